This is an optimization exercise on Yosys and OpenROAD, whose aim is a short achievable clock period and low power, not a production implementation.
RTL that was checked went through simulation tests only; none was proved equivalent to the original.
Runs are listed by start time; runs that overlapped did not see each other's results, and the first one shown may already differ from the original design.
Not every run is shown, and edits may drop behaviour that the tests do not exercise.
The RTL of runs 5, 8 to 11, 13, 17, 19 and 25 to 27 was laid out without a check of its function.
The clock port is modelled as an ideal driver; clocking choices that lean on that would not hold on a real chip.

--- design/flow/config.mk ---
export PLATFORM = sky130hd
export DESIGN_NAME = macs_axi4s
export DESIGN_NICKNAME = macs_axi4s
export VERILOG_FILES = /design/flow/design.v
export SDC_FILE = /design/flow/constraint.sdc
export NUM_CORES = 4
export LEC_CHECK = 0
export CAP_MARGIN = 20
export CORE_MARGIN = 2
export CORE_UTILIZATION = 40
export SLEW_MARGIN = 20
--- design/flow/constraint.sdc ---
create_clock -name core_clock -period 5.0 [get_ports {clk}]
set_input_delay 1.0000 -clock core_clock [delete_from_list [all_inputs] [get_ports {clk}]]
set_output_delay 1.0000 -clock core_clock [all_outputs]
set_load 0.01 [all_outputs]
--- design/flow/design.v ---
`timescale 1ns / 1ps
module mac_axi4s(
    input valid,
    input reset,
    input clk,
    input wire s_axis_tvalid,        
    output reg s_axis_tready,        
    input wire [15:0] s_axis_tdata,  
    output reg m_axis_tvalid,        
    input wire m_axis_tready,        
    output reg [15:0] m_axis_tdata   
);
    wire [7:0] data, weight;   
    reg [15:0] out1, w1;      
    assign data = s_axis_tdata[7:0];
    assign weight = s_axis_tdata[15:8];
    always @(posedge clk) begin
        if (!reset) begin
            m_axis_tdata <= 16'b0;
            w1 <= 16'b0;
            s_axis_tready <= 1'b0;
        end 
        else begin
            if (s_axis_tvalid && m_axis_tready && valid) begin
                    out1 = data * weight;       
                    m_axis_tdata = out1 + w1;   
                    w1 <= m_axis_tdata;         
            end
            s_axis_tready <= m_axis_tready;     
        end
    end
    always@(posedge clk) begin
        if (!reset)
            m_axis_tvalid <= 1'b0;
        else
            m_axis_tvalid <= s_axis_tvalid;
    end
endmodule
`timescale 1ns / 1ps
module macs_axi4s#(
    parameter NUM_MACS = 8
) (
    input reset,
    input clk,
    input wire s_axis_tvalid,           
    output wire s_axis_tready,          
    input wire [127:0] s_axis_tdata,    
    output wire [127:0] m_axis_tdata,   
    output wire m_axis_tvalid,          
    input wire m_axis_tready,           
    input wire [15:0] s_axis_tkeep,    
    output wire [15:0] m_axis_tkeep,
    input wire s_axis_tlast,
    output reg m_axis_tlast
);
    wire [7:0] mac_tready;                
    wire [7:0] mac_tvalid;                
    assign s_axis_tready = &mac_tready;   
    assign m_axis_tvalid = &mac_tvalid;   
    genvar i;
    generate
        for (i = 0; i < NUM_MACS; i = i + 1) begin
            mac_axi4s mac_i (
                .valid(1'b1),   
                .reset(reset),
                .clk(clk),
                .s_axis_tvalid(s_axis_tvalid),
                .s_axis_tready(mac_tready[i]),
                .s_axis_tdata(s_axis_tdata[(16*i+15):(16*i)]),  
                .m_axis_tvalid(mac_tvalid[i]),
                .m_axis_tready(m_axis_tready),
                .m_axis_tdata(m_axis_tdata[(16*i+15):(16*i)])    
            );
        end
    endgenerate
    always@(posedge clk) begin
        m_axis_tlast <= s_axis_tlast;
    end
    assign m_axis_tkeep = 16'hffff;
endmodule
--- design/flow/run.sh ---
#!/bin/bash
# synth_recipe.tcl (not shown) runs the flow's synth.tcl, then flattens the netlist and writes it again
# the make line also repeats each setting of config.mk as NAME=value (left out here)
make -C /OpenROAD-flow-scripts/flow DESIGN_CONFIG=/design/flow/config.mk WORK_HOME=/design/flow/orfs CLKGATE_MAP_FILE= SYNTH_SCRIPT=/design/flow/synth_recipe.tcl finish
==> metrics.cfg, run 1 <==
[hold_path]
worstHoldPathType = flop to flop
min_path_cells = 2

[place]
hpwlAfterDp_mm = 50.83
finalWeightedCongestion = 0.8396
place.port_buffers = 263

[drt]
via_count = 20290
iteration_count_of_the_initial_detailed_routing_pass = 5
drt-total-wl_mm = 61.77
drt.antenna.violating_nets = 0
drc_errors = 0
drt_iter0_markers = 777
route.detailed.vias_per_inst = 4.683
wl_per_cell_um = 14.26

[cts]
tritoncts_clock_tree = yes
clock_latency_on_the_worst_skew_pair_ns = 0.48
maximum_clock_insertion_buffer_count = 2
cts_inserted_buffers = 17
cts_root_buffer = sky130_fd_sc_hd__clkbuf_16
clkSlewWorstSetupHoldPaths_ns = 0.07
htree_levels = 4
cts_sink_cnt = 131
holdBufCountCts = 0

[critical_path]
crit_required_ns = 5.37
cpPeakStageDelay_ns = 0.55
crit_path_depth = 16
reg2reg_depth = 15
top_fanout_value_on_the_critical_path = 5
timing.setup.critical_path_class = input pin to flop
timing.critical_path.slowest_stage_cell = sky130_fd_sc_hd__fa_1
start_kind = input pin
r2r_setup_slack_ns = 0.60
crit_path_frequent_cell = sky130_fd_sc_hd__fa_1
cp_num_buf_inv = 4
cp_data_arrival_time_ns = 5.26
cp_cell_sequence = dlygate4sd2_1 -> buf_4 -> and2_1 -> fa_1 -> fa_1 -> fa_1 -> inv_1 -> fa_1 -> inv_1 -> ha_1 -> a21o_1 -> a21oi_1 -> o21ai_0 -> a31o_2 -> or3b_1 -> mux2i_1
cp_capture_type = flop
cpLargestDelayFamily = adder cells

[synthesis]
synth.yosys.warnings = 2
syn-cell-area_um2 = 24490
prevailing_post_synth_register_cell = sky130_fd_sc_hd__dfxtp_1
synth_enable_flop_cells = 0
async_set_reset_flop_share_out_of_synthesis_pct = 0
synth.yosys.seq_area_share_pct = 10.71
yosys_register_bits = 131
cell_count_after_synthesis = 2963
synth.distinct_cells = 66
synthesis.area_per_instance_um2 = 8.264

[floorplan]
rows = 90
die_width_um = 251.4
io-pin-count = 296
core_region_um2 = 60470
initial_core_util_pct = 40.49
design.die.area_um2 = 63210
die_height_um = 251.4

[sta]
maxSlewViolCount = 0
finalCriticalPeriod_ns = 4.888
timing.clock.skew_ns = 0.01729
setup_viol_count_final = 0
worst-slew-pin-transition_ns = 1.014
clock.fmax_mhz = 204.6
min_period_over_period_pct = 97.76
slew_headroom_pct = 32.12
hold_violations = 0
final_hold_slack_ns = 0.4740

[global_route]
antenna_found_initial = 2
track_usage_pct = 20.71
grt_pass1_vias = 20970
globalRouteOverflowTotal = 0
first_pass_grt_wire_length_mm = 105.2
grt_start_max_net_pins = 65

[cells_and_area]
syn2layout_area_growth_pct = 28.87
nets = 4364
drive_gt1_share_pct = 13.08
layout.cells.most_common_list = sky130_fd_sc_hd__inv_1, sky130_fd_sc_hd__nand2_1, sky130_fd_sc_hd__fa_1
most_frequent_standard_cell_in_the_layout_excluding_fill_and_tap_cells = sky130_fd_sc_hd__inv_1

[run]
cap_violations = 0

[outcome]
status = complete, no violations

==> cell type report <==
class	count	area, um^2
repair buffers	612	5420
diodes	2	5.005
multi-input cells	1990	18980
clock buffers	17	425.4
flip-flops and latches	131	2623
clock inverters	15	180.2
inverters	783	2942
well taps	782	978.4
fillers	5779	28920
==> stage by stage <==
stage | instance area [um^2] | setup TNS (ns) | setup slack, ns | utilization [%] | instances
after CTS | 31060 | 0 | 0.001064 | 51.37 | 4324
after detailed placement | 30460 | -26.96 | -0.7250 | 50.37 | 4292
after global placement | 30460 | -25.26 | -0.6849 | 50.37 | 4292
after global routing | 31560 | -0.02645 | -0.01464 | 52.18 | 4332
final | 31560 | 0 | 0.1119 | 52.18 | 4332
after floorplan | 24560 | 0 | 0.01411 | - | 2978
==> cell families (layout without fill, tap and decap cells) <==
| group | Yosys count | after routing | synth area share, % |
|---|---|---|---|
| compound gates | 349 | 349 | 9.004 |
| xor+xnor | 55 | 55 | 1.967 |
| fa+ha+maj | 680 | 680 | 47.01 |
| buf+inv | 857 | 1427 | 13.39 |
| flops | 131 | 131 | 10.71 |
| mux | 15 | 15 | 0.6234 |
| other cells | 1 | 18 | 0.01531 |
| simple gates | 875 | 875 | 17.28 |
==> worst paths after layout <==
kind                                                 start                                             end
min reg2reg           genblk1[3].mac_i.w1[15]$_SDFFE_PN0P_            genblk1[3].mac_i.w1[15]$_SDFFE_PN0P_
min                   genblk1[3].mac_i.w1[15]$_SDFFE_PN0P_            genblk1[3].mac_i.w1[15]$_SDFFE_PN0P_
max                                       s_axis_tdata[69]  genblk1[4].mac_i.m_axis_tdata[15]$_SDFFE_PN0P_
max reg2reg  genblk1[4].mac_i.m_axis_tdata[6]$_SDFFE_PN0P_  genblk1[4].mac_i.m_axis_tdata[15]$_SDFFE_PN0P_
==> layer usage <==
layer  track usage [%]  wire length [um]  up-vias
met1             28.38             29120     9837
met4             5.527              1073        0
met2             34.20             29270      319
met3             3.136              2298       54
li1                  -                 -    10080
met5                 0                 0        -
==> synth_stat cells (3+ instances only) <==
master | instances | area share, %
sky130_fd_sc_hd__a2111oi_0 | 4 | 0.14
sky130_fd_sc_hd__a211oi_1 | 33 | 1.0
sky130_fd_sc_hd__a21o_1 | 24 | 0.74
sky130_fd_sc_hd__a21oi_1 | 124 | 2.5
sky130_fd_sc_hd__a221o_1 | 4 | 0.16
sky130_fd_sc_hd__a31o_2 | 3 | 0.11
sky130_fd_sc_hd__a31oi_1 | 8 | 0.20
sky130_fd_sc_hd__and2_1 | 268 | 6.8
sky130_fd_sc_hd__and3_1 | 9 | 0.23
sky130_fd_sc_hd__buf_1 | 8 | 0.12
sky130_fd_sc_hd__buf_4 | 16 | 0.49
sky130_fd_sc_hd__clkbuf_1 | 48 | 0.74
sky130_fd_sc_hd__dfxtp_1 | 131 | 11
sky130_fd_sc_hd__fa_1 | 400 | 33
sky130_fd_sc_hd__ha_1 | 280 | 14
sky130_fd_sc_hd__inv_1 | 783 | 12
sky130_fd_sc_hd__mux2i_1 | 13 | 0.53
sky130_fd_sc_hd__nand2_1 | 409 | 6.3
sky130_fd_sc_hd__nand2b_1 | 19 | 0.49
sky130_fd_sc_hd__nand3_1 | 27 | 0.55
sky130_fd_sc_hd__nand3b_1 | 6 | 0.18
sky130_fd_sc_hd__nand4_1 | 3 | 0.077
sky130_fd_sc_hd__nand4b_1 | 5 | 0.18
sky130_fd_sc_hd__nor2_1 | 77 | 1.2
sky130_fd_sc_hd__nor2b_1 | 13 | 0.33
sky130_fd_sc_hd__nor3_1 | 20 | 0.41
sky130_fd_sc_hd__o211ai_1 | 4 | 0.12
sky130_fd_sc_hd__o21a_1 | 16 | 0.49
sky130_fd_sc_hd__o21ai_0 | 72 | 1.5
sky130_fd_sc_hd__o21bai_1 | 13 | 0.40
sky130_fd_sc_hd__o22ai_1 | 3 | 0.077
sky130_fd_sc_hd__o31a_1 | 6 | 0.21
sky130_fd_sc_hd__o31ai_1 | 6 | 0.18
sky130_fd_sc_hd__or3_1 | 9 | 0.23
sky130_fd_sc_hd__or4_1 | 3 | 0.092
sky130_fd_sc_hd__xnor2_1 | 42 | 1.5
sky130_fd_sc_hd__xor2_1 | 13 | 0.47
==> state kept, by name, indices dropped and copies added (netlist names) <==
name,flops
genblk1.mac_i.m_axis_tdata,112
genblk1.mac_i.m_axis_tvalid,1
genblk1.mac_i.s_axis_tready,1
genblk1.mac_i.w1,16
m_axis_tlast,1
==> what timing repair did <==
item                                   4_1_cts  5_1_grt
setup endpoints to repair                   19       46
gates resized for setup                     60      148
buffers inserted                             0        6
gates cloned                                 0        0
pin swaps                                   10       42
endpoints found under the hold margin        0        0
==> worst register-to-register path: stages (launching register included) <==
cell and delay [ns]:
sky130_fd_sc_hd__dfxtp_1 0.40, sky130_fd_sc_hd__inv_1 0.09, sky130_fd_sc_hd__fa_1 0.53, sky130_fd_sc_hd__inv_1 0.05, sky130_fd_sc_hd__fa_1 0.50, sky130_fd_sc_hd__inv_1 0.06
sky130_fd_sc_hd__fa_1 0.48, sky130_fd_sc_hd__fa_1 0.49, sky130_fd_sc_hd__inv_1 0.05, sky130_fd_sc_hd__ha_1 0.31, sky130_fd_sc_hd__o21a_1 0.19, sky130_fd_sc_hd__o31a_1 0.11
sky130_fd_sc_hd__o31a_1 0.36, sky130_fd_sc_hd__nand4_1 0.11, sky130_fd_sc_hd__or3b_1 0.42, sky130_fd_sc_hd__mux2i_1 0.14
Power of run 1 is not shown: the default activity estimate is doubtful for this run.
==> inputs of run 2 (changes only) <==
==> design/flow/design.v (replaced) <==
`timescale 1ns / 1ps
module mac_axi4s (
    input clk, input reset, input en,
    input [7:0] data, input [7:0] weight,
    output reg [15:0] acc
);
    wire [7:0] d = data & {8{en}};
    wire [7:0] w = weight & {8{en}};
    always @(posedge clk)
        if (!reset) acc <= 16'd0;
        else if (en) acc <= acc + d * w;
endmodule
`timescale 1ns / 1ps
module macs_axi4s #(
    parameter NUM_MACS = 8
) (
    input reset,
    input clk,
    input wire s_axis_tvalid,
    output reg s_axis_tready,
    input wire [127:0] s_axis_tdata,
    output wire [127:0] m_axis_tdata,
    output reg m_axis_tvalid,
    input wire m_axis_tready,
    input wire [15:0] s_axis_tkeep,
    output wire [15:0] m_axis_tkeep,
    input wire s_axis_tlast,
    output reg m_axis_tlast
);
    assign m_axis_tkeep = 16'hffff;
    always @(posedge clk) begin
        m_axis_tlast <= s_axis_tlast;
        if (!reset) begin
            s_axis_tready <= 1'b0;
            m_axis_tvalid <= 1'b0;
        end else begin
            s_axis_tready <= m_axis_tready;
            m_axis_tvalid <= s_axis_tvalid;
        end
    end
    wire en = s_axis_tvalid & m_axis_tready & reset;
    genvar i;
    generate
        for (i = 0; i < NUM_MACS; i = i + 1) begin : lane
            mac_axi4s mac_i (.clk(clk), .reset(reset), .en(en),
                .data(s_axis_tdata[16*i +: 8]), .weight(s_axis_tdata[16*i+8 +: 8]),
                .acc(m_axis_tdata[16*i +: 16]));
        end
    endgenerate
endmodule
==> metrics.cfg, run 2 <==
[outcome]
status = complete, but fails checks
violated_checks = setup timing

[cts]
cts_sink_cnt = 131  ; unchanged
htree_levels = 4  ; unchanged
clkSlewWorstSetupHoldPaths_ns = 0.07  ; about the same
maximum_clock_insertion_buffer_count = 2  ; unchanged
cts_inserted_buffers = 17  ; unchanged
cts_root_buffer = sky130_fd_sc_hd__clkbuf_16
holdBufCountCts = 0  ; unchanged
clock_latency_on_the_worst_skew_pair_ns = 0.49  ; about the same
tritoncts_clock_tree = yes

[critical_path]
top_fanout_value_on_the_critical_path = 7  ; +2
cp_capture_type = flop
cp_data_arrival_time_ns = 5.52  ; +0.26 ns
start_kind = input pin
crit_required_ns = 5.38  ; about the same
timing.setup.critical_path_class = input pin to flop

[floorplan]
die_height_um = 253.0  ; +0.64%
core_region_um2 = 61480  ; +1.7%
rows = 91  ; +1.1%
io-pin-count = 296  ; unchanged
initial_core_util_pct = 40.34  ; -0.15 points
die_width_um = 253.0  ; +0.64%
design.die.area_um2 = 64020  ; +1.3%

[place]
pre_cts_ws_ns = -1.163  ; -0.4375 ns
dpl-instance-area_um2 = 31360  ; +3.0%
hpwlAfterDp_mm = 57.31  ; +13%
finalWeightedCongestion = 0.8807  ; +4.9%
place.port_buffers = 263  ; unchanged
place_inst = 4277  ; -0.35%

[global_route]
antenna_found_initial = 1  ; -1
track_usage_pct = 23.12  ; +2.4 points
first_pass_grt_wire_length_mm = 118.0  ; +12%
globalRouteOverflowTotal = 0  ; unchanged
grt_pass1_vias = 23240  ; +11%
grt_start_max_net_pins = 81  ; +25%

[cells_and_area]
drive_gt1_share_pct = 20.34  ; +7.3 points
syn2layout_area_growth_pct = 35.94
most_frequent_standard_cell_in_the_layout_excluding_fill_and_tap_cells = sky130_fd_sc_hd__inv_1
finalInstanceArea_um2 = 33720  ; +6.9%
top_register = lane.mac_i.acc
fin_cells = 4360  ; +0.65%
antenna_diode_instance_count = 0  ; -2
layout.cells.most_common_list = sky130_fd_sc_hd__inv_1, sky130_fd_sc_hd__fa_1, sky130_fd_sc_hd__buf_4
nets = 4386  ; +0.50%
largest_register_ff_count = 128  ; +14%

[drt]
drt-total-wl_mm = 71.99  ; +17%
drt.antenna.violating_nets = 0  ; unchanged
wl_per_cell_um = 16.51  ; +16%
drc_errors = 0  ; unchanged
drt_iter0_markers = 1084  ; +40%
iteration_count_of_the_initial_detailed_routing_pass = 5  ; unchanged
via_count = 21920  ; +8.0%
route.detailed.vias_per_inst = 5.027  ; +7.3%

[sta]
rsz0062_at_grt = yes
timing.clock.skew_ns = 0.01687  ; -0.0004189 ns
clock.fmax_mhz = 194.6  ; -4.9%
finalCriticalPeriod_ns = 5.140  ; +0.2515 ns
worst-slew-pin-transition_ns = 0.8250  ; -0.1895 ns
min_period_over_period_pct = 102.8  ; +5.0 points
maxSlewViolCount = 0  ; unchanged
slew_headroom_pct = 45.00  ; +13 points
setup_viol_count_final = 16  ; +16
hold_violations = 0  ; unchanged
worst_slack_ns = -0.1396  ; -0.2515 ns

[synthesis]
post-synth-top-count-cell = sky130_fd_sc_hd__inv_1
synth.distinct_cells = 63  ; -4.5%
synth_top_area_cell = sky130_fd_sc_hd__fa_1
prevailing_post_synth_register_cell = sky130_fd_sc_hd__dfxtp_1
area_share_of_the_largest_cell_type_after_synthesis_pct = 32.28  ; -0.42 points
synth.yosys.warnings = 2  ; unchanged
yosys_register_bits = 131  ; unchanged
post_synth_main_area_contributors = sky130_fd_sc_hd__fa_1, sky130_fd_sc_hd__ha_1, sky130_fd_sc_hd__inv_1, sky130_fd_sc_hd__dfxtp_1, sky130_fd_sc_hd__and3_1
synth.yosys.seq_area_share_pct = 10.57  ; -0.14 points
synthesis.area_per_instance_um2 = 8.324  ; +0.73%
async_set_reset_flop_share_out_of_synthesis_pct = 0  ; unchanged
synth_enable_flop_cells = 0  ; unchanged
syn-cell-area_um2 = 24810  ; +1.3%
cell_count_after_synthesis = 2980  ; +0.57%
synth_commonest_cells = sky130_fd_sc_hd__inv_1, sky130_fd_sc_hd__fa_1, sky130_fd_sc_hd__ha_1, sky130_fd_sc_hd__nand2_1, sky130_fd_sc_hd__and3_1

[run]
cap_violations = 0  ; unchanged

[hold_path]
worstHoldPathType = flop to flop

[run 2: cells by family after synthesis]
group,Yosys count,synth area share (%)
buffers and inverters,907,14.11
other,1,0.01512
multiplexers,2,0.08071
AND/OR/NAND/NOR,852,17.43
flip-flops,131,10.57
adder cells (fa/ha/maj),680,46.41
XOR/XNOR,83,2.931
AO/OA/AOI/OAI,324,8.459
[run 2: layout make-up]
| cell class | count | area [um^2] |
|---|---|---|
| Timing Repair Buffer | 667 | 6186 |
| Fill cell | 5542 | 27760 |
| Clock inverter | 9 | 152.6 |
| Clock buffer | 23 | 467.9 |
| Tap cell | 790 | 988.4 |
| Multi-Input combinational cell | 1957 | 20360 |
| Sequential cell | 131 | 2623 |
| Inverter | 783 | 2939 |
[run 2: final timing paths]
| kind | startpoint | to | slack, ns | cells after the start |
|---|---|---|---|---|
| max reg2reg | lane[4].mac_i.acc[7]$_SDFFE_PN0N_ | lane[4].mac_i.acc[15]$_SDFFE_PN0N_ | 0.80 | 15 |
| min | lane[5].mac_i.acc[2]$_SDFFE_PN0N_ | lane[5].mac_i.acc[2]$_SDFFE_PN0N_ | 0.48 | 2 |
| min reg2reg | lane[5].mac_i.acc[2]$_SDFFE_PN0N_ | lane[5].mac_i.acc[2]$_SDFFE_PN0N_ | 0.48 | 2 |
| max | s_axis_tvalid | lane[3].mac_i.acc[15]$_SDFFE_PN0N_ | -0.14 | 20 |
[run 2: worst max-delay path, cell delays in order]
cell,delay (ns)
sky130_fd_sc_hd__buf_6,0.07
sky130_fd_sc_hd__and3_4,0.27
sky130_fd_sc_hd__buf_12,0.18
sky130_fd_sc_hd__buf_12,0.15
sky130_fd_sc_hd__buf_16,0.13
sky130_fd_sc_hd__buf_12,0.13
sky130_fd_sc_hd__nand3_2,0.09
sky130_fd_sc_hd__fa_1,0.57
sky130_fd_sc_hd__inv_1,0.06
sky130_fd_sc_hd__fa_2,0.38
sky130_fd_sc_hd__fa_1,0.51
sky130_fd_sc_hd__inv_1,0.05
sky130_fd_sc_hd__fa_1,0.50
sky130_fd_sc_hd__inv_1,0.07
sky130_fd_sc_hd__ha_4,0.22
sky130_fd_sc_hd__a211o_1,0.36
sky130_fd_sc_hd__o2111ai_2,0.24
sky130_fd_sc_hd__nand4_1,0.13
sky130_fd_sc_hd__a31o_1,0.23
sky130_fd_sc_hd__a21o_1,0.14
[run 2: stage by stage]
step | TNS [ns] | hold slack (ns) | util [%]
floorplan | -8.495 | 0.4816 | -
detailed placement | -70.44 | 0.4650 | 51.01
global route | -5.020 | 0.4970 | 54.84
global placement | -62.03 | 0.4612 | 51.01
finish | -0.6846 | 0.4762 | 54.84
CTS | -0.4198 | 0.4782 | 53.05
[run 2: layer usage]
layer	vias up	share of wire [%]	wire length (um)	global-route usage (%)
met3	119	5.2	3751	4.245
met2	522	48	34870	39.33
met1	10820	43	30870	29.33
li1	10450	-	-	-
met4	2	3.5	2484	8.301
met5	-	0.018	13	0
[run 2: timing repair]
item,4_1_cts,5_1_grt
endpoints found under the setup margin,71,54
cloned,5,7
pin swaps,58,147
endpoints found under the hold margin,0,0
gates resized for setup,103,198
buffers inserted,17,25
Power of run 2 is not shown: the default activity estimate is doubtful for this run.
==> inputs of run 3 (changes only) <==
--- a/design/flow/config.mk
+++ b/design/flow/config.mk
@@ -9,3 +9,7 @@
 export CORE_MARGIN = 2
 export CORE_UTILIZATION = 40
+export CTS_BUF_LIST = sky130_fd_sc_hd__clkbuf_4 sky130_fd_sc_hd__clkbuf_8
+export CTS_CLUSTER_DIAMETER = 100
+export CTS_CLUSTER_SIZE = 30
+export SETUP_SLACK_MARGIN = 0.3
 export SLEW_MARGIN = 20
==> metrics.cfg, run 3 <==
[outcome]
violated_checks = setup timing
status = complete, but fails checks

[synthesis]
post_synth_main_area_contributors = sky130_fd_sc_hd__fa_1, sky130_fd_sc_hd__ha_1, sky130_fd_sc_hd__inv_1, sky130_fd_sc_hd__dfxtp_1, sky130_fd_sc_hd__and3_1
synth_enable_flop_cells = 0  ; unchanged
syn-cell-area_um2 = 24810  ; unchanged
synth.distinct_cells = 63  ; unchanged
yosys_register_bits = 131  ; unchanged
synth.yosys.seq_area_share_pct = 10.57  ; unchanged
synth.yosys.warnings = 2  ; unchanged
synthesis.area_per_instance_um2 = 8.324  ; unchanged
area_share_of_the_largest_cell_type_after_synthesis_pct = 32.28  ; unchanged
post-synth-top-count-cell = sky130_fd_sc_hd__inv_1
prevailing_post_synth_register_cell = sky130_fd_sc_hd__dfxtp_1
async_set_reset_flop_share_out_of_synthesis_pct = 0  ; unchanged
synth_commonest_cells = sky130_fd_sc_hd__inv_1, sky130_fd_sc_hd__fa_1, sky130_fd_sc_hd__ha_1, sky130_fd_sc_hd__nand2_1, sky130_fd_sc_hd__and3_1
synth_top_area_cell = sky130_fd_sc_hd__fa_1
cell_count_after_synthesis = 2980  ; unchanged

[cts]
cts_inserted_buffers = 17  ; unchanged
clkSlewWorstSetupHoldPaths_ns = 0.08  ; about the same
maximum_clock_insertion_buffer_count = 2  ; unchanged
tritoncts_clock_tree = yes
htree_levels = 4  ; unchanged
cts_sink_cnt = 131  ; unchanged
cts_root_buffer = sky130_fd_sc_hd__clkbuf_8
clock_latency_on_the_worst_skew_pair_ns = 0.56  ; +0.07 ns

[sta]
slew_headroom_pct = 33.19  ; -12 points
finalCriticalPeriod_ns = 5.038  ; -0.1012 ns
worst_slack_ns = -0.03834  ; +0.1012 ns
rsz0062_at_grt = yes
timing.clock.skew_ns = 0.01439  ; -0.002485 ns
worst-slew-pin-transition_ns = 1.002  ; +0.1772 ns
maxSlewViolCount = 0  ; unchanged
setup_viol_count_final = 4  ; -12
min_period_over_period_pct = 100.8  ; -2.0 points
clock.fmax_mhz = 198.5  ; +2.0%
hold_violations = 0  ; unchanged
final_hold_slack_ns = 0.4670  ; -0.009220 ns

[floorplan]
io-pin-count = 296  ; unchanged
die_height_um = 253.0  ; unchanged
core_region_um2 = 61480  ; unchanged
initial_core_util_pct = 40.34  ; unchanged
design.die.area_um2 = 64020  ; unchanged
die_width_um = 253.0  ; unchanged
rows = 91  ; unchanged

[cells_and_area]
fill_cells = 5599  ; +1.0%
syn2layout_area_growth_pct = 35.02
sequential_cell_area_um2 = 2623  ; unchanged
drive_gt1_share_pct = 20.37  ; +0.030 points
nets = 4371  ; -0.34%
layout.cells.most_common_list = sky130_fd_sc_hd__inv_1, sky130_fd_sc_hd__fa_1, sky130_fd_sc_hd__buf_4
most_frequent_standard_cell_in_the_layout_excluding_fill_and_tap_cells = sky130_fd_sc_hd__inv_1
top_register = lane.mac_i.acc
multiInputGateArea_um2 = 20410  ; +0.25%
fin_cells = 4352  ; -0.18%
largest_register_ff_count = 128  ; unchanged

[place]
place_inst = 4263  ; -0.33%
place.port_buffers = 263  ; unchanged
finalWeightedCongestion = 0.8977  ; +1.9%
hpwlAfterDp_mm = 56.57  ; -1.3%

[drt]
wl_per_cell_um = 16.20  ; -1.9%
drt_iter0_markers = 1058  ; -2.4%
route.detailed.vias_per_inst = 5.015  ; -0.23%
drt-total-wl_mm = 70.50  ; -2.1%
drt.antenna.violating_nets = 0  ; unchanged
via_count = 21830  ; -0.41%
iteration_count_of_the_initial_detailed_routing_pass = 5  ; unchanged
drc_errors = 0  ; unchanged

[critical_path]
top_fanout_value_on_the_critical_path = 7  ; unchanged
r2r_setup_slack_ns = 0.77  ; -0.03 ns
r2r-start = lane[0].mac_i.acc[7]$_SDFFE_PN0N_
crit_required_ns = 5.45  ; +0.07 ns
cp_capture_type = flop
regToRegEndpoint = lane[0].mac_i.acc[14]$_SDFFE_PN0N_
crit_end = lane[0].mac_i.acc[15]$_SDFFE_PN0N_
timing.setup.critical_path_class = input pin to flop
reg2reg_depth = 15  ; unchanged
cp_data_arrival_time_ns = 5.49  ; -0.03 ns
start_kind = input pin
timing.critical_path.from = m_axis_tready

[global_route]
globalRouteOverflowTotal = 0  ; unchanged
antenna_found_initial = 5  ; +4
grt_start_max_net_pins = 80  ; -1.2%
track_usage_pct = 22.74  ; -0.38 points
grt_pass1_vias = 23310  ; +0.32%
first_pass_grt_wire_length_mm = 116.3  ; -1.5%

[run]
cap_violations = 0  ; unchanged

[hold_path]
worstHoldPathType = flop to flop

==> run 3: cell counts after synthesis <==
No cell type changed its count.
==> run 3: worst max-delay path, stage by stage <==
cell                       delay [ns]
sky130_fd_sc_hd__buf_6           0.09
sky130_fd_sc_hd__and3_4          0.22
sky130_fd_sc_hd__buf_12          0.16
sky130_fd_sc_hd__buf_8           0.13
sky130_fd_sc_hd__buf_6           0.12
sky130_fd_sc_hd__buf_16          0.12
sky130_fd_sc_hd__and3_4          0.18
sky130_fd_sc_hd__fa_1            0.51
sky130_fd_sc_hd__fa_1            0.53
sky130_fd_sc_hd__fa_1            0.57
sky130_fd_sc_hd__inv_2           0.04
sky130_fd_sc_hd__fa_1            0.48
sky130_fd_sc_hd__inv_2           0.05
sky130_fd_sc_hd__ha_4            0.23
sky130_fd_sc_hd__o21a_1          0.12
sky130_fd_sc_hd__o21a_2          0.24
sky130_fd_sc_hd__o211ai_1        0.12
sky130_fd_sc_hd__nand4_1         0.16
sky130_fd_sc_hd__a31o_2          0.27
sky130_fd_sc_hd__a21o_1          0.14
==> run 3: logic make-up after synthesis <==
kind of cell	Yosys count	synth area share [%]
other cells	1	0.01512
xor+xnor	83	2.931
simple gates	852	17.43
fa+ha+maj	680	46.41
mux	2	0.08071
buf+inv	907	14.11
flops	131	10.57
compound gates	324	8.459
==> run 3: final cells by class <==
cell class | instances | share of cell area (%)
flip-flops and latches | 131 | 7.831
diodes | 7 | 0.05230
inverters | 783 | 8.776
clock inverters | 11 | 0.4707
multi-input cells | 1957 | 60.95
clock buffers | 21 | 0.8256
well taps | 790 | 2.951
repair buffers | 652 | 18.14
==> run 3: metrics by stage <==
stage          instance area, um^2  utilization [%]  TNS (ns)  worst slack (ns)
6_report                     33490            54.47  -0.08052          -0.03834
4_1_cts                      32570            52.97         0           0.03548
3_3_place_gp                 31310            50.92    -62.22            -1.061
2_1_floorplan                25820                -    -8.515           -0.3667
5_1_grt                      33490            54.47    -1.629           -0.1607
3_5_place_dp                 31310            50.92    -69.78            -1.130
==> run 3: what timing repair did <==
| item | 4_1_cts | 5_1_grt |
|---|---|---|
| pin swaps | 58 | 83 |
| resized for setup | 144 | 170 |
| setup endpoints to repair | 83 | 68 |
| hold buffers | 0 | 0 |
| gates cloned | 5 | 3 |
| buffers inserted | 24 | 18 |
==> run 3: layer usage <==
metal  GRT usage (%)  vias to the layer above  wire, um
li1                -                    10430         -
met1           28.49                    10860     29890
met2           40.09                      438     36020
met3           3.413                      102      2822
met4           7.303                        0      1764
met5               0                        -         0
==> run 3: worst min-delay path by stage <==
stage	end	slack [ns]	depth (start not counted)	start
2_1_floorplan	lane[3].mac_i.acc[13]$_SDFFE_PN0N_	0.48	2	lane[3].mac_i.acc[13]$_SDFFE_PN0N_
6_report	lane[3].mac_i.acc[13]$_SDFFE_PN0N_	0.47	2	lane[3].mac_i.acc[13]$_SDFFE_PN0N_
3_3_place_gp	lane[3].mac_i.acc[13]$_SDFFE_PN0N_	0.46	2	lane[3].mac_i.acc[13]$_SDFFE_PN0N_
5_1_grt	lane[3].mac_i.acc[13]$_SDFFE_PN0N_	0.50	2	lane[3].mac_i.acc[13]$_SDFFE_PN0N_
3_5_place_dp	lane[3].mac_i.acc[13]$_SDFFE_PN0N_	0.46	2	lane[3].mac_i.acc[13]$_SDFFE_PN0N_
4_1_cts	lane[3].mac_i.acc[13]$_SDFFE_PN0N_	0.47	2	lane[3].mac_i.acc[13]$_SDFFE_PN0N_
Power of run 3 is not shown: the default activity estimate is doubtful for this run.
==> inputs of run 4 (changes only) <==
--- a/design/flow/config.mk
+++ b/design/flow/config.mk
@@ -8,8 +8,9 @@
 export CAP_MARGIN = 20
 export CORE_MARGIN = 2
-export CORE_UTILIZATION = 40
+export CORE_UTILIZATION = 65
 export CTS_BUF_LIST = sky130_fd_sc_hd__clkbuf_4 sky130_fd_sc_hd__clkbuf_8
 export CTS_CLUSTER_DIAMETER = 100
 export CTS_CLUSTER_SIZE = 30
+export PLACE_DENSITY = 0.75
 export SETUP_SLACK_MARGIN = 0.3
 export SLEW_MARGIN = 20
==> metrics.cfg, run 4 <==
[outcome]
status = complete, but fails checks
violated_checks = setup timing

[drt]
drc_errors = 0  ; unchanged
iteration_count_of_the_initial_detailed_routing_pass = 7  ; +2
drt_iter0_markers = 2927  ; +180%
drt.antenna.violating_nets = 0  ; unchanged
drt-total-wl_mm = 100.8  ; +43%
wl_per_cell_um = 24.37  ; +50%
via_count = 26310  ; +21%
route.detailed.vias_per_inst = 6.361  ; +27%

[critical_path]
timing.setup.critical_path_class = input pin to flop
reg2reg_depth = 15  ; unchanged
cp_num_buf_inv = 9  ; +2
crit_path_depth = 22  ; +10%
cpLargestDelayFamily = adder cells
cp_data_arrival_time_ns = 5.80  ; +0.31 ns
cpPeakStageDelay_ns = 0.55  ; -0.02 ns
timing.critical_path.from = reset
crit_required_ns = 5.46  ; about the same
r2r_setup_slack_ns = 0.45  ; -0.32 ns
regToRegEndpoint = lane[6].mac_i.acc[12]$_SDFFE_PN0N_
r2r-start = lane[6].mac_i.acc[6]$_SDFFE_PN0N_
crit_path_frequent_cell = sky130_fd_sc_hd__fa_1
cp_capture_type = flop
timing.critical_path.slowest_stage_cell = sky130_fd_sc_hd__fa_1
crit_end = lane[0].mac_i.acc[13]$_SDFFE_PN0N_
top_fanout_value_on_the_critical_path = 8  ; +1
cp_cell_sequence = buf_8 -> and3_4 -> buf_12 -> buf_16 -> buf_16 -> nand3_4 -> fa_1 -> fa_1 -> inv_2 -> fa_1 -> inv_2 -> fa_1 -> inv_2 -> ha_4 -> buf_4 -> buf_6 -> o21ai_4 -> a21oi_4 -> or2_4 -> a221oi_4 -> xor2_1 -> o21ai_0
start_kind = input pin

[cells_and_area]
fill_cells = 1349  ; -76%
sequential_cell_area_um2 = 2623  ; unchanged
syn2layout_area_growth_pct = 40.96
multiInputGateArea_um2 = 21330  ; +4.5%
drive_gt1_share_pct = 26.94  ; +6.6 points
top_register = lane.mac_i.acc
layout.cells.most_common_list = sky130_fd_sc_hd__inv_1, sky130_fd_sc_hd__fa_1, sky130_fd_sc_hd__buf_4
finish.utilization_pct = 92.83  ; +38 points
fin_cells = 4136  ; -5.0%
nets = 4439  ; +1.6%
largest_register_ff_count = 128  ; unchanged
most_frequent_standard_cell_in_the_layout_excluding_fill_and_tap_cells = sky130_fd_sc_hd__inv_1

[sta]
setup_viol_count_final = 55  ; +51
hold_violations = 0  ; unchanged
maxSlewViolCount = 0  ; unchanged
worst_slack_ns = -0.3385  ; -0.3001 ns
worst-slew-pin-transition_ns = 1.067  ; +0.06476 ns
slew_headroom_pct = 28.87  ; -4.3 points
finalCriticalPeriod_ns = 5.338  ; +0.3001 ns
timing.clock.skew_ns = 0.02729  ; +0.01290 ns
clock.fmax_mhz = 187.3  ; -5.6%
rsz0062_at_grt = yes
min_period_over_period_pct = 106.8  ; +6.0 points

[cts]
cts_inserted_buffers = 17  ; unchanged
htree_levels = 4  ; unchanged
clock_latency_on_the_worst_skew_pair_ns = 0.60  ; +0.04 ns
tritoncts_clock_tree = yes
cts_root_buffer = sky130_fd_sc_hd__clkbuf_8
cts_sink_cnt = 131  ; unchanged
holdBufCountCts = 0  ; unchanged
maximum_clock_insertion_buffer_count = 2  ; unchanged
clkSlewWorstSetupHoldPaths_ns = 0.12  ; +0.04 ns

[synthesis]
cell_count_after_synthesis = 2980  ; unchanged
syn-cell-area_um2 = 24810  ; unchanged
synth_top_area_cell = sky130_fd_sc_hd__fa_1
synth.yosys.warnings = 2  ; unchanged
async_set_reset_flop_share_out_of_synthesis_pct = 0  ; unchanged
yosys_register_bits = 131  ; unchanged
synthesis.area_per_instance_um2 = 8.324  ; unchanged
synth.yosys.seq_area_share_pct = 10.57  ; unchanged
post_synth_main_area_contributors = sky130_fd_sc_hd__fa_1, sky130_fd_sc_hd__ha_1, sky130_fd_sc_hd__inv_1, sky130_fd_sc_hd__dfxtp_1, sky130_fd_sc_hd__and3_1
post-synth-top-count-cell = sky130_fd_sc_hd__inv_1
area_share_of_the_largest_cell_type_after_synthesis_pct = 32.28  ; unchanged
synth_commonest_cells = sky130_fd_sc_hd__inv_1, sky130_fd_sc_hd__fa_1, sky130_fd_sc_hd__ha_1, sky130_fd_sc_hd__nand2_1, sky130_fd_sc_hd__and3_1
synth_enable_flop_cells = 0  ; unchanged
synth.distinct_cells = 63  ; unchanged
prevailing_post_synth_register_cell = sky130_fd_sc_hd__dfxtp_1

[floorplan]
die_height_um = 199.4  ; -21%
design.die.area_um2 = 39740  ; -38%
die_width_um = 199.4  ; -21%
initial_core_util_pct = 65.86  ; +26 points
core_region_um2 = 37670  ; -39%
io-pin-count = 296  ; unchanged
rows = 71  ; -22%

[place]
hpwlAfterDp_mm = 54.93  ; -2.9%
finalWeightedCongestion = 0.9142  ; +1.8%
place_inst = 3973  ; -6.8%
pre_cts_ws_ns = -1.139  ; -0.008400 ns
place.port_buffers = 263  ; unchanged

[global_route]
antenna_found_initial = 2  ; -3
grt_pass1_vias = 26520  ; +14%
track_usage_pct = 42.26  ; +20 points
globalRouteOverflowTotal = 0  ; unchanged
grt_start_max_net_pins = 84  ; +5.0%
first_pass_grt_wire_length_mm = 130.8  ; +12%

[hold_path]
worstHoldPathType = flop to flop

[run]
cap_violations = 0  ; unchanged

[run 4: cell types whose count changed in the layout (fill, tap and decap cells not counted), moves of 14 or more]
cell                      before  now
sky130_fd_sc_hd__and3_1      257  231
sky130_fd_sc_hd__ha_4         47   65
sky130_fd_sc_hd__nand2_2      16   32
sky130_fd_sc_hd__fa_1        375  359
sky130_fd_sc_hd__nand2_1     256  234
sky130_fd_sc_hd__o21ai_0      85   71
sky130_fd_sc_hd__ha_1        231  209
sky130_fd_sc_hd__inv_1       757  708
sky130_fd_sc_hd__and3_4       13   38
sky130_fd_sc_hd__inv_2        26   74
sky130_fd_sc_hd__fa_2         25   41
sky130_fd_sc_hd__buf_4       333  351
sky130_fd_sc_hd__buf_6        30   63
[run 4: final cells by class]
| class | instances | share of cell area, % |
|---|---|---|
| clock buffer | 19 | 0.7300 |
| multi-input combinational | 1957 | 61.01 |
| antenna | 2 | 0.01431 |
| timing repair buffer | 720 | 20.00 |
| tap | 511 | 1.829 |
| sequential | 131 | 7.500 |
| clock inverter | 13 | 0.5010 |
| inverter | 783 | 8.413 |
[run 4: worst register-to-register path, delay by kind of cell (launching register included)]
| kind | cells | cell delay (ns) |
|---|---|---|
| adders and majority gates | 5 | 2.47 |
| xor gates and xnor gates | 1 | 0.13 |
| and+or+nand+nor | 1 | 0.26 |
| AOI/OAI and AO/OA | 4 | 0.79 |
| buffers and inverters | 4 | 0.35 |
| DFF | 1 | 0.45 |
[run 4: worst min path at each step]
stage | start | cells past startpoint | slack (ns) | to
6_report | lane[6].mac_i.acc[13]$_SDFFE_PN0N_ | 2 | 0.49 | lane[6].mac_i.acc[13]$_SDFFE_PN0N_
5_1_grt | lane[2].mac_i.acc[0]$_SDFFE_PN0N_ | 2 | 0.52 | lane[2].mac_i.acc[0]$_SDFFE_PN0N_
4_1_cts | lane[6].mac_i.acc[1]$_SDFFE_PN0N_ | 2 | 0.48 | lane[6].mac_i.acc[1]$_SDFFE_PN0N_
3_5_place_dp | lane[6].mac_i.acc[1]$_SDFFE_PN0N_ | 2 | 0.47 | lane[6].mac_i.acc[1]$_SDFFE_PN0N_
3_3_place_gp | lane[3].mac_i.acc[13]$_SDFFE_PN0N_ | 2 | 0.46 | lane[3].mac_i.acc[13]$_SDFFE_PN0N_
2_1_floorplan | lane[3].mac_i.acc[13]$_SDFFE_PN0N_ | 2 | 0.48 | lane[3].mac_i.acc[13]$_SDFFE_PN0N_
[run 4: routing by layer]
metal | wire [um] | vias up | GRT usage, %
met4 | 10720 | 0 | 29.90
met5 | 0 | - | 0
met3 | 12010 | 984 | 8.321
li1 | - | 10560 | -
met2 | 46660 | 2309 | 73.14
met1 | 31420 | 12460 | 46.72
[run 4: cell families after synthesis]
kind of cell    synth area share (%)
buf+inv                        14.11
simple gates                   17.43
fa+ha+maj                      46.41
compound gates                 8.459
flops                          10.57
xor+xnor                       2.931
mux                          0.08071
other cells                  0.01512
[run 4: metrics by stage]
stage          setup TNS (ns)  instance area (um^2)  hold WS [ns]
2_1_floorplan          -8.515                 25820        0.4816
3_3_place_gp           -59.77                 30890        0.4635
3_5_place_dp           -70.27                 30890        0.4716
4_1_cts                -1.157                 33550        0.4837
5_1_grt                -15.03                 34960        0.5173
6_report               -9.673                 34970        0.4898
[run 4: repair_timing]
item,CTS,global route
endpoints found under the setup margin,88,80
cloned,15,6
hold endpoints to repair,0,0
setup buffers,57,51
pin swaps,215,196
resized for setup,364,226
Power of run 4 is not shown: the default activity estimate is doubtful for this run.
==> inputs of run 5 (changes only) <==
--- a/design/flow/design.v
+++ b/design/flow/design.v
@@ -1,13 +1,167 @@
 `timescale 1ns / 1ps
+module mac_iso (
+    input en,
+    input [7:0] a, input [7:0] b,
+    output [7:0] ya, output [7:0] yb
+);
+    assign ya = a & {8{en}};
+    assign yb = b & {8{en}};
+endmodule
 module mac_axi4s (
     input clk, input reset, input en,
     input [7:0] data, input [7:0] weight,
-    output reg [15:0] acc
+    output [15:0] acc
 );
-    wire [7:0] d = data & {8{en}};
-    wire [7:0] w = weight & {8{en}};
+    wire [7:0] d, w;
+    mac_iso iso (.en(en), .a(data), .b(weight), .ya(d), .yb(w));
+    reg [15:0] s;
+    reg [2:0] c;
+    wire [7:0] pp0 = d & {8{w[0]}};
+    wire [7:0] pp1 = d & {8{w[1]}};
+    wire [7:0] pp2 = d & {8{w[2]}};
+    wire [7:0] pp3 = d & {8{w[3]}};
+    wire [7:0] pp4 = d & {8{w[4]}};
+    wire [7:0] pp5 = d & {8{w[5]}};
+    wire [7:0] pp6 = d & {8{w[6]}};
+    wire [7:0] pp7 = d & {8{w[7]}};
+    wire t1 = pp0[4] ^ pp1[3];
+    wire u2 = pp0[4] & pp1[3];
+    wire t3 = pp0[5] ^ pp1[4] ^ pp2[3];
+    wire u4 = (pp0[5] & pp1[4]) | (pp0[5] & pp2[3]) | (pp1[4] & pp2[3]);
+    wire t5 = pp0[6] ^ pp1[5] ^ pp2[4];
+    wire u6 = (pp0[6] & pp1[5]) | (pp0[6] & pp2[4]) | (pp1[5] & pp2[4]);
+    wire t7 = pp3[3] ^ pp4[2];
+    wire u8 = pp3[3] & pp4[2];
+    wire t9 = pp0[7] ^ pp1[6] ^ pp2[5];
+    wire u10 = (pp0[7] & pp1[6]) | (pp0[7] & pp2[5]) | (pp1[6] & pp2[5]);
+    wire t11 = pp3[4] ^ pp4[3] ^ pp5[2];
+    wire u12 = (pp3[4] & pp4[3]) | (pp3[4] & pp5[2]) | (pp4[3] & pp5[2]);
+    wire t13 = pp6[1] ^ pp7[0];
+    wire u14 = pp6[1] & pp7[0];
+    wire t15 = pp1[7] ^ pp2[6] ^ pp3[5];
+    wire u16 = (pp1[7] & pp2[6]) | (pp1[7] & pp3[5]) | (pp2[6] & pp3[5]);
+    wire t17 = pp4[4] ^ pp5[3] ^ pp6[2];
+    wire u18 = (pp4[4] & pp5[3]) | (pp4[4] & pp6[2]) | (pp5[3] & pp6[2]);
+    wire t19 = pp7[1] ^ s[8] ^ c[1];
+    wire u20 = (pp7[1] & s[8]) | (pp7[1] & c[1]) | (s[8] & c[1]);
+    wire t21 = pp2[7] ^ pp3[6] ^ pp4[5];
+    wire u22 = (pp2[7] & pp3[6]) | (pp2[7] & pp4[5]) | (pp3[6] & pp4[5]);
+    wire t23 = pp5[4] ^ pp6[3] ^ pp7[2];
+    wire u24 = (pp5[4] & pp6[3]) | (pp5[4] & pp7[2]) | (pp6[3] & pp7[2]);
+    wire t25 = pp3[7] ^ pp4[6] ^ pp5[5];
+    wire u26 = (pp3[7] & pp4[6]) | (pp3[7] & pp5[5]) | (pp4[6] & pp5[5]);
+    wire t27 = pp0[3] ^ pp1[2];
+    wire u28 = pp0[3] & pp1[2];
+    wire t29 = t1 ^ pp2[2] ^ pp3[1];
+    wire u30 = (t1 & pp2[2]) | (t1 & pp3[1]) | (pp2[2] & pp3[1]);
+    wire t31 = pp4[0] ^ s[4];
+    wire u32 = pp4[0] & s[4];
+    wire t33 = u2 ^ t3 ^ pp3[2];
+    wire u34 = (u2 & t3) | (u2 & pp3[2]) | (t3 & pp3[2]);
+    wire t35 = pp4[1] ^ pp5[0] ^ s[5];
+    wire u36 = (pp4[1] & pp5[0]) | (pp4[1] & s[5]) | (pp5[0] & s[5]);
+    wire t37 = u4 ^ t5 ^ t7;
+    wire u38 = (u4 & t5) | (u4 & t7) | (t5 & t7);
+    wire t39 = pp5[1] ^ pp6[0] ^ s[6];
+    wire u40 = (pp5[1] & pp6[0]) | (pp5[1] & s[6]) | (pp6[0] & s[6]);
+    wire t41 = u6 ^ u8 ^ t9;
+    wire u42 = (u6 & u8) | (u6 & t9) | (u8 & t9);
+    wire t43 = t11 ^ t13 ^ s[7];
+    wire u44 = (t11 & t13) | (t11 & s[7]) | (t13 & s[7]);
+    wire t45 = u10 ^ u12 ^ u14;
+    wire u46 = (u10 & u12) | (u10 & u14) | (u12 & u14);
+    wire t47 = t15 ^ t17 ^ t19;
+    wire u48 = (t15 & t17) | (t15 & t19) | (t17 & t19);
+    wire t49 = u16 ^ u18 ^ u20;
+    wire u50 = (u16 & u18) | (u16 & u20) | (u18 & u20);
+    wire t51 = t21 ^ t23 ^ s[9];
+    wire u52 = (t21 & t23) | (t21 & s[9]) | (t23 & s[9]);
+    wire t53 = u22 ^ u24 ^ t25;
+    wire u54 = (u22 & u24) | (u22 & t25) | (u24 & t25);
+    wire t55 = pp6[4] ^ pp7[3] ^ s[10];
+    wire u56 = (pp6[4] & pp7[3]) | (pp6[4] & s[10]) | (pp7[3] & s[10]);
+    wire t57 = u26 ^ pp4[7] ^ pp5[6];
+    wire u58 = (u26 & pp4[7]) | (u26 & pp5[6]) | (pp4[7] & pp5[6]);
+    wire t59 = pp6[5] ^ pp7[4] ^ s[11];
+    wire u60 = (pp6[5] & pp7[4]) | (pp6[5] & s[11]) | (pp7[4] & s[11]);
+    wire t61 = pp5[7] ^ pp6[6] ^ pp7[5];
+    wire u62 = (pp5[7] & pp6[6]) | (pp5[7] & pp7[5]) | (pp6[6] & pp7[5]);
+    wire t63 = s[12] ^ c[2];
+    wire u64 = s[12] & c[2];
+    wire t65 = pp6[7] ^ pp7[6];
+    wire u66 = pp6[7] & pp7[6];
+    wire t67 = pp0[2] ^ pp1[1];
+    wire u68 = pp0[2] & pp1[1];
+    wire t69 = t27 ^ pp2[1] ^ pp3[0];
+    wire u70 = (t27 & pp2[1]) | (t27 & pp3[0]) | (pp2[1] & pp3[0]);
+    wire t71 = u28 ^ t29 ^ t31;
+    wire u72 = (u28 & t29) | (u28 & t31) | (t29 & t31);
+    wire t73 = u30 ^ u32 ^ t33;
+    wire u74 = (u30 & u32) | (u30 & t33) | (u32 & t33);
+    wire t75 = u34 ^ u36 ^ t37;
+    wire u76 = (u34 & u36) | (u34 & t37) | (u36 & t37);
+    wire t77 = u38 ^ u40 ^ t41;
+    wire u78 = (u38 & u40) | (u38 & t41) | (u40 & t41);
+    wire t79 = u42 ^ u44 ^ t45;
+    wire u80 = (u42 & u44) | (u42 & t45) | (u44 & t45);
+    wire t81 = u46 ^ u48 ^ t49;
+    wire u82 = (u46 & u48) | (u46 & t49) | (u48 & t49);
+    wire t83 = u50 ^ u52 ^ t53;
+    wire u84 = (u50 & u52) | (u50 & t53) | (u52 & t53);
+    wire t85 = u54 ^ u56 ^ t57;
+    wire u86 = (u54 & u56) | (u54 & t57) | (u56 & t57);
+    wire t87 = u58 ^ u60 ^ t61;
+    wire u88 = (u58 & u60) | (u58 & t61) | (u60 & t61);
+    wire t89 = u62 ^ u64 ^ t65;
+    wire u90 = (u62 & u64) | (u62 & t65) | (u64 & t65);
+    wire t91 = u66 ^ pp7[7];
+    wire u92 = u66 & pp7[7];
+    wire t93 = pp0[1] ^ pp1[0];
+    wire u94 = pp0[1] & pp1[0];
+    wire t95 = t67 ^ pp2[0] ^ s[2];
+    wire u96 = (t67 & pp2[0]) | (t67 & s[2]) | (pp2[0] & s[2]);
+    wire t97 = u68 ^ t69 ^ s[3];
+    wire u98 = (u68 & t69) | (u68 & s[3]) | (t69 & s[3]);
+    wire t99 = u70 ^ t71 ^ c[0];
+    wire u100 = (u70 & t71) | (u70 & c[0]) | (t71 & c[0]);
+    wire t101 = u72 ^ t73 ^ t35;
+    wire u102 = (u72 & t73) | (u72 & t35) | (t73 & t35);
+    wire t103 = u74 ^ t75 ^ t39;
+    wire u104 = (u74 & t75) | (u74 & t39) | (t75 & t39);
+    wire t105 = u76 ^ t77 ^ t43;
+    wire u106 = (u76 & t77) | (u76 & t43) | (t77 & t43);
+    wire t107 = u78 ^ t79 ^ t47;
+    wire u108 = (u78 & t79) | (u78 & t47) | (t79 & t47);
+    wire t109 = u80 ^ t81 ^ t51;
+    wire u110 = (u80 & t81) | (u80 & t51) | (t81 & t51);
+    wire t111 = u82 ^ t83 ^ t55;
+    wire u112 = (u82 & t83) | (u82 & t55) | (t83 & t55);
+    wire t113 = u84 ^ t85 ^ t59;
+    wire u114 = (u84 & t85) | (u84 & t59) | (t85 & t59);
+    wire t115 = u86 ^ t87 ^ t63;
+    wire u116 = (u86 & t87) | (u86 & t63) | (t87 & t63);
+    wire t117 = u88 ^ t89 ^ s[13];
+    wire u118 = (u88 & t89) | (u88 & s[13]) | (t89 & s[13]);
+    wire t119 = u90 ^ t91 ^ s[14];
+    wire u120 = (u90 & t91) | (u90 & s[14]) | (t91 & s[14]);
+    wire t121 = u92 ^ s[15];
+    wire u122 = u92 & s[15];
+    wire [15:0] x = {u120, u118, u116, u114, u112, u110, u108, u106, u104, u102, u100, u98, u96, u94, t93, pp0[0]};
+    wire [15:0] y = {t121, t119, t117, t115, t113, t111, t109, t107, t105, t103, t101, t99, t97, t95, s[1], s[0]};
+    wire [4:0] blk0 = {1'b0, x[3:0]} + {1'b0, y[3:0]};
+    wire [4:0] blk1 = {1'b0, x[7:4]} + {1'b0, y[7:4]};
+    wire [4:0] blk2 = {1'b0, x[11:8]} + {1'b0, y[11:8]};
+    wire [4:0] blk3 = {1'b0, x[15:12]} + {1'b0, y[15:12]};
+    wire [15:0] s_next = {blk3[3:0], blk2[3:0], blk1[3:0], blk0[3:0]};
+    wire [2:0] c_next = {blk2[4], blk1[4], blk0[4]};
+    assign acc = s + ({15'd0, c[0]} << 4) + ({15'd0, c[1]} << 8) + ({15'd0, c[2]} << 12);
     always @(posedge clk)
-        if (!reset) acc <= 16'd0;
-        else if (en) acc <= acc + d * w;
+        if (!reset) begin
+            s <= 16'd0;
+            c <= 0;
+        end else if (en) begin
+            s <= s_next;
+            c <= c_next;
+        end
 endmodule
 `timescale 1ns / 1ps
--- a/design/flow/config.mk
+++ b/design/flow/config.mk
@@ -8,9 +8,7 @@
 export CAP_MARGIN = 20
 export CORE_MARGIN = 2
-export CORE_UTILIZATION = 65
+export CORE_UTILIZATION = 40
 export CTS_BUF_LIST = sky130_fd_sc_hd__clkbuf_4 sky130_fd_sc_hd__clkbuf_8
-export CTS_CLUSTER_DIAMETER = 100
-export CTS_CLUSTER_SIZE = 30
-export PLACE_DENSITY = 0.75
 export SETUP_SLACK_MARGIN = 0.3
 export SLEW_MARGIN = 20
+export SYNTH_HIERARCHICAL = 1
==> metrics.cfg, run 5 <==
[cts]
cts_inserted_buffers = 17  ; unchanged
clkSlewWorstSetupHoldPaths_ns = 0.09  ; -0.03 ns
holdBufCountCts = 0  ; unchanged
htree_levels = 4  ; unchanged
clock_latency_on_the_worst_skew_pair_ns = 0.59  ; about the same
cts_sink_cnt = 155  ; +18%
tritoncts_clock_tree = yes
cts_root_buffer = sky130_fd_sc_hd__clkbuf_8
maximum_clock_insertion_buffer_count = 2  ; unchanged

[place]
dpl-instance-area_um2 = 30740  ; -0.49%
hpwlAfterDp_mm = 52.05  ; -5.3%
finalWeightedCongestion = 0.9039  ; -1.1%
place.port_buffers = 263  ; unchanged

[floorplan]
initial_core_util_pct = 40.47  ; -25 points
rows = 93  ; +31%
die_width_um = 259.4  ; +30%
die_height_um = 259.4  ; +30%
design.die.area_um2 = 67280  ; +69%
core_region_um2 = 64460  ; +71%
io-pin-count = 296  ; unchanged

[sta]
maxSlewViolCount = 0  ; unchanged
rsz0062_at_grt = no
final_hold_slack_ns = 0.5120  ; +0.02223 ns
slew_headroom_pct = 48.24  ; +19 points
fin_setup_tns_ns = 0  ; +9.673 ns
hold_violations = 0  ; unchanged
clock.fmax_mhz = 215.6  ; +15%
worst-slew-pin-transition_ns = 0.7764  ; -0.2905 ns
setup_viol_count_final = 0  ; -100%
timing.clock.skew_ns = 0.01956  ; -0.007725 ns
min_period_over_period_pct = 92.76  ; -14 points
finalCriticalPeriod_ns = 4.638  ; -0.7005 ns

[critical_path]
start_kind = input pin
timing.critical_path.slowest_stage_cell = sky130_fd_sc_hd__fa_1
cpPeakStageDelay_ns = 0.55  ; about the same
cp_cell_sequence = buf_6 -> and3_4 -> buf_12 -> buf_16 -> buf_8 -> and2_4 -> and2_4 -> fa_1 -> inv_2 -> fa_1 -> fa_1 -> inv_1 -> fa_1 -> inv_2 -> fa_2 -> nor2b_4 -> nor3_2 -> a21oi_1 -> nor2b_1
crit_required_ns = 5.52  ; +0.06 ns
top_fanout_value_on_the_critical_path = 7  ; -1
cp_data_arrival_time_ns = 5.15  ; -0.65 ns
timing.setup.critical_path_class = input pin to flop
cp_num_buf_inv = 7  ; -2
crit_path_frequent_cell = sky130_fd_sc_hd__fa_1
cp_capture_type = flop
cpLargestDelayFamily = adder cells

[synthesis]
post_synth_main_area_contributors = sky130_fd_sc_hd__fa_1, sky130_fd_sc_hd__dfxtp_1, sky130_fd_sc_hd__ha_1, sky130_fd_sc_hd__and2_1, sky130_fd_sc_hd__inv_1
synth.yosys.warnings = 8  ; +6
synth_commonest_cells = sky130_fd_sc_hd__inv_1, sky130_fd_sc_hd__fa_1, sky130_fd_sc_hd__and2_1, sky130_fd_sc_hd__nand2_1, sky130_fd_sc_hd__ha_1
cell_count_after_synthesis = 2815  ; -5.5%
synth.distinct_cells = 36  ; -43%
area_share_of_the_largest_cell_type_after_synthesis_pct = 33.15  ; +0.87 points
prevailing_post_synth_register_cell = sky130_fd_sc_hd__dfxtp_1
async_set_reset_flop_share_out_of_synthesis_pct = 0  ; unchanged
syn-cell-area_um2 = 26090  ; +5.2%
synthesis.area_per_instance_um2 = 9.268  ; +11%
post-synth-top-count-cell = sky130_fd_sc_hd__inv_1
synth_top_area_cell = sky130_fd_sc_hd__fa_1
synth.yosys.seq_area_share_pct = 11.89  ; +1.3 points
yosys_register_bits = 155  ; +18%
synth_enable_flop_cells = 0  ; unchanged

[cells_and_area]
most_frequent_standard_cell_in_the_layout_excluding_fill_and_tap_cells = sky130_fd_sc_hd__inv_1
layout_top_registers = lane.mac_i.s: 128 flops, lane.mac_i.c: 24 flops
largest_register_ff_count = 128  ; unchanged
syn2layout_area_growth_pct = 20.41
finalInstanceArea_um2 = 31410  ; -10%
drive_gt1_share_pct = 13.87  ; -13 points
top_register = lane.mac_i.s
nets = 3985  ; -10%
layout.cells.most_common_list = sky130_fd_sc_hd__inv_1, sky130_fd_sc_hd__fa_1, sky130_fd_sc_hd__and2_1

[run]
cap_violations = 0  ; unchanged

[drt]
drt-total-wl_mm = 61.72  ; -39%
via_count = 19860  ; -25%
wl_per_cell_um = 15.24  ; -37%
iteration_count_of_the_initial_detailed_routing_pass = 5  ; -2
drt.antenna.violating_nets = 0  ; unchanged
drc_errors = 0  ; unchanged
route.detailed.vias_per_inst = 4.904  ; -23%
drt_iter0_markers = 672  ; -77%

[global_route]
grt_pass1_vias = 21930  ; -17%
globalRouteOverflowTotal = 0  ; unchanged
grt_start_max_net_pins = 77  ; -8.3%
antenna_found_initial = 6  ; +4
track_usage_pct = 19.34  ; -23 points
first_pass_grt_wire_length_mm = 105.3  ; -19%

[outcome]
status = complete, no violations

[hold_path]
worstHoldPathType = flop to flop

run 5: changes by cell type in the layout (fill, tap and decap cells not counted), moves of 79 or more:
cell / change
sky130_fd_sc_hd__and3_1: -231
sky130_fd_sc_hd__buf_4: -191
sky130_fd_sc_hd__and2_1: +340
sky130_fd_sc_hd__inv_1: -248
sky130_fd_sc_hd__nand3_1: -79
sky130_fd_sc_hd__nor2b_1: +95
run 5: through the flow:
| stage | util (%) | cells | setup WS [ns] |
|---|---|---|---|
| after CTS | 48.43 | 4039 | 0.2769 |
| after global placement | 47.68 | 4003 | -0.4459 |
| after detailed placement | 47.68 | 4003 | -0.5055 |
| after global routing | 48.73 | 4049 | 0.3035 |
| after floorplan | - | 2830 | 0.2802 |
| final | 48.73 | 4050 | 0.3620 |
run 5: per-module statistics from Yosys, one instance, submodules excluded:
module      cell area [um^2]  copies in the design  cells  flops+latches
mac_iso                126.4                     8     17              0
macs_axi4s             205.2                     1     23              3
mac_axi4s               3109                     8    332             19
run 5: final timing paths:
path / to / slack, ns / depth (start not counted) / from
setup / recovery: lane[6].mac_i.s[6]$_SDFFE_PN0P_ / 0.36 / 19 / reset
setup reg to reg: lane[7].mac_i.s[10]$_SDFFE_PN0P_ / 1.55 / 12 / lane[7].mac_i.c[1]$_SDFFE_PN0P_
hold / removal: lane[6].mac_i.s[2]$_SDFFE_PN0P_ / 0.51 / 1 / lane[6].mac_i.s[2]$_SDFFE_PN0P_
hold reg to reg: lane[6].mac_i.s[2]$_SDFFE_PN0P_ / 0.51 / 1 / lane[6].mac_i.s[2]$_SDFFE_PN0P_
run 5: kinds of logic after synthesis:
kind of cell,after synthesis,share of synthesized area (%)
compound gates,264,7.251
xor+xnor,96,3.223
fa+ha+maj,656,43.89
buf+inv,576,9.246
flops,155,11.89
mux,56,2.148
other cells,1,0.01437
simple gates,1011,22.33
run 5: what timing repair did:
item	CTS	global route
endpoints found under the hold margin	0	0
gates resized for setup	15	29
setup endpoints to repair	64	80
pin swaps	3	17
buffers inserted	3	8
gates cloned	1	1
run 5: worst register-to-register path: stages, from the launching register on:
cell	delay (ns)
sky130_fd_sc_hd__dfxtp_1	0.43
sky130_fd_sc_hd__inv_1	0.09
sky130_fd_sc_hd__fa_1	0.45
sky130_fd_sc_hd__fa_1	0.46
sky130_fd_sc_hd__fa_1	0.49
sky130_fd_sc_hd__inv_1	0.05
sky130_fd_sc_hd__fa_1	0.53
sky130_fd_sc_hd__inv_1	0.07
sky130_fd_sc_hd__fa_2	0.35
sky130_fd_sc_hd__nor2b_1	0.16
sky130_fd_sc_hd__nor3_1	0.07
sky130_fd_sc_hd__a21oi_1	0.13
sky130_fd_sc_hd__nor2b_1	0.06
run 5: routing by layer:
layer  up-vias  share of wire (%)  GRT usage (%)
met1      9952                 42          22.80
met2       267                 52          35.53
li1       9539                  -              -
met5         -              0.063              0
met4         6                2.7          6.130
met3        98                3.2          3.310
run 5: cell type report:
| cell class | count | area, um^2 |
|---|---|---|
| antenna | 2 | 5.005 |
| clock buffer | 20 | 269.0 |
| clock inverter | 12 | 128.9 |
| fill | 6168 | 33050 |
| inverter | 472 | 1772 |
| multi-input combinational | 2099 | 21000 |
| sequential | 155 | 3103 |
| tap | 855 | 1070 |
| timing repair buffer | 435 | 4069 |
Power of run 5 is not shown: the default activity estimate is doubtful for this run.
==> inputs of run 6 (changes only) <==
==> design/flow/design.v (replaced) <==
`timescale 1ns / 1ps
module mac_iso (
    input s_axis_tvalid, input m_axis_tready, input reset,
    input [7:0] a, input [7:0] b,
    output en,
    output [7:0] ya, output [7:0] yb
);
    assign en = s_axis_tvalid & m_axis_tready & reset;
    assign ya = a & {8{en}};
    assign yb = b & {8{en}};
endmodule
module mac_axi4s (
    input clk, input reset,
    input s_axis_tvalid, input m_axis_tready,
    input [7:0] data, input [7:0] weight,
    output reg [15:0] acc
);
    wire en;
    wire [7:0] d, w;
    mac_iso iso (.s_axis_tvalid(s_axis_tvalid), .m_axis_tready(m_axis_tready), .reset(reset),
                 .a(data), .b(weight), .en(en), .ya(d), .yb(w));
    always @(posedge clk)
        if (!reset) acc <= 16'd0;
        else if (en) acc <= acc + d * w;
endmodule
`timescale 1ns / 1ps
module macs_axi4s #(
    parameter NUM_MACS = 8
) (
    input reset,
    input clk,
    input wire s_axis_tvalid,
    output reg s_axis_tready,
    input wire [127:0] s_axis_tdata,    
    output wire [127:0] m_axis_tdata,   
    output reg m_axis_tvalid,
    input wire m_axis_tready,
    input wire [15:0] s_axis_tkeep,
    output wire [15:0] m_axis_tkeep,
    input wire s_axis_tlast,
    output reg m_axis_tlast
);
    assign m_axis_tkeep = 16'hffff;
    always @(posedge clk) begin
        m_axis_tlast <= s_axis_tlast;
        if (!reset) begin
            s_axis_tready <= 1'b0;
            m_axis_tvalid <= 1'b0;
        end else begin
            s_axis_tready <= m_axis_tready;
            m_axis_tvalid <= s_axis_tvalid;
        end
    end
    genvar i;
    generate
        for (i = 0; i < NUM_MACS; i = i + 1) begin : lane
            mac_axi4s mac_i (
                .clk(clk), .reset(reset),
                .s_axis_tvalid(s_axis_tvalid), .m_axis_tready(m_axis_tready),
                .data(s_axis_tdata[16*i +: 8]), .weight(s_axis_tdata[16*i+8 +: 8]),
                .acc(m_axis_tdata[16*i +: 16]));
        end
    endgenerate
endmodule
--- a/design/flow/config.mk
+++ b/design/flow/config.mk
@@ -10,5 +10,5 @@
 export CORE_UTILIZATION = 40
 export CTS_BUF_LIST = sky130_fd_sc_hd__clkbuf_4 sky130_fd_sc_hd__clkbuf_8
-export SETUP_SLACK_MARGIN = 0.3
+export SETUP_SLACK_MARGIN = 0.5
 export SLEW_MARGIN = 20
 export SYNTH_HIERARCHICAL = 1
==> metrics.cfg, run 6 <==
[outcome]
status = complete, no violations

[global_route]
grt_pass1_vias = 24750  ; +13%
grt_start_max_net_pins = 46  ; -40%
globalRouteOverflowTotal = 0  ; unchanged
antenna_found_initial = 14  ; +8
first_pass_grt_wire_length_mm = 128.7  ; +22%
track_usage_pct = 23.08  ; +3.7 points

[critical_path]
crit_path_frequent_cell = sky130_fd_sc_hd__fa_1
regToRegEndpoint = lane[3].mac_i.acc[12]$_SDFFE_PN0P_
timing.critical_path.slowest_stage_cell = sky130_fd_sc_hd__fa_1
reg2reg_depth = 16  ; +4
cp_cell_sequence = buf_16 -> buf_12 -> buf_8 -> and4_4 -> nand2_2 -> fa_1 -> inv_2 -> fa_1 -> inv_2 -> fa_1 -> fa_1 -> inv_2 -> ha_4 -> a21o_1 -> a21oi_2 -> o31ai_4 -> a221oi_2 -> nand4_1 -> o211ai_1
start_kind = input pin
crit_required_ns = 5.47  ; -0.05 ns
top_fanout_value_on_the_critical_path = 7  ; unchanged
cp_capture_type = flop
timing.setup.critical_path_class = input pin to flop
cp_data_arrival_time_ns = 5.33  ; +0.18 ns
r2r-start = lane[3].mac_i.acc[6]$_SDFFE_PN0P_
cpPeakStageDelay_ns = 0.53  ; -0.02 ns
r2r_setup_slack_ns = 0.85  ; -0.70 ns

[sta]
rsz0062_at_grt = yes
fin_setup_tns_ns = 0  ; unchanged
clock.fmax_mhz = 205.8  ; -4.5%
maxSlewViolCount = 0  ; unchanged
finalCriticalPeriod_ns = 4.859  ; +0.2208 ns
worst_slack_ns = 0.1412  ; -0.2208 ns
hold_violations = 0  ; unchanged
worst-slew-pin-transition_ns = 1.026  ; +0.2495 ns
slew_headroom_pct = 31.60  ; -17 points
min_period_over_period_pct = 97.18  ; +4.4 points
setup_viol_count_final = 0  ; unchanged
timing.clock.skew_ns = 0.02072  ; +0.001161 ns

[synthesis]
syn-cell-area_um2 = 26670  ; +2.2%
synth_compound_gate_area_share_pct = 7.618  ; +0.37 points
post_synth_main_area_contributors = sky130_fd_sc_hd__fa_1, sky130_fd_sc_hd__ha_1, sky130_fd_sc_hd__inv_1, sky130_fd_sc_hd__dfxtp_1, sky130_fd_sc_hd__and2_1
synth.area.mux_share_pct = 3.002  ; +0.85 points
synth-adder-area-share_pct = 43.16  ; -0.73 points
prevailing_post_synth_register_cell = sky130_fd_sc_hd__dfxtp_1
synthesis.area_per_instance_um2 = 8.711  ; -6.0%
area_share_of_the_largest_cell_type_after_synthesis_pct = 30.02  ; -3.1 points
synth_top_area_cell = sky130_fd_sc_hd__fa_1
synth_xor_xnor_area_share_pct = 2.364  ; -0.86 points
yosys_register_bits = 131  ; -15%
synth-simple-area-share_pct = 21.33  ; -1.0 points
cell_count_after_synthesis = 3062  ; +8.8%
synth.distinct_cells = 40  ; +11%
synth.yosys.warnings = 8  ; unchanged
synth.yosys.seq_area_share_pct = 9.833  ; -2.1 points
async_set_reset_flop_share_out_of_synthesis_pct = 0  ; unchanged
post-synth-top-count-cell = sky130_fd_sc_hd__inv_1
synth_enable_flop_cells = 0  ; unchanged
main_combinational_cell_family_by_area_after_synthesis = adder cells
synth_commonest_cells = sky130_fd_sc_hd__inv_1, sky130_fd_sc_hd__fa_1, sky130_fd_sc_hd__nand2_1, sky130_fd_sc_hd__and2_1, sky130_fd_sc_hd__ha_1

[place]
finalWeightedCongestion = 0.8749  ; -3.2%
pre_cts_ws_ns = -0.5710  ; -0.06546 ns
hpwlAfterDp_mm = 58.07  ; +12%
place.port_buffers = 263  ; unchanged
place_inst = 4431  ; +11%

[hold_path]
min_to = lane[0].mac_i.acc[15]$_SDFFE_PN0P_
worstHoldPathType = flop to flop
min_from = lane[0].mac_i.acc[15]$_SDFFE_PN0P_
min_path_cells = 2  ; +1

[drt]
drt.antenna.violating_nets = 0  ; unchanged
iteration_count_of_the_initial_detailed_routing_pass = 5  ; unchanged
drt-total-wl_mm = 77.98  ; +26%
wl_per_cell_um = 16.82  ; +10%
drc_errors = 0  ; unchanged
drt_iter0_markers = 836  ; +24%
via_count = 22840  ; +15%
route.detailed.vias_per_inst = 4.926  ; +0.44%

[cells_and_area]
layout.cells.most_common_list = sky130_fd_sc_hd__inv_1, sky130_fd_sc_hd__fa_1, sky130_fd_sc_hd__buf_4
top_register = lane.mac_i.acc
fin_cells = 4636  ; +14%
finish.utilization_pct = 57.05  ; +8.3 points
most_frequent_standard_cell_in_the_layout_excluding_fill_and_tap_cells = sky130_fd_sc_hd__inv_1
fill_cells = 5791  ; -6.1%
syn2layout_area_growth_pct = 40.88
drive_gt1_share_pct = 29.05  ; +15 points
largest_register_ff_count = 128  ; unchanged
nets = 4586  ; +15%

[cts]
cts_sink_cnt = 131  ; -15%
tritoncts_clock_tree = yes
clkSlewWorstSetupHoldPaths_ns = 0.09  ; about the same
maximum_clock_insertion_buffer_count = 2  ; unchanged
clock_latency_on_the_worst_skew_pair_ns = 0.56  ; -0.03 ns
htree_levels = 4  ; unchanged
cts_inserted_buffers = 17  ; unchanged
cts_root_buffer = sky130_fd_sc_hd__clkbuf_8

[floorplan]
initial_core_util_pct = 40.50  ; about the same
core_region_um2 = 65860  ; +2.2%
design.die.area_um2 = 68760  ; +2.2%
io-pin-count = 296  ; unchanged
rows = 94  ; +1.1%
die_width_um = 262.2  ; +1.1%
die_height_um = 262.2  ; +1.1%

[run]
cap_violations = 0  ; unchanged

run 6: cell types whose count changed in the layout (fill, tap and decap cells not counted), sizes merged, moves of 43 or more:
cell | before | now
ha | 224 | 280
clkdlybuf4s50 | 260 | 207
buf | 172 | 476
and2 | 474 | 298
and4 | 0 | 128
nand2 | 232 | 304
inv | 477 | 795
dlygate4sd2 | 0 | 43
run 6: worst max path at each step:
| stage | from | endpoint | slack [ns] | depth (start not counted) |
|---|---|---|---|---|
| 2_1_floorplan | reset | lane[1].mac_i.acc[13]$_SDFFE_PN0P_ | 0.28 | 16 |
| 3_3_place_gp | s_axis_tdata[66] | lane[4].mac_i.acc[10]$_SDFFE_PN0P_ | -0.58 | 16 |
| 3_5_place_dp | s_axis_tdata[47] | lane[2].mac_i.acc[13]$_SDFFE_PN0P_ | -0.57 | 17 |
| 4_1_cts | reset | lane[3].mac_i.acc[12]$_SDFFE_PN0P_ | 0.21 | 20 |
| 5_1_grt | s_axis_tdata[41] | lane[2].mac_i.acc[12]$_SDFFE_PN0P_ | 0.04 | 18 |
| 6_report | s_axis_tvalid | lane[6].mac_i.acc[12]$_SDFFE_PN0P_ | 0.14 | 19 |
run 6: per-stage QoR:
stage	instance area (um^2)	hold WS, ns
after CTS	36320	0.4739
after floorplan	28180	0.4839
after global placement	33740	0.4526
after global routing	37580	0.4893
final	37580	0.4715
after detailed placement	33740	0.4608
run 6: timing repair:
item,CTS,global route
pin swaps,257,233
endpoints found under the hold margin,0,0
setup endpoints to repair,75,82
resized for setup,323,216
setup buffers,91,57
gates cloned,21,2
hold buffers,0,0
run 6: cells by family after synthesis:
group / Yosys count
AOI/OAI and AO/OA: 256
xor gates and xnor gates: 72
adders and majority gates: 680
buffers and inverters: 872
DFF: 131
muxes: 80
other: 1
and+or+nand+nor: 970
run 6: area by class of cell:
| class | instances | area (um^2) | area share (%) |
|---|---|---|---|
| Tap cell | 864 | 1081 | 2.877 |
| Clock inverter | 10 | 146.4 | 0.3896 |
| Inverter | 792 | 2973 | 7.912 |
| Clock buffer | 22 | 290.3 | 0.7725 |
| Timing Repair Buffer | 741 | 7430 | 19.77 |
| Sequential cell | 131 | 2623 | 6.979 |
| Antenna cell | 2 | 5.005 | 0.01332 |
| Multi-Input combinational cell | 2074 | 23030 | 61.28 |
run 6: layer usage:
metal,routed length (um),vias up,part of all wire (%),global-route usage (%)
li1,-,10920,-,-
met1,34710,11390,45,30.33
met2,38250,416,49,39.75
met3,3024,104,3.9,3.097
met4,1956,8,2.5,6.281
met5,37,-,0.047,0
run 6: Yosys stat by module (local to each module, per instance):
module	flip-flops and latches	cell area, um^2	cells inside	copies in the design
mac_iso	0	161.4	20	8
mac_axi4s	16	3148	360	8
macs_axi4s	3	196.4	22	1
run 6: worst max-delay path: cells and delay by family:
family,cells,cell delay [ns]
and+or+nand+nor,3,0.45
buffers and inverters,6,0.55
adders and majority gates,5,2.28
AOI/OAI and AO/OA,5,1.01
Power of run 6 is not shown: the default activity estimate is doubtful for this run.
==> inputs of run 7 (changes only) <==
==> design/flow/flow/run.sh (new file) <==
#!/bin/bash
# Own layout flow: the standard flow, run in two parts.
#  1. the standard synthesis, unchanged;
#  2. the rest of the standard flow, with clock tree synthesis told not to add dummy
#     load cells (they only balance the tree and burn clock power).
# Each part's full output goes to its own log file in the work folder.
set -euo pipefail
bash standard.sh synth > flow_synth.log 2>&1
CTS="-sink_clustering_enable -repair_clock_nets -dont_use_dummy_load"
CTS="$CTS -buf_list {sky130_fd_sc_hd__clkbuf_4 sky130_fd_sc_hd__clkbuf_8}"
bash standard.sh "CTS_ARGS=$CTS" finish > flow_layout.log 2>&1
==> design/flow/standard.sh (new file) <==
#!/bin/bash
# synth_recipe.tcl (not shown) runs the flow's synth.tcl, then flattens the netlist and writes it again
# the make line also repeats each setting of config.mk as NAME=value (left out here)
make -C /OpenROAD-flow-scripts/flow DESIGN_CONFIG=/design/flow/config.mk WORK_HOME=/design/flow/orfs CLKGATE_MAP_FILE= SYNTH_SCRIPT=/design/flow/synth_recipe.tcl "${@:-finish}"
removed: design/flow/run.sh
==> metrics.cfg, run 7 <==
[critical_path]
r2r-start = lane[3].mac_i.acc[6]$_SDFFE_PN0P_
timing.setup.critical_path_class = input pin to flop
timing.critical_path.slowest_stage_cell = sky130_fd_sc_hd__fa_1
cpLargestDelayFamily = adder cells
crit_path_frequent_cell = sky130_fd_sc_hd__fa_1
top_fanout_value_on_the_critical_path = 8  ; +1
cpPeakStageDelay_ns = 0.53  ; about the same
cp_capture_type = flop
cp_data_arrival_time_ns = 5.33  ; about the same
start_kind = input pin
cp_num_buf_inv = 6  ; unchanged
timing.critical_path.from = reset
crit_required_ns = 5.45  ; -0.02 ns
cp_cell_sequence = buf_16 -> buf_16 -> buf_6 -> and4_4 -> nand2_2 -> fa_1 -> inv_1 -> fa_1 -> inv_1 -> fa_1 -> fa_1 -> inv_2 -> ha_4 -> a21o_1 -> a21oi_2 -> o31ai_4 -> a221oi_2 -> nand4_1 -> o211ai_1

[sta]
worst-slew-pin-transition_ns = 1.036  ; +0.01042 ns
slew_headroom_pct = 30.91  ; -0.69 points
setup_viol_count_final = 0  ; unchanged
timing.clock.skew_ns = 0.03430  ; +0.01358 ns
min_period_over_period_pct = 97.60  ; +0.43 points
finalCriticalPeriod_ns = 4.880  ; +0.02126 ns
maxSlewViolCount = 0  ; unchanged
rsz0062_at_grt = yes
worst_slack_ns = 0.1200  ; -0.02126 ns
hold_violations = 0  ; unchanged
clock.fmax_mhz = 204.9  ; -0.44%

[floorplan]
core_region_um2 = 65860  ; unchanged
rows = 94  ; unchanged
die_width_um = 262.2  ; unchanged
initial_core_util_pct = 40.50  ; unchanged
io-pin-count = 296  ; unchanged
die_height_um = 262.2  ; unchanged
design.die.area_um2 = 68760  ; unchanged

[hold_path]
min_from = lane[2].mac_i.acc[15]$_SDFFE_PN0P_
worstHoldPathType = flop to flop

[global_route]
use_met3_pct = 3.539  ; +0.44 points
groute.layer.met1.usage_pct = 29.49  ; -0.84 points
grt_pass1_vias = 24530  ; -0.87%
globalRouteOverflowTotal = 0  ; unchanged
antenna_found_initial = 10  ; -4
track_usage_pct = 22.71  ; -0.37 points
busiest_layer = met2
grt_start_max_net_pins = 46  ; unchanged
first_pass_grt_wire_length_mm = 126.5  ; -1.7%
grt_use_met2_pct = 38.22  ; -1.5 points

[synthesis]
prevailing_post_synth_register_cell = sky130_fd_sc_hd__dfxtp_1
synth_enable_flop_cells = 0  ; unchanged
post_synth_main_area_contributors = sky130_fd_sc_hd__fa_1, sky130_fd_sc_hd__ha_1, sky130_fd_sc_hd__inv_1, sky130_fd_sc_hd__dfxtp_1, sky130_fd_sc_hd__and2_1
yosys_register_bits = 131  ; unchanged
area_share_of_the_largest_cell_type_after_synthesis_pct = 30.02  ; unchanged
synth_commonest_cells = sky130_fd_sc_hd__inv_1, sky130_fd_sc_hd__fa_1, sky130_fd_sc_hd__nand2_1, sky130_fd_sc_hd__and2_1, sky130_fd_sc_hd__ha_1
async_set_reset_flop_share_out_of_synthesis_pct = 0  ; unchanged
cell_count_after_synthesis = 3062  ; unchanged
post-synth-top-count-cell = sky130_fd_sc_hd__inv_1
synth.yosys.warnings = 8  ; unchanged
syn-cell-area_um2 = 26670  ; unchanged
synth_top_area_cell = sky130_fd_sc_hd__fa_1
synth.distinct_cells = 40  ; unchanged
synthesis.area_per_instance_um2 = 8.711  ; unchanged
synth.yosys.seq_area_share_pct = 9.833  ; unchanged

[drt]
via_count = 22730  ; -0.47%
route.detailed.vias_per_inst = 4.926  ; about the same
iteration_count_of_the_initial_detailed_routing_pass = 5  ; unchanged
drt_iter0_markers = 874  ; +4.5%
wl_per_cell_um = 17.04  ; +1.3%
drc_errors = 0  ; unchanged
drt-total-wl_mm = 78.62  ; +0.82%
drt.antenna.violating_nets = 0  ; unchanged

[cells_and_area]
finalInstanceArea_um2 = 37170  ; -1.1%
syn2layout_area_growth_pct = 39.36
layout.cells.most_common_list = sky130_fd_sc_hd__inv_1, sky130_fd_sc_hd__fa_1, sky130_fd_sc_hd__buf_4
top_register = lane.mac_i.acc
drive_gt1_share_pct = 26.94  ; -2.1 points
most_frequent_standard_cell_in_the_layout_excluding_fill_and_tap_cells = sky130_fd_sc_hd__inv_1
largest_register_ff_count = 128  ; unchanged
fin_cells = 4614  ; -0.47%
nets = 4576  ; -0.22%

[place]
pre_cts_ws_ns = -0.5710  ; unchanged
place.port_buffers = 263  ; unchanged
finalWeightedCongestion = 0.8749  ; unchanged
place_inst = 4431  ; unchanged
hpwlAfterDp_mm = 58.07  ; unchanged
dpl-instance-area_um2 = 33740  ; unchanged

[cts]
tritoncts_clock_tree = yes
htree_levels = 4  ; unchanged
clock_latency_on_the_worst_skew_pair_ns = 0.55  ; about the same
cts_sink_cnt = 131  ; unchanged
clkSlewWorstSetupHoldPaths_ns = 0.07  ; -0.02 ns
maximum_clock_insertion_buffer_count = 2  ; unchanged
cts_root_buffer = sky130_fd_sc_hd__clkbuf_8
cts_inserted_buffers = 17  ; unchanged

[run]
cap_violations = 0  ; unchanged

[outcome]
status = complete, no violations

## run 7: cell counts after synthesis
No cell type changed its count.
## run 7: worst register-to-register path: cells and delay by family, from the launching register on
kind	cells	cell delay (ns)
AOI/OAI and AO/OA	5	0.83
DFF	1	0.43
adders and majority gates	5	2.28
buffers and inverters	6	0.56
## run 7: metrics by stage
| step | setup TNS (ns) | util (%) | hold slack, ns |
|---|---|---|---|
| 2_1_floorplan | 0 | - | 0.4839 |
| 3_3_place_gp | -28.37 | 51.23 | 0.4526 |
| 3_5_place_dp | -31.56 | 51.23 | 0.4608 |
| 4_1_cts | 0 | 53.77 | 0.4714 |
| 5_1_grt | 0 | 56.43 | 0.4883 |
| 6_report | 0 | 56.43 | 0.4689 |
## run 7: Yosys stat by module (local to each module, per instance)
module / times used / flip-flops and latches
mac_iso: 8 / 0
macs_axi4s: 1 / 3
mac_axi4s: 8 / 16
## run 7: routing by layer
layer | up-vias | wire [um] | share of wire [%]
met5 | - | 42 | 0.053
met4 | 8 | 2506 | 3.2
met3 | 115 | 3089 | 3.9
met2 | 421 | 38100 | 48
met1 | 11280 | 34880 | 44
li1 | 10910 | - | -
## run 7: path summary, 6_finish.rpt
path / endpoint / slack (ns) / cells after the start
worst max-delay path: lane[6].mac_i.acc[12]$_SDFFE_PN0P_ / 0.12 / 19
worst min-delay path: lane[2].mac_i.acc[15]$_SDFFE_PN0P_ / 0.47 / 2
worst max register to register: lane[3].mac_i.acc[12]$_SDFFE_PN0P_ / 0.82 / 16
worst min register to register: lane[2].mac_i.acc[15]$_SDFFE_PN0P_ / 0.47 / 2
## run 7: repair_timing
item                                    in CTS  in global routing
gates resized for setup                    180                254
pin swaps                                  148                272
hold buffers                                 0                  0
gates cloned                                19                 10
buffers inserted                            48                 84
endpoints found under the setup margin      80                 84
## run 7: cells by family after synthesis
kind of cell / Yosys count / synth area share, %
other cells: 1 / 0.01406
mux: 80 / 3.002
flops: 131 / 9.833
fa+ha+maj: 680 / 43.16
compound gates: 256 / 7.618
xor+xnor: 72 / 2.364
buf+inv: 872 / 12.68
simple gates: 970 / 21.33
## run 7: area by class of cell
cell class	instances	area, um^2
diodes	5	12.51
clock buffers	17	234.0
fillers	5814	28690
inverters	792	2973
multi-input cells	2074	22820
flip-flops and latches	131	2623
well taps	864	1081
repair buffers	731	7428
Power of run 7 is not shown: the default activity estimate is doubtful for this run.
==> inputs of run 8 (changes only) <==
--- a/design/flow/design.v
+++ b/design/flow/design.v
@@ -14,5 +14,5 @@
     input s_axis_tvalid, input m_axis_tready,
     input [7:0] data, input [7:0] weight,
-    output reg [15:0] acc
+    output [15:0] acc
 );
     wire en;
@@ -20,7 +20,153 @@
     mac_iso iso (.s_axis_tvalid(s_axis_tvalid), .m_axis_tready(m_axis_tready), .reset(reset),
                  .a(data), .b(weight), .en(en), .ya(d), .yb(w));
+    reg [15:0] s;
+    reg [2:0] c;
+    wire [7:0] pp0 = d & {8{w[0]}};
+    wire [7:0] pp1 = d & {8{w[1]}};
+    wire [7:0] pp2 = d & {8{w[2]}};
+    wire [7:0] pp3 = d & {8{w[3]}};
+    wire [7:0] pp4 = d & {8{w[4]}};
+    wire [7:0] pp5 = d & {8{w[5]}};
+    wire [7:0] pp6 = d & {8{w[6]}};
+    wire [7:0] pp7 = d & {8{w[7]}};
+    wire t1 = pp0[4] ^ pp1[3];
+    wire u2 = pp0[4] & pp1[3];
+    wire t3 = pp0[5] ^ pp1[4] ^ pp2[3];
+    wire u4 = (pp0[5] & pp1[4]) | (pp0[5] & pp2[3]) | (pp1[4] & pp2[3]);
+    wire t5 = pp0[6] ^ pp1[5] ^ pp2[4];
+    wire u6 = (pp0[6] & pp1[5]) | (pp0[6] & pp2[4]) | (pp1[5] & pp2[4]);
+    wire t7 = pp3[3] ^ pp4[2];
+    wire u8 = pp3[3] & pp4[2];
+    wire t9 = pp0[7] ^ pp1[6] ^ pp2[5];
+    wire u10 = (pp0[7] & pp1[6]) | (pp0[7] & pp2[5]) | (pp1[6] & pp2[5]);
+    wire t11 = pp3[4] ^ pp4[3] ^ pp5[2];
+    wire u12 = (pp3[4] & pp4[3]) | (pp3[4] & pp5[2]) | (pp4[3] & pp5[2]);
+    wire t13 = pp6[1] ^ pp7[0];
+    wire u14 = pp6[1] & pp7[0];
+    wire t15 = pp1[7] ^ pp2[6] ^ pp3[5];
+    wire u16 = (pp1[7] & pp2[6]) | (pp1[7] & pp3[5]) | (pp2[6] & pp3[5]);
+    wire t17 = pp4[4] ^ pp5[3] ^ pp6[2];
+    wire u18 = (pp4[4] & pp5[3]) | (pp4[4] & pp6[2]) | (pp5[3] & pp6[2]);
+    wire t19 = pp7[1] ^ s[8] ^ c[1];
+    wire u20 = (pp7[1] & s[8]) | (pp7[1] & c[1]) | (s[8] & c[1]);
+    wire t21 = pp2[7] ^ pp3[6] ^ pp4[5];
+    wire u22 = (pp2[7] & pp3[6]) | (pp2[7] & pp4[5]) | (pp3[6] & pp4[5]);
+    wire t23 = pp5[4] ^ pp6[3] ^ pp7[2];
+    wire u24 = (pp5[4] & pp6[3]) | (pp5[4] & pp7[2]) | (pp6[3] & pp7[2]);
+    wire t25 = pp3[7] ^ pp4[6] ^ pp5[5];
+    wire u26 = (pp3[7] & pp4[6]) | (pp3[7] & pp5[5]) | (pp4[6] & pp5[5]);
+    wire t27 = pp0[3] ^ pp1[2];
+    wire u28 = pp0[3] & pp1[2];
+    wire t29 = t1 ^ pp2[2] ^ pp3[1];
+    wire u30 = (t1 & pp2[2]) | (t1 & pp3[1]) | (pp2[2] & pp3[1]);
+    wire t31 = pp4[0] ^ s[4];
+    wire u32 = pp4[0] & s[4];
+    wire t33 = u2 ^ t3 ^ pp3[2];
+    wire u34 = (u2 & t3) | (u2 & pp3[2]) | (t3 & pp3[2]);
+    wire t35 = pp4[1] ^ pp5[0] ^ s[5];
+    wire u36 = (pp4[1] & pp5[0]) | (pp4[1] & s[5]) | (pp5[0] & s[5]);
+    wire t37 = u4 ^ t5 ^ t7;
+    wire u38 = (u4 & t5) | (u4 & t7) | (t5 & t7);
+    wire t39 = pp5[1] ^ pp6[0] ^ s[6];
+    wire u40 = (pp5[1] & pp6[0]) | (pp5[1] & s[6]) | (pp6[0] & s[6]);
+    wire t41 = u6 ^ u8 ^ t9;
+    wire u42 = (u6 & u8) | (u6 & t9) | (u8 & t9);
+    wire t43 = t11 ^ t13 ^ s[7];
+    wire u44 = (t11 & t13) | (t11 & s[7]) | (t13 & s[7]);
+    wire t45 = u10 ^ u12 ^ u14;
+    wire u46 = (u10 & u12) | (u10 & u14) | (u12 & u14);
+    wire t47 = t15 ^ t17 ^ t19;
+    wire u48 = (t15 & t17) | (t15 & t19) | (t17 & t19);
+    wire t49 = u16 ^ u18 ^ u20;
+    wire u50 = (u16 & u18) | (u16 & u20) | (u18 & u20);
+    wire t51 = t21 ^ t23 ^ s[9];
+    wire u52 = (t21 & t23) | (t21 & s[9]) | (t23 & s[9]);
+    wire t53 = u22 ^ u24 ^ t25;
+    wire u54 = (u22 & u24) | (u22 & t25) | (u24 & t25);
+    wire t55 = pp6[4] ^ pp7[3] ^ s[10];
+    wire u56 = (pp6[4] & pp7[3]) | (pp6[4] & s[10]) | (pp7[3] & s[10]);
+    wire t57 = u26 ^ pp4[7] ^ pp5[6];
+    wire u58 = (u26 & pp4[7]) | (u26 & pp5[6]) | (pp4[7] & pp5[6]);
+    wire t59 = pp6[5] ^ pp7[4] ^ s[11];
+    wire u60 = (pp6[5] & pp7[4]) | (pp6[5] & s[11]) | (pp7[4] & s[11]);
+    wire t61 = pp5[7] ^ pp6[6] ^ pp7[5];
+    wire u62 = (pp5[7] & pp6[6]) | (pp5[7] & pp7[5]) | (pp6[6] & pp7[5]);
+    wire t63 = s[12] ^ c[2];
+    wire u64 = s[12] & c[2];
+    wire t65 = pp6[7] ^ pp7[6];
+    wire u66 = pp6[7] & pp7[6];
+    wire t67 = pp0[2] ^ pp1[1];
+    wire u68 = pp0[2] & pp1[1];
+    wire t69 = t27 ^ pp2[1] ^ pp3[0];
+    wire u70 = (t27 & pp2[1]) | (t27 & pp3[0]) | (pp2[1] & pp3[0]);
+    wire t71 = u28 ^ t29 ^ t31;
+    wire u72 = (u28 & t29) | (u28 & t31) | (t29 & t31);
+    wire t73 = u30 ^ u32 ^ t33;
+    wire u74 = (u30 & u32) | (u30 & t33) | (u32 & t33);
+    wire t75 = u34 ^ u36 ^ t37;
+    wire u76 = (u34 & u36) | (u34 & t37) | (u36 & t37);
+    wire t77 = u38 ^ u40 ^ t41;
+    wire u78 = (u38 & u40) | (u38 & t41) | (u40 & t41);
+    wire t79 = u42 ^ u44 ^ t45;
+    wire u80 = (u42 & u44) | (u42 & t45) | (u44 & t45);
+    wire t81 = u46 ^ u48 ^ t49;
+    wire u82 = (u46 & u48) | (u46 & t49) | (u48 & t49);
+    wire t83 = u50 ^ u52 ^ t53;
+    wire u84 = (u50 & u52) | (u50 & t53) | (u52 & t53);
+    wire t85 = u54 ^ u56 ^ t57;
+    wire u86 = (u54 & u56) | (u54 & t57) | (u56 & t57);
+    wire t87 = u58 ^ u60 ^ t61;
+    wire u88 = (u58 & u60) | (u58 & t61) | (u60 & t61);
+    wire t89 = u62 ^ u64 ^ t65;
+    wire u90 = (u62 & u64) | (u62 & t65) | (u64 & t65);
+    wire t91 = u66 ^ pp7[7];
+    wire u92 = u66 & pp7[7];
+    wire t93 = pp0[1] ^ pp1[0];
+    wire u94 = pp0[1] & pp1[0];
+    wire t95 = t67 ^ pp2[0] ^ s[2];
+    wire u96 = (t67 & pp2[0]) | (t67 & s[2]) | (pp2[0] & s[2]);
+    wire t97 = u68 ^ t69 ^ s[3];
+    wire u98 = (u68 & t69) | (u68 & s[3]) | (t69 & s[3]);
+    wire t99 = u70 ^ t71 ^ c[0];
+    wire u100 = (u70 & t71) | (u70 & c[0]) | (t71 & c[0]);
+    wire t101 = u72 ^ t73 ^ t35;
+    wire u102 = (u72 & t73) | (u72 & t35) | (t73 & t35);
+    wire t103 = u74 ^ t75 ^ t39;
+    wire u104 = (u74 & t75) | (u74 & t39) | (t75 & t39);
+    wire t105 = u76 ^ t77 ^ t43;
+    wire u106 = (u76 & t77) | (u76 & t43) | (t77 & t43);
+    wire t107 = u78 ^ t79 ^ t47;
+    wire u108 = (u78 & t79) | (u78 & t47) | (t79 & t47);
+    wire t109 = u80 ^ t81 ^ t51;
+    wire u110 = (u80 & t81) | (u80 & t51) | (t81 & t51);
+    wire t111 = u82 ^ t83 ^ t55;
+    wire u112 = (u82 & t83) | (u82 & t55) | (t83 & t55);
+    wire t113 = u84 ^ t85 ^ t59;
+    wire u114 = (u84 & t85) | (u84 & t59) | (t85 & t59);
+    wire t115 = u86 ^ t87 ^ t63;
+    wire u116 = (u86 & t87) | (u86 & t63) | (t87 & t63);
+    wire t117 = u88 ^ t89 ^ s[13];
+    wire u118 = (u88 & t89) | (u88 & s[13]) | (t89 & s[13]);
+    wire t119 = u90 ^ t91 ^ s[14];
+    wire u120 = (u90 & t91) | (u90 & s[14]) | (t91 & s[14]);
+    wire t121 = u92 ^ s[15];
+    wire u122 = u92 & s[15];
+    wire [15:0] x = {u120, u118, u116, u114, u112, u110, u108, u106, u104, u102, u100, u98, u96, u94, t93, pp0[0]};
+    wire [15:0] y = {t121, t119, t117, t115, t113, t111, t109, t107, t105, t103, t101, t99, t97, t95, s[1], s[0]};
+    wire [4:0] blk0 = {1'b0, x[3:0]} + {1'b0, y[3:0]};
+    wire [4:0] blk1 = {1'b0, x[7:4]} + {1'b0, y[7:4]};
+    wire [4:0] blk2 = {1'b0, x[11:8]} + {1'b0, y[11:8]};
+    wire [4:0] blk3 = {1'b0, x[15:12]} + {1'b0, y[15:12]};
+    wire [15:0] s_next = {blk3[3:0], blk2[3:0], blk1[3:0], blk0[3:0]};
+    wire [2:0] c_next = {blk2[4], blk1[4], blk0[4]};
+    assign acc = s + ({15'd0, c[0]} << 4) + ({15'd0, c[1]} << 8) + ({15'd0, c[2]} << 12);
     always @(posedge clk)
-        if (!reset) acc <= 16'd0;
-        else if (en) acc <= acc + d * w;
+        if (!reset) begin
+            s <= 16'd0;
+            c <= 0;
+        end else if (en) begin
+            s <= s_next;
+            c <= c_next;
+        end
 endmodule
 `timescale 1ns / 1ps
--- a/design/flow/config.mk
+++ b/design/flow/config.mk
@@ -10,5 +10,5 @@
 export CORE_UTILIZATION = 40
 export CTS_BUF_LIST = sky130_fd_sc_hd__clkbuf_4 sky130_fd_sc_hd__clkbuf_8
-export SETUP_SLACK_MARGIN = 0.5
+export SETUP_SLACK_MARGIN = 1.0
 export SLEW_MARGIN = 20
 export SYNTH_HIERARCHICAL = 1
==> metrics.cfg, run 8 <==
[floorplan]
rows = 94  ; unchanged
initial_core_util_pct = 40.24  ; -0.26 points
io-pin-count = 296  ; unchanged
die_width_um = 260.7  ; -0.58%
design.die.area_um2 = 67970  ; -1.1%
die_height_um = 260.7  ; -0.58%
core_region_um2 = 65510  ; -0.54%

[sta]
finalCriticalPeriod_ns = 4.360  ; -0.5196 ns
maxSlewViolCount = 0  ; unchanged
hold_violations = 0  ; unchanged
timing.clock.skew_ns = 0.02917  ; -0.005137 ns
clock.fmax_mhz = 229.3  ; +12%
slew_headroom_pct = 59.41  ; +28 points
min_period_over_period_pct = 87.21  ; -10 points
rsz0062_at_grt = yes
setup_viol_count_final = 0  ; unchanged
final_hold_slack_ns = 0.5153  ; +0.04641 ns
worst-slew-pin-transition_ns = 0.6089  ; -0.4275 ns

[synthesis]
synthesis.area_per_instance_um2 = 9.289  ; +6.6%
cell_count_after_synthesis = 2838  ; -7.3%
synth.yosys.warnings = 8  ; unchanged
post-synth-top-count-cell = sky130_fd_sc_hd__inv_1
synth.distinct_cells = 35  ; -13%
synth.yosys.seq_area_share_pct = 11.77  ; +1.9 points
synth_commonest_cells = sky130_fd_sc_hd__inv_1, sky130_fd_sc_hd__fa_1, sky130_fd_sc_hd__and2_1, sky130_fd_sc_hd__nand2_1, sky130_fd_sc_hd__ha_1
synth_enable_flop_cells = 0  ; unchanged
async_set_reset_flop_share_out_of_synthesis_pct = 0  ; unchanged
yosys_register_bits = 155  ; +18%
post_synth_main_area_contributors = sky130_fd_sc_hd__fa_1, sky130_fd_sc_hd__dfxtp_1, sky130_fd_sc_hd__ha_1, sky130_fd_sc_hd__and2_1, sky130_fd_sc_hd__inv_1
syn-cell-area_um2 = 26360  ; -1.2%
synth_top_area_cell = sky130_fd_sc_hd__fa_1
area_share_of_the_largest_cell_type_after_synthesis_pct = 32.81  ; +2.8 points
prevailing_post_synth_register_cell = sky130_fd_sc_hd__dfxtp_1

[global_route]
antenna_found_initial = 16  ; +6
grt_start_max_net_pins = 58  ; +26%
first_pass_grt_wire_length_mm = 116.7  ; -7.8%
track_usage_pct = 21.80  ; -0.91 points
grt_pass1_vias = 22440  ; -8.5%
globalRouteOverflowTotal = 0  ; unchanged

[hold_path]
worstHoldPathType = flop to flop
min_from = lane[6].mac_i.s[15]$_SDFFE_PN0P_

[cts]
clock_latency_on_the_worst_skew_pair_ns = 0.57  ; +0.02 ns
tritoncts_clock_tree = yes
maximum_clock_insertion_buffer_count = 2  ; unchanged
cts_sink_cnt = 155  ; +18%
cts_root_buffer = sky130_fd_sc_hd__clkbuf_8
clkSlewWorstSetupHoldPaths_ns = 0.08  ; about the same
cts_inserted_buffers = 17  ; unchanged
htree_levels = 4  ; unchanged
holdBufCountCts = 0  ; unchanged

[drt]
route.detailed.vias_per_inst = 5.142  ; +4.4%
iteration_count_of_the_initial_detailed_routing_pass = 7  ; +2
via_count = 21370  ; -6.0%
drc_errors = 0  ; unchanged
wl_per_cell_um = 17.80  ; +4.5%
drt_iter0_markers = 895  ; +2.4%
drt-total-wl_mm = 74.00  ; -5.9%
drt.antenna.violating_nets = 0  ; unchanged

[cells_and_area]
nets = 4092  ; -11%
multiInputGateArea_um2 = 22530  ; -1.3%
most_frequent_standard_cell_in_the_layout_excluding_fill_and_tap_cells = sky130_fd_sc_hd__inv_1
layout.cells.most_common_list = sky130_fd_sc_hd__inv_1, sky130_fd_sc_hd__and2_1, sky130_fd_sc_hd__fa_1
sequential_cell_area_um2 = 3103  ; +18%
top_register = lane.mac_i.s
largest_register_ff_count = 128  ; unchanged
drive_gt1_share_pct = 25.36  ; -1.6 points
syn2layout_area_growth_pct = 30.78
layout_top_registers = lane.mac_i.s: 128 flops, lane.mac_i.c: 24 flops
fill_cells = 5878  ; +1.1%

[run]
cap_violations = 0  ; unchanged

[place]
place.port_buffers = 263  ; unchanged
finalWeightedCongestion = 0.8767  ; +0.21%
hpwlAfterDp_mm = 54.16  ; -6.7%

[critical_path]
cp_capture_type = flop
timing.setup.critical_path_class = input pin to flop
r2r-start = lane[0].mac_i.c[1]$_SDFFE_PN0P_
start_kind = input pin
crit_required_ns = 5.50  ; +0.05 ns
cp_data_arrival_time_ns = 4.86  ; -0.47 ns
timing.critical_path.from = s_axis_tvalid
top_fanout_value_on_the_critical_path = 8  ; unchanged

[outcome]
status = complete, no violations

-- run 8: cell types whose count changed after synthesis, moves of 32 or more --
cell,previous run,this run
sky130_fd_sc_hd__ha_1,280,224
sky130_fd_sc_hd__xnor2_1,24,56
sky130_fd_sc_hd__fa_1,400,432
sky130_fd_sc_hd__o21ai_0,16,48
sky130_fd_sc_hd__and2_1,298,346
sky130_fd_sc_hd__inv_1,792,472
sky130_fd_sc_hd__buf_4,16,48
sky130_fd_sc_hd__nand2_1,304,232
-- run 8: final cells by class --
class                           count  share of cell area (%)
Tap cell                          864                   3.136
Antenna cell                        7                 0.05081
Timing Repair Buffer              535                   16.64
Multi-Input combinational cell   2106                   65.35
Clock buffer                       17                  0.6786
Sequential cell                   155                   9.000
Inverter                          472                   5.139
-- run 8: logic make-up after synthesis --
family / synth area share, %
xor+xnor: 3.190
flops: 11.77
fa+ha+maj: 43.44
other cells: 0.01423
buf+inv: 9.265
mux: 2.126
compound gates: 7.176
simple gates: 23.02
-- run 8: critical path, cell delays in order --
cell	delay [ns]
sky130_fd_sc_hd__buf_16	0.14
sky130_fd_sc_hd__buf_16	0.17
sky130_fd_sc_hd__clkbuf_16	0.18
sky130_fd_sc_hd__and4_4	0.20
sky130_fd_sc_hd__and2_1	0.16
sky130_fd_sc_hd__ha_1	0.27
sky130_fd_sc_hd__inv_1	0.05
sky130_fd_sc_hd__fa_1	0.53
sky130_fd_sc_hd__inv_1	0.06
sky130_fd_sc_hd__fa_1	0.51
sky130_fd_sc_hd__fa_1	0.51
sky130_fd_sc_hd__ha_2	0.18
sky130_fd_sc_hd__inv_1	0.05
sky130_fd_sc_hd__fa_2	0.36
sky130_fd_sc_hd__nor2b_1	0.15
sky130_fd_sc_hd__nor3_1	0.15
sky130_fd_sc_hd__a21oi_1	0.07
sky130_fd_sc_hd__nor2b_1	0.11
-- run 8: metal layers --
metal	up-vias	GRT usage [%]	share of wire [%]
met3	93	4.186	5.3
li1	10030	-	-
met4	20	6.730	1.9
met5	-	0	0.16
met1	10800	28.04	43
met2	427	36.97	49
-- run 8: repair_timing --
action | CTS | global route
setup endpoints to repair | 86 | 90
resized for setup | 246 | 199
cloned | 15 | 10
pin swaps | 156 | 175
buffers inserted | 102 | 59
-- run 8: worst paths after layout --
| path | to | slack, ns | depth (start not counted) |
|---|---|---|---|
| setup reg to reg | lane[0].mac_i.s[10]$_SDFFE_PN0P_ | 1.55 | 12 |
| hold / removal | lane[6].mac_i.s[15]$_SDFFE_PN0P_ | 0.52 | 2 |
| setup / recovery | lane[2].mac_i.s[6]$_SDFFE_PN0P_ | 0.64 | 18 |
| hold reg to reg | lane[6].mac_i.s[15]$_SDFFE_PN0P_ | 0.52 | 2 |
-- run 8: per-stage QoR --
step / setup slack [ns] / util, % / TNS (ns) / cells / instance area (um^2)
after floorplan: 0.6142 / - / 0 / 2853 / 27470
after global placement: -0.01359 / 47.41 / -0.01359 / 3946 / 31060
after detailed placement: -0.08001 / 47.41 / -0.4055 / 3946 / 31060
after CTS: 0.7277 / 50.56 / 0 / 4080 / 33120
after global routing: 0.5354 / 52.61 / 0 / 4152 / 34470
final: 0.6395 / 52.63 / 0 / 4156 / 34480
-- run 8: Yosys stat by module, one instance, submodules excluded --
module,area (um^2),cells,times used
mac_axi4s,3109,332,8
macs_axi4s,196.4,22,1
mac_iso,161.4,20,8
Power of run 8 is not shown: the default activity estimate is doubtful for this run.
==> inputs of run 9 (changes only) <==
==> design/flow/design.v (replaced) <==
`timescale 1ns / 1ps
module mac_iso (
    input s_axis_tvalid, input m_axis_tready, input reset,
    input [7:0] a, input [7:0] b,
    output en,
    output [7:0] ya, output [7:0] yb
);
    assign en = s_axis_tvalid & m_axis_tready & reset;
    assign ya = a & {8{en}};
    assign yb = b & {8{en}};
endmodule
module mac_axi4s (
    input clk, input reset,
    input s_axis_tvalid, input m_axis_tready,
    input [7:0] data, input [7:0] weight,
    output [15:0] acc
);
    wire en;
    wire [7:0] d, w;
    mac_iso iso (.s_axis_tvalid(s_axis_tvalid), .m_axis_tready(m_axis_tready), .reset(reset),
                 .a(data), .b(weight), .en(en), .ya(d), .yb(w));
    reg [15:0] s;
    reg [0:0] c;
    wire [7:0] pp0 = d & {8{w[0]}};
    wire [7:0] pp1 = d & {8{w[1]}};
    wire [7:0] pp2 = d & {8{w[2]}};
    wire [7:0] pp3 = d & {8{w[3]}};
    wire [7:0] pp4 = d & {8{w[4]}};
    wire [7:0] pp5 = d & {8{w[5]}};
    wire [7:0] pp6 = d & {8{w[6]}};
    wire [7:0] pp7 = d & {8{w[7]}};
    wire t1 = pp0[5] ^ pp1[4];
    wire u2 = pp0[5] & pp1[4];
    wire t3 = pp0[6] ^ pp1[5] ^ pp2[4];
    wire u4 = (pp0[6] & pp1[5]) | (pp0[6] & pp2[4]) | (pp1[5] & pp2[4]);
    wire t5 = pp3[3] ^ pp4[2];
    wire u6 = pp3[3] & pp4[2];
    wire t7 = pp0[7] ^ pp1[6] ^ pp2[5];
    wire u8 = (pp0[7] & pp1[6]) | (pp0[7] & pp2[5]) | (pp1[6] & pp2[5]);
    wire t9 = pp3[4] ^ pp4[3] ^ pp5[2];
    wire u10 = (pp3[4] & pp4[3]) | (pp3[4] & pp5[2]) | (pp4[3] & pp5[2]);
    wire t11 = pp6[1] ^ pp7[0];
    wire u12 = pp6[1] & pp7[0];
    wire t13 = pp1[7] ^ pp2[6] ^ pp3[5];
    wire u14 = (pp1[7] & pp2[6]) | (pp1[7] & pp3[5]) | (pp2[6] & pp3[5]);
    wire t15 = pp4[4] ^ pp5[3] ^ pp6[2];
    wire u16 = (pp4[4] & pp5[3]) | (pp4[4] & pp6[2]) | (pp5[3] & pp6[2]);
    wire t17 = pp7[1] ^ s[8] ^ c[0];
    wire u18 = (pp7[1] & s[8]) | (pp7[1] & c[0]) | (s[8] & c[0]);
    wire t19 = pp2[7] ^ pp3[6] ^ pp4[5];
    wire u20 = (pp2[7] & pp3[6]) | (pp2[7] & pp4[5]) | (pp3[6] & pp4[5]);
    wire t21 = pp5[4] ^ pp6[3] ^ pp7[2];
    wire u22 = (pp5[4] & pp6[3]) | (pp5[4] & pp7[2]) | (pp6[3] & pp7[2]);
    wire t23 = pp3[7] ^ pp4[6] ^ pp5[5];
    wire u24 = (pp3[7] & pp4[6]) | (pp3[7] & pp5[5]) | (pp4[6] & pp5[5]);
    wire t25 = pp0[3] ^ pp1[2];
    wire u26 = pp0[3] & pp1[2];
    wire t27 = pp0[4] ^ pp1[3] ^ pp2[2];
    wire u28 = (pp0[4] & pp1[3]) | (pp0[4] & pp2[2]) | (pp1[3] & pp2[2]);
    wire t29 = pp3[1] ^ pp4[0];
    wire u30 = pp3[1] & pp4[0];
    wire t31 = t1 ^ pp2[3] ^ pp3[2];
    wire u32 = (t1 & pp2[3]) | (t1 & pp3[2]) | (pp2[3] & pp3[2]);
    wire t33 = pp4[1] ^ pp5[0] ^ s[5];
    wire u34 = (pp4[1] & pp5[0]) | (pp4[1] & s[5]) | (pp5[0] & s[5]);
    wire t35 = u2 ^ t3 ^ t5;
    wire u36 = (u2 & t3) | (u2 & t5) | (t3 & t5);
    wire t37 = pp5[1] ^ pp6[0] ^ s[6];
    wire u38 = (pp5[1] & pp6[0]) | (pp5[1] & s[6]) | (pp6[0] & s[6]);
    wire t39 = u4 ^ u6 ^ t7;
    wire u40 = (u4 & u6) | (u4 & t7) | (u6 & t7);
    wire t41 = t9 ^ t11 ^ s[7];
    wire u42 = (t9 & t11) | (t9 & s[7]) | (t11 & s[7]);
    wire t43 = u8 ^ u10 ^ u12;
    wire u44 = (u8 & u10) | (u8 & u12) | (u10 & u12);
    wire t45 = t13 ^ t15 ^ t17;
    wire u46 = (t13 & t15) | (t13 & t17) | (t15 & t17);
    wire t47 = u14 ^ u16 ^ u18;
    wire u48 = (u14 & u16) | (u14 & u18) | (u16 & u18);
    wire t49 = t19 ^ t21 ^ s[9];
    wire u50 = (t19 & t21) | (t19 & s[9]) | (t21 & s[9]);
    wire t51 = u20 ^ u22 ^ t23;
    wire u52 = (u20 & u22) | (u20 & t23) | (u22 & t23);
    wire t53 = pp6[4] ^ pp7[3] ^ s[10];
    wire u54 = (pp6[4] & pp7[3]) | (pp6[4] & s[10]) | (pp7[3] & s[10]);
    wire t55 = u24 ^ pp4[7] ^ pp5[6];
    wire u56 = (u24 & pp4[7]) | (u24 & pp5[6]) | (pp4[7] & pp5[6]);
    wire t57 = pp6[5] ^ pp7[4] ^ s[11];
    wire u58 = (pp6[5] & pp7[4]) | (pp6[5] & s[11]) | (pp7[4] & s[11]);
    wire t59 = pp5[7] ^ pp6[6] ^ pp7[5];
    wire u60 = (pp5[7] & pp6[6]) | (pp5[7] & pp7[5]) | (pp6[6] & pp7[5]);
    wire t61 = pp0[2] ^ pp1[1];
    wire u62 = pp0[2] & pp1[1];
    wire t63 = t25 ^ pp2[1] ^ pp3[0];
    wire u64 = (t25 & pp2[1]) | (t25 & pp3[0]) | (pp2[1] & pp3[0]);
    wire t65 = u26 ^ t27 ^ t29;
    wire u66 = (u26 & t27) | (u26 & t29) | (t27 & t29);
    wire t67 = u28 ^ u30 ^ t31;
    wire u68 = (u28 & u30) | (u28 & t31) | (u30 & t31);
    wire t69 = u32 ^ u34 ^ t35;
    wire u70 = (u32 & u34) | (u32 & t35) | (u34 & t35);
    wire t71 = u36 ^ u38 ^ t39;
    wire u72 = (u36 & u38) | (u36 & t39) | (u38 & t39);
    wire t73 = u40 ^ u42 ^ t43;
    wire u74 = (u40 & u42) | (u40 & t43) | (u42 & t43);
    wire t75 = u44 ^ u46 ^ t47;
    wire u76 = (u44 & u46) | (u44 & t47) | (u46 & t47);
    wire t77 = u48 ^ u50 ^ t51;
    wire u78 = (u48 & u50) | (u48 & t51) | (u50 & t51);
    wire t79 = u52 ^ u54 ^ t55;
    wire u80 = (u52 & u54) | (u52 & t55) | (u54 & t55);
    wire t81 = u56 ^ u58 ^ t59;
    wire u82 = (u56 & u58) | (u56 & t59) | (u58 & t59);
    wire t83 = u60 ^ pp6[7] ^ pp7[6];
    wire u84 = (u60 & pp6[7]) | (u60 & pp7[6]) | (pp6[7] & pp7[6]);
    wire t85 = pp0[1] ^ pp1[0];
    wire u86 = pp0[1] & pp1[0];
    wire t87 = t61 ^ pp2[0] ^ s[2];
    wire u88 = (t61 & pp2[0]) | (t61 & s[2]) | (pp2[0] & s[2]);
    wire t89 = u62 ^ t63 ^ s[3];
    wire u90 = (u62 & t63) | (u62 & s[3]) | (t63 & s[3]);
    wire t91 = u64 ^ t65 ^ s[4];
    wire u92 = (u64 & t65) | (u64 & s[4]) | (t65 & s[4]);
    wire t93 = u66 ^ t67 ^ t33;
    wire u94 = (u66 & t67) | (u66 & t33) | (t67 & t33);
    wire t95 = u68 ^ t69 ^ t37;
    wire u96 = (u68 & t69) | (u68 & t37) | (t69 & t37);
    wire t97 = u70 ^ t71 ^ t41;
    wire u98 = (u70 & t71) | (u70 & t41) | (t71 & t41);
    wire t99 = u72 ^ t73 ^ t45;
    wire u100 = (u72 & t73) | (u72 & t45) | (t73 & t45);
    wire t101 = u74 ^ t75 ^ t49;
    wire u102 = (u74 & t75) | (u74 & t49) | (t75 & t49);
    wire t103 = u76 ^ t77 ^ t53;
    wire u104 = (u76 & t77) | (u76 & t53) | (t77 & t53);
    wire t105 = u78 ^ t79 ^ t57;
    wire u106 = (u78 & t79) | (u78 & t57) | (t79 & t57);
    wire t107 = u80 ^ t81 ^ s[12];
    wire u108 = (u80 & t81) | (u80 & s[12]) | (t81 & s[12]);
    wire t109 = u82 ^ t83 ^ s[13];
    wire u110 = (u82 & t83) | (u82 & s[13]) | (t83 & s[13]);
    wire t111 = u84 ^ pp7[7] ^ s[14];
    wire u112 = (u84 & pp7[7]) | (u84 & s[14]) | (pp7[7] & s[14]);
    wire [15:0] x = {u112, u110, u108, u106, u104, u102, u100, u98, u96, u94, u92, u90, u88, u86, t85, pp0[0]};
    wire [15:0] y = {s[15], t111, t109, t107, t105, t103, t101, t99, t97, t95, t93, t91, t89, t87, s[1], s[0]};
    wire [8:0] blk0 = {1'b0, x[7:0]} + {1'b0, y[7:0]};
    wire [8:0] blk1 = {1'b0, x[15:8]} + {1'b0, y[15:8]};
    wire [15:0] s_next = {blk1[7:0], blk0[7:0]};
    wire [0:0] c_next = {blk0[8]};
    assign acc = s + ({15'd0, c[0]} << 8);
    always @(posedge clk)
        if (!reset) begin
            s <= 16'd0;
            c <= 0;
        end else if (en) begin
            s <= s_next;
            c <= c_next;
        end
endmodule
`timescale 1ns / 1ps
module macs_axi4s #(
    parameter NUM_MACS = 8
) (
    input reset,
    input clk,
    input wire s_axis_tvalid,
    output reg s_axis_tready,
    input wire [127:0] s_axis_tdata,    
    output wire [127:0] m_axis_tdata,   
    output reg m_axis_tvalid,
    input wire m_axis_tready,
    input wire [15:0] s_axis_tkeep,
    output wire [15:0] m_axis_tkeep,
    input wire s_axis_tlast,
    output reg m_axis_tlast
);
    assign m_axis_tkeep = 16'hffff;
    always @(posedge clk) begin
        m_axis_tlast <= s_axis_tlast;
        if (!reset) begin
            s_axis_tready <= 1'b0;
            m_axis_tvalid <= 1'b0;
        end else begin
            s_axis_tready <= m_axis_tready;
            m_axis_tvalid <= s_axis_tvalid;
        end
    end
    genvar i;
    generate
        for (i = 0; i < NUM_MACS; i = i + 1) begin : lane
            mac_axi4s mac_i (
                .clk(clk), .reset(reset),
                .s_axis_tvalid(s_axis_tvalid), .m_axis_tready(m_axis_tready),
                .data(s_axis_tdata[16*i +: 8]), .weight(s_axis_tdata[16*i+8 +: 8]),
                .acc(m_axis_tdata[16*i +: 16]));
        end
    endgenerate
endmodule
==> metrics.cfg, run 9 <==
[synthesis]
synth_commonest_cells = sky130_fd_sc_hd__inv_1, sky130_fd_sc_hd__and2_1, sky130_fd_sc_hd__fa_1, sky130_fd_sc_hd__nand2_1, sky130_fd_sc_hd__ha_1
synth_enable_flop_cells = 0  ; unchanged
synth_top_area_cell = sky130_fd_sc_hd__fa_1
syn-cell-area_um2 = 26010  ; -1.3%
synth.yosys.seq_area_share_pct = 10.70  ; -1.1 points
area_share_of_the_largest_cell_type_after_synthesis_pct = 30.79  ; -2.0 points
prevailing_post_synth_register_cell = sky130_fd_sc_hd__dfxtp_1
synthesis.area_per_instance_um2 = 9.013  ; -3.0%
cell_count_after_synthesis = 2886  ; +1.7%
yosys_register_bits = 139  ; -10%
async_set_reset_flop_share_out_of_synthesis_pct = 0  ; unchanged
synth.yosys.warnings = 8  ; unchanged
post-synth-top-count-cell = sky130_fd_sc_hd__inv_1
post_synth_main_area_contributors = sky130_fd_sc_hd__fa_1, sky130_fd_sc_hd__dfxtp_1, sky130_fd_sc_hd__and2_1, sky130_fd_sc_hd__ha_1, sky130_fd_sc_hd__inv_1
synth.distinct_cells = 37  ; +5.7%

[place]
place_inst = 4163  ; +5.5%
finalWeightedCongestion = 0.8932  ; +1.9%
hpwlAfterDp_mm = 57.02  ; +5.3%
pre_cts_ws_ns = -0.4484  ; -0.3684 ns
place.port_buffers = 263  ; unchanged

[sta]
setup_viol_count_final = 0  ; unchanged
rsz0062_at_grt = yes
min_period_over_period_pct = 94.23  ; +7.0 points
maxSlewViolCount = 0  ; unchanged
timing.clock.skew_ns = 0.01588  ; -0.01329 ns
final_hold_slack_ns = 0.5221  ; +0.006818 ns
fin_setup_tns_ns = 0  ; unchanged
clock.fmax_mhz = 212.2  ; -7.5%
hold_violations = 0  ; unchanged
worst-slew-pin-transition_ns = 0.9782  ; +0.3693 ns
slew_headroom_pct = 34.79  ; -25 points
worst_slack_ns = 0.2885  ; -0.3510 ns
finalCriticalPeriod_ns = 4.711  ; +0.3510 ns

[floorplan]
io-pin-count = 296  ; unchanged
die_height_um = 259.0  ; -0.66%
rows = 93  ; -1.1%
die_width_um = 259.0  ; -0.66%
design.die.area_um2 = 67080  ; -1.3%
initial_core_util_pct = 40.42  ; +0.18 points
core_region_um2 = 64350  ; -1.8%

[critical_path]
r2r-start = lane[4].mac_i.c$_SDFFE_PN0P_
crit_required_ns = 5.47  ; -0.03 ns
cpPeakStageDelay_ns = 0.57  ; +0.04 ns
cp_capture_type = flop
cp_cell_sequence = buf_16 -> buf_12 -> buf_16 -> buf_6 -> and4_4 -> and2_4 -> fa_2 -> inv_2 -> fa_2 -> fa_1 -> inv_2 -> fa_1 -> buf_4 -> ha_4 -> a211oi_4 -> nor3_2 -> mux2_4 -> and3_4 -> o21a_1
top_fanout_value_on_the_critical_path = 7  ; -1
timing.critical_path.from = m_axis_tready
timing.setup.critical_path_class = input pin to flop
start_kind = input pin
regToRegEndpoint = lane[4].mac_i.s[15]$_SDFFE_PN0P_
cp_data_arrival_time_ns = 5.18  ; +0.32 ns
timing.critical_path.slowest_stage_cell = sky130_fd_sc_hd__fa_2
reg2reg_depth = 13  ; +1
r2r_setup_slack_ns = 1.08  ; -0.47 ns

[cells_and_area]
layout_top_registers = lane.mac_i.s: 128 flops, lane.mac_i.c: 8 flops
largest_register_ff_count = 128  ; unchanged
fill_cells = 5653  ; -3.8%
fin_cells = 4315  ; +3.8%
most_frequent_standard_cell_in_the_layout_excluding_fill_and_tap_cells = sky130_fd_sc_hd__inv_1
top_register = lane.mac_i.s
drive_gt1_share_pct = 31.83  ; +6.5 points
syn2layout_area_growth_pct = 38.70
nets = 4204  ; +2.7%
layout.cells.most_common_list = sky130_fd_sc_hd__inv_1, sky130_fd_sc_hd__and2_1, sky130_fd_sc_hd__fa_1

[hold_path]
min_from = lane[1].mac_i.s[2]$_SDFFE_PN0P_
min_to = lane[1].mac_i.s[2]$_SDFFE_PN0P_
worstHoldPathType = flop to flop
min_path_cells = 1  ; -1

[drt]
drt.antenna.violating_nets = 0  ; unchanged
wl_per_cell_um = 17.94  ; +0.76%
iteration_count_of_the_initial_detailed_routing_pass = 4  ; -3
drt_iter0_markers = 913  ; +2.0%
drt-total-wl_mm = 77.41  ; +4.6%
route.detailed.vias_per_inst = 5.057  ; -1.7%
via_count = 21820  ; +2.1%
drc_errors = 0  ; unchanged

[global_route]
grt_start_max_net_pins = 33  ; -43%
track_usage_pct = 23.44  ; +1.6 points
first_pass_grt_wire_length_mm = 123.4  ; +5.8%
antenna_found_initial = 14  ; -2
globalRouteOverflowTotal = 0  ; unchanged
grt_pass1_vias = 23480  ; +4.6%

[cts]
clkSlewWorstSetupHoldPaths_ns = 0.09  ; about the same
tritoncts_clock_tree = yes
cts_inserted_buffers = 17  ; unchanged
clock_latency_on_the_worst_skew_pair_ns = 0.56  ; about the same
maximum_clock_insertion_buffer_count = 2  ; unchanged
holdBufCountCts = 0  ; unchanged
cts_root_buffer = sky130_fd_sc_hd__clkbuf_8
htree_levels = 4  ; unchanged
cts_sink_cnt = 139  ; -10%

[run]
cap_violations = 0  ; unchanged

[outcome]
status = complete, no violations

-- run 9: changes by cell type in the layout (fill, tap and decap cells not counted), sizes merged, moves of 24 or more --
cell and delta:
fa -32, buf +162, nand4b +24, a31oi -24, xor2 -32, nor2 +24
nor2b -24, a21oi +24, ha -24, xnor2 +40, and2 +64
-- run 9: final cells by class --
cell class / instances / area (um^2) / share of cell area (%)
tap: 855 / 1070 / 2.965
antenna: 7 / 17.52 / 0.04855
multi-input combinational: 2154 / 23280 / 64.52
timing repair buffer: 687 / 6983 / 19.36
sequential: 139 / 2783 / 7.713
inverter: 456 / 1712 / 4.744
clock buffer: 17 / 234.0 / 0.6485
-- run 9: cells by family (layout without fill, tap and decap cells) --
group | count (synthesis) | in the layout | synth area share, %
AO/OA/AOI/OAI | 288 | 288 | 7.542
XOR/XNOR | 104 | 104 | 3.502
adder cells (fa/ha/maj) | 600 | 600 | 40.41
buffers and inverters | 608 | 1160 | 10.12
flip-flops | 139 | 139 | 10.70
multiplexers | 80 | 80 | 3.232
other | 1 | 23 | 0.01442
AND/OR/NAND/NOR | 1066 | 1066 | 24.48
-- run 9: timing repair --
action | 4_1_cts | 5_1_grt
gates cloned | 21 | 1
buffers inserted | 76 | 30
gates resized for setup | 462 | 224
pin swaps | 232 | 236
setup endpoints to repair | 86 | 94
hold endpoints to repair | 0 | 0
-- run 9: routing by layer --
| metal | global-route usage [%] | wire, um |
|---|---|---|
| met2 | 40.65 | 38840 |
| met1 | 29.11 | 33400 |
| met4 | 6.680 | 1592 |
| met5 | 0 | 125 |
| met3 | 5.331 | 3460 |
-- run 9: worst max-delay path by stage --
stage                     cells after the start                                to  slack, ns
after floorplan                              15  lane[1].mac_i.s[15]$_SDFFE_PN0P_       0.24
after global placement                       17  lane[7].mac_i.s[14]$_SDFFE_PN0P_      -0.40
after detailed placement                     16  lane[0].mac_i.s[14]$_SDFFE_PN0P_      -0.45
after CTS                                    17  lane[6].mac_i.s[15]$_SDFFE_PN0P_       0.35
after global routing                         19  lane[0].mac_i.s[14]$_SDFFE_PN0P_       0.23
final                                        19  lane[4].mac_i.s[15]$_SDFFE_PN0P_       0.29
-- run 9: critical path, delay by kind of cell --
kind                       cells  cell delay (ns)
and+or+nand+nor                4             0.53
adders and majority gates      5             2.16
AOI/OAI and AO/OA              2             0.39
buffers and inverters          7             0.76
muxes                          1             0.31
-- run 9: per-module statistics from Yosys (local to each module, per instance) --
module      copies in the design  flip-flops and latches  area [um^2]
mac_iso                        8                       0        161.4
macs_axi4s                     1                       3        196.4
mac_axi4s                      8                      17         3065
-- run 9: per-stage QoR --
step,cell area (um^2),util (%)
detailed placement,32210,50.06
finish,36080,56.07
global placement,32210,50.06
floorplan,27250,-
global route,36070,56.05
CTS,34950,54.31
Power of run 9 is not shown: the default activity estimate is doubtful for this run.
==> inputs of run 10 (changes only) <==
==> design/flow/design.v (replaced) <==
`timescale 1ns / 1ps
module mac_en (
    input s_axis_tvalid, input m_axis_tready, input reset,
    output en
);
    assign en = s_axis_tvalid & m_axis_tready & reset;
endmodule
module mac_iso (
    input en,
    input [7:0] a, input [7:0] b,
    output [7:0] ya, output [7:0] yb
);
    assign ya = a & {8{en}};
    assign yb = b & {8{en}};
endmodule
module mac_axi4s (
    input clk, input reset,
    input s_axis_tvalid, input m_axis_tready,
    input [7:0] data, input [7:0] weight,
    output [15:0] acc
);
    wire en;
    wire [7:0] d, w;
    mac_en acc_en (.s_axis_tvalid(s_axis_tvalid), .m_axis_tready(m_axis_tready), .reset(reset), .en(en));
    mac_iso iso (.en(en), .a(data), .b(weight), .ya(d), .yb(w));
    reg [15:0] s;
    reg [2:0] c;
    wire [7:0] pp0 = d & {8{w[0]}};
    wire [7:0] pp1 = d & {8{w[1]}};
    wire [7:0] pp2 = d & {8{w[2]}};
    wire [7:0] pp3 = d & {8{w[3]}};
    wire [7:0] pp4 = d & {8{w[4]}};
    wire [7:0] pp5 = d & {8{w[5]}};
    wire [7:0] pp6 = d & {8{w[6]}};
    wire [7:0] pp7 = d & {8{w[7]}};
    wire t1 = pp0[4] ^ pp1[3];
    wire u2 = pp0[4] & pp1[3];
    wire t3 = pp0[5] ^ pp1[4] ^ pp2[3];
    wire u4 = (pp0[5] & pp1[4]) | (pp0[5] & pp2[3]) | (pp1[4] & pp2[3]);
    wire t5 = pp0[6] ^ pp1[5] ^ pp2[4];
    wire u6 = (pp0[6] & pp1[5]) | (pp0[6] & pp2[4]) | (pp1[5] & pp2[4]);
    wire t7 = pp3[3] ^ pp4[2];
    wire u8 = pp3[3] & pp4[2];
    wire t9 = pp0[7] ^ pp1[6] ^ pp2[5];
    wire u10 = (pp0[7] & pp1[6]) | (pp0[7] & pp2[5]) | (pp1[6] & pp2[5]);
    wire t11 = pp3[4] ^ pp4[3] ^ pp5[2];
    wire u12 = (pp3[4] & pp4[3]) | (pp3[4] & pp5[2]) | (pp4[3] & pp5[2]);
    wire t13 = pp6[1] ^ pp7[0];
    wire u14 = pp6[1] & pp7[0];
    wire t15 = pp1[7] ^ pp2[6] ^ pp3[5];
    wire u16 = (pp1[7] & pp2[6]) | (pp1[7] & pp3[5]) | (pp2[6] & pp3[5]);
    wire t17 = pp4[4] ^ pp5[3] ^ pp6[2];
    wire u18 = (pp4[4] & pp5[3]) | (pp4[4] & pp6[2]) | (pp5[3] & pp6[2]);
    wire t19 = pp7[1] ^ s[8] ^ c[1];
    wire u20 = (pp7[1] & s[8]) | (pp7[1] & c[1]) | (s[8] & c[1]);
    wire t21 = pp2[7] ^ pp3[6] ^ pp4[5];
    wire u22 = (pp2[7] & pp3[6]) | (pp2[7] & pp4[5]) | (pp3[6] & pp4[5]);
    wire t23 = pp5[4] ^ pp6[3] ^ pp7[2];
    wire u24 = (pp5[4] & pp6[3]) | (pp5[4] & pp7[2]) | (pp6[3] & pp7[2]);
    wire t25 = pp3[7] ^ pp4[6] ^ pp5[5];
    wire u26 = (pp3[7] & pp4[6]) | (pp3[7] & pp5[5]) | (pp4[6] & pp5[5]);
    wire t27 = pp0[3] ^ pp1[2];
    wire u28 = pp0[3] & pp1[2];
    wire t29 = t1 ^ pp2[2] ^ pp3[1];
    wire u30 = (t1 & pp2[2]) | (t1 & pp3[1]) | (pp2[2] & pp3[1]);
    wire t31 = pp4[0] ^ s[4];
    wire u32 = pp4[0] & s[4];
    wire t33 = u2 ^ t3 ^ pp3[2];
    wire u34 = (u2 & t3) | (u2 & pp3[2]) | (t3 & pp3[2]);
    wire t35 = pp4[1] ^ pp5[0] ^ s[5];
    wire u36 = (pp4[1] & pp5[0]) | (pp4[1] & s[5]) | (pp5[0] & s[5]);
    wire t37 = u4 ^ t5 ^ t7;
    wire u38 = (u4 & t5) | (u4 & t7) | (t5 & t7);
    wire t39 = pp5[1] ^ pp6[0] ^ s[6];
    wire u40 = (pp5[1] & pp6[0]) | (pp5[1] & s[6]) | (pp6[0] & s[6]);
    wire t41 = u6 ^ u8 ^ t9;
    wire u42 = (u6 & u8) | (u6 & t9) | (u8 & t9);
    wire t43 = t11 ^ t13 ^ s[7];
    wire u44 = (t11 & t13) | (t11 & s[7]) | (t13 & s[7]);
    wire t45 = u10 ^ u12 ^ u14;
    wire u46 = (u10 & u12) | (u10 & u14) | (u12 & u14);
    wire t47 = t15 ^ t17 ^ t19;
    wire u48 = (t15 & t17) | (t15 & t19) | (t17 & t19);
    wire t49 = u16 ^ u18 ^ u20;
    wire u50 = (u16 & u18) | (u16 & u20) | (u18 & u20);
    wire t51 = t21 ^ t23 ^ s[9];
    wire u52 = (t21 & t23) | (t21 & s[9]) | (t23 & s[9]);
    wire t53 = u22 ^ u24 ^ t25;
    wire u54 = (u22 & u24) | (u22 & t25) | (u24 & t25);
    wire t55 = pp6[4] ^ pp7[3] ^ s[10];
    wire u56 = (pp6[4] & pp7[3]) | (pp6[4] & s[10]) | (pp7[3] & s[10]);
    wire t57 = u26 ^ pp4[7] ^ pp5[6];
    wire u58 = (u26 & pp4[7]) | (u26 & pp5[6]) | (pp4[7] & pp5[6]);
    wire t59 = pp6[5] ^ pp7[4] ^ s[11];
    wire u60 = (pp6[5] & pp7[4]) | (pp6[5] & s[11]) | (pp7[4] & s[11]);
    wire t61 = pp5[7] ^ pp6[6] ^ pp7[5];
    wire u62 = (pp5[7] & pp6[6]) | (pp5[7] & pp7[5]) | (pp6[6] & pp7[5]);
    wire t63 = s[12] ^ c[2];
    wire u64 = s[12] & c[2];
    wire t65 = pp6[7] ^ pp7[6];
    wire u66 = pp6[7] & pp7[6];
    wire t67 = pp0[2] ^ pp1[1];
    wire u68 = pp0[2] & pp1[1];
    wire t69 = t27 ^ pp2[1] ^ pp3[0];
    wire u70 = (t27 & pp2[1]) | (t27 & pp3[0]) | (pp2[1] & pp3[0]);
    wire t71 = u28 ^ t29 ^ t31;
    wire u72 = (u28 & t29) | (u28 & t31) | (t29 & t31);
    wire t73 = u30 ^ u32 ^ t33;
    wire u74 = (u30 & u32) | (u30 & t33) | (u32 & t33);
    wire t75 = u34 ^ u36 ^ t37;
    wire u76 = (u34 & u36) | (u34 & t37) | (u36 & t37);
    wire t77 = u38 ^ u40 ^ t41;
    wire u78 = (u38 & u40) | (u38 & t41) | (u40 & t41);
    wire t79 = u42 ^ u44 ^ t45;
    wire u80 = (u42 & u44) | (u42 & t45) | (u44 & t45);
    wire t81 = u46 ^ u48 ^ t49;
    wire u82 = (u46 & u48) | (u46 & t49) | (u48 & t49);
    wire t83 = u50 ^ u52 ^ t53;
    wire u84 = (u50 & u52) | (u50 & t53) | (u52 & t53);
    wire t85 = u54 ^ u56 ^ t57;
    wire u86 = (u54 & u56) | (u54 & t57) | (u56 & t57);
    wire t87 = u58 ^ u60 ^ t61;
    wire u88 = (u58 & u60) | (u58 & t61) | (u60 & t61);
    wire t89 = u62 ^ u64 ^ t65;
    wire u90 = (u62 & u64) | (u62 & t65) | (u64 & t65);
    wire t91 = u66 ^ pp7[7];
    wire u92 = u66 & pp7[7];
    wire t93 = pp0[1] ^ pp1[0];
    wire u94 = pp0[1] & pp1[0];
    wire t95 = t67 ^ pp2[0] ^ s[2];
    wire u96 = (t67 & pp2[0]) | (t67 & s[2]) | (pp2[0] & s[2]);
    wire t97 = u68 ^ t69 ^ s[3];
    wire u98 = (u68 & t69) | (u68 & s[3]) | (t69 & s[3]);
    wire t99 = u70 ^ t71 ^ c[0];
    wire u100 = (u70 & t71) | (u70 & c[0]) | (t71 & c[0]);
    wire t101 = u72 ^ t73 ^ t35;
    wire u102 = (u72 & t73) | (u72 & t35) | (t73 & t35);
    wire t103 = u74 ^ t75 ^ t39;
    wire u104 = (u74 & t75) | (u74 & t39) | (t75 & t39);
    wire t105 = u76 ^ t77 ^ t43;
    wire u106 = (u76 & t77) | (u76 & t43) | (t77 & t43);
    wire t107 = u78 ^ t79 ^ t47;
    wire u108 = (u78 & t79) | (u78 & t47) | (t79 & t47);
    wire t109 = u80 ^ t81 ^ t51;
    wire u110 = (u80 & t81) | (u80 & t51) | (t81 & t51);
    wire t111 = u82 ^ t83 ^ t55;
    wire u112 = (u82 & t83) | (u82 & t55) | (t83 & t55);
    wire t113 = u84 ^ t85 ^ t59;
    wire u114 = (u84 & t85) | (u84 & t59) | (t85 & t59);
    wire t115 = u86 ^ t87 ^ t63;
    wire u116 = (u86 & t87) | (u86 & t63) | (t87 & t63);
    wire t117 = u88 ^ t89 ^ s[13];
    wire u118 = (u88 & t89) | (u88 & s[13]) | (t89 & s[13]);
    wire t119 = u90 ^ t91 ^ s[14];
    wire u120 = (u90 & t91) | (u90 & s[14]) | (t91 & s[14]);
    wire t121 = u92 ^ s[15];
    wire u122 = u92 & s[15];
    wire [15:0] x = {u120, u118, u116, u114, u112, u110, u108, u106, u104, u102, u100, u98, u96, u94, t93, pp0[0]};
    wire [15:0] y = {t121, t119, t117, t115, t113, t111, t109, t107, t105, t103, t101, t99, t97, t95, s[1], s[0]};
    wire [4:0] blk0 = {1'b0, x[3:0]} + {1'b0, y[3:0]};
    wire [4:0] blk1 = {1'b0, x[7:4]} + {1'b0, y[7:4]};
    wire [4:0] blk2 = {1'b0, x[11:8]} + {1'b0, y[11:8]};
    wire [4:0] blk3 = {1'b0, x[15:12]} + {1'b0, y[15:12]};
    wire [15:0] s_next = {blk3[3:0], blk2[3:0], blk1[3:0], blk0[3:0]};
    wire [2:0] c_next = {blk2[4], blk1[4], blk0[4]};
    assign acc = s + ({15'd0, c[0]} << 4) + ({15'd0, c[1]} << 8) + ({15'd0, c[2]} << 12);
    always @(posedge clk)
        if (!reset) begin
            s <= 16'd0;
            c <= 0;
        end else if (en) begin
            s <= s_next;
            c <= c_next;
        end
endmodule
`timescale 1ns / 1ps
module macs_axi4s #(
    parameter NUM_MACS = 8
) (
    input reset,
    input clk,
    input wire s_axis_tvalid,
    output reg s_axis_tready,
    input wire [127:0] s_axis_tdata,    
    output wire [127:0] m_axis_tdata,   
    output reg m_axis_tvalid,
    input wire m_axis_tready,
    input wire [15:0] s_axis_tkeep,
    output wire [15:0] m_axis_tkeep,
    input wire s_axis_tlast,
    output reg m_axis_tlast
);
    assign m_axis_tkeep = 16'hffff;
    always @(posedge clk) begin
        m_axis_tlast <= s_axis_tlast;
        if (!reset) begin
            s_axis_tready <= 1'b0;
            m_axis_tvalid <= 1'b0;
        end else begin
            s_axis_tready <= m_axis_tready;
            m_axis_tvalid <= s_axis_tvalid;
        end
    end
    genvar i;
    generate
        for (i = 0; i < NUM_MACS; i = i + 1) begin : lane
            mac_axi4s mac_i (
                .clk(clk), .reset(reset),
                .s_axis_tvalid(s_axis_tvalid), .m_axis_tready(m_axis_tready),
                .data(s_axis_tdata[16*i +: 8]), .weight(s_axis_tdata[16*i+8 +: 8]),
                .acc(m_axis_tdata[16*i +: 16]));
        end
    endgenerate
endmodule
==> metrics.cfg, run 10 <==
[sta]
fin_setup_tns_ns = 0  ; unchanged
hold_violations = 0  ; unchanged
slew_headroom_pct = 44.76  ; +10 points
clock.fmax_mhz = 226.5  ; +6.7%
maxSlewViolCount = 0  ; unchanged
rsz0062_at_grt = yes
finalCriticalPeriod_ns = 4.415  ; -0.2961 ns
worst-slew-pin-transition_ns = 0.8286  ; -0.1497 ns
setup_viol_count_final = 0  ; unchanged
timing.clock.skew_ns = 0.03657  ; +0.02070 ns
min_period_over_period_pct = 88.31  ; -5.9 points

[drt]
iteration_count_of_the_initial_detailed_routing_pass = 5  ; +1
wl_per_cell_um = 16.74  ; -6.7%
drt_iter0_markers = 787  ; -14%
drt.antenna.violating_nets = 0  ; unchanged
drt-total-wl_mm = 70.14  ; -9.4%
route.detailed.vias_per_inst = 4.943  ; -2.3%
via_count = 20710  ; -5.1%
drc_errors = 0  ; unchanged

[cells_and_area]
most_frequent_standard_cell_in_the_layout_excluding_fill_and_tap_cells = sky130_fd_sc_hd__inv_1
finalInstanceArea_um2 = 34370  ; -4.7%
sequential_cell_area_um2 = 3103  ; +12%
largest_register_ff_count = 128  ; unchanged
layout.cells.most_common_list = sky130_fd_sc_hd__inv_1, sky130_fd_sc_hd__and2_1, sky130_fd_sc_hd__fa_1
layout_top_registers = lane.mac_i.s: 128 flops, lane.mac_i.c: 24 flops
top_register = lane.mac_i.s
fill_cells = 5838  ; +3.3%
syn2layout_area_growth_pct = 31.54
nets = 4139  ; -1.5%
drive_gt1_share_pct = 28.87  ; -3.0 points
multiInputGateArea_um2 = 22680  ; -2.6%

[cts]
tritoncts_clock_tree = yes
holdBufCountCts = 0  ; unchanged
cts_inserted_buffers = 17  ; unchanged
clkSlewWorstSetupHoldPaths_ns = 0.10  ; about the same
htree_levels = 4  ; unchanged
maximum_clock_insertion_buffer_count = 2  ; unchanged
cts_root_buffer = sky130_fd_sc_hd__clkbuf_8
clock_latency_on_the_worst_skew_pair_ns = 0.58  ; +0.02 ns
cts_sink_cnt = 155  ; +12%

[synthesis]
cell_count_after_synthesis = 2822  ; -2.2%
synth.distinct_cells = 36  ; -2.7%
post-synth-top-count-cell = sky130_fd_sc_hd__inv_1
synth.yosys.warnings = 8  ; unchanged
synth_enable_flop_cells = 0  ; unchanged
synth_commonest_cells = sky130_fd_sc_hd__inv_1, sky130_fd_sc_hd__fa_1, sky130_fd_sc_hd__and2_1, sky130_fd_sc_hd__nand2_1, sky130_fd_sc_hd__ha_1
post_synth_main_area_contributors = sky130_fd_sc_hd__fa_1, sky130_fd_sc_hd__dfxtp_1, sky130_fd_sc_hd__ha_1, sky130_fd_sc_hd__and2_1, sky130_fd_sc_hd__inv_1
syn-cell-area_um2 = 26130  ; +0.46%
synth.yosys.seq_area_share_pct = 11.87  ; +1.2 points
yosys_register_bits = 155  ; +12%
async_set_reset_flop_share_out_of_synthesis_pct = 0  ; unchanged
synthesis.area_per_instance_um2 = 9.260  ; +2.7%
synth_top_area_cell = sky130_fd_sc_hd__fa_1
area_share_of_the_largest_cell_type_after_synthesis_pct = 33.10  ; +2.3 points
prevailing_post_synth_register_cell = sky130_fd_sc_hd__dfxtp_1

[place]
finalWeightedCongestion = 0.8465  ; -5.2%
hpwlAfterDp_mm = 53.74  ; -5.8%
place.port_buffers = 263  ; unchanged
dpl-instance-area_um2 = 31350  ; -2.7%

[floorplan]
design.die.area_um2 = 67390  ; +0.46%
die_height_um = 259.6  ; +0.23%
initial_core_util_pct = 40.54  ; +0.11 points
die_width_um = 259.6  ; +0.23%
core_region_um2 = 64460  ; +0.18%
rows = 93  ; unchanged
io-pin-count = 296  ; unchanged

[global_route]
track_usage_pct = 21.59  ; -1.8 points
grt_start_max_net_pins = 88  ; +170%
first_pass_grt_wire_length_mm = 115.5  ; -6.4%
grt_pass1_vias = 22700  ; -3.3%
globalRouteOverflowTotal = 0  ; unchanged
antenna_found_initial = 3  ; -11

[critical_path]
start_kind = input pin
crit_required_ns = 5.51  ; +0.04 ns
top_fanout_value_on_the_critical_path = 7  ; unchanged
timing.setup.critical_path_class = input pin to flop
cp_data_arrival_time_ns = 4.92  ; -0.26 ns
cp_capture_type = flop

[outcome]
status = complete, no violations

[run]
cap_violations = 0  ; unchanged

[hold_path]
worstHoldPathType = flop to flop

## run 10: cell count changes in the layout (fill, tap and decap cells not counted), moves of 32 or more
cell	delta
sky130_fd_sc_hd__buf_6	-52
sky130_fd_sc_hd__dlygate4sd2_1	-37
sky130_fd_sc_hd__xor2_1	+32
sky130_fd_sc_hd__ha_1	+51
sky130_fd_sc_hd__and4_4	-111
sky130_fd_sc_hd__buf_4	-44
sky130_fd_sc_hd__clkdlybuf4s50_1	+52
sky130_fd_sc_hd__fa_2	+49
sky130_fd_sc_hd__and2_4	+53
## run 10: cell families (layout without fill, tap and decap cells)
group                      count (synthesis)  count (layout)  synth area share, %
AOI/OAI and AO/OA                        264             264                7.240
xor gates and xnor gates                  96              96                3.218
adders and majority gates                656             656                43.82
buffers and inverters                    576            1058                9.232
DFF                                      155             155                11.87
muxes                                     56              56                2.145
other                                      1              19              0.01435
and+or+nand+nor                         1018            1031                22.46
## run 10: stage by stage
stage / utilization, % / setup slack (ns) / instances / hold slack (ns)
6_report: 53.32 / 0.5846 / 4190 / 0.5170
5_1_grt: 53.32 / 0.4778 / 4190 / 0.5418
4_1_cts: 52.04 / 0.6403 / 4150 / 0.5155
3_5_place_dp: 48.63 / -0.4715 / 4029 / 0.5048
3_3_place_gp: 48.63 / -0.4511 / 4029 / 0.4858
2_1_floorplan: - / 0.5093 / 2837 / 0.4747
## run 10: area by class of cell
cell class	instances	share of cell area, %
Antenna cell	3	0.02184
Clock buffer	17	0.6807
Inverter	472	5.154
Multi-Input combinational cell	2119	65.97
Sequential cell	155	9.027
Tap cell	855	3.112
Timing Repair Buffer	569	16.03
## run 10: critical path, stage by stage
cell,delay [ns]
sky130_fd_sc_hd__buf_16,0.13
sky130_fd_sc_hd__buf_12,0.15
sky130_fd_sc_hd__buf_12,0.12
sky130_fd_sc_hd__and3_4,0.18
sky130_fd_sc_hd__and2_4,0.16
sky130_fd_sc_hd__and2_4,0.16
sky130_fd_sc_hd__fa_1,0.53
sky130_fd_sc_hd__inv_1,0.05
sky130_fd_sc_hd__fa_1,0.45
sky130_fd_sc_hd__fa_1,0.49
sky130_fd_sc_hd__inv_1,0.05
sky130_fd_sc_hd__fa_1,0.54
sky130_fd_sc_hd__inv_2,0.05
sky130_fd_sc_hd__fa_2,0.39
sky130_fd_sc_hd__nor2b_4,0.14
sky130_fd_sc_hd__nor3_2,0.17
sky130_fd_sc_hd__a21oi_2,0.04
sky130_fd_sc_hd__nor2b_1,0.11
## run 10: final timing paths
| kind | endpoint | cells past startpoint | slack (ns) | start |
|---|---|---|---|---|
| worst max-delay path | lane[5].mac_i.s[6]$_SDFFE_PN0P_ | 18 | 0.58 | s_axis_tvalid |
| worst min-delay path | lane[5].mac_i.s[15]$_SDFFE_PN0P_ | 2 | 0.52 | lane[5].mac_i.s[15]$_SDFFE_PN0P_ |
| worst max register to register | lane[6].mac_i.s[10]$_SDFFE_PN0P_ | 12 | 1.54 | lane[6].mac_i.c[1]$_SDFFE_PN0P_ |
| worst min register to register | lane[5].mac_i.s[15]$_SDFFE_PN0P_ | 2 | 0.52 | lane[5].mac_i.s[15]$_SDFFE_PN0P_ |
## run 10: per-module statistics from Yosys (local to each module, per instance)
module | times used | area (um^2) | flops+latches | cells
mac_axi4s | 8 | 3109 | 19 | 332
mac_en | 8 | 6.256 | 0 | 1
mac_iso | 8 | 126.4 | 0 | 17
macs_axi4s | 1 | 196.4 | 3 | 22
## run 10: timing repair
item,in CTS,in global routing
gates resized for setup,325,147
pin swaps,307,152
hold endpoints to repair,0,0
setup endpoints to repair,114,92
buffers inserted,84,37
cloned,20,0
## run 10: routing by layer
layer | up-vias | global-route usage (%) | routed length, um
li1 | 9867 | - | -
met5 | - | 0 | 0
met1 | 10400 | 26.89 | 30010
met4 | 0 | 7.599 | 1750
met3 | 93 | 3.752 | 2830
met2 | 352 | 37.59 | 35550
Power of run 10 is not shown: the default activity estimate is doubtful for this run.
==> inputs of run 11 (changes only) <==
==> design/flow/design.v (replaced) <==
`timescale 1ns / 1ps
module mac_en (
    input s_axis_tvalid, input m_axis_tready, input reset,
    output en
);
    assign en = s_axis_tvalid & m_axis_tready & reset;
endmodule
module mac_iso (
    input en,
    input [7:0] a, input [7:0] b,
    output [7:0] ya, output [7:0] yb
);
    assign ya = a & {8{en}};
    assign yb = b & {8{en}};
endmodule
module mac_axi4s (
    input clk, input reset,
    input s_axis_tvalid, input m_axis_tready,
    input [7:0] data, input [7:0] weight,
    output [15:0] acc
);
    wire en;
    wire [7:0] d, w;
    mac_en acc_en (.s_axis_tvalid(s_axis_tvalid), .m_axis_tready(m_axis_tready), .reset(reset), .en(en));
    mac_iso iso (.en(en), .a(data), .b(weight), .ya(d), .yb(w));
    reg [15:0] s;
    wire [7:0] pp0 = d & {8{w[0]}};
    wire [7:0] pp1 = d & {8{w[1]}};
    wire [7:0] pp2 = d & {8{w[2]}};
    wire [7:0] pp3 = d & {8{w[3]}};
    wire [7:0] pp4 = d & {8{w[4]}};
    wire [7:0] pp5 = d & {8{w[5]}};
    wire [7:0] pp6 = d & {8{w[6]}};
    wire [7:0] pp7 = d & {8{w[7]}};
    wire t1 = pp0[5] ^ pp1[4];
    wire u2 = pp0[5] & pp1[4];
    wire t3 = pp0[6] ^ pp1[5] ^ pp2[4];
    wire u4 = (pp0[6] & pp1[5]) | (pp0[6] & pp2[4]) | (pp1[5] & pp2[4]);
    wire t5 = pp3[3] ^ pp4[2];
    wire u6 = pp3[3] & pp4[2];
    wire t7 = pp0[7] ^ pp1[6] ^ pp2[5];
    wire u8 = (pp0[7] & pp1[6]) | (pp0[7] & pp2[5]) | (pp1[6] & pp2[5]);
    wire t9 = pp3[4] ^ pp4[3] ^ pp5[2];
    wire u10 = (pp3[4] & pp4[3]) | (pp3[4] & pp5[2]) | (pp4[3] & pp5[2]);
    wire t11 = pp6[1] ^ pp7[0];
    wire u12 = pp6[1] & pp7[0];
    wire t13 = pp1[7] ^ pp2[6] ^ pp3[5];
    wire u14 = (pp1[7] & pp2[6]) | (pp1[7] & pp3[5]) | (pp2[6] & pp3[5]);
    wire t15 = pp4[4] ^ pp5[3] ^ pp6[2];
    wire u16 = (pp4[4] & pp5[3]) | (pp4[4] & pp6[2]) | (pp5[3] & pp6[2]);
    wire t17 = pp7[1] ^ s[8];
    wire u18 = pp7[1] & s[8];
    wire t19 = pp2[7] ^ pp3[6] ^ pp4[5];
    wire u20 = (pp2[7] & pp3[6]) | (pp2[7] & pp4[5]) | (pp3[6] & pp4[5]);
    wire t21 = pp5[4] ^ pp6[3] ^ pp7[2];
    wire u22 = (pp5[4] & pp6[3]) | (pp5[4] & pp7[2]) | (pp6[3] & pp7[2]);
    wire t23 = pp3[7] ^ pp4[6] ^ pp5[5];
    wire u24 = (pp3[7] & pp4[6]) | (pp3[7] & pp5[5]) | (pp4[6] & pp5[5]);
    wire t25 = pp0[3] ^ pp1[2];
    wire u26 = pp0[3] & pp1[2];
    wire t27 = pp0[4] ^ pp1[3] ^ pp2[2];
    wire u28 = (pp0[4] & pp1[3]) | (pp0[4] & pp2[2]) | (pp1[3] & pp2[2]);
    wire t29 = pp3[1] ^ pp4[0];
    wire u30 = pp3[1] & pp4[0];
    wire t31 = t1 ^ pp2[3] ^ pp3[2];
    wire u32 = (t1 & pp2[3]) | (t1 & pp3[2]) | (pp2[3] & pp3[2]);
    wire t33 = pp4[1] ^ pp5[0] ^ s[5];
    wire u34 = (pp4[1] & pp5[0]) | (pp4[1] & s[5]) | (pp5[0] & s[5]);
    wire t35 = u2 ^ t3 ^ t5;
    wire u36 = (u2 & t3) | (u2 & t5) | (t3 & t5);
    wire t37 = pp5[1] ^ pp6[0] ^ s[6];
    wire u38 = (pp5[1] & pp6[0]) | (pp5[1] & s[6]) | (pp6[0] & s[6]);
    wire t39 = u4 ^ u6 ^ t7;
    wire u40 = (u4 & u6) | (u4 & t7) | (u6 & t7);
    wire t41 = t9 ^ t11 ^ s[7];
    wire u42 = (t9 & t11) | (t9 & s[7]) | (t11 & s[7]);
    wire t43 = u8 ^ u10 ^ u12;
    wire u44 = (u8 & u10) | (u8 & u12) | (u10 & u12);
    wire t45 = t13 ^ t15 ^ t17;
    wire u46 = (t13 & t15) | (t13 & t17) | (t15 & t17);
    wire t47 = u14 ^ u16 ^ u18;
    wire u48 = (u14 & u16) | (u14 & u18) | (u16 & u18);
    wire t49 = t19 ^ t21 ^ s[9];
    wire u50 = (t19 & t21) | (t19 & s[9]) | (t21 & s[9]);
    wire t51 = u20 ^ u22 ^ t23;
    wire u52 = (u20 & u22) | (u20 & t23) | (u22 & t23);
    wire t53 = pp6[4] ^ pp7[3] ^ s[10];
    wire u54 = (pp6[4] & pp7[3]) | (pp6[4] & s[10]) | (pp7[3] & s[10]);
    wire t55 = u24 ^ pp4[7] ^ pp5[6];
    wire u56 = (u24 & pp4[7]) | (u24 & pp5[6]) | (pp4[7] & pp5[6]);
    wire t57 = pp6[5] ^ pp7[4] ^ s[11];
    wire u58 = (pp6[5] & pp7[4]) | (pp6[5] & s[11]) | (pp7[4] & s[11]);
    wire t59 = pp5[7] ^ pp6[6] ^ pp7[5];
    wire u60 = (pp5[7] & pp6[6]) | (pp5[7] & pp7[5]) | (pp6[6] & pp7[5]);
    wire t61 = pp0[2] ^ pp1[1];
    wire u62 = pp0[2] & pp1[1];
    wire t63 = t25 ^ pp2[1] ^ pp3[0];
    wire u64 = (t25 & pp2[1]) | (t25 & pp3[0]) | (pp2[1] & pp3[0]);
    wire t65 = u26 ^ t27 ^ t29;
    wire u66 = (u26 & t27) | (u26 & t29) | (t27 & t29);
    wire t67 = u28 ^ u30 ^ t31;
    wire u68 = (u28 & u30) | (u28 & t31) | (u30 & t31);
    wire t69 = u32 ^ u34 ^ t35;
    wire u70 = (u32 & u34) | (u32 & t35) | (u34 & t35);
    wire t71 = u36 ^ u38 ^ t39;
    wire u72 = (u36 & u38) | (u36 & t39) | (u38 & t39);
    wire t73 = u40 ^ u42 ^ t43;
    wire u74 = (u40 & u42) | (u40 & t43) | (u42 & t43);
    wire t75 = u44 ^ u46 ^ t47;
    wire u76 = (u44 & u46) | (u44 & t47) | (u46 & t47);
    wire t77 = u48 ^ u50 ^ t51;
    wire u78 = (u48 & u50) | (u48 & t51) | (u50 & t51);
    wire t79 = u52 ^ u54 ^ t55;
    wire u80 = (u52 & u54) | (u52 & t55) | (u54 & t55);
    wire t81 = u56 ^ u58 ^ t59;
    wire u82 = (u56 & u58) | (u56 & t59) | (u58 & t59);
    wire t83 = u60 ^ pp6[7] ^ pp7[6];
    wire u84 = (u60 & pp6[7]) | (u60 & pp7[6]) | (pp6[7] & pp7[6]);
    wire t85 = pp0[1] ^ pp1[0];
    wire u86 = pp0[1] & pp1[0];
    wire t87 = t61 ^ pp2[0] ^ s[2];
    wire u88 = (t61 & pp2[0]) | (t61 & s[2]) | (pp2[0] & s[2]);
    wire t89 = u62 ^ t63 ^ s[3];
    wire u90 = (u62 & t63) | (u62 & s[3]) | (t63 & s[3]);
    wire t91 = u64 ^ t65 ^ s[4];
    wire u92 = (u64 & t65) | (u64 & s[4]) | (t65 & s[4]);
    wire t93 = u66 ^ t67 ^ t33;
    wire u94 = (u66 & t67) | (u66 & t33) | (t67 & t33);
    wire t95 = u68 ^ t69 ^ t37;
    wire u96 = (u68 & t69) | (u68 & t37) | (t69 & t37);
    wire t97 = u70 ^ t71 ^ t41;
    wire u98 = (u70 & t71) | (u70 & t41) | (t71 & t41);
    wire t99 = u72 ^ t73 ^ t45;
    wire u100 = (u72 & t73) | (u72 & t45) | (t73 & t45);
    wire t101 = u74 ^ t75 ^ t49;
    wire u102 = (u74 & t75) | (u74 & t49) | (t75 & t49);
    wire t103 = u76 ^ t77 ^ t53;
    wire u104 = (u76 & t77) | (u76 & t53) | (t77 & t53);
    wire t105 = u78 ^ t79 ^ t57;
    wire u106 = (u78 & t79) | (u78 & t57) | (t79 & t57);
    wire t107 = u80 ^ t81 ^ s[12];
    wire u108 = (u80 & t81) | (u80 & s[12]) | (t81 & s[12]);
    wire t109 = u82 ^ t83 ^ s[13];
    wire u110 = (u82 & t83) | (u82 & s[13]) | (t83 & s[13]);
    wire t111 = u84 ^ pp7[7] ^ s[14];
    wire u112 = (u84 & pp7[7]) | (u84 & s[14]) | (pp7[7] & s[14]);
    wire [15:0] x = {u112, u110, u108, u106, u104, u102, u100, u98, u96, u94, u92, u90, u88, u86, t85, pp0[0]};
    wire [15:0] y = {s[15], t111, t109, t107, t105, t103, t101, t99, t97, t95, t93, t91, t89, t87, s[1], s[0]};
    wire [16:0] blk0 = {1'b0, x[15:0]} + {1'b0, y[15:0]};
    wire [15:0] s_next = {blk0[15:0]};
    assign acc = s;
    always @(posedge clk)
        if (!reset) begin
            s <= 16'd0;
        end else if (en) begin
            s <= s_next;
        end
endmodule
`timescale 1ns / 1ps
module macs_axi4s #(
    parameter NUM_MACS = 8
) (
    input reset,
    input clk,
    input wire s_axis_tvalid,
    output reg s_axis_tready,
    input wire [127:0] s_axis_tdata,    
    output wire [127:0] m_axis_tdata,   
    output reg m_axis_tvalid,
    input wire m_axis_tready,
    input wire [15:0] s_axis_tkeep,
    output wire [15:0] m_axis_tkeep,
    input wire s_axis_tlast,
    output reg m_axis_tlast
);
    assign m_axis_tkeep = 16'hffff;
    always @(posedge clk) begin
        m_axis_tlast <= s_axis_tlast;
        if (!reset) begin
            s_axis_tready <= 1'b0;
            m_axis_tvalid <= 1'b0;
        end else begin
            s_axis_tready <= m_axis_tready;
            m_axis_tvalid <= s_axis_tvalid;
        end
    end
    genvar i;
    generate
        for (i = 0; i < NUM_MACS; i = i + 1) begin : lane
            mac_axi4s mac_i (
                .clk(clk), .reset(reset),
                .s_axis_tvalid(s_axis_tvalid), .m_axis_tready(m_axis_tready),
                .data(s_axis_tdata[16*i +: 8]), .weight(s_axis_tdata[16*i+8 +: 8]),
                .acc(m_axis_tdata[16*i +: 16]));
        end
    endgenerate
endmodule
==> metrics.cfg, run 11 <==
[sta]
finalCriticalPeriod_ns = 5.041  ; +0.6260 ns
min_period_over_period_pct = 100.8  ; +13 points
slew_headroom_pct = 31.60  ; -13 points
hold_violations = 0  ; unchanged
maxSlewViolCount = 0  ; unchanged
worst-slew-pin-transition_ns = 1.026  ; +0.1974 ns
timing.clock.skew_ns = 0.02948  ; -0.007095 ns
worst_slack_ns = -0.04147  ; -0.6260 ns
setup_viol_count_final = 8  ; +8
clock.fmax_mhz = 198.4  ; -12%
rsz0062_at_grt = yes

[synthesis]
syn-cell-area_um2 = 25770  ; -1.4%
yosys_register_bits = 131  ; -15%
main_combinational_cell_family_by_area_after_synthesis = adder cells
synth_xor_xnor_area_share_pct = 2.175  ; -1.0 points
area_share_of_the_largest_cell_type_after_synthesis_pct = 29.83  ; -3.3 points
prevailing_post_synth_register_cell = sky130_fd_sc_hd__dfxtp_1
post_synth_main_area_contributors = sky130_fd_sc_hd__fa_1, sky130_fd_sc_hd__and2_1, sky130_fd_sc_hd__dfxtp_1, sky130_fd_sc_hd__ha_1, sky130_fd_sc_hd__inv_1
synth.yosys.warnings = 8  ; unchanged
synth.area.mux_share_pct = 3.146  ; +1.0 points
synth_top_area_cell = sky130_fd_sc_hd__fa_1
synth_commonest_cells = sky130_fd_sc_hd__inv_1, sky130_fd_sc_hd__and2_1, sky130_fd_sc_hd__fa_1, sky130_fd_sc_hd__ha_1, sky130_fd_sc_hd__nand2_1
synth_compound_gate_area_share_pct = 10.06  ; +2.8 points
cell_count_after_synthesis = 2958  ; +4.8%
synth.yosys.seq_area_share_pct = 10.18  ; -1.7 points
synthesis.area_per_instance_um2 = 8.712  ; -5.9%
synth-simple-area-share_pct = 24.75  ; +2.3 points
post-synth-top-count-cell = sky130_fd_sc_hd__inv_1
async_set_reset_flop_share_out_of_synthesis_pct = 0  ; unchanged
synth-adder-area-share_pct = 39.15  ; -4.7 points
synth.distinct_cells = 50  ; +39%
synth_enable_flop_cells = 0  ; unchanged

[cells_and_area]
finalInstanceArea_um2 = 36430  ; +6.0%
most_frequent_standard_cell_in_the_layout_excluding_fill_and_tap_cells = sky130_fd_sc_hd__inv_1
largest_register_ff_count = 128  ; unchanged
top_register = lane.mac_i.s
fill_cells = 5581  ; -4.4%
layout.cells.most_common_list = sky130_fd_sc_hd__inv_1, sky130_fd_sc_hd__buf_4, sky130_fd_sc_hd__and2_1
syn2layout_area_growth_pct = 41.36
nets = 4437  ; +7.2%
drive_gt1_share_pct = 29.89  ; +1.0 points

[global_route]
grt_pass1_vias = 24340  ; +7.2%
antenna_found_initial = 13  ; +10
globalRouteOverflowTotal = 0  ; unchanged
first_pass_grt_wire_length_mm = 121.9  ; +5.6%
grt_start_max_net_pins = 97  ; +10%
track_usage_pct = 22.67  ; +1.1 points

[critical_path]
timing.setup.critical_path_class = input pin to flop
start_kind = input pin
cp_cell_sequence = buf_12 -> buf_12 -> and3_4 -> buf_6 -> and2_4 -> and2_4 -> fa_1 -> inv_1 -> fa_1 -> inv_2 -> fa_1 -> inv_2 -> fa_1 -> inv_2 -> ha_4 -> a21oi_4 -> or3_4 -> a31oi_4 -> a211oi_2 -> buf_4 -> nand4_1 -> o211ai_1
cp_data_arrival_time_ns = 5.47  ; +0.55 ns
timing.critical_path.slowest_stage_cell = sky130_fd_sc_hd__fa_1
crit_required_ns = 5.42  ; -0.09 ns
top_fanout_value_on_the_critical_path = 8  ; +1
crit_path_frequent_cell = sky130_fd_sc_hd__fa_1
cpPeakStageDelay_ns = 0.53  ; about the same
cp_capture_type = flop

[cts]
clkSlewWorstSetupHoldPaths_ns = 0.08  ; -0.02 ns
holdBufCountCts = 0  ; unchanged
cts_root_buffer = sky130_fd_sc_hd__clkbuf_8
tritoncts_clock_tree = yes
htree_levels = 4  ; unchanged
clock_latency_on_the_worst_skew_pair_ns = 0.56  ; -0.02 ns
cts_inserted_buffers = 17  ; unchanged
cts_sink_cnt = 131  ; -15%
maximum_clock_insertion_buffer_count = 2  ; unchanged

[place]
finalWeightedCongestion = 0.9128  ; +7.8%
dpl-instance-area_um2 = 33290  ; +6.2%
hpwlAfterDp_mm = 57.43  ; +6.9%
place.port_buffers = 263  ; unchanged

[hold_path]
worstHoldPathType = flop to flop

[drt]
wl_per_cell_um = 16.24  ; -3.0%
drt_iter0_markers = 857  ; +8.9%
drc_errors = 0  ; unchanged
route.detailed.vias_per_inst = 4.921  ; -0.44%
iteration_count_of_the_initial_detailed_routing_pass = 4  ; -1
drt-total-wl_mm = 74.22  ; +5.8%
drt.antenna.violating_nets = 0  ; unchanged
via_count = 22500  ; +8.6%

[run]
cap_violations = 0  ; unchanged

[floorplan]
design.die.area_um2 = 66470  ; -1.4%
io-pin-count = 296  ; unchanged
die_height_um = 257.8  ; -0.68%
die_width_um = 257.8  ; -0.68%
rows = 93  ; unchanged
initial_core_util_pct = 40.19  ; -0.34 points
core_region_um2 = 64120  ; -0.54%

[outcome]
status = complete, but fails checks
violated_checks = setup timing

[run 11: worst max-delay path: cells and delay by family]
family | cells | cell delay (ns)
adders and majority gates | 5 | 2.29
and+or+nand+nor | 5 | 0.97
buffers and inverters | 8 | 0.71
AOI/OAI and AO/OA | 4 | 0.47
[run 11: cell type report]
cell class	count	area, um^2	share of cell area [%]
Timing Repair Buffer	792	7029	19.30
Antenna cell	6	15.01	0.04121
Tap cell	855	1070	2.937
Sequential cell	131	2623	7.199
Inverter	592	2222	6.100
Clock buffer	17	234.0	0.6423
Multi-Input combinational cell	2178	23240	63.79
[run 11: what timing repair did]
action	CTS	global route
endpoints found under the setup margin	104	98
cloned	10	1
buffers inserted	45	41
pin swaps	168	172
gates resized for setup	251	255
[run 11: cells by family after synthesis]
| kind of cell | Yosys count |
|---|---|
| AND/OR/NAND/NOR | 1074 |
| flip-flops | 131 |
| other | 1 |
| buffers and inverters | 672 |
| AO/OA/AOI/OAI | 360 |
| multiplexers | 80 |
| adder cells (fa/ha/maj) | 576 |
| XOR/XNOR | 64 |
[run 11: metrics by stage]
step	hold slack [ns]	cells	TNS (ns)	util (%)	worst slack (ns)
final	0.4681	4571	-0.1957	56.82	-0.04147
after global routing	0.4967	4570	-1.786	56.82	-0.1485
after CTS	0.4722	4523	0	54.53	0.05428
after detailed placement	0.4592	4451	-70.98	51.92	-1.129
after global placement	0.4576	4451	-66.40	51.92	-1.037
after floorplan	0.4863	2973	0	-	0.001857
[run 11: worst paths after layout]
path / startpoint / to / slack, ns / cells past startpoint
max: m_axis_tready / lane[7].mac_i.s[13]$_SDFFE_PN0P_ / -0.04 / 22
min: lane[7].mac_i.s[15]$_SDFFE_PN0P_ / lane[7].mac_i.s[15]$_SDFFE_PN0P_ / 0.47 / 2
min reg2reg: lane[7].mac_i.s[15]$_SDFFE_PN0P_ / lane[7].mac_i.s[15]$_SDFFE_PN0P_ / 0.47 / 2
max reg2reg: lane[2].mac_i.s[8]$_SDFFE_PN0P_ / lane[2].mac_i.s[15]$_SDFFE_PN0P_ / 1.23 / 13
[run 11: per-layer routing]
layer / vias to the layer above / wire (um) / GRT usage [%] / part of all wire, %
met1: 11170 / 32210 / 28.57 / 43
met4: 16 / 1609 / 6.535 / 2.2
met3: 108 / 2779 / 3.857 / 3.7
li1: 10850 / - / - / -
met2: 350 / 37520 / 39.79 / 51
met5: - / 96 / 0 / 0.13
[run 11: per-module statistics from Yosys (local to each module, per instance)]
module      area (um^2)  copies in the design  cells inside  flops+latches
mac_axi4s          3064                     8           349             16
macs_axi4s        196.4                     1            22              3
mac_iso           126.4                     8            17              0
mac_en            6.256                     8             1              0
Power of run 11 is not shown: the default activity estimate is doubtful for this run.
==> inputs of run 12 (changes only) <==
==> design/flow/design.v (replaced) <==
`timescale 1ns / 1ps
module mac_iso (
    input s_axis_tvalid, input m_axis_tready, input reset,
    input [7:0] a, input [7:0] b,
    output en,
    output [7:0] ya, output [7:0] yb
);
    assign en = s_axis_tvalid & m_axis_tready & reset;
    assign ya = a & {8{en}};
    assign yb = b & {8{en}};
endmodule
module mac_axi4s (
    input clk, input reset,
    input s_axis_tvalid, input m_axis_tready,
    input [7:0] data, input [7:0] weight,
    output reg [15:0] acc
);
    wire en;
    wire [7:0] d, w;
    mac_iso iso (.s_axis_tvalid(s_axis_tvalid), .m_axis_tready(m_axis_tready), .reset(reset),
                 .a(data), .b(weight), .en(en), .ya(d), .yb(w));
    always @(posedge clk)
        if (!reset) acc <= 16'd0;
        else if (en) acc <= acc + d * w;
endmodule
`timescale 1ns / 1ps
module macs_axi4s #(
    parameter NUM_MACS = 8
) (
    input reset,
    input clk,
    input wire s_axis_tvalid,
    output reg s_axis_tready,
    input wire [127:0] s_axis_tdata,    
    output wire [127:0] m_axis_tdata,   
    output reg m_axis_tvalid,
    input wire m_axis_tready,
    input wire [15:0] s_axis_tkeep,
    output wire [15:0] m_axis_tkeep,
    input wire s_axis_tlast,
    output reg m_axis_tlast
);
    assign m_axis_tkeep = 16'hffff;
    always @(posedge clk) begin
        m_axis_tlast <= s_axis_tlast;
        if (!reset) begin
            s_axis_tready <= 1'b0;
            m_axis_tvalid <= 1'b0;
        end else begin
            s_axis_tready <= m_axis_tready;
            m_axis_tvalid <= s_axis_tvalid;
        end
    end
    genvar i;
    generate
        for (i = 0; i < NUM_MACS; i = i + 1) begin : lane
            mac_axi4s mac_i (
                .clk(clk), .reset(reset),
                .s_axis_tvalid(s_axis_tvalid), .m_axis_tready(m_axis_tready),
                .data(s_axis_tdata[16*i +: 8]), .weight(s_axis_tdata[16*i+8 +: 8]),
                .acc(m_axis_tdata[16*i +: 16]));
        end
    endgenerate
endmodule
==> design/flow/flow/run.sh (replaced) <==
#!/bin/bash
# Own layout flow: the standard flow, run in two parts.
#  1. the standard synthesis, unchanged;
#  2. the rest of the standard flow, with clock tree synthesis told not to add dummy
#     load cells (they only balance the tree and burn clock power), plus any extra ORFS
#     make variables listed one per line in flow/extra_vars.txt.
# Each part's full output goes to its own log file in the work folder.
set -euo pipefail
bash standard.sh synth > flow_synth.log 2>&1
CTS="-sink_clustering_enable -repair_clock_nets -dont_use_dummy_load"
CTS="$CTS -buf_list {sky130_fd_sc_hd__clkbuf_4 sky130_fd_sc_hd__clkbuf_8}"
EXTRA=()
if [[ -f flow/extra_vars.txt ]]; then
  mapfile -t EXTRA < <(grep -v '^#' flow/extra_vars.txt | grep . || true)
fi
bash standard.sh "CTS_ARGS=$CTS" "${EXTRA[@]}" finish > flow_layout.log 2>&1
--- a/design/flow/config.mk
+++ b/design/flow/config.mk
@@ -10,5 +10,5 @@
 export CORE_UTILIZATION = 40
 export CTS_BUF_LIST = sky130_fd_sc_hd__clkbuf_4 sky130_fd_sc_hd__clkbuf_8
-export SETUP_SLACK_MARGIN = 1.0
+export SETUP_SLACK_MARGIN = 0.5
 export SLEW_MARGIN = 20
 export SYNTH_HIERARCHICAL = 1
==> metrics.cfg, run 12 <==
[drt]
wl_per_cell_um = 17.04  ; +4.9%
via_count = 22730  ; +1.0%
iteration_count_of_the_initial_detailed_routing_pass = 5  ; +1
drt-total-wl_mm = 78.62  ; +5.9%
route.detailed.vias_per_inst = 4.926  ; about the same
drc_errors = 0  ; unchanged
drt.antenna.violating_nets = 0  ; unchanged
drt_iter0_markers = 874  ; +2.0%

[synthesis]
cell_count_after_synthesis = 3062  ; +3.5%
async_set_reset_flop_share_out_of_synthesis_pct = 0  ; unchanged
prevailing_post_synth_register_cell = sky130_fd_sc_hd__dfxtp_1
post-synth-top-count-cell = sky130_fd_sc_hd__inv_1
synth_top_area_cell = sky130_fd_sc_hd__fa_1
synthesis.area_per_instance_um2 = 8.711  ; about the same
syn-cell-area_um2 = 26670  ; +3.5%
post_synth_main_area_contributors = sky130_fd_sc_hd__fa_1, sky130_fd_sc_hd__ha_1, sky130_fd_sc_hd__inv_1, sky130_fd_sc_hd__dfxtp_1, sky130_fd_sc_hd__and2_1
synth.distinct_cells = 40  ; -20%
area_share_of_the_largest_cell_type_after_synthesis_pct = 30.02  ; +0.19 points
synth.yosys.seq_area_share_pct = 9.833  ; -0.34 points
synth_enable_flop_cells = 0  ; unchanged
synth_commonest_cells = sky130_fd_sc_hd__inv_1, sky130_fd_sc_hd__fa_1, sky130_fd_sc_hd__nand2_1, sky130_fd_sc_hd__and2_1, sky130_fd_sc_hd__ha_1
synth.yosys.warnings = 8  ; unchanged
yosys_register_bits = 131  ; unchanged

[floorplan]
initial_core_util_pct = 40.50  ; +0.30 points
design.die.area_um2 = 68760  ; +3.4%
rows = 94  ; +1.1%
die_width_um = 262.2  ; +1.7%
die_height_um = 262.2  ; +1.7%
core_region_um2 = 65860  ; +2.7%
io-pin-count = 296  ; unchanged

[cells_and_area]
nets = 4576  ; +3.1%
largest_register_ff_count = 128  ; unchanged
layout.cells.most_common_list = sky130_fd_sc_hd__inv_1, sky130_fd_sc_hd__fa_1, sky130_fd_sc_hd__buf_4
finalInstanceArea_um2 = 37170  ; +2.0%
drive_gt1_share_pct = 26.94  ; -2.9 points
top_register = lane.mac_i.acc
most_frequent_standard_cell_in_the_layout_excluding_fill_and_tap_cells = sky130_fd_sc_hd__inv_1
syn2layout_area_growth_pct = 39.36

[sta]
fin_setup_tns_ns = 0  ; +0.1957 ns
final_hold_slack_ns = 0.4689  ; +0.0007850 ns
rsz0062_at_grt = yes
worst_slack_ns = 0.1200  ; +0.1614 ns
hold_violations = 0  ; unchanged
setup_viol_count_final = 0  ; -8
timing.clock.skew_ns = 0.03430  ; +0.004824 ns
slew_headroom_pct = 30.91  ; -0.70 points
maxSlewViolCount = 0  ; unchanged
min_period_over_period_pct = 97.60  ; -3.2 points
finalCriticalPeriod_ns = 4.880  ; -0.1614 ns
clock.fmax_mhz = 204.9  ; +3.3%
worst-slew-pin-transition_ns = 1.036  ; +0.01044 ns

[critical_path]
r2r_setup_slack_ns = 0.82  ; -0.41 ns
timing.setup.critical_path_class = input pin to flop
crit_required_ns = 5.45  ; +0.03 ns
reg2reg_depth = 16  ; +3
top_fanout_value_on_the_critical_path = 8  ; unchanged
cp_capture_type = flop
start_kind = input pin
cp_data_arrival_time_ns = 5.33  ; -0.14 ns

[global_route]
globalRouteOverflowTotal = 0  ; unchanged
antenna_found_initial = 10  ; -3
first_pass_grt_wire_length_mm = 126.5  ; +3.7%
track_usage_pct = 22.71  ; +0.046 points
grt_start_max_net_pins = 46  ; -53%
grt_pass1_vias = 24530  ; +0.80%

[place]
place.port_buffers = 263  ; unchanged
hpwlAfterDp_mm = 58.07  ; +1.1%
finalWeightedCongestion = 0.8749  ; -4.2%
pre_cts_ws_ns = -0.5710  ; +0.5575 ns
dpl-instance-area_um2 = 33740  ; +1.4%

[cts]
holdBufCountCts = 0  ; unchanged
cts_inserted_buffers = 17  ; unchanged
tritoncts_clock_tree = yes
cts_root_buffer = sky130_fd_sc_hd__clkbuf_8
clkSlewWorstSetupHoldPaths_ns = 0.07  ; about the same
maximum_clock_insertion_buffer_count = 2  ; unchanged
cts_sink_cnt = 131  ; unchanged
clock_latency_on_the_worst_skew_pair_ns = 0.55  ; about the same
htree_levels = 4  ; unchanged

[outcome]
status = complete, no violations

[run]
cap_violations = 0  ; unchanged

[hold_path]
worstHoldPathType = flop to flop
min_path_cells = 2  ; unchanged

run 12: changes by cell type after synthesis, sizes merged, moves of 64 or more:
| cell | previous run | this run |
|---|---|---|
| and2 | 570 | 298 |
| inv | 592 | 792 |
| and4 | 0 | 128 |
| nand2 | 184 | 304 |
| ha | 192 | 280 |
| o21ai | 96 | 32 |
run 12: cells by family after synthesis:
| family | share of synthesized area, % |
|---|---|
| AO/OA/AOI/OAI | 7.618 |
| XOR/XNOR | 2.364 |
| adder cells (fa/ha/maj) | 43.16 |
| buffers and inverters | 12.68 |
| flip-flops | 9.833 |
| multiplexers | 3.002 |
| other | 0.01406 |
| AND/OR/NAND/NOR | 21.33 |
run 12: final timing paths:
kind | start | endpoint
min | lane[2].mac_i.acc[15]$_SDFFE_PN0P_ | lane[2].mac_i.acc[15]$_SDFFE_PN0P_
min reg2reg | lane[2].mac_i.acc[15]$_SDFFE_PN0P_ | lane[2].mac_i.acc[15]$_SDFFE_PN0P_
max reg2reg | lane[3].mac_i.acc[6]$_SDFFE_PN0P_ | lane[3].mac_i.acc[12]$_SDFFE_PN0P_
max | reset | lane[6].mac_i.acc[12]$_SDFFE_PN0P_
run 12: critical path: stages:
cell and delay [ns]:
sky130_fd_sc_hd__buf_16 0.16, sky130_fd_sc_hd__buf_16 0.17, sky130_fd_sc_hd__buf_6 0.12, sky130_fd_sc_hd__and4_4 0.30, sky130_fd_sc_hd__nand2_2 0.07, sky130_fd_sc_hd__fa_1 0.48, sky130_fd_sc_hd__inv_1 0.05, sky130_fd_sc_hd__fa_1 0.47
sky130_fd_sc_hd__inv_1 0.05, sky130_fd_sc_hd__fa_1 0.46, sky130_fd_sc_hd__fa_1 0.53, sky130_fd_sc_hd__inv_2 0.05, sky130_fd_sc_hd__ha_4 0.23, sky130_fd_sc_hd__a21o_1 0.18, sky130_fd_sc_hd__a21oi_2 0.20, sky130_fd_sc_hd__o31ai_4 0.14
sky130_fd_sc_hd__a221oi_2 0.34, sky130_fd_sc_hd__nand4_1 0.14, sky130_fd_sc_hd__o211ai_1 0.16
run 12: per-stage QoR:
| step | cells | utilization, % |
|---|---|---|
| after floorplan | 3077 | - |
| after global placement | 4431 | 51.23 |
| after global routing | 4613 | 56.43 |
| after CTS | 4515 | 53.77 |
| after detailed placement | 4431 | 51.23 |
| final | 4614 | 56.43 |
run 12: layer usage:
metal	vias to the layer above	track usage [%]	part of all wire, %	wire [um]
li1	10910	-	-	-
met1	11280	29.49	44	34880
met2	421	38.22	48	38100
met3	115	3.539	3.9	3089
met4	8	8.216	3.2	2506
met5	-	0	0.053	42
run 12: timing repair:
item | CTS | global route
gates resized for setup | 180 | 254
pin swaps | 148 | 272
hold endpoints to repair | 0 | 0
endpoints found under the setup margin | 80 | 84
buffers inserted | 48 | 84
gates cloned | 19 | 10
run 12: Yosys stat by module, one instance, submodules excluded:
module	flops+latches	copies in the design	cells
macs_axi4s	3	1	22
mac_iso	0	8	20
mac_axi4s	16	8	360
run 12: layout make-up:
class | instances | area [um^2]
multi-input combinational | 2074 | 22820
timing repair buffer | 731 | 7428
antenna | 5 | 12.51
tap | 864 | 1081
inverter | 792 | 2973
clock buffer | 17 | 234.0
sequential | 131 | 2623
fill | 5814 | 28690
Power of run 12 is not shown: the default activity estimate is doubtful for this run.
==> inputs of run 13 (changes only) <==
--- a/design/flow/design.v
+++ b/design/flow/design.v
@@ -1,10 +1,14 @@
 `timescale 1ns / 1ps
+module mac_en (
+    input s_axis_tvalid, input m_axis_tready, input reset,
+    output en
+);
+    assign en = s_axis_tvalid & m_axis_tready & reset;
+endmodule
 module mac_iso (
-    input s_axis_tvalid, input m_axis_tready, input reset,
+    input en,
     input [7:0] a, input [7:0] b,
-    output en,
     output [7:0] ya, output [7:0] yb
 );
-    assign en = s_axis_tvalid & m_axis_tready & reset;
     assign ya = a & {8{en}};
     assign yb = b & {8{en}};
@@ -14,13 +18,147 @@
     input s_axis_tvalid, input m_axis_tready,
     input [7:0] data, input [7:0] weight,
-    output reg [15:0] acc
+    output [15:0] acc
 );
     wire en;
     wire [7:0] d, w;
-    mac_iso iso (.s_axis_tvalid(s_axis_tvalid), .m_axis_tready(m_axis_tready), .reset(reset),
-                 .a(data), .b(weight), .en(en), .ya(d), .yb(w));
+    mac_en acc_en (.s_axis_tvalid(s_axis_tvalid), .m_axis_tready(m_axis_tready), .reset(reset), .en(en));
+    mac_iso iso (.en(en), .a(data), .b(weight), .ya(d), .yb(w));
+    reg [15:0] s;
+    reg [0:0] c;
+    wire [7:0] pp0 = d & {8{w[0]}};
+    wire [7:0] pp1 = d & {8{w[1]}};
+    wire [7:0] pp2 = d & {8{w[2]}};
+    wire [7:0] pp3 = d & {8{w[3]}};
+    wire [7:0] pp4 = d & {8{w[4]}};
+    wire [7:0] pp5 = d & {8{w[5]}};
+    wire [7:0] pp6 = d & {8{w[6]}};
+    wire [7:0] pp7 = d & {8{w[7]}};
+    wire t1 = pp0[5] ^ pp1[4];
+    wire u2 = pp0[5] & pp1[4];
+    wire t3 = pp0[6] ^ pp1[5] ^ pp2[4];
+    wire u4 = (pp0[6] & pp1[5]) | (pp0[6] & pp2[4]) | (pp1[5] & pp2[4]);
+    wire t5 = pp3[3] ^ pp4[2];
+    wire u6 = pp3[3] & pp4[2];
+    wire t7 = pp0[7] ^ pp1[6] ^ pp2[5];
+    wire u8 = (pp0[7] & pp1[6]) | (pp0[7] & pp2[5]) | (pp1[6] & pp2[5]);
+    wire t9 = pp3[4] ^ pp4[3] ^ pp5[2];
+    wire u10 = (pp3[4] & pp4[3]) | (pp3[4] & pp5[2]) | (pp4[3] & pp5[2]);
+    wire t11 = pp6[1] ^ pp7[0];
+    wire u12 = pp6[1] & pp7[0];
+    wire t13 = pp1[7] ^ pp2[6] ^ pp3[5];
+    wire u14 = (pp1[7] & pp2[6]) | (pp1[7] & pp3[5]) | (pp2[6] & pp3[5]);
+    wire t15 = pp4[4] ^ pp5[3] ^ pp6[2];
+    wire u16 = (pp4[4] & pp5[3]) | (pp4[4] & pp6[2]) | (pp5[3] & pp6[2]);
+    wire t17 = pp7[1] ^ s[8] ^ c[0];
+    wire u18 = (pp7[1] & s[8]) | (pp7[1] & c[0]) | (s[8] & c[0]);
+    wire t19 = pp2[7] ^ pp3[6] ^ pp4[5];
+    wire u20 = (pp2[7] & pp3[6]) | (pp2[7] & pp4[5]) | (pp3[6] & pp4[5]);
+    wire t21 = pp5[4] ^ pp6[3] ^ pp7[2];
+    wire u22 = (pp5[4] & pp6[3]) | (pp5[4] & pp7[2]) | (pp6[3] & pp7[2]);
+    wire t23 = pp3[7] ^ pp4[6] ^ pp5[5];
+    wire u24 = (pp3[7] & pp4[6]) | (pp3[7] & pp5[5]) | (pp4[6] & pp5[5]);
+    wire t25 = pp0[3] ^ pp1[2];
+    wire u26 = pp0[3] & pp1[2];
+    wire t27 = pp0[4] ^ pp1[3] ^ pp2[2];
+    wire u28 = (pp0[4] & pp1[3]) | (pp0[4] & pp2[2]) | (pp1[3] & pp2[2]);
+    wire t29 = pp3[1] ^ pp4[0];
+    wire u30 = pp3[1] & pp4[0];
+    wire t31 = t1 ^ pp2[3] ^ pp3[2];
+    wire u32 = (t1 & pp2[3]) | (t1 & pp3[2]) | (pp2[3] & pp3[2]);
+    wire t33 = pp4[1] ^ pp5[0] ^ s[5];
+    wire u34 = (pp4[1] & pp5[0]) | (pp4[1] & s[5]) | (pp5[0] & s[5]);
+    wire t35 = u2 ^ t3 ^ t5;
+    wire u36 = (u2 & t3) | (u2 & t5) | (t3 & t5);
+    wire t37 = pp5[1] ^ pp6[0] ^ s[6];
+    wire u38 = (pp5[1] & pp6[0]) | (pp5[1] & s[6]) | (pp6[0] & s[6]);
+    wire t39 = u4 ^ u6 ^ t7;
+    wire u40 = (u4 & u6) | (u4 & t7) | (u6 & t7);
+    wire t41 = t9 ^ t11 ^ s[7];
+    wire u42 = (t9 & t11) | (t9 & s[7]) | (t11 & s[7]);
+    wire t43 = u8 ^ u10 ^ u12;
+    wire u44 = (u8 & u10) | (u8 & u12) | (u10 & u12);
+    wire t45 = t13 ^ t15 ^ t17;
+    wire u46 = (t13 & t15) | (t13 & t17) | (t15 & t17);
+    wire t47 = u14 ^ u16 ^ u18;
+    wire u48 = (u14 & u16) | (u14 & u18) | (u16 & u18);
+    wire t49 = t19 ^ t21 ^ s[9];
+    wire u50 = (t19 & t21) | (t19 & s[9]) | (t21 & s[9]);
+    wire t51 = u20 ^ u22 ^ t23;
+    wire u52 = (u20 & u22) | (u20 & t23) | (u22 & t23);
+    wire t53 = pp6[4] ^ pp7[3] ^ s[10];
+    wire u54 = (pp6[4] & pp7[3]) | (pp6[4] & s[10]) | (pp7[3] & s[10]);
+    wire t55 = u24 ^ pp4[7] ^ pp5[6];
+    wire u56 = (u24 & pp4[7]) | (u24 & pp5[6]) | (pp4[7] & pp5[6]);
+    wire t57 = pp6[5] ^ pp7[4] ^ s[11];
+    wire u58 = (pp6[5] & pp7[4]) | (pp6[5] & s[11]) | (pp7[4] & s[11]);
+    wire t59 = pp5[7] ^ pp6[6] ^ pp7[5];
+    wire u60 = (pp5[7] & pp6[6]) | (pp5[7] & pp7[5]) | (pp6[6] & pp7[5]);
+    wire t61 = pp0[2] ^ pp1[1];
+    wire u62 = pp0[2] & pp1[1];
+    wire t63 = t25 ^ pp2[1] ^ pp3[0];
+    wire u64 = (t25 & pp2[1]) | (t25 & pp3[0]) | (pp2[1] & pp3[0]);
+    wire t65 = u26 ^ t27 ^ t29;
+    wire u66 = (u26 & t27) | (u26 & t29) | (t27 & t29);
+    wire t67 = u28 ^ u30 ^ t31;
+    wire u68 = (u28 & u30) | (u28 & t31) | (u30 & t31);
+    wire t69 = u32 ^ u34 ^ t35;
+    wire u70 = (u32 & u34) | (u32 & t35) | (u34 & t35);
+    wire t71 = u36 ^ u38 ^ t39;
+    wire u72 = (u36 & u38) | (u36 & t39) | (u38 & t39);
+    wire t73 = u40 ^ u42 ^ t43;
+    wire u74 = (u40 & u42) | (u40 & t43) | (u42 & t43);
+    wire t75 = u44 ^ u46 ^ t47;
+    wire u76 = (u44 & u46) | (u44 & t47) | (u46 & t47);
+    wire t77 = u48 ^ u50 ^ t51;
+    wire u78 = (u48 & u50) | (u48 & t51) | (u50 & t51);
+    wire t79 = u52 ^ u54 ^ t55;
+    wire u80 = (u52 & u54) | (u52 & t55) | (u54 & t55);
+    wire t81 = u56 ^ u58 ^ t59;
+    wire u82 = (u56 & u58) | (u56 & t59) | (u58 & t59);
+    wire t83 = u60 ^ pp6[7] ^ pp7[6];
+    wire u84 = (u60 & pp6[7]) | (u60 & pp7[6]) | (pp6[7] & pp7[6]);
+    wire t85 = pp0[1] ^ pp1[0];
+    wire u86 = pp0[1] & pp1[0];
+    wire t87 = t61 ^ pp2[0] ^ s[2];
+    wire u88 = (t61 & pp2[0]) | (t61 & s[2]) | (pp2[0] & s[2]);
+    wire t89 = u62 ^ t63 ^ s[3];
+    wire u90 = (u62 & t63) | (u62 & s[3]) | (t63 & s[3]);
+    wire t91 = u64 ^ t65 ^ s[4];
+    wire u92 = (u64 & t65) | (u64 & s[4]) | (t65 & s[4]);
+    wire t93 = u66 ^ t67 ^ t33;
+    wire u94 = (u66 & t67) | (u66 & t33) | (t67 & t33);
+    wire t95 = u68 ^ t69 ^ t37;
+    wire u96 = (u68 & t69) | (u68 & t37) | (t69 & t37);
+    wire t97 = u70 ^ t71 ^ t41;
+    wire u98 = (u70 & t71) | (u70 & t41) | (t71 & t41);
+    wire t99 = u72 ^ t73 ^ t45;
+    wire u100 = (u72 & t73) | (u72 & t45) | (t73 & t45);
+    wire t101 = u74 ^ t75 ^ t49;
+    wire u102 = (u74 & t75) | (u74 & t49) | (t75 & t49);
+    wire t103 = u76 ^ t77 ^ t53;
+    wire u104 = (u76 & t77) | (u76 & t53) | (t77 & t53);
+    wire t105 = u78 ^ t79 ^ t57;
+    wire u106 = (u78 & t79) | (u78 & t57) | (t79 & t57);
+    wire t107 = u80 ^ t81 ^ s[12];
+    wire u108 = (u80 & t81) | (u80 & s[12]) | (t81 & s[12]);
+    wire t109 = u82 ^ t83 ^ s[13];
+    wire u110 = (u82 & t83) | (u82 & s[13]) | (t83 & s[13]);
+    wire t111 = u84 ^ pp7[7] ^ s[14];
+    wire u112 = (u84 & pp7[7]) | (u84 & s[14]) | (pp7[7] & s[14]);
+    wire [15:0] x = {u112, u110, u108, u106, u104, u102, u100, u98, u96, u94, u92, u90, u88, u86, t85, pp0[0]};
+    wire [15:0] y = {s[15], t111, t109, t107, t105, t103, t101, t99, t97, t95, t93, t91, t89, t87, s[1], s[0]};
+    wire [8:0] blk0 = {1'b0, x[7:0]} + {1'b0, y[7:0]};
+    wire [8:0] blk1 = {1'b0, x[15:8]} + {1'b0, y[15:8]};
+    wire [15:0] s_next = {blk1[7:0], blk0[7:0]};
+    wire [0:0] c_next = {blk0[8]};
+    assign acc = s + ({15'd0, c[0]} << 8);
     always @(posedge clk)
-        if (!reset) acc <= 16'd0;
-        else if (en) acc <= acc + d * w;
+        if (!reset) begin
+            s <= 16'd0;
+            c <= 0;
+        end else if (en) begin
+            s <= s_next;
+            c <= c_next;
+        end
 endmodule
 `timescale 1ns / 1ps
==> design/flow/flow/extra_vars.txt (new file) <==
RECOVER_POWER=100
--- a/design/flow/config.mk
+++ b/design/flow/config.mk
@@ -6,9 +6,9 @@
 export NUM_CORES = 4
 export LEC_CHECK = 0
-export CAP_MARGIN = 20
+export CAP_MARGIN = 0
 export CORE_MARGIN = 2
 export CORE_UTILIZATION = 40
 export CTS_BUF_LIST = sky130_fd_sc_hd__clkbuf_4 sky130_fd_sc_hd__clkbuf_8
-export SETUP_SLACK_MARGIN = 0.5
-export SLEW_MARGIN = 20
+export SETUP_SLACK_MARGIN = 1.0
+export SLEW_MARGIN = 0
 export SYNTH_HIERARCHICAL = 1
==> metrics.cfg, run 13 <==
[cells_and_area]
top_register = lane.mac_i.s
layout.cells.most_common_list = sky130_fd_sc_hd__inv_1, sky130_fd_sc_hd__buf_4, sky130_fd_sc_hd__and2_1
nets = 4182  ; -8.6%
fill_cells = 5895  ; +1.4%
largest_register_ff_count = 128  ; unchanged
most_frequent_standard_cell_in_the_layout_excluding_fill_and_tap_cells = sky130_fd_sc_hd__inv_1
layout_top_registers = lane.mac_i.s: 128 flops, lane.mac_i.c: 8 flops
finalInstanceArea_um2 = 34440  ; -7.3%
syn2layout_area_growth_pct = 33.59
drive_gt1_share_pct = 29.99  ; +3.0 points

[synthesis]
synth_top_area_cell = sky130_fd_sc_hd__fa_1
synth.distinct_cells = 38  ; -5.0%
prevailing_post_synth_register_cell = sky130_fd_sc_hd__dfxtp_1
yosys_register_bits = 139  ; +6.1%
syn-cell-area_um2 = 25780  ; -3.3%
synth.yosys.seq_area_share_pct = 10.79  ; +0.96 points
async_set_reset_flop_share_out_of_synthesis_pct = 0  ; unchanged
post_synth_main_area_contributors = sky130_fd_sc_hd__fa_1, sky130_fd_sc_hd__dfxtp_1, sky130_fd_sc_hd__and2_1, sky130_fd_sc_hd__ha_1, sky130_fd_sc_hd__inv_1
synth_commonest_cells = sky130_fd_sc_hd__inv_1, sky130_fd_sc_hd__and2_1, sky130_fd_sc_hd__fa_1, sky130_fd_sc_hd__nand2_1, sky130_fd_sc_hd__ha_1
post-synth-top-count-cell = sky130_fd_sc_hd__inv_1
synth.yosys.warnings = 8  ; unchanged
synthesis.area_per_instance_um2 = 8.983  ; +3.1%
area_share_of_the_largest_cell_type_after_synthesis_pct = 31.06  ; +1.0 points
cell_count_after_synthesis = 2870  ; -6.3%
synth_enable_flop_cells = 0  ; unchanged

[global_route]
globalRouteOverflowTotal = 0  ; unchanged
grt_pass1_vias = 22750  ; -7.3%
antenna_found_initial = 10  ; unchanged
first_pass_grt_wire_length_mm = 113.7  ; -10%
track_usage_pct = 21.34  ; -1.4 points
grt_start_max_net_pins = 95  ; +110%

[drt]
drt-total-wl_mm = 69.29  ; -12%
via_count = 21030  ; -7.5%
wl_per_cell_um = 16.13  ; -5.3%
met2_length_mm = 34.53  ; -9.4%
met1_length_mm = 30.78  ; -12%
highest-signal-layer = met5
drt.antenna.violating_nets = 0  ; unchanged
dr_wl_met3_mm = 2.411  ; -22%
drc_errors = 0  ; unchanged
route.detailed.vias_per_inst = 4.896  ; -0.62%
iteration_count_of_the_initial_detailed_routing_pass = 5  ; unchanged
drt_iter0_markers = 703  ; -20%

[cts]
clock_latency_on_the_worst_skew_pair_ns = 0.55  ; about the same
cts_inserted_buffers = 17  ; unchanged
cts_sink_cnt = 139  ; +6.1%
holdBufCountCts = 0  ; unchanged
cts_root_buffer = sky130_fd_sc_hd__clkbuf_8
clkSlewWorstSetupHoldPaths_ns = 0.09  ; +0.02 ns
htree_levels = 4  ; unchanged
tritoncts_clock_tree = yes
maximum_clock_insertion_buffer_count = 2  ; unchanged

[sta]
slew_headroom_pct = 38.92  ; +8.0 points
setup_viol_count_final = 0  ; unchanged
rsz0062_at_grt = yes
min_period_over_period_pct = 96.85  ; -0.75 points
maxSlewViolCount = 0  ; unchanged
hold_violations = 0  ; unchanged
timing.clock.skew_ns = 0.03151  ; -0.002792 ns
clock.fmax_mhz = 206.5  ; +0.78%
worst-slew-pin-transition_ns = 0.9162  ; -0.1202 ns
finalCriticalPeriod_ns = 4.842  ; -0.03755 ns

[place]
hpwlAfterDp_mm = 53.52  ; -7.8%
finalWeightedCongestion = 0.8622  ; -1.5%
dpl-instance-area_um2 = 32460  ; -3.8%
place.port_buffers = 263  ; unchanged

[critical_path]
timing.setup.critical_path_class = input pin to flop
cp_data_arrival_time_ns = 5.28  ; -0.05 ns
crit_required_ns = 5.44  ; about the same
top_fanout_value_on_the_critical_path = 4  ; -4
start_kind = input pin
cp_capture_type = flop
r2r_setup_slack_ns = 1.08  ; +0.26 ns

[floorplan]
rows = 93  ; -1.1%
design.die.area_um2 = 66500  ; -3.3%
die_height_um = 257.9  ; -1.7%
initial_core_util_pct = 40.21  ; -0.29 points
core_region_um2 = 64120  ; -2.7%
io-pin-count = 296  ; unchanged
die_width_um = 257.9  ; -1.7%

[hold_path]
worstHoldPathType = flop to flop

[run]
cap_violations = 0  ; unchanged

[outcome]
status = complete, no violations

## run 13: cell count changes in the layout (fill, tap and decap cells not counted), sizes merged, moves of 80 or more
| cell | before | now |
|---|---|---|
| clkdlybuf4s50 | 221 | 128 |
| dlygate4sd3 | 0 | 132 |
| ha | 280 | 200 |
| nand2 | 304 | 216 |
| inv | 792 | 456 |
| and4 | 128 | 0 |
| and2 | 298 | 538 |
| buf | 458 | 375 |
## run 13: final timing paths
kind	start	depth (start not counted)	endpoint
setup / recovery	s_axis_tvalid	18	lane[6].mac_i.s[14]$_SDFFE_PN0P_
hold / removal	lane[1].mac_i.s[2]$_SDFFE_PN0P_	1	lane[1].mac_i.s[2]$_SDFFE_PN0P_
setup reg to reg	lane[0].mac_i.c$_SDFFE_PN0P_	13	lane[0].mac_i.s[14]$_SDFFE_PN0P_
hold reg to reg	lane[1].mac_i.s[2]$_SDFFE_PN0P_	1	lane[1].mac_i.s[2]$_SDFFE_PN0P_
## run 13: per-module statistics from Yosys, one instance, submodules excluded
module      flip-flops and latches  area [um^2]  copies in the design
mac_iso                          0        126.4                     8
macs_axi4s                       3        196.4                     1
mac_axi4s                       17         3065                     8
mac_en                           0        6.256                     8
## run 13: cell type report
| type | count | area, um^2 | share of cell area, % |
|---|---|---|---|
| diodes | 9 | 22.52 | 0.06539 |
| flip-flops and latches | 139 | 2783 | 8.080 |
| inverters | 456 | 1712 | 4.970 |
| repair buffers | 651 | 5827 | 16.92 |
| clock buffers | 17 | 234.0 | 0.6794 |
| well taps | 855 | 1070 | 3.106 |
| multi-input cells | 2168 | 22790 | 66.18 |
## run 13: what timing repair did
action                                  in CTS  in global routing
pin swaps                                  128                196
gates cloned                                20                  1
setup buffers                               35                 27
resized for setup                          180                211
endpoints found under the setup margin     107                 89
## run 13: per-layer routing
layer	track usage, %	vias to the layer above
met3	3.877	77
met5	0	-
met1	26.90	10520
li1	-	10140
met4	6.439	2
met2	37.13	289
## run 13: critical path, cell delays in order
cell and delay (ns):
sky130_fd_sc_hd__buf_12 0.13, sky130_fd_sc_hd__buf_16 0.16, sky130_fd_sc_hd__and3_1 0.23, sky130_fd_sc_hd__and2_4 0.20
sky130_fd_sc_hd__and2_4 0.16, sky130_fd_sc_hd__fa_2 0.54, sky130_fd_sc_hd__inv_2 0.04, sky130_fd_sc_hd__fa_2 0.34
sky130_fd_sc_hd__fa_2 0.57, sky130_fd_sc_hd__inv_1 0.05, sky130_fd_sc_hd__fa_2 0.33, sky130_fd_sc_hd__ha_1 0.25
sky130_fd_sc_hd__fa_2 0.40, sky130_fd_sc_hd__a21o_1 0.19, sky130_fd_sc_hd__a21oi_2 0.17, sky130_fd_sc_hd__o21ai_1 0.10
sky130_fd_sc_hd__mux2i_1 0.12, sky130_fd_sc_hd__a311o_1 0.31
## run 13: logic make-up (layout without fill, tap and decap cells)
kind of cell / Yosys count / count (layout) / share of synthesized area [%]
xor+xnor: 104 / 104 / 3.533
mux: 80 / 80 / 3.261
simple gates: 1066 / 1080 / 23.93
flops: 139 / 139 / 10.79
buf+inv: 592 / 1124 / 10.09
other cells: 1 / 25 / 0.01455
compound gates: 288 / 288 / 7.610
fa+ha+maj: 600 / 600 / 40.77
## run 13: stage by stage
stage / worst slack, ns / setup TNS [ns] / util [%] / std cells / hold WS [ns]
detailed placement: -0.8720 / -36.11 / 50.62 / 4186 / 0.4996
global route: 0.1046 / 0 / 53.70 / 4291 / 0.5494
CTS: 0.3271 / 0 / 52.71 / 4258 / 0.5217
global placement: -0.7530 / -32.04 / 50.62 / 4186 / 0.4916
floorplan: 0.04559 / 0 / - / 2885 / 0.4759
finish: 0.1575 / 0 / 53.72 / 4295 / 0.5107
Power of run 13 is not shown: the default activity estimate is doubtful for this run.
==> inputs of run 14 (changes only) <==
--- a/design/flow/design.v
+++ b/design/flow/design.v
@@ -154,10 +154,10 @@
     assign acc = s + ({15'd0, c[0]} << 8);
     always @(posedge clk)
-        if (!reset) begin
-            s <= 16'd0;
-            c <= 0;
-        end else if (en) begin
+        if (en) begin
             s <= s_next;
             c <= c_next;
+        end else begin
+            s <= s & {16{reset}};
+            c <= c & {1{reset}};
         end
 endmodule
--- a/design/flow/config.mk
+++ b/design/flow/config.mk
@@ -10,4 +10,5 @@
 export CORE_UTILIZATION = 40
 export CTS_BUF_LIST = sky130_fd_sc_hd__clkbuf_4 sky130_fd_sc_hd__clkbuf_8
+export PLACE_DENSITY = 0.8
 export SETUP_SLACK_MARGIN = 1.0
 export SLEW_MARGIN = 0
==> metrics.cfg, run 14 <==
[drt]
drt-total-wl_mm = 68.23  ; -1.5%
drt.antenna.violating_nets = 0  ; unchanged
route.detailed.vias_per_inst = 4.955  ; +1.2%
iteration_count_of_the_initial_detailed_routing_pass = 5  ; unchanged
wl_per_cell_um = 16.36  ; +1.4%
via_count = 20660  ; -1.7%
drc_errors = 0  ; unchanged
drt_iter0_markers = 962  ; +37%

[synthesis]
synth_commonest_cells = sky130_fd_sc_hd__inv_1, sky130_fd_sc_hd__and2_1, sky130_fd_sc_hd__fa_1, sky130_fd_sc_hd__nand2_1, sky130_fd_sc_hd__ha_1
main_combinational_cell_family_by_area_after_synthesis = adder cells
prevailing_post_synth_register_cell = sky130_fd_sc_hd__dfxtp_1
synth-simple-area-share_pct = 22.27  ; -1.7 points
async_set_reset_flop_share_out_of_synthesis_pct = 0  ; unchanged
syn-cell-area_um2 = 24960  ; -3.2%
synthesis.area_per_instance_um2 = 8.870  ; -1.3%
synth-adder-area-share_pct = 42.11  ; +1.3 points
synth_compound_gate_area_share_pct = 9.785  ; +2.2 points
synth_top_area_cell = sky130_fd_sc_hd__fa_1
synth.area.mux_share_pct = 0.3208  ; -2.9 points
synth_xor_xnor_area_share_pct = 3.649  ; +0.12 points
cell_count_after_synthesis = 2814  ; -2.0%
synth.yosys.seq_area_share_pct = 11.15  ; +0.35 points
synth.distinct_cells = 40  ; +5.3%
post_synth_main_area_contributors = sky130_fd_sc_hd__fa_1, sky130_fd_sc_hd__dfxtp_1, sky130_fd_sc_hd__and2_1, sky130_fd_sc_hd__ha_1, sky130_fd_sc_hd__inv_1
synth_enable_flop_cells = 0  ; unchanged
post-synth-top-count-cell = sky130_fd_sc_hd__inv_1
synth.yosys.warnings = 8  ; unchanged
yosys_register_bits = 139  ; unchanged
area_share_of_the_largest_cell_type_after_synthesis_pct = 32.08  ; +1.0 points

[floorplan]
initial_core_util_pct = 40.45  ; +0.24 points
io-pin-count = 296  ; unchanged
design.die.area_um2 = 64410  ; -3.1%
die_width_um = 253.8  ; -1.6%
die_height_um = 253.8  ; -1.6%
core_region_um2 = 61710  ; -3.7%
rows = 91  ; -2.2%

[sta]
clock.fmax_mhz = 206.1  ; -0.22%
worst-slew-pin-transition_ns = 1.130  ; +0.2136 ns
min_period_over_period_pct = 97.06  ; +0.21 points
fin_setup_tns_ns = 0  ; unchanged
slew_headroom_pct = 24.68  ; -14 points
timing.clock.skew_ns = 0.02531  ; -0.006204 ns
setup_viol_count_final = 0  ; unchanged
rsz0062_at_grt = yes
worst_slack_ns = 0.1470  ; -0.01049 ns
maxSlewViolCount = 0  ; unchanged
finalCriticalPeriod_ns = 4.853  ; +0.01049 ns
final_hold_slack_ns = 0.4740  ; -0.03672 ns
hold_violations = 0  ; unchanged

[cells_and_area]
largest_register_ff_count = 128  ; unchanged
layout.cells.most_common_list = sky130_fd_sc_hd__inv_1, sky130_fd_sc_hd__and2_1, sky130_fd_sc_hd__fa_1
drive_gt1_share_pct = 27.02  ; -3.0 points
most_frequent_standard_cell_in_the_layout_excluding_fill_and_tap_cells = sky130_fd_sc_hd__inv_1
fill_cells = 5362  ; -9.0%
finish.utilization_pct = 53.68  ; about the same
layout_top_registers = lane.mac_i.s: 128 flops, lane.mac_i.c: 8 flops
syn2layout_area_growth_pct = 32.73
top_register = lane.mac_i.s
nets = 4082  ; -2.4%

[critical_path]
timing.setup.critical_path_class = input pin to flop
start_kind = input pin
cp_data_arrival_time_ns = 5.28  ; about the same
r2r_setup_slack_ns = 1.15  ; +0.07 ns
cp_capture_type = flop
crit_required_ns = 5.42  ; -0.02 ns
top_fanout_value_on_the_critical_path = 8  ; +4

[cts]
clock_latency_on_the_worst_skew_pair_ns = 0.55  ; about the same
cts_sink_cnt = 139  ; unchanged
tritoncts_clock_tree = yes
cts_root_buffer = sky130_fd_sc_hd__clkbuf_8
clkSlewWorstSetupHoldPaths_ns = 0.07  ; -0.02 ns
cts_inserted_buffers = 17  ; unchanged
holdBufCountCts = 0  ; unchanged
maximum_clock_insertion_buffer_count = 2  ; unchanged
htree_levels = 4  ; unchanged

[global_route]
groute.layer.met1.usage_pct = 26.55  ; -0.35 points
globalRouteOverflowTotal = 0  ; unchanged
track_usage_pct = 21.41  ; +0.073 points
first_pass_grt_wire_length_mm = 109.3  ; -3.9%
grt_start_max_net_pins = 27  ; -72%
busiest_layer = met2
grt_pass1_vias = 21810  ; -4.1%
use_met3_pct = 4.363  ; +0.49 points
antenna_found_initial = 2  ; -8
grt_use_met2_pct = 37.06  ; -0.069 points

[run]
cap_violations = 0  ; unchanged

[place]
finalWeightedCongestion = 0.8730  ; +1.3%
place.port_buffers = 263  ; unchanged
pre_cts_ws_ns = -0.7370  ; +0.1350 ns
hpwlAfterDp_mm = 52.06  ; -2.7%

[outcome]
status = complete, no violations

[hold_path]
worstHoldPathType = flop to flop

==> run 14: final timing paths <==
kind,start,endpoint,cells past startpoint
hold / removal,lane[1].mac_i.s[2]$_DFF_P_,lane[1].mac_i.s[2]$_DFF_P_,2
setup reg to reg,lane[0].mac_i.c$_DFF_P_,lane[0].mac_i.s[13]$_DFF_P_,12
setup / recovery,m_axis_tready,lane[5].mac_i.s[13]$_DFF_P_,18
hold reg to reg,lane[1].mac_i.s[2]$_DFF_P_,lane[1].mac_i.s[2]$_DFF_P_,2
==> run 14: logic make-up (layout without fill, tap and decap cells) <==
group,after synthesis,in the layout
compound gates,344,344
xor+xnor,104,104
fa+ha+maj,600,600
buf+inv,616,1104
flops,139,139
mux,8,8
other cells,1,18
simple gates,1002,1016
==> run 14: Yosys stat by module, one instance, submodules excluded <==
module / times used / cells inside
mac_iso: 8 / 17
mac_axi4s: 8 / 331
mac_en: 8 / 1
macs_axi4s: 1 / 22
==> run 14: stage by stage <==
stage / std cells / cell area [um^2]
4_1_cts: 4148 / 32200
5_1_grt: 4170 / 33130
3_3_place_gp: 4069 / 30770
2_1_floorplan: 2829 / 25930
6_report: 4170 / 33130
3_5_place_dp: 4069 / 30770
==> run 14: cell type report <==
type | count | area [um^2] | share of cell area (%)
Multi-Input combinational cell | 2088 | 21820 | 65.85
Timing Repair Buffer | 591 | 5381 | 16.24
Sequential cell | 139 | 2783 | 8.399
Inverter | 496 | 1862 | 5.620
Tap cell | 837 | 1047 | 3.161
Clock buffer | 17 | 234.0 | 0.7062
Antenna cell | 2 | 5.005 | 0.01511
==> run 14: repair_timing <==
action                                  CTS  global route
pin swaps                               200           205
cloned                                   15             4
setup buffers                            47            16
gates resized for setup                 224           224
endpoints found under the setup margin  107            91
==> run 14: per-layer routing <==
metal | routed length, um | part of all wire [%]
met1 | 28090 | 41
met2 | 34450 | 50
met3 | 3549 | 5.2
met4 | 2149 | 3.1
met5 | 0 | 0
==> run 14: worst max-delay path, cell delays in order <==
cell and delay, ns:
sky130_fd_sc_hd__buf_12 0.12, sky130_fd_sc_hd__buf_12 0.14, sky130_fd_sc_hd__buf_12 0.13, sky130_fd_sc_hd__and3_1 0.24, sky130_fd_sc_hd__and2_4 0.18, sky130_fd_sc_hd__and2_4 0.16
sky130_fd_sc_hd__fa_1 0.53, sky130_fd_sc_hd__inv_1 0.06, sky130_fd_sc_hd__fa_2 0.38, sky130_fd_sc_hd__fa_1 0.51, sky130_fd_sc_hd__fa_2 0.58, sky130_fd_sc_hd__inv_2 0.05
sky130_fd_sc_hd__ha_4 0.21, sky130_fd_sc_hd__a211oi_2 0.20, sky130_fd_sc_hd__nor2_2 0.08, sky130_fd_sc_hd__o21a_1 0.17, sky130_fd_sc_hd__or3_1 0.31, sky130_fd_sc_hd__a31o_1 0.22
Power of run 14 is not shown: the default activity estimate is doubtful for this run.
==> inputs of run 15 (changes only) <==
--- a/design/flow/config.mk
+++ b/design/flow/config.mk
@@ -8,7 +8,7 @@
 export CAP_MARGIN = 0
 export CORE_MARGIN = 2
-export CORE_UTILIZATION = 40
+export CORE_UTILIZATION = 55
 export CTS_BUF_LIST = sky130_fd_sc_hd__clkbuf_4 sky130_fd_sc_hd__clkbuf_8
-export PLACE_DENSITY = 0.8
+export PLACE_DENSITY = 0.75
 export SETUP_SLACK_MARGIN = 1.0
 export SLEW_MARGIN = 0
==> metrics.cfg, run 15 <==
[cells_and_area]
largest_register_ff_count = 128  ; unchanged
top_register = lane.mac_i.s
layout_top_registers = lane.mac_i.s: 128 flops, lane.mac_i.c: 8 flops
finish.utilization_pct = 72.73  ; +19 points
syn2layout_area_growth_pct = 31.39
sequential_cell_area_um2 = 2783  ; unchanged
drive_gt1_share_pct = 27.29  ; +0.28 points
fin_cells = 3924  ; -5.9%
most_frequent_standard_cell_in_the_layout_excluding_fill_and_tap_cells = sky130_fd_sc_hd__inv_1
layout.cells.most_common_list = sky130_fd_sc_hd__inv_1, sky130_fd_sc_hd__and2_1, sky130_fd_sc_hd__fa_1
multiInputGateArea_um2 = 21770  ; -0.21%
finalInstanceArea_um2 = 32790  ; -1.0%
fill_cells = 3277  ; -39%
nets = 4074  ; -0.20%

[place]
place.port_buffers = 263  ; unchanged
finalWeightedCongestion = 0.8875  ; +1.7%
hpwlAfterDp_mm = 51.94  ; -0.23%
place_inst = 3826  ; -6.0%
dpl-instance-area_um2 = 30430  ; -1.1%

[sta]
maxSlewViolCount = 46  ; +46
slew_headroom_pct = -56.68  ; -81 points
fin_setup_tns_ns = 0  ; unchanged
timing.clock.skew_ns = 0.02631  ; +0.001007 ns
clock.fmax_mhz = 206.3  ; +0.12%
hold_violations = 0  ; unchanged
setup_viol_count_final = 0  ; unchanged
min_period_over_period_pct = 96.94  ; -0.12 points
finalCriticalPeriod_ns = 4.847  ; -0.005873 ns
worst-slew-pin-transition_ns = 2.350  ; +1.220 ns
rsz0062_at_grt = yes

[drt]
route.detailed.vias_per_inst = 5.330  ; +7.6%
via_count = 20910  ; +1.2%
wl_per_cell_um = 17.50  ; +6.9%
drt.antenna.violating_nets = 0  ; unchanged
drc_errors = 0  ; unchanged
iteration_count_of_the_initial_detailed_routing_pass = 5  ; unchanged
drt-total-wl_mm = 68.66  ; +0.63%
drt_iter0_markers = 1038  ; +7.9%

[synthesis]
prevailing_post_synth_register_cell = sky130_fd_sc_hd__dfxtp_1
synth.yosys.seq_area_share_pct = 11.15  ; unchanged
synth_top_area_cell = sky130_fd_sc_hd__fa_1
synth.distinct_cells = 40  ; unchanged
cell_count_after_synthesis = 2814  ; unchanged
synth.yosys.warnings = 8  ; unchanged
yosys_register_bits = 139  ; unchanged
synth_enable_flop_cells = 0  ; unchanged
syn-cell-area_um2 = 24960  ; unchanged
async_set_reset_flop_share_out_of_synthesis_pct = 0  ; unchanged
synth_commonest_cells = sky130_fd_sc_hd__inv_1, sky130_fd_sc_hd__and2_1, sky130_fd_sc_hd__fa_1, sky130_fd_sc_hd__nand2_1, sky130_fd_sc_hd__ha_1
post_synth_main_area_contributors = sky130_fd_sc_hd__fa_1, sky130_fd_sc_hd__dfxtp_1, sky130_fd_sc_hd__and2_1, sky130_fd_sc_hd__ha_1, sky130_fd_sc_hd__inv_1
post-synth-top-count-cell = sky130_fd_sc_hd__inv_1
area_share_of_the_largest_cell_type_after_synthesis_pct = 32.08  ; unchanged
synthesis.area_per_instance_um2 = 8.870  ; unchanged

[critical_path]
reg2reg_depth = 12  ; unchanged
timing.setup.critical_path_class = input pin to flop
timing.critical_path.slowest_stage_cell = sky130_fd_sc_hd__fa_1
r2r_setup_slack_ns = 1.14  ; about the same
cpLargestDelayFamily = adder cells
cp_data_arrival_time_ns = 5.29  ; about the same
cp_capture_type = flop
cp_cell_sequence = buf_12 -> buf_12 -> buf_16 -> and3_1 -> and2_0 -> and2_4 -> fa_1 -> inv_2 -> fa_2 -> fa_1 -> fa_1 -> inv_2 -> ha_4 -> a211oi_2 -> nor2_2 -> o21a_1 -> or3_1 -> a31o_1
r2r-start = lane[1].mac_i.c$_DFF_P_
regToRegEndpoint = lane[1].mac_i.s[13]$_DFF_P_
cp_num_buf_inv = 5  ; unchanged
start_kind = input pin
crit_required_ns = 5.45  ; +0.03 ns
top_fanout_value_on_the_critical_path = 8  ; unchanged
crit_path_frequent_cell = sky130_fd_sc_hd__fa_1
cpPeakStageDelay_ns = 0.55  ; -0.03 ns

[outcome]
violated_checks = capacitance limit, slew limit
status = complete, but fails checks

[hold_path]
min_from = lane[6].mac_i.s[3]$_DFF_P_
worstHoldPathType = flop to flop
min_path_cells = 2  ; unchanged
min_to = lane[6].mac_i.s[3]$_DFF_P_

[cts]
maximum_clock_insertion_buffer_count = 2  ; unchanged
tritoncts_clock_tree = yes
cts_sink_cnt = 139  ; unchanged
cts_inserted_buffers = 17  ; unchanged
htree_levels = 4  ; unchanged
cts_root_buffer = sky130_fd_sc_hd__clkbuf_8
clkSlewWorstSetupHoldPaths_ns = 0.08  ; about the same
clock_latency_on_the_worst_skew_pair_ns = 0.56  ; about the same

[floorplan]
core_region_um2 = 45090  ; -27%
rows = 78  ; -14%
design.die.area_um2 = 47100  ; -27%
die_width_um = 217.0  ; -14%
initial_core_util_pct = 55.36  ; +15 points
die_height_um = 217.0  ; -14%
io-pin-count = 296  ; unchanged

[global_route]
globalRouteOverflowTotal = 0  ; unchanged
antenna_found_initial = 2  ; unchanged
track_usage_pct = 29.78  ; +8.4 points
grt_start_max_net_pins = 46  ; +70%
grt_pass1_vias = 22960  ; +5.3%
first_pass_grt_wire_length_mm = 111.9  ; +2.4%

[run]
cap_violations = 1  ; +1

[run 15: cell types whose count changed in the layout (fill, tap and decap cells not counted), moves of 6 or more]
cell / delta
sky130_fd_sc_hd__inv_1: -13
sky130_fd_sc_hd__buf_4: -12
sky130_fd_sc_hd__inv_2: +13
sky130_fd_sc_hd__and2_2: +6
sky130_fd_sc_hd__and2_1: -9
[run 15: cell type report]
class                           count  area share, %
Tap cell                          600          2.289
Clock buffer                       17         0.7135
Multi-Input combinational cell   2086          66.39
Timing Repair Buffer              585          16.44
Sequential cell                   139          8.485
Inverter                          496          5.677
Antenna cell                        1       0.007631
[run 15: how the worst max path moves through the flow]
stage                        startpoint                           to  cells past startpoint  slack, ns
after floorplan                   reset  lane[0].mac_i.s[13]$_DFF_P_                     16       0.13
after global placement    s_axis_tvalid  lane[7].mac_i.s[13]$_DFF_P_                     16      -0.63
after detailed placement  s_axis_tvalid  lane[7].mac_i.s[14]$_DFF_P_                     20      -0.73
after CTS                 m_axis_tready  lane[0].mac_i.s[14]$_DFF_P_                     20       0.27
after global routing      m_axis_tready  lane[0].mac_i.s[14]$_DFF_P_                     21       0.03
final                     s_axis_tvalid  lane[6].mac_i.s[13]$_DFF_P_                     18       0.15
[run 15: timing repair]
| action | in CTS | in global routing |
|---|---|---|
| cloned | 14 | 1 |
| pin swaps | 174 | 222 |
| hold buffers | 0 | 0 |
| gates resized for setup | 234 | 248 |
| endpoints found under the hold margin | 0 | 0 |
| endpoints found under the setup margin | 107 | 96 |
| setup buffers | 47 | 18 |
[run 15: layer usage]
metal	vias up	GRT usage, %	wire length, um
met3	176	4.095	3122
met1	10420	36.46	27890
met5	-	0	0
li1	9758	-	-
met4	0	13.15	2972
met2	558	52.37	34680
[run 15: cell families (layout without fill, tap and decap cells)]
family / after synthesis / after routing / synth area share (%)
and+or+nand+nor: 1002 / 1014 / 22.27
DFF: 139 / 139 / 11.15
xor gates and xnor gates: 104 / 104 / 3.649
AOI/OAI and AO/OA: 344 / 344 / 9.785
other: 1 / 17 / 0.01502
buffers and inverters: 616 / 1098 / 10.71
muxes: 8 / 8 / 0.3208
adders and majority gates: 600 / 600 / 42.11
[run 15: modules after synthesis (local to each module, per instance)]
module / area [um^2] / flops+latches / copies in the design / cells inside
macs_axi4s: 196.4 / 3 / 1 / 22
mac_iso: 126.4 / 0 / 8 / 17
mac_en: 6.256 / 0 / 8 / 1
mac_axi4s: 2963 / 17 / 8 / 331
[run 15: stage by stage]
step | setup slack [ns] | hold slack, ns
after floorplan | 0.1298 | 0.4478
after global placement | -0.6335 | 0.4638
after detailed placement | -0.7281 | 0.4651
after CTS | 0.2668 | 0.4780
after global routing | 0.03330 | 0.4938
final | 0.1529 | 0.4746
[run 15: worst reg2reg max path, cell delays in order (launching register included)]
cell                       delay (ns)
sky130_fd_sc_hd__dfxtp_1         0.40
sky130_fd_sc_hd__inv_1           0.08
sky130_fd_sc_hd__fa_1            0.51
sky130_fd_sc_hd__fa_2            0.41
sky130_fd_sc_hd__fa_1            0.48
sky130_fd_sc_hd__fa_1            0.59
sky130_fd_sc_hd__inv_2           0.06
sky130_fd_sc_hd__ha_4            0.22
sky130_fd_sc_hd__a211oi_2        0.20
sky130_fd_sc_hd__nor2_2          0.07
sky130_fd_sc_hd__o21a_1          0.19
sky130_fd_sc_hd__or3_1           0.31
sky130_fd_sc_hd__a31o_1          0.22
Power of run 15 is not shown: the default activity estimate is doubtful for this run.
==> inputs of run 16 (changes only) <==
--- a/design/flow/config.mk
+++ b/design/flow/config.mk
@@ -8,7 +8,6 @@
 export CAP_MARGIN = 0
 export CORE_MARGIN = 2
-export CORE_UTILIZATION = 55
+export CORE_UTILIZATION = 40
 export CTS_BUF_LIST = sky130_fd_sc_hd__clkbuf_4 sky130_fd_sc_hd__clkbuf_8
-export PLACE_DENSITY = 0.75
 export SETUP_SLACK_MARGIN = 1.0
 export SLEW_MARGIN = 0
==> metrics.cfg, run 16 <==
[outcome]
status = complete, no violations

[drt]
route.detailed.vias_per_inst = 4.849  ; -9.0%
via_count = 20240  ; -3.2%
drt.antenna.violating_nets = 0  ; unchanged
drt-total-wl_mm = 67.71  ; -1.4%
wl_per_cell_um = 16.22  ; -7.3%
drc_errors = 0  ; unchanged
drt_iter0_markers = 694  ; -33%
iteration_count_of_the_initial_detailed_routing_pass = 5  ; unchanged

[cells_and_area]
syn2layout_area_growth_pct = 30.52
finalInstanceArea_um2 = 32580  ; -0.66%
layout.cells.most_common_list = sky130_fd_sc_hd__inv_1, sky130_fd_sc_hd__and2_1, sky130_fd_sc_hd__fa_1
finish.utilization_pct = 52.79  ; -20 points
largest_register_ff_count = 128  ; unchanged
nets = 4087  ; +0.32%
drive_gt1_share_pct = 25.45  ; -1.8 points
most_frequent_standard_cell_in_the_layout_excluding_fill_and_tap_cells = sky130_fd_sc_hd__inv_1
layout_top_registers = lane.mac_i.s: 128 flops, lane.mac_i.c: 8 flops
top_register = lane.mac_i.s

[synthesis]
yosys_register_bits = 139  ; unchanged
synth.yosys.seq_area_share_pct = 11.15  ; unchanged
syn-cell-area_um2 = 24960  ; unchanged
prevailing_post_synth_register_cell = sky130_fd_sc_hd__dfxtp_1
synth_commonest_cells = sky130_fd_sc_hd__inv_1, sky130_fd_sc_hd__and2_1, sky130_fd_sc_hd__fa_1, sky130_fd_sc_hd__nand2_1, sky130_fd_sc_hd__ha_1
area_share_of_the_largest_cell_type_after_synthesis_pct = 32.08  ; unchanged
post_synth_main_area_contributors = sky130_fd_sc_hd__fa_1, sky130_fd_sc_hd__dfxtp_1, sky130_fd_sc_hd__and2_1, sky130_fd_sc_hd__ha_1, sky130_fd_sc_hd__inv_1
synth_top_area_cell = sky130_fd_sc_hd__fa_1
async_set_reset_flop_share_out_of_synthesis_pct = 0  ; unchanged
cell_count_after_synthesis = 2814  ; unchanged
synth_enable_flop_cells = 0  ; unchanged
post-synth-top-count-cell = sky130_fd_sc_hd__inv_1
synthesis.area_per_instance_um2 = 8.870  ; unchanged
synth.yosys.warnings = 8  ; unchanged
synth.distinct_cells = 40  ; unchanged

[critical_path]
r2r_setup_slack_ns = 1.09  ; -0.05 ns
reg2reg_depth = 12  ; unchanged
start_kind = input pin
timing.critical_path.from = s_axis_tvalid
crit_required_ns = 5.47  ; +0.02 ns
top_fanout_value_on_the_critical_path = 6  ; -2
cp_data_arrival_time_ns = 5.37  ; +0.08 ns
crit_end = lane[5].mac_i.s[13]$_DFF_P_
r2r-start = lane[2].mac_i.c$_DFF_P_
timing.setup.critical_path_class = input pin to flop
regToRegEndpoint = lane[2].mac_i.s[13]$_DFF_P_
cp_capture_type = flop

[sta]
timing.clock.skew_ns = 0.03205  ; +0.005734 ns
hold_violations = 0  ; unchanged
slew_headroom_pct = 33.03  ; +90 points
min_period_over_period_pct = 98.01  ; +1.1 points
maxSlewViolCount = 0  ; -100%
rsz0062_at_grt = yes
finalCriticalPeriod_ns = 4.901  ; +0.05360 ns
setup_viol_count_final = 0  ; unchanged
worst-slew-pin-transition_ns = 1.003  ; -1.348 ns
clock.fmax_mhz = 204.1  ; -1.1%

[cts]
cts_sink_cnt = 139  ; unchanged
cts_root_buffer = sky130_fd_sc_hd__clkbuf_8
cts_inserted_buffers = 17  ; unchanged
tritoncts_clock_tree = yes
clkSlewWorstSetupHoldPaths_ns = 0.10  ; +0.02 ns
holdBufCountCts = 0  ; unchanged
clock_latency_on_the_worst_skew_pair_ns = 0.57  ; about the same
maximum_clock_insertion_buffer_count = 2  ; unchanged
htree_levels = 4  ; unchanged

[global_route]
first_pass_grt_wire_length_mm = 110.4  ; -1.4%
antenna_found_initial = 1  ; -1
track_usage_pct = 21.63  ; -8.2 points
grt_pass1_vias = 22030  ; -4.0%
globalRouteOverflowTotal = 0  ; unchanged
grt_start_max_net_pins = 25  ; -46%

[place]
dpl-instance-area_um2 = 30880  ; +1.5%
finalWeightedCongestion = 0.8820  ; -0.62%
hpwlAfterDp_mm = 55.02  ; +5.9%
place.port_buffers = 263  ; unchanged

[floorplan]
die_height_um = 253.8  ; +17%
core_region_um2 = 61710  ; +37%
rows = 91  ; +17%
initial_core_util_pct = 40.45  ; -15 points
die_width_um = 253.8  ; +17%
io-pin-count = 296  ; unchanged
design.die.area_um2 = 64410  ; +37%

[hold_path]
min_path_cells = 2  ; unchanged
worstHoldPathType = flop to flop

[run]
cap_violations = 0  ; -1

## run 16: cell count changes in the layout (fill, tap and decap cells not counted), sizes merged
cell	before	now
diode	1	2
clkdlybuf4s50	128	127
dlygate4sd2	0	2
buf	314	323
and3	52	50
clkbuf	24	33
clkdlybuf4s25	4	0
## run 16: timing repair
| item | CTS | global route |
|---|---|---|
| gates cloned | 10 | 0 |
| resized for setup | 189 | 200 |
| endpoints found under the setup margin | 111 | 98 |
| setup buffers | 43 | 19 |
| pin swaps | 151 | 201 |
## run 16: routing by layer
| layer | wire [um] | track usage, % |
|---|---|---|
| met1 | 29750 | 27.07 |
| met2 | 34290 | 38.41 |
| met3 | 1876 | 3.011 |
| met4 | 1791 | 6.773 |
| met5 | 0 | 0 |
## run 16: per-module statistics from Yosys (local to each module, per instance)
| module | flip-flops and latches | cell area, um^2 |
|---|---|---|
| mac_iso | 0 | 126.4 |
| mac_axi4s | 17 | 2963 |
| mac_en | 0 | 6.256 |
| macs_axi4s | 3 | 196.4 |
## run 16: worst min-delay path by stage
| stage | end | from | slack (ns) |
|---|---|---|---|
| finish | lane[0].mac_i.s[2]$_DFF_P_ | lane[0].mac_i.s[2]$_DFF_P_ | 0.49 |
| global route | lane[0].mac_i.s[2]$_DFF_P_ | lane[0].mac_i.s[2]$_DFF_P_ | 0.51 |
| CTS | lane[0].mac_i.s[2]$_DFF_P_ | lane[0].mac_i.s[2]$_DFF_P_ | 0.49 |
| detailed placement | lane[0].mac_i.s[2]$_DFF_P_ | lane[0].mac_i.s[2]$_DFF_P_ | 0.47 |
| global placement | lane[0].mac_i.s[2]$_DFF_P_ | lane[0].mac_i.s[2]$_DFF_P_ | 0.47 |
| floorplan | lane[0].mac_i.s[3]$_DFF_P_ | lane[0].mac_i.s[3]$_DFF_P_ | 0.45 |
## run 16: cells by family (layout without fill, tap and decap cells)
| kind of cell | count (synthesis) | after routing | share of synthesized area [%] |
|---|---|---|---|
| AND/OR/NAND/NOR | 1002 | 1012 | 22.27 |
| multiplexers | 8 | 8 | 0.3208 |
| buffers and inverters | 616 | 1113 | 10.71 |
| flip-flops | 139 | 139 | 11.15 |
| XOR/XNOR | 104 | 104 | 3.649 |
| adder cells (fa/ha/maj) | 600 | 600 | 42.11 |
| AO/OA/AOI/OAI | 344 | 344 | 9.785 |
| other | 1 | 18 | 0.01502 |
## run 16: final cells by class
cell class / count / area, um^2
Antenna cell: 2 / 5.005
Clock buffer: 17 / 234.0
Fill cell: 5752 / 29130
Inverter: 496 / 1862
Multi-Input combinational cell: 2084 / 21300
Sequential cell: 139 / 2783
Tap cell: 837 / 1047
Timing Repair Buffer: 600 / 5348
## run 16: per-stage QoR
stage | hold WS [ns] | setup WS, ns | TNS, ns | std cells
2_1_floorplan | 0.4478 | 0.1298 | 0 | 2829
3_3_place_gp | 0.4718 | -0.6795 | -37.24 | 4084
3_5_place_dp | 0.4728 | -0.7720 | -41.43 | 4084
4_1_cts | 0.4859 | 0.1968 | 0 | 4154
5_1_grt | 0.5114 | 0.04216 | 0 | 4175
6_report | 0.4864 | 0.09928 | 0 | 4175
## run 16: worst max-delay path: stages
cell	delay, ns
sky130_fd_sc_hd__buf_6	0.10
sky130_fd_sc_hd__buf_12	0.14
sky130_fd_sc_hd__buf_6	0.14
sky130_fd_sc_hd__and3_1	0.25
sky130_fd_sc_hd__clkbuf_4	0.17
sky130_fd_sc_hd__and2_4	0.15
sky130_fd_sc_hd__and2_4	0.16
sky130_fd_sc_hd__fa_1	0.53
sky130_fd_sc_hd__inv_1	0.05
sky130_fd_sc_hd__fa_1	0.46
sky130_fd_sc_hd__fa_1	0.49
sky130_fd_sc_hd__inv_1	0.05
sky130_fd_sc_hd__fa_1	0.54
sky130_fd_sc_hd__ha_4	0.22
sky130_fd_sc_hd__o21ai_2	0.12
sky130_fd_sc_hd__nor2_2	0.06
sky130_fd_sc_hd__o21a_1	0.18
sky130_fd_sc_hd__or3_1	0.31
sky130_fd_sc_hd__a31o_1	0.22
Power of run 16 is not shown: the default activity estimate is doubtful for this run.
==> inputs of run 17 (changes only) <==
==> design/flow/design.v (replaced) <==
`timescale 1ns / 1ps
module mac_en (
    input s_axis_tvalid, input m_axis_tready, input reset,
    output en
);
    assign en = s_axis_tvalid & m_axis_tready & reset;
endmodule
module mac_iso (
    input en,
    input [7:0] a, input [7:0] b,
    output [7:0] ya, output [7:0] yb
);
    assign ya = a & {8{en}};
    assign yb = b & {8{en}};
endmodule
module mac_axi4s (
    input clk, input reset,
    input s_axis_tvalid, input m_axis_tready,
    input [7:0] data, input [7:0] weight,
    output [15:0] acc
);
    wire en;
    wire [7:0] d, w;
    mac_en acc_en (.s_axis_tvalid(s_axis_tvalid), .m_axis_tready(m_axis_tready), .reset(reset), .en(en));
    mac_iso iso (.en(en), .a(data), .b(weight), .ya(d), .yb(w));
    reg [15:0] s;
    reg [0:0] c;
    wire [7:0] pp0 = d & {8{w[0]}};
    wire [7:0] pp1 = d & {8{w[1]}};
    wire [7:0] pp2 = d & {8{w[2]}};
    wire [7:0] pp3 = d & {8{w[3]}};
    wire [7:0] pp4 = d & {8{w[4]}};
    wire [7:0] pp5 = d & {8{w[5]}};
    wire [7:0] pp6 = d & {8{w[6]}};
    wire [7:0] pp7 = d & {8{w[7]}};
    wire t1 = pp0[5] ^ pp1[4];
    wire u2 = pp0[5] & pp1[4];
    wire t3 = pp0[6] ^ pp1[5] ^ pp2[4];
    wire u4 = (pp0[6] & pp1[5]) | (pp0[6] & pp2[4]) | (pp1[5] & pp2[4]);
    wire t5 = pp3[3] ^ pp4[2];
    wire u6 = pp3[3] & pp4[2];
    wire t7 = pp0[7] ^ pp1[6] ^ pp2[5];
    wire u8 = (pp0[7] & pp1[6]) | (pp0[7] & pp2[5]) | (pp1[6] & pp2[5]);
    wire t9 = pp3[4] ^ pp4[3] ^ pp5[2];
    wire u10 = (pp3[4] & pp4[3]) | (pp3[4] & pp5[2]) | (pp4[3] & pp5[2]);
    wire t11 = pp6[1] ^ pp7[0];
    wire u12 = pp6[1] & pp7[0];
    wire t13 = pp1[7] ^ pp2[6] ^ pp3[5];
    wire u14 = (pp1[7] & pp2[6]) | (pp1[7] & pp3[5]) | (pp2[6] & pp3[5]);
    wire t15 = pp4[4] ^ pp5[3] ^ pp6[2];
    wire u16 = (pp4[4] & pp5[3]) | (pp4[4] & pp6[2]) | (pp5[3] & pp6[2]);
    wire t17 = pp7[1] ^ s[8];
    wire u18 = pp7[1] & s[8];
    wire t19 = pp2[7] ^ pp3[6] ^ pp4[5];
    wire u20 = (pp2[7] & pp3[6]) | (pp2[7] & pp4[5]) | (pp3[6] & pp4[5]);
    wire t21 = pp5[4] ^ pp6[3] ^ pp7[2];
    wire u22 = (pp5[4] & pp6[3]) | (pp5[4] & pp7[2]) | (pp6[3] & pp7[2]);
    wire t23 = pp3[7] ^ pp4[6] ^ pp5[5];
    wire u24 = (pp3[7] & pp4[6]) | (pp3[7] & pp5[5]) | (pp4[6] & pp5[5]);
    wire t25 = pp6[4] ^ pp7[3];
    wire u26 = pp6[4] & pp7[3];
    wire t27 = pp4[7] ^ pp5[6];
    wire u28 = pp4[7] & pp5[6];
    wire t29 = pp0[3] ^ pp1[2];
    wire u30 = pp0[3] & pp1[2];
    wire t31 = pp0[4] ^ pp1[3] ^ pp2[2];
    wire u32 = (pp0[4] & pp1[3]) | (pp0[4] & pp2[2]) | (pp1[3] & pp2[2]);
    wire t33 = pp3[1] ^ pp4[0];
    wire u34 = pp3[1] & pp4[0];
    wire t35 = t1 ^ pp2[3] ^ pp3[2];
    wire u36 = (t1 & pp2[3]) | (t1 & pp3[2]) | (pp2[3] & pp3[2]);
    wire t37 = pp4[1] ^ pp5[0] ^ s[5];
    wire u38 = (pp4[1] & pp5[0]) | (pp4[1] & s[5]) | (pp5[0] & s[5]);
    wire t39 = u2 ^ t3 ^ t5;
    wire u40 = (u2 & t3) | (u2 & t5) | (t3 & t5);
    wire t41 = pp5[1] ^ pp6[0] ^ s[6];
    wire u42 = (pp5[1] & pp6[0]) | (pp5[1] & s[6]) | (pp6[0] & s[6]);
    wire t43 = u4 ^ u6 ^ t7;
    wire u44 = (u4 & u6) | (u4 & t7) | (u6 & t7);
    wire t45 = t9 ^ t11 ^ s[7];
    wire u46 = (t9 & t11) | (t9 & s[7]) | (t11 & s[7]);
    wire t47 = u8 ^ u10 ^ u12;
    wire u48 = (u8 & u10) | (u8 & u12) | (u10 & u12);
    wire t49 = t13 ^ t15 ^ t17;
    wire u50 = (t13 & t15) | (t13 & t17) | (t15 & t17);
    wire t51 = u14 ^ u16 ^ u18;
    wire u52 = (u14 & u16) | (u14 & u18) | (u16 & u18);
    wire t53 = t19 ^ t21 ^ s[9];
    wire u54 = (t19 & t21) | (t19 & s[9]) | (t21 & s[9]);
    wire t55 = u20 ^ u22 ^ t23;
    wire u56 = (u20 & u22) | (u20 & t23) | (u22 & t23);
    wire t57 = t25 ^ s[10] ^ c[0];
    wire u58 = (t25 & s[10]) | (t25 & c[0]) | (s[10] & c[0]);
    wire t59 = u24 ^ u26 ^ t27;
    wire u60 = (u24 & u26) | (u24 & t27) | (u26 & t27);
    wire t61 = pp6[5] ^ pp7[4] ^ s[11];
    wire u62 = (pp6[5] & pp7[4]) | (pp6[5] & s[11]) | (pp7[4] & s[11]);
    wire t63 = u28 ^ pp5[7] ^ pp6[6];
    wire u64 = (u28 & pp5[7]) | (u28 & pp6[6]) | (pp5[7] & pp6[6]);
    wire t65 = pp7[5] ^ s[12];
    wire u66 = pp7[5] & s[12];
    wire t67 = pp6[7] ^ pp7[6];
    wire u68 = pp6[7] & pp7[6];
    wire t69 = pp0[2] ^ pp1[1];
    wire u70 = pp0[2] & pp1[1];
    wire t71 = t29 ^ pp2[1] ^ pp3[0];
    wire u72 = (t29 & pp2[1]) | (t29 & pp3[0]) | (pp2[1] & pp3[0]);
    wire t73 = u30 ^ t31 ^ t33;
    wire u74 = (u30 & t31) | (u30 & t33) | (t31 & t33);
    wire t75 = u32 ^ u34 ^ t35;
    wire u76 = (u32 & u34) | (u32 & t35) | (u34 & t35);
    wire t77 = u36 ^ u38 ^ t39;
    wire u78 = (u36 & u38) | (u36 & t39) | (u38 & t39);
    wire t79 = u40 ^ u42 ^ t43;
    wire u80 = (u40 & u42) | (u40 & t43) | (u42 & t43);
    wire t81 = u44 ^ u46 ^ t47;
    wire u82 = (u44 & u46) | (u44 & t47) | (u46 & t47);
    wire t83 = u48 ^ u50 ^ t51;
    wire u84 = (u48 & u50) | (u48 & t51) | (u50 & t51);
    wire t85 = u52 ^ u54 ^ t55;
    wire u86 = (u52 & u54) | (u52 & t55) | (u54 & t55);
    wire t87 = u56 ^ u58 ^ t59;
    wire u88 = (u56 & u58) | (u56 & t59) | (u58 & t59);
    wire t89 = u60 ^ u62 ^ t63;
    wire u90 = (u60 & u62) | (u60 & t63) | (u62 & t63);
    wire t91 = u64 ^ u66 ^ t67;
    wire u92 = (u64 & u66) | (u64 & t67) | (u66 & t67);
    wire t93 = u68 ^ pp7[7];
    wire u94 = u68 & pp7[7];
    wire t95 = pp0[1] ^ pp1[0];
    wire u96 = pp0[1] & pp1[0];
    wire t97 = t69 ^ pp2[0] ^ s[2];
    wire u98 = (t69 & pp2[0]) | (t69 & s[2]) | (pp2[0] & s[2]);
    wire t99 = u70 ^ t71 ^ s[3];
    wire u100 = (u70 & t71) | (u70 & s[3]) | (t71 & s[3]);
    wire t101 = u72 ^ t73 ^ s[4];
    wire u102 = (u72 & t73) | (u72 & s[4]) | (t73 & s[4]);
    wire t103 = u74 ^ t75 ^ t37;
    wire u104 = (u74 & t75) | (u74 & t37) | (t75 & t37);
    wire t105 = u76 ^ t77 ^ t41;
    wire u106 = (u76 & t77) | (u76 & t41) | (t77 & t41);
    wire t107 = u78 ^ t79 ^ t45;
    wire u108 = (u78 & t79) | (u78 & t45) | (t79 & t45);
    wire t109 = u80 ^ t81 ^ t49;
    wire u110 = (u80 & t81) | (u80 & t49) | (t81 & t49);
    wire t111 = u82 ^ t83 ^ t53;
    wire u112 = (u82 & t83) | (u82 & t53) | (t83 & t53);
    wire t113 = u84 ^ t85 ^ t57;
    wire u114 = (u84 & t85) | (u84 & t57) | (t85 & t57);
    wire t115 = u86 ^ t87 ^ t61;
    wire u116 = (u86 & t87) | (u86 & t61) | (t87 & t61);
    wire t117 = u88 ^ t89 ^ t65;
    wire u118 = (u88 & t89) | (u88 & t65) | (t89 & t65);
    wire t119 = u90 ^ t91 ^ s[13];
    wire u120 = (u90 & t91) | (u90 & s[13]) | (t91 & s[13]);
    wire t121 = u92 ^ t93 ^ s[14];
    wire u122 = (u92 & t93) | (u92 & s[14]) | (t93 & s[14]);
    wire t123 = u94 ^ s[15];
    wire u124 = u94 & s[15];
    wire [15:0] x = {u122, u120, u118, u116, u114, u112, u110, u108, u106, u104, u102, u100, u98, u96, t95, pp0[0]};
    wire [15:0] y = {t123, t121, t119, t117, t115, t113, t111, t109, t107, t105, t103, t101, t99, t97, s[1], s[0]};
    wire [10:0] blk0 = {1'b0, x[9:0]} + {1'b0, y[9:0]};
    wire [6:0] blk1 = {1'b0, x[15:10]} + {1'b0, y[15:10]};
    wire [15:0] s_next = {blk1[5:0], blk0[9:0]};
    wire [0:0] c_next = {blk0[10]};
    assign acc = s + ({15'd0, c[0]} << 10);
    always @(posedge clk)
        if (en) begin
            s <= s_next;
            c <= c_next;
        end else begin
            s <= s & {16{reset}};
            c <= c & {1{reset}};
        end
endmodule
`timescale 1ns / 1ps
module macs_axi4s #(
    parameter NUM_MACS = 8
) (
    input reset,
    input clk,
    input wire s_axis_tvalid,
    output reg s_axis_tready,
    input wire [127:0] s_axis_tdata,    
    output wire [127:0] m_axis_tdata,   
    output reg m_axis_tvalid,
    input wire m_axis_tready,
    input wire [15:0] s_axis_tkeep,
    output wire [15:0] m_axis_tkeep,
    input wire s_axis_tlast,
    output reg m_axis_tlast
);
    assign m_axis_tkeep = 16'hffff;
    always @(posedge clk) begin
        m_axis_tlast <= s_axis_tlast;
        if (!reset) begin
            s_axis_tready <= 1'b0;
            m_axis_tvalid <= 1'b0;
        end else begin
            s_axis_tready <= m_axis_tready;
            m_axis_tvalid <= s_axis_tvalid;
        end
    end
    genvar i;
    generate
        for (i = 0; i < NUM_MACS; i = i + 1) begin : lane
            mac_axi4s mac_i (
                .clk(clk), .reset(reset),
                .s_axis_tvalid(s_axis_tvalid), .m_axis_tready(m_axis_tready),
                .data(s_axis_tdata[16*i +: 8]), .weight(s_axis_tdata[16*i+8 +: 8]),
                .acc(m_axis_tdata[16*i +: 16]));
        end
    endgenerate
endmodule
==> metrics.cfg, run 17 <==
[sta]
maxSlewViolCount = 0  ; unchanged
rsz0062_at_grt = yes
timing.clock.skew_ns = 0.03259  ; +0.0005400 ns
slew_headroom_pct = 27.48  ; -5.6 points
clock.fmax_mhz = 206.2  ; +1.0%
worst-slew-pin-transition_ns = 1.086  ; +0.08308 ns
finalCriticalPeriod_ns = 4.850  ; -0.05041 ns
setup_viol_count_final = 0  ; unchanged
min_period_over_period_pct = 97.01  ; -1.0 points
hold_violations = 0  ; unchanged

[synthesis]
synth.distinct_cells = 36  ; -10%
synth.yosys.seq_area_share_pct = 10.85  ; -0.30 points
post_synth_main_area_contributors = sky130_fd_sc_hd__fa_1, sky130_fd_sc_hd__ha_1, sky130_fd_sc_hd__dfxtp_1, sky130_fd_sc_hd__and2_1, sky130_fd_sc_hd__inv_1
syn-cell-area_um2 = 25640  ; +2.7%
synth.yosys.warnings = 8  ; unchanged
synthesis.area_per_instance_um2 = 8.739  ; -1.5%
post-synth-top-count-cell = sky130_fd_sc_hd__inv_1
synth_top_area_cell = sky130_fd_sc_hd__fa_1
area_share_of_the_largest_cell_type_after_synthesis_pct = 30.61  ; -1.5 points
prevailing_post_synth_register_cell = sky130_fd_sc_hd__dfxtp_1
synth_commonest_cells = sky130_fd_sc_hd__inv_1, sky130_fd_sc_hd__and2_1, sky130_fd_sc_hd__fa_1, sky130_fd_sc_hd__ha_1, sky130_fd_sc_hd__nand2_1
cell_count_after_synthesis = 2934  ; +4.3%
async_set_reset_flop_share_out_of_synthesis_pct = 0  ; unchanged
yosys_register_bits = 139  ; unchanged
synth_enable_flop_cells = 0  ; unchanged

[critical_path]
timing.critical_path.from = m_axis_tready
timing.setup.critical_path_class = input pin to flop
cp_capture_type = flop
timing.critical_path.slowest_stage_cell = sky130_fd_sc_hd__fa_1
top_fanout_value_on_the_critical_path = 7  ; +1
cpPeakStageDelay_ns = 0.52  ; -0.02 ns
crit_path_frequent_cell = sky130_fd_sc_hd__fa_1
start_kind = input pin
cp_data_arrival_time_ns = 5.30  ; -0.07 ns
crit_required_ns = 5.45  ; -0.02 ns
r2r-start = lane[7].mac_i.s[8]$_DFF_P_
cp_cell_sequence = buf_12 -> buf_12 -> and3_1 -> and2_4 -> nand2_1 -> fa_1 -> fa_1 -> inv_2 -> fa_1 -> inv_1 -> fa_1 -> inv_2 -> ha_4 -> nand4_1 -> nor2b_4 -> o31a_1 -> or3_1 -> a32o_1

[hold_path]
worstHoldPathType = flop to flop
min_from = lane[6].mac_i.s[2]$_DFF_P_

[floorplan]
io-pin-count = 296  ; unchanged
initial_core_util_pct = 40.57  ; +0.13 points
design.die.area_um2 = 66140  ; +2.7%
core_region_um2 = 63200  ; +2.4%
die_height_um = 257.2  ; +1.3%
rows = 92  ; +1.1%
die_width_um = 257.2  ; +1.3%

[cells_and_area]
top_register = lane.mac_i.s
syn2layout_area_growth_pct = 32.22
most_frequent_standard_cell_in_the_layout_excluding_fill_and_tap_cells = sky130_fd_sc_hd__inv_1
nets = 4289  ; +4.9%
fin_cells = 4345  ; +4.1%
largest_register_ff_count = 128  ; unchanged
multiInputGateArea_um2 = 21500  ; +0.92%
layout.cells.most_common_list = sky130_fd_sc_hd__inv_1, sky130_fd_sc_hd__and2_1, sky130_fd_sc_hd__fa_1
fill_cells = 5784  ; +0.56%
sequential_cell_area_um2 = 2783  ; unchanged
drive_gt1_share_pct = 25.81  ; +0.37 points
layout_top_registers = lane.mac_i.s: 128 flops, lane.mac_i.c: 8 flops
finalInstanceArea_um2 = 33900  ; +4.1%

[cts]
htree_levels = 4  ; unchanged
maximum_clock_insertion_buffer_count = 2  ; unchanged
cts_sink_cnt = 139  ; unchanged
tritoncts_clock_tree = yes
cts_root_buffer = sky130_fd_sc_hd__clkbuf_8
clkSlewWorstSetupHoldPaths_ns = 0.09  ; about the same
holdBufCountCts = 0  ; unchanged
cts_inserted_buffers = 17  ; unchanged
clock_latency_on_the_worst_skew_pair_ns = 0.55  ; -0.02 ns

[global_route]
first_pass_grt_wire_length_mm = 115.3  ; +4.4%
grt_start_max_net_pins = 17  ; -32%
globalRouteOverflowTotal = 0  ; unchanged
track_usage_pct = 21.59  ; -0.039 points
antenna_found_initial = 1  ; unchanged
grt_pass1_vias = 22680  ; +2.9%

[place]
hpwlAfterDp_mm = 56.11  ; +2.0%
place_inst = 4257  ; +4.2%
finalWeightedCongestion = 0.8715  ; -1.2%
dpl-instance-area_um2 = 31830  ; +3.1%
place.port_buffers = 263  ; unchanged

[drt]
drt.antenna.violating_nets = 0  ; unchanged
wl_per_cell_um = 15.95  ; -1.6%
drc_errors = 0  ; unchanged
iteration_count_of_the_initial_detailed_routing_pass = 5  ; unchanged
route.detailed.vias_per_inst = 4.759  ; -1.8%
drt_iter0_markers = 757  ; +9.1%
drt-total-wl_mm = 69.31  ; +2.4%
via_count = 20680  ; +2.2%

[outcome]
status = complete, no violations

[run]
cap_violations = 0  ; unchanged

==> run 17: cell types whose count changed in the layout (fill, tap and decap cells not counted), sizes merged, moves of 24 or more <==
cell	previous run	this run
inv	496	632
buf	323	378
ha	200	248
xor2	32	72
nand3	72	40
o21ai	104	136
and3	50	24
a31o	24	0
nand2b	24	0
nor2	64	40
==> run 17: critical path, delay by kind of cell <==
family	cells	cell delay, ns
buf+inv	5	0.42
compound gates	2	0.50
simple gates	6	1.19
fa+ha+maj	5	2.16
==> run 17: cells by family after synthesis <==
group                    share of synthesized area, %
AO/OA/AOI/OAI                                   9.486
XOR/XNOR                                        4.645
adder cells (fa/ha/maj)                         42.71
buffers and inverters                           12.77
flip-flops                                      10.85
other                                         0.01463
AND/OR/NAND/NOR                                 19.53
==> run 17: final cells by class <==
type | instances | area share, %
multi-input combinational | 2058 | 63.41
timing repair buffer | 652 | 17.57
sequential | 139 | 8.208
inverter | 632 | 6.997
tap | 846 | 3.122
clock buffer | 17 | 0.6901
antenna | 1 | 0.007381
==> run 17: per-stage QoR <==
stage	utilization (%)	TNS, ns	hold WS, ns	setup WS, ns
detailed placement	50.36	-40.90	0.4772	-0.7260
global placement	50.36	-37.30	0.4659	-0.7033
global route	53.65	0	0.5112	0.09822
floorplan	-	0	0.4480	0.1550
finish	53.65	0	0.4813	0.1497
CTS	52.87	0	0.4865	0.3351
==> run 17: layer usage <==
metal	vias up	share of wire, %	GRT usage (%)
met5	-	0	0
met4	0	2.2	6.040
met3	92	4.0	3.615
met2	332	50	37.25
met1	10180	44	27.80
li1	10070	-	-
==> run 17: final timing paths <==
path	endpoint	slack, ns	depth (start not counted)
setup / recovery	lane[0].mac_i.s[8]$_DFF_P_	0.15	18
hold reg to reg	lane[6].mac_i.s[2]$_DFF_P_	0.48	2
hold / removal	lane[6].mac_i.s[2]$_DFF_P_	0.48	2
setup reg to reg	lane[7].mac_i.s[14]$_DFF_P_	1.60	14
==> run 17: what timing repair did <==
action,4_1_cts,5_1_grt
cloned,13,0
endpoints found under the setup margin,110,100
setup buffers,45,12
pin swaps,194,180
resized for setup,345,186
==> run 17: modules after synthesis, one instance, submodules excluded <==
module      copies in the design  flops+latches  cells  cell area [um^2]
macs_axi4s                     1              3     22             196.4
mac_iso                        8              0     17             126.4
mac_en                         8              0      1             6.256
mac_axi4s                      8             17    346              3048
Power of run 17 is not shown: the default activity estimate is doubtful for this run.
==> inputs of run 18 (changes only) <==
==> design/flow/design.v: back to that of run 14 <==
--- a/design/flow/config.mk
+++ b/design/flow/config.mk
@@ -10,5 +10,5 @@
 export CORE_UTILIZATION = 40
 export CTS_BUF_LIST = sky130_fd_sc_hd__clkbuf_4 sky130_fd_sc_hd__clkbuf_8
-export SETUP_SLACK_MARGIN = 1.0
+export SETUP_SLACK_MARGIN = 0.1
 export SLEW_MARGIN = 0
 export SYNTH_HIERARCHICAL = 1
==> metrics.cfg, run 18 <==
[synthesis]
prevailing_post_synth_register_cell = sky130_fd_sc_hd__dfxtp_1
synth.yosys.seq_area_share_pct = 11.15  ; +0.30 points
synth.yosys.warnings = 8  ; unchanged
post_synth_main_area_contributors = sky130_fd_sc_hd__fa_1, sky130_fd_sc_hd__dfxtp_1, sky130_fd_sc_hd__and2_1, sky130_fd_sc_hd__ha_1, sky130_fd_sc_hd__inv_1
synthesis.area_per_instance_um2 = 8.870  ; +1.5%
synth_commonest_cells = sky130_fd_sc_hd__inv_1, sky130_fd_sc_hd__and2_1, sky130_fd_sc_hd__fa_1, sky130_fd_sc_hd__nand2_1, sky130_fd_sc_hd__ha_1
yosys_register_bits = 139  ; unchanged
synth_enable_flop_cells = 0  ; unchanged
synth.distinct_cells = 40  ; +11%
synth_top_area_cell = sky130_fd_sc_hd__fa_1
post-synth-top-count-cell = sky130_fd_sc_hd__inv_1
syn-cell-area_um2 = 24960  ; -2.7%
area_share_of_the_largest_cell_type_after_synthesis_pct = 32.08  ; +1.5 points
async_set_reset_flop_share_out_of_synthesis_pct = 0  ; unchanged
cell_count_after_synthesis = 2814  ; -4.1%

[floorplan]
initial_core_util_pct = 40.45  ; -0.13 points
io-pin-count = 296  ; unchanged
core_region_um2 = 61710  ; -2.3%
die_width_um = 253.8  ; -1.3%
rows = 91  ; -1.1%
die_height_um = 253.8  ; -1.3%
design.die.area_um2 = 64410  ; -2.6%

[cells_and_area]
top_register = lane.mac_i.s
layout.cells.most_common_list = sky130_fd_sc_hd__inv_1, sky130_fd_sc_hd__and2_1, sky130_fd_sc_hd__fa_1
syn2layout_area_growth_pct = 24.44
nets = 4041  ; -5.8%
layout_top_registers = lane.mac_i.s: 128 flops, lane.mac_i.c: 8 flops
finish.utilization_pct = 50.33  ; -3.3 points
largest_register_ff_count = 128  ; unchanged
finalInstanceArea_um2 = 31060  ; -8.4%
drive_gt1_share_pct = 17.23  ; -8.6 points
most_frequent_standard_cell_in_the_layout_excluding_fill_and_tap_cells = sky130_fd_sc_hd__inv_1

[sta]
worst_slack_ns = 0.1525  ; +0.002809 ns
maxSlewViolCount = 0  ; unchanged
rsz0062_at_grt = no
slew_headroom_pct = 40.83  ; +13 points
min_period_over_period_pct = 96.95  ; about the same
hold_violations = 0  ; unchanged
finalCriticalPeriod_ns = 4.848  ; -0.002809 ns
fin_setup_tns_ns = 0  ; unchanged
setup_viol_count_final = 0  ; unchanged
worst-slew-pin-transition_ns = 0.8858  ; -0.1998 ns
clock.fmax_mhz = 206.3  ; about the same
timing.clock.skew_ns = 0.02408  ; -0.008507 ns

[critical_path]
cp_data_arrival_time_ns = 5.27  ; -0.03 ns
start_kind = input pin
crit_required_ns = 5.42  ; -0.03 ns
cp_capture_type = flop
timing.setup.critical_path_class = input pin to flop
top_fanout_value_on_the_critical_path = 8  ; +1

[drt]
via_count = 19840  ; -4.0%
wl_per_cell_um = 16.05  ; +0.63%
route.detailed.vias_per_inst = 4.806  ; +0.98%
drc_errors = 0  ; unchanged
iteration_count_of_the_initial_detailed_routing_pass = 5  ; unchanged
drt.antenna.violating_nets = 0  ; unchanged
drt_iter0_markers = 790  ; +4.4%
drt-total-wl_mm = 66.29  ; -4.4%

[global_route]
track_usage_pct = 20.98  ; -0.61 points
grt_start_max_net_pins = 20  ; +3
grt_pass1_vias = 21050  ; -7.2%
first_pass_grt_wire_length_mm = 107.2  ; -7.0%
antenna_found_initial = 2  ; +1
globalRouteOverflowTotal = 0  ; unchanged

[cts]
tritoncts_clock_tree = yes
cts_root_buffer = sky130_fd_sc_hd__clkbuf_8
htree_levels = 4  ; unchanged
maximum_clock_insertion_buffer_count = 2  ; unchanged
holdBufCountCts = 0  ; unchanged
clkSlewWorstSetupHoldPaths_ns = 0.07  ; -0.02 ns
clock_latency_on_the_worst_skew_pair_ns = 0.54  ; about the same
cts_sink_cnt = 139  ; unchanged
cts_inserted_buffers = 17  ; unchanged

[run]
cap_violations = 0  ; unchanged

[place]
pre_cts_ws_ns = -0.7892  ; -0.06323 ns
dpl-instance-area_um2 = 30530  ; -4.1%
hpwlAfterDp_mm = 54.35  ; -3.1%
finalWeightedCongestion = 0.9049  ; +3.8%
place.port_buffers = 263  ; unchanged

[outcome]
status = complete, no violations

[hold_path]
worstHoldPathType = flop to flop

[run 18: changes by cell type after synthesis, moves of 24 or more]
cell,delta
sky130_fd_sc_hd__nand3_1,+32
sky130_fd_sc_hd__and3_1,+24
sky130_fd_sc_hd__nand2b_1,+24
sky130_fd_sc_hd__nor2_1,+24
sky130_fd_sc_hd__inv_1,-136
sky130_fd_sc_hd__ha_1,-48
sky130_fd_sc_hd__o21ai_0,-32
sky130_fd_sc_hd__xor2_1,-40
[run 18: through the flow]
stage,cells,hold WS (ns)
floorplan,2829,0.4477
detailed placement,4090,0.4692
finish,4129,0.4747
CTS,4117,0.4799
global placement,4090,0.4702
global route,4129,0.4981
[run 18: metal layers]
layer  GRT usage [%]  up-vias  share of wire (%)
li1                -     9683                  -
met4           5.697        0                2.1
met5               0        -                  0
met3           3.145       70                4.2
met2           36.03      297                 49
met1           27.48     9794                 45
[run 18: layout make-up]
type	instances	area, um^2
repair buffers	557	4918
clock buffers	17	234.0
well taps	837	1047
diodes	2	5.005
multi-input cells	2081	20210
inverters	496	1862
flip-flops and latches	139	2783
fillers	5947	30650
[run 18: Yosys stat by module (local to each module, per instance)]
module	cell area, um^2	copies in the design	cells inside
mac_iso	126.4	8	17
mac_axi4s	2963	8	331
mac_en	6.256	8	1
macs_axi4s	196.4	1	22
[run 18: cells by family after synthesis]
kind of cell / share of synthesized area [%]
AOI/OAI and AO/OA: 9.785
DFF: 11.15
xor gates and xnor gates: 3.649
and+or+nand+nor: 22.27
adders and majority gates: 42.11
buffers and inverters: 10.71
other: 0.01502
muxes: 0.3208
[run 18: repair_timing]
action                                  CTS  global route
cloned                                    7             4
buffers inserted                          3             6
resized for setup                        20            58
pin swaps                                 3            18
endpoints found under the setup margin   47            42
[run 18: worst paths after layout]
path,start,to,slack [ns],cells after the start
worst max-delay path,m_axis_tready,lane[5].mac_i.s[13]$_DFF_P_,0.15,17
worst min-delay path,lane[5].mac_i.s[2]$_DFF_P_,lane[5].mac_i.s[2]$_DFF_P_,0.47,2
worst max register to register,lane[4].mac_i.s[8]$_DFF_P_,lane[4].mac_i.s[13]$_DFF_P_,1.10,12
worst min register to register,lane[5].mac_i.s[2]$_DFF_P_,lane[5].mac_i.s[2]$_DFF_P_,0.47,2
[run 18: critical path, stage by stage]
cell and delay [ns]:
sky130_fd_sc_hd__buf_6 0.13, sky130_fd_sc_hd__clkbuf_16 0.19, sky130_fd_sc_hd__and3_1 0.27, sky130_fd_sc_hd__and2_4 0.20, sky130_fd_sc_hd__and2_1 0.18, sky130_fd_sc_hd__fa_2 0.56, sky130_fd_sc_hd__inv_1 0.05, sky130_fd_sc_hd__fa_1 0.47
sky130_fd_sc_hd__fa_1 0.50, sky130_fd_sc_hd__inv_1 0.05, sky130_fd_sc_hd__fa_1 0.54, sky130_fd_sc_hd__ha_4 0.22, sky130_fd_sc_hd__o21ai_2 0.14, sky130_fd_sc_hd__nor2_2 0.06, sky130_fd_sc_hd__o21a_1 0.17, sky130_fd_sc_hd__or3_1 0.30
sky130_fd_sc_hd__a31o_1 0.21
Power of run 18 is not shown: the default activity estimate is doubtful for this run.
==> inputs of run 19 (changes only) <==
==> design/flow/design.v (replaced) <==
`timescale 1ns / 1ps
module mac_en (
    input s_axis_tvalid, input m_axis_tready, input reset,
    output en
);
    assign en = s_axis_tvalid & m_axis_tready & reset;
endmodule
module mac_iso (
    input en,
    input [7:0] a, input [7:0] b,
    output [7:0] ya, output [7:0] yb
);
    assign ya = a & {8{en}};
    assign yb = b & {8{en}};
endmodule
module mac_axi4s (
    input clk, input reset,
    input s_axis_tvalid, input m_axis_tready,
    input [7:0] data, input [7:0] weight,
    output reg [15:0] acc
);
    wire en;
    wire [7:0] d, w;
    mac_en acc_en (.s_axis_tvalid(s_axis_tvalid), .m_axis_tready(m_axis_tready), .reset(reset), .en(en));
    mac_iso iso (.en(en), .a(data), .b(weight), .ya(d), .yb(w));
    always @(posedge clk)
        if (en) acc <= acc + d * w;
        else acc <= acc & {16{reset}};
endmodule
`timescale 1ns / 1ps
module macs_axi4s #(
    parameter NUM_MACS = 8
) (
    input reset,
    input clk,
    input wire s_axis_tvalid,
    output reg s_axis_tready,
    input wire [127:0] s_axis_tdata,    
    output wire [127:0] m_axis_tdata,   
    output reg m_axis_tvalid,
    input wire m_axis_tready,
    input wire [15:0] s_axis_tkeep,
    output wire [15:0] m_axis_tkeep,
    input wire s_axis_tlast,
    output reg m_axis_tlast
);
    assign m_axis_tkeep = 16'hffff;
    always @(posedge clk) begin
        m_axis_tlast <= s_axis_tlast;
        if (!reset) begin
            s_axis_tready <= 1'b0;
            m_axis_tvalid <= 1'b0;
        end else begin
            s_axis_tready <= m_axis_tready;
            m_axis_tvalid <= s_axis_tvalid;
        end
    end
    genvar i;
    generate
        for (i = 0; i < NUM_MACS; i = i + 1) begin : lane
            mac_axi4s mac_i (
                .clk(clk), .reset(reset),
                .s_axis_tvalid(s_axis_tvalid), .m_axis_tready(m_axis_tready),
                .data(s_axis_tdata[16*i +: 8]), .weight(s_axis_tdata[16*i+8 +: 8]),
                .acc(m_axis_tdata[16*i +: 16]));
        end
    endgenerate
endmodule
==> metrics.cfg, run 19 <==
[outcome]
status = complete, but fails checks
violated_checks = setup timing

[cts]
holdBufCountCts = 0  ; unchanged
clkSlewWorstSetupHoldPaths_ns = 0.07  ; about the same
htree_levels = 4  ; unchanged
maximum_clock_insertion_buffer_count = 2  ; unchanged
cts_inserted_buffers = 17  ; unchanged
cts_sink_cnt = 131  ; -5.8%
tritoncts_clock_tree = yes
cts_root_buffer = sky130_fd_sc_hd__clkbuf_8
clock_latency_on_the_worst_skew_pair_ns = 0.54  ; about the same

[sta]
finalCriticalPeriod_ns = 5.098  ; +0.2503 ns
worst-slew-pin-transition_ns = 1.244  ; +0.3582 ns
slew_headroom_pct = 17.07  ; -24 points
hold_violations = 0  ; unchanged
worst_slack_ns = -0.09776  ; -0.2503 ns
maxSlewViolCount = 0  ; unchanged
clock.fmax_mhz = 196.2  ; -4.9%
final_hold_slack_ns = 0.4738  ; -0.0008830 ns
min_period_over_period_pct = 102.0  ; +5.0 points
timing.clock.skew_ns = 0.03272  ; +0.008637 ns
setup_viol_count_final = 9  ; +9
rsz0062_at_grt = yes

[critical_path]
cpPeakStageDelay_ns = 0.55  ; about the same
r2r-start = lane[1].mac_i.acc[7]$_DFF_P_
cpLargestDelayFamily = adder cells
top_fanout_value_on_the_critical_path = 8  ; unchanged
timing.critical_path.slowest_stage_cell = sky130_fd_sc_hd__fa_1
reg2reg_depth = 14  ; +2
cp_num_buf_inv = 6  ; +2
crit_required_ns = 5.43  ; about the same
timing.critical_path.from = s_axis_tvalid
cp_data_arrival_time_ns = 5.53  ; +0.26 ns
cp_capture_type = flop
start_kind = input pin
regToRegEndpoint = lane[1].mac_i.acc[12]$_DFF_P_
crit_path_frequent_cell = sky130_fd_sc_hd__fa_1
timing.setup.critical_path_class = input pin to flop
crit_path_depth = 19  ; +2
crit_end = lane[5].mac_i.acc[12]$_DFF_P_
r2r_setup_slack_ns = 0.83  ; -0.27 ns
cp_cell_sequence = buf_12 -> buf_12 -> buf_12 -> and3_4 -> and2_4 -> nand2_2 -> fa_1 -> fa_1 -> inv_1 -> fa_1 -> inv_1 -> fa_1 -> inv_2 -> ha_4 -> a21o_1 -> a31oi_4 -> a211oi_2 -> or3_1 -> a32o_1

[global_route]
antenna_found_initial = 5  ; +3
globalRouteOverflowTotal = 0  ; unchanged
grt_pass1_vias = 23110  ; +9.8%
track_usage_pct = 22.80  ; +1.8 points
first_pass_grt_wire_length_mm = 120.5  ; +12%
grt_start_max_net_pins = 58  ; +190%

[floorplan]
core_region_um2 = 63310  ; +2.6%
die_width_um = 257.4  ; +1.4%
rows = 92  ; +1.1%
initial_core_util_pct = 40.58  ; +0.13 points
die_height_um = 257.4  ; +1.4%
design.die.area_um2 = 66270  ; +2.9%
io-pin-count = 296  ; unchanged

[place]
place.port_buffers = 263  ; unchanged
finalWeightedCongestion = 0.8672  ; -4.2%
hpwlAfterDp_mm = 56.82  ; +4.6%
pre_cts_ws_ns = -1.073  ; -0.2840 ns

[run]
cap_violations = 0  ; unchanged

[synthesis]
synth.yosys.seq_area_share_pct = 10.21  ; -0.94 points
synth_top_area_cell = sky130_fd_sc_hd__fa_1
yosys_register_bits = 131  ; -5.8%
area_share_of_the_largest_cell_type_after_synthesis_pct = 31.17  ; -0.91 points
synth.yosys.warnings = 8  ; unchanged
prevailing_post_synth_register_cell = sky130_fd_sc_hd__dfxtp_1
post_synth_main_area_contributors = sky130_fd_sc_hd__fa_1, sky130_fd_sc_hd__ha_1, sky130_fd_sc_hd__inv_1, sky130_fd_sc_hd__dfxtp_1, sky130_fd_sc_hd__and2_1
syn-cell-area_um2 = 25690  ; +2.9%
cell_count_after_synthesis = 3070  ; +9.1%
synthesis.area_per_instance_um2 = 8.368  ; -5.7%
synth.distinct_cells = 43  ; +7.5%
async_set_reset_flop_share_out_of_synthesis_pct = 0  ; unchanged
synth_commonest_cells = sky130_fd_sc_hd__inv_1, sky130_fd_sc_hd__fa_1, sky130_fd_sc_hd__nand2_1, sky130_fd_sc_hd__and2_1, sky130_fd_sc_hd__ha_1
post-synth-top-count-cell = sky130_fd_sc_hd__inv_1
synth_enable_flop_cells = 0  ; unchanged

[cells_and_area]
syn2layout_area_growth_pct = 35.64
top_register = lane.mac_i.acc
fill_cells = 5934  ; -0.22%
nets = 4541  ; +12%
most_frequent_standard_cell_in_the_layout_excluding_fill_and_tap_cells = sky130_fd_sc_hd__inv_1
layout.cells.most_common_list = sky130_fd_sc_hd__inv_1, sky130_fd_sc_hd__buf_4, sky130_fd_sc_hd__fa_1
drive_gt1_share_pct = 25.36  ; +8.1 points
largest_register_ff_count = 128  ; unchanged

[drt]
wl_per_cell_um = 16.01  ; -0.25%
iteration_count_of_the_initial_detailed_routing_pass = 5  ; unchanged
route.detailed.vias_per_inst = 4.819  ; +0.28%
drt_iter0_markers = 936  ; +18%
via_count = 21970  ; +11%
drc_errors = 0  ; unchanged
drt-total-wl_mm = 73.00  ; +10%
drt.antenna.violating_nets = 0  ; unchanged

[hold_path]
worstHoldPathType = flop to flop

-- run 19: cell count changes in the layout (fill, tap and decap cells not counted), moves of 77 or more --
cell / previous run / this run
sky130_fd_sc_hd__buf_4: 268 / 365
sky130_fd_sc_hd__o21ai_1: 8 / 85
sky130_fd_sc_hd__inv_1: 488 / 748
sky130_fd_sc_hd__and2_4: 44 / 127
sky130_fd_sc_hd__clkdlybuf4s50_1: 128 / 259
sky130_fd_sc_hd__and2_1: 395 / 230
sky130_fd_sc_hd__dlygate4sd3_1: 132 / 1
sky130_fd_sc_hd__nand2_1: 224 / 336
-- run 19: per-stage QoR --
step                TNS [ns]  area (um^2)  utilization [%]  std cells
finish               -0.4310        34850            55.04       4559
global route          -2.431        34850            55.04       4559
CTS                 -0.04439        33730            53.28       4512
detailed placement    -66.46        32350            51.10       4438
global placement      -63.74        32350            51.10       4438
floorplan             -2.872        26850                -       3085
-- run 19: kinds of logic (layout without fill, tap and decap cells) --
kind of cell / after synthesis / in the layout / synth area share, %
adder cells (fa/ha/maj): 680 / 680 / 44.81
multiplexers: 8 / 8 / 0.3117
other: 1 / 19 / 0.01460
XOR/XNOR: 64 / 64 / 2.182
buffers and inverters: 880 / 1490 / 13.44
AO/OA/AOI/OAI: 352 / 352 / 9.195
flip-flops: 131 / 131 / 10.21
AND/OR/NAND/NOR: 954 / 969 / 19.84
-- run 19: worst min path at each step --
stage,start,end,slack (ns),cells after the start
floorplan,lane[0].mac_i.acc[8]$_DFF_P_,lane[0].mac_i.acc[8]$_DFF_P_,0.49,2
global placement,lane[7].mac_i.acc[5]$_DFF_P_,lane[7].mac_i.acc[5]$_DFF_P_,0.46,2
detailed placement,lane[2].mac_i.acc[1]$_DFF_P_,lane[2].mac_i.acc[1]$_DFF_P_,0.47,2
CTS,lane[2].mac_i.acc[1]$_DFF_P_,lane[2].mac_i.acc[1]$_DFF_P_,0.48,2
global route,lane[2].mac_i.acc[1]$_DFF_P_,lane[2].mac_i.acc[1]$_DFF_P_,0.49,2
finish,lane[2].mac_i.acc[1]$_DFF_P_,lane[2].mac_i.acc[1]$_DFF_P_,0.47,2
-- run 19: cell type report --
type                    instances  area [um^2]  area share (%)
diodes                          3        7.507         0.02154
clock buffers                  17        234.0          0.6715
inverters                     800         3003           8.618
multi-input cells            2089        21830           62.64
flip-flops and latches        131         2623           7.526
well taps                     846         1059           3.038
repair buffers                673         6095           17.49
-- run 19: metal layers --
metal,vias to the layer above,global-route usage [%],part of all wire [%]
li1,10700,-,-
met1,10810,29.71,44
met2,370,38.56,49
met3,90,3.704,4.3
met4,4,7.418,2.5
met5,-,0,0.032
-- run 19: per-module statistics from Yosys (local to each module, per instance) --
| module | flip-flops and latches | times used | cells | cell area [um^2] |
|---|---|---|---|---|
| macs_axi4s | 3 | 1 | 22 | 196.4 |
| mac_axi4s | 16 | 8 | 363 | 3054 |
| mac_iso | 0 | 8 | 17 | 126.4 |
| mac_en | 0 | 8 | 1 | 6.256 |
-- run 19: what timing repair did --
| action | 4_1_cts | 5_1_grt |
|---|---|---|
| setup buffers | 37 | 45 |
| pin swaps | 108 | 189 |
| gates resized for setup | 182 | 211 |
| setup endpoints to repair | 70 | 55 |
| cloned | 20 | 0 |
-- run 19: worst reg2reg max path: cells and delay by family (launching register included) --
kind	cells	cell delay (ns)
AOI/OAI and AO/OA	4	0.84
adders and majority gates	5	2.24
buffers and inverters	4	0.24
DFF	1	0.44
and+or+nand+nor	1	0.32
Power of run 19 is not shown: the default activity estimate is doubtful for this run.
==> inputs of run 20 (changes only) <==
==> design/flow/design.v: back to that of run 14 <==
--- a/design/flow/config.mk
+++ b/design/flow/config.mk
@@ -10,4 +10,6 @@
 export CORE_UTILIZATION = 40
 export CTS_BUF_LIST = sky130_fd_sc_hd__clkbuf_4 sky130_fd_sc_hd__clkbuf_8
+export GPL_ROUTABILITY_DRIVEN = 0
+export GPL_TIMING_DRIVEN = 0
 export SETUP_SLACK_MARGIN = 0.1
 export SLEW_MARGIN = 0
==> metrics.cfg, run 20 <==
[floorplan]
initial_core_util_pct = 40.45  ; -0.13 points
rows = 91  ; -1.1%
die_height_um = 253.8  ; -1.4%
io-pin-count = 296  ; unchanged
core_region_um2 = 61710  ; -2.5%
design.die.area_um2 = 64410  ; -2.8%
die_width_um = 253.8  ; -1.4%

[cts]
cts_sink_cnt = 139  ; +6.1%
tritoncts_clock_tree = yes
cts_inserted_buffers = 17  ; unchanged
maximum_clock_insertion_buffer_count = 2  ; unchanged
cts_root_buffer = sky130_fd_sc_hd__clkbuf_8
clock_latency_on_the_worst_skew_pair_ns = 0.56  ; +0.02 ns
clkSlewWorstSetupHoldPaths_ns = 0.08  ; about the same
holdBufCountCts = 0  ; unchanged
htree_levels = 4  ; unchanged

[sta]
finalCriticalPeriod_ns = 4.854  ; -0.2442 ns
maxSlewViolCount = 0  ; unchanged
slew_headroom_pct = 60.66  ; +44 points
worst_slack_ns = 0.1465  ; +0.2442 ns
worst-slew-pin-transition_ns = 0.5901  ; -0.6539 ns
hold_violations = 0  ; unchanged
clock.fmax_mhz = 206.0  ; +5.0%
timing.clock.skew_ns = 0.02162  ; -0.01110 ns
min_period_over_period_pct = 97.07  ; -4.9 points
rsz0062_at_grt = yes
setup_viol_count_final = 0  ; -9

[global_route]
antenna_found_initial = 3  ; -2
track_usage_pct = 20.44  ; -2.4 points
grt_pass1_vias = 20180  ; -13%
globalRouteOverflowTotal = 0  ; unchanged
grt_start_max_net_pins = 19  ; -67%
first_pass_grt_wire_length_mm = 104.4  ; -13%

[place]
pre_cts_ws_ns = -1.924  ; -0.8503 ns
place.port_buffers = 263  ; unchanged
hpwlAfterDp_mm = 52.71  ; -7.2%

[cells_and_area]
largest_register_ff_count = 128  ; unchanged
drive_gt1_share_pct = 12.48  ; -13 points
top_register = lane.mac_i.s
layout_top_registers = lane.mac_i.s: 128 flops, lane.mac_i.c: 8 flops
most_frequent_standard_cell_in_the_layout_excluding_fill_and_tap_cells = sky130_fd_sc_hd__inv_1
nets = 3875  ; -15%
finish.utilization_pct = 48.00  ; -7.0 points
syn2layout_area_growth_pct = 18.68
layout.cells.most_common_list = sky130_fd_sc_hd__inv_1, sky130_fd_sc_hd__fa_1, sky130_fd_sc_hd__and2_1

[drt]
drt-total-wl_mm = 62.53  ; -14%
drc_errors = 0  ; unchanged
drt_iter0_markers = 782  ; -16%
iteration_count_of_the_initial_detailed_routing_pass = 4  ; -1
drt.antenna.violating_nets = 0  ; unchanged
wl_per_cell_um = 15.78  ; -1.4%
via_count = 19110  ; -13%
route.detailed.vias_per_inst = 4.823  ; about the same

[critical_path]
top_fanout_value_on_the_critical_path = 11  ; +3
timing.critical_path.slowest_stage_cell = sky130_fd_sc_hd__fa_1
cp_capture_type = flop
r2r_setup_slack_ns = 1.15  ; +0.32 ns
r2r-start = lane[4].mac_i.c$_DFF_P_
crit_end = lane[1].mac_i.s[13]$_DFF_P_
crit_required_ns = 5.45  ; +0.02 ns
crit_path_frequent_cell = sky130_fd_sc_hd__fa_1
reg2reg_depth = 12  ; -2
cpPeakStageDelay_ns = 0.56  ; about the same
timing.critical_path.from = m_axis_tready
timing.setup.critical_path_class = input pin to flop
start_kind = input pin
cp_data_arrival_time_ns = 5.30  ; -0.23 ns
regToRegEndpoint = lane[4].mac_i.s[13]$_DFF_P_
cp_cell_sequence = buf_6 -> and3_4 -> buf_6 -> and2_2 -> and2_0 -> fa_1 -> inv_1 -> fa_1 -> fa_1 -> inv_1 -> fa_1 -> ha_4 -> a211oi_4 -> nor2_2 -> o21a_1 -> or3_1 -> a31o_1

[synthesis]
synthesis.area_per_instance_um2 = 8.870  ; +6.0%
area_share_of_the_largest_cell_type_after_synthesis_pct = 32.08  ; +0.91 points
post_synth_main_area_contributors = sky130_fd_sc_hd__fa_1, sky130_fd_sc_hd__dfxtp_1, sky130_fd_sc_hd__and2_1, sky130_fd_sc_hd__ha_1, sky130_fd_sc_hd__inv_1
post-synth-top-count-cell = sky130_fd_sc_hd__inv_1
synth.yosys.seq_area_share_pct = 11.15  ; +0.94 points
syn-cell-area_um2 = 24960  ; -2.8%
synth.distinct_cells = 40  ; -7.0%
cell_count_after_synthesis = 2814  ; -8.3%
async_set_reset_flop_share_out_of_synthesis_pct = 0  ; unchanged
synth_commonest_cells = sky130_fd_sc_hd__inv_1, sky130_fd_sc_hd__and2_1, sky130_fd_sc_hd__fa_1, sky130_fd_sc_hd__nand2_1, sky130_fd_sc_hd__ha_1
prevailing_post_synth_register_cell = sky130_fd_sc_hd__dfxtp_1
synth_enable_flop_cells = 0  ; unchanged
synth.yosys.warnings = 8  ; unchanged
synth_top_area_cell = sky130_fd_sc_hd__fa_1
yosys_register_bits = 139  ; +6.1%

[outcome]
status = complete, no violations

[hold_path]
worstHoldPathType = flop to flop

[run]
cap_violations = 0  ; unchanged

-- run 20: layout make-up --
type / instances / area, um^2
fill: 6025 / 32090
multi-input combinational: 2076 / 20140
sequential: 139 / 2783
timing repair buffer: 276 / 2743
inverter: 496 / 1862
tap: 837 / 1047
buffer: 120 / 810.8
clock buffer: 17 / 234.0
antenna: 1 / 2.502
-- run 20: kinds of logic (layout without fill, tap and decap cells) --
group                      count (synthesis)  in the layout  synth area share, %
DFF                                      139            139                11.15
buffers and inverters                    616            909                10.71
and+or+nand+nor                         1002           1004                22.27
other                                      1             17              0.01502
xor gates and xnor gates                 104            104                3.649
muxes                                      8              8               0.3208
adders and majority gates                600            600                42.11
AOI/OAI and AO/OA                        344            344                9.785
-- run 20: worst max-delay path: cells and delay by family --
kind | cells | cell delay [ns]
buf+inv | 4 | 0.40
compound gates | 3 | 0.65
fa+ha+maj | 5 | 2.15
simple gates | 5 | 1.07
-- run 20: stage by stage --
step | hold slack, ns | TNS (ns) | instance area [um^2] | cells
4_1_cts | 0.4899 | 0 | 29450 | 3946
3_3_place_gp | 0.4607 | -146.12 | 29200 | 3929
2_1_floorplan | 0.4477 | 0 | 25520 | 2829
3_5_place_dp | 0.4793 | -155.91 | 29200 | 3929
6_report | 0.4894 | 0 | 29620 | 3962
5_1_grt | 0.5158 | 0 | 29620 | 3962
-- run 20: modules after synthesis (local to each module, per instance) --
module | cell area, um^2 | cells | flops+latches | times used
mac_iso | 126.4 | 17 | 0 | 8
macs_axi4s | 196.4 | 22 | 3 | 1
mac_en | 6.256 | 1 | 0 | 8
mac_axi4s | 2963 | 331 | 17 | 8
-- run 20: per-layer routing --
layer  GRT usage (%)  wire length [um]  up-vias
met5               0                 0        -
met4           5.546              1030        0
met3           3.257              2469       54
met2           35.04             30840      306
met1           26.73             28190     9423
li1                -                 -     9326
-- run 20: how the worst min path moves through the flow --
stage                                     from                          to  cells after the start
floorplan           lane[0].mac_i.s[3]$_DFF_P_  lane[0].mac_i.s[3]$_DFF_P_                      2
global route        lane[7].mac_i.s[2]$_DFF_P_  lane[7].mac_i.s[2]$_DFF_P_                      2
CTS                 lane[6].mac_i.s[3]$_DFF_P_  lane[6].mac_i.s[3]$_DFF_P_                      2
detailed placement  lane[4].mac_i.s[3]$_DFF_P_  lane[4].mac_i.s[3]$_DFF_P_                      2
finish              lane[6].mac_i.s[3]$_DFF_P_  lane[6].mac_i.s[3]$_DFF_P_                      2
global placement    lane[4].mac_i.s[3]$_DFF_P_  lane[4].mac_i.s[3]$_DFF_P_                      2
-- run 20: repair_timing --
| item | in CTS | in global routing |
|---|---|---|
| endpoints found under the setup margin | 109 | 35 |
| resized for setup | 28 | 60 |
| hold endpoints to repair | 0 | 0 |
| cloned | 0 | 2 |
| pin swaps | 1 | 9 |
| setup buffers | 0 | 13 |
Power of run 20 is not shown: the default activity estimate is doubtful for this run.
==> inputs of run 21 (changes only) <==
--- a/design/flow/config.mk
+++ b/design/flow/config.mk
@@ -12,4 +12,5 @@
 export GPL_ROUTABILITY_DRIVEN = 0
 export GPL_TIMING_DRIVEN = 0
+export PLACE_DENSITY = 0.85
 export SETUP_SLACK_MARGIN = 0.1
 export SLEW_MARGIN = 0
==> metrics.cfg, run 21 <==
[cts]
clkSlewWorstSetupHoldPaths_ns = 0.08  ; about the same
tritoncts_clock_tree = yes
cts_root_buffer = sky130_fd_sc_hd__clkbuf_8
maximum_clock_insertion_buffer_count = 2  ; unchanged
cts_sink_cnt = 139  ; unchanged
clock_latency_on_the_worst_skew_pair_ns = 0.56  ; about the same
cts_inserted_buffers = 17  ; unchanged
holdBufCountCts = 0  ; unchanged
htree_levels = 4  ; unchanged

[cells_and_area]
drive_gt1_share_pct = 12.98  ; +0.50 points
finalInstanceArea_um2 = 29680  ; +0.20%
largest_register_ff_count = 128  ; unchanged
layout_top_registers = lane.mac_i.s: 128 flops, lane.mac_i.c: 8 flops
syn2layout_area_growth_pct = 18.92
nets = 3878  ; +0.077%
layout.cells.most_common_list = sky130_fd_sc_hd__inv_1, sky130_fd_sc_hd__fa_1, sky130_fd_sc_hd__and2_1
most_frequent_standard_cell_in_the_layout_excluding_fill_and_tap_cells = sky130_fd_sc_hd__inv_1
top_register = lane.mac_i.s

[critical_path]
reg2reg_depth = 12  ; unchanged
cpPeakStageDelay_ns = 0.59  ; +0.03 ns
timing.critical_path.slowest_stage_cell = sky130_fd_sc_hd__fa_2
cp_data_arrival_time_ns = 5.30  ; about the same
crit_required_ns = 5.44  ; about the same
cp_cell_sequence = buf_12 -> and3_1 -> buf_6 -> and2_4 -> nand2_1 -> fa_1 -> fa_1 -> fa_1 -> fa_2 -> inv_2 -> ha_4 -> a211oi_2 -> nor2_2 -> o21a_1 -> or3_1 -> a31o_1
cp_num_buf_inv = 3  ; -1
start_kind = input pin
cp_capture_type = flop
r2r-start = lane[1].mac_i.c$_DFF_P_
timing.setup.critical_path_class = input pin to flop
top_fanout_value_on_the_critical_path = 20  ; +9
regToRegEndpoint = lane[1].mac_i.s[13]$_DFF_P_
crit_path_frequent_cell = sky130_fd_sc_hd__fa_1
cpLargestDelayFamily = adder cells
r2r_setup_slack_ns = 1.20  ; +0.05 ns

[run]
cap_violations = 0  ; unchanged

[place]
hpwlAfterDp_mm = 49.53  ; -6.0%
pre_cts_ws_ns = -1.708  ; +0.2159 ns
dpl-instance-area_um2 = 29190  ; about the same
place.port_buffers = 263  ; unchanged

[hold_path]
min_from = lane[2].mac_i.s[3]$_DFF_P_
min_to = lane[2].mac_i.s[3]$_DFF_P_
min_path_cells = 2  ; unchanged
worstHoldPathType = flop to flop

[drt]
wl_per_cell_um = 15.18  ; -3.8%
drc_errors = 0  ; unchanged
iteration_count_of_the_initial_detailed_routing_pass = 4  ; unchanged
dr_wl_met3_mm = 3.354  ; +36%
drt-total-wl_mm = 60.21  ; -3.7%
met1_length_mm = 25.37  ; -10%
via_count = 19460  ; +1.9%
highest-signal-layer = met4
drt_iter0_markers = 818  ; +4.6%
met2_length_mm = 30.27  ; -1.8%
route.detailed.vias_per_inst = 4.906  ; +1.7%
drt.antenna.violating_nets = 0  ; unchanged

[global_route]
track_usage_pct = 19.42  ; -1.0 points
grt_start_max_net_pins = 19  ; unchanged
grt_pass1_vias = 20540  ; +1.8%
antenna_found_initial = 4  ; +1
first_pass_grt_wire_length_mm = 99.99  ; -4.2%
globalRouteOverflowTotal = 0  ; unchanged

[synthesis]
yosys_register_bits = 139  ; unchanged
async_set_reset_flop_share_out_of_synthesis_pct = 0  ; unchanged
post-synth-top-count-cell = sky130_fd_sc_hd__inv_1
synth.distinct_cells = 40  ; unchanged
area_share_of_the_largest_cell_type_after_synthesis_pct = 32.08  ; unchanged
syn-cell-area_um2 = 24960  ; unchanged
synth.yosys.warnings = 8  ; unchanged
post_synth_main_area_contributors = sky130_fd_sc_hd__fa_1, sky130_fd_sc_hd__dfxtp_1, sky130_fd_sc_hd__and2_1, sky130_fd_sc_hd__ha_1, sky130_fd_sc_hd__inv_1
synth_enable_flop_cells = 0  ; unchanged
synthesis.area_per_instance_um2 = 8.870  ; unchanged
synth_top_area_cell = sky130_fd_sc_hd__fa_1
prevailing_post_synth_register_cell = sky130_fd_sc_hd__dfxtp_1
synth_commonest_cells = sky130_fd_sc_hd__inv_1, sky130_fd_sc_hd__and2_1, sky130_fd_sc_hd__fa_1, sky130_fd_sc_hd__nand2_1, sky130_fd_sc_hd__ha_1
synth.yosys.seq_area_share_pct = 11.15  ; unchanged
cell_count_after_synthesis = 2814  ; unchanged

[sta]
min_period_over_period_pct = 97.35  ; +0.28 points
setup_viol_count_final = 0  ; unchanged
slew_headroom_pct = 53.78  ; -6.9 points
worst_slack_ns = 0.1325  ; -0.01398 ns
hold_violations = 0  ; unchanged
timing.clock.skew_ns = 0.02764  ; +0.006016 ns
maxSlewViolCount = 0  ; unchanged
clock.fmax_mhz = 205.4  ; -0.29%
worst-slew-pin-transition_ns = 0.6933  ; +0.1031 ns
finalCriticalPeriod_ns = 4.867  ; +0.01398 ns
fin_setup_tns_ns = 0  ; unchanged
rsz0062_at_grt = yes

[outcome]
status = complete, no violations

[floorplan]
design.die.area_um2 = 64410  ; unchanged
core_region_um2 = 61710  ; unchanged
io-pin-count = 296  ; unchanged
die_width_um = 253.8  ; unchanged
rows = 91  ; unchanged
die_height_um = 253.8  ; unchanged
initial_core_util_pct = 40.45  ; unchanged

## run 21: changes by cell type in the layout (fill, tap and decap cells not counted), moves of 3 or more
cell,delta
sky130_fd_sc_hd__and2_0,-4
sky130_fd_sc_hd__a221oi_2,+4
sky130_fd_sc_hd__buf_4,+4
sky130_fd_sc_hd__and2_2,+10
sky130_fd_sc_hd__a221oi_1,-4
sky130_fd_sc_hd__nor2_1,-5
sky130_fd_sc_hd__and2_4,-10
sky130_fd_sc_hd__nor2_2,+5
sky130_fd_sc_hd__and2_1,+4
sky130_fd_sc_hd__ha_2,+3
## run 21: cell families (layout without fill, tap and decap cells)
kind of cell    Yosys count  count (layout)  synth area share (%)
other cells               1              19               0.01502
simple gates           1002            1004                 22.27
buf+inv                 616             912                 10.71
xor+xnor                104             104                 3.649
flops                   139             139                 11.15
fa+ha+maj               600             600                 42.11
compound gates          344             344                 9.785
mux                       8               8                0.3208
## run 21: tightest hold or removal path: stages (launching register included)
cell,delay (ns)
sky130_fd_sc_hd__dfxtp_1,0.33
sky130_fd_sc_hd__nand2_1,0.06
sky130_fd_sc_hd__o31ai_1,0.05
## run 21: cell type report
| class | instances | area, um^2 |
|---|---|---|
| Clock buffer | 17 | 234.0 |
| Inverter | 496 | 1862 |
| Buffer | 120 | 810.8 |
| Multi-Input combinational cell | 2076 | 20170 |
| Timing Repair Buffer | 279 | 2773 |
| Antenna cell | 3 | 7.507 |
| Fill cell | 5759 | 32030 |
| Tap cell | 837 | 1047 |
| Sequential cell | 139 | 2783 |
## run 21: modules after synthesis, one instance, submodules excluded
| module | area (um^2) | flops+latches | copies in the design | cells inside |
|---|---|---|---|---|
| mac_iso | 126.4 | 0 | 8 | 17 |
| mac_axi4s | 2963 | 17 | 8 | 331 |
| macs_axi4s | 196.4 | 3 | 1 | 22 |
| mac_en | 6.256 | 0 | 8 | 1 |
## run 21: worst max-delay path by stage
stage | startpoint | to | cells after the start
finish | reset | lane[7].mac_i.s[13]$_DFF_P_ | 16
global route | reset | lane[6].mac_i.s[14]$_DFF_P_ | 19
global placement | reset | lane[5].mac_i.s[13]$_DFF_P_ | 16
detailed placement | m_axis_tready | lane[5].mac_i.s[13]$_DFF_P_ | 16
CTS | reset | lane[5].mac_i.s[13]$_DFF_P_ | 16
floorplan | reset | lane[0].mac_i.s[13]$_DFF_P_ | 16
## run 21: stage by stage
stage          hold slack (ns)  util (%)  instances
3_5_place_dp            0.4724     47.30       3929
4_1_cts                 0.4843     47.76       3950
5_1_grt                 0.5230     48.10       3967
2_1_floorplan           0.4477         -       2829
6_report                0.4802     48.10       3967
3_3_place_gp            0.4618     47.31       3929
## run 21: layer usage
layer  vias up  GRT usage [%]
met5         -              0
met4         0          5.748
met3        68          4.804
met2       362          33.47
met1      9690          23.96
li1       9344              -
## run 21: timing repair
action | in CTS | in global routing
buffers inserted | 4 | 12
endpoints found under the setup margin | 98 | 36
gates resized for setup | 23 | 52
pin swaps | 2 | 9
gates cloned | 0 | 2
Power of run 21 is not shown: the default activity estimate is doubtful for this run.
==> inputs of run 22 (changes only) <==
==> design/flow/config.mk (replaced) <==
export PLATFORM = sky130hd
export DESIGN_NAME = macs_axi4s
export DESIGN_NICKNAME = macs_axi4s
export VERILOG_FILES = /design/flow/design.v
export SDC_FILE = /design/flow/constraint.sdc
export NUM_CORES = 4
export LEC_CHECK = 0
export CAP_MARGIN = 5
export CORE_MARGIN = 2
export CORE_UTILIZATION = 50
export CTS_BUF_LIST = sky130_fd_sc_hd__clkbuf_4 sky130_fd_sc_hd__clkbuf_8
export GPL_ROUTABILITY_DRIVEN = 0
export GPL_TIMING_DRIVEN = 0
export SETUP_SLACK_MARGIN = 0.1
export SLEW_MARGIN = 5
export SYNTH_HIERARCHICAL = 1
==> metrics.cfg, run 22 <==
[outcome]
status = complete, no violations

[sta]
hold_violations = 0  ; unchanged
timing.clock.skew_ns = 0.01905  ; -0.008582 ns
setup_viol_count_final = 0  ; unchanged
finalCriticalPeriod_ns = 4.852  ; -0.01502 ns
rsz0062_at_grt = yes
slew_headroom_pct = 51.12  ; -2.7 points
min_period_over_period_pct = 97.05  ; -0.30 points
worst-slew-pin-transition_ns = 0.7332  ; +0.03990 ns
maxSlewViolCount = 0  ; unchanged
clock.fmax_mhz = 206.1  ; +0.31%

[synthesis]
async_set_reset_flop_share_out_of_synthesis_pct = 0  ; unchanged
synth_commonest_cells = sky130_fd_sc_hd__inv_1, sky130_fd_sc_hd__and2_1, sky130_fd_sc_hd__fa_1, sky130_fd_sc_hd__nand2_1, sky130_fd_sc_hd__ha_1
cell_count_after_synthesis = 2814  ; unchanged
synthesis.area_per_instance_um2 = 8.870  ; unchanged
synth.yosys.warnings = 8  ; unchanged
prevailing_post_synth_register_cell = sky130_fd_sc_hd__dfxtp_1
yosys_register_bits = 139  ; unchanged
synth_enable_flop_cells = 0  ; unchanged
synth.yosys.seq_area_share_pct = 11.15  ; unchanged
synth_top_area_cell = sky130_fd_sc_hd__fa_1
synth.distinct_cells = 40  ; unchanged
post-synth-top-count-cell = sky130_fd_sc_hd__inv_1
syn-cell-area_um2 = 24960  ; unchanged
post_synth_main_area_contributors = sky130_fd_sc_hd__fa_1, sky130_fd_sc_hd__dfxtp_1, sky130_fd_sc_hd__and2_1, sky130_fd_sc_hd__ha_1, sky130_fd_sc_hd__inv_1
area_share_of_the_largest_cell_type_after_synthesis_pct = 32.08  ; unchanged

[critical_path]
cpLargestDelayFamily = adder cells
r2r-start = lane[5].mac_i.c$_DFF_P_
timing.setup.critical_path_class = input pin to flop
crit_end = lane[5].mac_i.s[13]$_DFF_P_
cp_num_buf_inv = 4  ; +1
regToRegEndpoint = lane[5].mac_i.s[13]$_DFF_P_
cpPeakStageDelay_ns = 0.55  ; -0.04 ns
timing.critical_path.slowest_stage_cell = sky130_fd_sc_hd__fa_1
start_kind = input pin
timing.critical_path.from = s_axis_tvalid
crit_required_ns = 5.45  ; about the same
cp_capture_type = flop
crit_path_frequent_cell = sky130_fd_sc_hd__fa_1
top_fanout_value_on_the_critical_path = 10  ; -50%
reg2reg_depth = 12  ; unchanged
cp_cell_sequence = buf_6 -> and3_4 -> buf_6 -> and2_2 -> and2_0 -> fa_1 -> inv_1 -> fa_1 -> fa_1 -> inv_1 -> fa_2 -> ha_1 -> a211oi_1 -> nor2_2 -> o21a_1 -> or3_1 -> a31o_1
cp_data_arrival_time_ns = 5.30  ; about the same
crit_path_depth = 17  ; +1
r2r_setup_slack_ns = 1.17  ; -0.03 ns

[hold_path]
worstHoldPathType = flop to flop
min_from = lane[0].mac_i.s[3]$_DFF_P_

[global_route]
antenna_found_initial = 6  ; +2
grt_pass1_vias = 20380  ; -0.75%
globalRouteOverflowTotal = 0  ; unchanged
track_usage_pct = 24.92  ; +5.5 points
first_pass_grt_wire_length_mm = 101.5  ; +1.5%
grt_start_max_net_pins = 19  ; unchanged

[floorplan]
initial_core_util_pct = 50.78  ; +10 points
design.die.area_um2 = 51720  ; -20%
die_width_um = 227.4  ; -10%
rows = 81  ; -11%
core_region_um2 = 49150  ; -20%
die_height_um = 227.4  ; -10%
io-pin-count = 296  ; unchanged

[cells_and_area]
fill_cells = 4527  ; -21%
nets = 3880  ; +0.052%
largest_register_ff_count = 128  ; unchanged
layout.cells.most_common_list = sky130_fd_sc_hd__inv_1, sky130_fd_sc_hd__fa_1, sky130_fd_sc_hd__and2_1
syn2layout_area_growth_pct = 17.98
drive_gt1_share_pct = 12.82  ; -0.17 points
sequential_cell_area_um2 = 2783  ; unchanged
finalInstanceArea_um2 = 29450  ; -0.79%
layout_top_registers = lane.mac_i.s: 128 flops, lane.mac_i.c: 8 flops
most_frequent_standard_cell_in_the_layout_excluding_fill_and_tap_cells = sky130_fd_sc_hd__inv_1
top_register = lane.mac_i.s
multiInputGateArea_um2 = 20150  ; about the same

[place]
dpl-instance-area_um2 = 28980  ; -0.72%
hpwlAfterDp_mm = 50.76  ; +2.5%
place.port_buffers = 263  ; unchanged

[drt]
route.detailed.vias_per_inst = 5.112  ; +4.2%
via_count = 19400  ; -0.35%
drt-total-wl_mm = 61.21  ; +1.7%
wl_per_cell_um = 16.13  ; +6.3%
drc_errors = 0  ; unchanged
drt_iter0_markers = 774  ; -5.4%
drt.antenna.violating_nets = 0  ; unchanged
iteration_count_of_the_initial_detailed_routing_pass = 5  ; +1

[run]
cap_violations = 0  ; unchanged

[cts]
clock_latency_on_the_worst_skew_pair_ns = 0.55  ; about the same
clkSlewWorstSetupHoldPaths_ns = 0.08  ; about the same
holdBufCountCts = 0  ; unchanged
cts_sink_cnt = 139  ; unchanged
maximum_clock_insertion_buffer_count = 2  ; unchanged
htree_levels = 4  ; unchanged
tritoncts_clock_tree = yes
cts_root_buffer = sky130_fd_sc_hd__clkbuf_8
cts_inserted_buffers = 17  ; unchanged

## run 22: cell types whose count changed in the layout (fill, tap and decap cells not counted), sizes merged
cell | before | now
diode | 3 | 1
buf | 107 | 109
clkbuf | 49 | 50
and3 | 42 | 41
## run 22: final cells by class
| type | count | share of cell area, % |
|---|---|---|
| repair buffers | 282 | 9.437 |
| flip-flops and latches | 139 | 9.449 |
| plain buffers | 120 | 2.753 |
| inverters | 496 | 6.322 |
| diodes | 1 | 0.008498 |
| clock buffers | 17 | 0.7945 |
| multi-input cells | 2075 | 68.41 |
| well taps | 664 | 2.821 |
## run 22: through the flow
| stage | util [%] | std cells | setup TNS, ns | hold slack, ns | worst slack (ns) |
|---|---|---|---|---|---|
| global route | 59.91 | 3793 | 0 | 0.5056 | 0.03894 |
| CTS | 59.53 | 3778 | 0 | 0.4779 | 0.03824 |
| finish | 59.91 | 3794 | 0 | 0.4729 | 0.1475 |
| floorplan | - | 2829 | 0 | 0.4477 | 0.09535 |
| global placement | 58.96 | 3756 | -128.52 | 0.4651 | -1.639 |
| detailed placement | 58.96 | 3756 | -134.95 | 0.4678 | -1.706 |
## run 22: worst min path at each step
stage,slack (ns),to,cells past startpoint
after floorplan,0.45,lane[0].mac_i.s[3]$_DFF_P_,2
after global placement,0.47,lane[2].mac_i.s[3]$_DFF_P_,2
after detailed placement,0.47,lane[0].mac_i.s[3]$_DFF_P_,2
after CTS,0.48,lane[0].mac_i.s[3]$_DFF_P_,2
after global routing,0.51,lane[2].mac_i.s[3]$_DFF_P_,2
final,0.47,lane[0].mac_i.s[3]$_DFF_P_,2
## run 22: what timing repair did
action	CTS	global route
pin swaps	2	9
resized for setup	29	55
endpoints found under the setup margin	100	35
setup buffers	5	14
gates cloned	0	1
## run 22: layer usage
layer | up-vias | GRT usage, % | wire length, um
met5 | - | 0 | 50
met4 | 8 | 6.915 | 1182
met3 | 67 | 4.324 | 2590
met2 | 318 | 42.76 | 30030
met1 | 9645 | 32.40 | 27360
li1 | 9357 | - | -
## run 22: logic make-up (layout without fill, tap and decap cells)
group	count (synthesis)	after routing	synth area share, %
AO/OA/AOI/OAI	344	344	9.785
XOR/XNOR	104	104	3.649
adder cells (fa/ha/maj)	600	600	42.11
buffers and inverters	616	915	10.71
flip-flops	139	139	11.15
multiplexers	8	8	0.3208
other	1	17	0.01502
AND/OR/NAND/NOR	1002	1003	22.27
## run 22: per-module statistics from Yosys, one instance, submodules excluded
| module | flip-flops and latches | cells inside | times used |
|---|---|---|---|
| mac_axi4s | 17 | 331 | 8 |
| mac_en | 0 | 1 | 8 |
| mac_iso | 0 | 17 | 8 |
| macs_axi4s | 3 | 22 | 1 |
## run 22: tightest hold or removal path, stage by stage (launching register included)
cell and delay (ns):
sky130_fd_sc_hd__dfxtp_1 0.32, sky130_fd_sc_hd__nand2_1 0.05, sky130_fd_sc_hd__o31ai_1 0.05
Power of run 22 is not shown: the default activity estimate is doubtful for this run.
==> inputs of run 23 (changes only) <==
==> design/flow/flow/run.sh (replaced) <==
#!/bin/bash
# Own layout flow: the standard flow, run in two parts.
#  1. the standard synthesis, unchanged;
#  2. the rest of the standard flow, with the clock tree built by flow/pre_cts.tcl
#     (sourced by ORFS before its CTS step, which it then leaves alone), plus any extra
#     ORFS make variables listed one per line in flow/extra_vars.txt.
# Each part's full output goes to its own log file in the work folder.
set -euo pipefail
bash standard.sh synth > flow_synth.log 2>&1
CTS="-sink_clustering_enable -repair_clock_nets -dont_use_dummy_load"
CTS="$CTS -buf_list {sky130_fd_sc_hd__clkbuf_4 sky130_fd_sc_hd__clkbuf_8}"
EXTRA=()
if [[ -f flow/extra_vars.txt ]]; then
  mapfile -t EXTRA < <(grep -v '^#' flow/extra_vars.txt | grep . || true)
fi
bash standard.sh "CTS_ARGS=$CTS" "PRE_CTS_TCL=$(pwd)/flow/pre_cts.tcl" "${EXTRA[@]}" finish > flow_layout.log 2>&1
==> design/flow/flow/pre_cts.tcl (new file) <==
# Clock tree built by hand, sourced before CTS (PRE_CTS_TCL). The clock port drives a few
# mid-level buffers; each drives a group of leaf buffers, and each leaf drives one cluster
# of flip-flops found by capacitated k-means on their placed positions. TritonCTS is then
# told to skip these nets, so it adds nothing.
# Build a two-level clock tree by hand: the clock port drives NLEAF leaf buffers
# directly; each leaf drives one cluster of flip-flops (k-means on their positions).
proc my_clock_tree {nleaf master_name {nmid 0} {mid_master ""}} {
  set db [ord::get_db]
  set block [ord::get_db_block]
  set master [$db findMaster $master_name]
  set clknet [$block findNet clk]
  set sinks {}
  foreach it [$clknet getITerms] {
    if {[$it isInputSignal] || [[$it getMTerm] getSigType] eq "CLOCK" || [$it isClocked]} { lappend sinks $it }
  }
  set pts {}
  foreach it $sinks {
    set b [[$it getInst] getBBox]
    lappend pts [list [expr {([$b xMin]+[$b xMax])/2}] [expr {([$b yMin]+[$b yMax])/2}]]
  }
  set n [llength $pts]
  # init centers: spread along sorted x then y
  set order [lsort -integer -indices [lmap p $pts {expr {[lindex $p 0]*7 + [lindex $p 1]}}]]
  set cs {}
  for {set k 0} {$k < $nleaf} {incr k} {
    lappend cs [lindex $pts [lindex $order [expr {int(($k+0.5)*$n/$nleaf)}]]]
  }
  set cap [expr {int(ceil(double($n)/$nleaf)) + 2}]
  for {set iter 0} {$iter < 30} {incr iter} {
    # capacitated assignment: greedy by distance
    set pairs {}
    for {set i 0} {$i < $n} {incr i} {
      set p [lindex $pts $i]
      for {set k 0} {$k < $nleaf} {incr k} {
        set c [lindex $cs $k]
        lappend pairs [list [expr {abs([lindex $p 0]-[lindex $c 0]) + abs([lindex $p 1]-[lindex $c 1])}] $i $k]
      }
    }
    set pairs [lsort -real -index 0 $pairs]
    set asg [lrepeat $n -1]
    set cnt [lrepeat $nleaf 0]
    foreach pr $pairs {
      lassign $pr d i k
      if {[lindex $asg $i] >= 0} continue
      if {[lindex $cnt $k] >= $cap} continue
      lset asg $i $k
      lset cnt $k [expr {[lindex $cnt $k]+1}]
    }
    set sx [lrepeat $nleaf 0]; set sy [lrepeat $nleaf 0]
    for {set i 0} {$i < $n} {incr i} {
      set k [lindex $asg $i]
      lset sx $k [expr {[lindex $sx $k] + [lindex $pts $i 0]}]
      lset sy $k [expr {[lindex $sy $k] + [lindex $pts $i 1]}]
    }
    set cs {}
    for {set k 0} {$k < $nleaf} {incr k} {
      set m [expr {max(1,[lindex $cnt $k])}]
      lappend cs [list [expr {[lindex $sx $k]/$m}] [expr {[lindex $sy $k]/$m}]]
    }
  }
  for {set k 0} {$k < $nleaf} {incr k} {
    set inst [odb::dbInst_create $block $master "clkleaf_$k"]
    set net [odb::dbNet_create $block "clknet_leaf_$k"]
    $net setSigType CLOCK
    [$inst findITerm A] connect $clknet
    [$inst findITerm X] connect $net
    $inst setOrigin [expr {int([lindex $cs $k 0])}] [expr {int([lindex $cs $k 1])}]
    $inst setPlacementStatus PLACED
    set leafnet($k) $net
  }
  for {set i 0} {$i < $n} {incr i} {
    set it [lindex $sinks $i]
    $it disconnect
    $it connect $leafnet([lindex $asg $i])
  }
  puts "my_clock_tree: $n sinks, $nleaf leaves, sizes $cnt"
  if {$nmid > 0} {
    # second level: group the leaves under nmid mid buffers driven by the port
    set mm [$db findMaster $mid_master]
    set per [expr {int(ceil(double($nleaf)/$nmid))}]
    # order leaves by angle around the die centre so that groups are compact
    set cx 0; set cy 0
    foreach c $cs { set cx [expr {$cx + [lindex $c 0]}]; set cy [expr {$cy + [lindex $c 1]}] }
    set cx [expr {$cx/$nleaf}]; set cy [expr {$cy/$nleaf}]
    set ang {}
    for {set k 0} {$k < $nleaf} {incr k} { lappend ang [expr {atan2([lindex $cs $k 1]-$cy, [lindex $cs $k 0]-$cx)}] }
    set ord [lsort -real -indices $ang]
    for {set m 0} {$m < $nmid} {incr m} {
      set inst [odb::dbInst_create $block $mm "clkmid_$m"]
      set net [odb::dbNet_create $block "clknet_mid_$m"]
      $net setSigType CLOCK
      [$inst findITerm A] connect $clknet
      [$inst findITerm X] connect $net
      set mx 0; set my 0; set nm 0
      foreach k [lrange $ord [expr {$m*$per}] [expr {min($nleaf, ($m+1)*$per) - 1}]] {
        set li [$block findInst "clkleaf_$k"]
        [$li findITerm A] disconnect
        [$li findITerm A] connect $net
        set mx [expr {$mx + [lindex $cs $k 0]}]; set my [expr {$my + [lindex $cs $k 1]}]; incr nm
      }
      $inst setOrigin [expr {int($mx/$nm)}] [expr {int($my/$nm)}]
      $inst setPlacementStatus PLACED
    }
    puts "my_clock_tree: $nmid mid buffers"
  }
}

my_clock_tree 12 sky130_fd_sc_hd__clkbuf_8 4 sky130_fd_sc_hd__clkbuf_2
global_connect
set skip [list clk]
foreach n [[ord::get_db_block] getNets] {
  if {[string match clknet_* [$n getName]]} { lappend skip [$n getName] }
}
set_cts_config -skip_nets $skip
set_propagated_clock [all_clocks]
--- a/design/flow/config.mk
+++ b/design/flow/config.mk
@@ -6,11 +6,11 @@
 export NUM_CORES = 4
 export LEC_CHECK = 0
-export CAP_MARGIN = 5
+export CAP_MARGIN = 0
 export CORE_MARGIN = 2
-export CORE_UTILIZATION = 50
+export CORE_UTILIZATION = 40
 export CTS_BUF_LIST = sky130_fd_sc_hd__clkbuf_4 sky130_fd_sc_hd__clkbuf_8
 export GPL_ROUTABILITY_DRIVEN = 0
 export GPL_TIMING_DRIVEN = 0
 export SETUP_SLACK_MARGIN = 0.1
-export SLEW_MARGIN = 5
+export SLEW_MARGIN = 0
 export SYNTH_HIERARCHICAL = 1
==> metrics.cfg, run 23 <==
[outcome]
status = complete, no violations

[cells_and_area]
drive_gt1_share_pct = 15.95  ; +3.1 points
nets = 3918  ; +0.98%
layout_top_registers = lane.mac_i.s: 128 flops, lane.mac_i.c: 8 flops
fin_cells = 4008  ; +5.6%
syn2layout_area_growth_pct = 21.67
layout.cells.most_common_list = sky130_fd_sc_hd__inv_1, sky130_fd_sc_hd__and2_1, sky130_fd_sc_hd__fa_1
largest_register_ff_count = 128  ; unchanged
finish.utilization_pct = 49.21  ; -11 points
top_register = lane.mac_i.s
fill_cells = 5995  ; +32%
most_frequent_standard_cell_in_the_layout_excluding_fill_and_tap_cells = sky130_fd_sc_hd__inv_1

[floorplan]
die_width_um = 253.8  ; +12%
design.die.area_um2 = 64410  ; +25%
initial_core_util_pct = 40.45  ; -10 points
die_height_um = 253.8  ; +12%
io-pin-count = 296  ; unchanged
rows = 91  ; +12%
core_region_um2 = 61710  ; +26%

[global_route]
grt_pass1_vias = 20320  ; -0.30%
grt_start_max_net_pins = 19  ; unchanged
globalRouteOverflowTotal = 0  ; unchanged
antenna_found_initial = 3  ; -3
track_usage_pct = 19.99  ; -4.9 points
first_pass_grt_wire_length_mm = 105.1  ; +3.6%

[critical_path]
cp_capture_type = flop
timing.setup.critical_path_class = input pin to flop
top_fanout_value_on_the_critical_path = 8  ; -2
start_kind = input pin
cp_data_arrival_time_ns = 5.23  ; -0.07 ns
crit_required_ns = 5.33  ; -0.12 ns

[sta]
timing.clock.skew_ns = 0.05822  ; +0.03917 ns
maxSlewViolCount = 0  ; unchanged
slew_headroom_pct = 48.31  ; -2.8 points
worst_slack_ns = 0.09912  ; -0.04841 ns
worst-slew-pin-transition_ns = 0.7754  ; +0.04219 ns
hold_violations = 0  ; unchanged
setup_viol_count_final = 0  ; unchanged
rsz0062_at_grt = yes
finalCriticalPeriod_ns = 4.901  ; +0.04841 ns
min_period_over_period_pct = 98.02  ; +0.97 points
clock.fmax_mhz = 204.0  ; -0.99%
final_hold_slack_ns = 0.4905  ; +0.01763 ns

[place]
hpwlAfterDp_mm = 52.71  ; +3.8%
pre_cts_ws_ns = -1.924  ; -0.2176 ns
place.port_buffers = 263  ; unchanged
place_inst = 3929  ; +4.6%

[drt]
drc_errors = 0  ; unchanged
drt.antenna.violating_nets = 0  ; unchanged
wl_per_cell_um = 16.14  ; about the same
route.detailed.vias_per_inst = 4.833  ; -5.5%
drt_iter0_markers = 699  ; -9.7%
drt-total-wl_mm = 64.69  ; +5.7%
iteration_count_of_the_initial_detailed_routing_pass = 5  ; unchanged
via_count = 19370  ; -0.13%

[synthesis]
synth.distinct_cells = 40  ; unchanged
synth_top_area_cell = sky130_fd_sc_hd__fa_1
synth.yosys.warnings = 8  ; unchanged
synthesis.area_per_instance_um2 = 8.870  ; unchanged
cell_count_after_synthesis = 2814  ; unchanged
synth.yosys.seq_area_share_pct = 11.15  ; unchanged
syn-cell-area_um2 = 24960  ; unchanged
async_set_reset_flop_share_out_of_synthesis_pct = 0  ; unchanged
post-synth-top-count-cell = sky130_fd_sc_hd__inv_1
synth_commonest_cells = sky130_fd_sc_hd__inv_1, sky130_fd_sc_hd__and2_1, sky130_fd_sc_hd__fa_1, sky130_fd_sc_hd__nand2_1, sky130_fd_sc_hd__ha_1
post_synth_main_area_contributors = sky130_fd_sc_hd__fa_1, sky130_fd_sc_hd__dfxtp_1, sky130_fd_sc_hd__and2_1, sky130_fd_sc_hd__ha_1, sky130_fd_sc_hd__inv_1
synth_enable_flop_cells = 0  ; unchanged
prevailing_post_synth_register_cell = sky130_fd_sc_hd__dfxtp_1
yosys_register_bits = 139  ; unchanged
area_share_of_the_largest_cell_type_after_synthesis_pct = 32.08  ; unchanged

[cts]
clkSlewWorstSetupHoldPaths_ns = 0.10  ; +0.02 ns
holdBufCountCts = 0  ; unchanged
clock_latency_on_the_worst_skew_pair_ns = 0.46  ; -0.09 ns

[run]
cap_violations = 0  ; unchanged

[hold_path]
worstHoldPathType = flop to flop

[run 23: cell count changes in the layout (fill, tap and decap cells not counted), moves of 5 or more]
cell and change:
sky130_fd_sc_hd__a221oi_1 -10, sky130_fd_sc_hd__a221oi_2 +10, sky130_fd_sc_hd__and2_0 -17, sky130_fd_sc_hd__and2_2 -49, sky130_fd_sc_hd__and2_4 +64, sky130_fd_sc_hd__buf_4 +29, sky130_fd_sc_hd__clkbuf_8 -5, sky130_fd_sc_hd__fa_1 -22
sky130_fd_sc_hd__fa_2 +22, sky130_fd_sc_hd__ha_1 -5, sky130_fd_sc_hd__inv_1 -8, sky130_fd_sc_hd__inv_2 +8, sky130_fd_sc_hd__o21ai_0 -5
[run 23: final cells by class]
| cell class | count | area (um^2) | area share, % |
|---|---|---|---|
| Inverter | 496 | 1862 | 6.131 |
| Antenna cell | 4 | 10.01 | 0.03296 |
| Tap cell | 837 | 1047 | 3.448 |
| Timing Repair Buffer | 322 | 3152 | 10.38 |
| Sequential cell | 139 | 2783 | 9.163 |
| Multi-Input combinational cell | 2074 | 20520 | 67.57 |
| Buffer | 136 | 996.0 | 3.280 |
[run 23: metrics by stage]
| step | TNS [ns] | cell area [um^2] |
|---|---|---|
| floorplan | 0 | 25520 |
| global route | -0.009604 | 30370 |
| finish | 0 | 30370 |
| CTS | 0 | 29520 |
| detailed placement | -155.91 | 29200 |
| global placement | -146.12 | 29200 |
[run 23: logic make-up after synthesis]
family	after synthesis	synth area share, %
and+or+nand+nor	1002	22.27
adders and majority gates	600	42.11
xor gates and xnor gates	104	3.649
buffers and inverters	616	10.71
AOI/OAI and AO/OA	344	9.785
other	1	0.01502
muxes	8	0.3208
DFF	139	11.15
[run 23: repair_timing]
item / in CTS / in global routing
pin swaps: 6 / 80
gates cloned: 0 / 6
gates resized for setup: 44 / 177
buffers inserted: 13 / 40
endpoints found under the setup margin: 112 / 40
[run 23: modules after synthesis, one instance, submodules excluded]
module | copies in the design | cells
macs_axi4s | 1 | 22
mac_axi4s | 8 | 331
mac_iso | 8 | 17
mac_en | 8 | 1
[run 23: routing by layer]
metal  global-route usage (%)  vias up  share of wire (%)
li1                         -     9415                  -
met1                    26.95     9587                 45
met2                    34.95      308                 49
met3                    2.090       59                3.9
met4                    3.597        0                2.1
met5                        0        -                  0
[run 23: path summary, 6_finish.rpt]
check | start | to | slack, ns | cells after the start
max reg2reg | lane[4].mac_i.c$_DFF_P_ | lane[4].mac_i.s[13]$_DFF_P_ | 1.04 | 12
min | lane[7].mac_i.s[2]$_DFF_P_ | lane[7].mac_i.s[2]$_DFF_P_ | 0.49 | 2
min reg2reg | lane[7].mac_i.s[2]$_DFF_P_ | lane[7].mac_i.s[2]$_DFF_P_ | 0.49 | 2
max | m_axis_tready | lane[4].mac_i.s[13]$_DFF_P_ | 0.1 | 17
[run 23: worst max-delay path, cell delays in order]
cell and delay (ns):
sky130_fd_sc_hd__buf_16 0.13, sky130_fd_sc_hd__and3_4 0.23, sky130_fd_sc_hd__buf_6 0.13, sky130_fd_sc_hd__and2_4 0.16, sky130_fd_sc_hd__and2_1 0.18, sky130_fd_sc_hd__fa_1 0.53, sky130_fd_sc_hd__inv_1 0.05, sky130_fd_sc_hd__fa_1 0.42
sky130_fd_sc_hd__fa_1 0.55, sky130_fd_sc_hd__inv_1 0.05, sky130_fd_sc_hd__fa_1 0.45, sky130_fd_sc_hd__ha_4 0.21, sky130_fd_sc_hd__a211oi_4 0.29, sky130_fd_sc_hd__nor2_4 0.08, sky130_fd_sc_hd__o21a_1 0.19, sky130_fd_sc_hd__or3_1 0.34
sky130_fd_sc_hd__a31o_1 0.21
Power of run 23 is not shown: the default activity estimate is doubtful for this run.
==> inputs of run 24 (changes only) <==
==> design/flow/flow/extra_vars.txt (replaced) <==
RECOVER_POWER=100
BUFFER_PORTS_ARGS=-buffer_cell sky130_fd_sc_hd__buf_1
==> metrics.cfg, run 24 <==
[synthesis]
async_set_reset_flop_share_out_of_synthesis_pct = 0  ; unchanged
synth.yosys.warnings = 8  ; unchanged
synth.distinct_cells = 40  ; unchanged
yosys_register_bits = 139  ; unchanged
synth_enable_flop_cells = 0  ; unchanged
synth_top_area_cell = sky130_fd_sc_hd__fa_1
cell_count_after_synthesis = 2814  ; unchanged
syn-cell-area_um2 = 24960  ; unchanged
post_synth_main_area_contributors = sky130_fd_sc_hd__fa_1, sky130_fd_sc_hd__dfxtp_1, sky130_fd_sc_hd__and2_1, sky130_fd_sc_hd__ha_1, sky130_fd_sc_hd__inv_1
synth_commonest_cells = sky130_fd_sc_hd__inv_1, sky130_fd_sc_hd__and2_1, sky130_fd_sc_hd__fa_1, sky130_fd_sc_hd__nand2_1, sky130_fd_sc_hd__ha_1
prevailing_post_synth_register_cell = sky130_fd_sc_hd__dfxtp_1
synth.yosys.seq_area_share_pct = 11.15  ; unchanged
area_share_of_the_largest_cell_type_after_synthesis_pct = 32.08  ; unchanged
post-synth-top-count-cell = sky130_fd_sc_hd__inv_1
synthesis.area_per_instance_um2 = 8.870  ; unchanged

[drt]
wl_per_cell_um = 15.51  ; -3.9%
drt_iter0_markers = 785  ; +12%
iteration_count_of_the_initial_detailed_routing_pass = 5  ; unchanged
drc_errors = 0  ; unchanged
drt-total-wl_mm = 62.07  ; -4.1%
drt.antenna.violating_nets = 0  ; unchanged
highest-signal-layer = met4
via_count = 19100  ; -1.4%
met1_length_mm = 29.10  ; +0.17%
route.detailed.vias_per_inst = 4.771  ; -1.3%
met2_length_mm = 29.65  ; -6.6%
dr_wl_met3_mm = 2.405  ; -5.8%

[sta]
finalCriticalPeriod_ns = 4.910  ; +0.009310 ns
worst-slew-pin-transition_ns = 1.083  ; +0.3075 ns
min_period_over_period_pct = 98.20  ; +0.19 points
slew_headroom_pct = 27.81  ; -21 points
timing.clock.skew_ns = 0.06877  ; +0.01055 ns
setup_viol_count_final = 0  ; unchanged
final_hold_slack_ns = 0.4815  ; -0.009030 ns
hold_violations = 0  ; unchanged
clock.fmax_mhz = 203.7  ; -0.19%
rsz0062_at_grt = yes
maxSlewViolCount = 0  ; unchanged

[cells_and_area]
most_frequent_standard_cell_in_the_layout_excluding_fill_and_tap_cells = sky130_fd_sc_hd__inv_1
drive_gt1_share_pct = 14.64  ; -1.3 points
nets = 3913  ; -0.13%
syn2layout_area_growth_pct = 13.93
largest_register_ff_count = 128  ; unchanged
fill_cells = 6180  ; +3.1%
layout.cells.most_common_list = sky130_fd_sc_hd__inv_1, sky130_fd_sc_hd__and2_1, sky130_fd_sc_hd__fa_1
top_register = lane.mac_i.s
layout_top_registers = lane.mac_i.s: 128 flops, lane.mac_i.c: 8 flops
fin_cells = 4003  ; -0.12%

[critical_path]
timing.setup.critical_path_class = input pin to flop
cp_data_arrival_time_ns = 5.26  ; +0.03 ns
start_kind = input pin
crit_required_ns = 5.35  ; +0.02 ns
r2r_setup_slack_ns = 1.11  ; +0.07 ns
top_fanout_value_on_the_critical_path = 11  ; +3
cp_capture_type = flop
reg2reg_depth = 13  ; +1

[cts]
clkSlewWorstSetupHoldPaths_ns = 0.10  ; about the same
clock_latency_on_the_worst_skew_pair_ns = 0.51  ; +0.05 ns

[run]
cap_violations = 0  ; unchanged

[floorplan]
rows = 91  ; unchanged
core_region_um2 = 61710  ; unchanged
initial_core_util_pct = 40.45  ; unchanged
die_height_um = 253.8  ; unchanged
die_width_um = 253.8  ; unchanged
design.die.area_um2 = 64410  ; unchanged
io-pin-count = 296  ; unchanged

[global_route]
first_pass_grt_wire_length_mm = 100.8  ; -4.1%
grt_start_max_net_pins = 19  ; unchanged
antenna_found_initial = 1  ; -2
grt_pass1_vias = 19440  ; -4.3%
globalRouteOverflowTotal = 0  ; unchanged
track_usage_pct = 19.12  ; -0.86 points

[place]
place_inst = 3929  ; unchanged
place.port_buffers = 263  ; unchanged
hpwlAfterDp_mm = 50.53  ; -4.1%

[outcome]
status = complete, no violations

[hold_path]
min_path_cells = 2  ; unchanged
worstHoldPathType = flop to flop

-- run 24: cell count changes in the layout (fill, tap and decap cells not counted), moves of 4 or more --
cell,before,now
sky130_fd_sc_hd__a221oi_1,4,11
sky130_fd_sc_hd__a221oi_2,12,5
sky130_fd_sc_hd__and2_0,12,18
sky130_fd_sc_hd__and2_2,50,64
sky130_fd_sc_hd__and2_4,105,86
sky130_fd_sc_hd__buf_1,0,253
sky130_fd_sc_hd__buf_4,127,63
sky130_fd_sc_hd__buf_6,12,8
sky130_fd_sc_hd__clkbuf_1,37,53
sky130_fd_sc_hd__clkbuf_4,1,53
sky130_fd_sc_hd__clkdlybuf4s50_1,128,0
sky130_fd_sc_hd__dlygate4sd3_1,132,0
sky130_fd_sc_hd__ha_1,174,179
sky130_fd_sc_hd__ha_4,24,19
-- run 24: final timing paths --
| path | endpoint | start |
|---|---|---|
| hold reg to reg | lane[1].mac_i.s[3]$_DFF_P_ | lane[1].mac_i.s[3]$_DFF_P_ |
| hold / removal | lane[1].mac_i.s[3]$_DFF_P_ | lane[1].mac_i.s[3]$_DFF_P_ |
| setup reg to reg | lane[0].mac_i.s[15]$_DFF_P_ | lane[0].mac_i.c$_DFF_P_ |
| setup / recovery | lane[0].mac_i.s[15]$_DFF_P_ | s_axis_tvalid |
-- run 24: logic make-up (layout without fill, tap and decap cells) --
group / Yosys count / count (layout) / share of synthesized area, %
muxes: 8 / 8 / 0.3208
adders and majority gates: 600 / 600 / 42.11
xor gates and xnor gates: 104 / 104 / 3.649
AOI/OAI and AO/OA: 344 / 344 / 9.785
and+or+nand+nor: 1002 / 1004 / 22.27
other: 1 / 20 / 0.01502
DFF: 139 / 139 / 11.15
buffers and inverters: 616 / 947 / 10.71
-- run 24: layout make-up --
class | count | area [um^2] | area share (%)
timing repair buffer | 315 | 1441 | 5.069
sequential | 139 | 2783 | 9.786
antenna | 4 | 10.01 | 0.03520
tap | 837 | 1047 | 3.683
buffer | 136 | 958.4 | 3.370
multi-input combinational | 2076 | 20330 | 71.51
inverter | 496 | 1862 | 6.547
-- run 24: stage by stage --
stage | setup WS (ns) | area (um^2) | utilization (%) | TNS [ns]
after floorplan | 0.09535 | 25520 | - | 0
after global placement | -1.658 | 27550 | 44.65 | -123.32
after detailed placement | -1.410 | 27550 | 44.65 | -95.10
after CTS | 0.07931 | 27840 | 45.12 | 0
after global routing | -0.002552 | 28430 | 46.07 | -0.002552
final | 0.08981 | 28440 | 46.08 | 0
-- run 24: layer usage --
layer | track usage, % | vias to the layer above
li1 | - | 9414
met1 | 26.71 | 9360
met2 | 32.72 | 275
met3 | 1.885 | 48
met4 | 2.739 | 0
met5 | 0 | -
-- run 24: what timing repair did --
item / CTS / global route
gates resized for setup: 40 / 134
setup buffers: 5 / 41
hold buffers: 0 / 0
endpoints found under the setup margin: 95 / 38
pin swaps: 2 / 66
gates cloned: 0 / 8
-- run 24: critical path, cell delays in order --
cell and delay, ns:
sky130_fd_sc_hd__buf_12 0.14, sky130_fd_sc_hd__and3_4 0.22, sky130_fd_sc_hd__buf_6 0.13, sky130_fd_sc_hd__and2_2 0.22, sky130_fd_sc_hd__and2_4 0.18, sky130_fd_sc_hd__fa_1 0.53
sky130_fd_sc_hd__inv_1 0.07, sky130_fd_sc_hd__fa_2 0.38, sky130_fd_sc_hd__fa_1 0.47, sky130_fd_sc_hd__fa_2 0.57, sky130_fd_sc_hd__inv_2 0.04, sky130_fd_sc_hd__ha_4 0.22
sky130_fd_sc_hd__a211oi_4 0.27, sky130_fd_sc_hd__nor2_4 0.07, sky130_fd_sc_hd__buf_4 0.14, sky130_fd_sc_hd__a221oi_1 0.31, sky130_fd_sc_hd__xnor2_1 0.12, sky130_fd_sc_hd__a22o_1 0.18
-- run 24: per-module statistics from Yosys (local to each module, per instance) --
module	copies in the design	cells	flip-flops and latches
mac_iso	8	17	0
macs_axi4s	1	22	3
mac_axi4s	8	331	17
mac_en	8	1	0
Power of run 24 is not shown: the default activity estimate is doubtful for this run.
==> inputs of run 25 (changes only) <==
--- a/design/flow/design.v
+++ b/design/flow/design.v
@@ -25,5 +25,4 @@
     mac_iso iso (.en(en), .a(data), .b(weight), .ya(d), .yb(w));
     reg [15:0] s;
-    reg [0:0] c;
     wire [7:0] pp0 = d & {8{w[0]}};
     wire [7:0] pp1 = d & {8{w[1]}};
@@ -50,6 +49,6 @@
     wire t15 = pp4[4] ^ pp5[3] ^ pp6[2];
     wire u16 = (pp4[4] & pp5[3]) | (pp4[4] & pp6[2]) | (pp5[3] & pp6[2]);
-    wire t17 = pp7[1] ^ s[8] ^ c[0];
-    wire u18 = (pp7[1] & s[8]) | (pp7[1] & c[0]) | (s[8] & c[0]);
+    wire t17 = pp7[1] ^ s[8];
+    wire u18 = pp7[1] & s[8];
     wire t19 = pp2[7] ^ pp3[6] ^ pp4[5];
     wire u20 = (pp2[7] & pp3[6]) | (pp2[7] & pp4[5]) | (pp3[6] & pp4[5]);
@@ -148,16 +147,14 @@
     wire [15:0] x = {u112, u110, u108, u106, u104, u102, u100, u98, u96, u94, u92, u90, u88, u86, t85, pp0[0]};
     wire [15:0] y = {s[15], t111, t109, t107, t105, t103, t101, t99, t97, t95, t93, t91, t89, t87, s[1], s[0]};
-    wire [8:0] blk0 = {1'b0, x[7:0]} + {1'b0, y[7:0]};
-    wire [8:0] blk1 = {1'b0, x[15:8]} + {1'b0, y[15:8]};
-    wire [15:0] s_next = {blk1[7:0], blk0[7:0]};
-    wire [0:0] c_next = {blk0[8]};
-    assign acc = s + ({15'd0, c[0]} << 8);
+    wire [8:0] lo = {1'b0, x[7:0]} + {1'b0, y[7:0]};
+    wire [7:0] hi0 = x[15:8] + y[15:8];
+    wire [7:0] hi1 = x[15:8] + y[15:8] + 8'd1;
+    wire [15:0] s_next = {lo[8] ? hi1 : hi0, lo[7:0]};
+    assign acc = s;
     always @(posedge clk)
         if (en) begin
             s <= s_next;
-            c <= c_next;
         end else begin
             s <= s & {16{reset}};
-            c <= c & {1{reset}};
         end
 endmodule
==> metrics.cfg, run 25 <==
[cts]
clock_latency_on_the_worst_skew_pair_ns = 0.43  ; -0.08 ns
clkSlewWorstSetupHoldPaths_ns = 0.09  ; about the same
holdBufCountCts = 0  ; unchanged

[critical_path]
crit_required_ns = 5.30  ; -0.05 ns
timing.setup.critical_path_class = input pin to flop
cp_data_arrival_time_ns = 5.86  ; +0.60 ns
start_kind = input pin
top_fanout_value_on_the_critical_path = 5  ; -6
r2r_setup_slack_ns = 0.91  ; -0.20 ns
cp_capture_type = flop

[sta]
worst-slew-pin-transition_ns = 0.9996  ; -0.08330 ns
fin_setup_tns_ns = -12.70  ; -12.70 ns
slew_headroom_pct = 33.36  ; +5.6 points
rsz0062_at_grt = yes
worst_slack_ns = -0.5636  ; -0.6534 ns
min_period_over_period_pct = 111.3  ; +13 points
final_hold_slack_ns = 0.4844  ; +0.002889 ns
setup_viol_count_final = 61  ; +61
maxSlewViolCount = 0  ; unchanged
clock.fmax_mhz = 179.7  ; -12%
finalCriticalPeriod_ns = 5.564  ; +0.6534 ns
timing.clock.skew_ns = 0.05545  ; -0.01331 ns
hold_violations = 0  ; unchanged

[floorplan]
design.die.area_um2 = 64140  ; -0.43%
initial_core_util_pct = 40.34  ; -0.10 points
io-pin-count = 296  ; unchanged
rows = 91  ; unchanged
die_width_um = 253.3  ; -0.22%
core_region_um2 = 61600  ; -0.18%
die_height_um = 253.3  ; -0.22%

[drt]
drt.antenna.violating_nets = 0  ; unchanged
highest-signal-layer = met5
met2_length_mm = 31.67  ; +6.8%
route.detailed.vias_per_inst = 4.836  ; +1.4%
drt_iter0_markers = 768  ; -2.2%
wl_per_cell_um = 15.63  ; +0.78%
drt-total-wl_mm = 65.64  ; +5.7%
met1_length_mm = 29.19  ; +0.34%
via_count = 20310  ; +6.4%
iteration_count_of_the_initial_detailed_routing_pass = 5  ; unchanged
dr_wl_met3_mm = 3.325  ; +38%
drc_errors = 0  ; unchanged

[hold_path]
worstHoldPathType = flop to flop

[cells_and_area]
finish.utilization_pct = 50.07  ; +4.0 points
top_register = lane.mac_i.s
most_frequent_standard_cell_in_the_layout_excluding_fill_and_tap_cells = sky130_fd_sc_hd__inv_1
drive_gt1_share_pct = 21.91  ; +7.3 points
layout.cells.most_common_list = sky130_fd_sc_hd__inv_1, sky130_fd_sc_hd__fa_1, sky130_fd_sc_hd__and2_1
largest_register_ff_count = 128  ; unchanged
nets = 4097  ; +4.7%
syn2layout_area_growth_pct = 24.12

[synthesis]
synth.yosys.warnings = 8  ; unchanged
async_set_reset_flop_share_out_of_synthesis_pct = 0  ; unchanged
synth_enable_flop_cells = 0  ; unchanged
synthesis.area_per_instance_um2 = 8.683  ; -2.1%
synth.distinct_cells = 44  ; +10%
post-synth-top-count-cell = sky130_fd_sc_hd__inv_1
cell_count_after_synthesis = 2862  ; +1.7%
synth.yosys.seq_area_share_pct = 10.55  ; -0.60 points
prevailing_post_synth_register_cell = sky130_fd_sc_hd__dfxtp_1
yosys_register_bits = 131  ; -5.8%
synth_commonest_cells = sky130_fd_sc_hd__inv_1, sky130_fd_sc_hd__and2_1, sky130_fd_sc_hd__fa_1, sky130_fd_sc_hd__nand2_1, sky130_fd_sc_hd__ha_1
syn-cell-area_um2 = 24850  ; -0.44%
post_synth_main_area_contributors = sky130_fd_sc_hd__fa_1, sky130_fd_sc_hd__dfxtp_1, sky130_fd_sc_hd__and2_1, sky130_fd_sc_hd__ha_1, sky130_fd_sc_hd__inv_1
area_share_of_the_largest_cell_type_after_synthesis_pct = 31.58  ; -0.50 points
synth_top_area_cell = sky130_fd_sc_hd__fa_1

[place]
pre_cts_ws_ns = -1.764  ; -0.3538 ns
place.port_buffers = 263  ; unchanged
hpwlAfterDp_mm = 51.15  ; +1.2%

[global_route]
globalRouteOverflowTotal = 0  ; unchanged
grt_pass1_vias = 20700  ; +6.5%
antenna_found_initial = 9  ; +8
track_usage_pct = 20.54  ; +1.4 points
grt_start_max_net_pins = 16  ; -3
first_pass_grt_wire_length_mm = 107.2  ; +6.4%

[run]
cap_violations = 0  ; unchanged

[outcome]
violated_checks = setup timing
status = complete, but fails checks

## run 25: cell count changes after synthesis, moves of 32 or more
cell / change
sky130_fd_sc_hd__nand3_1: -32
sky130_fd_sc_hd__o21ai_0: +32
sky130_fd_sc_hd__buf_4: -64
sky130_fd_sc_hd__xor2_1: +48
sky130_fd_sc_hd__and2_1: -40
sky130_fd_sc_hd__nor2b_1: +32
sky130_fd_sc_hd__nand2_1: +56
sky130_fd_sc_hd__nor2_1: +56
sky130_fd_sc_hd__and3_1: -32
## run 25: final timing paths
check                             start                     endpoint  cells past startpoint
max                               reset  lane[6].mac_i.s[15]$_DFF_P_                     23
min          lane[3].mac_i.s[3]$_DFF_P_   lane[3].mac_i.s[3]$_DFF_P_                      2
max reg2reg  lane[3].mac_i.s[8]$_DFF_P_  lane[3].mac_i.s[15]$_DFF_P_                     15
min reg2reg  lane[3].mac_i.s[3]$_DFF_P_   lane[3].mac_i.s[3]$_DFF_P_                      2
## run 25: repair_timing
| item | 4_1_cts | 5_1_grt |
|---|---|---|
| pin swaps | 150 | 107 |
| setup endpoints to repair | 74 | 66 |
| gates cloned | 8 | 0 |
| gates resized for setup | 203 | 149 |
| buffers inserted | 140 | 55 |
## run 25: area by class of cell
cell class	count	area [um^2]
Multi-Input combinational cell	2218	22070
Buffer	56	455.4
Antenna cell	9	22.52
Inverter	488	1832
Timing Repair Buffer	461	2789
Fill cell	5898	30750
Tap cell	837	1047
Sequential cell	131	2623
## run 25: per-stage QoR
| stage | instances | cell area (um^2) |
|---|---|---|
| after floorplan | 2877 | 25640 |
| after global placement | 3977 | 27670 |
| after global routing | 4194 | 30830 |
| after detailed placement | 3978 | 27690 |
| final | 4200 | 30840 |
| after CTS | 4142 | 29860 |
## run 25: worst max-delay path, cell delays in order
cell	delay, ns
sky130_fd_sc_hd__buf_16	0.12
sky130_fd_sc_hd__buf_4	0.13
sky130_fd_sc_hd__buf_6	0.11
sky130_fd_sc_hd__and3_4	0.20
sky130_fd_sc_hd__buf_6	0.14
sky130_fd_sc_hd__and2_4	0.17
sky130_fd_sc_hd__and2_4	0.16
sky130_fd_sc_hd__fa_2	0.35
sky130_fd_sc_hd__inv_2	0.06
sky130_fd_sc_hd__fa_1	0.42
sky130_fd_sc_hd__fa_1	0.53
sky130_fd_sc_hd__inv_2	0.04
sky130_fd_sc_hd__fa_1	0.50
sky130_fd_sc_hd__ha_2	0.18
sky130_fd_sc_hd__inv_2	0.04
sky130_fd_sc_hd__fa_2	0.41
sky130_fd_sc_hd__nand2b_4	0.17
sky130_fd_sc_hd__a21oi_2	0.14
sky130_fd_sc_hd__xor2_1	0.24
sky130_fd_sc_hd__nand2_2	0.13
sky130_fd_sc_hd__nor4_4	0.29
sky130_fd_sc_hd__mux2i_1	0.23
sky130_fd_sc_hd__nand4_1	0.10
## run 25: cell families (layout without fill, tap and decap cells)
kind of cell	Yosys count	after routing	share of synthesized area (%)
other cells	1	25	0.01509
mux	24	24	0.9667
fa+ha+maj	592	592	41.65
compound gates	336	336	8.902
xor+xnor	128	128	4.511
flops	131	131	10.55
buf+inv	528	1005	8.459
simple gates	1122	1122	24.94
## run 25: per-module statistics from Yosys (local to each module, per instance)
| module | cell area [um^2] | cells inside | times used | flops+latches |
|---|---|---|---|---|
| mac_axi4s | 2949 | 337 | 8 | 16 |
| macs_axi4s | 196.4 | 22 | 1 | 3 |
| mac_iso | 126.4 | 17 | 8 | 0 |
| mac_en | 6.256 | 1 | 8 | 0 |
## run 25: layer usage
| layer | global-route usage, % | vias to the layer above |
|---|---|---|
| li1 | - | 9951 |
| met4 | 3.922 | 6 |
| met3 | 3.104 | 72 |
| met5 | 0 | - |
| met1 | 27.35 | 9917 |
| met2 | 35.49 | 364 |
Power of run 25 is not shown: the default activity estimate is doubtful for this run.
==> inputs of run 26 (changes only) <==
==> design/flow/design.v (replaced) <==
`timescale 1ns / 1ps
module mac_en (
    input s_axis_tvalid, input m_axis_tready, input reset,
    output en
);
    assign en = s_axis_tvalid & m_axis_tready & reset;
endmodule
module mac_iso (
    input en,
    input [7:0] a, input [7:0] b,
    output [7:0] ya, output [7:0] yb
);
    assign ya = a & {8{en}};
    assign yb = b & {8{en}};
endmodule
module mac_axi4s (
    input clk, input reset,
    input s_axis_tvalid, input m_axis_tready,
    input [7:0] data, input [7:0] weight,
    output [15:0] acc
);
    wire en;
    wire [7:0] d, w;
    mac_en acc_en (.s_axis_tvalid(s_axis_tvalid), .m_axis_tready(m_axis_tready), .reset(reset), .en(en));
    mac_iso iso (.en(en), .a(data), .b(weight), .ya(d), .yb(w));
    reg [15:0] s;
    reg [0:0] c;
    wire [7:0] pp0 = d & {8{w[0]}};
    wire [7:0] pp1 = d & {8{w[1]}};
    wire [7:0] pp2 = d & {8{w[2]}};
    wire [7:0] pp3 = d & {8{w[3]}};
    wire [7:0] pp4 = d & {8{w[4]}};
    wire [7:0] pp5 = d & {8{w[5]}};
    wire [7:0] pp6 = d & {8{w[6]}};
    wire [7:0] pp7 = d & {8{w[7]}};
    wire t1 = pp0[5] ^ pp1[4];
    wire u2 = pp0[5] & pp1[4];
    wire t3 = pp0[6] ^ pp1[5] ^ pp2[4];
    wire u4 = (pp0[6] & pp1[5]) | (pp0[6] & pp2[4]) | (pp1[5] & pp2[4]);
    wire t5 = pp3[3] ^ pp4[2];
    wire u6 = pp3[3] & pp4[2];
    wire t7 = pp0[7] ^ pp1[6] ^ pp2[5];
    wire u8 = (pp0[7] & pp1[6]) | (pp0[7] & pp2[5]) | (pp1[6] & pp2[5]);
    wire t9 = pp3[4] ^ pp4[3] ^ pp5[2];
    wire u10 = (pp3[4] & pp4[3]) | (pp3[4] & pp5[2]) | (pp4[3] & pp5[2]);
    wire t11 = pp6[1] ^ pp7[0];
    wire u12 = pp6[1] & pp7[0];
    wire t13 = pp1[7] ^ pp2[6] ^ pp3[5];
    wire u14 = (pp1[7] & pp2[6]) | (pp1[7] & pp3[5]) | (pp2[6] & pp3[5]);
    wire t15 = pp4[4] ^ pp5[3] ^ pp6[2];
    wire u16 = (pp4[4] & pp5[3]) | (pp4[4] & pp6[2]) | (pp5[3] & pp6[2]);
    wire t17 = pp7[1] ^ s[8];
    wire u18 = pp7[1] & s[8];
    wire t19 = pp2[7] ^ pp3[6] ^ pp4[5];
    wire u20 = (pp2[7] & pp3[6]) | (pp2[7] & pp4[5]) | (pp3[6] & pp4[5]);
    wire t21 = pp5[4] ^ pp6[3] ^ pp7[2];
    wire u22 = (pp5[4] & pp6[3]) | (pp5[4] & pp7[2]) | (pp6[3] & pp7[2]);
    wire t23 = pp3[7] ^ pp4[6] ^ pp5[5];
    wire u24 = (pp3[7] & pp4[6]) | (pp3[7] & pp5[5]) | (pp4[6] & pp5[5]);
    wire t25 = pp4[7] ^ pp5[6];
    wire u26 = pp4[7] & pp5[6];
    wire t27 = pp0[3] ^ pp1[2];
    wire u28 = pp0[3] & pp1[2];
    wire t29 = pp0[4] ^ pp1[3] ^ pp2[2];
    wire u30 = (pp0[4] & pp1[3]) | (pp0[4] & pp2[2]) | (pp1[3] & pp2[2]);
    wire t31 = pp3[1] ^ pp4[0];
    wire u32 = pp3[1] & pp4[0];
    wire t33 = t1 ^ pp2[3] ^ pp3[2];
    wire u34 = (t1 & pp2[3]) | (t1 & pp3[2]) | (pp2[3] & pp3[2]);
    wire t35 = pp4[1] ^ pp5[0] ^ s[5];
    wire u36 = (pp4[1] & pp5[0]) | (pp4[1] & s[5]) | (pp5[0] & s[5]);
    wire t37 = u2 ^ t3 ^ t5;
    wire u38 = (u2 & t3) | (u2 & t5) | (t3 & t5);
    wire t39 = pp5[1] ^ pp6[0] ^ s[6];
    wire u40 = (pp5[1] & pp6[0]) | (pp5[1] & s[6]) | (pp6[0] & s[6]);
    wire t41 = u4 ^ u6 ^ t7;
    wire u42 = (u4 & u6) | (u4 & t7) | (u6 & t7);
    wire t43 = t9 ^ t11 ^ s[7];
    wire u44 = (t9 & t11) | (t9 & s[7]) | (t11 & s[7]);
    wire t45 = u8 ^ u10 ^ u12;
    wire u46 = (u8 & u10) | (u8 & u12) | (u10 & u12);
    wire t47 = t13 ^ t15 ^ t17;
    wire u48 = (t13 & t15) | (t13 & t17) | (t15 & t17);
    wire t49 = u14 ^ u16 ^ u18;
    wire u50 = (u14 & u16) | (u14 & u18) | (u16 & u18);
    wire t51 = t19 ^ t21 ^ s[9];
    wire u52 = (t19 & t21) | (t19 & s[9]) | (t21 & s[9]);
    wire t53 = u20 ^ u22 ^ t23;
    wire u54 = (u20 & u22) | (u20 & t23) | (u22 & t23);
    wire t55 = pp6[4] ^ pp7[3] ^ s[10];
    wire u56 = (pp6[4] & pp7[3]) | (pp6[4] & s[10]) | (pp7[3] & s[10]);
    wire t57 = u24 ^ t25 ^ pp6[5];
    wire u58 = (u24 & t25) | (u24 & pp6[5]) | (t25 & pp6[5]);
    wire t59 = pp7[4] ^ s[11] ^ c[0];
    wire u60 = (pp7[4] & s[11]) | (pp7[4] & c[0]) | (s[11] & c[0]);
    wire t61 = u26 ^ pp5[7] ^ pp6[6];
    wire u62 = (u26 & pp5[7]) | (u26 & pp6[6]) | (pp5[7] & pp6[6]);
    wire t63 = pp7[5] ^ s[12];
    wire u64 = pp7[5] & s[12];
    wire t65 = pp6[7] ^ pp7[6];
    wire u66 = pp6[7] & pp7[6];
    wire t67 = pp0[2] ^ pp1[1];
    wire u68 = pp0[2] & pp1[1];
    wire t69 = t27 ^ pp2[1] ^ pp3[0];
    wire u70 = (t27 & pp2[1]) | (t27 & pp3[0]) | (pp2[1] & pp3[0]);
    wire t71 = u28 ^ t29 ^ t31;
    wire u72 = (u28 & t29) | (u28 & t31) | (t29 & t31);
    wire t73 = u30 ^ u32 ^ t33;
    wire u74 = (u30 & u32) | (u30 & t33) | (u32 & t33);
    wire t75 = u34 ^ u36 ^ t37;
    wire u76 = (u34 & u36) | (u34 & t37) | (u36 & t37);
    wire t77 = u38 ^ u40 ^ t41;
    wire u78 = (u38 & u40) | (u38 & t41) | (u40 & t41);
    wire t79 = u42 ^ u44 ^ t45;
    wire u80 = (u42 & u44) | (u42 & t45) | (u44 & t45);
    wire t81 = u46 ^ u48 ^ t49;
    wire u82 = (u46 & u48) | (u46 & t49) | (u48 & t49);
    wire t83 = u50 ^ u52 ^ t53;
    wire u84 = (u50 & u52) | (u50 & t53) | (u52 & t53);
    wire t85 = u54 ^ u56 ^ t57;
    wire u86 = (u54 & u56) | (u54 & t57) | (u56 & t57);
    wire t87 = u58 ^ u60 ^ t61;
    wire u88 = (u58 & u60) | (u58 & t61) | (u60 & t61);
    wire t89 = u62 ^ u64 ^ t65;
    wire u90 = (u62 & u64) | (u62 & t65) | (u64 & t65);
    wire t91 = u66 ^ pp7[7];
    wire u92 = u66 & pp7[7];
    wire t93 = pp0[1] ^ pp1[0];
    wire u94 = pp0[1] & pp1[0];
    wire t95 = t67 ^ pp2[0] ^ s[2];
    wire u96 = (t67 & pp2[0]) | (t67 & s[2]) | (pp2[0] & s[2]);
    wire t97 = u68 ^ t69 ^ s[3];
    wire u98 = (u68 & t69) | (u68 & s[3]) | (t69 & s[3]);
    wire t99 = u70 ^ t71 ^ s[4];
    wire u100 = (u70 & t71) | (u70 & s[4]) | (t71 & s[4]);
    wire t101 = u72 ^ t73 ^ t35;
    wire u102 = (u72 & t73) | (u72 & t35) | (t73 & t35);
    wire t103 = u74 ^ t75 ^ t39;
    wire u104 = (u74 & t75) | (u74 & t39) | (t75 & t39);
    wire t105 = u76 ^ t77 ^ t43;
    wire u106 = (u76 & t77) | (u76 & t43) | (t77 & t43);
    wire t107 = u78 ^ t79 ^ t47;
    wire u108 = (u78 & t79) | (u78 & t47) | (t79 & t47);
    wire t109 = u80 ^ t81 ^ t51;
    wire u110 = (u80 & t81) | (u80 & t51) | (t81 & t51);
    wire t111 = u82 ^ t83 ^ t55;
    wire u112 = (u82 & t83) | (u82 & t55) | (t83 & t55);
    wire t113 = u84 ^ t85 ^ t59;
    wire u114 = (u84 & t85) | (u84 & t59) | (t85 & t59);
    wire t115 = u86 ^ t87 ^ t63;
    wire u116 = (u86 & t87) | (u86 & t63) | (t87 & t63);
    wire t117 = u88 ^ t89 ^ s[13];
    wire u118 = (u88 & t89) | (u88 & s[13]) | (t89 & s[13]);
    wire t119 = u90 ^ t91 ^ s[14];
    wire u120 = (u90 & t91) | (u90 & s[14]) | (t91 & s[14]);
    wire t121 = u92 ^ s[15];
    wire u122 = u92 & s[15];
    wire [15:0] x = {u120, u118, u116, u114, u112, u110, u108, u106, u104, u102, u100, u98, u96, u94, t93, pp0[0]};
    wire [15:0] y = {t121, t119, t117, t115, t113, t111, t109, t107, t105, t103, t101, t99, t97, t95, s[1], s[0]};
    wire [11:0] blk0 = {1'b0, x[10:0]} + {1'b0, y[10:0]};
    wire [5:0] blk1 = {1'b0, x[15:11]} + {1'b0, y[15:11]};
    wire [15:0] s_next = {blk1[4:0], blk0[10:0]};
    wire [0:0] c_next = {blk0[11]};
    assign acc = s + ({15'd0, c[0]} << 11);
    always @(posedge clk)
        if (en) begin
            s <= s_next;
            c <= c_next;
        end else begin
            s <= s & {16{reset}};
            c <= c & {1{reset}};
        end
endmodule
`timescale 1ns / 1ps
module macs_axi4s #(
    parameter NUM_MACS = 8
) (
    input reset,
    input clk,
    input wire s_axis_tvalid,
    output reg s_axis_tready,
    input wire [127:0] s_axis_tdata,    
    output wire [127:0] m_axis_tdata,   
    output reg m_axis_tvalid,
    input wire m_axis_tready,
    input wire [15:0] s_axis_tkeep,
    output wire [15:0] m_axis_tkeep,
    input wire s_axis_tlast,
    output reg m_axis_tlast
);
    assign m_axis_tkeep = 16'hffff;
    always @(posedge clk) begin
        m_axis_tlast <= s_axis_tlast;
        if (!reset) begin
            s_axis_tready <= 1'b0;
            m_axis_tvalid <= 1'b0;
        end else begin
            s_axis_tready <= m_axis_tready;
            m_axis_tvalid <= s_axis_tvalid;
        end
    end
    genvar i;
    generate
        for (i = 0; i < NUM_MACS; i = i + 1) begin : lane
            mac_axi4s mac_i (
                .clk(clk), .reset(reset),
                .s_axis_tvalid(s_axis_tvalid), .m_axis_tready(m_axis_tready),
                .data(s_axis_tdata[16*i +: 8]), .weight(s_axis_tdata[16*i+8 +: 8]),
                .acc(m_axis_tdata[16*i +: 16]));
        end
    endgenerate
endmodule
==> metrics.cfg, run 26 <==
[global_route]
track_usage_pct = 18.89  ; -1.7 points
first_pass_grt_wire_length_mm = 103.6  ; -3.4%
antenna_found_initial = 4  ; -5
globalRouteOverflowTotal = 0  ; unchanged
grt_start_max_net_pins = 27  ; +11
grt_pass1_vias = 20380  ; -1.6%

[cts]
clock_latency_on_the_worst_skew_pair_ns = 0.50  ; +0.07 ns
holdBufCountCts = 0  ; unchanged
clkSlewWorstSetupHoldPaths_ns = 0.09  ; about the same

[cells_and_area]
top_register = lane.mac_i.s
syn2layout_area_growth_pct = 13.28
finalInstanceArea_um2 = 29210  ; -5.3%
most_frequent_standard_cell_in_the_layout_excluding_fill_and_tap_cells = sky130_fd_sc_hd__inv_1
drive_gt1_share_pct = 14.00  ; -7.9 points
nets = 4082  ; -0.37%
fin_cells = 4160  ; -0.95%
layout_top_registers = lane.mac_i.s: 128 flops, lane.mac_i.c: 8 flops
layout.cells.most_common_list = sky130_fd_sc_hd__inv_1, sky130_fd_sc_hd__and2_1, sky130_fd_sc_hd__fa_1
largest_register_ff_count = 128  ; unchanged

[synthesis]
synth.yosys.seq_area_share_pct = 10.79  ; +0.24 points
synthesis.area_per_instance_um2 = 8.692  ; +0.11%
synth_top_area_cell = sky130_fd_sc_hd__fa_1
yosys_register_bits = 139  ; +6.1%
synth.distinct_cells = 40  ; -9.1%
post_synth_main_area_contributors = sky130_fd_sc_hd__fa_1, sky130_fd_sc_hd__and2_1, sky130_fd_sc_hd__ha_1, sky130_fd_sc_hd__dfxtp_1, sky130_fd_sc_hd__inv_1
synth.yosys.warnings = 8  ; unchanged
synth_enable_flop_cells = 0  ; unchanged
area_share_of_the_largest_cell_type_after_synthesis_pct = 30.44  ; -1.1 points
syn-cell-area_um2 = 25780  ; +3.7%
async_set_reset_flop_share_out_of_synthesis_pct = 0  ; unchanged
prevailing_post_synth_register_cell = sky130_fd_sc_hd__dfxtp_1
synth_commonest_cells = sky130_fd_sc_hd__inv_1, sky130_fd_sc_hd__and2_1, sky130_fd_sc_hd__fa_1, sky130_fd_sc_hd__ha_1, sky130_fd_sc_hd__nand2_1
cell_count_after_synthesis = 2966  ; +3.6%
post-synth-top-count-cell = sky130_fd_sc_hd__inv_1

[critical_path]
crit_required_ns = 5.27  ; -0.03 ns
cp_capture_type = flop
start_kind = input pin
timing.setup.critical_path_class = input pin to flop
top_fanout_value_on_the_critical_path = 7  ; +2
cp_data_arrival_time_ns = 5.16  ; -0.70 ns

[drt]
drt-total-wl_mm = 62.67  ; -4.5%
wl_per_cell_um = 15.07  ; -3.6%
via_count = 19650  ; -3.3%
iteration_count_of_the_initial_detailed_routing_pass = 5  ; unchanged
drt.antenna.violating_nets = 0  ; unchanged
route.detailed.vias_per_inst = 4.723  ; -2.3%
drc_errors = 0  ; unchanged
drt_iter0_markers = 804  ; +4.7%

[floorplan]
rows = 93  ; +2.2%
core_region_um2 = 64120  ; +4.1%
io-pin-count = 296  ; unchanged
die_height_um = 257.9  ; +1.8%
design.die.area_um2 = 66500  ; +3.7%
initial_core_util_pct = 40.21  ; -0.13 points
die_width_um = 257.9  ; +1.8%

[place]
dpl-instance-area_um2 = 28420  ; +2.6%
hpwlAfterDp_mm = 51.12  ; about the same
place_inst = 4099  ; +3.0%
place.port_buffers = 263  ; unchanged

[outcome]
status = complete, but fails checks
violated_checks = capacitance limit, slew limit

[run]
cap_violations = 1  ; +1

[sta]
rsz0062_at_grt = yes
finalCriticalPeriod_ns = 4.892  ; -0.6715 ns
slew_headroom_pct = -0.1048  ; -33 points
maxSlewViolCount = 13  ; +13
final_hold_slack_ns = 0.4824  ; -0.002001 ns
clock.fmax_mhz = 204.4  ; +14%
hold_violations = 0  ; unchanged
setup_viol_count_final = 0  ; -100%
worst-slew-pin-transition_ns = 1.502  ; +0.5020 ns
timing.clock.skew_ns = 0.08180  ; +0.02634 ns
min_period_over_period_pct = 97.84  ; -13 points

[hold_path]
worstHoldPathType = flop to flop

run 26: per-layer routing:
metal,share of wire (%),track usage (%),vias to the layer above
met2,48,32.49,317
met1,46,26.10,9622
met4,2.2,3.597,2
li1,-,-,9633
met5,0.021,0,-
met3,3.6,1.629,74
run 26: worst max-delay path, cell delays in order:
cell                      delay, ns
sky130_fd_sc_hd__buf_16        0.14
sky130_fd_sc_hd__and3_4        0.20
sky130_fd_sc_hd__buf_6         0.13
sky130_fd_sc_hd__and2_4        0.17
sky130_fd_sc_hd__and2_4        0.16
sky130_fd_sc_hd__fa_1          0.51
sky130_fd_sc_hd__inv_2         0.04
sky130_fd_sc_hd__fa_1          0.47
sky130_fd_sc_hd__inv_1         0.05
sky130_fd_sc_hd__fa_1          0.48
sky130_fd_sc_hd__inv_1         0.05
sky130_fd_sc_hd__fa_1          0.48
sky130_fd_sc_hd__inv_2         0.04
sky130_fd_sc_hd__ha_4          0.23
sky130_fd_sc_hd__and2_4        0.14
sky130_fd_sc_hd__nor2_2        0.14
sky130_fd_sc_hd__o21ai_2       0.08
sky130_fd_sc_hd__or3_1         0.37
sky130_fd_sc_hd__a32o_1        0.25
run 26: kinds of logic (layout without fill, tap and decap cells):
logic type | after synthesis | count (layout) | share of synthesized area, %
other | 1 | 22 | 0.01455
DFF | 139 | 139 | 10.79
and+or+nand+nor | 986 | 986 | 21.60
adders and majority gates | 632 | 632 | 42.09
AOI/OAI and AO/OA | 312 | 312 | 8.503
muxes | 8 | 8 | 0.3106
xor gates and xnor gates | 104 | 104 | 3.533
buffers and inverters | 784 | 1102 | 13.16
run 26: layout make-up:
class	count	area [um^2]
fillers	6468	34910
multi-input cells	2058	20490
flip-flops and latches	139	2783
inverters	640	2402
repair buffers	302	1336
plain buffers	160	1105
well taps	855	1070
diodes	6	15.01
run 26: Yosys stat by module, one instance, submodules excluded:
| module | flip-flops and latches | cells inside |
|---|---|---|
| mac_axi4s | 17 | 350 |
| macs_axi4s | 3 | 22 |
| mac_iso | 0 | 17 |
| mac_en | 0 | 1 |
run 26: repair_timing:
item / in CTS / in global routing
setup endpoints to repair: 88 / 30
pin swaps: 10 / 46
hold endpoints to repair: 0 / 0
cloned: 0 / 4
resized for setup: 43 / 120
setup buffers: 16 / 19
run 26: final timing paths:
check                             start                          end  slack [ns]  cells after the start
min          lane[0].mac_i.s[2]$_DFF_P_   lane[0].mac_i.s[2]$_DFF_P_        0.48                      2
min reg2reg  lane[0].mac_i.s[2]$_DFF_P_   lane[0].mac_i.s[2]$_DFF_P_        0.48                      2
max reg2reg  lane[6].mac_i.s[8]$_DFF_P_  lane[6].mac_i.s[10]$_DFF_P_        1.24                     14
max                               reset   lane[4].mac_i.s[9]$_DFF_P_        0.11                     19
run 26: per-stage QoR:
stage	setup TNS (ns)	setup slack (ns)	util, %
2_1_floorplan	0	0.09467	-
3_3_place_gp	-178.33	-2.224	44.32
6_report	0	0.1079	45.55
4_1_cts	0	0.04291	44.92
3_5_place_dp	-74.57	-1.287	44.32
5_1_grt	-0.001806	-0.001806	45.55
Power of run 26 is not shown: the default activity estimate is doubtful for this run.
==> inputs of run 27 (changes only) <==
==> design/flow/design.v: back to that of run 17 <==
==> metrics.cfg, run 27 <==
[critical_path]
cp_num_buf_inv = 7  ; +1
cp_data_arrival_time_ns = 5.20  ; +0.04 ns
cp_cell_sequence = buf_16 -> buf_16 -> and3_4 -> buf_6 -> and2_4 -> and2_1 -> ha_1 -> inv_1 -> fa_1 -> inv_1 -> fa_1 -> inv_1 -> fa_1 -> inv_2 -> ha_4 -> a21oi_2 -> a21boi_1 -> o31a_1 -> or3_1 -> a32o_1
cp_capture_type = flop
regToRegEndpoint = lane[5].mac_i.s[14]$_DFF_P_
start_kind = input pin
r2r_setup_slack_ns = 1.57  ; +0.33 ns
r2r-start = lane[5].mac_i.s[8]$_DFF_P_
top_fanout_value_on_the_critical_path = 10  ; +3
reg2reg_depth = 14  ; unchanged
timing.setup.critical_path_class = input pin to flop
crit_required_ns = 5.29  ; +0.02 ns
timing.critical_path.slowest_stage_cell = sky130_fd_sc_hd__fa_1
cpLargestDelayFamily = adder cells
cpPeakStageDelay_ns = 0.53  ; +0.02 ns

[sta]
setup_viol_count_final = 0  ; unchanged
timing.clock.skew_ns = 0.07271  ; -0.009087 ns
min_period_over_period_pct = 98.21  ; +0.37 points
clock.fmax_mhz = 203.6  ; -0.37%
rsz0062_at_grt = yes
worst_slack_ns = 0.08952  ; -0.01840 ns
worst-slew-pin-transition_ns = 0.9219  ; -0.5797 ns
hold_violations = 0  ; unchanged
final_hold_slack_ns = 0.4857  ; +0.003339 ns
slew_headroom_pct = 38.54  ; +39 points
finalCriticalPeriod_ns = 4.910  ; +0.01840 ns
fin_setup_tns_ns = 0  ; unchanged
maxSlewViolCount = 0  ; -13

[floorplan]
die_width_um = 257.2  ; -0.27%
design.die.area_um2 = 66140  ; -0.53%
die_height_um = 257.2  ; -0.27%
rows = 92  ; -1.1%
core_region_um2 = 63200  ; -1.4%
initial_core_util_pct = 40.57  ; +0.36 points
io-pin-count = 296  ; unchanged

[global_route]
globalRouteOverflowTotal = 0  ; unchanged
grt_start_max_net_pins = 15  ; -44%
grt_pass1_vias = 20490  ; +0.58%
antenna_found_initial = 5  ; +1
track_usage_pct = 19.10  ; +0.20 points
first_pass_grt_wire_length_mm = 103.9  ; +0.35%

[cells_and_area]
drive_gt1_share_pct = 14.96  ; +0.95 points
largest_register_ff_count = 128  ; unchanged
layout_top_registers = lane.mac_i.s: 128 flops, lane.mac_i.c: 8 flops
syn2layout_area_growth_pct = 15.88
nets = 4114  ; +0.78%
top_register = lane.mac_i.s
fin_cells = 4173  ; +0.31%
most_frequent_standard_cell_in_the_layout_excluding_fill_and_tap_cells = sky130_fd_sc_hd__inv_1
layout.cells.most_common_list = sky130_fd_sc_hd__inv_1, sky130_fd_sc_hd__and2_1, sky130_fd_sc_hd__fa_1

[place]
hpwlAfterDp_mm = 50.55  ; -1.1%
place_inst = 4059  ; -0.98%
place.port_buffers = 263  ; unchanged
pre_cts_ws_ns = -1.375  ; -0.08758 ns

[synthesis]
post_synth_main_area_contributors = sky130_fd_sc_hd__fa_1, sky130_fd_sc_hd__ha_1, sky130_fd_sc_hd__dfxtp_1, sky130_fd_sc_hd__and2_1, sky130_fd_sc_hd__inv_1
synth_top_area_cell = sky130_fd_sc_hd__fa_1
synth_commonest_cells = sky130_fd_sc_hd__inv_1, sky130_fd_sc_hd__and2_1, sky130_fd_sc_hd__fa_1, sky130_fd_sc_hd__ha_1, sky130_fd_sc_hd__nand2_1
post-synth-top-count-cell = sky130_fd_sc_hd__inv_1
synth.yosys.warnings = 8  ; unchanged
prevailing_post_synth_register_cell = sky130_fd_sc_hd__dfxtp_1
synth.distinct_cells = 36  ; -10%
synth_enable_flop_cells = 0  ; unchanged
synthesis.area_per_instance_um2 = 8.739  ; +0.54%
yosys_register_bits = 139  ; unchanged
async_set_reset_flop_share_out_of_synthesis_pct = 0  ; unchanged
area_share_of_the_largest_cell_type_after_synthesis_pct = 30.61  ; +0.17 points
syn-cell-area_um2 = 25640  ; -0.54%
synth.yosys.seq_area_share_pct = 10.85  ; +0.059 points
cell_count_after_synthesis = 2934  ; -1.1%

[drt]
drt.antenna.violating_nets = 0  ; unchanged
drc_errors = 0  ; unchanged
via_count = 19720  ; +0.37%
iteration_count_of_the_initial_detailed_routing_pass = 4  ; -1
drt-total-wl_mm = 63.42  ; +1.2%
wl_per_cell_um = 15.20  ; +0.88%
route.detailed.vias_per_inst = 4.726  ; about the same
drt_iter0_markers = 677  ; -16%

[hold_path]
worstHoldPathType = flop to flop
min_from = lane[1].mac_i.s[2]$_DFF_P_
min_to = lane[1].mac_i.s[2]$_DFF_P_
min_path_cells = 2  ; unchanged

[run]
cap_violations = 0  ; -1

[outcome]
status = complete, no violations

[cts]
holdBufCountCts = 0  ; unchanged
clock_latency_on_the_worst_skew_pair_ns = 0.46  ; -0.04 ns
clkSlewWorstSetupHoldPaths_ns = 0.10  ; about the same

-- run 27: changes by cell type after synthesis, moves of 16 or more --
cell / previous run / this run
sky130_fd_sc_hd__and2_1: 482 / 434
sky130_fd_sc_hd__o21ai_1: 24 / 0
sky130_fd_sc_hd__xor2_1: 40 / 72
sky130_fd_sc_hd__a211oi_1: 8 / 24
sky130_fd_sc_hd__nor2_1: 88 / 40
sky130_fd_sc_hd__o21ai_0: 64 / 136
-- run 27: final cells by class --
class                      count  area (um^2)
tap                          846         1059
sequential                   139         2783
timing repair buffer         358         1936
multi-input combinational   2050        20470
inverter                     632         2372
fill                        6324        33480
antenna                        4        10.01
buffer                       144         1086
-- run 27: what timing repair did --
item	4_1_cts	5_1_grt
buffers inserted	19	65
pin swaps	6	115
cloned	3	7
endpoints found under the setup margin	90	43
resized for setup	49	163
-- run 27: how the worst max path moves through the flow --
stage	start	to	cells after the start
floorplan	m_axis_tready	lane[0].mac_i.s[8]$_DFF_P_	16
global placement	reset	lane[3].mac_i.s[15]$_DFF_P_	17
detailed placement	m_axis_tready	lane[0].mac_i.s[14]$_DFF_P_	19
CTS	reset	lane[2].mac_i.s[15]$_DFF_P_	18
global route	reset	lane[0].mac_i.s[8]$_DFF_P_	20
finish	reset	lane[4].mac_i.s[8]$_DFF_P_	20
-- run 27: through the flow --
step	instance area, um^2	util (%)
6_report	29710	47.02
5_1_grt	29710	47.02
4_1_cts	28630	45.30
3_5_place_dp	28090	44.46
2_1_floorplan	26030	-
3_3_place_gp	28070	44.42
-- run 27: routing by layer --
metal  share of wire, %  GRT usage, %  vias up  wire (um)
met5              0.090             0        -         57
met3                3.0         1.675       78       1892
met1                 45         24.88     9694      28590
met4                2.3         3.747        8       1444
met2                 50         34.49      234      31430
li1                   -             -     9706          -
-- run 27: worst min-delay path: stages (launching register included) --
cell	delay, ns
sky130_fd_sc_hd__dfxtp_1	0.33
sky130_fd_sc_hd__nand2_1	0.05
sky130_fd_sc_hd__o21ai_0	0.06
-- run 27: cells by family (layout without fill, tap and decap cells) --
| group | count (synthesis) | after routing | synth area share, % |
|---|---|---|---|
| AOI/OAI and AO/OA | 376 | 376 | 9.486 |
| xor gates and xnor gates | 136 | 136 | 4.645 |
| adders and majority gates | 640 | 640 | 42.71 |
| buffers and inverters | 760 | 1134 | 12.77 |
| DFF | 139 | 139 | 10.85 |
| other | 1 | 20 | 0.01463 |
| and+or+nand+nor | 882 | 882 | 19.53 |
-- run 27: Yosys stat by module, one instance, submodules excluded --
| module | flops+latches | copies in the design | cells | area, um^2 |
|---|---|---|---|---|
| mac_iso | 0 | 8 | 17 | 126.4 |
| macs_axi4s | 3 | 1 | 22 | 196.4 |
| mac_en | 0 | 8 | 1 | 6.256 |
| mac_axi4s | 17 | 8 | 346 | 3048 |
Power of run 27 is not shown: the default activity estimate is doubtful for this run.

-- re-timing with driven ports --
The flow's constraints put no driver on any port. The routed layouts listed below were extracted and timed again, unchanged, in two steps.
Step 1: set_driving_cell puts a clkbuf_16 on clk and a buf_2 on each other input, an assumption about the parent block.
Step 2 times the ports against the registers' clock, not the clock port: input delays grow and output delays shrink by t, the midpoint of the rising clock arrivals with the driver on.
Slacks: ideal ports / drivers / drivers and shift; pairs: ideal ports / drivers.
| run | t, ns | setup slack, ns | hold WS [ns] | clock arrival spread, ns | slew at the worst register clock pin (ns) |
|---|---|---|---|---|---|
| run 1 | 0.533 | 0.112 / 0.152 / -0.381 | 0.474 / 0.474 / 0.474 | 0.019 / 0.018 | 0.07 / 0.07 |
| run 2 | 0.546 | -0.140 / -0.117 / -0.663 | 0.476 / 0.476 / 0.476 | 0.018 / 0.018 | 0.07 / 0.07 |
| run 3 | 0.608 | -0.038 / -0.017 / -0.625 | 0.467 / 0.467 / 0.467 | 0.021 / 0.020 | 0.10 / 0.10 |
| run 4 | 0.643 | -0.338 / -0.402 / -1.045 | 0.490 / 0.490 / 0.490 | 0.028 / 0.027 | 0.12 / 0.12 |
| run 5 | 0.625 | 0.362 / 0.351 / -0.274 | 0.512 / 0.512 / 0.512 | 0.031 / 0.032 | 0.12 / 0.12 |
| run 6 | 0.603 | 0.141 / -0.008 / -0.611 | 0.471 / 0.471 / 0.471 | 0.026 / 0.026 | 0.10 / 0.10 |
| run 7 | 0.588 | 0.120 / -0.028 / -0.616 | 0.469 / 0.469 / 0.469 | 0.036 / 0.036 | 0.09 / 0.09 |
| run 8 | 0.611 | 0.640 / 0.489 / -0.121 | 0.515 / 0.515 / 0.515 | 0.035 / 0.035 | 0.10 / 0.10 |
| run 9 | 0.615 | 0.289 / 0.168 / -0.447 | 0.522 / 0.522 / 0.522 | 0.024 / 0.024 | 0.10 / 0.10 |
| run 10 | 0.619 | 0.585 / 0.585 / -0.034 | 0.517 / 0.517 / 0.517 | 0.039 / 0.040 | 0.11 / 0.11 |
| run 11 | 0.599 | -0.041 / -0.041 / -0.640 | 0.468 / 0.468 / 0.468 | 0.039 / 0.039 | 0.10 / 0.10 |
| run 12 | 0.588 | 0.120 / -0.028 / -0.616 | 0.469 / 0.469 / 0.469 | 0.036 / 0.036 | 0.09 / 0.09 |
| run 13 | 0.587 | 0.158 / 0.114 / -0.472 | 0.511 / 0.511 / 0.511 | 0.033 / 0.033 | 0.09 / 0.09 |
| run 14 | 0.591 | 0.147 / 0.121 / -0.470 | 0.474 / 0.474 / 0.474 | 0.029 / 0.028 | 0.09 / 0.09 |
| run 15 | 0.594 | 0.153 / 0.157 / -0.437 | 0.475 / 0.475 / 0.475 | 0.028 / 0.028 | 0.09 / 0.09 |
| run 16 | 0.607 | 0.099 / 0.120 / -0.487 | 0.486 / 0.486 / 0.486 | 0.040 / 0.040 | 0.10 / 0.10 |
| run 17 | 0.583 | 0.150 / 0.141 / -0.443 | 0.481 / 0.481 / 0.481 | 0.034 / 0.035 | 0.09 / 0.09 |
| run 18 | 0.593 | 0.152 / 0.151 / -0.442 | 0.475 / 0.475 / 0.475 | 0.026 / 0.026 | 0.10 / 0.10 |
| run 19 | 0.583 | -0.098 / -0.125 / -0.707 | 0.474 / 0.474 / 0.474 | 0.037 / 0.037 | 0.10 / 0.10 |
| run 20 | 0.601 | 0.146 / 0.164 / -0.436 | 0.489 / 0.489 / 0.489 | 0.033 / 0.033 | 0.09 / 0.09 |
| run 21 | 0.596 | 0.133 / 0.122 / -0.474 | 0.480 / 0.480 / 0.480 | 0.032 / 0.032 | 0.09 / 0.09 |
| run 22 | 0.593 | 0.148 / 0.167 / -0.425 | 0.473 / 0.473 / 0.473 | 0.027 / 0.027 | 0.09 / 0.09 |
| run 23 | 0.536 | 0.099 / 0.069 / -0.467 | 0.491 / 0.491 / 0.491 | 0.059 / 0.058 | 0.10 / 0.10 |
| run 24 | 0.553 | 0.090 / 0.056 / -0.498 | 0.481 / 0.481 / 0.481 | 0.121 / 0.121 | 0.10 / 0.10 |
| run 25 | 0.512 | -0.564 / -0.574 / -1.086 | 0.484 / 0.484 / 0.484 | 0.066 / 0.066 | 0.10 / 0.10 |
| run 26 | 0.539 | 0.108 / 0.004 / -0.535 | 0.482 / 0.482 / 0.482 | 0.125 / 0.126 | 0.12 / 0.12 |
| run 27 | 0.527 | 0.090 / -0.010 / -0.537 | 0.486 / 0.486 / 0.486 | 0.076 / 0.077 | 0.10 / 0.10 |
The setup slack of run 8, which loses most, moves by -0.151 ns with the drivers and by -0.761 ns with both steps.
